Context: an optimization exercise on an open-source flow, tuned for small area and a short achievable clock period. The choices shown serve that exercise and are no tape-out recipe. At most, simulation tests tie the RTL to the original design; equivalence was not proved. The runs stand in the order in which they began. Some may have run side by side, so a run need not build on the results above it, and the first need not be the original design. Not every run is shown, and edits may drop behaviour that the tests do not exercise. Only the layout flow was run in runs 12 to 14, 16, 17 and 20; the RTL was not checked for function there. No activity file was given, so power comes from the tool's default toggle rates.

$ cat config.mk
export PLATFORM = sky130hd
export DESIGN_NAME = Two_neuron
export DESIGN_NICKNAME = Two_neuron
export VERILOG_FILES = /design/flow/design.v
export SDC_FILE = /design/flow/constraint.sdc
export NUM_CORES = 4
export LEC_CHECK = 0
export CAP_MARGIN = 20
export CORE_MARGIN = 2
export CORE_UTILIZATION = 40
export SLEW_MARGIN = 20
$ cat constraint.sdc
create_clock -name core_clock -period 25.0 [get_ports {clk}]
set_input_delay 5.0000 -clock core_clock [delete_from_list [all_inputs] [get_ports {clk}]]
set_output_delay 5.0000 -clock core_clock [all_outputs]
set_load 0.01 [all_outputs]
$ cat design.v
module Multiplier #(
    parameter DATA_WIDTH = 8,
    parameter LENGTH = 8
)
(
    input signed [DATA_WIDTH-1:0] inp,
    input signed [DATA_WIDTH-1:0] weight,
    output signed [DATA_WIDTH*2-1:0] out
);
    assign out=inp*weight;
endmodule
module Addertree(in_addends, out_sum);
parameter DATA_WIDTH = 8;
parameter LENGTH = 42;
localparam OUT_WIDTH = DATA_WIDTH + $clog2(LENGTH);
localparam LENGTH_A = LENGTH / 2;
localparam LENGTH_B = LENGTH - LENGTH_A;
localparam OUT_WIDTH_A = DATA_WIDTH + $clog2(LENGTH_A);
localparam OUT_WIDTH_B = DATA_WIDTH + $clog2(LENGTH_B);
input [LENGTH*DATA_WIDTH-1:0] in_addends;
output signed [OUT_WIDTH-1:0] out_sum;
generate
	if (LENGTH == 1) begin
		assign out_sum = $signed(in_addends[DATA_WIDTH-1:0]);
	end else begin
		wire signed [OUT_WIDTH_A-1:0] sum_a;
		wire signed [OUT_WIDTH_B-1:0] sum_b;
		wire [LENGTH_A*DATA_WIDTH-1:0] addends_a;
		wire [LENGTH_B*DATA_WIDTH-1:0] addends_b;
		assign addends_a = in_addends[LENGTH_A*DATA_WIDTH-1:0];
		assign addends_b = in_addends[LENGTH*DATA_WIDTH-1:LENGTH_A*DATA_WIDTH];
		Addertree #(
			.DATA_WIDTH(DATA_WIDTH),
			.LENGTH(LENGTH_A)
		) subtree_a (
			.in_addends(addends_a),
			.out_sum(sum_a)
		);
		Addertree #(
			.DATA_WIDTH(DATA_WIDTH),
			.LENGTH(LENGTH_B)
		) subtree_b (
			.in_addends(addends_b),
			.out_sum(sum_b)
		);
		assign out_sum = sum_a + sum_b;
	end
endgenerate
endmodule
module sat_rounding_Q44 (inp,res);
    parameter DATA_WIDTH = 19;
    parameter INT_LENGTH = 10;
    input signed [DATA_WIDTH-1:0] inp;
    output reg signed [7:0] res;
    always_comb begin
        res[7] = inp[DATA_WIDTH-1];
        res[3:0] = inp[DATA_WIDTH-INT_LENGTH-2:DATA_WIDTH-INT_LENGTH-5];
        if((inp[DATA_WIDTH-1]==0&&(~|inp[DATA_WIDTH-2:DATA_WIDTH-INT_LENGTH+2]))||
        (inp[DATA_WIDTH-1]==1&&(&inp[DATA_WIDTH-2:DATA_WIDTH-INT_LENGTH+2]))) begin
            res[6:4] = inp[DATA_WIDTH-INT_LENGTH+1:DATA_WIDTH-INT_LENGTH-1];
        end
        else begin
            res[6:4] = {3{~inp[DATA_WIDTH-1]}};
        end
    end
endmodule
module Sigmoid_unit #(
    parameter DATA_WIDTH = 8
) (
    input signed [DATA_WIDTH-1:0] inp,
    output signed [DATA_WIDTH-1:0] out
);
    localparam SF = 2**((DATA_WIDTH+1)/2);
    logic signed [DATA_WIDTH-1:0] y,z,sum;
    logic signed [2*DATA_WIDTH-1:0] sq,sh,sr;
    always@(*)
    begin
    if(inp[DATA_WIDTH-1]==1'b1)
        y=-inp;
    else
        y=inp;
    z=y>>>2 ;
    sum= z+(-1*SF);
    sq=sum*sum;
    sh=sq>>>1;
    if(inp[DATA_WIDTH-1]==1'b1)
        if(y>=4*SF || y[DATA_WIDTH-1]==1'b1)
            sr=0;
        else
            sr=sh;
    else
        if(y>=4*SF)
            sr=1*SF*SF;
        else
            sr=1*SF*SF-sh;
    end
    assign out={sr[15],sr[10:4]};
endmodule
module MAC_unit(inp,weight,clk,reset,enable,mac_out,rdy);
    parameter DATA_WIDTH = 8;
    parameter S1_NUM = 8;
    localparam MAC_OUT_WIDTH=DATA_WIDTH*2+S1_NUM-1;
    input signed [DATA_WIDTH-1:0] inp;
    input signed [DATA_WIDTH-1:0] weight;
    input clk;
    input reset;
    input enable;
    output reg signed [MAC_OUT_WIDTH-1:0] mac_out;
    output reg rdy;
    logic signed [MAC_OUT_WIDTH-1:0] sum;
    integer sum_num;
    always@(posedge clk ) begin
        if(reset==1) begin
            sum<=0;
            sum_num<=0;
            mac_out<=0;
            rdy<=1'b0;
        end else if(sum_num==S1_NUM) begin
            sum<=inp*weight;
            sum_num<=1;
            mac_out<=sum;
            rdy<=1'b1;
        end else if(enable==1) begin
            sum<=sum+inp*weight;
            sum_num<=sum_num+1;
            rdy<=1'b0;
        end
    end
endmodule
module Stage1 (clk,reset,wgt,inp,out);
    parameter DATA_WIDTH = 8;
    parameter LENGTH = 8;
    localparam MULOUT_DATA_WIDTH = 2*DATA_WIDTH;
    localparam ADTREE_DATA_WIDTH = MULOUT_DATA_WIDTH + $clog2(LENGTH);
    input clk;
    input reset;
    input [LENGTH*DATA_WIDTH-1:0] wgt;
    input [LENGTH*DATA_WIDTH-1:0] inp;
    output signed [DATA_WIDTH-1:0] out;
    logic [LENGTH*MULOUT_DATA_WIDTH-1:0] mul_out;
    logic signed [ADTREE_DATA_WIDTH-1:0] adtree_out;
    logic signed [DATA_WIDTH-1:0] rounding_out;
    genvar i;
    generate
        for(i=0;i<LENGTH;i++) begin
            Multiplier #(
                .DATA_WIDTH(DATA_WIDTH)
            )
            Mul_mod
            (
                .inp(inp[i*DATA_WIDTH+:DATA_WIDTH]),
                .weight(wgt[i*DATA_WIDTH+:DATA_WIDTH]),
                .out(mul_out[i*MULOUT_DATA_WIDTH+:MULOUT_DATA_WIDTH])
            );
        end
    endgenerate
    Addertree #(
        .DATA_WIDTH(MULOUT_DATA_WIDTH),
        .LENGTH(LENGTH)
    )
    Adtree_mod
    (
        .in_addends(mul_out),
        .out_sum(adtree_out)
    );
    sat_rounding_Q44 #(
        .DATA_WIDTH(ADTREE_DATA_WIDTH),
        .INT_LENGTH(ADTREE_DATA_WIDTH-8+1)
    )
    rounding_mod
    (
        .inp(adtree_out),
        .res(rounding_out)
    );
    Sigmoid_unit #(
        .DATA_WIDTH(DATA_WIDTH)
    )
    Sigmoid_mod
    (
        .inp(rounding_out),
        .out(out)
    );
endmodule
module Stage2 (inp,weights,clk,reset,enable,out_vector);
    parameter S1_NUM = 8;
    parameter S2_NUM = 8;
    parameter DATA_WIDTH = 8;
    localparam MAC_OUT_WIDTH = DATA_WIDTH*2+S1_NUM-1;
    input signed [DATA_WIDTH-1:0] inp;
    input [S2_NUM*DATA_WIDTH-1:0] weights;
    input clk;
    input reset;
    input enable;
    output [S2_NUM*DATA_WIDTH-1:0] out_vector;
    logic [S2_NUM-1:0] mac_rdy;
    logic [S2_NUM*MAC_OUT_WIDTH-1:0] mac_out;
    logic [S2_NUM*DATA_WIDTH-1:0] rounding_out;
    genvar i;
    generate
        for(i=0;i<S2_NUM;i++) begin
            MAC_unit #(
                .DATA_WIDTH(DATA_WIDTH),
                .S1_NUM(S1_NUM)
            )
            MAC_mod
            (
                .inp(inp),
                .weight(weights[i*DATA_WIDTH+:DATA_WIDTH]),
                .clk(clk),
                .reset(reset),
                .enable(enable),
                .mac_out(mac_out[i*MAC_OUT_WIDTH+:MAC_OUT_WIDTH]),
                .rdy(mac_rdy[i])
            );    
            sat_rounding_Q44 #(
                .DATA_WIDTH(MAC_OUT_WIDTH),
                .INT_LENGTH(MAC_OUT_WIDTH-8+1)
            )
            rounding_mod
            (
                .inp(mac_out[i*MAC_OUT_WIDTH+:MAC_OUT_WIDTH]),
                .res(rounding_out[i*DATA_WIDTH+:DATA_WIDTH])
            );
            Sigmoid_unit #(
                .DATA_WIDTH(DATA_WIDTH)
            )
            Sigmoid_mod
            (
                .inp(rounding_out[i*DATA_WIDTH+:DATA_WIDTH]),
                .out(out_vector[i*DATA_WIDTH+:DATA_WIDTH])
            );
        end
    endgenerate
endmodule
module Two_neuron (clk,reset,enable,wgt1,wgt2,inp,out_vector);
    parameter S0_NUM = 8;
    parameter S1_NUM = 8;
    parameter S2_NUM = 8;
    parameter DATA_WIDTH = 8;
    input clk;
    input reset;
    input enable;
    input [S0_NUM*DATA_WIDTH-1:0] wgt1;
    input [S2_NUM*DATA_WIDTH-1:0] wgt2;
    input [S0_NUM*DATA_WIDTH-1:0] inp;
    output [S2_NUM*DATA_WIDTH-1:0] out_vector;
    logic signed [DATA_WIDTH-1:0] s1_out;
    Stage1 #(
        .DATA_WIDTH(DATA_WIDTH),
        .LENGTH(S0_NUM)
    )
    S1_mod
    (
        .inp(inp),
        .wgt(wgt1),
        .clk(clk),
        .reset(reset),
        .out(s1_out)
    );
    Stage2 #(
        .S1_NUM(S1_NUM),
        .S2_NUM(S2_NUM),
        .DATA_WIDTH(DATA_WIDTH)
    )
    S2_mod
    (
        .inp(s1_out),
        .weights(wgt2),
        .clk(clk),
        .reset(reset),
        .enable(enable),
        .out_vector(out_vector)
    );
endmodule
$ cat run.sh
#!/bin/bash
# synth_recipe.tcl (not shown) runs the flow's synth.tcl, then flattens the netlist and writes it again
# the make line also repeats each setting of config.mk as NAME=value (left out here)
make -C /OpenROAD-flow-scripts/flow DESIGN_CONFIG=/design/flow/config.mk WORK_HOME=/design/flow/orfs CLKGATE_MAP_FILE= SYNTH_SCRIPT=/design/flow/synth_recipe.tcl finish
==> results.txt, run 1 <==
- Relative slew slack: 25.9%
- Clock H-tree levels: 3
- Status: finished clean
- EDFF count, synth: 0
- TritonCTS Buffers: 73
- Max_cap viols: 0
- Vias in the first global route: 77100
- Synthesis-to-layout area growth: 12.7%
- Flops & latches, synth: 608
- Worst path buffer plus inverter count: 15
- Synth top area share: slightly below 30%
- Synth area leaders: fa_1, dfxtp_1, ha_1, inv_1, nand2_1
- Drt drc: 0
- Pin count of the biggest net entering global routing: approximately 140
- Max Root-Sink Buffers: 3
- Vias: 72900
- Largest family of logic cells by synthesized area: adder cells
- Die ar.: roughly 240000 um2
- Grt total ovfl: 0
- Crit path max-delay family: adder cells
- Mean number of vias per cell: between 5 and 6
- Antenna Nets Post-Route: 0
- Fill cells: between 20000 and 25000
- Final layout net count: 13900
- Clk Latency, worst-skew pair: 700 ps
- Pins Over Slew Limit: 0
- Synth warn: 4
- Crit path launch type: input pin
- Clock sink count: between 600 and 700
- Clock slew at reported path FFs: 60 ps
- Die span in x: just under 500 um
- Total Wirelength: between 200 and 250 mm
- Tmin final: about 24000 ps
- Clock Skew: between 40 and 50 ps
- Worst setup path category: input pin to flop
- Global-route wire length before repair: ~390 mm
- Cell Area, Synth: approximately 90000 um2
- Arr. time, crit path: around 25000 ps
- Layout cell share with drive strength beyond 1: about 6.3%
- Io pins: ~260
- Fin. Hold Viols: 0
- Initial antenna violation count: 38
- Maximum fanout along the worst path: 10
- 1st-iter DRT viols: about 3300
- WL per Instance: approximately 16 um
- TNS Setup: 0 ps
- Asr flop ratio synth: 0%
- Syn_area_per_cell: ~8.5 um2
- Synth Area in Simple Gates: between 10% and 20%
- Primary FF master, synth: dfxtp_1
- Root buf cell: clkbuf_16
- CP most frequent cell: fa_1
- Sequential area share after synthesis: around an eighth
- Worst path slowest cell: fa_1
- Hold Buf Count CTS: 0
- IO buf count: roughly 260
- Area share of xor/xnor cells in the synthesized design: about 7.3%
- Endpoints failing setup: 0
- Critical Path RT: approximately 26000 ps
- Worst path max stage delay: ~660 ps
- CTS tree: built
- HP Class: flop to flop
- Worst Max-Slew Pin Slew: approximately 1100 ps
- Die H: between 400 and 500 um
- Gr usage total: between 10% and 20%
- Post-synthesis mux area share: ~1.2%
- Synth unique cells: 86
- Post-Syn Instances: 10900
- Post-synth top area cell: fa_1
- Synth Area in Adders: a little over two fifths
- Initial Utilization: a little over 40%
- Post-synthesis compound-gate area fraction: 9.86%
- Worst setup EP type: flop
- Row cnt: about 180
- Period utilization: between 90 and 100%
- Detail Placement HPWL: 191 mm
- Core area: between 200000 and 250000 um2
- GP Congestion: around 0.9
- TritonRoute pass-1 iters: 8
- Fmax: around 0.042 GHz
==> cell families (layout without fill, tap and decap cells) <==
family / after synthesis / after routing
fa+ha+maj: 2301 / 2301
compound gates: 1451 / 1451
mux: 114 / 114
other cells: 0 / 21
flops: 608 / 608
simple gates: 3429 / 3429
buf+inv: 2181 / 2742
xor+xnor: 772 / 772
==> placed cells by master, fill, tap and decap left out, drive strengths merged, types with 144 or more instances in the layout <==
cell type and count:
inv 1907, fa 1359, nand2 1126, ha 942, nor2 864, dfxtp 608, a21oi 592, and2 540
xnor2 477, buf 453, xor2 293, clkdlybuf4s50 255, o21ai 194, nand3 181, a211oi 144
==> cells in the mapped netlist (66+ instances only) <==
cell and count:
a211oi_1 143, a21o_1 95, a21oi_1 591, and2_1 540, and3_1 82, clkbuf_1 244
dfxtp_1 608, fa_1 1359, ha_1 942, inv_1 1901, mux2i_1 107, nand2_1 1124
nand2b_1 75, nand3_1 181, nand4_1 107, nor2_1 863, nor2b_1 91, nor3_1 128
nor4_1 72, o21a_1 66, o21ai_0 187, o21bai_1 126, xnor2_1 476, xor2_1 293
==> final timing paths <==
check | from | endpoint | slack (ps) | cells after the start
setup / recovery | inp[55] | S2_mod.genblk1[2].MAC_mod.sum[21] | 930 | 79
hold / removal | S2_mod.genblk1[5].MAC_mod.mac_out[6] | S2_mod.genblk1[5].MAC_mod.mac_out[6] | 450 | 2
setup reg to reg | S2_mod.genblk1[5].MAC_mod.sum[0] | S2_mod.genblk1[5].MAC_mod.sum[22] | 20490 | 19
hold reg to reg | S2_mod.genblk1[5].MAC_mod.mac_out[6] | S2_mod.genblk1[5].MAC_mod.mac_out[6] | 450 | 2
==> worst register-to-register path: stages (launching register included) <==
cell	delay, ps
dfxtp_1	310
ha_1	230
fa_1	450
a21oi_1	170
o21bai_1	130
a2111oi_0	420
buf_4	180
o21ai_0	110
a2111oi_0	460
nor3_1	170
a41oi_1	400
a2111oi_2	130
buf_4	160
o21a_1	180
o21ai_1	220
a21oi_2	100
buf_4	140
a21o_1	170
a32oi_1	150
a31oi_1	100
==> per-layer routing <==
metal	global-route usage (%)	routed length [um]
met2	34.4	111000
met1	25.6	102000
met4	5.29	6020
met3	2.79	10600
met5	0	131
==> layout make-up <==
| class | count | area [um2] | area share, % |
|---|---|---|---|
| multi-input cells | 8067 | 72700 | 69.6 |
| flip-flops and latches | 608 | 12200 | 11.7 |
| inverters | 1903 | 7150 | 6.84 |
| repair buffers | 709 | 6170 | 5.91 |
| well taps | 3026 | 3790 | 3.62 |
| clock buffers | 98 | 2050 | 1.96 |
| clock inverters | 32 | 335 | 0.321 |
| diodes | 21 | 52.6 | 0.0503 |
==> sequential cells by signal (all words and copies together), names as in the netlist <==
name and cells:
S2_mod.genblk1.MAC_mod.mac_out 168, S2_mod.genblk1.MAC_mod.sum 184, S2_mod.genblk1.MAC_mod.sum_num 256
==> stage by stage <==
step                utilization (%)  cells  hold slack, ps  worst slack, ps  instance area [um2]
finish                         45.4  14500             452              925               104000
global route                   45.4  14500             476            -60.2               104000
CTS                            45.2  14400             453              320               104000
detailed placement             44.1  14300             445             -416               102000
global placement               44.1  14300             447            -46.0               102000
floorplan                         -  10900             432              226                92700
==> what timing repair did <==
item / in CTS / in global routing
gates resized for setup: 0 / 80
buffers inserted: 0 / 14
setup endpoints to repair: 0 / 49
Power of run 1 is left out: the tool's default activity adds up to more than one toggle a clock period on the data nets, which glitch-free logic cannot reach.
==> inputs of run 2 (changes only) <==
==> design.v (replaced) <==
module Multiplier (h, w, p);
    input  [4:0] h;
    input  signed [7:0] w;
    output signed [12:0] p;
    assign p = $signed({1'b0, h}) * w;
endmodule
module Dot8 (a, b, p);
    input  [63:0] a;
    input  [63:0] b;
    output signed [18:0] p;
    assign p = $signed(a[ 7: 0]) * $signed(b[ 7: 0]) + $signed(a[15: 8]) * $signed(b[15: 8])
             + $signed(a[23:16]) * $signed(b[23:16]) + $signed(a[31:24]) * $signed(b[31:24])
             + $signed(a[39:32]) * $signed(b[39:32]) + $signed(a[47:40]) * $signed(b[47:40])
             + $signed(a[55:48]) * $signed(b[55:48]) + $signed(a[63:56]) * $signed(b[63:56]);
endmodule
module Sigmoid_unit #(
    parameter W = 19
) (
    input  signed [W-1:0] v,
    output reg [4:0] h
);
    wire neg = v[W-1];
    wire [W-1:0] u = neg ? ~v : v;            
    wire [8:0] t = neg ? ({1'b0, u[7:0]} + 9'd4) : {1'b0, u[7:0]};
    wire sat = (|u[W-2:8]) | t[8];
    always @(*) begin
        if (sat) h = neg ? 5'd0 : 5'd16;
        else if (neg) begin
            case (t[7:4])
                4'd0: h = 5'd8;  4'd1: h = 5'd7;  4'd2: h = 5'd6;  4'd3: h = 5'd5;
                4'd4: h = 5'd4;  4'd5: h = 5'd3;  4'd6: h = 5'd3;  4'd7: h = 5'd2;
                4'd8: h = 5'd2;  4'd9: h = 5'd1;  4'd10: h = 5'd1; default: h = 5'd0;
            endcase
        end else begin
            case (t[7:4])
                4'd0: h = 5'd8;  4'd1: h = 5'd9;  4'd2: h = 5'd9;  4'd3: h = 5'd10;
                4'd4: h = 5'd11; 4'd5: h = 5'd12; 4'd6: h = 5'd12; 4'd7: h = 5'd13;
                4'd8: h = 5'd14; 4'd9: h = 5'd14; 4'd10: h = 5'd14; 4'd11: h = 5'd15;
                4'd12: h = 5'd15; 4'd13: h = 5'd15; 4'd14: h = 5'd15; default: h = 5'd16;
            endcase
        end
    end
endmodule
module MAC_unit (clk, reset, enable, full, h, w, o);
    input clk, reset, enable, full;
    input [4:0] h;
    input signed [7:0] w;
    output reg [4:0] o;
    reg  signed [14:0] sum;
    wire signed [12:0] term;
    wire [4:0] f;
    Multiplier mul_mod (.h(h), .w(w), .p(term));
    Sigmoid_unit #(.W(15)) sig_mod (.v(sum), .h(f));
    wire signed [14:0] base = full ? 15'sd0 : sum;
    always @(posedge clk) begin
        if (reset) begin
            sum <= 15'sd0;
            o   <= 5'd8;
        end else begin
            if (full | enable) sum <= base + term;
            if (full) o <= f;
        end
    end
endmodule
module Stage1 (wgt, inp, h);
    input  [63:0] wgt;
    input  [63:0] inp;
    output [4:0]  h;
    wire signed [18:0] p;
    Dot8 dot_mod (.a(inp), .b(wgt), .p(p));
    Sigmoid_unit #(.W(19)) sig_mod (.v(p), .h(h));
endmodule
module Stage2 (clk, reset, enable, h, weights, out_vector);
    input clk, reset, enable;
    input [4:0] h;
    input [63:0] weights;
    output [63:0] out_vector;
    reg [3:0] cnt;
    wire full = cnt[3];    
    always @(posedge clk) begin
        if (reset) cnt <= 4'd0;
        else if (full) cnt <= 4'd1;
        else if (enable) cnt <= cnt + 4'd1;
    end
    genvar j;
    generate
        for (j = 0; j < 8; j = j + 1) begin : g
            wire [4:0] o;
            MAC_unit mac_mod (.clk(clk), .reset(reset), .enable(enable), .full(full),
                              .h(h), .w(weights[8*j+:8]), .o(o));
            assign out_vector[8*j+:8] = {3'b000, o};
        end
    endgenerate
endmodule
module Two_neuron (clk,reset,enable,wgt1,wgt2,inp,out_vector);
    input clk;
    input reset;
    input enable;
    input  [63:0] wgt1;
    input  [63:0] wgt2;
    input  [63:0] inp;
    output [63:0] out_vector;
    wire [4:0] h;
    Stage1 S1_mod (.wgt(wgt1), .inp(inp), .h(h));
    Stage2 S2_mod (.clk(clk), .reset(reset), .enable(enable), .h(h), .weights(wgt2),
                   .out_vector(out_vector));
endmodule
==> run 2 against run 1 <==
Compared with the run above: final cell count decreased by 50%; largest cell class unchanged; setup slack better by 3100 ps; global-route usage rose by 0.82 points.
==> results.txt, run 2 <==
- Most common cell after layout, fill and taps aside: inv_1
- Initial Utilization: approximately 40%
- Reg-to-reg startpoint: S2_mod.cnt[3]
- Worst path buffer plus inverter count: 11
- Clock Skew: roughly 11 ps
- Postcts setup bufs: 0
- Maximum fanout along the worst path: 50
- Synth Area in Adders: a little under 50%
- Post-Syn Instances: 5537
- Crit path launch type: input pin
- Clock sink count: ~160
- Flop2flop setup slack: about 20000 ps
- Vias: approximately 36000
- Die span in x: 352 um
- HP Class: flop to flop
- Synth warn: 4
- Worst path slowest cell: clkdlybuf4s50_1
- Area share of xor/xnor cells in the synthesized design: 5.24%
- CP most frequent cell: fa_1
- Syn_area_per_cell: roughly 8.7 um2
- Post-synth top area cell: fa_1
- EDFF count, synth: 0
- Asr flop ratio synth: 0%
- Synthesis-to-layout area growth: 9.15%
- Fin. Hold Viols: 0
- Biggest register: S2_mod.g.mac_mod.sum
- Post-synthesis compound-gate area fraction: ~10%
- Synth top area share: ~36%
- Max_cap viols: 0
- WL per Instance: around 17 um
- Relative slew slack: between 20% and 30%
- Max FFs per register: between 100 and 150
- Final layout net count: 7248
- Critical Path RT: approximately 25000 ps
- Flops & latches, synth: between 150 and 200
- Endpoints failing setup: 0
- Clock slew at reported path FFs: 80 ps
- Drt drc: 0
- Gr usage total: ~20%
- Worst reg2reg path endpoint: S2_mod.g[1].mac_mod.sum[14]
- Synth Area in Simple Gates: between 10% and 20%
- Largest family of logic cells by synthesized area: adder cells
- Pins Over Slew Limit: 0
- CP Depth: 55
- Worst setup EP type: flop
- Post-CTS Resized: 0
- Root buf cell: clkbuf_16
- Biggest regs: S2_mod.g.mac_mod.sum (120), S2_mod.g.mac_mod.o (40), S2_mod.cnt (4)
- TritonRoute pass-1 iters: 5
- Critical path capture point: S2_mod.g[2].mac_mod.sum[14]
- Hold Buf Count CTS: 0
- Worst Hold Launch: S2_mod.g[6].mac_mod.sum[1]
- Hold Path Stages: 2
- Leading cell types by count after synthesis: inv_1, fa_1, and2_1
- Tmin final: 20970 ps
- Most common cell in the netlist: inv_1
- Most frequent cells in the layout: inv_1, fa_1, and2_1
- TNS Setup: 0 ps
- Antenna Nets Post-Route: 0
- Layout cell share with drive strength beyond 1: about 1.8%
- Die ar.: 124000 um2
- GP Congestion: between 0.9 and 1
- Period utilization: between 80% and 90%
- Status: finished clean
- Mean number of vias per cell: approximately 5.0
- 1st-iter DRT viols: 1943
- Synth unique cells: 98
- Global-route wire length before repair: just over 200 mm
- Arr. time, crit path: approximately 21000 ps
- Cell Area, Synth: approximately 48000 um2
- Core area: around 120000 um2
- Vias in the first global route: 37400
- Post-synthesis mux area share: less than 1%
- Worst setup path category: input pin to flop
- Clk Latency, worst-skew pair: 470 ps
- Synth area leaders: fa_1, ha_1, inv_1, and2_1, dfxtp_1
- Worst Max-Slew Pin Slew: 1070 ps
- CP startpoint: inp[39]
- Initial antenna violation count: 19
- Max Root-Sink Buffers: 2
- Sequential area share after synthesis: 6.78%
- Pin count of the biggest net entering global routing: between 100 and 150
- Fmax: approximately 0.048 GHz
- Detail Placement HPWL: 106 mm
- Worst path max stage delay: 670 ps
- IO buf count: 234
- Die H: roughly 350 um
- Row cnt: roughly 130
- Grt total ovfl: 0
- Crit path max-delay family: adder cells
- Io pins: 259
- CTS tree: built
- Total Wirelength: between 100 and 150 mm
- TritonCTS Buffers: 17
- RSZ-0062 raised after global routing: false
- Clock H-tree levels: 4
- Worst Reg-to-Reg Cells: 17
- Primary FF master, synth: dfxtp_1
==> run 2: worst min-delay path by stage <==
| stage | end | slack (ps) |
|---|---|---|
| after floorplan | S2_mod.g[0].mac_mod.sum[0] | 430 |
| after global placement | S2_mod.g[7].mac_mod.sum[0] | 430 |
| after CTS | S2_mod.g[6].mac_mod.sum[1] | 450 |
| after detailed placement | S2_mod.g[6].mac_mod.sum[1] | 440 |
| final | S2_mod.g[6].mac_mod.sum[1] | 450 |
| after global routing | S2_mod.g[3].mac_mod.sum[0] | 470 |
==> run 2: stage by stage <==
step | worst slack [ps] | utilization (%) | area (um2) | hold slack (ps) | cells
2_1_floorplan | 5940 | - | 48500 | 427 | 5560
4_1_cts | 4010 | 44.1 | 52900 | 449 | 7288
6_report | 4030 | 44.1 | 52900 | 447 | 7297
3_3_place_gp | 3800 | 43.6 | 52300 | 433 | 7256
5_1_grt | 3110 | 44.1 | 52900 | 469 | 7297
3_5_place_dp | 3530 | 43.6 | 52300 | 438 | 7256
==> run 2: area by class of cell <==
class	instances	area [um2]
fillers	12000	67100
well taps	1612	2020
diodes	9	22.5
multi-input cells	4112	40300
repair buffers	249	2460
inverters	1119	4200
flip-flops and latches	164	3290
clock buffers	24	482
clock inverters	8	65.1
==> run 2: kinds of logic after synthesis <==
kind of cell / Yosys count
other: 1
AND/OR/NAND/NOR: 1649
multiplexers: 24
flip-flops: 164
buffers and inverters: 1284
AO/OA/AOI/OAI: 742
adder cells (fa/ha/maj): 1390
XOR/XNOR: 283
==> run 2: worst reg2reg max path, cell delays in order (launching register included) <==
cell and delay (ps):
dfxtp_4 660, buf_4 510, nor2b_1 110, ha_1 250
fa_1 470, a21o_1 200, a21oi_1 230, nor2b_1 80
o21a_1 200, o41ai_1 550, o21ai_0 250, o21a_1 220
or2_2 290, a32oi_1 160, nand3_1 110, a21oi_2 210
nand2_1 70, a32o_1 270
==> run 2: routing by layer <==
metal	routed length (um)	global-route usage (%)	up-vias
met5	100	0	-
met4	3620	6.49	16
met3	5780	2.78	152
met2	58400	33.7	691
met1	57800	28.2	18000
li1	-	-	17500
Power of run 2 is left out for the same reason.
## Run 3: large edit since run 2, in outline
design.v: 107 -> 1262 lines; modules unchanged: 0
  FA: new, 6 lines
  HA: new, 6 lines
  Two_neuron: edited, 13 -> 1250 lines, shown in part
  removed: Multiplier, Dot8, Sigmoid_unit, MAC_unit, Stage1, Stage2
==> module FA as of run 3 <==
module FA (a, b, c, s, co);
    input a, b, c;
    output s, co;
    assign s  = a ^ b ^ c;
    assign co = (a & b) | (a & c) | (b & c);
endmodule
==> module HA as of run 3 <==
module HA (a, b, s, co);
    input a, b;
    output s, co;
    assign s  = a ^ b;
    assign co = a & b;
endmodule
==> module Two_neuron, changes in run 3, first 36 of 1249 lines <==
@@ -7,7 +7,1244 @@
     input  [63:0] inp;
     output [63:0] out_vector;
-    wire [4:0] h;
-    Stage1 S1_mod (.wgt(wgt1), .inp(inp), .h(h));
-    Stage2 S2_mod (.clk(clk), .reset(reset), .enable(enable), .h(h), .weights(wgt2),
-                   .out_vector(out_vector));
+    function automatic [4:0] sigc;
+        input [18:0] v;
+        reg neg, sat;
+        reg [18:0] u;
+        reg [8:0] t;
+        begin
+            neg = v[18];
+            u = neg ? ~v : v;
+            t = neg ? ({1'b0, u[7:0]} + 9'd4) : {1'b0, u[7:0]};
+            sat = (|u[17:8]) | t[8];
+            if (sat) sigc = neg ? 5'd0 : 5'd16;
+            else if (neg) begin
+                case (t[7:4])
+                    4'd0: sigc = 5'd8;  4'd1: sigc = 5'd7;  4'd2: sigc = 5'd6;  4'd3: sigc = 5'd5;
+                    4'd4: sigc = 5'd4;  4'd5: sigc = 5'd3;  4'd6: sigc = 5'd3;  4'd7: sigc = 5'd2;
+                    4'd8: sigc = 5'd2;  4'd9: sigc = 5'd1;  4'd10: sigc = 5'd1; default: sigc = 5'd0;
+                endcase
+            end else begin
+                case (t[7:4])
+                    4'd0: sigc = 5'd8;  4'd1: sigc = 5'd9;  4'd2: sigc = 5'd9;  4'd3: sigc = 5'd10;
+                    4'd4: sigc = 5'd11; 4'd5: sigc = 5'd12; 4'd6: sigc = 5'd12; 4'd7: sigc = 5'd13;
+                    4'd8: sigc = 5'd14; 4'd9: sigc = 5'd14; 4'd10: sigc = 5'd14; 4'd11: sigc = 5'd15;
+                    4'd12: sigc = 5'd15; 4'd13: sigc = 5'd15; 4'd14: sigc = 5'd15; default: sigc = 5'd16;
+                endcase
+            end
+        end
+    endfunction
+    wire a1, a2, a3, a4, a5, a6, a7, a8, a9, a10, a11, a12, a13, a14, a15, a16;
+    wire a17, a18, a19, a20, a21, a22, a23, a24, a25, a26, a27, a28, a29, a30, a31, a32;
--- a/config.mk
+++ b/config.mk
@@ -10,2 +10,4 @@
 export CORE_UTILIZATION = 40
 export SLEW_MARGIN = 20
+export SYNTH_HIERARCHICAL = 1
+export SYNTH_MINIMUM_KEEP_SIZE = 0
==> run 3 against run 2 <==
Compared with the run above: still clean on timing, DRC and antenna; hold slack better by 9.7 ps; via count down 26%; clock-buffer cell count up 24; wire length down 18%; sequential cell count up 104; first-iteration DRC count down 2.8%; global-route usage up 2.2 points; maximum frequency up 93%; synthesized cell count down 34%; critical endpoint is now o5[0]; highest routed layer is now met4.
==> results.txt, run 3 <==
- WHS: between 400 and 500 ps
- Status: finished clean
- Tmin final: 10880 ps
- Fin. Hold Viols: 0
- 1st-iter DRT viols: ~1900
- TritonRoute pass-1 iters: 5
- Arr. time, crit path: about 11000 ps
- IO buf count: approximately 230
- Initial Utilization: 40.4%
- Antenna Nets Post-Route: 0
- Clock sink count: 268
- Final Cell Area: between 30000 and 40000 um2
- Synthesis-to-layout area growth: 11.4%
- Critical Path RT: 25440 ps
- HP Class: flop to flop
- Max FFs per register: between 60 and 70
- Worst path slowest cell: fa_1
- Worst path max stage delay: roughly 560 ps
- Dpl cell area: 38600 um2
- Die ar.: between 90000 and 100000 um2
- Crit path max-delay family: adder cells
- Sequential area share after synthesis: 15.0%
- Most common cell in the netlist: fa_1
- Met2 WL: slightly above 50 mm
- Post-CTS Resized: 0
- Fmax: about 0.092 GHz
- Core area: roughly 88000 um2
- Hold Buf Count CTS: 0
- WL per Instance: roughly 21 um
- TNS Setup: 0 ps
- Postcts setup bufs: 0
- Synth warn: 7
- Vias in the first global route: 27800
- Initial antenna violation count: 4
- Primary FF master, synth: dfxtp_1
- Global-route wire length before repair: around 160 mm
- Asr flop ratio synth: 0%
- Cell Area, Synth: 35700 um2
- Period utilization: 43.5%
- CP startpoint: q13_0
- Grt total ovfl: 0
- Drt drc: 0
- Maximum fanout along the worst path: 40
- Layout cell share with drive strength beyond 1: around 4.5%
- Endpoints failing setup: 0
- Biggest register: pw
- Reg-to-reg startpoint: q13_0
- Synth unique cells: 90
- Worst setup EP type: flop
- Top Metal Used: met4
- Worst setup path category: flop to flop
- Die H: slightly above 300 um
- Pins Over Slew Limit: 0
- Gr usage total: a little under a quarter
- Die span in x: ~300 um
- CP most frequent cell: fa_1
- Clock H-tree levels: 2
- Mean number of vias per cell: about 5.5
- M1 WL: around 43 mm
- Total Wirelength: 103 mm
- Pin count of the biggest net entering global routing: between 200 and 250
- Final layout net count: 4865
- Relative slew slack: between 20% and 30%
- CTS tree: built
- Max Root-Sink Buffers: 3
- EDFF count, synth: 0
- GP Congestion: ~0.9
- Clock slew at reported path FFs: 60 ps
- Max_cap viols: 0
- Worst path buffer plus inverter count: 3
- RSZ-0062 raised after global routing: false
- Detail Placement HPWL: between 80 and 90 mm
- Row cnt: between 100 and 150
- Io pins: ~260
- Syn_area_per_cell: slightly below 10 um2
- Leading cell types by count after synthesis: fa_1, nand2_1, nand3_1
- Post-Syn Instances: ~3600
- Worst Hold Launch: o2[2]
- Clock Skew: between 10 and 15 ps
- Flops & latches, synth: roughly 270
- Most frequent cells in the layout: fa_1, nand2_1, nand3_1
- Post-synth top area cell: fa_1
- WL met3: 6.27 mm
- Worst Max-Slew Pin Slew: 1090 ps
- TritonCTS Buffers: 36
- Clk Latency, worst-skew pair: 550 ps
- Synth area leaders: fa_1, dfxtp_1, ha_1, nand2_1, nand3_1
- Most common cell after layout, fill and taps aside: fa_1
- Synth top area share: between 40% and 50%
- Inserted Diodes: 0
- Root buf cell: clkbuf_16
- Vias: around 27000
- Crit path launch type: flop
-- run 3: cell type report --
type	count	area, um2
inverters	221	830
flip-flops and latches	268	5370
well taps	1165	1460
clock inverters	9	105
clock buffers	48	1050
fillers	8408	48600
repair buffers	249	2490
multi-input cells	2935	28500
-- run 3: metal layers --
layer  up-vias  global-route usage (%)
li1      12100                       -
met1     13600                    29.8
met2       920                    38.9
met3       173                    3.14
met4         0                    8.02
met5         -                       0
-- run 3: final timing paths --
check        slack (ps)     to  depth (start not counted)
max               14120  o5[0]                         38
min                 460  o2[2]                          2
max reg2reg       14120  o5[0]                         38
min reg2reg         460  o2[2]                          2
-- run 3: cells by family (layout without fill, tap and decap cells) --
group	count (synthesis)	after routing	share of synthesized area (%)
other	1	24	0.0105
adder cells (fa/ha/maj)	959	959	49.2
multiplexers	23	23	0.676
AO/OA/AOI/OAI	411	411	7.98
flip-flops	268	268	15.0
AND/OR/NAND/NOR	1405	1405	18.8
XOR/XNOR	113	113	2.81
buffers and inverters	460	527	5.50
-- run 3: Yosys stat by module, one instance, submodules excluded --
| module | times used | cells inside | cell area (um2) |
|---|---|---|---|
| FA | 732 | 1 | 20.0 |
| HA | 36 | 1 | 12.5 |
| Two_neuron | 1 | 2872 | 20600 |
-- run 3: stage by stage --
stage	setup WS, ps	std cells	util (%)
2_1_floorplan	15720	3663	-
3_3_place_gp	14370	4837	43.7
3_5_place_dp	14220	4838	43.7
4_1_cts	14190	4895	45.0
5_1_grt	13430	4895	45.0
6_report	14120	4895	45.0
-- run 3: worst min-delay path: cells and delay by family (launching register included) --
| family | cells | cell delay [ps] |
|---|---|---|
| DFF | 1 | 320 |
| AOI/OAI and AO/OA | 1 | 60 |
| and+or+nand+nor | 1 | 50 |
Power of run 3 is left out for the same reason.
--- run 4: outline of the changes from run 3 ---
design.v: 1262 -> 1237 lines; modules unchanged: 2
  Two_neuron: edited, 1250 -> 1225 lines, shown in part
==> module Two_neuron, changes in run 4, first 29 of 1278 lines <==
@@ -95,5 +95,5 @@
     wire a945, a946, a947, a948, a949, a950, a951, a952, a953, a954, a955, a956, a957, a958, a959, a960;
     wire a961, a962, a963, a964, a965, a966, a967, a968, a969, a970, a971, a972, a973, a974, a975, a976;
-    wire a977, a978, a979, a980;
+    wire a977, a978, a979, a980, a981, a982, a983, a984, a985, a986, a987, a988, a989, a990;
     assign a1 = ~(~(inp[0] & wgt1[0]) ^ ~(inp[8] & wgt1[8]));
     assign a2 = ~(inp[0] & wgt1[0]) | ~(inp[8] & wgt1[8]);
@@ -276,5 +276,5 @@
     FA u_a345 (.a(a248), .b(a339), .c(a341), .s(a345), .co(a346));
     FA u_a347 (.a(a250), .b(a343), .c(a345), .s(a347), .co(a348));
-    HA u_a349 (.a(a252), .b(a347), .s(a349), .co(a350));
+    FA u_a349 (.a(a252), .b(a347), .c(a254), .s(a349), .co(a350));
     assign a351 = ~((inp[0] & wgt1[7]) ^ ~(inp[1] & wgt1[6]));
     assign a352 = (inp[0] & wgt1[7]) | ~(inp[1] & wgt1[6]);
@@ -332,6 +332,6 @@
     FA u_a455 (.a(a447), .b(a342), .c(a449), .s(a455), .co(a456));
     FA u_a457 (.a(a451), .b(a344), .c(a453), .s(a457), .co(a458));
-    HA u_a459 (.a(a346), .b(a455), .s(a459), .co(a460));
-    HA u_a461 (.a(a459), .b(a457), .s(a461), .co(a462));
+    FA u_a459 (.a(a346), .b(a455), .c(a457), .s(a459), .co(a460));
+    HA u_a461 (.a(a348), .b(a459), .s(a461), .co(a462));
     assign a463 = ~((inp[1] & wgt1[7]) ^ ~(inp[2] & wgt1[6]));
     assign a464 = (inp[1] & wgt1[7]) | ~(inp[2] & wgt1[6]);
@@ -389,211 +389,216 @@
     FA u_a567 (.a(a559), .b(a561), .c(a454), .s(a567), .co(a568));
     FA u_a569 (.a(a563), .b(a456), .c(a565), .s(a569), .co(a570));
-    FA u_a571 (.a(a460), .b(a458), .c(a567), .s(a571), .co(a572));
-    assign a573 = ~((inp[2] & wgt1[7]) ^ ~(inp[3] & wgt1[6]));
-    assign a574 = (inp[2] & wgt1[7]) | ~(inp[3] & wgt1[6]);
==> run 4 against run 3 <==
Compared with the run above: clock skew shrank 3.8 ps; critical path depth decreased by 3; hold slack got worse by 11 ps; still clean; core utilization rose by 0.21 points; maximum frequency grew 5.5%; via count about the same; non-clock buffer count rose by 6; final cell count increased by 0.18%; setup slack better by 570 ps; critical endpoint is now o5[1]; die area shrank 2.0%; sequential cell count down 8; first-iteration DRC count fell by 7.2%.
==> results.txt, run 4 <==
- Postcts setup bufs: 0
- Drt drc: 0
- GP Congestion: between 1 and 1.5
- Fin. Hold Viols: 0
- Crit path max-delay family: adder cells
- Antenna Nets Post-Route: 0
- Crit path launch type: flop
- EDFF count, synth: 0
- Worst Max-Slew Pin Slew: 1010 ps
- Vias in the first global route: roughly 28000
- Period utilization: 41.2%
- Grt total ovfl: 0
- Total area of sequential cells: 5210 um2
- Layout cell share with drive strength beyond 1: roughly 4.0%
- Fill cells: roughly 8400
- Clock slew at reported path FFs: ~60 ps
- Synth unique cells: between 80 and 90
- 1st-iter DRT viols: about 1800
- Worst setup path category: flop to flop
- Post-CTS Resized: 0
- Gr usage total: between 20% and 30%
- Clk Latency, worst-skew pair: approximately 600 ps
- Arr. time, crit path: 10820 ps
- Most common cell in the netlist: fa_1
- Syn_area_per_cell: between 9 and 10 um2
- Pin count of the biggest net entering global routing: 73
- Clock sink count: 260
- Synth top area share: 38.7%
- Flop2flop setup slack: around 15000 ps
- Max FFs per register: 64
- Io pins: between 200 and 300
- Die ar.: 89900 um2
- Worst setup EP type: flop
- Critical Path RT: 25510 ps
- TritonCTS Buffers: 31
- Most common cell after layout, fill and taps aside: fa_1
- CP most frequent cell: fa_1
- Sequential area share after synthesis: between 10% and 20%
- Endpoints failing setup: 0
- Post-Place Cells: 4846
- Asr flop ratio synth: 0%
- Worst path slowest cell: xnor2_1
- Hold Buf Count CTS: 0
- IO buf count: between 200 and 250
- Maximum fanout along the worst path: 39
- Max Root-Sink Buffers: 3
- Clock Skew: 10.6 ps
- Core area: a little under 90000 um2
- Primary FF master, synth: dfxtp_1
- Worst path max stage delay: 820 ps
- Flops & latches, synth: 260
- Multi-input combinational cell area: 28200 um2
- Mean number of vias per cell: ~5.5
- Row cnt: 108
- Die span in x: about 300 um
- Tmin final: between 10000 and 15000 ps
- Synth area leaders: fa_1, dfxtp_1, ha_1, nand2_1, and2_1
- Biggest register: pw
- Global-route wire length before repair: roughly 160 mm
- Detail Placement HPWL: 85.8 mm
- Initial Utilization: 40.3%
- Fmax: 0.0970 GHz
- Worst path buffer plus inverter count: 3
- Max_cap viols: 0
- CTS tree: built
- Non-Filler Instances: 4904
- Status: finished clean
- Post-synth top area cell: fa_1
- TritonRoute pass-1 iters: 6
- Die H: about 300 um
- Pins Over Slew Limit: 0
- Root buf cell: clkbuf_16
- WL per Instance: approximately 21 um
- Total Wirelength: roughly 100 mm
- RSZ-0062 raised after global routing: false
- Synthesis-to-layout area growth: 12.1%
- HP Class: flop to flop
- Relative slew slack: between 30% and 40%
- Leading cell types by count after synthesis: fa_1, nand2_1, ha_1
- Post-Syn Instances: 3629
- Most frequent cells in the layout: fa_1, nand2_1, ha_1
- Vias: 26700
- Synth warn: 7
- TNS Setup: 0 ps
- Final layout net count: between 4000 and 5000
- Clock H-tree levels: 1
- Cell Area, Synth: ~35000 um2
- Initial antenna violation count: 5
[run 4: path summary, 6_finish.rpt]
path              endpoint  cells after the start  start
hold reg to reg      o3[2]                      2  o3[2]
setup reg to reg     o5[1]                     35   q9_0
setup / recovery     o5[1]                     35   q9_0
hold / removal       o3[2]                      2  o3[2]
[run 4: tightest hold or removal path, stage by stage, from the launching register on]
cell     delay [ps]
dfxtp_1         310
nand2_1          50
o21ai_1          50
[run 4: modules after synthesis, one instance, submodules excluded]
module	cells	flops+latches	times used	area, um2
Two_neuron	2871	260	1	20500
FA	1	0	667	20.0
HA	1	0	91	12.5
[run 4: logic make-up after synthesis]
logic type                 after synthesis  share of synthesized area, %
muxes                                   22                         0.640
adders and majority gates              958                          48.7
buffers and inverters                  422                          4.84
xor gates and xnor gates               101                          2.57
DFF                                    260                          14.9
AOI/OAI and AO/OA                      576                          11.4
and+or+nand+nor                       1289                          16.9
other                                    1                        0.0107
[run 4: cell type report]
| class | count | area share, % |
|---|---|---|
| timing repair buffer | 255 | 6.37 |
| clock buffer | 44 | 2.33 |
| antenna | 1 | 0.00638 |
| sequential | 260 | 13.3 |
| multi-input combinational | 2970 | 72.0 |
| clock inverter | 13 | 0.373 |
| tap | 1155 | 3.68 |
| inverter | 206 | 1.97 |
[run 4: metrics by stage]
stage               hold slack [ps]  utilization [%]  setup WS [ps]  area (um2)
global route                    482             45.2          14000       39200
CTS                             452             45.2          14720       39200
finish                          446             45.2          14690       39200
global placement                439             44.0          14610       38200
floorplan                       441                -          15500       35100
detailed placement              444             44.0          14560       38200
[run 4: layer usage]
layer  up-vias  routed length [um]  track usage [%]
met5         -                  27                0
met1     13500               44600             31.2
li1      12200                   -                -
met3       193                6480             3.71
met2       846               50800             40.0
met4         4                3090             6.50
Power of run 4 is left out for the same reason.
==> inputs of run 5 (changes only) <==
--- a/design.v
+++ b/design.v
@@ -708,5 +708,5 @@
     wire h34 = h[3] | h[4];
     reg [14:0] zs0;
-    reg [4:0] o0;
+    reg [14:0] acc0;    
     wire [14:0] zt0 = clr ? 15'h7fff : zs0;
     wire m0_1, m0_2, m0_3, m0_4, m0_5, m0_6, m0_7, m0_8, m0_9, m0_10, m0_11, m0_12, m0_13, m0_14, m0_15, m0_16;
@@ -769,10 +769,10 @@
     always @(posedge clk) begin
         zs0 <= zn0;
-        if (reset) o0 <= 5'd8;
-        else if (full) o0 <= sigc({{4{~zn0[14]}}, ~zn0});
+        if (reset) acc0 <= 15'h7fff;
+        else if (full) acc0 <= zn0;
     end
-    assign out_vector[7:0] = {3'b000, o0};
+    assign out_vector[7:0] = {3'b000, sigc({{4{~acc0[14]}}, ~acc0})};
     reg [14:0] zs1;
-    reg [4:0] o1;
+    reg [14:0] acc1;    
     wire [14:0] zt1 = clr ? 15'h7fff : zs1;
     wire m1_1, m1_2, m1_3, m1_4, m1_5, m1_6, m1_7, m1_8, m1_9, m1_10, m1_11, m1_12, m1_13, m1_14, m1_15, m1_16;
@@ -835,10 +835,10 @@
     always @(posedge clk) begin
         zs1 <= zn1;
-        if (reset) o1 <= 5'd8;
-        else if (full) o1 <= sigc({{4{~zn1[14]}}, ~zn1});
+        if (reset) acc1 <= 15'h7fff;
+        else if (full) acc1 <= zn1;
     end
-    assign out_vector[15:8] = {3'b000, o1};
+    assign out_vector[15:8] = {3'b000, sigc({{4{~acc1[14]}}, ~acc1})};
     reg [14:0] zs2;
-    reg [4:0] o2;
+    reg [14:0] acc2;    
     wire [14:0] zt2 = clr ? 15'h7fff : zs2;
     wire m2_1, m2_2, m2_3, m2_4, m2_5, m2_6, m2_7, m2_8, m2_9, m2_10, m2_11, m2_12, m2_13, m2_14, m2_15, m2_16;
@@ -901,10 +901,10 @@
     always @(posedge clk) begin
         zs2 <= zn2;
-        if (reset) o2 <= 5'd8;
-        else if (full) o2 <= sigc({{4{~zn2[14]}}, ~zn2});
+        if (reset) acc2 <= 15'h7fff;
+        else if (full) acc2 <= zn2;
     end
-    assign out_vector[23:16] = {3'b000, o2};
+    assign out_vector[23:16] = {3'b000, sigc({{4{~acc2[14]}}, ~acc2})};
     reg [14:0] zs3;
-    reg [4:0] o3;
+    reg [14:0] acc3;    
     wire [14:0] zt3 = clr ? 15'h7fff : zs3;
     wire m3_1, m3_2, m3_3, m3_4, m3_5, m3_6, m3_7, m3_8, m3_9, m3_10, m3_11, m3_12, m3_13, m3_14, m3_15, m3_16;
@@ -967,10 +967,10 @@
     always @(posedge clk) begin
         zs3 <= zn3;
-        if (reset) o3 <= 5'd8;
-        else if (full) o3 <= sigc({{4{~zn3[14]}}, ~zn3});
+        if (reset) acc3 <= 15'h7fff;
+        else if (full) acc3 <= zn3;
     end
-    assign out_vector[31:24] = {3'b000, o3};
+    assign out_vector[31:24] = {3'b000, sigc({{4{~acc3[14]}}, ~acc3})};
     reg [14:0] zs4;
-    reg [4:0] o4;
+    reg [14:0] acc4;    
     wire [14:0] zt4 = clr ? 15'h7fff : zs4;
     wire m4_1, m4_2, m4_3, m4_4, m4_5, m4_6, m4_7, m4_8, m4_9, m4_10, m4_11, m4_12, m4_13, m4_14, m4_15, m4_16;
@@ -1033,10 +1033,10 @@
     always @(posedge clk) begin
         zs4 <= zn4;
-        if (reset) o4 <= 5'd8;
-        else if (full) o4 <= sigc({{4{~zn4[14]}}, ~zn4});
+        if (reset) acc4 <= 15'h7fff;
+        else if (full) acc4 <= zn4;
     end
-    assign out_vector[39:32] = {3'b000, o4};
+    assign out_vector[39:32] = {3'b000, sigc({{4{~acc4[14]}}, ~acc4})};
     reg [14:0] zs5;
-    reg [4:0] o5;
+    reg [14:0] acc5;    
     wire [14:0] zt5 = clr ? 15'h7fff : zs5;
     wire m5_1, m5_2, m5_3, m5_4, m5_5, m5_6, m5_7, m5_8, m5_9, m5_10, m5_11, m5_12, m5_13, m5_14, m5_15, m5_16;
@@ -1099,10 +1099,10 @@
     always @(posedge clk) begin
         zs5 <= zn5;
-        if (reset) o5 <= 5'd8;
-        else if (full) o5 <= sigc({{4{~zn5[14]}}, ~zn5});
+        if (reset) acc5 <= 15'h7fff;
+        else if (full) acc5 <= zn5;
     end
-    assign out_vector[47:40] = {3'b000, o5};
+    assign out_vector[47:40] = {3'b000, sigc({{4{~acc5[14]}}, ~acc5})};
     reg [14:0] zs6;
-    reg [4:0] o6;
+    reg [14:0] acc6;    
     wire [14:0] zt6 = clr ? 15'h7fff : zs6;
     wire m6_1, m6_2, m6_3, m6_4, m6_5, m6_6, m6_7, m6_8, m6_9, m6_10, m6_11, m6_12, m6_13, m6_14, m6_15, m6_16;
@@ -1165,10 +1165,10 @@
     always @(posedge clk) begin
         zs6 <= zn6;
-        if (reset) o6 <= 5'd8;
-        else if (full) o6 <= sigc({{4{~zn6[14]}}, ~zn6});
+        if (reset) acc6 <= 15'h7fff;
+        else if (full) acc6 <= zn6;
     end
-    assign out_vector[55:48] = {3'b000, o6};
+    assign out_vector[55:48] = {3'b000, sigc({{4{~acc6[14]}}, ~acc6})};
     reg [14:0] zs7;
-    reg [4:0] o7;
+    reg [14:0] acc7;    
     wire [14:0] zt7 = clr ? 15'h7fff : zs7;
     wire m7_1, m7_2, m7_3, m7_4, m7_5, m7_6, m7_7, m7_8, m7_9, m7_10, m7_11, m7_12, m7_13, m7_14, m7_15, m7_16;
@@ -1231,7 +1231,7 @@
     always @(posedge clk) begin
         zs7 <= zn7;
-        if (reset) o7 <= 5'd8;
-        else if (full) o7 <= sigc({{4{~zn7[14]}}, ~zn7});
+        if (reset) acc7 <= 15'h7fff;
+        else if (full) acc7 <= zn7;
     end
-    assign out_vector[63:56] = {3'b000, o7};
+    assign out_vector[63:56] = {3'b000, sigc({{4{~acc7[14]}}, ~acc7})};
 endmodule
==> run 5 against run 4 <==
Compared with the run above: final area rose by 8.9%; largest cell class unchanged; wire length up 12%; clock skew increased by 9.5 ps; critical path type is now input pin to flop; die area grew 9.9%.
==> results.txt, run 5 <==
- Worst setup EP type: flop
- Worst path buffer plus inverter count: 1
- Gr usage total: a little under a quarter
- Worst setup path category: input pin to flop
- Row cnt: 113
- Post-synth top area cell: fa_1
- Detail Placement HPWL: 91.6 mm
- Clock Skew: approximately 20 ps
- Grt total ovfl: 0
- Most common cell in the netlist: fa_1
- RSZ-0062 raised after global routing: false
- Initial antenna violation count: 9
- TritonCTS Buffers: 40
- Maximum fanout along the worst path: 8
- TritonRoute pass-1 iters: 5
- Vias in the first global route: 30600
- Max FFs per register: 64
- WL per Instance: 22.3 um
- Worst Hold Launch: cnt[1]
- Worst Reg-to-Reg Cells: 28
- Flops & latches, synth: 324
- Hold Path Stages: 2
- Post-Syn Instances: approximately 4000
- Worst path max stage delay: 910 ps
- CTS tree: built
- Cell Area, Synth: a little under 40000 um2
- Fin. Hold Viols: 0
- Leading cell types by count after synthesis: fa_1, nand2_1, dfxtp_1
- Relative slew slack: 39.1%
- Hold Buf Count CTS: 0
- Max_cap viols: 0
- Tmin final: ~10000 ps
- Die span in x: roughly 310 um
- Fmax: 0.101 GHz
- Status: finished clean
- EDFF count, synth: 0
- Fin util: between 40 and 50%
- Worst path slowest cell: clkdlybuf4s50_1
- Reg-to-reg startpoint: q13_0
- Crit path launch type: input pin
- Root buf cell: clkbuf_16
- Synth warn: 7
- Grt peak-use layer: met2
- Clock sink count: between 300 and 400
- 1st-iter DRT viols: 2302
- Postcts setup bufs: 0
- Met3 Usage GRT: under 10%
- Drt drc: 0
- Synth unique cells: 76
- Primary FF master, synth: dfxtp_1
- Worst Max-Slew Pin Slew: 914 ps
- Core area: 95200 um2
- Total Wirelength: roughly 120 mm
- Crit path max-delay family: adder cells
- Antenna Nets Post-Route: 0
- GP Congestion: about 0.98
- Max Root-Sink Buffers: 3
- Critical Path RT: between 20000 and 30000 ps
- Post-Place Cells: 5202
- Worst reg2reg path endpoint: acc1[12]
- Most frequent cells in the layout: fa_1, nand2_1, dfxtp_1
- Period utilization: roughly two fifths
- TNS Setup: 0 ps
- Clock H-tree levels: 2
- CP most frequent cell: fa_1
- Worst Hold Endpoint: cnt[3]
- Syn_area_per_cell: 9.71 um2
- Layout cell share with drive strength beyond 1: 4.02%
- Global-route wire length before repair: about 180 mm
- Vias: around 30000
- Pins Over Slew Limit: 0
- CP cell instances: clkdlybuf4s50_1 -> nand2_1 -> fa_1 -> fa_1 -> fa_1 -> fa_1 -> fa_1 -> fa_1 -> fa_1 -> fa_1 -> ha_1
- Biggest register: pw
- M1 GR Usage: a little under a third
- Synthesis-to-layout area growth: 10.9%
- Io pins: 259
- Asr flop ratio synth: 0%
- Most common cell after layout, fill and taps aside: fa_1
- Post-CTS Resized: 0
- Die ar.: approximately 99000 um2
- Synth top area share: 35.1%
- Pin count of the biggest net entering global routing: roughly 80
- Die H: 314 um
- HP Class: flop to flop
- Clock slew at reported path FFs: about 60 ps
- Non-Filler Instances: 5273
- Met2 Use GR: 40.3%
- Flop2flop setup slack: between 15000 and 20000 ps
- Arr. time, crit path: 10330 ps
- Clk Latency, worst-skew pair: roughly 570 ps
- Sequential area share after synthesis: between 10% and 20%
- Final layout net count: slightly above 5000
- IO buf count: approximately 230
- Endpoints failing setup: 0
- Mean number of vias per cell: ~5.6
- Initial Utilization: between 40 and 50%
- WHS: 459 ps
- Synth area leaders: fa_1, dfxtp_1, ha_1, nand2_1, inv_1
[run 5: changes by cell type in the layout (fill, tap and decap cells not counted), moves of 34 or more]
| cell | before | now |
|---|---|---|
| inv_1 | 195 | 239 |
| nor2b_1 | 20 | 62 |
| nand2_1 | 651 | 555 |
| a211o_1 | 15 | 89 |
| a22oi_1 | 52 | 6 |
| o2111ai_1 | 38 | 0 |
| mux2i_1 | 19 | 53 |
| a32oi_1 | 2 | 48 |
| o211a_1 | 6 | 46 |
| nor3_1 | 28 | 62 |
| o211ai_1 | 10 | 116 |
| dfxtp_1 | 259 | 322 |
[run 5: stage by stage]
step / setup slack, ps / cell area, um2
2_1_floorplan: 15500 / 38600
3_3_place_gp: 14600 / 41400
3_5_place_dp: 14580 / 41400
4_1_cts: 15180 / 42700
5_1_grt: 15040 / 42700
6_report: 15110 / 42700
[run 5: how the worst max path moves through the flow]
stage | from | endpoint | slack (ps) | depth (start not counted)
floorplan | wgt1[14] | q11_1 | 15500 | 11
global placement | inp[37] | q10_1 | 14600 | 11
detailed placement | wgt1[40] | q10_1 | 14580 | 11
CTS | wgt1[40] | q10_1 | 15180 | 11
global route | wgt1[27] | q10_1 | 15040 | 11
finish | inp[62] | q12_1 | 15110 | 11
[run 5: Yosys stat by module (local to each module, per instance)]
| module | flops+latches | cells | copies in the design |
|---|---|---|---|
| Two_neuron | 324 | 3210 | 1 |
| HA | 0 | 1 | 91 |
| FA | 0 | 1 | 667 |
[run 5: final cells by class]
type                       instances  area [um2]
fill                            9055       52400
multi-input combinational       3120       29900
sequential                       324        6490
timing repair buffer             253        2480
tap                             1265        1580
clock buffer                      53        1110
inverter                         240         901
clock inverter                    14         229
antenna                            4        10.0
[run 5: cells by family after synthesis]
group / count (synthesis) / share of synthesized area (%)
other: 1 / 0.00974
DFF: 324 / 16.8
AOI/OAI and AO/OA: 677 / 12.9
xor gates and xnor gates: 123 / 2.80
muxes: 57 / 1.49
and+or+nand+nor: 1286 / 15.9
buffers and inverters: 547 / 5.90
adders and majority gates: 953 / 44.1
[run 5: layer usage]
metal / up-vias / routed length (um) / share of wire [%]
met5: - / 74 / 0.063
li1: 13300 / - / -
met2: 1047 / 56700 / 48
met4: 12 / 4100 / 3.5
met1: 14900 / 49500 / 42
met3: 218 / 7150 / 6.1
[run 5: worst reg2reg max path, delay by kind of cell (launching register included)]
kind                       cells  cell delay [ps]
buffers and inverters          2              740
DFF                            1              320
AOI/OAI and AO/OA             13             3190
and+or+nand+nor                3              370
adders and majority gates      8             3370
xor gates and xnor gates       2              310
Power of run 5 is not shown: the default activity estimate is doubtful for this run.
==> inputs of run 6 (changes only) <==
==> flow/run.sh (new file) <==
#!/bin/bash
# The standard layout (standard.sh, unchanged synthesis), with every input and
# output port buffered by a sky130_fd_sc_hd__buf_2 instead of the resizer's default pick.
set -e
export BUFFER_PORTS_ARGS="-buffer_cell sky130_fd_sc_hd__buf_2"
bash standard.sh > standard.log 2>&1
==> standard.sh (new file) <==
#!/bin/bash
# synth_recipe.tcl (not shown) runs the flow's synth.tcl, then flattens the netlist and writes it again
# the make line also repeats each setting of config.mk as NAME=value (left out here)
make -C /OpenROAD-flow-scripts/flow DESIGN_CONFIG=/design/flow/config.mk WORK_HOME=/design/flow/orfs CLKGATE_MAP_FILE= SYNTH_SCRIPT=/design/flow/synth_recipe.tcl "${@:-finish}"
removed: run.sh
==> run 6 against run 5 <==
Compared with the run above: wire length decreased by 3.2%; synthesized cell count stayed put; hold slack gained 8.0 ps; register-to-register slack is essentially flat; clock-buffer cell count up 1; sequential cell count unchanged; global-route usage decreased by 0.74 points; highest routed layer unchanged; final cell count grew 0.15%; area after synthesis stayed put.
==> results.txt, run 6 <==
- Status: finished clean
- Worst Hold Launch: cnt[1]
- Io pins: approximately 260
- Row cnt: between 100 and 150
- Worst path max stage delay: around 530 ps
- Period utilization: 37.2%
- Crit path launch type: input pin
- Flops & latches, synth: roughly 320
- Pin count of the biggest net entering global routing: a little over 80
- CTS tree: built
- Critical Path RT: around 25000 ps
- Grt total ovfl: 0
- Clock slew at reported path FFs: around 60 ps
- Antenna Nets Post-Route: 0
- Clk Latency, worst-skew pair: about 550 ps
- Gr usage total: between 20% and 30%
- Multi-input combinational cell area: approximately 30000 um2
- CP most frequent cell: fa_1
- Most common cell after layout, fill and taps aside: fa_1
- Initial Utilization: approximately two fifths
- Biggest register: pw
- Synth top area share: 35.1%
- Synth area leaders: fa_1, dfxtp_1, ha_1, nand2_1, inv_1
- Sequential area share after synthesis: between 10% and 20%
- Total Wirelength: between 100 and 150 mm
- Relative slew slack: 35.9%
- Worst setup EP type: flop
- Maximum fanout along the worst path: 8
- Mean number of vias per cell: around 5.6
- Total area of sequential cells: 6490 um2
- Initial antenna violation count: 17
- HP Class: flop to flop
- Reg-to-reg startpoint: q12_0
- TritonCTS Buffers: 38
- Post-CTS Resized: 0
- Detail Placement HPWL: between 80 and 90 mm
- Hold Buf Count CTS: 0
- Drt drc: 0
- Post-Syn Instances: roughly 4000
- Non-Filler Instances: roughly 5300
- Clock sink count: about 320
- EDFF count, synth: 0
- Fmax: roughly 0.11 GHz
- Clock H-tree levels: 2
- Root buf cell: clkbuf_16
- IO buf count: 234
- Asr flop ratio synth: 0%
- Postcts setup bufs: 0
- Worst Reg-to-Reg Cells: 27
- Fin. Hold Viols: 0
- Vias: ~29000
- Cell Area, Synth: between 30000 and 40000 um2
- Die ar.: 98800 um2
- Primary FF master, synth: dfxtp_1
- Fill cells: 9205
- Most frequent cells in the layout: fa_1, nand2_1, dfxtp_1
- Layout cell share with drive strength beyond 1: under 10%
- Vias in the first global route: 30400
- WL per Instance: ~22 um
- Final layout net count: ~5100
- Flop2flop setup slack: approximately 17000 ps
- Worst Max-Slew Pin Slew: roughly 960 ps
- Max_cap viols: 0
- Die span in x: around 310 um
- Fin util: 43.7%
- Die H: approximately 310 um
- Max Root-Sink Buffers: 3
- Tmin final: 9300 ps
- Clock Skew: between 10 and 15 ps
- Worst setup path category: input pin to flop
- 1st-iter DRT viols: 2189
- Synthesis-to-layout area growth: 7.95%
- Leading cell types by count after synthesis: fa_1, nand2_1, dfxtp_1
- Most common cell in the netlist: fa_1
- TNS Setup: 0 ps
- Synth unique cells: 76
- Max FFs per register: 64
- Synth warn: 7
- Post-synth top area cell: fa_1
- Post-Place Cells: 5204
- Worst path slowest cell: fa_1
- Global-route wire length before repair: 178 mm
- Pins Over Slew Limit: 0
- Worst reg2reg path endpoint: acc1[12]
- Endpoints failing setup: 0
- Worst Hold Endpoint: cnt[3]
- RSZ-0062 raised after global routing: false
- CP cell instances: buf_2 -> nand2_1 -> fa_1 -> fa_1 -> fa_1 -> fa_1 -> fa_1 -> fa_1 -> fa_1 -> fa_1 -> fa_1
- Arr. time, crit path: between 9000 and 10000 ps
- Hold Path Stages: 2
- TritonRoute pass-1 iters: 5
- Core area: 95200 um2
- Syn_area_per_cell: roughly 9.7 um2
- GP Congestion: 0.967
## run 6: final cells by class
class	count	area share [%]
inverters	240	2.17
multi-input cells	3120	71.9
flip-flops and latches	324	15.6
diodes	10	0.0602
clock buffers	54	2.67
repair buffers	255	3.20
clock inverters	13	0.551
well taps	1265	3.81
## run 6: critical path, delay by kind of cell
kind | cells | cell delay, ps
simple gates | 1 | 150
buf+inv | 1 | 230
fa+ha+maj | 9 | 4330
## run 6: routing by layer
| layer | routed length [um] | GRT usage, % |
|---|---|---|
| met1 | 47500 | 30.3 |
| met2 | 54500 | 39.2 |
| met3 | 8060 | 3.99 |
| met4 | 3680 | 7.22 |
| met5 | 56 | 0 |
## run 6: how the worst max path moves through the flow
| stage | from | to | slack [ps] | cells past startpoint |
|---|---|---|---|---|
| 2_1_floorplan | wgt1[14] | q11_1 | 15500 | 11 |
| 3_3_place_gp | wgt1[27] | q10_1 | 15240 | 11 |
| 3_5_place_dp | inp[5] | q10_1 | 15160 | 11 |
| 4_1_cts | inp[5] | q10_1 | 15770 | 11 |
| 5_1_grt | inp[26] | q10_1 | 15630 | 11 |
| 6_report | inp[5] | q10_1 | 15700 | 11 |
## run 6: kinds of logic (layout without fill, tap and decap cells)
| family | Yosys count | after routing | synth area share (%) |
|---|---|---|---|
| adders and majority gates | 953 | 953 | 44.1 |
| muxes | 57 | 57 | 1.49 |
| and+or+nand+nor | 1286 | 1286 | 15.9 |
| AOI/OAI and AO/OA | 677 | 677 | 12.9 |
| xor gates and xnor gates | 123 | 123 | 2.80 |
| DFF | 324 | 324 | 16.8 |
| buffers and inverters | 547 | 562 | 5.90 |
| other | 1 | 34 | 0.00974 |
## run 6: per-stage QoR
step | hold WS [ps] | instance area (um2) | worst slack, ps
after detailed placement | 464 | 40200 | 15160
after CTS | 471 | 41600 | 15770
after floorplan | 441 | 38600 | 15500
final | 467 | 41600 | 15700
after global placement | 453 | 40200 | 15240
after global routing | 521 | 41600 | 15630
## run 6: modules after synthesis (local to each module, per instance)
module | flip-flops and latches | copies in the design | area, um2 | cells inside
FA | 0 | 667 | 20.0 | 1
Two_neuron | 324 | 1 | 24000 | 3210
HA | 0 | 91 | 12.5 | 1
Power of run 6 is not shown: the default activity estimate is doubtful for this run.
==> inputs of run 7 (changes only) <==
--- a/design.v
+++ b/design.v
@@ -19,29 +19,38 @@
     input  [63:0] inp;
     output [63:0] out_vector;
-    function automatic [4:0] sigc;
-        input [18:0] v;
-        reg neg, sat;
-        reg [18:0] u;
+    function automatic [4:0] sig_pos;
+        input sat;
+        input [3:0] m;
+        begin
+            if (sat) sig_pos = 5'd16;
+            else case (m)
+                4'd0: sig_pos = 5'd8;  4'd1: sig_pos = 5'd9;  4'd2: sig_pos = 5'd9;  4'd3: sig_pos = 5'd10;
+                4'd4: sig_pos = 5'd11; 4'd5: sig_pos = 5'd12; 4'd6: sig_pos = 5'd12; 4'd7: sig_pos = 5'd13;
+                4'd8: sig_pos = 5'd14; 4'd9: sig_pos = 5'd14; 4'd10: sig_pos = 5'd14; 4'd11: sig_pos = 5'd15;
+                4'd12: sig_pos = 5'd15; 4'd13: sig_pos = 5'd15; 4'd14: sig_pos = 5'd15; default: sig_pos = 5'd16;
+            endcase
+        end
+    endfunction
+    function automatic [4:0] sig_neg;
+        input sat;
+        input [3:0] m;
+        begin
+            if (sat) sig_neg = 5'd0;
+            else case (m)
+                4'd0: sig_neg = 5'd8;  4'd1: sig_neg = 5'd7;  4'd2: sig_neg = 5'd6;  4'd3: sig_neg = 5'd5;
+                4'd4: sig_neg = 5'd4;  4'd5: sig_neg = 5'd3;  4'd6: sig_neg = 5'd3;  4'd7: sig_neg = 5'd2;
+                4'd8: sig_neg = 5'd2;  4'd9: sig_neg = 5'd1;  4'd10: sig_neg = 5'd1; default: sig_neg = 5'd0;
+            endcase
+        end
+    endfunction
+    function automatic [4:0] sig_sel;
+        input neg;
+        input hi_any;       
+        input hi_all;       
+        input [7:0] lo;
         reg [8:0] t;
         begin
-            neg = v[18];
-            u = neg ? ~v : v;
-            t = neg ? ({1'b0, u[7:0]} + 9'd4) : {1'b0, u[7:0]};
-            sat = (|u[17:8]) | t[8];
-            if (sat) sigc = neg ? 5'd0 : 5'd16;
-            else if (neg) begin
-                case (t[7:4])
-                    4'd0: sigc = 5'd8;  4'd1: sigc = 5'd7;  4'd2: sigc = 5'd6;  4'd3: sigc = 5'd5;
-                    4'd4: sigc = 5'd4;  4'd5: sigc = 5'd3;  4'd6: sigc = 5'd3;  4'd7: sigc = 5'd2;
-                    4'd8: sigc = 5'd2;  4'd9: sigc = 5'd1;  4'd10: sigc = 5'd1; default: sigc = 5'd0;
-                endcase
-            end else begin
-                case (t[7:4])
-                    4'd0: sigc = 5'd8;  4'd1: sigc = 5'd9;  4'd2: sigc = 5'd9;  4'd3: sigc = 5'd10;
-                    4'd4: sigc = 5'd11; 4'd5: sigc = 5'd12; 4'd6: sigc = 5'd12; 4'd7: sigc = 5'd13;
-                    4'd8: sigc = 5'd14; 4'd9: sigc = 5'd14; 4'd10: sigc = 5'd14; 4'd11: sigc = 5'd15;
-                    4'd12: sigc = 5'd15; 4'd13: sigc = 5'd15; 4'd14: sigc = 5'd15; default: sigc = 5'd16;
-                endcase
-            end
+            t = {1'b0, ~lo} + 9'd4;
+            sig_sel = neg ? sig_neg(~hi_all | t[8], t[7:4]) : sig_pos(hi_any, lo[7:4]);
         end
     endfunction
@@ -704,9 +713,10 @@
     wire [18:0] n1 = {1'b1, b17, b15, b13, b10, b9, b7, b5, b2, 1'b0, q8_1, q7_1, 1'b0, 1'b0, 1'b0, 1'b0, 1'b0, 1'b0, 1'b0};
     wire [18:0] np = n0 + n1;                  
-    wire [4:0] hs = sigc(~np);
+    wire [18:0] pp = ~np;                      
+    wire [4:0] hs = sig_sel(pp[18], |pp[17:8], &pp[17:8], pp[7:0]);
     wire [4:0] h = pv ? hs : 5'd0;
     wire h34 = h[3] | h[4];
     reg [14:0] zs0;
-    reg [14:0] acc0;    
+    reg [4:0] o0;
     wire [14:0] zt0 = clr ? 15'h7fff : zs0;
     wire m0_1, m0_2, m0_3, m0_4, m0_5, m0_6, m0_7, m0_8, m0_9, m0_10, m0_11, m0_12, m0_13, m0_14, m0_15, m0_16;
@@ -769,10 +779,10 @@
     always @(posedge clk) begin
         zs0 <= zn0;
-        if (reset) acc0 <= 15'h7fff;
-        else if (full) acc0 <= zn0;
+        if (reset) o0 <= 5'd8;
+        else if (full) o0 <= sig_sel(~zn0[14], ~&zn0[13:8], ~|zn0[13:8], ~zn0[7:0]);
     end
-    assign out_vector[7:0] = {3'b000, sigc({{4{~acc0[14]}}, ~acc0})};
+    assign out_vector[7:0] = {3'b000, o0};
     reg [14:0] zs1;
-    reg [14:0] acc1;    
+    reg [4:0] o1;
     wire [14:0] zt1 = clr ? 15'h7fff : zs1;
     wire m1_1, m1_2, m1_3, m1_4, m1_5, m1_6, m1_7, m1_8, m1_9, m1_10, m1_11, m1_12, m1_13, m1_14, m1_15, m1_16;
@@ -835,10 +845,10 @@
     always @(posedge clk) begin
         zs1 <= zn1;
-        if (reset) acc1 <= 15'h7fff;
-        else if (full) acc1 <= zn1;
+        if (reset) o1 <= 5'd8;
+        else if (full) o1 <= sig_sel(~zn1[14], ~&zn1[13:8], ~|zn1[13:8], ~zn1[7:0]);
     end
-    assign out_vector[15:8] = {3'b000, sigc({{4{~acc1[14]}}, ~acc1})};
+    assign out_vector[15:8] = {3'b000, o1};
     reg [14:0] zs2;
-    reg [14:0] acc2;    
+    reg [4:0] o2;
     wire [14:0] zt2 = clr ? 15'h7fff : zs2;
     wire m2_1, m2_2, m2_3, m2_4, m2_5, m2_6, m2_7, m2_8, m2_9, m2_10, m2_11, m2_12, m2_13, m2_14, m2_15, m2_16;
@@ -901,10 +911,10 @@
     always @(posedge clk) begin
         zs2 <= zn2;
-        if (reset) acc2 <= 15'h7fff;
-        else if (full) acc2 <= zn2;
+        if (reset) o2 <= 5'd8;
+        else if (full) o2 <= sig_sel(~zn2[14], ~&zn2[13:8], ~|zn2[13:8], ~zn2[7:0]);
     end
-    assign out_vector[23:16] = {3'b000, sigc({{4{~acc2[14]}}, ~acc2})};
+    assign out_vector[23:16] = {3'b000, o2};
     reg [14:0] zs3;
-    reg [14:0] acc3;    
+    reg [4:0] o3;
     wire [14:0] zt3 = clr ? 15'h7fff : zs3;
     wire m3_1, m3_2, m3_3, m3_4, m3_5, m3_6, m3_7, m3_8, m3_9, m3_10, m3_11, m3_12, m3_13, m3_14, m3_15, m3_16;
@@ -967,10 +977,10 @@
     always @(posedge clk) begin
         zs3 <= zn3;
-        if (reset) acc3 <= 15'h7fff;
-        else if (full) acc3 <= zn3;
+        if (reset) o3 <= 5'd8;
+        else if (full) o3 <= sig_sel(~zn3[14], ~&zn3[13:8], ~|zn3[13:8], ~zn3[7:0]);
     end
-    assign out_vector[31:24] = {3'b000, sigc({{4{~acc3[14]}}, ~acc3})};
+    assign out_vector[31:24] = {3'b000, o3};
     reg [14:0] zs4;
-    reg [14:0] acc4;    
+    reg [4:0] o4;
     wire [14:0] zt4 = clr ? 15'h7fff : zs4;
     wire m4_1, m4_2, m4_3, m4_4, m4_5, m4_6, m4_7, m4_8, m4_9, m4_10, m4_11, m4_12, m4_13, m4_14, m4_15, m4_16;
@@ -1033,10 +1043,10 @@
     always @(posedge clk) begin
         zs4 <= zn4;
-        if (reset) acc4 <= 15'h7fff;
-        else if (full) acc4 <= zn4;
+        if (reset) o4 <= 5'd8;
+        else if (full) o4 <= sig_sel(~zn4[14], ~&zn4[13:8], ~|zn4[13:8], ~zn4[7:0]);
     end
-    assign out_vector[39:32] = {3'b000, sigc({{4{~acc4[14]}}, ~acc4})};
+    assign out_vector[39:32] = {3'b000, o4};
     reg [14:0] zs5;
-    reg [14:0] acc5;    
+    reg [4:0] o5;
     wire [14:0] zt5 = clr ? 15'h7fff : zs5;
     wire m5_1, m5_2, m5_3, m5_4, m5_5, m5_6, m5_7, m5_8, m5_9, m5_10, m5_11, m5_12, m5_13, m5_14, m5_15, m5_16;
@@ -1099,10 +1109,10 @@
     always @(posedge clk) begin
         zs5 <= zn5;
-        if (reset) acc5 <= 15'h7fff;
-        else if (full) acc5 <= zn5;
+        if (reset) o5 <= 5'd8;
+        else if (full) o5 <= sig_sel(~zn5[14], ~&zn5[13:8], ~|zn5[13:8], ~zn5[7:0]);
     end
-    assign out_vector[47:40] = {3'b000, sigc({{4{~acc5[14]}}, ~acc5})};
+    assign out_vector[47:40] = {3'b000, o5};
     reg [14:0] zs6;
-    reg [14:0] acc6;    
+    reg [4:0] o6;
     wire [14:0] zt6 = clr ? 15'h7fff : zs6;
     wire m6_1, m6_2, m6_3, m6_4, m6_5, m6_6, m6_7, m6_8, m6_9, m6_10, m6_11, m6_12, m6_13, m6_14, m6_15, m6_16;
@@ -1165,10 +1175,10 @@
     always @(posedge clk) begin
         zs6 <= zn6;
-        if (reset) acc6 <= 15'h7fff;
-        else if (full) acc6 <= zn6;
+        if (reset) o6 <= 5'd8;
+        else if (full) o6 <= sig_sel(~zn6[14], ~&zn6[13:8], ~|zn6[13:8], ~zn6[7:0]);
     end
-    assign out_vector[55:48] = {3'b000, sigc({{4{~acc6[14]}}, ~acc6})};
+    assign out_vector[55:48] = {3'b000, o6};
     reg [14:0] zs7;
-    reg [14:0] acc7;    
+    reg [4:0] o7;
     wire [14:0] zt7 = clr ? 15'h7fff : zs7;
     wire m7_1, m7_2, m7_3, m7_4, m7_5, m7_6, m7_7, m7_8, m7_9, m7_10, m7_11, m7_12, m7_13, m7_14, m7_15, m7_16;
@@ -1231,7 +1241,7 @@
     always @(posedge clk) begin
         zs7 <= zn7;
-        if (reset) acc7 <= 15'h7fff;
-        else if (full) acc7 <= zn7;
+        if (reset) o7 <= 5'd8;
+        else if (full) o7 <= sig_sel(~zn7[14], ~&zn7[13:8], ~|zn7[13:8], ~zn7[7:0]);
     end
-    assign out_vector[63:56] = {3'b000, sigc({{4{~acc7[14]}}, ~acc7})};
+    assign out_vector[63:56] = {3'b000, o7};
 endmodule
==> run 7 against run 6 <==
Compared with the run above: synthesized cell count is 13% lower; sequential cell count is 64 lower; setup slack better by 72 ps; hold slack worse by 3.5 ps; final cell count is 11% lower; clock-buffer cell count is 15 lower; non-clock buffer count is 9 lower; highest routed layer unchanged; via count is 14% lower; still clean; critical path type unchanged; largest cell class unchanged.
==> results.txt, run 7 <==
- IO buf count: 234
- Synth unique cells: 90
- Period utilization: a little under two fifths
- Worst setup path category: input pin to flop
- Final layout net count: between 4000 and 5000
- Post-Syn Instances: between 3000 and 4000
- Global-route wire length before repair: between 150 and 200 mm
- Clock slew at reported path FFs: approximately 60 ps
- Primary FF master, synth: dfxtp_1
- Worst setup EP type: flop
- Max FFs per register: 64
- Postcts setup bufs: 0
- Pins Over Slew Limit: 0
- Synthesis-to-layout area growth: 8.57%
- CP cell instances: buf_2 -> nand2_1 -> fa_1 -> fa_1 -> fa_1 -> fa_1 -> fa_1 -> fa_1 -> fa_1 -> fa_1 -> fa_1
- Status: finished clean
- Crit path launch type: input pin
- Crit path max-delay family: adder cells
- Drt drc: 0
- WL per Instance: about 21 um
- Mean number of vias per cell: 5.38
- Syn_area_per_cell: approximately 9.9 um2
- Asr flop ratio synth: 0%
- Fill cells: between 8000 and 9000
- Initial Utilization: around 40%
- Synth area leaders: fa_1, dfxtp_1, ha_1, nand2_1, nand3_1
- Worst path slowest cell: fa_1
- Fin. Hold Viols: 0
- Flops & latches, synth: 260
- RSZ-0062 raised after global routing: false
- Pin count of the biggest net entering global routing: 234
- Initial antenna violation count: 5
- Clk Latency, worst-skew pair: approximately 600 ps
- Hold Buf Count CTS: 0
- Max Root-Sink Buffers: 3
- Total Wirelength: 98.7 mm
- Tmin final: 9230 ps
- Vias: ~25000
- HP Class: flop to flop
- Sequential area share after synthesis: roughly 15%
- Detail Placement HPWL: between 80 and 90 mm
- TNS Setup: 0 ps
- Clock sink count: 260
- 1st-iter DRT viols: about 1400
- Core area: 85000 um2
- CP most frequent cell: fa_1
- EDFF count, synth: 0
- Layout cell share with drive strength beyond 1: between 10% and 20%
- Critical Path RT: around 25000 ps
- CTS tree: built
- Die span in x: around 300 um
- Hold Path Stages: 2
- Most frequent cells in the layout: fa_1, nand2_1, ha_1
- Clock H-tree levels: 1
- Worst Reg-to-Reg Cells: 24
- Worst path max stage delay: roughly 530 ps
- Most common cell in the netlist: fa_1
- Row cnt: ~110
- GP Congestion: about 1
- Synth top area share: between 30% and 40%
- Endpoints failing setup: 0
- Antenna Nets Post-Route: 0
- Biggest register: pw
- Grt total ovfl: 0
- Most common cell after layout, fill and taps aside: fa_1
- Leading cell types by count after synthesis: fa_1, nand2_1, ha_1
- Cell Area, Synth: around 34000 um2
- Worst Max-Slew Pin Slew: 884 ps
- Maximum fanout along the worst path: 8
- Flop2flop setup slack: 16250 ps
- TritonRoute pass-1 iters: 7
- Synth warn: 7
- Arr. time, crit path: 9690 ps
- Die H: roughly 300 um
- Io pins: roughly 260
- Relative slew slack: roughly 41%
- Clock Skew: 17.1 ps
- Root buf cell: clkbuf_16
- Worst path buffer plus inverter count: 1
- Die ar.: 87900 um2
- CP Depth: 11
- Post-CTS Resized: 0
- Vias in the first global route: between 20000 and 30000
- Gr usage total: 22.8%
- TritonCTS Buffers: 31
- Post-synth top area cell: fa_1
- Max_cap viols: 0
- Fmax: approximately 0.11 GHz
==> run 7: cell families after synthesis <==
family	synth area share, %
compound gates	7.81
mux	0.369
buf+inv	4.87
xor+xnor	3.53
simple gates	18.2
flops	15.2
fa+ha+maj	50.0
other cells	0.0110
==> run 7: cell type report <==
| cell class | instances | area, um2 | share of cell area (%) |
|---|---|---|---|
| diodes | 3 | 7.51 | 0.0202 |
| flip-flops and latches | 260 | 5210 | 14.0 |
| well taps | 1144 | 1430 | 3.85 |
| inverters | 189 | 709 | 1.91 |
| multi-input cells | 2806 | 27500 | 74.0 |
| repair buffers | 246 | 1270 | 3.43 |
| clock buffers | 39 | 857 | 2.31 |
| clock inverters | 14 | 170 | 0.458 |
==> run 7: stage by stage <==
| stage | instance area, um2 | utilization (%) | setup WS [ps] | hold slack (ps) | std cells |
|---|---|---|---|---|---|
| detailed placement | 36100 | 42.5 | 15220 | 456 | 4645 |
| global route | 37200 | 43.7 | 15690 | 494 | 4700 |
| global placement | 36100 | 42.5 | 15250 | 435 | 4645 |
| CTS | 37200 | 43.7 | 15840 | 470 | 4698 |
| finish | 37200 | 43.7 | 15770 | 464 | 4701 |
| floorplan | 34300 | - | 15500 | 441 | 3475 |
==> run 7: Yosys stat by module (local to each module, per instance) <==
module,flip-flops and latches,cell area [um2],times used,cells
FA,0,20.0,667,1
HA,0,12.5,91,1
Two_neuron,260,19700,1,2694
==> run 7: worst reg2reg max path, cell delays in order, from the launching register on <==
cell and delay (ps):
dfxtp_1 320, fa_1 480, ha_1 390, o21ai_1 110
a221oi_1 450, a21boi_1 140, xnor2_1 170, or4b_1 640
nor3_2 260, a32o_4 470, buf_4 540, nand3_1 230
fa_1 590, fa_1 450, fa_1 410, ha_1 250
fa_1 430, a211oi_1 270, o21bai_1 160, a2111oi_2 410
or3_1 180, o211ai_1 110, or4b_1 580, or4b_1 520
o211ai_1 110
==> run 7: layer usage <==
| layer | share of wire [%] | track usage (%) |
|---|---|---|
| met4 | 3.4 | 7.55 |
| met1 | 41 | 29.2 |
| met5 | 0.0081 | 0 |
| met2 | 49 | 39.8 |
| met3 | 6.0 | 3.03 |
==> run 7: final timing paths <==
path                             start  endpoint
worst min-delay path             o1[4]     o1[4]
worst max-delay path            inp[2]     q10_1
worst max register to register   q13_0     o3[2]
worst min register to register   o1[4]     o1[4]
Power of run 7 is left out: the tool's default activity adds up to more than one toggle a clock period on the data nets, which glitch-free logic cannot reach.
==> run 8: too many edits to list; what changed since run 7 <==
design.v: 1247 -> 1266 lines; modules unchanged: 2
  Two_neuron: edited, 1235 -> 1254 lines, shown in part
==> module Two_neuron, changes in run 8, first 36 of 807 lines <==
@@ -43,4 +43,15 @@
         end
     endfunction
+    function automatic [5:0] sig_pre;
+        input neg;
+        input hi_any;
+        input hi_all;
+        input [7:0] lo;
+        reg [8:0] t;
+        begin
+            t = {1'b0, ~lo} + 9'd4;
+            sig_pre = neg ? {1'b1, ~hi_all | t[8], t[7:4]} : {1'b0, hi_any, lo[7:4]};
+        end
+    endfunction
     wire a1, a2, a3, a4, a5, a6, a7, a8, a9, a10, a11, a12, a13, a14, a15, a16;
     wire a17, a18, a19, a20, a21, a22, a23, a24, a25, a26, a27, a28, a29, a30, a31, a32;
@@ -104,5 +115,5 @@
     wire a945, a946, a947, a948, a949, a950, a951, a952, a953, a954, a955, a956, a957, a958, a959, a960;
     wire a961, a962, a963, a964, a965, a966, a967, a968, a969, a970, a971, a972, a973, a974, a975, a976;
-    wire a977, a978, a979, a980, a981, a982, a983, a984, a985, a986, a987, a988, a989, a990;
+    wire a977, a978, a979, a980, a981, a982;
     assign a1 = ~(~(inp[0] & wgt1[0]) ^ ~(inp[8] & wgt1[8]));
     assign a2 = ~(inp[0] & wgt1[0]) | ~(inp[8] & wgt1[8]);
@@ -285,5 +296,5 @@
     FA u_a345 (.a(a248), .b(a339), .c(a341), .s(a345), .co(a346));
     FA u_a347 (.a(a250), .b(a343), .c(a345), .s(a347), .co(a348));
-    FA u_a349 (.a(a252), .b(a347), .c(a254), .s(a349), .co(a350));
+    HA u_a349 (.a(a252), .b(a347), .s(a349), .co(a350));
     assign a351 = ~((inp[0] & wgt1[7]) ^ ~(inp[1] & wgt1[6]));
     assign a352 = (inp[0] & wgt1[7]) | ~(inp[1] & wgt1[6]);
@@ -342,272 +353,268 @@
     FA u_a457 (.a(a451), .b(a344), .c(a453), .s(a457), .co(a458));
     FA u_a459 (.a(a346), .b(a455), .c(a457), .s(a459), .co(a460));
-    HA u_a461 (.a(a348), .b(a459), .s(a461), .co(a462));
-    assign a463 = ~((inp[1] & wgt1[7]) ^ ~(inp[2] & wgt1[6]));
-    assign a464 = (inp[1] & wgt1[7]) | ~(inp[2] & wgt1[6]);
==> run 8 against run 7 <==
Compared with the run above: maximum frequency decreased by 4.3%; global-route usage decreased by 0.67 points; synthesized cell count increased by 3.3%; sequential cell count increased by 85; sequential share of layout area increased by 3.5 points; clock skew increased by 0.96 ps; highest routed layer unchanged; core utilization increased by 0.23 points; clock-buffer cell count increased by 9; hold slack got worse by 19 ps; critical path depth increased by 18; setup slack got worse by 410 ps; still clean on timing, DRC and antenna.
==> results.txt, run 8 <==
- Syn_area_per_cell: roughly 10 um2
- Pins Over Slew Limit: 0
- Clock Skew: ~18 ps
- Worst path max stage delay: 670 ps
- Post-Syn Instances: about 3600
- Pin count of the biggest net entering global routing: 80
- 1st-iter DRT viols: 1653
- Gr usage total: roughly 22%
- Fin. Hold Viols: 0
- Worst setup path category: flop to flop
- Antenna Nets Post-Route: 0
- Clk Latency, worst-skew pair: slightly below 600 ps
- Die ar.: 93000 um2
- Worst Hold Launch: o1[1]
- Period utilization: between 30% and 40%
- Sequential area share after synthesis: about a fifth
- Endpoints failing setup: 0
- Synth warn: 7
- Flops & latches, synth: 345
- CP most frequent cell: fa_1
- TritonCTS Buffers: 41
- Core area: about 90000 um2
- Grt total ovfl: 0
- Tmin final: around 9600 ps
- Initial antenna violation count: 13
- EDFF count, synth: 0
- Detail Placement HPWL: around 83 mm
- Relative slew slack: ~33%
- Hold Buf Count CTS: 0
- Root buf cell: clkbuf_16
- Asr flop ratio synth: 0%
- Drt drc: 0
- Postcts setup bufs: 0
- Fill cells: about 8700
- WL per Instance: approximately 21 um
- Reg-to-reg startpoint: q9_0
- Mean number of vias per cell: 5.31
- Die H: just over 300 um
- Global-route wire length before repair: between 150 and 200 mm
- Critical Path RT: roughly 26000 ps
- CTS tree: built
- Vias in the first global route: 27500
- Initial Utilization: between 40% and 50%
- Post-CTS Resized: 0
- RSZ-0062 raised after global routing: false
- Vias: about 26000
- Die span in x: between 300 and 400 um
- Max_cap viols: 0
- TritonRoute pass-1 iters: 5
- Most common cell in the netlist: fa_1
- Io pins: ~260
- CP startpoint: q9_0
- Layout cell share with drive strength beyond 1: approximately 11%
- Most common cell after layout, fill and taps aside: fa_1
- HP Class: flop to flop
- WHS: 445 ps
- Primary FF master, synth: dfxtp_1
- TNS Setup: 0 ps
- Clock slew at reported path FFs: approximately 60 ps
- Status: finished clean
- Non-Filler Instances: a little under 5000
- IO buf count: approximately 230
- Row cnt: 110
- Worst Max-Slew Pin Slew: between 1000 and 1500 ps
- Worst path slowest cell: buf_4
- Fmax: between 0.1 and 0.15 GHz
- Cell Area, Synth: 36200 um2
- Final layout net count: about 4800
- Clock H-tree levels: 2
- Most frequent cells in the layout: fa_1, nand2_1, dfxtp_1
- Clock sink count: about 350
- Synth unique cells: 84
- Total Wirelength: about 100 mm
- Maximum fanout along the worst path: 79
- Max Root-Sink Buffers: 3
- Arr. time, crit path: 10140 ps
- Post-synth top area cell: fa_1
- Synthesis-to-layout area growth: 9.07%
- GP Congestion: just over 0.9
- Synth top area share: between 30 and 40%
- Post-Place Cells: about 4800
- Crit path launch type: flop
- Leading cell types by count after synthesis: fa_1, nand2_1, dfxtp_1
- Worst setup EP type: flop
- Synth area leaders: fa_1, dfxtp_1, ha_1, nand2_1, nand3_1
## run 8: cell count changes in the layout (fill, tap and decap cells not counted), moves of 20 or more
cell / before / now
a22oi_1: 1 / 57
nor2_1: 165 / 210
inv_1: 188 / 208
mux2i_1: 7 / 64
dfxtp_1: 258 / 344
a21o_1: 34 / 13
a31oi_1: 64 / 21
xnor2_1: 105 / 77
and3_1: 95 / 58
nand3_1: 206 / 169
## run 8: layout make-up
type | instances | area [um2] | share of cell area [%]
antenna | 2 | 5.00 | 0.0127
clock buffer | 48 | 1140 | 2.90
clock inverter | 26 | 338 | 0.855
inverter | 217 | 815 | 2.06
multi-input combinational | 2806 | 27500 | 69.7
sequential | 345 | 6910 | 17.5
tap | 1176 | 1470 | 3.72
timing repair buffer | 249 | 1280 | 3.24
## run 8: critical path: cells and delay by family (launching register included)
kind | cells | cell delay, ps
DFF | 1 | 310
and+or+nand+nor | 4 | 1140
buffers and inverters | 2 | 800
xor gates and xnor gates | 3 | 800
adders and majority gates | 8 | 3260
AOI/OAI and AO/OA | 12 | 3120
## run 8: Yosys stat by module (local to each module, per instance)
module | times used | cells | area (um2) | flip-flops and latches
Two_neuron | 1 | 2811 | 21800 | 345
HA | 90 | 1 | 12.5 | 0
FA | 666 | 1 | 20.0 | 0
## run 8: per-layer routing
layer  up-vias  global-route usage [%]  wire (um)
li1      11900                       -          -
met1     12900                    28.0      41800
met2       889                    37.9      49500
met3       176                    5.41       7970
met4        22                    5.71       2600
met5         -                       0        138
## run 8: path summary, 6_finish.rpt
check | slack [ps] | cells after the start | end
worst max-delay path | 15360 | 29 | flop
worst min-delay path | 440 | 2 | o1[1]
worst max register to register | 15360 | 29 | flop
worst min register to register | 440 | 2 | o1[1]
## run 8: cell families (layout without fill, tap and decap cells)
| family | after synthesis | in the layout | synth area share (%) |
|---|---|---|---|
| AO/OA/AOI/OAI | 394 | 394 | 7.70 |
| XOR/XNOR | 124 | 124 | 3.02 |
| adder cells (fa/ha/maj) | 960 | 960 | 47.1 |
| buffers and inverters | 439 | 540 | 5.23 |
| flip-flops | 345 | 345 | 19.1 |
| multiplexers | 66 | 66 | 1.83 |
| other | 1 | 26 | 0.0104 |
| AND/OR/NAND/NOR | 1238 | 1238 | 16.0 |
## run 8: metrics by stage
stage          utilization, %  area [um2]  worst slack, ps
2_1_floorplan               -       36300            15770
3_3_place_gp             42.3       38000            15450
3_5_place_dp             42.3       38000            15390
4_1_cts                  43.9       39500            15370
5_1_grt                  44.0       39500            14720
6_report                 44.0       39500            15360
Power of run 8 is left out for the same reason.
==> inputs of run 9 (changes only) <==
--- a/config.mk
+++ b/config.mk
@@ -8,5 +8,5 @@
 export CAP_MARGIN = 20
 export CORE_MARGIN = 2
-export CORE_UTILIZATION = 40
+export CORE_UTILIZATION = 60
 export SLEW_MARGIN = 20
 export SYNTH_HIERARCHICAL = 1
==> run 9 against run 8 <==
Compared with the run above: non-clock buffer count down 1; die area fell by 33%; critical path type unchanged; global-route usage is 10 points higher; sequential share of layout area up 0.32 points; core utilization up 21 points; via count rose by 3.4%; clock skew rose by 13 ps.
==> results.txt, run 9 <==
- HP Class: flop to flop
- Final layout net count: between 4000 and 5000
- Endpoints failing setup: 0
- Period utilization: 39.9%
- Worst Max-Slew Pin Slew: 1040 ps
- Hold Buf Count CTS: 0
- Worst path buffer plus inverter count: 2
- Grt total ovfl: 0
- Initial antenna violation count: 1
- Clock sink count: roughly 350
- Most frequent cells in the layout: fa_1, nand2_1, dfxtp_1
- WL per Instance: 22.4 um
- Gr usage total: between 30% and 40%
- Max Root-Sink Buffers: 3
- Synthesis-to-layout area growth: 7.13%
- Postcts setup bufs: 0
- Leading cell types by count after synthesis: fa_1, nand2_1, dfxtp_1
- IO buf count: about 230
- Area share of xor/xnor cells in the synthesized design: a little over 3%
- Maximum fanout along the worst path: 100
- Most common cell after layout, fill and taps aside: fa_1
- Worst Reg-to-Reg Cells: 30
- RSZ-0062 raised after global routing: false
- Tmin final: 9990 ps
- Fmax: between 0.1 and 0.15 GHz
- Vias: about 27000
- Post-synth top area cell: fa_1
- CP Depth: 30
- Clock H-tree levels: 2
- Root buf cell: clkbuf_16
- Layout cell share with drive strength beyond 1: 11.0%
- Synth top area share: a little under two fifths
- Detail Placement HPWL: between 80 and 90 mm
- Worst setup EP type: flop
- Drt drc: 0
- Total Wirelength: roughly 100 mm
- Synth Area in Adders: a little under half
- Most common cell in the netlist: fa_1
- Clock slew at reported path FFs: 60 ps
- Clock Skew: just over 30 ps
- TNS Setup: 0 ps
- Primary FF master, synth: dfxtp_1
- 1st-iter DRT viols: roughly 1600
- Mean number of vias per cell: 5.99
- Worst path slowest cell: buf_4
- Crit path launch type: flop
- CP most frequent cell: fa_1
- Syn_area_per_cell: between 10 and 15 um2
- Pin count of the biggest net entering global routing: 101
- Io pins: ~260
- Relative slew slack: a little under a third
- Synth warn: 7
- Worst path max stage delay: about 860 ps
- Post-CTS Resized: 0
- Global-route wire length before repair: ~160 mm
- Asr flop ratio synth: 0%
- Synth Area in Simple Gates: between 15 and 20%
- Pins Over Slew Limit: 0
- Core area: ~60000 um2
- Inserted Diodes: 0
- Synth area leaders: fa_1, dfxtp_1, ha_1, nand2_1, nand3_1
- Largest family of logic cells by synthesized area: adder cells
- Synth unique cells: 84
- Status: finished clean
- Die span in x: between 200 and 250 um
- Initial Utilization: 60.4%
- Post-synthesis mux area share: under 10%
- Clk Latency, worst-skew pair: approximately 550 ps
- Reg-to-reg startpoint: q9_0
- GP Congestion: about 1.1
- Critical Path RT: ~25000 ps
- Die ar.: ~62000 um2
- Cell Area, Synth: 36200 um2
- Row cnt: 90
- Flop2flop setup slack: 15010 ps
- Post-Syn Instances: between 3000 and 4000
- Fin. Hold Viols: 0
- Antenna Nets Post-Route: 0
- Die H: about 250 um
- Flops & latches, synth: 345
- Crit path max-delay family: adder cells
- TritonRoute pass-1 iters: 6
- EDFF count, synth: 0
- CTS tree: built
- Worst setup path category: flop to flop
- Max_cap viols: 0
- Arr. time, crit path: ~10000 ps
- TritonCTS Buffers: 38
- Sequential area share after synthesis: between 10% and 20%
- Vias in the first global route: a little under 30000
- CP startpoint: q9_0
- Post-synthesis compound-gate area fraction: under 10%
-- run 9: cell families (layout without fill, tap and decap cells) --
family / after synthesis / after routing
buffers and inverters: 439 / 531
other: 1 / 24
flip-flops: 345 / 345
AO/OA/AOI/OAI: 394 / 394
adder cells (fa/ha/maj): 960 / 960
AND/OR/NAND/NOR: 1238 / 1238
XOR/XNOR: 124 / 124
multiplexers: 66 / 66
-- run 9: how the worst min path moves through the flow --
stage | cells after the start | startpoint | slack, ps | endpoint
floorplan | 2 | o0[1] | 410 | o0[1]
global placement | 2 | o4[0] | 420 | o4[0]
detailed placement | 2 | o0[1] | 440 | o0[1]
CTS | 2 | o0[1] | 450 | o0[1]
global route | 2 | o2[1] | 480 | o2[1]
finish | 2 | o1[1] | 440 | o1[1]
-- run 9: worst reg2reg max path: cells and delay by family, from the launching register on --
kind            cells  cell delay (ps)
flops               1              310
simple gates        6             1540
fa+ha+maj           8             3310
xor+xnor            3              570
compound gates     11             3180
buf+inv             2             1040
-- run 9: layout make-up --
cell class | instances | area (um2)
clock buffer | 47 | 1060
clock inverter | 19 | 238
fill | 4876 | 21200
inverter | 217 | 815
multi-input combinational | 2806 | 27500
sequential | 345 | 6910
tap | 782 | 978
timing repair buffer | 248 | 1280
-- run 9: modules after synthesis (local to each module, per instance) --
module	flip-flops and latches	area, um2	copies in the design
Two_neuron	345	21800	1
HA	0	12.5	90
FA	0	20.0	666
-- run 9: per-layer routing --
| metal | GRT usage, % | vias to the layer above | share of wire [%] |
|---|---|---|---|
| met5 | 0 | - | 0 |
| met4 | 17.7 | 0 | 5.9 |
| met3 | 3.74 | 396 | 5.2 |
| met2 | 57.1 | 1084 | 50 |
| met1 | 38.8 | 13400 | 39 |
| li1 | - | 11800 | - |
-- run 9: per-stage QoR --
stage	area, um2	setup slack (ps)	hold slack, ps	util (%)	instances
3_3_place_gp	37500	15360	425	62.5	4398
2_1_floorplan	36300	15770	415	-	3590
6_report	38800	15010	444	64.7	4464
4_1_cts	38800	15110	449	64.7	4464
3_5_place_dp	37500	15180	436	62.5	4398
5_1_grt	38800	14390	482	64.7	4464
Power of run 9 is left out for the same reason.
## Run 10: large edit since run 9, in outline
design.v: 1266 -> 1111 lines; modules unchanged: 2
  Two_neuron: edited, 1254 -> 1099 lines, shown in part
==> module Two_neuron, changes in run 10, first 36 of 868 lines <==
@@ -7,28 +7,17 @@
     input  [63:0] inp;
     output [63:0] out_vector;
+    localparam [79:0] TAB_POS = {5'd16, 5'd15, 5'd15, 5'd15, 5'd15, 5'd14, 5'd14, 5'd14,
+                                 5'd13, 5'd12, 5'd12, 5'd11, 5'd10, 5'd9,  5'd9,  5'd8};
+    localparam [79:0] TAB_NEG = {5'd0,  5'd0,  5'd0,  5'd0,  5'd0,  5'd1,  5'd1,  5'd2,
+                                 5'd2,  5'd3,  5'd3,  5'd4,  5'd5,  5'd6,  5'd7,  5'd8};
     function automatic [4:0] sig_pos;
         input sat;
         input [3:0] m;
-        begin
-            if (sat) sig_pos = 5'd16;
-            else case (m)
-                4'd0: sig_pos = 5'd8;  4'd1: sig_pos = 5'd9;  4'd2: sig_pos = 5'd9;  4'd3: sig_pos = 5'd10;
-                4'd4: sig_pos = 5'd11; 4'd5: sig_pos = 5'd12; 4'd6: sig_pos = 5'd12; 4'd7: sig_pos = 5'd13;
-                4'd8: sig_pos = 5'd14; 4'd9: sig_pos = 5'd14; 4'd10: sig_pos = 5'd14; 4'd11: sig_pos = 5'd15;
-                4'd12: sig_pos = 5'd15; 4'd13: sig_pos = 5'd15; 4'd14: sig_pos = 5'd15; default: sig_pos = 5'd16;
-            endcase
-        end
+        sig_pos = sat ? 5'd16 : TAB_POS[5*m +: 5];
     endfunction
     function automatic [4:0] sig_neg;
         input sat;
         input [3:0] m;
-        begin
-            if (sat) sig_neg = 5'd0;
-            else case (m)
-                4'd0: sig_neg = 5'd8;  4'd1: sig_neg = 5'd7;  4'd2: sig_neg = 5'd6;  4'd3: sig_neg = 5'd5;
-                4'd4: sig_neg = 5'd4;  4'd5: sig_neg = 5'd3;  4'd6: sig_neg = 5'd3;  4'd7: sig_neg = 5'd2;
-                4'd8: sig_neg = 5'd2;  4'd9: sig_neg = 5'd1;  4'd10: sig_neg = 5'd1; default: sig_neg = 5'd0;
-            endcase
-        end
+        sig_neg = sat ? 5'd0 : TAB_NEG[5*m +: 5];
     endfunction
     function automatic [4:0] sig_sel;
@@ -726,528 +715,384 @@
--- a/config.mk
+++ b/config.mk
@@ -8,5 +8,5 @@
 export CAP_MARGIN = 20
 export CORE_MARGIN = 2
-export CORE_UTILIZATION = 60
+export CORE_UTILIZATION = 40
 export SLEW_MARGIN = 20
 export SYNTH_HIERARCHICAL = 1
==> run 10 against run 9 <==
Compared with the run above: hold slack better by 58 ps; final cell count is 1.6% higher; core utilization is 21 points lower; via count is 8.0% lower; first-iteration DRC count is 2.6% lower; global-route usage is 9.0 points lower; wire length hardly changed; maximum frequency is 12% higher; largest cell class unchanged.
==> results.txt, run 10 <==
- Io pins: approximately 260
- P per Cell Area: about 130 nW/um2
- Flops & latches, synth: about 270
- Met2 Use GR: roughly 39%
- Vias: approximately 25000
- Synth area leaders: fa_1, dfxtp_1, ha_1, nand2_1, nor2b_1
- Syn_area_per_cell: just over 10 um2
- Synth warn: 7
- Layout cell share with drive strength beyond 1: under 10%
- Synthesis-to-layout area growth: 8.90%
- IO buf count: between 200 and 250
- Post-synth top area cell: fa_1
- Biggest register: pw
- IR drop worst, VDD: 0.123 mV
- Static Leak: 15.2 nW
- Worst reg2reg path endpoint: o5[4]
- Post-Place Worst Slack: between 15000 and 20000 ps
- Status: finished clean
- Core area: between 80000 and 90000 um2
- Cell Area, Synth: approximately 34000 um2
- Clk Latency, worst-skew pair: 560 ps
- TritonCTS Buffers: 36
- Drt drc: 0
- Primary FF master, synth: dfxtp_1
- Sequential area share after synthesis: 16.2%
- CTS tree: built
- Total Wirelength: around 100 mm
- Die H: between 200 and 300 um
- Most frequent cells in the layout: fa_1, nand2_1, dfxtp_1
- Row cnt: ~110
- Antenna Nets Post-Route: 0
- Setup WS post-layout: between 15000 and 20000 ps
- Crit path launch type: input pin
- Synth top area share: between 40 and 50%
- Clock Skew: just under 40 ps
- Clock slew at reported path FFs: 60 ps
- Worst Max-Slew Pin Slew: about 1000 ps
- Grt peak-use layer: met2
- Clock H-tree levels: 2
- RSZ-0062 raised after global routing: false
- Vias in the first global route: roughly 26000
- Reg-to-reg startpoint: q11_0
- Max_cap viols: 0
- Pins Over Slew Limit: 0
- Leading cell types by count after synthesis: fa_1, nand2_1, dfxtp_1
- Period utilization: between 30% and 40%
- Fmax: approximately 0.11 GHz
- 1st-iter DRT viols: roughly 1600
- GP Congestion: just under 1
- TritonRoute pass-1 iters: 5
- WL per Instance: 22.0 um
- Maximum fanout along the worst path: 8
- Post-Syn Instances: 3346
- HP Class: flop to flop
- Root buf cell: clkbuf_16
- Initial Utilization: 40.4%
- Worst setup path category: input pin to flop
- Gr usage total: about a quarter
- Endpoints failing setup: 0
- Arr. time, crit path: 9350 ps
- Detail Placement HPWL: slightly above 80 mm
- Final layout net count: around 4500
- Relative slew slack: 30.9%
- Hold Buf Count CTS: 0
- Grt total ovfl: 0
- Hold Path Stages: 2
- Asr flop ratio synth: 0%
- Flop2flop setup slack: approximately 17000 ps
- Most common cell after layout, fill and taps aside: fa_1
- Fin. Hold Viols: 0
- Initial antenna violation count: 7
- Pin count of the biggest net entering global routing: 65
- Global-route wire length before repair: around 150 mm
- Max Root-Sink Buffers: 3
- Synth unique cells: 76
- Worst Hold Launch: cnt[2]
- Met3 Usage GRT: about 3.4%
- Postcts setup bufs: 0
- M1 GR Usage: a little under a third
- Fin util: about 44%
- Fill cells: between 8000 and 9000
- Clock sink count: ~270
- Max FFs per register: 64
- Post-CTS Resized: 0
- Most common cell in the netlist: fa_1
- Power, Total: around 0.0046 W
- Die ar.: a little under 90000 um2
- Critical Path RT: between 20000 and 30000 ps
- Worst Hold Endpoint: cnt[3]
- Worst Reg-to-Reg Cells: 24
- Tmin final: ~9000 ps
- Worst setup EP type: flop
- Die span in x: roughly 290 um
- EDFF count, synth: 0
- TNS Setup: 0 ps
- Mean number of vias per cell: about 5.4
run 10: cell count changes in the layout (fill, tap and decap cells not counted), sizes merged, moves of 72 or more:
| cell | delta |
|---|---|
| dfxtp | -72 |
| ha | -117 |
| inv | -94 |
| nand3 | -112 |
| nor2 | -90 |
| nor2b | +218 |
run 10: report_power, final:
group          internal [W]  switching [W]
combinational       0.00149        0.00196
clock              0.000323       0.000204
sequential         0.000616      0.0000376
total               0.00243        0.00220
run 10: how the worst max path moves through the flow:
stage	startpoint	end	cells after the start
after detailed placement	inp[8]	q11_1	10
after global placement	wgt1[28]	q11_1	10
after floorplan	wgt1[14]	q11_1	10
after global routing	inp[8]	q11_1	10
final	inp[40]	q11_1	10
after CTS	inp[8]	q11_1	10
run 10: layout make-up:
class / count / area, um2 / area share [%]
sequential: 273 / 5470 / 14.9
multi-input combinational: 2751 / 27000 / 73.5
antenna: 1 / 2.50 / 0.00681
clock inverter: 12 / 178 / 0.484
clock buffer: 49 / 1010 / 2.75
tap: 1080 / 1350 / 3.68
inverter: 124 / 465 / 1.27
timing repair buffer: 246 / 1260 / 3.43
run 10: logic make-up (layout without fill, tap and decap cells):
logic type | Yosys count | after routing | synth area share, %
buffers and inverters | 345 | 431 | 4.15
AND/OR/NAND/NOR | 1290 | 1290 | 19.2
flip-flops | 273 | 273 | 16.2
other | 1 | 25 | 0.0111
multiplexers | 24 | 24 | 0.720
adder cells (fa/ha/maj) | 851 | 851 | 46.7
AO/OA/AOI/OAI | 409 | 409 | 8.95
XOR/XNOR | 153 | 153 | 3.97
run 10: per-layer routing:
| metal | vias up | share of wire, % |
|---|---|---|
| met3 | 187 | 6.3 |
| met2 | 872 | 48 |
| li1 | 11100 | - |
| met4 | 8 | 4.4 |
| met1 | 12400 | 41 |
| met5 | - | 0.055 |
run 10: modules after synthesis, one instance, submodules excluded:
module | area, um2 | flops+latches | cells
HA | 12.5 | 0 | 1
FA | 20.0 | 0 | 1
Two_neuron | 20000 | 273 | 2654
run 10: stage by stage:
step / hold slack (ps) / instance area, um2 / cells
floorplan: 451 / 33800 / 3369
global placement: 466 / 35500 / 4474
detailed placement: 486 / 35500 / 4474
CTS: 499 / 36700 / 4535
global route: 541 / 36700 / 4536
finish: 502 / 36700 / 4536
run 10: worst max-delay path, cell delays in order:
cell,delay [ps]
buf_2,240
nand2_1,130
fa_1,460
fa_1,530
fa_1,490
fa_1,480
fa_1,480
fa_1,530
fa_1,600
fa_1,410
--- run 11: outline of the changes from run 10 ---
design.v: 1111 -> 1139 lines; modules unchanged: 2
  HSEL: new, 6 lines
  Two_neuron: edited, 1099 -> 1121 lines, shown in part
==> module HSEL as of run 11 <==
module HSEL (neg, pv, hn, hp, h);
    input neg, pv;
    input [4:0] hn, hp;
    output [4:0] h;
    assign h = pv ? (neg ? hn : hp) : 5'd0;
endmodule
==> module Two_neuron as of run 11, first 47 of 1121 lines <==
module Two_neuron (clk,reset,enable,wgt1,wgt2,inp,out_vector);
    input clk;
    input reset;
    input enable;
    input  [63:0] wgt1;
    input  [63:0] wgt2;
    input  [63:0] inp;
    output [63:0] out_vector;
    localparam [79:0] TAB_POS = {5'd16, 5'd15, 5'd15, 5'd15, 5'd15, 5'd14, 5'd14, 5'd14,
                                 5'd13, 5'd12, 5'd12, 5'd11, 5'd10, 5'd9,  5'd9,  5'd8};
    localparam [79:0] TAB_NEG = {5'd0,  5'd0,  5'd0,  5'd0,  5'd0,  5'd1,  5'd1,  5'd2,
                                 5'd2,  5'd3,  5'd3,  5'd4,  5'd5,  5'd6,  5'd7,  5'd8};
    function automatic [4:0] sig_pos;
        input sat;
        input [3:0] m;
        sig_pos = sat ? 5'd16 : TAB_POS[5*m +: 5];
    endfunction
    function automatic [4:0] sig_neg;
        input sat;
        input [3:0] m;
        sig_neg = sat ? 5'd0 : TAB_NEG[5*m +: 5];
    endfunction
    function automatic [4:0] sig_sel;
        input neg;
        input hi_any;       
        input hi_all;       
        input [7:0] lo;
        reg [8:0] t;
        begin
            t = {1'b0, ~lo} + 9'd4;
            sig_sel = neg ? sig_neg(~hi_all | t[8], t[7:4]) : sig_pos(hi_any, lo[7:4]);
        end
    endfunction
    function automatic [5:0] sig_pre;
        input neg;
        input hi_any;
        input hi_all;
        input [7:0] lo;
        reg [8:0] t;
        begin
            t = {1'b0, ~lo} + 9'd4;
            sig_pre = neg ? {1'b1, ~hi_all | t[8], t[7:4]} : {1'b0, hi_any, lo[7:4]};
        end
    endfunction
    wire a1, a2, a3, a4, a5, a6, a7, a8, a9, a10, a11, a12, a13, a14, a15, a16;
    wire a17, a18, a19, a20, a21, a22, a23, a24, a25, a26, a27, a28, a29, a30, a31, a32;
    wire a33, a34, a35, a36, a37, a38, a39, a40, a41, a42, a43, a44, a45, a46, a47, a48;
==> run 11 against run 10 <==
Compared with the run above: largest power group unchanged; synthesized cell count increased by 1.7%; non-clock buffer count increased by 13; setup slack improved by 180 ps.
==> results.txt, run 11 <==
- Status: finished clean
- CP most frequent cell: fa_1
- Post-synth top area cell: fa_1
- Clock slew at reported path FFs: 60 ps
- Pin count of the biggest net entering global routing: 56
- Row cnt: around 110
- Synth Area in Adders: roughly 46%
- Worst path max stage delay: roughly 500 ps
- TNS Setup: 0 ps
- Endpoints failing setup: 0
- Synth area leaders: fa_1, dfxtp_1, ha_1, and2_1, nand2_1
- Clock Skew: ~21 ps
- Sequential area share after synthesis: between 15 and 20%
- TritonRoute pass-1 iters: 5
- Arr. time, crit path: 9190 ps
- Worst path slowest cell: fa_1
- Area share of xor/xnor cells in the synthesized design: around 3.5%
- Most frequent cells in the layout: fa_1, nand2_1, and2_1
- Non-Filler Instances: between 4000 and 5000
- Pins Over Slew Limit: 0
- Max Root-Sink Buffers: 3
- Drt drc: 0
- Post-Syn Instances: 3402
- Most common cell after layout, fill and taps aside: fa_1
- Post-CTS Resized: 0
- Io pins: approximately 260
- Worst setup EP type: flop
- Static Leak: approximately 16 nW
- CP cell instances: buf_2 -> nand2_1 -> fa_1 -> fa_1 -> fa_1 -> fa_1 -> fa_1 -> fa_1 -> fa_1 -> fa_1
- Final layout net count: between 4000 and 5000
- Synth top area share: approximately two fifths
- 1st-iter DRT viols: between 1000 and 1500
- Die H: 297 um
- Synth warn: 7
- P per Cell Area: approximately 130 nW/um2
- Detail Placement HPWL: approximately 82 mm
- Fmax: about 0.11 GHz
- Maximum fanout along the worst path: 8
- Fin util: between 40% and 50%
- Antenna Nets Post-Route: 0
- Vias in the first global route: ~26000
- Leading cell types by count after synthesis: fa_1, nand2_1, and2_1
- Hold Buf Count CTS: 0
- IO buf count: ~230
- Worst setup path category: input pin to flop
- TritonCTS Buffers: 35
- EDFF count, synth: 0
- Synth Area in Simple Gates: between 10% and 20%
- Crit path max-delay family: adder cells
- RSZ-0062 raised after global routing: false
- Primary FF master, synth: dfxtp_1
- Synth unique cells: 85
- Die ar.: slightly below 90000 um2
- IR drop worst, VDD: between 0.1 and 0.15 mV
- Fin. Hold Viols: 0
- WL per Instance: ~21 um
- Core area: roughly 85000 um2
- Layout cell share with drive strength beyond 1: about a tenth
- Syn_area_per_cell: roughly 10 um2
- Total Wirelength: between 90 and 100 mm
- Dpl cell area: between 30000 and 40000 um2
- Initial Utilization: 40.4%
- Initial antenna violation count: 10
- Synthesis-to-layout area growth: 9.20%
- Worst Max-Slew Pin Slew: around 840 ps
- Relative slew slack: between 40 and 50%
- Most common cell in the netlist: fa_1
- HP Class: flop to flop
- Postcts setup bufs: 0
- Clock sink count: 276
- Final Cell Area: ~37000 um2
- Max_cap viols: 0
- Largest family of logic cells by synthesized area: adder cells
- Post-synthesis compound-gate area fraction: a little under a tenth
- Vias: approximately 25000
- Flops & latches, synth: 276
- Cell Area, Synth: 34300 um2
- Clock H-tree levels: 2
- Biggest register: pw
- Tmin final: roughly 8800 ps
- Crit path launch type: input pin
- Global-route wire length before repair: roughly 150 mm
- CTS tree: built
- Asr flop ratio synth: 0%
- Gr usage total: between 20% and 30%
- Clk Latency, worst-skew pair: around 560 ps
- Root buf cell: clkbuf_16
- GP Congestion: between 0.9 and 1
- Post-synthesis mux area share: under 10%
- Mean number of vias per cell: around 5.3
- Critical Path RT: 25420 ps
- Die span in x: approximately 300 um
- Worst path buffer plus inverter count: 1
- Grt total ovfl: 0
- Post-Place Cells: 4615
- Max FFs per register: between 60 and 70
- Period utilization: 35.1%
-- run 11: routing by layer --
layer	share of wire, %	wire length, um	up-vias	GRT usage (%)
met3	5.3	5240	196	3.39
met2	50	49300	764	39.4
li1	-	-	11400	-
met4	3.1	3010	6	6.51
met5	0.046	45	-	0
met1	41	40700	12600	28.0
-- run 11: logic make-up after synthesis --
| group | after synthesis |
|---|---|
| flops | 276 |
| buf+inv | 349 |
| compound gates | 410 |
| simple gates | 1337 |
| xor+xnor | 136 |
| mux | 44 |
| other cells | 1 |
| fa+ha+maj | 849 |
-- run 11: final cells by class --
class	count	area, um2
clock inverter	14	188
timing repair buffer	259	1360
tap	1144	1430
inverter	132	495
multi-input combinational	2804	27400
antenna	1	2.50
fill	8187	47600
clock buffer	48	1020
sequential	276	5530
-- run 11: worst paths after layout --
check | startpoint | endpoint | slack, ps | depth (start not counted)
max reg2reg | q10_0 | o4[0] | 16850 | 24
min | cnt[2] | cnt[3] | 470 | 2
max | wgt1[11] | q13_3 | 16230 | 10
min reg2reg | cnt[2] | cnt[3] | 470 | 2
-- run 11: Yosys stat by module (local to each module, per instance) --
| module | copies in the design | area [um2] |
|---|---|---|
| Two_neuron | 1 | 20100 |
| FA | 684 | 20.0 |
| HSEL | 4 | 92.6 |
| HA | 12 | 12.5 |
-- run 11: stage by stage --
step	setup WS, ps	hold WS [ps]	total power (W)
6_report	16230	469	0.00472
5_1_grt	16130	489	0.00524
4_1_cts	16280	469	0.00477
3_5_place_dp	15690	458	0.00420
3_3_place_gp	15720	465	0.00413
2_1_floorplan	15920	451	0.00325
-- run 11: worst reg2reg max path: stages (launching register included) --
cell and delay [ps]:
dfxtp_1 310, fa_1 480, fa_1 380, ha_1 390, and3_1 190, a221oi_2 300
xnor2_1 230, nor4bb_1 360, o211ai_1 230, nor4_1 600, mux2i_1 180, nor2b_2 570
and2_1 260, fa_1 190, fa_1 430, fa_1 390, fa_1 390, ha_1 350
nand3_1 120, or3_1 350, o22ai_2 140, and3_1 380, nor3_1 110, or4_1 500
a311oi_1 250
-- run 11: report_power, final --
| group | switching (W) | total (W) | internal, W |
|---|---|---|---|
| combinational | 0.00197 | 0.00351 | 0.00153 |
| sequential | 0.0000455 | 0.000673 | 0.000628 |
| clock | 0.000209 | 0.000535 | 0.000326 |
==> inputs of run 12 (changes only) <==
--- a/design.v
+++ b/design.v
@@ -122,5 +122,5 @@
     wire a945, a946, a947, a948, a949, a950, a951, a952, a953, a954, a955, a956, a957, a958, a959, a960;
     wire a961, a962, a963, a964, a965, a966, a967, a968, a969, a970, a971, a972, a973, a974, a975, a976;
-    wire a977, a978, a979, a980;
+    wire a977, a978, a979, a980, a981, a982;
     assign a1 = ~(~(inp[0] & wgt1[0]) ^ ~(inp[8] & wgt1[8]));
     assign a2 = ~(inp[0] & wgt1[0]) | ~(inp[8] & wgt1[8]);
@@ -359,159 +359,159 @@
     FA u_a455 (.a(a447), .b(a342), .c(a449), .s(a455), .co(a456));
     FA u_a457 (.a(a451), .b(a344), .c(a453), .s(a457), .co(a458));
-    HA u_a459 (.a(a346), .b(a455), .s(a459), .co(a460));
-    HA u_a461 (.a(a459), .b(a457), .s(a461), .co(a462));
-    assign a463 = ~((inp[1] & wgt1[7]) ^ ~(inp[2] & wgt1[6]));
-    assign a464 = (inp[1] & wgt1[7]) | ~(inp[2] & wgt1[6]);
-    FA u_a465 (.a(~(inp[3] & wgt1[5])), .b(~(inp[4] & wgt1[4])), .c(~(inp[5] & wgt1[3])), .s(a465), .co(a466));
-    FA u_a467 (.a(~(inp[6] & wgt1[2])), .b((inp[7] & wgt1[1])), .c((inp[9] & wgt1[15])), .s(a467), .co(a468));
-    FA u_a469 (.a(~(inp[10] & wgt1[14])), .b(~(inp[11] & wgt1[13])), .c(~(inp[12] & wgt1[12])), .s(a469), .co(a470));
-    FA u_a471 (.a(~(inp[13] & wgt1[11])), .b(~(inp[14] & wgt1[10])), .c((inp[15] & wgt1[9])), .s(a471), .co(a472));
-    FA u_a473 (.a((inp[17] & wgt1[23])), .b(~(inp[18] & wgt1[22])), .c(~(inp[19] & wgt1[21])), .s(a473), .co(a474));
-    FA u_a475 (.a(~(inp[20] & wgt1[20])), .b(~(inp[21] & wgt1[19])), .c(~(inp[22] & wgt1[18])), .s(a475), .co(a476));
-    FA u_a477 (.a((inp[23] & wgt1[17])), .b((inp[25] & wgt1[31])), .c(~(inp[26] & wgt1[30])), .s(a477), .co(a478));
-    FA u_a479 (.a(~(inp[27] & wgt1[29])), .b(~(inp[28] & wgt1[28])), .c(~(inp[29] & wgt1[27])), .s(a479), .co(a480));
-    FA u_a481 (.a(~(inp[30] & wgt1[26])), .b((inp[31] & wgt1[25])), .c((inp[33] & wgt1[39])), .s(a481), .co(a482));
-    FA u_a483 (.a(~(inp[34] & wgt1[38])), .b(~(inp[35] & wgt1[37])), .c(~(inp[36] & wgt1[36])), .s(a483), .co(a484));
-    FA u_a485 (.a(~(inp[37] & wgt1[35])), .b(~(inp[38] & wgt1[34])), .c((inp[39] & wgt1[33])), .s(a485), .co(a486));
-    FA u_a487 (.a((inp[41] & wgt1[47])), .b(~(inp[42] & wgt1[46])), .c(~(inp[43] & wgt1[45])), .s(a487), .co(a488));
-    FA u_a489 (.a(~(inp[44] & wgt1[44])), .b(~(inp[45] & wgt1[43])), .c(~(inp[46] & wgt1[42])), .s(a489), .co(a490));
-    FA u_a491 (.a((inp[47] & wgt1[41])), .b((inp[49] & wgt1[55])), .c(~(inp[50] & wgt1[54])), .s(a491), .co(a492));
-    FA u_a493 (.a(~(inp[51] & wgt1[53])), .b(~(inp[52] & wgt1[52])), .c(~(inp[53] & wgt1[51])), .s(a493), .co(a494));
-    FA u_a495 (.a(~(inp[54] & wgt1[50])), .b((inp[55] & wgt1[49])), .c((inp[57] & wgt1[63])), .s(a495), .co(a496));
-    FA u_a497 (.a(~(inp[58] & wgt1[62])), .b(~(inp[59] & wgt1[61])), .c(~(inp[60] & wgt1[60])), .s(a497), .co(a498));
-    FA u_a499 (.a(~(inp[61] & wgt1[59])), .b(~(inp[62] & wgt1[58])), .c((inp[63] & wgt1[57])), .s(a499), .co(a500));
-    FA u_a501 (.a(a352), .b(a463), .c(a354), .s(a501), .co(a502));
-    FA u_a503 (.a(a356), .b(a358), .c(a360), .s(a503), .co(a504));
-    FA u_a505 (.a(a362), .b(a364), .c(a366), .s(a505), .co(a506));
-    FA u_a507 (.a(a368), .b(a370), .c(a372), .s(a507), .co(a508));
-    FA u_a509 (.a(a374), .b(a376), .c(a378), .s(a509), .co(a510));
-    FA u_a511 (.a(a380), .b(a382), .c(a384), .s(a511), .co(a512));
-    FA u_a513 (.a(a386), .b(a388), .c(a390), .s(a513), .co(a514));
-    FA u_a515 (.a(a392), .b(a465), .c(a467), .s(a515), .co(a516));
-    FA u_a517 (.a(a469), .b(a471), .c(a473), .s(a517), .co(a518));
-    FA u_a519 (.a(a475), .b(a477), .c(a479), .s(a519), .co(a520));
-    FA u_a521 (.a(a481), .b(a483), .c(a485), .s(a521), .co(a522));
-    FA u_a523 (.a(a487), .b(a489), .c(a491), .s(a523), .co(a524));
-    FA u_a525 (.a(a493), .b(a495), .c(a497), .s(a525), .co(a526));
-    FA u_a527 (.a(a499), .b(a394), .c(a396), .s(a527), .co(a528));
-    FA u_a529 (.a(a398), .b(a400), .c(a402), .s(a529), .co(a530));
-    FA u_a531 (.a(a404), .b(a406), .c(a408), .s(a531), .co(a532));
-    FA u_a533 (.a(a410), .b(a412), .c(a414), .s(a533), .co(a534));
-    FA u_a535 (.a(a416), .b(a418), .c(a420), .s(a535), .co(a536));
-    FA u_a537 (.a(a501), .b(a503), .c(a505), .s(a537), .co(a538));
-    FA u_a539 (.a(a507), .b(a509), .c(a511), .s(a539), .co(a540));
-    FA u_a541 (.a(a513), .b(a515), .c(a517), .s(a541), .co(a542));
-    FA u_a543 (.a(a519), .b(a521), .c(a523), .s(a543), .co(a544));
-    FA u_a545 (.a(a525), .b(a422), .c(a424), .s(a545), .co(a546));
-    FA u_a547 (.a(a426), .b(a428), .c(a430), .s(a547), .co(a548));
-    FA u_a549 (.a(a432), .b(a527), .c(a529), .s(a549), .co(a550));
-    FA u_a551 (.a(a434), .b(a436), .c(a531), .s(a551), .co(a552));
-    FA u_a553 (.a(a533), .b(a535), .c(a537), .s(a553), .co(a554));
-    FA u_a555 (.a(a539), .b(a541), .c(a543), .s(a555), .co(a556));
-    FA u_a557 (.a(a438), .b(a440), .c(a545), .s(a557), .co(a558));
-    FA u_a559 (.a(a547), .b(a549), .c(a442), .s(a559), .co(a560));
-    FA u_a561 (.a(a444), .b(a446), .c(a551), .s(a561), .co(a562));
-    FA u_a563 (.a(a553), .b(a555), .c(a448), .s(a563), .co(a564));
-    FA u_a565 (.a(a450), .b(a557), .c(a452), .s(a565), .co(a566));
-    FA u_a567 (.a(a559), .b(a561), .c(a454), .s(a567), .co(a568));
-    FA u_a569 (.a(a563), .b(a456), .c(a565), .s(a569), .co(a570));
-    FA u_a571 (.a(a460), .b(a458), .c(a567), .s(a571), .co(a572));
-    assign a573 = ~((inp[2] & wgt1[7]) ^ ~(inp[3] & wgt1[6]));
-    assign a574 = (inp[2] & wgt1[7]) | ~(inp[3] & wgt1[6]);
-    FA u_a575 (.a(~(inp[4] & wgt1[5])), .b(~(inp[5] & wgt1[4])), .c(~(inp[6] & wgt1[3])), .s(a575), .co(a576));
-    FA u_a577 (.a((inp[7] & wgt1[2])), .b((inp[10] & wgt1[15])), .c(~(inp[11] & wgt1[14])), .s(a577), .co(a578));
-    FA u_a579 (.a(~(inp[12] & wgt1[13])), .b(~(inp[13] & wgt1[12])), .c(~(inp[14] & wgt1[11])), .s(a579), .co(a580));
-    FA u_a581 (.a((inp[15] & wgt1[10])), .b((inp[18] & wgt1[23])), .c(~(inp[19] & wgt1[22])), .s(a581), .co(a582));
-    FA u_a583 (.a(~(inp[20] & wgt1[21])), .b(~(inp[21] & wgt1[20])), .c(~(inp[22] & wgt1[19])), .s(a583), .co(a584));
-    FA u_a585 (.a((inp[23] & wgt1[18])), .b((inp[26] & wgt1[31])), .c(~(inp[27] & wgt1[30])), .s(a585), .co(a586));
-    FA u_a587 (.a(~(inp[28] & wgt1[29])), .b(~(inp[29] & wgt1[28])), .c(~(inp[30] & wgt1[27])), .s(a587), .co(a588));
-    FA u_a589 (.a((inp[31] & wgt1[26])), .b((inp[34] & wgt1[39])), .c(~(inp[35] & wgt1[38])), .s(a589), .co(a590));
-    FA u_a591 (.a(~(inp[36] & wgt1[37])), .b(~(inp[37] & wgt1[36])), .c(~(inp[38] & wgt1[35])), .s(a591), .co(a592));
-    FA u_a593 (.a((inp[39] & wgt1[34])), .b((inp[42] & wgt1[47])), .c(~(inp[43] & wgt1[46])), .s(a593), .co(a594));
-    FA u_a595 (.a(~(inp[44] & wgt1[45])), .b(~(inp[45] & wgt1[44])), .c(~(inp[46] & wgt1[43])), .s(a595), .co(a596));
-    FA u_a597 (.a((inp[47] & wgt1[42])), .b((inp[50] & wgt1[55])), .c(~(inp[51] & wgt1[54])), .s(a597), .co(a598));
-    FA u_a599 (.a(~(inp[52] & wgt1[53])), .b(~(inp[53] & wgt1[52])), .c(~(inp[54] & wgt1[51])), .s(a599), .co(a600));
-    FA u_a601 (.a((inp[55] & wgt1[50])), .b((inp[58] & wgt1[63])), .c(~(inp[59] & wgt1[62])), .s(a601), .co(a602));
-    FA u_a603 (.a(~(inp[60] & wgt1[61])), .b(~(inp[61] & wgt1[60])), .c(~(inp[62] & wgt1[59])), .s(a603), .co(a604));
-    FA u_a605 (.a((inp[63] & wgt1[58])), .b(a464), .c(a573), .s(a605), .co(a606));
-    FA u_a607 (.a(a466), .b(a468), .c(a470), .s(a607), .co(a608));
-    FA u_a609 (.a(a472), .b(a474), .c(a476), .s(a609), .co(a610));
-    FA u_a611 (.a(a478), .b(a480), .c(a482), .s(a611), .co(a612));
-    FA u_a613 (.a(a484), .b(a486), .c(a488), .s(a613), .co(a614));
-    FA u_a615 (.a(a490), .b(a492), .c(a494), .s(a615), .co(a616));
-    FA u_a617 (.a(a496), .b(a498), .c(a500), .s(a617), .co(a618));
-    FA u_a619 (.a(a575), .b(a577), .c(a579), .s(a619), .co(a620));
-    FA u_a621 (.a(a581), .b(a583), .c(a585), .s(a621), .co(a622));
-    FA u_a623 (.a(a587), .b(a589), .c(a591), .s(a623), .co(a624));
-    FA u_a625 (.a(a593), .b(a595), .c(a597), .s(a625), .co(a626));
-    FA u_a627 (.a(a599), .b(a601), .c(a603), .s(a627), .co(a628));
-    FA u_a629 (.a(a605), .b(a502), .c(a504), .s(a629), .co(a630));
-    FA u_a631 (.a(a506), .b(a508), .c(a510), .s(a631), .co(a632));
-    FA u_a633 (.a(a512), .b(a514), .c(a516), .s(a633), .co(a634));
-    FA u_a635 (.a(a518), .b(a520), .c(a522), .s(a635), .co(a636));
-    FA u_a637 (.a(a524), .b(a526), .c(a607), .s(a637), .co(a638));
-    FA u_a639 (.a(a609), .b(a611), .c(a613), .s(a639), .co(a640));
-    FA u_a641 (.a(a615), .b(a617), .c(a619), .s(a641), .co(a642));
-    FA u_a643 (.a(a621), .b(a623), .c(a625), .s(a643), .co(a644));
-    FA u_a645 (.a(a627), .b(a528), .c(a530), .s(a645), .co(a646));
-    FA u_a647 (.a(a532), .b(a534), .c(a536), .s(a647), .co(a648));
-    FA u_a649 (.a(a538), .b(a540), .c(a629), .s(a649), .co(a650));
-    FA u_a651 (.a(a631), .b(a542), .c(a544), .s(a651), .co(a652));
-    FA u_a653 (.a(a633), .b(a635), .c(a637), .s(a653), .co(a654));
-    FA u_a655 (.a(a639), .b(a641), .c(a643), .s(a655), .co(a656));
-    FA u_a657 (.a(a546), .b(a548), .c(a550), .s(a657), .co(a658));
-    FA u_a659 (.a(a645), .b(a647), .c(a649), .s(a659), .co(a660));
-    FA u_a661 (.a(a552), .b(a554), .c(a556), .s(a661), .co(a662));
-    FA u_a663 (.a(a651), .b(a653), .c(a655), .s(a663), .co(a664));
-    FA u_a665 (.a(a558), .b(a560), .c(a657), .s(a665), .co(a666));
-    FA u_a667 (.a(a562), .b(a659), .c(a661), .s(a667), .co(a668));
-    FA u_a669 (.a(a663), .b(a564), .c(a566), .s(a669), .co(a670));
-    FA u_a671 (.a(a665), .b(a667), .c(a568), .s(a671), .co(a672));
-    HA u_a673 (.a(a570), .b(a669), .s(a673), .co(a674));
-    assign a675 = ~((inp[3] & wgt1[7]) ^ ~(inp[4] & wgt1[6]));
-    assign a676 = (inp[3] & wgt1[7]) | ~(inp[4] & wgt1[6]);
-    FA u_a677 (.a(~(inp[5] & wgt1[5])), .b(~(inp[6] & wgt1[4])), .c((inp[7] & wgt1[3])), .s(a677), .co(a678));
-    FA u_a679 (.a((inp[11] & wgt1[15])), .b(~(inp[12] & wgt1[14])), .c(~(inp[13] & wgt1[13])), .s(a679), .co(a680));
-    FA u_a681 (.a(~(inp[14] & wgt1[12])), .b((inp[15] & wgt1[11])), .c((inp[19] & wgt1[23])), .s(a681), .co(a682));
-    FA u_a683 (.a(~(inp[20] & wgt1[22])), .b(~(inp[21] & wgt1[21])), .c(~(inp[22] & wgt1[20])), .s(a683), .co(a684));
-    FA u_a685 (.a((inp[23] & wgt1[19])), .b((inp[27] & wgt1[31])), .c(~(inp[28] & wgt1[30])), .s(a685), .co(a686));
-    FA u_a687 (.a(~(inp[29] & wgt1[29])), .b(~(inp[30] & wgt1[28])), .c((inp[31] & wgt1[27])), .s(a687), .co(a688));
-    FA u_a689 (.a((inp[35] & wgt1[39])), .b(~(inp[36] & wgt1[38])), .c(~(inp[37] & wgt1[37])), .s(a689), .co(a690));
-    FA u_a691 (.a(~(inp[38] & wgt1[36])), .b((inp[39] & wgt1[35])), .c((inp[43] & wgt1[47])), .s(a691), .co(a692));
-    FA u_a693 (.a(~(inp[44] & wgt1[46])), .b(~(inp[45] & wgt1[45])), .c(~(inp[46] & wgt1[44])), .s(a693), .co(a694));
-    FA u_a695 (.a((inp[47] & wgt1[43])), .b((inp[51] & wgt1[55])), .c(~(inp[52] & wgt1[54])), .s(a695), .co(a696));
-    FA u_a697 (.a(~(inp[53] & wgt1[53])), .b(~(inp[54] & wgt1[52])), .c((inp[55] & wgt1[51])), .s(a697), .co(a698));
-    FA u_a699 (.a((inp[59] & wgt1[63])), .b(~(inp[60] & wgt1[62])), .c(~(inp[61] & wgt1[61])), .s(a699), .co(a700));
-    FA u_a701 (.a(~(inp[62] & wgt1[60])), .b((inp[63] & wgt1[59])), .c(a574), .s(a701), .co(a702));
-    FA u_a703 (.a(a675), .b(a576), .c(a578), .s(a703), .co(a704));
-    FA u_a705 (.a(a580), .b(a582), .c(a584), .s(a705), .co(a706));
-    FA u_a707 (.a(a586), .b(a588), .c(a590), .s(a707), .co(a708));
-    FA u_a709 (.a(a592), .b(a594), .c(a596), .s(a709), .co(a710));
-    FA u_a711 (.a(a598), .b(a600), .c(a602), .s(a711), .co(a712));
-    FA u_a713 (.a(a604), .b(a677), .c(a679), .s(a713), .co(a714));
-    FA u_a715 (.a(a681), .b(a683), .c(a685), .s(a715), .co(a716));
-    FA u_a717 (.a(a687), .b(a689), .c(a691), .s(a717), .co(a718));
-    FA u_a719 (.a(a693), .b(a695), .c(a697), .s(a719), .co(a720));
-    FA u_a721 (.a(a699), .b(a606), .c(a701), .s(a721), .co(a722));
-    FA u_a723 (.a(a608), .b(a610), .c(a612), .s(a723), .co(a724));
-    FA u_a725 (.a(a614), .b(a616), .c(a618), .s(a725), .co(a726));
-    FA u_a727 (.a(a620), .b(a622), .c(a624), .s(a727), .co(a728));
-    FA u_a729 (.a(a626), .b(a628), .c(a703), .s(a729), .co(a730));
-    FA u_a731 (.a(a705), .b(a707), .c(a709), .s(a731), .co(a732));
-    FA u_a733 (.a(a711), .b(a713), .c(a715), .s(a733), .co(a734));
-    FA u_a735 (.a(a717), .b(a719), .c(a721), .s(a735), .co(a736));
-    FA u_a737 (.a(a630), .b(a632), .c(a634), .s(a737), .co(a738));
-    FA u_a739 (.a(a636), .b(a638), .c(a640), .s(a739), .co(a740));
-    FA u_a741 (.a(a723), .b(a725), .c(a642), .s(a741), .co(a742));
-    FA u_a743 (.a(a644), .b(a727), .c(a729), .s(a743), .co(a744));
-    FA u_a745 (.a(a731), .b(a733), .c(a646), .s(a745), .co(a746));
-    FA u_a747 (.a(a648), .b(a650), .c(a735), .s(a747), .co(a748));
-    FA u_a749 (.a(a737), .b(a739), .c(a652), .s(a749), .co(a750));
-    FA u_a751 (.a(a654), .b(a656), .c(a741), .s(a751), .co(a752));
-    FA u_a753 (.a(a743), .b(a658), .c(a745), .s(a753), .co(a754));
-    FA u_a755 (.a(a660), .b(a747), .c(a662), .s(a755), .co(a756));
-    FA u_a757 (.a(a749), .b(a664), .c(a751), .s(a757), .co(a758));
-    FA u_a759 (.a(a666), .b(a753), .c(a668), .s(a759), .co(a760));
-    FA u_a761 (.a(a755), .b(a757), .c(a670), .s(a761), .co(a762));
+    FA u_a459 (.a(a346), .b(a455), .c(a457), .s(a459), .co(a460));
+    assign a461 = ~((inp[1] & wgt1[7]) ^ ~(inp[2] & wgt1[6]));
+    assign a462 = (inp[1] & wgt1[7]) | ~(inp[2] & wgt1[6]);
+    FA u_a463 (.a(~(inp[3] & wgt1[5])), .b(~(inp[4] & wgt1[4])), .c(~(inp[5] & wgt1[3])), .s(a463), .co(a464));
+    FA u_a465 (.a(~(inp[6] & wgt1[2])), .b((inp[7] & wgt1[1])), .c((inp[9] & wgt1[15])), .s(a465), .co(a466));
+    FA u_a467 (.a(~(inp[10] & wgt1[14])), .b(~(inp[11] & wgt1[13])), .c(~(inp[12] & wgt1[12])), .s(a467), .co(a468));
+    FA u_a469 (.a(~(inp[13] & wgt1[11])), .b(~(inp[14] & wgt1[10])), .c((inp[15] & wgt1[9])), .s(a469), .co(a470));
+    FA u_a471 (.a((inp[17] & wgt1[23])), .b(~(inp[18] & wgt1[22])), .c(~(inp[19] & wgt1[21])), .s(a471), .co(a472));
+    FA u_a473 (.a(~(inp[20] & wgt1[20])), .b(~(inp[21] & wgt1[19])), .c(~(inp[22] & wgt1[18])), .s(a473), .co(a474));
+    FA u_a475 (.a((inp[23] & wgt1[17])), .b((inp[25] & wgt1[31])), .c(~(inp[26] & wgt1[30])), .s(a475), .co(a476));
+    FA u_a477 (.a(~(inp[27] & wgt1[29])), .b(~(inp[28] & wgt1[28])), .c(~(inp[29] & wgt1[27])), .s(a477), .co(a478));
+    FA u_a479 (.a(~(inp[30] & wgt1[26])), .b((inp[31] & wgt1[25])), .c((inp[33] & wgt1[39])), .s(a479), .co(a480));
+    FA u_a481 (.a(~(inp[34] & wgt1[38])), .b(~(inp[35] & wgt1[37])), .c(~(inp[36] & wgt1[36])), .s(a481), .co(a482));
+    FA u_a483 (.a(~(inp[37] & wgt1[35])), .b(~(inp[38] & wgt1[34])), .c((inp[39] & wgt1[33])), .s(a483), .co(a484));
+    FA u_a485 (.a((inp[41] & wgt1[47])), .b(~(inp[42] & wgt1[46])), .c(~(inp[43] & wgt1[45])), .s(a485), .co(a486));
+    FA u_a487 (.a(~(inp[44] & wgt1[44])), .b(~(inp[45] & wgt1[43])), .c(~(inp[46] & wgt1[42])), .s(a487), .co(a488));
+    FA u_a489 (.a((inp[47] & wgt1[41])), .b((inp[49] & wgt1[55])), .c(~(inp[50] & wgt1[54])), .s(a489), .co(a490));
+    FA u_a491 (.a(~(inp[51] & wgt1[53])), .b(~(inp[52] & wgt1[52])), .c(~(inp[53] & wgt1[51])), .s(a491), .co(a492));
+    FA u_a493 (.a(~(inp[54] & wgt1[50])), .b((inp[55] & wgt1[49])), .c((inp[57] & wgt1[63])), .s(a493), .co(a494));
+    FA u_a495 (.a(~(inp[58] & wgt1[62])), .b(~(inp[59] & wgt1[61])), .c(~(inp[60] & wgt1[60])), .s(a495), .co(a496));
+    FA u_a497 (.a(~(inp[61] & wgt1[59])), .b(~(inp[62] & wgt1[58])), .c((inp[63] & wgt1[57])), .s(a497), .co(a498));
+    FA u_a499 (.a(a352), .b(a461), .c(a354), .s(a499), .co(a500));
+    FA u_a501 (.a(a356), .b(a358), .c(a360), .s(a501), .co(a502));
+    FA u_a503 (.a(a362), .b(a364), .c(a366), .s(a503), .co(a504));
+    FA u_a505 (.a(a368), .b(a370), .c(a372), .s(a505), .co(a506));
+    FA u_a507 (.a(a374), .b(a376), .c(a378), .s(a507), .co(a508));
+    FA u_a509 (.a(a380), .b(a382), .c(a384), .s(a509), .co(a510));
+    FA u_a511 (.a(a386), .b(a388), .c(a390), .s(a511), .co(a512));
+    FA u_a513 (.a(a392), .b(a463), .c(a465), .s(a513), .co(a514));
+    FA u_a515 (.a(a467), .b(a469), .c(a471), .s(a515), .co(a516));
+    FA u_a517 (.a(a473), .b(a475), .c(a477), .s(a517), .co(a518));
+    FA u_a519 (.a(a479), .b(a481), .c(a483), .s(a519), .co(a520));
+    FA u_a521 (.a(a485), .b(a487), .c(a489), .s(a521), .co(a522));
+    FA u_a523 (.a(a491), .b(a493), .c(a495), .s(a523), .co(a524));
+    FA u_a525 (.a(a497), .b(a394), .c(a396), .s(a525), .co(a526));
+    FA u_a527 (.a(a398), .b(a400), .c(a402), .s(a527), .co(a528));
+    FA u_a529 (.a(a404), .b(a406), .c(a408), .s(a529), .co(a530));
+    FA u_a531 (.a(a410), .b(a412), .c(a414), .s(a531), .co(a532));
+    FA u_a533 (.a(a416), .b(a418), .c(a420), .s(a533), .co(a534));
+    FA u_a535 (.a(a499), .b(a501), .c(a503), .s(a535), .co(a536));
+    FA u_a537 (.a(a505), .b(a507), .c(a509), .s(a537), .co(a538));
+    FA u_a539 (.a(a511), .b(a513), .c(a515), .s(a539), .co(a540));
+    FA u_a541 (.a(a517), .b(a519), .c(a521), .s(a541), .co(a542));
+    FA u_a543 (.a(a523), .b(a422), .c(a424), .s(a543), .co(a544));
+    FA u_a545 (.a(a426), .b(a428), .c(a430), .s(a545), .co(a546));
+    FA u_a547 (.a(a432), .b(a525), .c(a527), .s(a547), .co(a548));
+    FA u_a549 (.a(a434), .b(a436), .c(a529), .s(a549), .co(a550));
+    FA u_a551 (.a(a531), .b(a533), .c(a535), .s(a551), .co(a552));
+    FA u_a553 (.a(a537), .b(a539), .c(a541), .s(a553), .co(a554));
+    FA u_a555 (.a(a438), .b(a440), .c(a543), .s(a555), .co(a556));
+    FA u_a557 (.a(a545), .b(a547), .c(a442), .s(a557), .co(a558));
+    FA u_a559 (.a(a444), .b(a446), .c(a549), .s(a559), .co(a560));
+    FA u_a561 (.a(a551), .b(a553), .c(a448), .s(a561), .co(a562));
+    FA u_a563 (.a(a450), .b(a555), .c(a452), .s(a563), .co(a564));
+    FA u_a565 (.a(a557), .b(a559), .c(a454), .s(a565), .co(a566));
+    FA u_a567 (.a(a561), .b(a456), .c(a563), .s(a567), .co(a568));
+    FA u_a569 (.a(a458), .b(a565), .c(a567), .s(a569), .co(a570));
+    assign a571 = ~((inp[2] & wgt1[7]) ^ ~(inp[3] & wgt1[6]));
+    assign a572 = (inp[2] & wgt1[7]) | ~(inp[3] & wgt1[6]);
+    FA u_a573 (.a(~(inp[4] & wgt1[5])), .b(~(inp[5] & wgt1[4])), .c(~(inp[6] & wgt1[3])), .s(a573), .co(a574));
+    FA u_a575 (.a((inp[7] & wgt1[2])), .b((inp[10] & wgt1[15])), .c(~(inp[11] & wgt1[14])), .s(a575), .co(a576));
+    FA u_a577 (.a(~(inp[12] & wgt1[13])), .b(~(inp[13] & wgt1[12])), .c(~(inp[14] & wgt1[11])), .s(a577), .co(a578));
+    FA u_a579 (.a((inp[15] & wgt1[10])), .b((inp[18] & wgt1[23])), .c(~(inp[19] & wgt1[22])), .s(a579), .co(a580));
+    FA u_a581 (.a(~(inp[20] & wgt1[21])), .b(~(inp[21] & wgt1[20])), .c(~(inp[22] & wgt1[19])), .s(a581), .co(a582));
+    FA u_a583 (.a((inp[23] & wgt1[18])), .b((inp[26] & wgt1[31])), .c(~(inp[27] & wgt1[30])), .s(a583), .co(a584));
+    FA u_a585 (.a(~(inp[28] & wgt1[29])), .b(~(inp[29] & wgt1[28])), .c(~(inp[30] & wgt1[27])), .s(a585), .co(a586));
+    FA u_a587 (.a((inp[31] & wgt1[26])), .b((inp[34] & wgt1[39])), .c(~(inp[35] & wgt1[38])), .s(a587), .co(a588));
+    FA u_a589 (.a(~(inp[36] & wgt1[37])), .b(~(inp[37] & wgt1[36])), .c(~(inp[38] & wgt1[35])), .s(a589), .co(a590));
+    FA u_a591 (.a((inp[39] & wgt1[34])), .b((inp[42] & wgt1[47])), .c(~(inp[43] & wgt1[46])), .s(a591), .co(a592));
+    FA u_a593 (.a(~(inp[44] & wgt1[45])), .b(~(inp[45] & wgt1[44])), .c(~(inp[46] & wgt1[43])), .s(a593), .co(a594));
+    FA u_a595 (.a((inp[47] & wgt1[42])), .b((inp[50] & wgt1[55])), .c(~(inp[51] & wgt1[54])), .s(a595), .co(a596));
+    FA u_a597 (.a(~(inp[52] & wgt1[53])), .b(~(inp[53] & wgt1[52])), .c(~(inp[54] & wgt1[51])), .s(a597), .co(a598));
+    FA u_a599 (.a((inp[55] & wgt1[50])), .b((inp[58] & wgt1[63])), .c(~(inp[59] & wgt1[62])), .s(a599), .co(a600));
+    FA u_a601 (.a(~(inp[60] & wgt1[61])), .b(~(inp[61] & wgt1[60])), .c(~(inp[62] & wgt1[59])), .s(a601), .co(a602));
+    FA u_a603 (.a((inp[63] & wgt1[58])), .b(a462), .c(a571), .s(a603), .co(a604));
+    FA u_a605 (.a(a464), .b(a466), .c(a468), .s(a605), .co(a606));
+    FA u_a607 (.a(a470), .b(a472), .c(a474), .s(a607), .co(a608));
+    FA u_a609 (.a(a476), .b(a478), .c(a480), .s(a609), .co(a610));
+    FA u_a611 (.a(a482), .b(a484), .c(a486), .s(a611), .co(a612));
+    FA u_a613 (.a(a488), .b(a490), .c(a492), .s(a613), .co(a614));
+    FA u_a615 (.a(a494), .b(a496), .c(a498), .s(a615), .co(a616));
+    FA u_a617 (.a(a573), .b(a575), .c(a577), .s(a617), .co(a618));
+    FA u_a619 (.a(a579), .b(a581), .c(a583), .s(a619), .co(a620));
+    FA u_a621 (.a(a585), .b(a587), .c(a589), .s(a621), .co(a622));
+    FA u_a623 (.a(a591), .b(a593), .c(a595), .s(a623), .co(a624));
+    FA u_a625 (.a(a597), .b(a599), .c(a601), .s(a625), .co(a626));
+    FA u_a627 (.a(a603), .b(a500), .c(a502), .s(a627), .co(a628));
+    FA u_a629 (.a(a504), .b(a506), .c(a508), .s(a629), .co(a630));
+    FA u_a631 (.a(a510), .b(a512), .c(a514), .s(a631), .co(a632));
+    FA u_a633 (.a(a516), .b(a518), .c(a520), .s(a633), .co(a634));
+    FA u_a635 (.a(a522), .b(a524), .c(a605), .s(a635), .co(a636));
+    FA u_a637 (.a(a607), .b(a609), .c(a611), .s(a637), .co(a638));
+    FA u_a639 (.a(a613), .b(a615), .c(a617), .s(a639), .co(a640));
+    FA u_a641 (.a(a619), .b(a621), .c(a623), .s(a641), .co(a642));
+    FA u_a643 (.a(a625), .b(a526), .c(a528), .s(a643), .co(a644));
+    FA u_a645 (.a(a530), .b(a532), .c(a534), .s(a645), .co(a646));
+    FA u_a647 (.a(a536), .b(a538), .c(a627), .s(a647), .co(a648));
+    FA u_a649 (.a(a629), .b(a540), .c(a542), .s(a649), .co(a650));
+    FA u_a651 (.a(a631), .b(a633), .c(a635), .s(a651), .co(a652));
+    FA u_a653 (.a(a637), .b(a639), .c(a641), .s(a653), .co(a654));
+    FA u_a655 (.a(a544), .b(a546), .c(a548), .s(a655), .co(a656));
+    FA u_a657 (.a(a643), .b(a645), .c(a647), .s(a657), .co(a658));
+    FA u_a659 (.a(a550), .b(a552), .c(a554), .s(a659), .co(a660));
+    FA u_a661 (.a(a649), .b(a651), .c(a653), .s(a661), .co(a662));
+    FA u_a663 (.a(a556), .b(a558), .c(a655), .s(a663), .co(a664));
+    FA u_a665 (.a(a560), .b(a657), .c(a659), .s(a665), .co(a666));
+    FA u_a667 (.a(a661), .b(a562), .c(a564), .s(a667), .co(a668));
+    FA u_a669 (.a(a663), .b(a665), .c(a566), .s(a669), .co(a670));
+    HA u_a671 (.a(a568), .b(a667), .s(a671), .co(a672));
+    assign a673 = ~((inp[3] & wgt1[7]) ^ ~(inp[4] & wgt1[6]));
+    assign a674 = (inp[3] & wgt1[7]) | ~(inp[4] & wgt1[6]);
+    FA u_a675 (.a(~(inp[5] & wgt1[5])), .b(~(inp[6] & wgt1[4])), .c((inp[7] & wgt1[3])), .s(a675), .co(a676));
+    FA u_a677 (.a((inp[11] & wgt1[15])), .b(~(inp[12] & wgt1[14])), .c(~(inp[13] & wgt1[13])), .s(a677), .co(a678));
+    FA u_a679 (.a(~(inp[14] & wgt1[12])), .b((inp[15] & wgt1[11])), .c((inp[19] & wgt1[23])), .s(a679), .co(a680));
+    FA u_a681 (.a(~(inp[20] & wgt1[22])), .b(~(inp[21] & wgt1[21])), .c(~(inp[22] & wgt1[20])), .s(a681), .co(a682));
+    FA u_a683 (.a((inp[23] & wgt1[19])), .b((inp[27] & wgt1[31])), .c(~(inp[28] & wgt1[30])), .s(a683), .co(a684));
+    FA u_a685 (.a(~(inp[29] & wgt1[29])), .b(~(inp[30] & wgt1[28])), .c((inp[31] & wgt1[27])), .s(a685), .co(a686));
+    FA u_a687 (.a((inp[35] & wgt1[39])), .b(~(inp[36] & wgt1[38])), .c(~(inp[37] & wgt1[37])), .s(a687), .co(a688));
+    FA u_a689 (.a(~(inp[38] & wgt1[36])), .b((inp[39] & wgt1[35])), .c((inp[43] & wgt1[47])), .s(a689), .co(a690));
+    FA u_a691 (.a(~(inp[44] & wgt1[46])), .b(~(inp[45] & wgt1[45])), .c(~(inp[46] & wgt1[44])), .s(a691), .co(a692));
+    FA u_a693 (.a((inp[47] & wgt1[43])), .b((inp[51] & wgt1[55])), .c(~(inp[52] & wgt1[54])), .s(a693), .co(a694));
+    FA u_a695 (.a(~(inp[53] & wgt1[53])), .b(~(inp[54] & wgt1[52])), .c((inp[55] & wgt1[51])), .s(a695), .co(a696));
+    FA u_a697 (.a((inp[59] & wgt1[63])), .b(~(inp[60] & wgt1[62])), .c(~(inp[61] & wgt1[61])), .s(a697), .co(a698));
+    FA u_a699 (.a(~(inp[62] & wgt1[60])), .b((inp[63] & wgt1[59])), .c(a572), .s(a699), .co(a700));
+    FA u_a701 (.a(a673), .b(a574), .c(a576), .s(a701), .co(a702));
+    FA u_a703 (.a(a578), .b(a580), .c(a582), .s(a703), .co(a704));
+    FA u_a705 (.a(a584), .b(a586), .c(a588), .s(a705), .co(a706));
+    FA u_a707 (.a(a590), .b(a592), .c(a594), .s(a707), .co(a708));
+    FA u_a709 (.a(a596), .b(a598), .c(a600), .s(a709), .co(a710));
+    FA u_a711 (.a(a602), .b(a675), .c(a677), .s(a711), .co(a712));
+    FA u_a713 (.a(a679), .b(a681), .c(a683), .s(a713), .co(a714));
+    FA u_a715 (.a(a685), .b(a687), .c(a689), .s(a715), .co(a716));
+    FA u_a717 (.a(a691), .b(a693), .c(a695), .s(a717), .co(a718));
+    FA u_a719 (.a(a697), .b(a604), .c(a699), .s(a719), .co(a720));
+    FA u_a721 (.a(a606), .b(a608), .c(a610), .s(a721), .co(a722));
+    FA u_a723 (.a(a612), .b(a614), .c(a616), .s(a723), .co(a724));
+    FA u_a725 (.a(a618), .b(a620), .c(a622), .s(a725), .co(a726));
+    FA u_a727 (.a(a624), .b(a626), .c(a701), .s(a727), .co(a728));
+    FA u_a729 (.a(a703), .b(a705), .c(a707), .s(a729), .co(a730));
+    FA u_a731 (.a(a709), .b(a711), .c(a713), .s(a731), .co(a732));
+    FA u_a733 (.a(a715), .b(a717), .c(a719), .s(a733), .co(a734));
+    FA u_a735 (.a(a628), .b(a630), .c(a632), .s(a735), .co(a736));
+    FA u_a737 (.a(a634), .b(a636), .c(a638), .s(a737), .co(a738));
+    FA u_a739 (.a(a721), .b(a723), .c(a640), .s(a739), .co(a740));
+    FA u_a741 (.a(a642), .b(a725), .c(a727), .s(a741), .co(a742));
+    FA u_a743 (.a(a729), .b(a731), .c(a644), .s(a743), .co(a744));
+    FA u_a745 (.a(a646), .b(a648), .c(a733), .s(a745), .co(a746));
+    FA u_a747 (.a(a735), .b(a737), .c(a650), .s(a747), .co(a748));
+    FA u_a749 (.a(a652), .b(a654), .c(a739), .s(a749), .co(a750));
+    FA u_a751 (.a(a741), .b(a656), .c(a743), .s(a751), .co(a752));
+    FA u_a753 (.a(a658), .b(a745), .c(a660), .s(a753), .co(a754));
+    FA u_a755 (.a(a747), .b(a662), .c(a749), .s(a755), .co(a756));
+    FA u_a757 (.a(a664), .b(a751), .c(a666), .s(a757), .co(a758));
+    FA u_a759 (.a(a753), .b(a755), .c(a668), .s(a759), .co(a760));
+    HA u_a761 (.a(a757), .b(a670), .s(a761), .co(a762));
     FA u_a763 (.a((inp[4] & wgt1[7])), .b(~(inp[5] & wgt1[6])), .c(~(inp[6] & wgt1[5])), .s(a763), .co(a764));
     FA u_a765 (.a((inp[7] & wgt1[4])), .b((inp[12] & wgt1[15])), .c(~(inp[13] & wgt1[14])), .s(a765), .co(a766));
@@ -524,31 +524,31 @@
     FA u_a779 (.a((inp[52] & wgt1[55])), .b(~(inp[53] & wgt1[54])), .c(~(inp[54] & wgt1[53])), .s(a779), .co(a780));
     FA u_a781 (.a((inp[55] & wgt1[52])), .b((inp[60] & wgt1[63])), .c(~(inp[61] & wgt1[62])), .s(a781), .co(a782));
-    FA u_a783 (.a(~(inp[62] & wgt1[61])), .b((inp[63] & wgt1[60])), .c(a676), .s(a783), .co(a784));
-    FA u_a785 (.a(a678), .b(a680), .c(a682), .s(a785), .co(a786));
-    FA u_a787 (.a(a684), .b(a686), .c(a688), .s(a787), .co(a788));
-    FA u_a789 (.a(a690), .b(a692), .c(a694), .s(a789), .co(a790));
-    FA u_a791 (.a(a696), .b(a698), .c(a700), .s(a791), .co(a792));
+    FA u_a783 (.a(~(inp[62] & wgt1[61])), .b((inp[63] & wgt1[60])), .c(a674), .s(a783), .co(a784));
+    FA u_a785 (.a(a676), .b(a678), .c(a680), .s(a785), .co(a786));
+    FA u_a787 (.a(a682), .b(a684), .c(a686), .s(a787), .co(a788));
+    FA u_a789 (.a(a688), .b(a690), .c(a692), .s(a789), .co(a790));
+    FA u_a791 (.a(a694), .b(a696), .c(a698), .s(a791), .co(a792));
     FA u_a793 (.a(a763), .b(a765), .c(a767), .s(a793), .co(a794));
     FA u_a795 (.a(a769), .b(a771), .c(a773), .s(a795), .co(a796));
     FA u_a797 (.a(a775), .b(a777), .c(a779), .s(a797), .co(a798));
-    FA u_a799 (.a(a781), .b(a702), .c(a783), .s(a799), .co(a800));
-    FA u_a801 (.a(a704), .b(a706), .c(a708), .s(a801), .co(a802));
-    FA u_a803 (.a(a710), .b(a712), .c(a714), .s(a803), .co(a804));
-    FA u_a805 (.a(a716), .b(a718), .c(a720), .s(a805), .co(a806));
+    FA u_a799 (.a(a781), .b(a700), .c(a783), .s(a799), .co(a800));
+    FA u_a801 (.a(a702), .b(a704), .c(a706), .s(a801), .co(a802));
+    FA u_a803 (.a(a708), .b(a710), .c(a712), .s(a803), .co(a804));
+    FA u_a805 (.a(a714), .b(a716), .c(a718), .s(a805), .co(a806));
     FA u_a807 (.a(a785), .b(a787), .c(a789), .s(a807), .co(a808));
     FA u_a809 (.a(a791), .b(a793), .c(a795), .s(a809), .co(a810));
-    FA u_a811 (.a(a797), .b(a722), .c(a799), .s(a811), .co(a812));
-    FA u_a813 (.a(a724), .b(a726), .c(a728), .s(a813), .co(a814));
-    FA u_a815 (.a(a730), .b(a732), .c(a801), .s(a815), .co(a816));
-    FA u_a817 (.a(a734), .b(a803), .c(a805), .s(a817), .co(a818));
-    FA u_a819 (.a(a807), .b(a809), .c(a736), .s(a819), .co(a820));
-    FA u_a821 (.a(a738), .b(a740), .c(a811), .s(a821), .co(a822));
-    FA u_a823 (.a(a813), .b(a815), .c(a742), .s(a823), .co(a824));
-    FA u_a825 (.a(a744), .b(a817), .c(a746), .s(a825), .co(a826));
-    FA u_a827 (.a(a748), .b(a819), .c(a750), .s(a827), .co(a828));
-    FA u_a829 (.a(a821), .b(a752), .c(a823), .s(a829), .co(a830));
-    FA u_a831 (.a(a754), .b(a825), .c(a756), .s(a831), .co(a832));
-    FA u_a833 (.a(a827), .b(a758), .c(a829), .s(a833), .co(a834));
-    HA u_a835 (.a(a760), .b(a831), .s(a835), .co(a836));
+    FA u_a811 (.a(a797), .b(a720), .c(a799), .s(a811), .co(a812));
+    FA u_a813 (.a(a722), .b(a724), .c(a726), .s(a813), .co(a814));
+    FA u_a815 (.a(a728), .b(a730), .c(a801), .s(a815), .co(a816));
+    FA u_a817 (.a(a732), .b(a803), .c(a805), .s(a817), .co(a818));
+    FA u_a819 (.a(a807), .b(a809), .c(a734), .s(a819), .co(a820));
+    FA u_a821 (.a(a736), .b(a738), .c(a811), .s(a821), .co(a822));
+    FA u_a823 (.a(a813), .b(a815), .c(a740), .s(a823), .co(a824));
+    FA u_a825 (.a(a742), .b(a817), .c(a744), .s(a825), .co(a826));
+    FA u_a827 (.a(a746), .b(a819), .c(a748), .s(a827), .co(a828));
+    FA u_a829 (.a(a821), .b(a750), .c(a823), .s(a829), .co(a830));
+    FA u_a831 (.a(a752), .b(a825), .c(a754), .s(a831), .co(a832));
+    FA u_a833 (.a(a827), .b(a756), .c(a829), .s(a833), .co(a834));
+    FA u_a835 (.a(a758), .b(a831), .c(a833), .s(a835), .co(a836));
     FA u_a837 (.a((inp[5] & wgt1[7])), .b(~(inp[6] & wgt1[6])), .c((inp[7] & wgt1[5])), .s(a837), .co(a838));
     FA u_a839 (.a((inp[13] & wgt1[15])), .b(~(inp[14] & wgt1[14])), .c((inp[15] & wgt1[13])), .s(a839), .co(a840));
@@ -579,48 +579,49 @@
     FA u_a889 (.a(a883), .b(a826), .c(a885), .s(a889), .co(a890));
     FA u_a891 (.a(a828), .b(a830), .c(a887), .s(a891), .co(a892));
-    HA u_a893 (.a(a889), .b(a832), .s(a893), .co(a894));
-    HA u_a895 (.a(a834), .b(a891), .s(a895), .co(a896));
-    FA u_a897 (.a((inp[6] & wgt1[7])), .b((inp[7] & wgt1[6])), .c((inp[14] & wgt1[15])), .s(a897), .co(a898));
-    FA u_a899 (.a((inp[15] & wgt1[14])), .b((inp[22] & wgt1[23])), .c((inp[23] & wgt1[22])), .s(a899), .co(a900));
-    FA u_a901 (.a((inp[30] & wgt1[31])), .b((inp[31] & wgt1[30])), .c((inp[38] & wgt1[39])), .s(a901), .co(a902));
-    FA u_a903 (.a((inp[39] & wgt1[38])), .b((inp[46] & wgt1[47])), .c((inp[47] & wgt1[46])), .s(a903), .co(a904));
-    FA u_a905 (.a((inp[54] & wgt1[55])), .b((inp[55] & wgt1[54])), .c((inp[62] & wgt1[63])), .s(a905), .co(a906));
-    FA u_a907 (.a((inp[63] & wgt1[62])), .b(a838), .c(a840), .s(a907), .co(a908));
-    FA u_a909 (.a(a842), .b(a844), .c(a846), .s(a909), .co(a910));
-    FA u_a911 (.a(a848), .b(a850), .c(a852), .s(a911), .co(a912));
-    FA u_a913 (.a(a897), .b(a899), .c(a901), .s(a913), .co(a914));
-    FA u_a915 (.a(a903), .b(a905), .c(a854), .s(a915), .co(a916));
-    FA u_a917 (.a(a856), .b(a858), .c(a860), .s(a917), .co(a918));
-    FA u_a919 (.a(a862), .b(a864), .c(a907), .s(a919), .co(a920));
-    FA u_a921 (.a(a909), .b(a911), .c(a913), .s(a921), .co(a922));
-    FA u_a923 (.a(a866), .b(a868), .c(a870), .s(a923), .co(a924));
-    FA u_a925 (.a(a915), .b(a872), .c(a917), .s(a925), .co(a926));
-    FA u_a927 (.a(a919), .b(a921), .c(a874), .s(a927), .co(a928));
-    FA u_a929 (.a(a876), .b(a923), .c(a878), .s(a929), .co(a930));
-    FA u_a931 (.a(a880), .b(a925), .c(a927), .s(a931), .co(a932));
-    FA u_a933 (.a(a882), .b(a884), .c(a929), .s(a933), .co(a934));
-    FA u_a935 (.a(a886), .b(a931), .c(a888), .s(a935), .co(a936));
-    FA u_a937 (.a(a933), .b(a890), .c(a892), .s(a937), .co(a938));
-    FA u_a939 (.a(~(inp[7] & wgt1[7])), .b(~(inp[15] & wgt1[15])), .c(~(inp[23] & wgt1[23])), .s(a939), .co(a940));
-    FA u_a941 (.a(~(inp[31] & wgt1[31])), .b(~(inp[39] & wgt1[39])), .c(~(inp[47] & wgt1[47])), .s(a941), .co(a942));
-    FA u_a943 (.a(~(inp[55] & wgt1[55])), .b(~(inp[63] & wgt1[63])), .c(a898), .s(a943), .co(a944));
-    FA u_a945 (.a(a900), .b(a902), .c(a904), .s(a945), .co(a946));
-    FA u_a947 (.a(a906), .b(a939), .c(a941), .s(a947), .co(a948));
-    FA u_a949 (.a(a908), .b(a910), .c(a912), .s(a949), .co(a950));
-    FA u_a951 (.a(a914), .b(a943), .c(a945), .s(a951), .co(a952));
-    FA u_a953 (.a(a947), .b(a916), .c(a918), .s(a953), .co(a954));
-    FA u_a955 (.a(a920), .b(a949), .c(a922), .s(a955), .co(a956));
-    FA u_a957 (.a(a951), .b(a924), .c(a953), .s(a957), .co(a958));
-    FA u_a959 (.a(a926), .b(a955), .c(a928), .s(a959), .co(a960));
-    FA u_a961 (.a(a930), .b(a957), .c(a932), .s(a961), .co(a962));
-    FA u_a963 (.a(a959), .b(a934), .c(a961), .s(a963), .co(a964));
-    FA u_a965 (.a(a940), .b(a942), .c(a944), .s(a965), .co(a966));
-    FA u_a967 (.a(a946), .b(a948), .c(a950), .s(a967), .co(a968));
-    FA u_a969 (.a(a952), .b(a965), .c(a954), .s(a969), .co(a970));
-    FA u_a971 (.a(a967), .b(a956), .c(a958), .s(a971), .co(a972));
-    FA u_a973 (.a(a969), .b(a960), .c(a971), .s(a973), .co(a974));
-    HA u_a975 (.a(a962), .b(a973), .s(a975), .co(a976));
-    FA u_a977 (.a(a966), .b(a968), .c(a970), .s(a977), .co(a978));
-    FA u_a979 (.a(a972), .b(a977), .c(a974), .s(a979), .co(a980));
+    FA u_a893 (.a(a889), .b(a832), .c(a834), .s(a893), .co(a894));
+    FA u_a895 (.a((inp[6] & wgt1[7])), .b((inp[7] & wgt1[6])), .c((inp[14] & wgt1[15])), .s(a895), .co(a896));
+    FA u_a897 (.a((inp[15] & wgt1[14])), .b((inp[22] & wgt1[23])), .c((inp[23] & wgt1[22])), .s(a897), .co(a898));
+    FA u_a899 (.a((inp[30] & wgt1[31])), .b((inp[31] & wgt1[30])), .c((inp[38] & wgt1[39])), .s(a899), .co(a900));
+    FA u_a901 (.a((inp[39] & wgt1[38])), .b((inp[46] & wgt1[47])), .c((inp[47] & wgt1[46])), .s(a901), .co(a902));
+    FA u_a903 (.a((inp[54] & wgt1[55])), .b((inp[55] & wgt1[54])), .c((inp[62] & wgt1[63])), .s(a903), .co(a904));
+    FA u_a905 (.a((inp[63] & wgt1[62])), .b(a838), .c(a840), .s(a905), .co(a906));
+    FA u_a907 (.a(a842), .b(a844), .c(a846), .s(a907), .co(a908));
+    FA u_a909 (.a(a848), .b(a850), .c(a852), .s(a909), .co(a910));
+    FA u_a911 (.a(a895), .b(a897), .c(a899), .s(a911), .co(a912));
+    FA u_a913 (.a(a901), .b(a903), .c(a854), .s(a913), .co(a914));
+    FA u_a915 (.a(a856), .b(a858), .c(a860), .s(a915), .co(a916));
+    FA u_a917 (.a(a862), .b(a864), .c(a905), .s(a917), .co(a918));
+    FA u_a919 (.a(a907), .b(a909), .c(a911), .s(a919), .co(a920));
+    FA u_a921 (.a(a866), .b(a868), .c(a870), .s(a921), .co(a922));
+    FA u_a923 (.a(a913), .b(a872), .c(a915), .s(a923), .co(a924));
+    FA u_a925 (.a(a917), .b(a919), .c(a874), .s(a925), .co(a926));
+    FA u_a927 (.a(a876), .b(a921), .c(a878), .s(a927), .co(a928));
+    FA u_a929 (.a(a880), .b(a923), .c(a925), .s(a929), .co(a930));
+    FA u_a931 (.a(a882), .b(a884), .c(a927), .s(a931), .co(a932));
+    FA u_a933 (.a(a886), .b(a929), .c(a888), .s(a933), .co(a934));
+    FA u_a935 (.a(a931), .b(a890), .c(a892), .s(a935), .co(a936));
+    FA u_a937 (.a(~(inp[7] & wgt1[7])), .b(~(inp[15] & wgt1[15])), .c(~(inp[23] & wgt1[23])), .s(a937), .co(a938));
+    FA u_a939 (.a(~(inp[31] & wgt1[31])), .b(~(inp[39] & wgt1[39])), .c(~(inp[47] & wgt1[47])), .s(a939), .co(a940));
+    FA u_a941 (.a(~(inp[55] & wgt1[55])), .b(~(inp[63] & wgt1[63])), .c(a896), .s(a941), .co(a942));
+    FA u_a943 (.a(a898), .b(a900), .c(a902), .s(a943), .co(a944));
+    FA u_a945 (.a(a904), .b(a937), .c(a939), .s(a945), .co(a946));
+    FA u_a947 (.a(a906), .b(a908), .c(a910), .s(a947), .co(a948));
+    FA u_a949 (.a(a912), .b(a941), .c(a943), .s(a949), .co(a950));
+    FA u_a951 (.a(a945), .b(a914), .c(a916), .s(a951), .co(a952));
+    FA u_a953 (.a(a918), .b(a947), .c(a920), .s(a953), .co(a954));
+    FA u_a955 (.a(a949), .b(a922), .c(a951), .s(a955), .co(a956));
+    FA u_a957 (.a(a924), .b(a953), .c(a926), .s(a957), .co(a958));
+    FA u_a959 (.a(a928), .b(a955), .c(a930), .s(a959), .co(a960));
+    FA u_a961 (.a(a957), .b(a932), .c(a959), .s(a961), .co(a962));
+    HA u_a963 (.a(a934), .b(a961), .s(a963), .co(a964));
+    FA u_a965 (.a(a938), .b(a940), .c(a942), .s(a965), .co(a966));
+    FA u_a967 (.a(a944), .b(a946), .c(a948), .s(a967), .co(a968));
+    FA u_a969 (.a(a950), .b(a965), .c(a952), .s(a969), .co(a970));
+    FA u_a971 (.a(a967), .b(a954), .c(a956), .s(a971), .co(a972));
+    FA u_a973 (.a(a969), .b(a958), .c(a971), .s(a973), .co(a974));
+    HA u_a975 (.a(a960), .b(a973), .s(a975), .co(a976));
+    HA u_a977 (.a(a962), .b(a975), .s(a977), .co(a978));
+    FA u_a979 (.a(a966), .b(a968), .c(a970), .s(a979), .co(a980));
+    FA u_a981 (.a(a972), .b(a979), .c(a974), .s(a981), .co(a982));
     reg q0_0;
     reg q1_0;
@@ -636,5 +637,4 @@
     reg q8_0;
     reg q8_1;
-    reg q8_2;
     reg q9_0;
     reg q9_1;
@@ -643,5 +643,4 @@
     reg q10_1;
     reg q10_2;
-    reg q10_3;
     reg q11_0;
     reg q11_1;
@@ -653,12 +652,11 @@
     reg q13_1;
     reg q13_2;
-    reg q13_3;
     reg q14_0;
     reg q14_1;
-    reg q14_2;
     reg q15_0;
     reg q15_1;
     reg q16_0;
     reg q16_1;
+    reg q16_2;
     reg q17_0;
     reg q17_1;
@@ -678,35 +676,32 @@
         q6_1 <= a349;
         q7_0 <= a348;
-        q7_1 <= a461;
-        q7_2 <= a350;
-        q8_0 <= a569;
-        q8_1 <= a462;
-        q8_2 <= a571;
-        q9_0 <= a673;
-        q9_1 <= a572;
-        q9_2 <= a671;
-        q10_0 <= a759;
-        q10_1 <= a672;
-        q10_2 <= a674;
-        q10_3 <= a761;
-        q11_0 <= a833;
+        q7_1 <= a350;
+        q7_2 <= a459;
+        q8_0 <= a460;
+        q8_1 <= a569;
+        q9_0 <= a671;
+        q9_1 <= a669;
+        q9_2 <= a570;
+        q10_0 <= a672;
+        q10_1 <= a759;
+        q10_2 <= a761;
+        q11_0 <= a760;
         q11_1 <= a835;
         q11_2 <= a762;
-        q12_0 <= a893;
+        q12_0 <= a891;
         q12_1 <= a836;
-        q12_2 <= a895;
-        q13_0 <= a935;
+        q12_2 <= a893;
+        q13_0 <= a933;
         q13_1 <= a894;
-        q13_2 <= a896;
-        q13_3 <= a937;
+        q13_2 <= a935;
         q14_0 <= a936;
         q14_1 <= a963;
-        q14_2 <= a938;
         q15_0 <= a964;
-        q15_1 <= a975;
+        q15_1 <= a977;
         q16_0 <= a976;
-        q16_1 <= a979;
-        q17_0 <= a978;
-        q17_1 <= a980;
+        q16_1 <= a981;
+        q16_2 <= a978;
+        q17_0 <= a980;
+        q17_1 <= a982;
         pw  <= wgt2;
         pv  <= ~reset & (full | enable);
@@ -717,23 +712,18 @@
     end
     wire b1, b2, b3, b4, b5, b6, b7, b8, b9, b10, b11, b12, b13, b14, b15, b16;
-    wire b17, b18, b19, b20, b21, b22, b23, b24, b25, b26, b27, b28, b29, b30, b31, b32;
+    wire b17, b18, b19, b20, b21, b22;
     FA u_b1 (.a(q7_0), .b(q7_1), .c(q7_2), .s(b1), .co(b2));
-    FA u_b3 (.a(q8_0), .b(q8_1), .c(q8_2), .s(b3), .co(b4));
+    HA u_b3 (.a(q8_0), .b(q8_1), .s(b3), .co(b4));
     FA u_b5 (.a(q9_0), .b(q9_1), .c(q9_2), .s(b5), .co(b6));
     FA u_b7 (.a(q10_0), .b(q10_1), .c(q10_2), .s(b7), .co(b8));
-    FA u_b9 (.a(q10_3), .b(b6), .c(b7), .s(b9), .co(b10));
-    FA u_b11 (.a(q11_0), .b(q11_1), .c(q11_2), .s(b11), .co(b12));
-    HA u_b13 (.a(b8), .b(b11), .s(b13), .co(b14));
-    FA u_b15 (.a(q12_0), .b(q12_1), .c(q12_2), .s(b15), .co(b16));
-    HA u_b17 (.a(b12), .b(b15), .s(b17), .co(b18));
-    FA u_b19 (.a(q13_0), .b(q13_1), .c(q13_2), .s(b19), .co(b20));
-    FA u_b21 (.a(q13_3), .b(b16), .c(b19), .s(b21), .co(b22));
-    FA u_b23 (.a(q14_0), .b(q14_1), .c(q14_2), .s(b23), .co(b24));
-    HA u_b25 (.a(b20), .b(b23), .s(b25), .co(b26));
-    FA u_b27 (.a(q15_0), .b(q15_1), .c(b24), .s(b27), .co(b28));
-    HA u_b29 (.a(q16_0), .b(q16_1), .s(b29), .co(b30));
-    FA u_b31 (.a(q17_0), .b(q17_1), .c(b30), .s(b31), .co(b32));
-    wire [18:0] n0 = {b32, b31, b29, b26, b25, b18, b14, b13, b9, b4, b2, b1, q6_0, q5_0, q4_0, q3_0, q2_0, q1_0, q0_0};
-    wire [18:0] n1 = {1'b1, 1'b0, b28, b27, b22, b21, b17, b10, 1'b0, b5, b3, 1'b0, q6_1, 1'b0, 1'b0, 1'b0, 1'b0, 1'b0, 1'b0};
+    FA u_b9 (.a(q11_0), .b(q11_1), .c(q11_2), .s(b9), .co(b10));
+    FA u_b11 (.a(q12_0), .b(q12_1), .c(q12_2), .s(b11), .co(b12));
+    FA u_b13 (.a(q13_0), .b(q13_1), .c(q13_2), .s(b13), .co(b14));
+    HA u_b15 (.a(q14_0), .b(q14_1), .s(b15), .co(b16));
+    HA u_b17 (.a(q15_0), .b(q15_1), .s(b17), .co(b18));
+    FA u_b19 (.a(q16_0), .b(q16_1), .c(q16_2), .s(b19), .co(b20));
+    HA u_b21 (.a(q17_0), .b(q17_1), .s(b21), .co(b22));
+    wire [18:0] n0 = {b22, b21, b18, b16, b15, b12, b10, b8, b6, b4, b3, b1, q6_0, q5_0, q4_0, q3_0, q2_0, q1_0, q0_0};
+    wire [18:0] n1 = {1'b1, b20, b19, b17, b14, b13, b11, b9, b7, b5, b2, 1'b0, q6_1, 1'b0, 1'b0, 1'b0, 1'b0, 1'b0, 1'b0};
     wire [18:0] np = n0 + n1;                  
     wire [18:0] pp = ~np;                      
==> run 12 against run 11 <==
Compared with the run above: still clean; first-iteration DRC count shrank 4.2%; sequential cell count shrank 3; register-to-register slack lost 350 ps; global-route usage up 0.11 points; core utilization grew 0.18 points; area after synthesis fell by 0.96%; final cell count decreased by 0.73%; synthesized cell count decreased by 0.73%; critical endpoint is now q11_1; largest power group unchanged.
==> results.txt, run 12 <==
- Status: finished clean
- Crit path launch type: input pin
- Primary FF master, synth: dfxtp_1
- RSZ-0062 raised after global routing: false
- Most common cell in the netlist: fa_1
- IR drop worst, VDD: about 0.1 mV
- Power, Total: around 0.0045 W
- Critical path capture point: q11_1
- Clock sink count: 273
- Die span in x: around 300 um
- Most frequent cells in the layout: fa_1, nand2_1, and2_1
- Post-synth top area cell: fa_1
- Asr flop ratio synth: 0%
- Post-CTS Resized: 0
- Postcts setup bufs: 0
- Crit path max-delay family: adder cells
- Layout cell share with drive strength beyond 1: 9.75%
- WHS: ~480 ps
- Max Root-Sink Buffers: 3
- Tmin final: between 8000 and 9000 ps
- Worst setup EP type: flop
- 1st-iter DRT viols: about 1400
- Root buf cell: clkbuf_16
- Most common cell after layout, fill and taps aside: fa_1
- Worst path max stage delay: 540 ps
- Synthesis-to-layout area growth: 9.15%
- Sequential area share after synthesis: 16.1%
- Relative slew slack: between 30% and 40%
- Post-Syn Instances: between 3000 and 4000
- TritonCTS Buffers: 36
- Core area: 83800 um2
- Gr usage total: 22.4%
- CTS tree: built
- Pins Over Slew Limit: 0
- Fin. Hold Viols: 0
- Arr. time, crit path: 9290 ps
- CP startpoint: inp[52]
- Synth area leaders: fa_1, dfxtp_1, ha_1, and2_1, nand2_1
- P per Cell Area: 123 nW/um2
- Initial Utilization: 40.5%
- Flop2flop setup slack: between 15000 and 20000 ps
- Flops & latches, synth: 273
- Static Leak: around 15 nW
- Worst path buffer plus inverter count: 1
- Grt total ovfl: 0
- Synth warn: 7
- Row cnt: between 100 and 150
- CP cell instances: buf_2 -> nand2_1 -> fa_1 -> fa_1 -> fa_1 -> fa_1 -> fa_1 -> fa_1 -> fa_1 -> fa_1
- Syn_area_per_cell: 10.1 um2
- Detail Placement HPWL: 80.7 mm
- Clock slew at reported path FFs: roughly 60 ps
- Pin count of the biggest net entering global routing: 62
- CP most frequent cell: fa_1
- Worst setup path category: input pin to flop
- Worst path slowest cell: fa_1
- Worst Max-Slew Pin Slew: 1020 ps
- TritonRoute pass-1 iters: 5
- Global-route wire length before repair: around 150 mm
- Hold Buf Count CTS: 0
- Mean number of vias per cell: 5.24
- Drt drc: 0
- Clk Latency, worst-skew pair: 560 ps
- Total Wirelength: between 90 and 100 mm
- Maximum fanout along the worst path: 8
- HP Class: flop to flop
- WL per Instance: about 21 um
- Clock Skew: 23.7 ps
- Vias: between 20000 and 25000
- Period utilization: between 30 and 40%
- IO buf count: between 200 and 250
- GP Congestion: ~0.98
- Initial antenna violation count: 10
- Critical Path RT: about 25000 ps
- Worst Reg-to-Reg Cells: 24
- Io pins: about 260
- Synth unique cells: between 80 and 90
- Reg-to-reg startpoint: q7_0
- Endpoints failing setup: 0
- Dpl cell area: approximately 36000 um2
- Die H: about 300 um
- Max_cap viols: 0
- Fmax: about 0.11 GHz
- Vias in the first global route: between 20000 and 30000
- Final Cell Area: ~37000 um2
- Worst reg2reg path endpoint: o3[1]
- Max FFs per register: 64
- Synth top area share: 40.2%
- TNS Setup: 0 ps
- EDFF count, synth: 0
- Biggest register: pw
- Final layout net count: between 4000 and 5000
- Clock H-tree levels: 2
- CP Depth: 10
- Die ar.: 87300 um2
- Antenna Nets Post-Route: 0
- Cell Area, Synth: around 34000 um2
- Leading cell types by count after synthesis: fa_1, nand2_1, and2_1
-- run 12: per-layer routing --
metal  wire [um]  track usage [%]  up-vias
li1            -                -    11200
met1       39700             27.9    12200
met2       47700             39.4      724
met3        5620             3.71      190
met4        3150             7.09       10
met5          67                0        -
-- run 12: tightest hold or removal path: stages (launching register included) --
cell,delay [ps]
dfxtp_1,320
nand4_1,90
nor2_1,40
-- run 12: how the worst min path moves through the flow --
stage / cells past startpoint / start / to / slack [ps]
2_1_floorplan: 2 / cnt[2] / cnt[3] / 450
3_3_place_gp: 2 / cnt[1] / cnt[3] / 470
3_5_place_dp: 2 / cnt[2] / cnt[3] / 470
4_1_cts: 2 / cnt[2] / cnt[3] / 480
5_1_grt: 2 / cnt[0] / cnt[3] / 520
6_report: 2 / cnt[2] / cnt[3] / 480
-- run 12: area by class of cell --
cell class                 instances  area, um2
tap                             1134       1420
fill                            8164      46700
clock inverter                    10        141
clock buffer                      51       1030
inverter                         141        529
antenna                            3       7.51
multi-input combinational       2777      27200
timing repair buffer             255       1330
sequential                       273       5470
-- run 12: power by group --
part           switching (W)  total (W)  internal [W]
Combinational        0.00186    0.00335       0.00149
Clock               0.000209   0.000526      0.000317
Sequential         0.0000464   0.000671      0.000624
Total                0.00212    0.00455       0.00243
-- run 12: logic make-up after synthesis --
kind of cell,share of synthesized area (%)
other,0.0110
muxes,1.39
AOI/OAI and AO/OA,8.50
xor gates and xnor gates,3.97
buffers and inverters,4.31
adders and majority gates,46.3
DFF,16.1
and+or+nand+nor,19.5
-- run 12: through the flow --
step                      utilization (%)  std cells  setup WS, ps
after detailed placement             42.8       4580         15590
after floorplan                         -       3404         15770
final                                44.2       4644         16130
after global placement               42.8       4580         15580
after CTS                            44.2       4641         16180
after global routing                 44.2       4643         15780
-- run 12: modules after synthesis (local to each module, per instance) --
module      flops+latches  times used
Two_neuron            273           1
HSEL                    0           4
FA                      0         682
HA                      0          10
==> run 13: too many edits to list; what changed since run 12 <==
design.v: 1129 -> 1172 lines; modules unchanged: 3
  Two_neuron: edited, 1111 -> 1154 lines, shown in part
==> module Two_neuron as of run 13, first 47 of 1154 lines <==
module Two_neuron (clk,reset,enable,wgt1,wgt2,inp,out_vector);
    input clk;
    input reset;
    input enable;
    input  [63:0] wgt1;
    input  [63:0] wgt2;
    input  [63:0] inp;
    output [63:0] out_vector;
    localparam [79:0] TAB_POS = {5'd16, 5'd15, 5'd15, 5'd15, 5'd15, 5'd14, 5'd14, 5'd14,
                                 5'd13, 5'd12, 5'd12, 5'd11, 5'd10, 5'd9,  5'd9,  5'd8};
    localparam [79:0] TAB_NEG = {5'd0,  5'd0,  5'd0,  5'd0,  5'd0,  5'd1,  5'd1,  5'd2,
                                 5'd2,  5'd3,  5'd3,  5'd4,  5'd5,  5'd6,  5'd7,  5'd8};
    function automatic [4:0] sig_pos;
        input sat;
        input [3:0] m;
        sig_pos = sat ? 5'd16 : TAB_POS[5*m +: 5];
    endfunction
    function automatic [4:0] sig_neg;
        input sat;
        input [3:0] m;
        sig_neg = sat ? 5'd0 : TAB_NEG[5*m +: 5];
    endfunction
    function automatic [4:0] sig_sel;
        input neg;
        input hi_any;       
        input hi_all;       
        input [7:0] lo;
        reg [8:0] t;
        begin
            t = {1'b0, ~lo} + 9'd4;
            sig_sel = neg ? sig_neg(~hi_all | t[8], t[7:4]) : sig_pos(hi_any, lo[7:4]);
        end
    endfunction
    function automatic [5:0] sig_pre;
        input neg;
        input hi_any;
        input hi_all;
        input [7:0] lo;
        reg [8:0] t;
        begin
            t = {1'b0, ~lo} + 9'd4;
            sig_pre = neg ? {1'b1, ~hi_all | t[8], t[7:4]} : {1'b0, hi_any, lo[7:4]};
        end
    endfunction
    wire a1, a2, a3, a4, a5, a6, a7, a8, a9, a10, a11, a12, a13, a14, a15, a16;
    wire a17, a18, a19, a20, a21, a22, a23, a24, a25, a26, a27, a28, a29, a30, a31, a32;
    wire a33, a34, a35, a36, a37, a38, a39, a40, a41, a42, a43, a44, a45, a46, a47, a48;
==> run 13 against run 12 <==
Compared with the run above: final area up 2.7%; first-iteration DRC count up 7.2%; die area up 2.4%; final cell count up 2.1%; critical endpoint is now o7[0]; largest cell class unchanged; synthesized cell count up 1.9%.
==> results.txt, run 13 <==
- Period utilization: 34.8%
- Clock slew at reported path FFs: approximately 60 ps
- Grt total ovfl: 0
- Flops & latches, synth: ~280
- Sw Pwr: between 0.002 and 0.0025 W
- Worst path slowest cell: or4_4
- Hold Path Stages: 2
- EDFF count, synth: 0
- Cell Area, Synth: approximately 35000 um2
- Pin count of the biggest net entering global routing: 46
- Non-Filler Instances: about 4700
- Leading cell types by count after synthesis: fa_1, nand2_1, and2_1
- TNS Setup: 0 ps
- Endpoints failing setup: 0
- CTS tree: built
- Sw Ratio: 47.7%
- Worst reg2reg path endpoint: o7[0]
- Global-route wire length before repair: around 160 mm
- RSZ-0062 raised after global routing: false
- Synth Area in Adders: a little under half
- Post-Place Cells: between 4000 and 5000
- Most frequent cells in the layout: fa_1, nand2_1, and2_1
- Die span in x: 299 um
- Fin util: approximately 44%
- Hold Buf Count CTS: 0
- Postcts setup bufs: 0
- Worst path max stage delay: 610 ps
- Detail Placement HPWL: around 84 mm
- Biggest register: pw
- IR drop worst, VDD: ~0.15 mV
- Flop2flop setup slack: roughly 16000 ps
- Post-synth top area cell: fa_1
- CP most frequent cell: fa_1
- Gr usage total: a little under a quarter
- Synthesis-to-layout area growth: 9.47%
- Vias: 25200
- Maximum fanout along the worst path: 10
- Synth warn: 7
- Row cnt: roughly 110
- Worst setup path category: flop to flop
- Asr flop ratio synth: 0%
- 1st-iter DRT viols: between 1000 and 1500
- Worst Hold Launch: cnt[1]
- Layout cell share with drive strength beyond 1: under 10%
- Syn_area_per_cell: roughly 10 um2
- Internal: 0.00258 W
- Tmin final: between 8000 and 9000 ps
- GP Congestion: 0.960
- Worst setup EP type: flop
- Fill cells: 8393
- P per Cell Area: approximately 130 nW/um2
- Clock Skew: 33.0 ps
- Synth Area in Simple Gates: about a fifth
- Crit path launch type: flop
- Synth top area share: 39.1%
- IO buf count: about 230
- Antenna Nets Post-Route: 0
- Die H: approximately 300 um
- Total Wirelength: between 100 and 150 mm
- Most common cell in the netlist: fa_1
- Synth area leaders: fa_1, dfxtp_1, ha_1, and2_1, nand2_1
- Relative slew slack: 41.4%
- Clock H-tree levels: 2
- Clock sink count: 283
- Initial antenna violation count: 5
- Static Leak: between 15 and 20 nW
- Post-synthesis compound-gate area fraction: under 10%
- Post-CTS Resized: 0
- HP Class: flop to flop
- Worst Max-Slew Pin Slew: 877 ps
- TritonCTS Buffers: 38
- Flop pwr share: a little over an eighth
- Core area: roughly 86000 um2
- Arr. time, crit path: 9130 ps
- Clk Latency, worst-skew pair: ~580 ps
- Drt drc: 0
- Root buf cell: clkbuf_16
- Clock Power Share: about an eighth
- Synth unique cells: 90
- Critical Path RT: about 25000 ps
- Max FFs per register: 64
- Final layout net count: about 4600
- Fin. Hold Viols: 0
- Post-synthesis mux area share: between 1.5 and 2%
- Worst Reg-to-Reg Cells: 26
- Largest family of logic cells by synthesized area: adder cells
- Sequential area share after synthesis: between 10% and 20%
- Post-Syn Instances: 3442
- WL per Instance: 21.4 um
- Fmax: ~0.11 GHz
- Die ar.: 89400 um2
- Max_cap viols: 0
- Area share of xor/xnor cells in the synthesized design: 3.71%
- Reg-to-reg startpoint: q11_0
- Mean number of vias per cell: 5.31
- Part of the power in combinational logic: roughly 74%
- Max Root-Sink Buffers: 3
- Status: finished clean
- TritonRoute pass-1 iters: 5
- Most common cell after layout, fill and taps aside: fa_1
- Worst Hold Endpoint: cnt[3]
- Primary FF master, synth: dfxtp_1
- Io pins: 259
- Pins Over Slew Limit: 0
- Initial Utilization: about 40%
- Power, Total: 0.00494 W
- Vias in the first global route: 26800
-- run 13: Yosys stat by module, one instance, submodules excluded --
module	cells inside	flip-flops and latches	cell area, um2
Two_neuron	2653	283	20200
HSEL	11	0	92.6
HA	1	0	12.5
FA	1	0	20.0
-- run 13: power by group through the flow --
stage	combinational (W)	sequential (W)	clock (W)
floorplan	0.00267	0.000674	0
global placement	0.00362	0.000689	0
detailed placement	0.00366	0.000689	0
CTS	0.00368	0.000681	0.000612
global route	0.00412	0.000690	0.000628
finish	0.00367	0.000679	0.000592
-- run 13: critical path, delay by kind of cell (launching register included) --
kind / cells / cell delay (ps)
multiplexers: 1 / 80
adder cells (fa/ha/maj): 8 / 3080
buffers and inverters: 1 / 270
flip-flops: 1 / 310
AND/OR/NAND/NOR: 6 / 2060
AO/OA/AOI/OAI: 7 / 1690
XOR/XNOR: 3 / 1060
-- run 13: layer usage --
layer  global-route usage (%)  vias up  wire length, um
li1                         -    11600                -
met1                     28.6    12600            41300
met2                     40.5      799            50500
met3                     3.77      206             6150
met4                     7.26        6             3490
met5                        0        -               30
-- run 13: how the worst max path moves through the flow --
stage / slack [ps] / from / end
after floorplan: 16080 / wgt1[34] / q13_2
after global placement: 15820 / wgt1[28] / q11_3
after detailed placement: 15810 / inp[36] / q11_3
after CTS: 16130 / q11_0 / o7[0]
after global routing: 15540 / q11_0 / o7[0]
final: 16300 / q11_0 / o7[0]
-- run 13: cell families after synthesis --
| kind of cell | count (synthesis) |
|---|---|
| and+or+nand+nor | 1347 |
| adders and majority gates | 858 |
| buffers and inverters | 341 |
| muxes | 58 |
| DFF | 283 |
| other | 1 |
| AOI/OAI and AO/OA | 409 |
| xor gates and xnor gates | 145 |
-- run 13: final cells by class --
class	instances	area, um2	share of cell area [%]
multi-input cells	2849	27800	73.0
repair buffers	252	1310	3.43
clock inverters	18	258	0.677
diodes	3	7.51	0.0197
clock buffers	50	1090	2.85
well taps	1155	1450	3.79
inverters	132	495	1.30
flip-flops and latches	283	5670	14.9
-- run 13: per-stage QoR --
stage,cell area (um2),hold WS [ps],worst slack (ps)
after floorplan,34900,426,16080
after global placement,36700,443,15820
after detailed placement,36700,447,15810
after CTS,38100,456,16130
after global routing,38100,504,15540
final,38100,453,16300
==> inputs of run 14 (changes only) <==
--- a/design.v
+++ b/design.v
@@ -121,6 +121,5 @@
     wire a929, a930, a931, a932, a933, a934, a935, a936, a937, a938, a939, a940, a941, a942, a943, a944;
     wire a945, a946, a947, a948, a949, a950, a951, a952, a953, a954, a955, a956, a957, a958, a959, a960;
-    wire a961, a962, a963, a964, a965, a966, a967, a968, a969, a970, a971, a972, a973, a974, a975, a976;
-    wire a977, a978, a979, a980, a981, a982, a983, a984, a985, a986;
+    wire a961, a962;
     assign a1 = ~(~(inp[0] & wgt1[0]) ^ ~(inp[8] & wgt1[8]));
     assign a2 = ~(inp[0] & wgt1[0]) | ~(inp[8] & wgt1[8]);
@@ -254,53 +253,53 @@
     FA u_a249 (.a(a241), .b(a243), .c(a170), .s(a249), .co(a250));
     FA u_a251 (.a(a245), .b(a247), .c(a172), .s(a251), .co(a252));
-    HA u_a253 (.a(a249), .b(a174), .s(a253), .co(a254));
-    assign a255 = ~(~(inp[0] & wgt1[6]) ^ ~(inp[1] & wgt1[5]));
-    assign a256 = ~(inp[0] & wgt1[6]) | ~(inp[1] & wgt1[5]);
-    FA u_a257 (.a(~(inp[2] & wgt1[4])), .b(~(inp[3] & wgt1[3])), .c(~(inp[4] & wgt1[2])), .s(a257), .co(a258));
-    FA u_a259 (.a(~(inp[5] & wgt1[1])), .b(~(inp[6] & wgt1[0])), .c(~(inp[8] & wgt1[14])), .s(a259), .co(a260));
-    FA u_a261 (.a(~(inp[9] & wgt1[13])), .b(~(inp[10] & wgt1[12])), .c(~(inp[11] & wgt1[11])), .s(a261), .co(a262));
-    FA u_a263 (.a(~(inp[12] & wgt1[10])), .b(~(inp[13] & wgt1[9])), .c(~(inp[14] & wgt1[8])), .s(a263), .co(a264));
-    FA u_a265 (.a(~(inp[16] & wgt1[22])), .b(~(inp[17] & wgt1[21])), .c(~(inp[18] & wgt1[20])), .s(a265), .co(a266));
-    FA u_a267 (.a(~(inp[19] & wgt1[19])), .b(~(inp[20] & wgt1[18])), .c(~(inp[21] & wgt1[17])), .s(a267), .co(a268));
-    FA u_a269 (.a(~(inp[22] & wgt1[16])), .b(~(inp[24] & wgt1[30])), .c(~(inp[25] & wgt1[29])), .s(a269), .co(a270));
-    FA u_a271 (.a(~(inp[26] & wgt1[28])), .b(~(inp[27] & wgt1[27])), .c(~(inp[28] & wgt1[26])), .s(a271), .co(a272));
-    FA u_a273 (.a(~(inp[29] & wgt1[25])), .b(~(inp[30] & wgt1[24])), .c(~(inp[32] & wgt1[38])), .s(a273), .co(a274));
-    FA u_a275 (.a(~(inp[33] & wgt1[37])), .b(~(inp[34] & wgt1[36])), .c(~(inp[35] & wgt1[35])), .s(a275), .co(a276));
-    FA u_a277 (.a(~(inp[36] & wgt1[34])), .b(~(inp[37] & wgt1[33])), .c(~(inp[38] & wgt1[32])), .s(a277), .co(a278));
-    FA u_a279 (.a(~(inp[40] & wgt1[46])), .b(~(inp[41] & wgt1[45])), .c(~(inp[42] & wgt1[44])), .s(a279), .co(a280));
-    FA u_a281 (.a(~(inp[43] & wgt1[43])), .b(~(inp[44] & wgt1[42])), .c(~(inp[45] & wgt1[41])), .s(a281), .co(a282));
-    FA u_a283 (.a(~(inp[46] & wgt1[40])), .b(~(inp[48] & wgt1[54])), .c(~(inp[49] & wgt1[53])), .s(a283), .co(a284));
-    FA u_a285 (.a(~(inp[50] & wgt1[52])), .b(~(inp[51] & wgt1[51])), .c(~(inp[52] & wgt1[50])), .s(a285), .co(a286));
-    FA u_a287 (.a(~(inp[53] & wgt1[49])), .b(~(inp[54] & wgt1[48])), .c(~(inp[56] & wgt1[62])), .s(a287), .co(a288));
-    FA u_a289 (.a(~(inp[57] & wgt1[61])), .b(~(inp[58] & wgt1[60])), .c(~(inp[59] & wgt1[59])), .s(a289), .co(a290));
-    FA u_a291 (.a(~(inp[60] & wgt1[58])), .b(~(inp[61] & wgt1[57])), .c(~(inp[62] & wgt1[56])), .s(a291), .co(a292));
-    FA u_a293 (.a(a176), .b(a255), .c(a178), .s(a293), .co(a294));
-    FA u_a295 (.a(a180), .b(a182), .c(a184), .s(a295), .co(a296));
-    FA u_a297 (.a(a186), .b(a188), .c(a190), .s(a297), .co(a298));
-    FA u_a299 (.a(a192), .b(a194), .c(a196), .s(a299), .co(a300));
-    FA u_a301 (.a(a198), .b(a200), .c(a202), .s(a301), .co(a302));
-    FA u_a303 (.a(a204), .b(a206), .c(a257), .s(a303), .co(a304));
-    FA u_a305 (.a(a259), .b(a261), .c(a263), .s(a305), .co(a306));
-    FA u_a307 (.a(a265), .b(a267), .c(a269), .s(a307), .co(a308));
-    FA u_a309 (.a(a271), .b(a273), .c(a275), .s(a309), .co(a310));
-    FA u_a311 (.a(a277), .b(a279), .c(a281), .s(a311), .co(a312));
-    FA u_a313 (.a(a283), .b(a285), .c(a287), .s(a313), .co(a314));
-    FA u_a315 (.a(a289), .b(a291), .c(a208), .s(a315), .co(a316));
-    FA u_a317 (.a(a210), .b(a212), .c(a214), .s(a317), .co(a318));
-    FA u_a319 (.a(a216), .b(a218), .c(a220), .s(a319), .co(a320));
-    FA u_a321 (.a(a222), .b(a224), .c(a226), .s(a321), .co(a322));
-    FA u_a323 (.a(a293), .b(a295), .c(a297), .s(a323), .co(a324));
-    FA u_a325 (.a(a299), .b(a301), .c(a303), .s(a325), .co(a326));
-    FA u_a327 (.a(a305), .b(a307), .c(a309), .s(a327), .co(a328));
-    FA u_a329 (.a(a311), .b(a313), .c(a315), .s(a329), .co(a330));
-    FA u_a331 (.a(a228), .b(a230), .c(a232), .s(a331), .co(a332));
-    FA u_a333 (.a(a234), .b(a317), .c(a236), .s(a333), .co(a334));
-    FA u_a335 (.a(a238), .b(a319), .c(a321), .s(a335), .co(a336));
-    FA u_a337 (.a(a323), .b(a325), .c(a327), .s(a337), .co(a338));
-    FA u_a339 (.a(a329), .b(a240), .c(a331), .s(a339), .co(a340));
-    FA u_a341 (.a(a242), .b(a244), .c(a333), .s(a341), .co(a342));
-    FA u_a343 (.a(a335), .b(a337), .c(a246), .s(a343), .co(a344));
-    FA u_a345 (.a(a248), .b(a339), .c(a341), .s(a345), .co(a346));
-    FA u_a347 (.a(a250), .b(a343), .c(a345), .s(a347), .co(a348));
+    assign a253 = ~(~(inp[0] & wgt1[6]) ^ ~(inp[1] & wgt1[5]));
+    assign a254 = ~(inp[0] & wgt1[6]) | ~(inp[1] & wgt1[5]);
+    FA u_a255 (.a(~(inp[2] & wgt1[4])), .b(~(inp[3] & wgt1[3])), .c(~(inp[4] & wgt1[2])), .s(a255), .co(a256));
+    FA u_a257 (.a(~(inp[5] & wgt1[1])), .b(~(inp[6] & wgt1[0])), .c(~(inp[8] & wgt1[14])), .s(a257), .co(a258));
+    FA u_a259 (.a(~(inp[9] & wgt1[13])), .b(~(inp[10] & wgt1[12])), .c(~(inp[11] & wgt1[11])), .s(a259), .co(a260));
+    FA u_a261 (.a(~(inp[12] & wgt1[10])), .b(~(inp[13] & wgt1[9])), .c(~(inp[14] & wgt1[8])), .s(a261), .co(a262));
+    FA u_a263 (.a(~(inp[16] & wgt1[22])), .b(~(inp[17] & wgt1[21])), .c(~(inp[18] & wgt1[20])), .s(a263), .co(a264));
+    FA u_a265 (.a(~(inp[19] & wgt1[19])), .b(~(inp[20] & wgt1[18])), .c(~(inp[21] & wgt1[17])), .s(a265), .co(a266));
+    FA u_a267 (.a(~(inp[22] & wgt1[16])), .b(~(inp[24] & wgt1[30])), .c(~(inp[25] & wgt1[29])), .s(a267), .co(a268));
+    FA u_a269 (.a(~(inp[26] & wgt1[28])), .b(~(inp[27] & wgt1[27])), .c(~(inp[28] & wgt1[26])), .s(a269), .co(a270));
+    FA u_a271 (.a(~(inp[29] & wgt1[25])), .b(~(inp[30] & wgt1[24])), .c(~(inp[32] & wgt1[38])), .s(a271), .co(a272));
+    FA u_a273 (.a(~(inp[33] & wgt1[37])), .b(~(inp[34] & wgt1[36])), .c(~(inp[35] & wgt1[35])), .s(a273), .co(a274));
+    FA u_a275 (.a(~(inp[36] & wgt1[34])), .b(~(inp[37] & wgt1[33])), .c(~(inp[38] & wgt1[32])), .s(a275), .co(a276));
+    FA u_a277 (.a(~(inp[40] & wgt1[46])), .b(~(inp[41] & wgt1[45])), .c(~(inp[42] & wgt1[44])), .s(a277), .co(a278));
+    FA u_a279 (.a(~(inp[43] & wgt1[43])), .b(~(inp[44] & wgt1[42])), .c(~(inp[45] & wgt1[41])), .s(a279), .co(a280));
+    FA u_a281 (.a(~(inp[46] & wgt1[40])), .b(~(inp[48] & wgt1[54])), .c(~(inp[49] & wgt1[53])), .s(a281), .co(a282));
+    FA u_a283 (.a(~(inp[50] & wgt1[52])), .b(~(inp[51] & wgt1[51])), .c(~(inp[52] & wgt1[50])), .s(a283), .co(a284));
+    FA u_a285 (.a(~(inp[53] & wgt1[49])), .b(~(inp[54] & wgt1[48])), .c(~(inp[56] & wgt1[62])), .s(a285), .co(a286));
+    FA u_a287 (.a(~(inp[57] & wgt1[61])), .b(~(inp[58] & wgt1[60])), .c(~(inp[59] & wgt1[59])), .s(a287), .co(a288));
+    FA u_a289 (.a(~(inp[60] & wgt1[58])), .b(~(inp[61] & wgt1[57])), .c(~(inp[62] & wgt1[56])), .s(a289), .co(a290));
+    FA u_a291 (.a(a176), .b(a253), .c(a178), .s(a291), .co(a292));
+    FA u_a293 (.a(a180), .b(a182), .c(a184), .s(a293), .co(a294));
+    FA u_a295 (.a(a186), .b(a188), .c(a190), .s(a295), .co(a296));
+    FA u_a297 (.a(a192), .b(a194), .c(a196), .s(a297), .co(a298));
+    FA u_a299 (.a(a198), .b(a200), .c(a202), .s(a299), .co(a300));
+    FA u_a301 (.a(a204), .b(a206), .c(a255), .s(a301), .co(a302));
+    FA u_a303 (.a(a257), .b(a259), .c(a261), .s(a303), .co(a304));
+    FA u_a305 (.a(a263), .b(a265), .c(a267), .s(a305), .co(a306));
+    FA u_a307 (.a(a269), .b(a271), .c(a273), .s(a307), .co(a308));
+    FA u_a309 (.a(a275), .b(a277), .c(a279), .s(a309), .co(a310));
+    FA u_a311 (.a(a281), .b(a283), .c(a285), .s(a311), .co(a312));
+    FA u_a313 (.a(a287), .b(a289), .c(a208), .s(a313), .co(a314));
+    FA u_a315 (.a(a210), .b(a212), .c(a214), .s(a315), .co(a316));
+    FA u_a317 (.a(a216), .b(a218), .c(a220), .s(a317), .co(a318));
+    FA u_a319 (.a(a222), .b(a224), .c(a226), .s(a319), .co(a320));
+    FA u_a321 (.a(a291), .b(a293), .c(a295), .s(a321), .co(a322));
+    FA u_a323 (.a(a297), .b(a299), .c(a301), .s(a323), .co(a324));
+    FA u_a325 (.a(a303), .b(a305), .c(a307), .s(a325), .co(a326));
+    FA u_a327 (.a(a309), .b(a311), .c(a313), .s(a327), .co(a328));
+    FA u_a329 (.a(a228), .b(a230), .c(a232), .s(a329), .co(a330));
+    FA u_a331 (.a(a234), .b(a315), .c(a236), .s(a331), .co(a332));
+    FA u_a333 (.a(a238), .b(a317), .c(a319), .s(a333), .co(a334));
+    FA u_a335 (.a(a321), .b(a323), .c(a325), .s(a335), .co(a336));
+    FA u_a337 (.a(a327), .b(a240), .c(a329), .s(a337), .co(a338));
+    FA u_a339 (.a(a242), .b(a244), .c(a331), .s(a339), .co(a340));
+    FA u_a341 (.a(a333), .b(a335), .c(a246), .s(a341), .co(a342));
+    FA u_a343 (.a(a248), .b(a337), .c(a339), .s(a343), .co(a344));
+    HA u_a345 (.a(a250), .b(a341), .s(a345), .co(a346));
+    HA u_a347 (.a(a343), .b(a345), .s(a347), .co(a348));
     assign a349 = ~((inp[0] & wgt1[7]) ^ ~(inp[1] & wgt1[6]));
     assign a350 = (inp[0] & wgt1[7]) | ~(inp[1] & wgt1[6]);
@@ -325,12 +324,12 @@
     FA u_a387 (.a((inp[56] & wgt1[63])), .b(~(inp[57] & wgt1[62])), .c(~(inp[58] & wgt1[61])), .s(a387), .co(a388));
     FA u_a389 (.a(~(inp[59] & wgt1[60])), .b(~(inp[60] & wgt1[59])), .c(~(inp[61] & wgt1[58])), .s(a389), .co(a390));
-    FA u_a391 (.a(~(inp[62] & wgt1[57])), .b((inp[63] & wgt1[56])), .c(a256), .s(a391), .co(a392));
-    FA u_a393 (.a(a349), .b(a258), .c(a260), .s(a393), .co(a394));
-    FA u_a395 (.a(a262), .b(a264), .c(a266), .s(a395), .co(a396));
-    FA u_a397 (.a(a268), .b(a270), .c(a272), .s(a397), .co(a398));
-    FA u_a399 (.a(a274), .b(a276), .c(a278), .s(a399), .co(a400));
-    FA u_a401 (.a(a280), .b(a282), .c(a284), .s(a401), .co(a402));
-    FA u_a403 (.a(a286), .b(a288), .c(a290), .s(a403), .co(a404));
-    FA u_a405 (.a(a292), .b(a351), .c(a353), .s(a405), .co(a406));
+    FA u_a391 (.a(~(inp[62] & wgt1[57])), .b((inp[63] & wgt1[56])), .c(a254), .s(a391), .co(a392));
+    FA u_a393 (.a(a349), .b(a256), .c(a258), .s(a393), .co(a394));
+    FA u_a395 (.a(a260), .b(a262), .c(a264), .s(a395), .co(a396));
+    FA u_a397 (.a(a266), .b(a268), .c(a270), .s(a397), .co(a398));
+    FA u_a399 (.a(a272), .b(a274), .c(a276), .s(a399), .co(a400));
+    FA u_a401 (.a(a278), .b(a280), .c(a282), .s(a401), .co(a402));
+    FA u_a403 (.a(a284), .b(a286), .c(a288), .s(a403), .co(a404));
+    FA u_a405 (.a(a290), .b(a351), .c(a353), .s(a405), .co(a406));
     FA u_a407 (.a(a355), .b(a357), .c(a359), .s(a407), .co(a408));
     FA u_a409 (.a(a361), .b(a363), .c(a365), .s(a409), .co(a410));
@@ -339,24 +338,24 @@
     FA u_a415 (.a(a379), .b(a381), .c(a383), .s(a415), .co(a416));
     FA u_a417 (.a(a385), .b(a387), .c(a389), .s(a417), .co(a418));
-    FA u_a419 (.a(a391), .b(a294), .c(a296), .s(a419), .co(a420));
-    FA u_a421 (.a(a298), .b(a300), .c(a302), .s(a421), .co(a422));
-    FA u_a423 (.a(a304), .b(a306), .c(a308), .s(a423), .co(a424));
-    FA u_a425 (.a(a310), .b(a312), .c(a314), .s(a425), .co(a426));
+    FA u_a419 (.a(a391), .b(a292), .c(a294), .s(a419), .co(a420));
+    FA u_a421 (.a(a296), .b(a298), .c(a300), .s(a421), .co(a422));
+    FA u_a423 (.a(a302), .b(a304), .c(a306), .s(a423), .co(a424));
+    FA u_a425 (.a(a308), .b(a310), .c(a312), .s(a425), .co(a426));
     FA u_a427 (.a(a393), .b(a395), .c(a397), .s(a427), .co(a428));
     FA u_a429 (.a(a399), .b(a401), .c(a403), .s(a429), .co(a430));
     FA u_a431 (.a(a405), .b(a407), .c(a409), .s(a431), .co(a432));
     FA u_a433 (.a(a411), .b(a413), .c(a415), .s(a433), .co(a434));
-    FA u_a435 (.a(a417), .b(a316), .c(a318), .s(a435), .co(a436));
-    FA u_a437 (.a(a320), .b(a322), .c(a324), .s(a437), .co(a438));
-    FA u_a439 (.a(a419), .b(a421), .c(a326), .s(a439), .co(a440));
-    FA u_a441 (.a(a328), .b(a423), .c(a425), .s(a441), .co(a442));
+    FA u_a435 (.a(a417), .b(a314), .c(a316), .s(a435), .co(a436));
+    FA u_a437 (.a(a318), .b(a320), .c(a322), .s(a437), .co(a438));
+    FA u_a439 (.a(a419), .b(a421), .c(a324), .s(a439), .co(a440));
+    FA u_a441 (.a(a326), .b(a423), .c(a425), .s(a441), .co(a442));
     FA u_a443 (.a(a427), .b(a429), .c(a431), .s(a443), .co(a444));
-    FA u_a445 (.a(a433), .b(a330), .c(a332), .s(a445), .co(a446));
-    FA u_a447 (.a(a435), .b(a437), .c(a334), .s(a447), .co(a448));
-    FA u_a449 (.a(a336), .b(a338), .c(a439), .s(a449), .co(a450));
-    FA u_a451 (.a(a441), .b(a443), .c(a340), .s(a451), .co(a452));
-    FA u_a453 (.a(a445), .b(a342), .c(a447), .s(a453), .co(a454));
-    FA u_a455 (.a(a449), .b(a344), .c(a451), .s(a455), .co(a456));
-    HA u_a457 (.a(a346), .b(a453), .s(a457), .co(a458));
+    FA u_a445 (.a(a433), .b(a328), .c(a330), .s(a445), .co(a446));
+    FA u_a447 (.a(a435), .b(a437), .c(a332), .s(a447), .co(a448));
+    FA u_a449 (.a(a334), .b(a336), .c(a439), .s(a449), .co(a450));
+    FA u_a451 (.a(a441), .b(a443), .c(a338), .s(a451), .co(a452));
+    FA u_a453 (.a(a445), .b(a340), .c(a447), .s(a453), .co(a454));
+    FA u_a455 (.a(a449), .b(a342), .c(a451), .s(a455), .co(a456));
+    HA u_a457 (.a(a344), .b(a453), .s(a457), .co(a458));
     assign a459 = ~((inp[1] & wgt1[7]) ^ ~(inp[2] & wgt1[6]));
     assign a460 = (inp[1] & wgt1[7]) | ~(inp[2] & wgt1[6]);
@@ -414,216 +413,204 @@
     FA u_a563 (.a(a555), .b(a557), .c(a452), .s(a563), .co(a564));
     FA u_a565 (.a(a559), .b(a454), .c(a561), .s(a565), .co(a566));
-    HA u_a567 (.a(a458), .b(a456), .s(a567), .co(a568));
-    assign a569 = ~((inp[2] & wgt1[7]) ^ ~(inp[3] & wgt1[6]));
-    assign a570 = (inp[2] & wgt1[7]) | ~(inp[3] & wgt1[6]);
-    FA u_a571 (.a(~(inp[4] & wgt1[5])), .b(~(inp[5] & wgt1[4])), .c(~(inp[6] & wgt1[3])), .s(a571), .co(a572));
-    FA u_a573 (.a((inp[7] & wgt1[2])), .b((inp[10] & wgt1[15])), .c(~(inp[11] & wgt1[14])), .s(a573), .co(a574));
-    FA u_a575 (.a(~(inp[12] & wgt1[13])), .b(~(inp[13] & wgt1[12])), .c(~(inp[14] & wgt1[11])), .s(a575), .co(a576));
-    FA u_a577 (.a((inp[15] & wgt1[10])), .b((inp[18] & wgt1[23])), .c(~(inp[19] & wgt1[22])), .s(a577), .co(a578));
-    FA u_a579 (.a(~(inp[20] & wgt1[21])), .b(~(inp[21] & wgt1[20])), .c(~(inp[22] & wgt1[19])), .s(a579), .co(a580));
-    FA u_a581 (.a((inp[23] & wgt1[18])), .b((inp[26] & wgt1[31])), .c(~(inp[27] & wgt1[30])), .s(a581), .co(a582));
-    FA u_a583 (.a(~(inp[28] & wgt1[29])), .b(~(inp[29] & wgt1[28])), .c(~(inp[30] & wgt1[27])), .s(a583), .co(a584));
-    FA u_a585 (.a((inp[31] & wgt1[26])), .b((inp[34] & wgt1[39])), .c(~(inp[35] & wgt1[38])), .s(a585), .co(a586));
-    FA u_a587 (.a(~(inp[36] & wgt1[37])), .b(~(inp[37] & wgt1[36])), .c(~(inp[38] & wgt1[35])), .s(a587), .co(a588));
-    FA u_a589 (.a((inp[39] & wgt1[34])), .b((inp[42] & wgt1[47])), .c(~(inp[43] & wgt1[46])), .s(a589), .co(a590));
-    FA u_a591 (.a(~(inp[44] & wgt1[45])), .b(~(inp[45] & wgt1[44])), .c(~(inp[46] & wgt1[43])), .s(a591), .co(a592));
-    FA u_a593 (.a((inp[47] & wgt1[42])), .b((inp[50] & wgt1[55])), .c(~(inp[51] & wgt1[54])), .s(a593), .co(a594));
-    FA u_a595 (.a(~(inp[52] & wgt1[53])), .b(~(inp[53] & wgt1[52])), .c(~(inp[54] & wgt1[51])), .s(a595), .co(a596));
-    FA u_a597 (.a((inp[55] & wgt1[50])), .b((inp[58] & wgt1[63])), .c(~(inp[59] & wgt1[62])), .s(a597), .co(a598));
-    FA u_a599 (.a(~(inp[60] & wgt1[61])), .b(~(inp[61] & wgt1[60])), .c(~(inp[62] & wgt1[59])), .s(a599), .co(a600));
-    FA u_a601 (.a((inp[63] & wgt1[58])), .b(a460), .c(a569), .s(a601), .co(a602));
-    FA u_a603 (.a(a462), .b(a464), .c(a466), .s(a603), .co(a604));
-    FA u_a605 (.a(a468), .b(a470), .c(a472), .s(a605), .co(a606));
-    FA u_a607 (.a(a474), .b(a476), .c(a478), .s(a607), .co(a608));
-    FA u_a609 (.a(a480), .b(a482), .c(a484), .s(a609), .co(a610));
-    FA u_a611 (.a(a486), .b(a488), .c(a490), .s(a611), .co(a612));
-    FA u_a613 (.a(a492), .b(a494), .c(a496), .s(a613), .co(a614));
-    FA u_a615 (.a(a571), .b(a573), .c(a575), .s(a615), .co(a616));
-    FA u_a617 (.a(a577), .b(a579), .c(a581), .s(a617), .co(a618));
-    FA u_a619 (.a(a583), .b(a585), .c(a587), .s(a619), .co(a620));
-    FA u_a621 (.a(a589), .b(a591), .c(a593), .s(a621), .co(a622));
-    FA u_a623 (.a(a595), .b(a597), .c(a599), .s(a623), .co(a624));
-    FA u_a625 (.a(a601), .b(a498), .c(a500), .s(a625), .co(a626));
-    FA u_a627 (.a(a502), .b(a504), .c(a506), .s(a627), .co(a628));
-    FA u_a629 (.a(a508), .b(a510), .c(a512), .s(a629), .co(a630));
-    FA u_a631 (.a(a514), .b(a516), .c(a518), .s(a631), .co(a632));
-    FA u_a633 (.a(a520), .b(a522), .c(a603), .s(a633), .co(a634));
-    FA u_a635 (.a(a605), .b(a607), .c(a609), .s(a635), .co(a636));
-    FA u_a637 (.a(a611), .b(a613), .c(a615), .s(a637), .co(a638));
-    FA u_a639 (.a(a617), .b(a619), .c(a621), .s(a639), .co(a640));
-    FA u_a641 (.a(a623), .b(a524), .c(a526), .s(a641), .co(a642));
-    FA u_a643 (.a(a528), .b(a530), .c(a532), .s(a643), .co(a644));
-    FA u_a645 (.a(a534), .b(a536), .c(a625), .s(a645), .co(a646));
-    FA u_a647 (.a(a627), .b(a538), .c(a540), .s(a647), .co(a648));
-    FA u_a649 (.a(a629), .b(a631), .c(a633), .s(a649), .co(a650));
-    FA u_a651 (.a(a635), .b(a637), .c(a639), .s(a651), .co(a652));
-    FA u_a653 (.a(a542), .b(a544), .c(a546), .s(a653), .co(a654));
-    FA u_a655 (.a(a641), .b(a643), .c(a645), .s(a655), .co(a656));
-    FA u_a657 (.a(a548), .b(a550), .c(a552), .s(a657), .co(a658));
-    FA u_a659 (.a(a647), .b(a649), .c(a651), .s(a659), .co(a660));
-    FA u_a661 (.a(a554), .b(a556), .c(a653), .s(a661), .co(a662));
-    FA u_a663 (.a(a558), .b(a655), .c(a657), .s(a663), .co(a664));
-    FA u_a665 (.a(a659), .b(a560), .c(a562), .s(a665), .co(a666));
-    HA u_a667 (.a(a661), .b(a663), .s(a667), .co(a668));
-    HA u_a669 (.a(a564), .b(a667), .s(a669), .co(a670));
-    HA u_a671 (.a(a566), .b(a665), .s(a671), .co(a672));
-    assign a673 = ~((inp[3] & wgt1[7]) ^ ~(inp[4] & wgt1[6]));
-    assign a674 = (inp[3] & wgt1[7]) | ~(inp[4] & wgt1[6]);
-    FA u_a675 (.a(~(inp[5] & wgt1[5])), .b(~(inp[6] & wgt1[4])), .c((inp[7] & wgt1[3])), .s(a675), .co(a676));
-    FA u_a677 (.a((inp[11] & wgt1[15])), .b(~(inp[12] & wgt1[14])), .c(~(inp[13] & wgt1[13])), .s(a677), .co(a678));
-    FA u_a679 (.a(~(inp[14] & wgt1[12])), .b((inp[15] & wgt1[11])), .c((inp[19] & wgt1[23])), .s(a679), .co(a680));
-    FA u_a681 (.a(~(inp[20] & wgt1[22])), .b(~(inp[21] & wgt1[21])), .c(~(inp[22] & wgt1[20])), .s(a681), .co(a682));
-    FA u_a683 (.a((inp[23] & wgt1[19])), .b((inp[27] & wgt1[31])), .c(~(inp[28] & wgt1[30])), .s(a683), .co(a684));
-    FA u_a685 (.a(~(inp[29] & wgt1[29])), .b(~(inp[30] & wgt1[28])), .c((inp[31] & wgt1[27])), .s(a685), .co(a686));
-    FA u_a687 (.a((inp[35] & wgt1[39])), .b(~(inp[36] & wgt1[38])), .c(~(inp[37] & wgt1[37])), .s(a687), .co(a688));
-    FA u_a689 (.a(~(inp[38] & wgt1[36])), .b((inp[39] & wgt1[35])), .c((inp[43] & wgt1[47])), .s(a689), .co(a690));
-    FA u_a691 (.a(~(inp[44] & wgt1[46])), .b(~(inp[45] & wgt1[45])), .c(~(inp[46] & wgt1[44])), .s(a691), .co(a692));
-    FA u_a693 (.a((inp[47] & wgt1[43])), .b((inp[51] & wgt1[55])), .c(~(inp[52] & wgt1[54])), .s(a693), .co(a694));
-    FA u_a695 (.a(~(inp[53] & wgt1[53])), .b(~(inp[54] & wgt1[52])), .c((inp[55] & wgt1[51])), .s(a695), .co(a696));
-    FA u_a697 (.a((inp[59] & wgt1[63])), .b(~(inp[60] & wgt1[62])), .c(~(inp[61] & wgt1[61])), .s(a697), .co(a698));
-    FA u_a699 (.a(~(inp[62] & wgt1[60])), .b((inp[63] & wgt1[59])), .c(a570), .s(a699), .co(a700));
-    FA u_a701 (.a(a673), .b(a572), .c(a574), .s(a701), .co(a702));
-    FA u_a703 (.a(a576), .b(a578), .c(a580), .s(a703), .co(a704));
-    FA u_a705 (.a(a582), .b(a584), .c(a586), .s(a705), .co(a706));
-    FA u_a707 (.a(a588), .b(a590), .c(a592), .s(a707), .co(a708));
-    FA u_a709 (.a(a594), .b(a596), .c(a598), .s(a709), .co(a710));
-    FA u_a711 (.a(a600), .b(a675), .c(a677), .s(a711), .co(a712));
-    FA u_a713 (.a(a679), .b(a681), .c(a683), .s(a713), .co(a714));
-    FA u_a715 (.a(a685), .b(a687), .c(a689), .s(a715), .co(a716));
-    FA u_a717 (.a(a691), .b(a693), .c(a695), .s(a717), .co(a718));
-    FA u_a719 (.a(a697), .b(a602), .c(a699), .s(a719), .co(a720));
-    FA u_a721 (.a(a604), .b(a606), .c(a608), .s(a721), .co(a722));
-    FA u_a723 (.a(a610), .b(a612), .c(a614), .s(a723), .co(a724));
-    FA u_a725 (.a(a616), .b(a618), .c(a620), .s(a725), .co(a726));
-    FA u_a727 (.a(a622), .b(a624), .c(a701), .s(a727), .co(a728));
-    FA u_a729 (.a(a703), .b(a705), .c(a707), .s(a729), .co(a730));
-    FA u_a731 (.a(a709), .b(a711), .c(a713), .s(a731), .co(a732));
-    FA u_a733 (.a(a715), .b(a717), .c(a719), .s(a733), .co(a734));
-    FA u_a735 (.a(a626), .b(a628), .c(a630), .s(a735), .co(a736));
-    FA u_a737 (.a(a632), .b(a634), .c(a636), .s(a737), .co(a738));
-    FA u_a739 (.a(a721), .b(a723), .c(a638), .s(a739), .co(a740));
-    FA u_a741 (.a(a640), .b(a725), .c(a727), .s(a741), .co(a742));
-    FA u_a743 (.a(a729), .b(a731), .c(a642), .s(a743), .co(a744));
-    FA u_a745 (.a(a644), .b(a646), .c(a733), .s(a745), .co(a746));
-    FA u_a747 (.a(a735), .b(a737), .c(a648), .s(a747), .co(a748));
-    FA u_a749 (.a(a650), .b(a652), .c(a739), .s(a749), .co(a750));
-    FA u_a751 (.a(a741), .b(a654), .c(a743), .s(a751), .co(a752));
-    FA u_a753 (.a(a656), .b(a745), .c(a658), .s(a753), .co(a754));
-    FA u_a755 (.a(a747), .b(a660), .c(a749), .s(a755), .co(a756));
-    FA u_a757 (.a(a662), .b(a751), .c(a664), .s(a757), .co(a758));
-    HA u_a759 (.a(a753), .b(a755), .s(a759), .co(a760));
-    HA u_a761 (.a(a666), .b(a668), .s(a761), .co(a762));
-    FA u_a763 (.a((inp[4] & wgt1[7])), .b(~(inp[5] & wgt1[6])), .c(~(inp[6] & wgt1[5])), .s(a763), .co(a764));
-    FA u_a765 (.a((inp[7] & wgt1[4])), .b((inp[12] & wgt1[15])), .c(~(inp[13] & wgt1[14])), .s(a765), .co(a766));
-    FA u_a767 (.a(~(inp[14] & wgt1[13])), .b((inp[15] & wgt1[12])), .c((inp[20] & wgt1[23])), .s(a767), .co(a768));
-    FA u_a769 (.a(~(inp[21] & wgt1[22])), .b(~(inp[22] & wgt1[21])), .c((inp[23] & wgt1[20])), .s(a769), .co(a770));
-    FA u_a771 (.a((inp[28] & wgt1[31])), .b(~(inp[29] & wgt1[30])), .c(~(inp[30] & wgt1[29])), .s(a771), .co(a772));
-    FA u_a773 (.a((inp[31] & wgt1[28])), .b((inp[36] & wgt1[39])), .c(~(inp[37] & wgt1[38])), .s(a773), .co(a774));
-    FA u_a775 (.a(~(inp[38] & wgt1[37])), .b((inp[39] & wgt1[36])), .c((inp[44] & wgt1[47])), .s(a775), .co(a776));
-    FA u_a777 (.a(~(inp[45] & wgt1[46])), .b(~(inp[46] & wgt1[45])), .c((inp[47] & wgt1[44])), .s(a777), .co(a778));
-    FA u_a779 (.a((inp[52] & wgt1[55])), .b(~(inp[53] & wgt1[54])), .c(~(inp[54] & wgt1[53])), .s(a779), .co(a780));
-    FA u_a781 (.a((inp[55] & wgt1[52])), .b((inp[60] & wgt1[63])), .c(~(inp[61] & wgt1[62])), .s(a781), .co(a782));
-    FA u_a783 (.a(~(inp[62] & wgt1[61])), .b((inp[63] & wgt1[60])), .c(a674), .s(a783), .co(a784));
-    FA u_a785 (.a(a676), .b(a678), .c(a680), .s(a785), .co(a786));
-    FA u_a787 (.a(a682), .b(a684), .c(a686), .s(a787), .co(a788));
-    FA u_a789 (.a(a688), .b(a690), .c(a692), .s(a789), .co(a790));
-    FA u_a791 (.a(a694), .b(a696), .c(a698), .s(a791), .co(a792));
-    FA u_a793 (.a(a763), .b(a765), .c(a767), .s(a793), .co(a794));
-    FA u_a795 (.a(a769), .b(a771), .c(a773), .s(a795), .co(a796));
-    FA u_a797 (.a(a775), .b(a777), .c(a779), .s(a797), .co(a798));
-    FA u_a799 (.a(a781), .b(a700), .c(a783), .s(a799), .co(a800));
-    FA u_a801 (.a(a702), .b(a704), .c(a706), .s(a801), .co(a802));
-    FA u_a803 (.a(a708), .b(a710), .c(a712), .s(a803), .co(a804));
-    FA u_a805 (.a(a714), .b(a716), .c(a718), .s(a805), .co(a806));
-    FA u_a807 (.a(a785), .b(a787), .c(a789), .s(a807), .co(a808));
-    FA u_a809 (.a(a791), .b(a793), .c(a795), .s(a809), .co(a810));
-    FA u_a811 (.a(a797), .b(a720), .c(a799), .s(a811), .co(a812));
-    FA u_a813 (.a(a722), .b(a724), .c(a726), .s(a813), .co(a814));
-    FA u_a815 (.a(a728), .b(a730), .c(a801), .s(a815), .co(a816));
-    FA u_a817 (.a(a732), .b(a803), .c(a805), .s(a817), .co(a818));
-    FA u_a819 (.a(a807), .b(a809), .c(a734), .s(a819), .co(a820));
-    FA u_a821 (.a(a736), .b(a738), .c(a811), .s(a821), .co(a822));
-    FA u_a823 (.a(a813), .b(a815), .c(a740), .s(a823), .co(a824));
-    FA u_a825 (.a(a742), .b(a817), .c(a744), .s(a825), .co(a826));
-    FA u_a827 (.a(a746), .b(a819), .c(a748), .s(a827), .co(a828));
-    FA u_a829 (.a(a821), .b(a750), .c(a823), .s(a829), .co(a830));
-    FA u_a831 (.a(a752), .b(a825), .c(a754), .s(a831), .co(a832));
-    FA u_a833 (.a(a827), .b(a756), .c(a829), .s(a833), .co(a834));
-    HA u_a835 (.a(a760), .b(a758), .s(a835), .co(a836));
-    FA u_a837 (.a((inp[5] & wgt1[7])), .b(~(inp[6] & wgt1[6])), .c((inp[7] & wgt1[5])), .s(a837), .co(a838));
-    FA u_a839 (.a((inp[13] & wgt1[15])), .b(~(inp[14] & wgt1[14])), .c((inp[15] & wgt1[13])), .s(a839), .co(a840));
-    FA u_a841 (.a((inp[21] & wgt1[23])), .b(~(inp[22] & wgt1[22])), .c((inp[23] & wgt1[21])), .s(a841), .co(a842));
-    FA u_a843 (.a((inp[29] & wgt1[31])), .b(~(inp[30] & wgt1[30])), .c((inp[31] & wgt1[29])), .s(a843), .co(a844));
-    FA u_a845 (.a((inp[37] & wgt1[39])), .b(~(inp[38] & wgt1[38])), .c((inp[39] & wgt1[37])), .s(a845), .co(a846));
-    FA u_a847 (.a((inp[45] & wgt1[47])), .b(~(inp[46] & wgt1[46])), .c((inp[47] & wgt1[45])), .s(a847), .co(a848));
-    FA u_a849 (.a((inp[53] & wgt1[55])), .b(~(inp[54] & wgt1[54])), .c((inp[55] & wgt1[53])), .s(a849), .co(a850));
-    FA u_a851 (.a((inp[61] & wgt1[63])), .b(~(inp[62] & wgt1[62])), .c((inp[63] & wgt1[61])), .s(a851), .co(a852));
-    FA u_a853 (.a(a764), .b(a766), .c(a768), .s(a853), .co(a854));
-    FA u_a855 (.a(a770), .b(a772), .c(a774), .s(a855), .co(a856));
-    FA u_a857 (.a(a776), .b(a778), .c(a780), .s(a857), .co(a858));
-    FA u_a859 (.a(a782), .b(a837), .c(a839), .s(a859), .co(a860));
-    FA u_a861 (.a(a841), .b(a843), .c(a845), .s(a861), .co(a862));
-    FA u_a863 (.a(a847), .b(a849), .c(a851), .s(a863), .co(a864));
-    FA u_a865 (.a(a784), .b(a786), .c(a788), .s(a865), .co(a866));
-    FA u_a867 (.a(a790), .b(a792), .c(a794), .s(a867), .co(a868));
-    FA u_a869 (.a(a796), .b(a798), .c(a853), .s(a869), .co(a870));
-    FA u_a871 (.a(a855), .b(a857), .c(a859), .s(a871), .co(a872));
-    FA u_a873 (.a(a861), .b(a863), .c(a800), .s(a873), .co(a874));
-    FA u_a875 (.a(a802), .b(a804), .c(a806), .s(a875), .co(a876));
-    FA u_a877 (.a(a808), .b(a865), .c(a810), .s(a877), .co(a878));
-    FA u_a879 (.a(a867), .b(a869), .c(a871), .s(a879), .co(a880));
-    FA u_a881 (.a(a873), .b(a812), .c(a814), .s(a881), .co(a882));
-    FA u_a883 (.a(a816), .b(a875), .c(a818), .s(a883), .co(a884));
-    FA u_a885 (.a(a877), .b(a879), .c(a820), .s(a885), .co(a886));
-    FA u_a887 (.a(a822), .b(a824), .c(a881), .s(a887), .co(a888));
-    FA u_a889 (.a(a883), .b(a826), .c(a885), .s(a889), .co(a890));
-    FA u_a891 (.a(a828), .b(a830), .c(a887), .s(a891), .co(a892));
-    HA u_a893 (.a(a889), .b(a832), .s(a893), .co(a894));
-    FA u_a895 (.a((inp[6] & wgt1[7])), .b((inp[7] & wgt1[6])), .c((inp[14] & wgt1[15])), .s(a895), .co(a896));
-    FA u_a897 (.a((inp[15] & wgt1[14])), .b((inp[22] & wgt1[23])), .c((inp[23] & wgt1[22])), .s(a897), .co(a898));
-    FA u_a899 (.a((inp[30] & wgt1[31])), .b((inp[31] & wgt1[30])), .c((inp[38] & wgt1[39])), .s(a899), .co(a900));
-    FA u_a901 (.a((inp[39] & wgt1[38])), .b((inp[46] & wgt1[47])), .c((inp[47] & wgt1[46])), .s(a901), .co(a902));
-    FA u_a903 (.a((inp[54] & wgt1[55])), .b((inp[55] & wgt1[54])), .c((inp[62] & wgt1[63])), .s(a903), .co(a904));
-    FA u_a905 (.a((inp[63] & wgt1[62])), .b(a838), .c(a840), .s(a905), .co(a906));
-    FA u_a907 (.a(a842), .b(a844), .c(a846), .s(a907), .co(a908));
-    FA u_a909 (.a(a848), .b(a850), .c(a852), .s(a909), .co(a910));
-    FA u_a911 (.a(a895), .b(a897), .c(a899), .s(a911), .co(a912));
-    FA u_a913 (.a(a901), .b(a903), .c(a854), .s(a913), .co(a914));
-    FA u_a915 (.a(a856), .b(a858), .c(a860), .s(a915), .co(a916));
-    FA u_a917 (.a(a862), .b(a864), .c(a905), .s(a917), .co(a918));
-    FA u_a919 (.a(a907), .b(a909), .c(a911), .s(a919), .co(a920));
-    FA u_a921 (.a(a866), .b(a868), .c(a870), .s(a921), .co(a922));
-    FA u_a923 (.a(a913), .b(a872), .c(a915), .s(a923), .co(a924));
-    FA u_a925 (.a(a917), .b(a919), .c(a874), .s(a925), .co(a926));
-    FA u_a927 (.a(a876), .b(a921), .c(a878), .s(a927), .co(a928));
-    FA u_a929 (.a(a880), .b(a923), .c(a925), .s(a929), .co(a930));
-    FA u_a931 (.a(a882), .b(a884), .c(a927), .s(a931), .co(a932));
-    FA u_a933 (.a(a886), .b(a929), .c(a888), .s(a933), .co(a934));
-    HA u_a935 (.a(a931), .b(a890), .s(a935), .co(a936));
-    HA u_a937 (.a(a892), .b(a933), .s(a937), .co(a938));
-    FA u_a939 (.a(~(inp[7] & wgt1[7])), .b(~(inp[15] & wgt1[15])), .c(~(inp[23] & wgt1[23])), .s(a939), .co(a940));
-    FA u_a941 (.a(~(inp[31] & wgt1[31])), .b(~(inp[39] & wgt1[39])), .c(~(inp[47] & wgt1[47])), .s(a941), .co(a942));
-    FA u_a943 (.a(~(inp[55] & wgt1[55])), .b(~(inp[63] & wgt1[63])), .c(a896), .s(a943), .co(a944));
-    FA u_a945 (.a(a898), .b(a900), .c(a902), .s(a945), .co(a946));
-    FA u_a947 (.a(a904), .b(a939), .c(a941), .s(a947), .co(a948));
-    FA u_a949 (.a(a906), .b(a908), .c(a910), .s(a949), .co(a950));
-    FA u_a951 (.a(a912), .b(a943), .c(a945), .s(a951), .co(a952));
-    FA u_a953 (.a(a947), .b(a914), .c(a916), .s(a953), .co(a954));
-    FA u_a955 (.a(a918), .b(a949), .c(a920), .s(a955), .co(a956));
-    FA u_a957 (.a(a951), .b(a922), .c(a953), .s(a957), .co(a958));
-    FA u_a959 (.a(a924), .b(a955), .c(a926), .s(a959), .co(a960));
-    FA u_a961 (.a(a928), .b(a957), .c(a930), .s(a961), .co(a962));
-    HA u_a963 (.a(a959), .b(a932), .s(a963), .co(a964));
-    HA u_a965 (.a(a961), .b(a963), .s(a965), .co(a966));
-    FA u_a967 (.a(a940), .b(a942), .c(a944), .s(a967), .co(a968));
-    FA u_a969 (.a(a946), .b(a948), .c(a950), .s(a969), .co(a970));
-    FA u_a971 (.a(a952), .b(a967), .c(a954), .s(a971), .co(a972));
-    FA u_a973 (.a(a969), .b(a956), .c(a958), .s(a973), .co(a974));
-    FA u_a975 (.a(a971), .b(a960), .c(a973), .s(a975), .co(a976));
-    HA u_a977 (.a(a962), .b(a964), .s(a977), .co(a978));
-    FA u_a979 (.a(a968), .b(a970), .c(a972), .s(a979), .co(a980));
-    HA u_a981 (.a(a974), .b(a979), .s(a981), .co(a982));
-    HA u_a983 (.a(a981), .b(a976), .s(a983), .co(a984));
-    HA u_a985 (.a(a980), .b(a982), .s(a985), .co(a986));
+    assign a567 = ~((inp[2] & wgt1[7]) ^ ~(inp[3] & wgt1[6]));
+    assign a568 = (inp[2] & wgt1[7]) | ~(inp[3] & wgt1[6]);
+    FA u_a569 (.a(~(inp[4] & wgt1[5])), .b(~(inp[5] & wgt1[4])), .c(~(inp[6] & wgt1[3])), .s(a569), .co(a570));
+    FA u_a571 (.a((inp[7] & wgt1[2])), .b((inp[10] & wgt1[15])), .c(~(inp[11] & wgt1[14])), .s(a571), .co(a572));
+    FA u_a573 (.a(~(inp[12] & wgt1[13])), .b(~(inp[13] & wgt1[12])), .c(~(inp[14] & wgt1[11])), .s(a573), .co(a574));
+    FA u_a575 (.a((inp[15] & wgt1[10])), .b((inp[18] & wgt1[23])), .c(~(inp[19] & wgt1[22])), .s(a575), .co(a576));
+    FA u_a577 (.a(~(inp[20] & wgt1[21])), .b(~(inp[21] & wgt1[20])), .c(~(inp[22] & wgt1[19])), .s(a577), .co(a578));
+    FA u_a579 (.a((inp[23] & wgt1[18])), .b((inp[26] & wgt1[31])), .c(~(inp[27] & wgt1[30])), .s(a579), .co(a580));
+    FA u_a581 (.a(~(inp[28] & wgt1[29])), .b(~(inp[29] & wgt1[28])), .c(~(inp[30] & wgt1[27])), .s(a581), .co(a582));
+    FA u_a583 (.a((inp[31] & wgt1[26])), .b((inp[34] & wgt1[39])), .c(~(inp[35] & wgt1[38])), .s(a583), .co(a584));
+    FA u_a585 (.a(~(inp[36] & wgt1[37])), .b(~(inp[37] & wgt1[36])), .c(~(inp[38] & wgt1[35])), .s(a585), .co(a586));
+    FA u_a587 (.a((inp[39] & wgt1[34])), .b((inp[42] & wgt1[47])), .c(~(inp[43] & wgt1[46])), .s(a587), .co(a588));
+    FA u_a589 (.a(~(inp[44] & wgt1[45])), .b(~(inp[45] & wgt1[44])), .c(~(inp[46] & wgt1[43])), .s(a589), .co(a590));
+    FA u_a591 (.a((inp[47] & wgt1[42])), .b((inp[50] & wgt1[55])), .c(~(inp[51] & wgt1[54])), .s(a591), .co(a592));
+    FA u_a593 (.a(~(inp[52] & wgt1[53])), .b(~(inp[53] & wgt1[52])), .c(~(inp[54] & wgt1[51])), .s(a593), .co(a594));
+    FA u_a595 (.a((inp[55] & wgt1[50])), .b((inp[58] & wgt1[63])), .c(~(inp[59] & wgt1[62])), .s(a595), .co(a596));
+    FA u_a597 (.a(~(inp[60] & wgt1[61])), .b(~(inp[61] & wgt1[60])), .c(~(inp[62] & wgt1[59])), .s(a597), .co(a598));
+    FA u_a599 (.a((inp[63] & wgt1[58])), .b(a460), .c(a567), .s(a599), .co(a600));
+    FA u_a601 (.a(a462), .b(a464), .c(a466), .s(a601), .co(a602));
+    FA u_a603 (.a(a468), .b(a470), .c(a472), .s(a603), .co(a604));
+    FA u_a605 (.a(a474), .b(a476), .c(a478), .s(a605), .co(a606));
+    FA u_a607 (.a(a480), .b(a482), .c(a484), .s(a607), .co(a608));
+    FA u_a609 (.a(a486), .b(a488), .c(a490), .s(a609), .co(a610));
+    FA u_a611 (.a(a492), .b(a494), .c(a496), .s(a611), .co(a612));
+    FA u_a613 (.a(a569), .b(a571), .c(a573), .s(a613), .co(a614));
+    FA u_a615 (.a(a575), .b(a577), .c(a579), .s(a615), .co(a616));
+    FA u_a617 (.a(a581), .b(a583), .c(a585), .s(a617), .co(a618));
+    FA u_a619 (.a(a587), .b(a589), .c(a591), .s(a619), .co(a620));
+    FA u_a621 (.a(a593), .b(a595), .c(a597), .s(a621), .co(a622));
+    FA u_a623 (.a(a599), .b(a498), .c(a500), .s(a623), .co(a624));
+    FA u_a625 (.a(a502), .b(a504), .c(a506), .s(a625), .co(a626));
+    FA u_a627 (.a(a508), .b(a510), .c(a512), .s(a627), .co(a628));
+    FA u_a629 (.a(a514), .b(a516), .c(a518), .s(a629), .co(a630));
+    FA u_a631 (.a(a520), .b(a522), .c(a601), .s(a631), .co(a632));
+    FA u_a633 (.a(a603), .b(a605), .c(a607), .s(a633), .co(a634));
+    FA u_a635 (.a(a609), .b(a611), .c(a613), .s(a635), .co(a636));
+    FA u_a637 (.a(a615), .b(a617), .c(a619), .s(a637), .co(a638));
+    FA u_a639 (.a(a621), .b(a524), .c(a526), .s(a639), .co(a640));
+    FA u_a641 (.a(a528), .b(a530), .c(a532), .s(a641), .co(a642));
+    FA u_a643 (.a(a534), .b(a536), .c(a623), .s(a643), .co(a644));
+    FA u_a645 (.a(a625), .b(a538), .c(a540), .s(a645), .co(a646));
+    FA u_a647 (.a(a627), .b(a629), .c(a631), .s(a647), .co(a648));
+    FA u_a649 (.a(a633), .b(a635), .c(a637), .s(a649), .co(a650));
+    FA u_a651 (.a(a542), .b(a544), .c(a546), .s(a651), .co(a652));
+    FA u_a653 (.a(a639), .b(a641), .c(a643), .s(a653), .co(a654));
+    FA u_a655 (.a(a548), .b(a550), .c(a552), .s(a655), .co(a656));
+    FA u_a657 (.a(a645), .b(a647), .c(a649), .s(a657), .co(a658));
+    FA u_a659 (.a(a554), .b(a556), .c(a651), .s(a659), .co(a660));
+    FA u_a661 (.a(a558), .b(a653), .c(a655), .s(a661), .co(a662));
+    FA u_a663 (.a(a657), .b(a560), .c(a562), .s(a663), .co(a664));
+    HA u_a665 (.a(a659), .b(a661), .s(a665), .co(a666));
+    assign a667 = ~((inp[3] & wgt1[7]) ^ ~(inp[4] & wgt1[6]));
+    assign a668 = (inp[3] & wgt1[7]) | ~(inp[4] & wgt1[6]);
+    FA u_a669 (.a(~(inp[5] & wgt1[5])), .b(~(inp[6] & wgt1[4])), .c((inp[7] & wgt1[3])), .s(a669), .co(a670));
+    FA u_a671 (.a((inp[11] & wgt1[15])), .b(~(inp[12] & wgt1[14])), .c(~(inp[13] & wgt1[13])), .s(a671), .co(a672));
+    FA u_a673 (.a(~(inp[14] & wgt1[12])), .b((inp[15] & wgt1[11])), .c((inp[19] & wgt1[23])), .s(a673), .co(a674));
+    FA u_a675 (.a(~(inp[20] & wgt1[22])), .b(~(inp[21] & wgt1[21])), .c(~(inp[22] & wgt1[20])), .s(a675), .co(a676));
+    FA u_a677 (.a((inp[23] & wgt1[19])), .b((inp[27] & wgt1[31])), .c(~(inp[28] & wgt1[30])), .s(a677), .co(a678));
+    FA u_a679 (.a(~(inp[29] & wgt1[29])), .b(~(inp[30] & wgt1[28])), .c((inp[31] & wgt1[27])), .s(a679), .co(a680));
+    FA u_a681 (.a((inp[35] & wgt1[39])), .b(~(inp[36] & wgt1[38])), .c(~(inp[37] & wgt1[37])), .s(a681), .co(a682));
+    FA u_a683 (.a(~(inp[38] & wgt1[36])), .b((inp[39] & wgt1[35])), .c((inp[43] & wgt1[47])), .s(a683), .co(a684));
+    FA u_a685 (.a(~(inp[44] & wgt1[46])), .b(~(inp[45] & wgt1[45])), .c(~(inp[46] & wgt1[44])), .s(a685), .co(a686));
+    FA u_a687 (.a((inp[47] & wgt1[43])), .b((inp[51] & wgt1[55])), .c(~(inp[52] & wgt1[54])), .s(a687), .co(a688));
+    FA u_a689 (.a(~(inp[53] & wgt1[53])), .b(~(inp[54] & wgt1[52])), .c((inp[55] & wgt1[51])), .s(a689), .co(a690));
+    FA u_a691 (.a((inp[59] & wgt1[63])), .b(~(inp[60] & wgt1[62])), .c(~(inp[61] & wgt1[61])), .s(a691), .co(a692));
+    FA u_a693 (.a(~(inp[62] & wgt1[60])), .b((inp[63] & wgt1[59])), .c(a568), .s(a693), .co(a694));
+    FA u_a695 (.a(a667), .b(a570), .c(a572), .s(a695), .co(a696));
+    FA u_a697 (.a(a574), .b(a576), .c(a578), .s(a697), .co(a698));
+    FA u_a699 (.a(a580), .b(a582), .c(a584), .s(a699), .co(a700));
+    FA u_a701 (.a(a586), .b(a588), .c(a590), .s(a701), .co(a702));
+    FA u_a703 (.a(a592), .b(a594), .c(a596), .s(a703), .co(a704));
+    FA u_a705 (.a(a598), .b(a669), .c(a671), .s(a705), .co(a706));
+    FA u_a707 (.a(a673), .b(a675), .c(a677), .s(a707), .co(a708));
+    FA u_a709 (.a(a679), .b(a681), .c(a683), .s(a709), .co(a710));
+    FA u_a711 (.a(a685), .b(a687), .c(a689), .s(a711), .co(a712));
+    FA u_a713 (.a(a691), .b(a600), .c(a693), .s(a713), .co(a714));
+    FA u_a715 (.a(a602), .b(a604), .c(a606), .s(a715), .co(a716));
+    FA u_a717 (.a(a608), .b(a610), .c(a612), .s(a717), .co(a718));
+    FA u_a719 (.a(a614), .b(a616), .c(a618), .s(a719), .co(a720));
+    FA u_a721 (.a(a620), .b(a622), .c(a695), .s(a721), .co(a722));
+    FA u_a723 (.a(a697), .b(a699), .c(a701), .s(a723), .co(a724));
+    FA u_a725 (.a(a703), .b(a705), .c(a707), .s(a725), .co(a726));
+    FA u_a727 (.a(a709), .b(a711), .c(a713), .s(a727), .co(a728));
+    FA u_a729 (.a(a624), .b(a626), .c(a628), .s(a729), .co(a730));
+    FA u_a731 (.a(a630), .b(a632), .c(a634), .s(a731), .co(a732));
+    FA u_a733 (.a(a715), .b(a717), .c(a636), .s(a733), .co(a734));
+    FA u_a735 (.a(a638), .b(a719), .c(a721), .s(a735), .co(a736));
+    FA u_a737 (.a(a723), .b(a725), .c(a640), .s(a737), .co(a738));
+    FA u_a739 (.a(a642), .b(a644), .c(a727), .s(a739), .co(a740));
+    FA u_a741 (.a(a729), .b(a731), .c(a646), .s(a741), .co(a742));
+    FA u_a743 (.a(a648), .b(a650), .c(a733), .s(a743), .co(a744));
+    FA u_a745 (.a(a735), .b(a652), .c(a737), .s(a745), .co(a746));
+    FA u_a747 (.a(a654), .b(a739), .c(a656), .s(a747), .co(a748));
+    FA u_a749 (.a(a741), .b(a658), .c(a743), .s(a749), .co(a750));
+    FA u_a751 (.a(a660), .b(a745), .c(a662), .s(a751), .co(a752));
+    HA u_a753 (.a(a747), .b(a749), .s(a753), .co(a754));
+    FA u_a755 (.a((inp[4] & wgt1[7])), .b(~(inp[5] & wgt1[6])), .c(~(inp[6] & wgt1[5])), .s(a755), .co(a756));
+    FA u_a757 (.a((inp[7] & wgt1[4])), .b((inp[12] & wgt1[15])), .c(~(inp[13] & wgt1[14])), .s(a757), .co(a758));
+    FA u_a759 (.a(~(inp[14] & wgt1[13])), .b((inp[15] & wgt1[12])), .c((inp[20] & wgt1[23])), .s(a759), .co(a760));
+    FA u_a761 (.a(~(inp[21] & wgt1[22])), .b(~(inp[22] & wgt1[21])), .c((inp[23] & wgt1[20])), .s(a761), .co(a762));
+    FA u_a763 (.a((inp[28] & wgt1[31])), .b(~(inp[29] & wgt1[30])), .c(~(inp[30] & wgt1[29])), .s(a763), .co(a764));
+    FA u_a765 (.a((inp[31] & wgt1[28])), .b((inp[36] & wgt1[39])), .c(~(inp[37] & wgt1[38])), .s(a765), .co(a766));
+    FA u_a767 (.a(~(inp[38] & wgt1[37])), .b((inp[39] & wgt1[36])), .c((inp[44] & wgt1[47])), .s(a767), .co(a768));
+    FA u_a769 (.a(~(inp[45] & wgt1[46])), .b(~(inp[46] & wgt1[45])), .c((inp[47] & wgt1[44])), .s(a769), .co(a770));
+    FA u_a771 (.a((inp[52] & wgt1[55])), .b(~(inp[53] & wgt1[54])), .c(~(inp[54] & wgt1[53])), .s(a771), .co(a772));
+    FA u_a773 (.a((inp[55] & wgt1[52])), .b((inp[60] & wgt1[63])), .c(~(inp[61] & wgt1[62])), .s(a773), .co(a774));
+    FA u_a775 (.a(~(inp[62] & wgt1[61])), .b((inp[63] & wgt1[60])), .c(a668), .s(a775), .co(a776));
+    FA u_a777 (.a(a670), .b(a672), .c(a674), .s(a777), .co(a778));
+    FA u_a779 (.a(a676), .b(a678), .c(a680), .s(a779), .co(a780));
+    FA u_a781 (.a(a682), .b(a684), .c(a686), .s(a781), .co(a782));
+    FA u_a783 (.a(a688), .b(a690), .c(a692), .s(a783), .co(a784));
+    FA u_a785 (.a(a755), .b(a757), .c(a759), .s(a785), .co(a786));
+    FA u_a787 (.a(a761), .b(a763), .c(a765), .s(a787), .co(a788));
+    FA u_a789 (.a(a767), .b(a769), .c(a771), .s(a789), .co(a790));
+    FA u_a791 (.a(a773), .b(a694), .c(a775), .s(a791), .co(a792));
+    FA u_a793 (.a(a696), .b(a698), .c(a700), .s(a793), .co(a794));
+    FA u_a795 (.a(a702), .b(a704), .c(a706), .s(a795), .co(a796));
+    FA u_a797 (.a(a708), .b(a710), .c(a712), .s(a797), .co(a798));
+    FA u_a799 (.a(a777), .b(a779), .c(a781), .s(a799), .co(a800));
+    FA u_a801 (.a(a783), .b(a785), .c(a787), .s(a801), .co(a802));
+    FA u_a803 (.a(a789), .b(a714), .c(a791), .s(a803), .co(a804));
+    FA u_a805 (.a(a716), .b(a718), .c(a720), .s(a805), .co(a806));
+    FA u_a807 (.a(a722), .b(a724), .c(a793), .s(a807), .co(a808));
+    FA u_a809 (.a(a726), .b(a795), .c(a797), .s(a809), .co(a810));
+    FA u_a811 (.a(a799), .b(a801), .c(a728), .s(a811), .co(a812));
+    FA u_a813 (.a(a730), .b(a732), .c(a803), .s(a813), .co(a814));
+    FA u_a815 (.a(a805), .b(a807), .c(a734), .s(a815), .co(a816));
+    FA u_a817 (.a(a736), .b(a809), .c(a738), .s(a817), .co(a818));
+    FA u_a819 (.a(a740), .b(a811), .c(a742), .s(a819), .co(a820));
+    FA u_a821 (.a(a813), .b(a744), .c(a815), .s(a821), .co(a822));
+    FA u_a823 (.a(a746), .b(a817), .c(a748), .s(a823), .co(a824));
+    FA u_a825 (.a(a819), .b(a750), .c(a821), .s(a825), .co(a826));
+    FA u_a827 (.a((inp[5] & wgt1[7])), .b(~(inp[6] & wgt1[6])), .c((inp[7] & wgt1[5])), .s(a827), .co(a828));
+    FA u_a829 (.a((inp[13] & wgt1[15])), .b(~(inp[14] & wgt1[14])), .c((inp[15] & wgt1[13])), .s(a829), .co(a830));
+    FA u_a831 (.a((inp[21] & wgt1[23])), .b(~(inp[22] & wgt1[22])), .c((inp[23] & wgt1[21])), .s(a831), .co(a832));
+    FA u_a833 (.a((inp[29] & wgt1[31])), .b(~(inp[30] & wgt1[30])), .c((inp[31] & wgt1[29])), .s(a833), .co(a834));
+    FA u_a835 (.a((inp[37] & wgt1[39])), .b(~(inp[38] & wgt1[38])), .c((inp[39] & wgt1[37])), .s(a835), .co(a836));
+    FA u_a837 (.a((inp[45] & wgt1[47])), .b(~(inp[46] & wgt1[46])), .c((inp[47] & wgt1[45])), .s(a837), .co(a838));
+    FA u_a839 (.a((inp[53] & wgt1[55])), .b(~(inp[54] & wgt1[54])), .c((inp[55] & wgt1[53])), .s(a839), .co(a840));
+    FA u_a841 (.a((inp[61] & wgt1[63])), .b(~(inp[62] & wgt1[62])), .c((inp[63] & wgt1[61])), .s(a841), .co(a842));
+    FA u_a843 (.a(a756), .b(a758), .c(a760), .s(a843), .co(a844));
+    FA u_a845 (.a(a762), .b(a764), .c(a766), .s(a845), .co(a846));
+    FA u_a847 (.a(a768), .b(a770), .c(a772), .s(a847), .co(a848));
+    FA u_a849 (.a(a774), .b(a827), .c(a829), .s(a849), .co(a850));
+    FA u_a851 (.a(a831), .b(a833), .c(a835), .s(a851), .co(a852));
+    FA u_a853 (.a(a837), .b(a839), .c(a841), .s(a853), .co(a854));
+    FA u_a855 (.a(a776), .b(a778), .c(a780), .s(a855), .co(a856));
+    FA u_a857 (.a(a782), .b(a784), .c(a786), .s(a857), .co(a858));
+    FA u_a859 (.a(a788), .b(a790), .c(a843), .s(a859), .co(a860));
+    FA u_a861 (.a(a845), .b(a847), .c(a849), .s(a861), .co(a862));
+    FA u_a863 (.a(a851), .b(a853), .c(a792), .s(a863), .co(a864));
+    FA u_a865 (.a(a794), .b(a796), .c(a798), .s(a865), .co(a866));
+    FA u_a867 (.a(a800), .b(a855), .c(a802), .s(a867), .co(a868));
+    FA u_a869 (.a(a857), .b(a859), .c(a861), .s(a869), .co(a870));
+    FA u_a871 (.a(a863), .b(a804), .c(a806), .s(a871), .co(a872));
+    FA u_a873 (.a(a808), .b(a865), .c(a810), .s(a873), .co(a874));
+    FA u_a875 (.a(a867), .b(a869), .c(a812), .s(a875), .co(a876));
+    FA u_a877 (.a(a814), .b(a816), .c(a871), .s(a877), .co(a878));
+    FA u_a879 (.a(a873), .b(a818), .c(a875), .s(a879), .co(a880));
+    FA u_a881 (.a(a820), .b(a822), .c(a877), .s(a881), .co(a882));
+    FA u_a883 (.a((inp[6] & wgt1[7])), .b((inp[7] & wgt1[6])), .c((inp[14] & wgt1[15])), .s(a883), .co(a884));
+    FA u_a885 (.a((inp[15] & wgt1[14])), .b((inp[22] & wgt1[23])), .c((inp[23] & wgt1[22])), .s(a885), .co(a886));
+    FA u_a887 (.a((inp[30] & wgt1[31])), .b((inp[31] & wgt1[30])), .c((inp[38] & wgt1[39])), .s(a887), .co(a888));
+    FA u_a889 (.a((inp[39] & wgt1[38])), .b((inp[46] & wgt1[47])), .c((inp[47] & wgt1[46])), .s(a889), .co(a890));
+    FA u_a891 (.a((inp[54] & wgt1[55])), .b((inp[55] & wgt1[54])), .c((inp[62] & wgt1[63])), .s(a891), .co(a892));
+    FA u_a893 (.a((inp[63] & wgt1[62])), .b(a828), .c(a830), .s(a893), .co(a894));
+    FA u_a895 (.a(a832), .b(a834), .c(a836), .s(a895), .co(a896));
+    FA u_a897 (.a(a838), .b(a840), .c(a842), .s(a897), .co(a898));
+    FA u_a899 (.a(a883), .b(a885), .c(a887), .s(a899), .co(a900));
+    FA u_a901 (.a(a889), .b(a891), .c(a844), .s(a901), .co(a902));
+    FA u_a903 (.a(a846), .b(a848), .c(a850), .s(a903), .co(a904));
+    FA u_a905 (.a(a852), .b(a854), .c(a893), .s(a905), .co(a906));
+    FA u_a907 (.a(a895), .b(a897), .c(a899), .s(a907), .co(a908));
+    FA u_a909 (.a(a856), .b(a858), .c(a860), .s(a909), .co(a910));
+    FA u_a911 (.a(a901), .b(a862), .c(a903), .s(a911), .co(a912));
+    FA u_a913 (.a(a905), .b(a907), .c(a864), .s(a913), .co(a914));
+    FA u_a915 (.a(a866), .b(a909), .c(a868), .s(a915), .co(a916));
+    FA u_a917 (.a(a870), .b(a911), .c(a913), .s(a917), .co(a918));
+    FA u_a919 (.a(a872), .b(a874), .c(a915), .s(a919), .co(a920));
+    FA u_a921 (.a(a876), .b(a917), .c(a878), .s(a921), .co(a922));
+    FA u_a923 (.a(~(inp[7] & wgt1[7])), .b(~(inp[15] & wgt1[15])), .c(~(inp[23] & wgt1[23])), .s(a923), .co(a924));
+    FA u_a925 (.a(~(inp[31] & wgt1[31])), .b(~(inp[39] & wgt1[39])), .c(~(inp[47] & wgt1[47])), .s(a925), .co(a926));
+    FA u_a927 (.a(~(inp[55] & wgt1[55])), .b(~(inp[63] & wgt1[63])), .c(a884), .s(a927), .co(a928));
+    FA u_a929 (.a(a886), .b(a888), .c(a890), .s(a929), .co(a930));
+    FA u_a931 (.a(a892), .b(a923), .c(a925), .s(a931), .co(a932));
+    FA u_a933 (.a(a894), .b(a896), .c(a898), .s(a933), .co(a934));
+    FA u_a935 (.a(a900), .b(a927), .c(a929), .s(a935), .co(a936));
+    FA u_a937 (.a(a931), .b(a902), .c(a904), .s(a937), .co(a938));
+    FA u_a939 (.a(a906), .b(a933), .c(a908), .s(a939), .co(a940));
+    FA u_a941 (.a(a935), .b(a910), .c(a937), .s(a941), .co(a942));
+    FA u_a943 (.a(a912), .b(a939), .c(a914), .s(a943), .co(a944));
+    FA u_a945 (.a(a916), .b(a941), .c(a918), .s(a945), .co(a946));
+    HA u_a947 (.a(a943), .b(a920), .s(a947), .co(a948));
+    FA u_a949 (.a(a924), .b(a926), .c(a928), .s(a949), .co(a950));
+    FA u_a951 (.a(a930), .b(a932), .c(a934), .s(a951), .co(a952));
+    FA u_a953 (.a(a936), .b(a949), .c(a938), .s(a953), .co(a954));
+    FA u_a955 (.a(a951), .b(a940), .c(a942), .s(a955), .co(a956));
+    FA u_a957 (.a(a953), .b(a944), .c(a955), .s(a957), .co(a958));
+    FA u_a959 (.a(a950), .b(a952), .c(a954), .s(a959), .co(a960));
+    HA u_a961 (.a(a956), .b(a959), .s(a961), .co(a962));
     reg q0_0;
     reg q1_0;
@@ -633,21 +620,23 @@
     reg q5_0;
     reg q5_1;
+    reg q5_2;
     reg q6_0;
     reg q6_1;
-    reg q6_2;
     reg q7_0;
     reg q7_1;
     reg q7_2;
+    reg q7_3;
     reg q8_0;
     reg q8_1;
     reg q8_2;
+    reg q8_3;
     reg q9_0;
     reg q9_1;
     reg q9_2;
+    reg q9_3;
     reg q10_0;
     reg q10_1;
     reg q10_2;
     reg q10_3;
-    reg q10_4;
     reg q11_0;
     reg q11_1;
@@ -661,8 +650,8 @@
     reg q13_1;
     reg q13_2;
+    reg q13_3;
     reg q14_0;
     reg q14_1;
     reg q14_2;
-    reg q14_3;
     reg q15_0;
     reg q15_1;
@@ -672,5 +661,4 @@
     reg q17_0;
     reg q17_1;
-    reg q18_0;
     reg [63:0] pw;      
     reg pv;             
@@ -684,46 +672,47 @@
         q3_0 <= a109;
         q4_0 <= a173;
-        q5_0 <= a251;
-        q5_1 <= a253;
+        q5_0 <= a249;
+        q5_1 <= a174;
+        q5_2 <= a251;
         q6_0 <= a252;
         q6_1 <= a347;
-        q6_2 <= a254;
-        q7_0 <= a457;
-        q7_1 <= a455;
-        q7_2 <= a348;
-        q8_0 <= a563;
-        q8_1 <= a565;
-        q8_2 <= a567;
-        q9_0 <= a568;
-        q9_1 <= a669;
-        q9_2 <= a671;
-        q10_0 <= a759;
-        q10_1 <= a757;
-        q10_2 <= a670;
-        q10_3 <= a761;
-        q10_4 <= a672;
-        q11_0 <= a831;
-        q11_1 <= a833;
-        q11_2 <= a762;
-        q11_3 <= a835;
-        q12_0 <= a834;
-        q12_1 <= a891;
-        q12_2 <= a893;
-        q12_3 <= a836;
-        q13_0 <= a935;
-        q13_1 <= a894;
-        q13_2 <= a937;
-        q14_0 <= a934;
-        q14_1 <= a936;
-        q14_2 <= a965;
-        q14_3 <= a938;
-        q15_0 <= a975;
-        q15_1 <= a966;
-        q15_2 <= a977;
-        q16_0 <= a978;
-        q16_1 <= a983;
-        q17_0 <= a985;
-        q17_1 <= a984;
-        q18_0 <= a986;
+        q7_0 <= a346;
+        q7_1 <= a457;
+        q7_2 <= a455;
+        q7_3 <= a348;
+        q8_0 <= a458;
+        q8_1 <= a456;
+        q8_2 <= a563;
+        q8_3 <= a565;
+        q9_0 <= a564;
+        q9_1 <= a665;
+        q9_2 <= a566;
+        q9_3 <= a663;
+        q10_0 <= a664;
+        q10_1 <= a666;
+        q10_2 <= a753;
+        q10_3 <= a751;
+        q11_0 <= a754;
+        q11_1 <= a752;
+        q11_2 <= a823;
+        q11_3 <= a825;
+        q12_0 <= a879;
+        q12_1 <= a824;
+        q12_2 <= a826;
+        q12_3 <= a881;
+        q13_0 <= a919;
+        q13_1 <= a880;
+        q13_2 <= a882;
+        q13_3 <= a921;
+        q14_0 <= a945;
+        q14_1 <= a947;
+        q14_2 <= a922;
+        q15_0 <= a946;
+        q15_1 <= a948;
+        q15_2 <= a957;
+        q16_0 <= a961;
+        q16_1 <= a958;
+        q17_0 <= a960;
+        q17_1 <= a962;
         pw  <= wgt2;
         pv  <= ~reset & (full | enable);
@@ -735,26 +724,29 @@
     wire b1, b2, b3, b4, b5, b6, b7, b8, b9, b10, b11, b12, b13, b14, b15, b16;
     wire b17, b18, b19, b20, b21, b22, b23, b24, b25, b26, b27, b28, b29, b30, b31, b32;
-    wire b33, b34, b35, b36, b37;
-    FA u_b1 (.a(q6_0), .b(q6_1), .c(q6_2), .s(b1), .co(b2));
-    FA u_b3 (.a(q7_0), .b(q7_1), .c(q7_2), .s(b3), .co(b4));
-    FA u_b5 (.a(q8_0), .b(q8_1), .c(q8_2), .s(b5), .co(b6));
-    FA u_b7 (.a(q9_0), .b(q9_1), .c(q9_2), .s(b7), .co(b8));
-    FA u_b9 (.a(q10_0), .b(q10_1), .c(q10_2), .s(b9), .co(b10));
-    FA u_b11 (.a(q10_3), .b(q10_4), .c(b8), .s(b11), .co(b12));
-    FA u_b13 (.a(q11_0), .b(q11_1), .c(q11_2), .s(b13), .co(b14));
-    FA u_b15 (.a(q11_3), .b(b10), .c(b13), .s(b15), .co(b16));
-    FA u_b17 (.a(q12_0), .b(q12_1), .c(q12_2), .s(b17), .co(b18));
-    FA u_b19 (.a(q12_3), .b(b14), .c(b17), .s(b19), .co(b20));
-    FA u_b21 (.a(q13_0), .b(q13_1), .c(q13_2), .s(b21), .co(b22));
-    HA u_b23 (.a(b18), .b(b21), .s(b23), .co(b24));
-    FA u_b25 (.a(q14_0), .b(q14_1), .c(q14_2), .s(b25), .co(b26));
-    FA u_b27 (.a(q14_3), .b(b22), .c(b25), .s(b27), .co(b28));
-    FA u_b29 (.a(q15_0), .b(q15_1), .c(q15_2), .s(b29), .co(b30));
-    HA u_b31 (.a(b26), .b(b29), .s(b31), .co(b32));
-    FA u_b33 (.a(q16_0), .b(q16_1), .c(b30), .s(b33), .co(b34));
-    HA u_b35 (.a(q17_0), .b(q17_1), .s(b35), .co(b36));
-    assign b37 = ~(q18_0 ^ b36);
-    wire [18:0] n0 = {b37, b35, b32, b31, b24, b23, b16, b12, b9, b6, b4, b2, b1, q5_0, q4_0, q3_0, q2_0, q1_0, q0_0};
-    wire [18:0] n1 = {1'b0, b34, b33, b28, b27, b20, b19, b15, b11, b7, b5, b3, 1'b0, q5_1, 1'b0, 1'b0, 1'b0, 1'b0, 1'b0};
+    wire b33, b34, b35, b36, b37, b38, b39, b40, b41, b42, b43, b44;
+    FA u_b1 (.a(q5_0), .b(q5_1), .c(q5_2), .s(b1), .co(b2));
+    FA u_b3 (.a(q6_0), .b(q6_1), .c(b2), .s(b3), .co(b4));
+    FA u_b5 (.a(q7_0), .b(q7_1), .c(q7_2), .s(b5), .co(b6));
+    HA u_b7 (.a(q7_3), .b(b5), .s(b7), .co(b8));
+    FA u_b9 (.a(q8_0), .b(q8_1), .c(q8_2), .s(b9), .co(b10));
+    FA u_b11 (.a(q8_3), .b(b6), .c(b9), .s(b11), .co(b12));
+    FA u_b13 (.a(q9_0), .b(q9_1), .c(q9_2), .s(b13), .co(b14));
+    FA u_b15 (.a(q9_3), .b(b10), .c(b13), .s(b15), .co(b16));
+    FA u_b17 (.a(q10_0), .b(q10_1), .c(q10_2), .s(b17), .co(b18));
+    FA u_b19 (.a(q10_3), .b(b14), .c(b17), .s(b19), .co(b20));
+    FA u_b21 (.a(q11_0), .b(q11_1), .c(q11_2), .s(b21), .co(b22));
+    FA u_b23 (.a(q11_3), .b(b18), .c(b21), .s(b23), .co(b24));
+    FA u_b25 (.a(q12_0), .b(q12_1), .c(q12_2), .s(b25), .co(b26));
+    FA u_b27 (.a(q12_3), .b(b22), .c(b25), .s(b27), .co(b28));
+    FA u_b29 (.a(q13_0), .b(q13_1), .c(q13_2), .s(b29), .co(b30));
+    FA u_b31 (.a(q13_3), .b(b26), .c(b29), .s(b31), .co(b32));
+    FA u_b33 (.a(q14_0), .b(q14_1), .c(q14_2), .s(b33), .co(b34));
+    HA u_b35 (.a(b30), .b(b33), .s(b35), .co(b36));
+    FA u_b37 (.a(q15_0), .b(q15_1), .c(q15_2), .s(b37), .co(b38));
+    HA u_b39 (.a(b34), .b(b37), .s(b39), .co(b40));
+    FA u_b41 (.a(q16_0), .b(q16_1), .c(b38), .s(b41), .co(b42));
+    HA u_b43 (.a(q17_0), .b(q17_1), .s(b43), .co(b44));
+    wire [18:0] n0 = {b44, b43, b40, b36, b35, b28, b24, b20, b16, b12, b8, b7, b3, b1, q4_0, q3_0, q2_0, q1_0, q0_0};
+    wire [18:0] n1 = {1'b1, b42, b41, b39, b32, b31, b27, b23, b19, b15, b11, b4, 1'b0, 1'b0, 1'b0, 1'b0, 1'b0, 1'b0, 1'b0};
     wire [18:0] np = n0 + n1;                  
     wire [18:0] pp = ~np;                      
==> run 14 against run 13 <==
Compared with the run above: synthesized cell count decreased by 1.4%; highest routed layer unchanged; clock power down 7.4%; still clean on timing, DRC and antenna; sequential power shrank 0.7%; critical path type unchanged; die area decreased by 1.5%; total power down 10%.
==> results.txt, run 14 <==
- Final Cell Area: ~37000 um2
- Synth warn: 7
- 1st-iter DRT viols: 1392
- Layout cell share with drive strength beyond 1: between 9 and 10%
- IO buf count: 234
- Worst setup EP type: flop
- Post-CTS Resized: 0
- Post-synth top area cell: fa_1
- Die ar.: around 88000 um2
- GP Congestion: between 0.9 and 1
- Worst path buffer plus inverter count: 1
- Most common cell after layout, fill and taps aside: fa_1
- Cell Area, Synth: ~34000 um2
- Fin. Hold Viols: 0
- Worst setup path category: flop to flop
- Hold Buf Count CTS: 0
- Clock Skew: between 15 and 20 ps
- Worst reg2reg path endpoint: o6[0]
- Die span in x: about 300 um
- Crit path max-delay family: adder cells
- Worst Hold Endpoint: cnt[3]
- Vias in the first global route: about 26000
- Endpoints failing setup: 0
- Worst Max-Slew Pin Slew: around 1000 ps
- Asr flop ratio synth: 0%
- Worst path slowest cell: nor4_4
- Most common cell in the netlist: fa_1
- Pins Over Slew Limit: 0
- Clock slew at reported path FFs: around 60 ps
- EDFF count, synth: 0
- Synth unique cells: between 80 and 90
- Antenna Nets Post-Route: 0
- Biggest register: pw
- CP most frequent cell: fa_1
- Initial Utilization: about two fifths
- Postcts setup bufs: 0
- Die H: around 300 um
- Root buf cell: clkbuf_16
- Worst Hold Launch: cnt[2]
- Critical Path RT: between 20000 and 30000 ps
- Io pins: ~260
- Gr usage total: between 20% and 30%
- RSZ-0062 raised after global routing: false
- Max Root-Sink Buffers: 3
- Pin count of the biggest net entering global routing: 68
- Detail Placement HPWL: 79.0 mm
- Sequential area share after synthesis: ~17%
- TritonCTS Buffers: 36
- Arr. time, crit path: approximately 10000 ps
- Relative slew slack: 31.5%
- Initial antenna violation count: 3
- Leading cell types by count after synthesis: fa_1, nand2_1, and2_1
- Dpl cell area: about 36000 um2
- Clock H-tree levels: 2
- Worst path max stage delay: slightly below 1000 ps
- P per Cell Area: approximately 120 nW/um2
- Flop2flop setup slack: 15510 ps
- Flops & latches, synth: ~280
- Status: finished clean
- Most frequent cells in the layout: fa_1, nand2_1, and2_1
- Worst Reg-to-Reg Cells: 27
- Static Leak: ~15 nW
- Post-Syn Instances: 3395
- CTS tree: built
- Clock sink count: roughly 280
- Max_cap viols: 0
- Final layout net count: 4536
- Period utilization: a little under two fifths
- IR drop worst, VDD: approximately 0.12 mV
- WL per Instance: slightly above 20 um
- TritonRoute pass-1 iters: 5
- CP Depth: 27
- Fmax: roughly 0.11 GHz
- Grt total ovfl: 0
- Hold Path Stages: 2
- Drt drc: 0
- Total Wirelength: about 95 mm
- TNS Setup: 0 ps
- Tmin final: ~9500 ps
- Primary FF master, synth: dfxtp_1
- Synth area leaders: fa_1, dfxtp_1, ha_1, and2_1, nand2_1
- Maximum fanout along the worst path: 12
- HP Class: flop to flop
- Global-route wire length before repair: roughly 150 mm
- Syn_area_per_cell: roughly 10 um2
- Row cnt: approximately 110
- Core area: about 85000 um2
- Crit path launch type: flop
- Max FFs per register: 64
- Mean number of vias per cell: between 5 and 6
- Synthesis-to-layout area growth: 8.96%
- Synth top area share: 39.9%
- Reg-to-reg startpoint: q8_0
- Clk Latency, worst-skew pair: 560 ps
- Vias: around 24000
[run 14: cells by family after synthesis]
| group | after synthesis | share of synthesized area, % |
|---|---|---|
| other cells | 1 | 0.0109 |
| fa+ha+maj | 849 | 46.0 |
| buf+inv | 345 | 4.28 |
| flops | 284 | 16.6 |
| simple gates | 1336 | 19.6 |
| compound gates | 371 | 7.91 |
| xor+xnor | 150 | 3.88 |
| mux | 59 | 1.72 |
[run 14: worst max-delay path by stage]
stage | start | end | slack (ps)
floorplan | wgt1[34] | q11_3 | 16240
global placement | q7_0 | o1[4] | 15420
detailed placement | q7_0 | o6[0] | 15350
CTS | q8_0 | o6[0] | 15340
global route | q7_0 | o6[0] | 14650
finish | q8_0 | o6[0] | 15510
[run 14: worst min-delay path, cell delays in order (launching register included)]
cell and delay, ps:
dfxtp_1 320, nand4_1 80, nor2_1 30
[run 14: through the flow]
stage | power [W] | worst slack [ps] | std cells | utilization, % | hold WS [ps]
global placement | 0.00390 | 15420 | 4598 | 42.5 | 459
CTS | 0.00450 | 15340 | 4663 | 43.9 | 471
floorplan | 0.00314 | 16240 | 3426 | - | 451
finish | 0.00444 | 15510 | 4666 | 43.9 | 465
global route | 0.00494 | 14650 | 4663 | 43.9 | 488
detailed placement | 0.00393 | 15350 | 4598 | 42.5 | 462
[run 14: modules after synthesis (local to each module, per instance)]
| module | flops+latches | cells | area [um2] | times used |
|---|---|---|---|---|
| HA | 0 | 1 | 12.5 | 11 |
| FA | 0 | 1 | 20.0 | 682 |
| HSEL | 0 | 11 | 92.6 | 8 |
| Two_neuron | 284 | 2614 | 19700 | 1 |
[run 14: layout make-up]
| cell class | instances | area, um2 |
|---|---|---|
| Antenna cell | 3 | 7.51 |
| Clock buffer | 51 | 1040 |
| Clock inverter | 14 | 181 |
| Fill cell | 8268 | 47700 |
| Inverter | 129 | 484 |
| Multi-Input combinational cell | 2797 | 27200 |
| Sequential cell | 284 | 5690 |
| Tap cell | 1144 | 1430 |
| Timing Repair Buffer | 244 | 1250 |
[run 14: report_power, final]
part           switching (W)  total, W  internal [W]
combinational        0.00183   0.00322       0.00139
clock               0.000217  0.000548      0.000332
sequential         0.0000472  0.000674      0.000627
[run 14: metal layers]
metal  up-vias  global-route usage (%)  routed length, um
met5         -                       0                 13
met4         2                    6.52               2950
met3       192                    3.95               6130
met2       827                    38.6              47300
met1     12100                    27.5              38800
li1      11200                       -                  -
==> inputs of run 15 (changes only) <==
==> design.v: back to that of run 11 <==
--- a/config.mk
+++ b/config.mk
@@ -6,8 +6,8 @@
 export NUM_CORES = 4
 export LEC_CHECK = 0
-export CAP_MARGIN = 20
+export CAP_MARGIN = 50
 export CORE_MARGIN = 2
 export CORE_UTILIZATION = 40
-export SLEW_MARGIN = 20
+export SLEW_MARGIN = 70
 export SYNTH_HIERARCHICAL = 1
 export SYNTH_MINIMUM_KEEP_SIZE = 0
==> run 15 against run 14 <==
Compared with the run above: still clean; global-route usage increased by 0.48 points; final cell count increased by 0.41%; synthesized cell count increased by 0.21%; clock skew increased by 0.93 ps; hold slack improved by 7.5 ps; wire length increased by 4.0%; via count increased by 2.4%; setup slack improved by 720 ps; maximum frequency increased by 8.2%.
==> results.txt, run 15 <==
- Worst path buffer plus inverter count: 1
- Pin count of the biggest net entering global routing: 56
- IR drop worst, VDD: between 0.1 and 0.15 mV
- Period utilization: a little over a third
- Root buf cell: clkbuf_16
- Synth warn: 7
- Row cnt: 107
- Sequential area share after synthesis: between 10% and 20%
- Post-Syn Instances: around 3400
- Clk Latency, worst-skew pair: about 560 ps
- 1st-iter DRT viols: between 1000 and 1500
- Inserted Diodes: 0
- Io pins: around 260
- Synth top area share: about two fifths
- Clock Skew: a little under 20 ps
- Flops & latches, synth: about 280
- Synth Area in Simple Gates: about a fifth
- Max FFs per register: between 60 and 70
- Fin. Hold Viols: 0
- Crit path max-delay family: adder cells
- Vias: around 25000
- Total Wirelength: 98.9 mm
- Syn_area_per_cell: roughly 10 um2
- Worst setup EP type: flop
- Worst setup path category: input pin to flop
- Max Root-Sink Buffers: 3
- Initial Utilization: ~40%
- Die span in x: 297 um
- WHS: between 400 and 500 ps
- Biggest register: pw
- Arr. time, crit path: 9190 ps
- Most common cell in the netlist: fa_1
- Worst Hold Launch: cnt[2]
- Leading cell types by count after synthesis: fa_1, nand2_1, and2_1
- Core area: 85000 um2
- Antenna Nets Post-Route: 0
- Detail Placement HPWL: 82.6 mm
- Synth unique cells: between 80 and 90
- Vias in the first global route: between 20000 and 30000
- Worst path max stage delay: around 540 ps
- Initial antenna violation count: 9
- Crit path launch type: input pin
- Gr usage total: 22.4%
- IO buf count: 234
- TritonRoute pass-1 iters: 5
- Post-CTS Resized: 0
- Global-route wire length before repair: around 150 mm
- Grt total ovfl: 0
- Area share of xor/xnor cells in the synthesized design: roughly 3.5%
- Postcts setup bufs: 0
- Post-synthesis compound-gate area fraction: about 9%
- GP Congestion: 0.995
- Most frequent cells in the layout: fa_1, nand2_1, and2_1
- Most common cell after layout, fill and taps aside: fa_1
- Synthesis-to-layout area growth: 10.8%
- TNS Setup: 0 ps
- Maximum fanout along the worst path: 8
- RSZ-0062 raised after global routing: false
- Reg-to-reg startpoint: q10_0
- Power, Total: around 0.005 W
- Endpoints failing setup: 0
- CTS tree: built
- Final layout net count: 4560
- Hold Buf Count CTS: 0
- Primary FF master, synth: dfxtp_1
- WL per Instance: 21.1 um
- CP most frequent cell: fa_1
- Worst path slowest cell: fa_1
- Critical Path RT: ~25000 ps
- Clock H-tree levels: 2
- Asr flop ratio synth: 0%
- Max_cap viols: 0
- Layout cell share with drive strength beyond 1: a little under an eighth
- HP Class: flop to flop
- Largest family of logic cells by synthesized area: adder cells
- Tmin final: 8770 ps
- Die H: 297 um
- Pins Over Slew Limit: 0
- Clock sink count: about 280
- P per Cell Area: approximately 130 nW/um2
- Drt drc: 0
- Synth Area in Adders: 45.9%
- Static Leak: roughly 16 nW
- Die ar.: between 80000 and 90000 um2
- EDFF count, synth: 0
- Mean number of vias per cell: 5.32
- Fmax: between 0.1 and 0.15 GHz
- CP cell instances: buf_2 -> nand2_1 -> fa_1 -> fa_1 -> fa_1 -> fa_1 -> fa_1 -> fa_1 -> fa_1 -> fa_1
- CP startpoint: wgt1[53]
- Status: finished clean
- Post-synth top area cell: fa_1
- Fill cells: approximately 8200
- TritonCTS Buffers: 35
- Cell Area, Synth: about 34000 um2
- Clock slew at reported path FFs: 60 ps
- Synth area leaders: fa_1, dfxtp_1, ha_1, and2_1, nand2_1
- Post-synthesis mux area share: 1.29%
[run 15: changes by cell type in the layout (fill, tap and decap cells not counted), sizes merged, moves of 9 or more]
cell,before,now
nor2b,151,131
nor2,149,126
nor3,32,41
xor2,64,52
buf,244,267
mux2i,59,42
a211oi,33,43
nor4,18,28
and3,7,18
[run 15: layer usage]
layer,GRT usage (%),up-vias,part of all wire (%)
li1,-,11400,-
met1,28.2,12600,41
met2,39.5,722,50
met3,3.20,199,4.9
met4,7.52,2,3.5
met5,0,-,0.016
[run 15: worst min-delay path, cell delays in order, from the launching register on]
cell and delay (ps):
dfxtp_1 320, nand4_1 80, nor2_1 40
[run 15: cell families (layout without fill, tap and decap cells)]
logic type	count (synthesis)	after routing
AOI/OAI and AO/OA	410	410
xor gates and xnor gates	136	136
adders and majority gates	849	849
buffers and inverters	349	461
DFF	276	276
muxes	44	44
other	1	28
and+or+nand+nor	1337	1337
[run 15: power by group]
group,switching [W],internal (W),leakage (nW)
Combinational,0.00209,0.00162,12.9
Sequential,0.0000464,0.000628,2.30
Clock,0.000211,0.000328,0.583
[run 15: path summary, 6_finish.rpt]
path                  to  slack, ps  depth (start not counted)
hold / removal    cnt[3]        470                          2
hold reg to reg   cnt[3]        470                          2
setup / recovery   q13_3      16230                         10
setup reg to reg   o1[4]      16970                         25
[run 15: cell type report]
cell class	instances	area, um2	area share, %
multi-input cells	2804	27900	73.4
clock inverters	14	211	0.556
repair buffers	267	1450	3.82
inverters	132	495	1.30
flip-flops and latches	276	5550	14.6
clock buffers	48	985	2.59
well taps	1144	1430	3.77
[run 15: per-module statistics from Yosys, one instance, submodules excluded]
module      cell area, um2  flip-flops and latches  times used  cells
FA                    20.0                       0         684      1
HA                    12.5                       0          12      1
Two_neuron           20100                     276           1   2662
HSEL                  92.6                       0           4     11
[run 15: through the flow]
stage | cell area [um2] | util, % | instances | setup WS (ps)
floorplan | 34400 | - | 3429 | 15920
global placement | 36300 | 42.6 | 4615 | 15720
detailed placement | 36600 | 43.0 | 4621 | 15700
CTS | 37800 | 44.4 | 4683 | 16280
global route | 38000 | 44.7 | 4685 | 16110
finish | 38000 | 44.7 | 4685 | 16230
## Run 16: large edit since run 15, in outline
design.v: 1139 -> 1180 lines; modules unchanged: 3
  Two_neuron: edited, 1121 -> 1162 lines, shown in part
==> module Two_neuron, changes in run 16, first 34 of 1302 lines <==
@@ -32,4 +32,12 @@
         end
     endfunction
+    function automatic [4:0] sig_out;
+        input [7:0] r;
+        reg [3:0] mn;
+        begin
+            mn = ~r[4:1] + {3'b000, r[0]};
+            sig_out = r[7] ? sig_neg(~r[5] | (r[4:1] == 4'd0 & r[0]), mn) : sig_pos(r[6], r[4:1]);
+        end
+    endfunction
     function automatic [5:0] sig_pre;
         input neg;
@@ -104,5 +112,5 @@
     wire a945, a946, a947, a948, a949, a950, a951, a952, a953, a954, a955, a956, a957, a958, a959, a960;
     wire a961, a962, a963, a964, a965, a966, a967, a968, a969, a970, a971, a972, a973, a974, a975, a976;
-    wire a977, a978, a979, a980;
+    wire a977, a978, a979, a980, a981, a982, a983, a984, a985, a986;
     assign a1 = ~(~(inp[0] & wgt1[0]) ^ ~(inp[8] & wgt1[8]));
     assign a2 = ~(inp[0] & wgt1[0]) | ~(inp[8] & wgt1[8]);
@@ -236,5 +244,5 @@
     FA u_a249 (.a(a241), .b(a243), .c(a170), .s(a249), .co(a250));
     FA u_a251 (.a(a245), .b(a247), .c(a172), .s(a251), .co(a252));
-    FA u_a253 (.a(a249), .b(a174), .c(a251), .s(a253), .co(a254));
+    HA u_a253 (.a(a249), .b(a174), .s(a253), .co(a254));
     assign a255 = ~(~(inp[0] & wgt1[6]) ^ ~(inp[1] & wgt1[5]));
     assign a256 = ~(inp[0] & wgt1[6]) | ~(inp[1] & wgt1[5]);
@@ -285,215 +293,215 @@
     FA u_a345 (.a(a248), .b(a339), .c(a341), .s(a345), .co(a346));
     FA u_a347 (.a(a250), .b(a343), .c(a345), .s(a347), .co(a348));
-    HA u_a349 (.a(a252), .b(a347), .s(a349), .co(a350));
-    assign a351 = ~((inp[0] & wgt1[7]) ^ ~(inp[1] & wgt1[6]));
-    assign a352 = (inp[0] & wgt1[7]) | ~(inp[1] & wgt1[6]);
-    FA u_a353 (.a(~(inp[2] & wgt1[5])), .b(~(inp[3] & wgt1[4])), .c(~(inp[4] & wgt1[3])), .s(a353), .co(a354));
--- a/config.mk
+++ b/config.mk
@@ -6,8 +6,8 @@
 export NUM_CORES = 4
 export LEC_CHECK = 0
-export CAP_MARGIN = 50
+export CAP_MARGIN = 20
 export CORE_MARGIN = 2
 export CORE_UTILIZATION = 40
-export SLEW_MARGIN = 70
+export SLEW_MARGIN = 20
 export SYNTH_HIERARCHICAL = 1
 export SYNTH_MINIMUM_KEEP_SIZE = 0
==> run 16 against run 15 <==
Compared with the run above: die area is 3.9% higher; wire length up 2.0%; clock skew up 14 ps; final cell count rose by 2.8%; final area increased by 2.3%; synthesized cell count increased by 3.2%; clock power about the same; largest power group unchanged; area after synthesis is 4.0% higher; still clean on timing, DRC and antenna.
==> results.txt, run 16 <==
- Clock H-tree levels: 2
- Synth Area in Adders: 45.3%
- Period utilization: between 30% and 40%
- Vias in the first global route: around 27000
- Worst setup EP type: flop
- Most common cell in the netlist: fa_1
- Initial Utilization: 40.4%
- Drt drc: 0
- Die ar.: about 92000 um2
- Initial antenna violation count: 5
- Fill cells: about 8600
- Primary FF master, synth: dfxtp_1
- Static Leak: 16.2 nW
- WHS: 466 ps
- Worst setup path category: flop to flop
- Total area of sequential cells: around 6000 um2
- Pin count of the biggest net entering global routing: 70
- IO buf count: ~230
- Cell Area, Synth: 35700 um2
- Pins Over Slew Limit: 0
- Syn_area_per_cell: roughly 10 um2
- Biggest register: pw
- Crit path launch type: flop
- IR drop worst, VDD: approximately 0.12 mV
- TNS Setup: 0 ps
- Synth top area share: 38.2%
- Area share of xor/xnor cells in the synthesized design: between 3 and 4%
- Max_cap viols: 0
- Die span in x: 303 um
- Sequential area share after synthesis: around 17%
- CTS tree: built
- CP startpoint: q12_0
- GP Congestion: 0.994
- Synth area leaders: fa_1, dfxtp_1, ha_1, and2_1, nand2_1
- Clk Latency, worst-skew pair: around 580 ps
- Layout cell share with drive strength beyond 1: 9.40%
- Vias: approximately 25000
- Global-route wire length before repair: 157 mm
- Asr flop ratio synth: 0%
- Relative slew slack: between 20 and 30%
- Worst Hold Launch: cnt[2]
- Most frequent cells in the layout: fa_1, nand2_1, and2_1
- Fin util: 44.0%
- Reg-to-reg startpoint: q12_0
- Final layout net count: about 4700
- Gr usage total: around 22%
- Post-CTS Resized: 0
- Mean number of vias per cell: 5.27
- 1st-iter DRT viols: 1349
- TritonCTS Buffers: 38
- WL per Instance: 20.9 um
- Hold Buf Count CTS: 0
- Worst Max-Slew Pin Slew: 1090 ps
- P per Cell Area: approximately 130 nW/um2
- Tmin final: just under 9000 ps
- Row cnt: ~110
- Post-Place Worst Slack: approximately 16000 ps
- Post-Place Cells: about 4700
- Detail Placement HPWL: 83.9 mm
- EDFF count, synth: 0
- Flops & latches, synth: about 300
- Most common cell after layout, fill and taps aside: fa_1
- Max Root-Sink Buffers: 3
- Core area: ~90000 um2
- Setup WS post-layout: roughly 16000 ps
- Fmax: 0.115 GHz
- Endpoints failing setup: 0
- Fin. Hold Viols: 0
- Max FFs per register: 64
- HP Class: flop to flop
- Post-synthesis mux area share: between 2 and 3%
- Clock sink count: roughly 300
- Postcts setup bufs: 0
- Synth unique cells: 75
- Synth Area in Simple Gates: about a fifth
- Antenna Nets Post-Route: 0
- TritonRoute pass-1 iters: 5
- Post-synth top area cell: fa_1
- Grt total ovfl: 0
- Clock slew at reported path FFs: about 60 ps
- Maximum fanout along the worst path: 9
- Io pins: 259
- Root buf cell: clkbuf_16
- Die H: around 300 um
- Status: finished clean
- Leading cell types by count after synthesis: fa_1, nand2_1, and2_1
- Non-Filler Instances: 4818
- Synth warn: 7
- RSZ-0062 raised after global routing: false
- Post-synthesis compound-gate area fraction: 8.11%
- Synthesis-to-layout area growth: 9.00%
- Largest family of logic cells by synthesized area: adder cells
- Total Wirelength: a little over 100 mm
- Clock Skew: between 30 and 40 ps
- Multi-input combinational cell area: ~28000 um2
- Arr. time, crit path: between 9000 and 10000 ps
- Critical Path RT: 25450 ps
- Post-Syn Instances: between 3000 and 4000
[run 16: worst paths after layout]
kind / end / slack (ps) / cells past startpoint
max reg2reg: o7[6] / 16320 / 22
min reg2reg: cnt[3] / 470 / 2
max: o7[6] / 16320 / 22
min: cnt[3] / 470 / 2
[run 16: where the power goes]
group	total, W	switching (W)	internal [W]
Sequential	0.000706	0.0000467	0.000659
Combinational	0.00364	0.00204	0.00160
Clock	0.000540	0.000224	0.000316
[run 16: per-layer routing]
layer / GRT usage [%] / routed length, um
met3: 3.54 / 5690
met2: 39.3 / 50000
met4: 7.25 / 3440
met5: 0 / 26
met1: 28.1 / 41700
[run 16: worst max-delay path, cell delays in order (launching register included)]
cell	delay [ps]
dfxtp_1	310
fa_1	550
fa_1	410
ha_1	390
a21oi_1	300
o21ai_0	200
a211oi_1	430
mux2_2	390
o211ai_1	410
a211o_1	620
mux2i_1	150
nor2b_1	540
a22o_1	250
fa_1	440
fa_1	410
fa_1	380
ha_1	360
a21oi_1	550
o22ai_1	180
a311oi_1	290
o211ai_1	220
or4b_1	520
o31a_1	250
[run 16: area by class of cell]
cell class | count | share of cell area (%)
well taps | 1165 | 3.75
clock inverters | 12 | 0.219
repair buffers | 249 | 3.30
clock buffers | 57 | 2.92
multi-input cells | 2898 | 73.1
diodes | 3 | 0.0193
inverters | 135 | 1.30
flip-flops and latches | 299 | 15.4
[run 16: stage by stage]
step	total power, W	instance area (um2)
floorplan	0.00343	35800
global placement	0.00432	37600
detailed placement	0.00436	37600
CTS	0.00493	38900
global route	0.00541	38900
finish	0.00488	38900
[run 16: logic make-up after synthesis]
family                   count (synthesis)
XOR/XNOR                               157
AO/OA/AOI/OAI                          391
AND/OR/NAND/NOR                       1337
flip-flops                             299
other                                    1
multiplexers                            99
adder cells (fa/ha/maj)                882
buffers and inverters                  346
[run 16: modules after synthesis (local to each module, per instance)]
module	times used	cells inside
HSEL	8	11
Two_neuron	1	2723
FA	680	1
HA	21	1
==> inputs of run 17 (changes only) <==
==> design.v: back to that of run 13 <==
--- a/config.mk
+++ b/config.mk
@@ -9,4 +9,5 @@
 export CORE_MARGIN = 2
 export CORE_UTILIZATION = 40
+export GPL_TIMING_DRIVEN = 0
 export SLEW_MARGIN = 20
 export SYNTH_HIERARCHICAL = 1
==> run 17 against run 16 <==
Compared with the run above: critical path type is now input pin to flop; total power shrank 1.3%; final area is 1.4% lower; sequential cell count shrank 16; clock skew decreased by 19 ps; maximum frequency shrank 3.3%; sequential power decreased by 4.4%; hold slack got worse by 15 ps; via count up 1.2%.
==> results.txt, run 17 <==
- Pins Over Slew Limit: 0
- Primary FF master, synth: dfxtp_1
- Vias in the first global route: roughly 27000
- Flop pwr share: 14.0%
- Initial Utilization: just over 40%
- Cell Area, Synth: around 35000 um2
- Vias: ~26000
- Tmin final: 8980 ps
- Grt total ovfl: 0
- Synthesis-to-layout area growth: 10.2%
- Post-Syn Instances: between 3000 and 4000
- Io pins: 259
- Max FFs per register: between 60 and 70
- Critical Path RT: 25420 ps
- WL per Instance: ~21 um
- IO buf count: 134
- Post-synthesis compound-gate area fraction: 8.74%
- Status: finished clean
- Post-CTS Resized: 0
- Arr. time, crit path: around 9400 ps
- Worst setup EP type: flop
- Syn_area_per_cell: ~10 um2
- Layout cell share with drive strength beyond 1: under 10%
- Postcts setup bufs: 0
- Clock Power Share: a little over a tenth
- Worst Reg-to-Reg Cells: 26
- Total Wirelength: 102 mm
- Most common cell after layout, fill and taps aside: fa_1
- Synth Area in Simple Gates: between 10% and 20%
- Synth top area share: 39.1%
- Part of the power in combinational logic: between 70% and 80%
- Die span in x: roughly 300 um
- TNS Setup: 0 ps
- Endpoints failing setup: 0
- IR drop worst, VDD: around 0.11 mV
- Initial antenna violation count: 3
- Row cnt: about 110
- Max Root-Sink Buffers: 3
- Fill cells: about 8400
- Max_cap viols: 0
- HP Class: flop to flop
- Final layout net count: about 4700
- Synth Area in Adders: a little under half
- Internal: about 0.0025 W
- Mean number of vias per cell: approximately 5.3
- Clock Skew: about 15 ps
- Core area: between 80000 and 90000 um2
- Drt drc: 0
- Post-synthesis mux area share: under 10%
- Fin util: between 40% and 50%
- Fin. Hold Viols: 0
- Clock slew at reported path FFs: roughly 50 ps
- Detail Placement HPWL: roughly 86 mm
- Die ar.: just under 90000 um2
- P per Cell Area: roughly 130 nW/um2
- TritonCTS Buffers: 36
- Synth unique cells: 90
- Asr flop ratio synth: 0%
- Most frequent cells in the layout: fa_1, nand2_1, and2_1
- Maximum fanout along the worst path: 8
- TritonRoute pass-1 iters: 5
- Die H: approximately 300 um
- Synth warn: 7
- EDFF count, synth: 0
- Worst setup path category: input pin to flop
- Static Leak: between 15 and 20 nW
- Flop2flop setup slack: about 16000 ps
- Pin count of the biggest net entering global routing: 41
- Clock H-tree levels: 2
- Post-synth top area cell: fa_1
- Sw Pwr: between 0.002 and 0.0025 W
- Global-route wire length before repair: 159 mm
- 1st-iter DRT viols: roughly 1300
- GP Congestion: approximately 0.97
- Area share of xor/xnor cells in the synthesized design: 3.71%
- Antenna Nets Post-Route: 0
- Synth area leaders: fa_1, dfxtp_1, ha_1, and2_1, nand2_1
- Flops & latches, synth: roughly 280
- Most common cell in the netlist: fa_1
- Sequential area share after synthesis: about 16%
- Non-Filler Instances: around 4800
- Clock sink count: roughly 280
- Worst Max-Slew Pin Slew: 1010 ps
- Crit path launch type: input pin
- Hold Path Stages: 2
- Gr usage total: 23.1%
- Leading cell types by count after synthesis: fa_1, nand2_1, and2_1
- Fmax: 0.111 GHz
- Largest family of logic cells by synthesized area: adder cells
- Root buf cell: clkbuf_16
- Clk Latency, worst-skew pair: between 500 and 600 ps
- Hold Buf Count CTS: 0
- RSZ-0062 raised after global routing: false
- Relative slew slack: about a third
- Period utilization: 35.9%
- Sw Ratio: between 40% and 50%
- CTS tree: built
- Post-Place Cells: 4772
- Biggest register: pw
## run 17: per-module statistics from Yosys, one instance, submodules excluded
module | copies in the design | area [um2] | flip-flops and latches | cells
HA | 21 | 12.5 | 0 | 1
HSEL | 8 | 92.6 | 0 | 11
FA | 680 | 20.0 | 0 | 1
Two_neuron | 1 | 20200 | 283 | 2653
## run 17: logic make-up (layout without fill, tap and decap cells)
kind of cell / after synthesis / after routing
and+or+nand+nor: 1347 / 1347
adders and majority gates: 858 / 858
AOI/OAI and AO/OA: 409 / 409
buffers and inverters: 341 / 549
DFF: 283 / 283
xor gates and xnor gates: 145 / 145
muxes: 58 / 58
other: 1 / 34
## run 17: final cells by class
type	count	area, um2	area share, %
Clock buffer	53	1050	2.73
Tap cell	1155	1450	3.77
Clock inverter	11	104	0.271
Inverter	132	495	1.29
Multi-Input combinational cell	2849	27900	72.7
Timing Repair Buffer	144	758	1.98
Antenna cell	2	5.00	0.0131
Sequential cell	283	5670	14.8
Buffer	209	952	2.48
## run 17: power groups by stage
| stage | logic (W) | clock network, W | registers, W |
|---|---|---|---|
| after floorplan | 0.00267 | 0 | 0.000674 |
| after global placement | 0.00354 | 0 | 0.000684 |
| after detailed placement | 0.00364 | 0 | 0.000684 |
| after CTS | 0.00367 | 0.000530 | 0.000675 |
| after global routing | 0.00412 | 0.000547 | 0.000687 |
| final | 0.00363 | 0.000513 | 0.000675 |
## run 17: path summary, 6_finish.rpt
check | from | endpoint
max | inp[37] | q9_2
min | cnt[1] | cnt[3]
max reg2reg | q11_0 | o7[1]
min reg2reg | cnt[1] | cnt[3]
## run 17: metal layers
metal	part of all wire (%)	vias up	GRT usage, %	wire [um]
met5	0.0098	-	0	10
met1	40	12900	28.5	40600
met3	6.7	199	4.06	6890
met4	3.3	2	7.45	3400
met2	50	838	41.0	51300
li1	-	11700	-	-
## run 17: worst max-delay path: stages
cell and delay (ps):
clkbuf_1 440, nand2_1 230, fa_1 540, fa_1 470, fa_1 440, fa_1 520
fa_1 470, fa_1 510, fa_1 470, ha_1 280
## run 17: metrics by stage
stage	area [um2]	total power, W	hold WS, ps	setup slack (ps)
floorplan	34900	0.00334	426	16080
global placement	37000	0.00422	441	14280
detailed placement	37200	0.00433	440	15450
CTS	38300	0.00488	448	15990
global route	38300	0.00535	493	15430
finish	38300	0.00482	450	16020
==> inputs of run 18 (changes only) <==
==> design.v: back to that of run 10 <==
--- a/config.mk
+++ b/config.mk
@@ -9,5 +9,5 @@
 export CORE_MARGIN = 2
 export CORE_UTILIZATION = 40
-export GPL_TIMING_DRIVEN = 0
+export PLACE_DENSITY = 0.8
 export SLEW_MARGIN = 20
 export SYNTH_HIERARCHICAL = 1
==> run 18 against run 17 <==
Compared with the run above: setup slack got worse by 4.9 ps; sequential power decreased by 3%; clock power increased by 9.7%; total power decreased by 0.71%; largest cell class unchanged; die area decreased by 3.0%; sequential share of layout area increased by 0.085 points; core utilization decreased by 0.29 points; final area decreased by 4.0%; area after synthesis decreased by 3.1%; highest routed layer unchanged; still clean on timing, DRC and antenna; first-iteration DRC count increased by 61%.
==> results.txt, run 18 <==
- Status: finished clean
- IO buf count: 234
- Flops & latches, synth: 273
- Antenna Nets Post-Route: 0
- Clock sink count: ~270
- Postcts setup bufs: 0
- Max FFs per register: 64
- Io pins: roughly 260
- Asr flop ratio synth: 0%
- Multi-input combinational cell area: between 20000 and 30000 um2
- Synth Area in Adders: between 40% and 50%
- Synth top area share: between 40% and 50%
- CTS tree: built
- Flop pwr share: a little over an eighth
- Post-Syn Instances: 3346
- Internal: roughly 0.0025 W
- Most frequent cells in the layout: fa_1, nand2_1, dfxtp_1
- Gr usage total: between 20 and 25%
- Post-CTS Resized: 0
- Critical Path RT: 25430 ps
- Clock Power Share: between 10% and 20%
- TritonRoute pass-1 iters: 6
- Power, Total: ~0.0048 W
- TNS Setup: 0 ps
- Synth unique cells: 76
- Total Wirelength: slightly below 100 mm
- Static Leak: 15.2 nW
- IR drop worst, VDD: between 0.15 and 0.2 mV
- Endpoints failing setup: 0
- Period utilization: 35.9%
- Met2 Use GR: between 30% and 40%
- EDFF count, synth: 0
- Crit path max-delay family: adder cells
- Final layout net count: ~4500
- Root buf cell: clkbuf_16
- Die H: slightly below 300 um
- Clock Skew: around 35 ps
- Worst path buffer plus inverter count: 1
- Total area of sequential cells: between 5000 and 6000 um2
- Synthesis-to-layout area growth: 9.10%
- 1st-iter DRT viols: roughly 2100
- Sequential area share after synthesis: between 10% and 20%
- Hold Buf Count CTS: 0
- Mean number of vias per cell: between 5 and 6
- Worst setup path category: input pin to flop
- Cell Area, Synth: between 30000 and 40000 um2
- Max Root-Sink Buffers: 3
- Die ar.: a little under 90000 um2
- Fin util: about 44%
- Worst Max-Slew Pin Slew: roughly 1000 ps
- Fmax: ~0.11 GHz
- HP Class: flop to flop
- TritonCTS Buffers: 36
- CP cell instances: buf_2 -> nand2_1 -> fa_1 -> fa_1 -> fa_1 -> fa_1 -> fa_1 -> fa_1 -> fa_1 -> fa_1
- Tmin final: about 9000 ps
- Part of the power in combinational logic: about three quarters
- Synth area leaders: fa_1, dfxtp_1, ha_1, nand2_1, nor2b_1
- Area share of xor/xnor cells in the synthesized design: 3.97%
- Die span in x: around 290 um
- Clock slew at reported path FFs: 60 ps
- Dpl cell area: 35500 um2
- Row cnt: roughly 110
- Vias in the first global route: 26400
- Max_cap viols: 0
- Worst path slowest cell: fa_1
- Pins Over Slew Limit: 0
- Drt drc: 0
- Post-synthesis mux area share: 0.720%
- Worst path max stage delay: around 570 ps
- Relative slew slack: between 20% and 30%
- Synth Area in Simple Gates: about 19%
- Fin. Hold Viols: 0
- Layout cell share with drive strength beyond 1: about a tenth
- Sw Ratio: between 40% and 50%
- Sw Pwr: ~0.0023 W
- Grt total ovfl: 0
- Syn_area_per_cell: 10.1 um2
- Initial Utilization: between 40% and 50%
- Maximum fanout along the worst path: 8
- Arr. time, crit path: between 9000 and 10000 ps
- Final Cell Area: between 30000 and 40000 um2
- Global-route wire length before repair: about 150 mm
- P per Cell Area: between 100 and 150 nW/um2
- RSZ-0062 raised after global routing: false
- Core area: ~84000 um2
- Biggest register: pw
- Crit path launch type: input pin
- Pin count of the biggest net entering global routing: 70
- Grt peak-use layer: met2
- Synth warn: 7
- Clk Latency, worst-skew pair: around 550 ps
- Post-synthesis compound-gate area fraction: 8.95%
- Detail Placement HPWL: 78.0 mm
- Most common cell in the netlist: fa_1
- Met3 Usage GRT: under 10%
- Fill cells: 7774
- Leading cell types by count after synthesis: fa_1, nand2_1, dfxtp_1
- Primary FF master, synth: dfxtp_1
- M1 GR Usage: about a quarter
- Largest family of logic cells by synthesized area: adder cells
- Initial antenna violation count: 16
- Most common cell after layout, fill and taps aside: fa_1
- Vias: roughly 25000
- Clock H-tree levels: 2
- WL per Instance: between 20 and 25 um
- CP most frequent cell: fa_1
- Worst setup EP type: flop
- Post-synth top area cell: fa_1
- GP Congestion: about 1
==> run 18: changes by cell type after synthesis, sizes merged, moves of 9 or more <==
cell | before | now
and2 | 317 | 199
nor2b | 151 | 230
mux2i | 56 | 22
clkbuf | 155 | 181
nor3 | 46 | 30
buf | 54 | 40
o21ai | 44 | 57
xor2 | 60 | 72
a211oi | 39 | 28
a21o | 14 | 4
dfxtp | 283 | 273
ha | 178 | 169
==> run 18: final timing paths <==
| path | slack [ps] | depth (start not counted) | startpoint | to |
|---|---|---|---|---|
| hold reg to reg | 470 | 2 | cnt[2] | cnt[3] |
| setup / recovery | 16020 | 10 | inp[59] | q11_1 |
| hold / removal | 470 | 2 | cnt[2] | cnt[3] |
| setup reg to reg | 17060 | 23 | q13_2 | o3[0] |
==> run 18: power groups by stage <==
| stage | logic (W) | registers [W] | clock network, W |
|---|---|---|---|
| 2_1_floorplan | 0.00246 | 0.000650 | 0 |
| 3_3_place_gp | 0.00337 | 0.000662 | 0 |
| 3_5_place_dp | 0.00349 | 0.000665 | 0 |
| 4_1_cts | 0.00352 | 0.000657 | 0.000577 |
| 5_1_grt | 0.00400 | 0.000667 | 0.000591 |
| 6_report | 0.00357 | 0.000658 | 0.000563 |
==> run 18: cell families after synthesis <==
logic type / Yosys count
and+or+nand+nor: 1290
adders and majority gates: 851
AOI/OAI and AO/OA: 409
buffers and inverters: 345
DFF: 273
xor gates and xnor gates: 153
muxes: 24
other: 1
==> run 18: per-module statistics from Yosys (local to each module, per instance) <==
module | times used | flip-flops and latches
FA | 682 | 0
HA | 10 | 0
Two_neuron | 1 | 273
==> run 18: worst reg2reg max path: cells and delay by family (launching register included) <==
kind            cells  cell delay, ps
flops               1             410
compound gates     12            3100
xor+xnor            1             240
simple gates        2             420
fa+ha+maj           6            2620
buf+inv             2             970
==> run 18: through the flow <==
| step | setup WS (ps) | std cells | hold slack [ps] |
|---|---|---|---|
| 2_1_floorplan | 15770 | 3369 | 451 |
| 3_3_place_gp | 15530 | 4472 | 463 |
| 3_5_place_dp | 15510 | 4472 | 465 |
| 4_1_cts | 16080 | 4534 | 475 |
| 5_1_grt | 15980 | 4535 | 497 |
| 6_report | 16020 | 4537 | 472 |
==> run 18: routing by layer <==
metal  routed length [um]  share of wire (%)
met1                35900                 37
met4                 4990                5.2
met3                 9230                9.6
met2                46200                 48
met5                   87              0.090
==> run 18: area by class of cell <==
cell class / count / area share (%)
sequential: 273 / 14.9
clock buffer: 47 / 2.70
tap: 1080 / 3.67
antenna: 3 / 0.0204
timing repair buffer: 244 / 3.39
inverter: 124 / 1.26
clock inverter: 15 / 0.745
multi-input combinational: 2751 / 73.4
==> inputs of run 19 (changes only) <==
==> flow/run.sh (replaced) <==
#!/bin/bash
# The standard layout (standard.sh, unchanged synthesis), with every input and
# output port buffered by a sky130_fd_sc_hd__buf_4 instead of the resizer's default pick.
set -e
export BUFFER_PORTS_ARGS="-buffer_cell sky130_fd_sc_hd__buf_4"
bash standard.sh > standard.log 2>&1
--- a/config.mk
+++ b/config.mk
@@ -9,5 +9,4 @@
 export CORE_MARGIN = 2
 export CORE_UTILIZATION = 40
-export PLACE_DENSITY = 0.8
 export SLEW_MARGIN = 20
 export SYNTH_HIERARCHICAL = 1
==> run 19 against run 18 <==
Compared with the run above: critical path depth is the same; sequential cell count is the same; non-clock buffer count is 1 higher; setup slack better by 59 ps; largest cell class unchanged; clock power increased by 7.1%; clock skew shrank 6.6 ps; maximum frequency rose by 0.66%; still clean; final area up 1.9%; first-iteration DRC count shrank 32%; sequential power is essentially flat; area after synthesis is the same.
==> results.txt, run 19 <==
- Status: finished clean
- Mean number of vias per cell: approximately 5.4
- Tmin final: 8920 ps
- P per Cell Area: about 120 nW/um2
- Fin. Hold Viols: 0
- Clock sink count: between 200 and 300
- Clock slew at reported path FFs: ~60 ps
- Detail Placement HPWL: approximately 80 mm
- Clock H-tree levels: 2
- CP cell instances: buf_4 -> and2_1 -> fa_1 -> fa_1 -> fa_1 -> fa_1 -> fa_1 -> fa_1 -> fa_1 -> fa_1
- Arr. time, crit path: between 9000 and 10000 ps
- Max FFs per register: 64
- Cell Area, Synth: 33700 um2
- IR drop worst, VDD: about 0.11 mV
- RSZ-0062 raised after global routing: false
- HP Class: flop to flop
- Most frequent cells in the layout: fa_1, nand2_1, dfxtp_1
- Clk Latency, worst-skew pair: approximately 560 ps
- Worst Hold Launch: cnt[2]
- IO buf count: 234
- Fin util: between 40 and 50%
- Pins Over Slew Limit: 0
- Endpoints failing setup: 0
- Die ar.: between 80000 and 90000 um2
- Post-Syn Instances: about 3300
- Die span in x: approximately 300 um
- Worst setup EP type: flop
- Period utilization: around 36%
- Sw Pwr: around 0.0022 W
- Initial antenna violation count: 6
- Synth top area share: 40.5%
- Hold Buf Count CTS: 0
- TritonCTS Buffers: 37
- Synthesis-to-layout area growth: 11.2%
- Layout cell share with drive strength beyond 1: approximately a tenth
- Crit path launch type: input pin
- Vias: between 20000 and 25000
- Post-CTS Resized: 0
- Asr flop ratio synth: 0%
- Most common cell in the netlist: fa_1
- Pin count of the biggest net entering global routing: 65
- Synth warn: 7
- Post-synth top area cell: fa_1
- EDFF count, synth: 0
- Worst Max-Slew Pin Slew: between 1000 and 1500 ps
- Part of the power in combinational logic: 73.1%
- Biggest register: pw
- Total Wirelength: ~100 mm
- Primary FF master, synth: dfxtp_1
- Maximum fanout along the worst path: 8
- Antenna Nets Post-Route: 0
- Worst path max stage delay: 550 ps
- TritonRoute pass-1 iters: 5
- TNS Setup: 0 ps
- Root buf cell: clkbuf_16
- Core area: about 84000 um2
- Max Root-Sink Buffers: 3
- Synth unique cells: 76
- Die H: between 200 and 300 um
- WL per Instance: approximately 22 um
- Worst setup path category: input pin to flop
- 1st-iter DRT viols: approximately 1500
- GP Congestion: around 0.94
- Worst path slowest cell: fa_1
- Io pins: around 260
- Row cnt: between 100 and 150
- Relative slew slack: 30.0%
- Gr usage total: 23.1%
- Syn_area_per_cell: roughly 10 um2
- Initial Utilization: about two fifths
- CP most frequent cell: fa_1
- Fmax: between 0.1 and 0.15 GHz
- Reg-to-reg startpoint: q7_0
- Vias in the first global route: about 26000
- Max_cap viols: 0
- CP startpoint: inp[39]
- Drt drc: 0
- CTS tree: built
- Synth area leaders: fa_1, dfxtp_1, ha_1, nand2_1, nor2b_1
- Static Leak: around 15 nW
- Clock Skew: 28.5 ps
- Internal: approximately 0.0025 W
- Critical Path RT: ~25000 ps
- Global-route wire length before repair: around 150 mm
- Leading cell types by count after synthesis: fa_1, nand2_1, dfxtp_1
- Final layout net count: roughly 4500
- Flop pwr share: roughly 14%
- Most common cell after layout, fill and taps aside: fa_1
- Sw Ratio: 46.9%
- Clock Power Share: 12.9%
- Postcts setup bufs: 0
- Grt total ovfl: 0
- Sequential area share after synthesis: 16.2%
- Flops & latches, synth: approximately 270
run 19: cell counts after synthesis:
Identical to the previous run, type by type.
run 19: worst max-delay path: cells and delay by family:
family                     cells  cell delay [ps]
adders and majority gates      8             3980
and+or+nand+nor                1              170
buffers and inverters          1              180
run 19: cell families (layout without fill, tap and decap cells):
kind of cell	count (synthesis)	count (layout)	synth area share, %
other	1	26	0.0111
AND/OR/NAND/NOR	1290	1290	19.2
AO/OA/AOI/OAI	409	409	8.95
flip-flops	273	273	16.2
buffers and inverters	345	435	4.15
adder cells (fa/ha/maj)	851	851	46.7
multiplexers	24	24	0.720
XOR/XNOR	153	153	3.97
run 19: final timing paths:
path | endpoint | slack (ps) | depth (start not counted)
setup / recovery | q11_1 | 16080 | 10
hold / removal | cnt[3] | 470 | 2
setup reg to reg | o5[4] | 16720 | 24
hold reg to reg | cnt[3] | 470 | 2
run 19: layout make-up:
class | count | area, um2
Multi-Input combinational cell | 2751 | 27000
Antenna cell | 2 | 5.00
Timing Repair Buffer | 245 | 1840
Sequential cell | 273 | 5470
Inverter | 124 | 465
Clock inverter | 21 | 348
Clock buffer | 45 | 1030
Fill cell | 8012 | 46100
Tap cell | 1080 | 1350
run 19: power by group through the flow:
stage	clock network, W	logic, W	registers (W)
after floorplan	0	0.00246	0.000650
after global placement	0	0.00334	0.000665
after detailed placement	0	0.00343	0.000666
after CTS	0.000623	0.00345	0.000657
after global routing	0.000636	0.00388	0.000666
final	0.000603	0.00342	0.000656
run 19: metrics by stage:
stage	hold WS, ps	total power, W	instance area [um2]	setup slack, ps	std cells
floorplan	451	0.00311	33800	15770	3369
global placement	462	0.00401	36100	15600	4473
detailed placement	463	0.00410	36100	15560	4473
CTS	471	0.00473	37500	16170	4539
global route	499	0.00519	37500	16040	4540
finish	472	0.00468	37500	16080	4541
run 19: Yosys stat by module (local to each module, per instance):
module	cells	copies in the design	cell area (um2)	flops+latches
HA	1	10	12.5	0
Two_neuron	2654	1	20000	273
FA	1	682	20.0	0
run 19: metal layers:
layer | vias up | global-route usage [%] | share of wire (%)
met2 | 820 | 39.1 | 48
li1 | 11100 | - | -
met5 | - | 0 | 0.053
met3 | 197 | 5.15 | 7.4
met1 | 12200 | 29.1 | 41
met4 | 8 | 8.20 | 3.8
--- run 20: outline of the changes from run 19 ---
design.v: 1111 -> 1140 lines; modules unchanged: 2
  HSEL: new, 6 lines
  Two_neuron: edited, 1099 -> 1122 lines, shown in part
==> module HSEL as of run 20 <==
module HSEL (neg, pv, hn, hp, h);
    input neg, pv;
    input [4:0] hn, hp;
    output [4:0] h;
    assign h = pv ? (neg ? hn : hp) : 5'd0;
endmodule
==> module Two_neuron, changes in run 20, first 28 of 1390 lines <==
@@ -103,6 +103,5 @@
     wire a929, a930, a931, a932, a933, a934, a935, a936, a937, a938, a939, a940, a941, a942, a943, a944;
     wire a945, a946, a947, a948, a949, a950, a951, a952, a953, a954, a955, a956, a957, a958, a959, a960;
-    wire a961, a962, a963, a964, a965, a966, a967, a968, a969, a970, a971, a972, a973, a974, a975, a976;
-    wire a977, a978, a979, a980, a981, a982;
+    wire a961, a962, a963, a964, a965, a966, a967, a968, a969, a970, a971, a972;
     assign a1 = ~(~(inp[0] & wgt1[0]) ^ ~(inp[8] & wgt1[8]));
     assign a2 = ~(inp[0] & wgt1[0]) | ~(inp[8] & wgt1[8]);
@@ -155,10 +154,10 @@
     FA u_a91 (.a(a67), .b(a69), .c(a71), .s(a91), .co(a92));
     FA u_a93 (.a(a73), .b(a75), .c(a77), .s(a93), .co(a94));
-    FA u_a95 (.a(a79), .b(a81), .c(a46), .s(a95), .co(a96));
-    FA u_a97 (.a(a83), .b(a48), .c(a50), .s(a97), .co(a98));
+    FA u_a95 (.a(a79), .b(a81), .c(a83), .s(a95), .co(a96));
+    FA u_a97 (.a(a46), .b(a48), .c(a50), .s(a97), .co(a98));
     FA u_a99 (.a(a52), .b(a85), .c(a87), .s(a99), .co(a100));
     FA u_a101 (.a(a89), .b(a91), .c(a93), .s(a101), .co(a102));
     FA u_a103 (.a(a54), .b(a95), .c(a56), .s(a103), .co(a104));
-    FA u_a105 (.a(a58), .b(a97), .c(a99), .s(a105), .co(a106));
+    FA u_a105 (.a(a97), .b(a58), .c(a99), .s(a105), .co(a106));
     FA u_a107 (.a(a101), .b(a103), .c(a60), .s(a107), .co(a108));
     FA u_a109 (.a(a105), .b(a62), .c(a107), .s(a109), .co(a110));
@@ -191,9 +190,9 @@
     FA u_a161 (.a(a147), .b(a149), .c(a151), .s(a161), .co(a162));
     FA u_a163 (.a(a96), .b(a153), .c(a98), .s(a163), .co(a164));
-    FA u_a165 (.a(a100), .b(a102), .c(a155), .s(a165), .co(a166));
+    FA u_a165 (.a(a100), .b(a155), .c(a102), .s(a165), .co(a166));
     FA u_a167 (.a(a157), .b(a159), .c(a161), .s(a167), .co(a168));
==> flow/run.sh (replaced) <==
#!/bin/bash
# The standard layout (standard.sh, unchanged synthesis), with every input and
# output port buffered by a sky130_fd_sc_hd__buf_2 instead of the resizer's default pick.
set -e
export BUFFER_PORTS_ARGS="-buffer_cell sky130_fd_sc_hd__buf_2"
bash standard.sh > standard.log 2>&1
==> run 20 against run 19 <==
Compared with the run above: wire length shrank 3.1%; clock power fell by 11%; setup slack gained 180 ps; hold slack better by 2.8 ps; still clean; final cell count rose by 3.4%; maximum frequency rose by 2.1%; core utilization fell by 0.81 points; sequential power is 3% higher.
==> results.txt, run 20 <==
- Mean number of vias per cell: 5.29
- RSZ-0062 raised after global routing: false
- Synth area leaders: fa_1, dfxtp_1, ha_1, and2_1, nand2_1
- Asr flop ratio synth: 0%
- Core area: 85000 um2
- Worst Max-Slew Pin Slew: 1080 ps
- Clock H-tree levels: 2
- 1st-iter DRT viols: around 1400
- Post-Syn Instances: between 3000 and 4000
- Post-synth top area cell: fa_1
- Max FFs per register: 64
- Sw Pwr: around 0.0021 W
- Io pins: around 260
- Dpl cell area: about 36000 um2
- Crit path max-delay family: adder cells
- Period utilization: a little over a third
- Worst path max stage delay: approximately 840 ps
- Clock slew at reported path FFs: ~60 ps
- Primary FF master, synth: dfxtp_1
- Fill cells: a little over 8000
- Post-CTS Resized: 0
- Die span in x: ~300 um
- CP most frequent cell: fa_1
- TritonCTS Buffers: 38
- Worst setup path category: flop to flop
- CP Depth: 26
- Clk Latency, worst-skew pair: approximately 570 ps
- Post-Place Worst Slack: 15730 ps
- Worst setup EP type: flop
- Sequential area share after synthesis: about 16%
- Worst path slowest cell: nor2b_1
- Setup WS post-layout: roughly 16000 ps
- Detail Placement HPWL: between 70 and 80 mm
- Biggest register: pw
- IO buf count: approximately 230
- Syn_area_per_cell: 10.0 um2
- GP Congestion: approximately 0.95
- Critical Path RT: 25470 ps
- Tmin final: between 8000 and 9000 ps
- CTS tree: built
- Total Wirelength: 95.4 mm
- Leading cell types by count after synthesis: fa_1, nand2_1, and2_1
- IR drop worst, VDD: between 0.09 and 0.1 mV
- Grt total ovfl: 0
- Pins Over Slew Limit: 0
- Part of the power in combinational logic: around 73%
- Max_cap viols: 0
- Synth warn: 7
- Crit path launch type: flop
- Worst Reg-to-Reg Cells: 26
- Die H: ~300 um
- Flops & latches, synth: approximately 280
- TritonRoute pass-1 iters: 5
- Initial Utilization: between 40% and 50%
- Die ar.: 88100 um2
- Synth unique cells: 82
- Pin count of the biggest net entering global routing: 62
- Row cnt: roughly 110
- Static Leak: 15.6 nW
- Most common cell after layout, fill and taps aside: fa_1
- Vias in the first global route: about 26000
- Fin. Hold Viols: 0
- Sw Ratio: 46.8%
- Synth top area share: 39.4%
- Hold Path Stages: 2
- Internal: 0.00237 W
- Relative slew slack: 27.7%
- P per Cell Area: roughly 120 nW/um2
- Global-route wire length before repair: around 150 mm
- WL per Instance: between 20 and 25 um
- Power, Total: 0.00447 W
- Initial antenna violation count: 19
- Endpoints failing setup: 0
- TNS Setup: 0 ps
- Worst path buffer plus inverter count: 0
- Layout cell share with drive strength beyond 1: under 10%
- Clock Power Share: approximately an eighth
- Flop pwr share: between 15 and 20%
- Maximum fanout along the worst path: 16
- Final Cell Area: 37500 um2
- Fin util: 44.1%
- Final layout net count: ~4600
- Postcts setup bufs: 0
- Clock Skew: roughly 26 ps
- Fmax: 0.114 GHz
- Drt drc: 0
- Status: finished clean
- Hold Buf Count CTS: 0
- Most common cell in the netlist: fa_1
- Most frequent cells in the layout: fa_1, nand2_1, and2_1
- Antenna Nets Post-Route: 0
- Gr usage total: 21.8%
- Cell Area, Synth: between 30000 and 40000 um2
- EDFF count, synth: 0
- Clock sink count: approximately 280
- HP Class: flop to flop
- Synthesis-to-layout area growth: 9.21%
- Root buf cell: clkbuf_16
- Arr. time, crit path: ~9000 ps
- Vias: 24800
- Max Root-Sink Buffers: 3
==> run 20: changes by cell type in the layout (fill, tap and decap cells not counted), moves of 12 or more <==
| cell | previous run | this run |
|---|---|---|
| xor2_1 | 72 | 53 |
| mux2i_1 | 22 | 41 |
| a211oi_1 | 27 | 48 |
| and2_1 | 198 | 322 |
| and3_1 | 15 | 3 |
| buf_4 | 245 | 24 |
| o21ai_0 | 52 | 37 |
| buf_2 | 0 | 234 |
| nor2_1 | 120 | 133 |
| nor2b_1 | 230 | 129 |
==> run 20: worst paths after layout <==
kind,startpoint,slack [ps],endpoint
max,q6_0,16260,o2[2]
min,cnt[0],470,cnt[3]
max reg2reg,q6_0,16260,o2[2]
min reg2reg,cnt[0],470,cnt[3]
==> run 20: cells by family after synthesis <==
| family | share of synthesized area [%] |
|---|---|
| and+or+nand+nor | 19.5 |
| adders and majority gates | 45.9 |
| AOI/OAI and AO/OA | 8.98 |
| buffers and inverters | 4.28 |
| DFF | 16.3 |
| xor gates and xnor gates | 3.80 |
| muxes | 1.23 |
| other | 0.0109 |
==> run 20: power by group through the flow <==
stage	combinational (W)	sequential (W)	clock (W)
3_3_place_gp	0.00322	0.000685	0
3_5_place_dp	0.00328	0.000685	0
2_1_floorplan	0.00246	0.000665	0
5_1_grt	0.00373	0.000688	0.000571
6_report	0.00326	0.000676	0.000534
4_1_cts	0.00331	0.000677	0.000554
==> run 20: worst register-to-register path: cells and delay by family (launching register included) <==
family	cells	cell delay, ps
multiplexers	1	110
AO/OA/AOI/OAI	9	2570
flip-flops	1	320
AND/OR/NAND/NOR	6	2180
adder cells (fa/ha/maj)	7	2780
XOR/XNOR	3	710
==> run 20: layer usage <==
layer	vias to the layer above	routed length, um	track usage [%]
met5	-	65	0
met4	10	3520	7.50
met3	214	5640	3.89
met2	742	46600	37.1
met1	12400	39600	27.8
li1	11400	-	-
==> run 20: final cells by class <==
cell class	instances	area, um2	area share [%]
diodes	3	7.51	0.0200
clock inverters	14	154	0.411
multi-input cells	2809	27400	73.0
inverters	133	500	1.34
repair buffers	258	1350	3.61
well taps	1144	1430	3.82
clock buffers	54	1070	2.86
flip-flops and latches	279	5590	14.9
==> run 20: metrics by stage <==
step                      std cells  hold WS [ps]
final                          4694           475
after global routing           4694           502
after CTS                      4691           482
after detailed placement       4623           465
after global placement         4623           468
after floorplan                3442           451
==> run 20: Yosys stat by module (local to each module, per instance) <==
module	copies in the design	cells inside	area [um2]
HSEL	4	11	92.6
HA	16	1	12.5
FA	676	1	20.0
Two_neuron	1	2679	20200
==> inputs of run 21 (changes only) <==
==> design.v: back to that of run 10 <==
--- a/config.mk
+++ b/config.mk
@@ -9,4 +9,5 @@
 export CORE_MARGIN = 2
 export CORE_UTILIZATION = 40
+export CTS_BUF_LIST = sky130_fd_sc_hd__clkbuf_4 sky130_fd_sc_hd__clkbuf_8
 export SLEW_MARGIN = 20
 export SYNTH_HIERARCHICAL = 1
==> run 21 against run 20 <==
Compared with the run above: register-to-register slack gained 600 ps; area after synthesis shrank 1.7%; clock power shrank 1%; global-route usage grew 1.7 points; still clean on timing, DRC and antenna; largest power group unchanged.
==> results.txt, run 21 <==
- Status: finished clean
- Worst setup path category: input pin to flop
- Clk Latency, worst-skew pair: roughly 670 ps
- Vias: roughly 25000
- P per Cell Area: 126 nW/um2
- Biggest register: pw
- CP startpoint: inp[8]
- Fmax: 0.113 GHz
- Cell Area, Synth: 33700 um2
- Clock Skew: 47.2 ps
- Post-synth top area cell: fa_1
- Core area: approximately 84000 um2
- Pins Over Slew Limit: 0
- Sequential area share after synthesis: between 10% and 20%
- Synth warn: 7
- TritonCTS Buffers: 52
- GP Congestion: just under 1
- Clock H-tree levels: 2
- Io pins: about 260
- Arr. time, crit path: about 9400 ps
- CTS tree: built
- Total Wirelength: between 100 and 150 mm
- Worst setup EP type: flop
- Die H: 294 um
- Synthesis-to-layout area growth: 9.08%
- Grt total ovfl: 0
- Critical Path RT: ~26000 ps
- RSZ-0062 raised after global routing: false
- Power, Total: roughly 0.0046 W
- Maximum fanout along the worst path: 8
- Die span in x: about 290 um
- Crit path max-delay family: adder cells
- Vias in the first global route: 25800
- Clock slew at reported path FFs: 60 ps
- WHS: 506 ps
- Max Root-Sink Buffers: 3
- Mean number of vias per cell: roughly 5.4
- Hold Buf Count CTS: 0
- Row cnt: approximately 110
- CP most frequent cell: fa_1
- Fill cells: 8110
- Drt drc: 0
- Worst Max-Slew Pin Slew: between 1000 and 1500 ps
- Post-Place Cells: between 4000 and 5000
- Tmin final: slightly below 9000 ps
- Most common cell after layout, fill and taps aside: fa_1
- Syn_area_per_cell: roughly 10 um2
- IO buf count: approximately 230
- Root buf cell: clkbuf_8
- Endpoints failing setup: 0
- Postcts setup bufs: 0
- IR drop worst, VDD: roughly 0.12 mV
- HP Class: flop to flop
- Synth top area share: 40.5%
- CP cell instances: buf_2 -> and2_1 -> fa_1 -> fa_1 -> fa_1 -> fa_1 -> fa_1 -> fa_1 -> fa_1 -> fa_1
- Worst path slowest cell: fa_1
- Relative slew slack: a little under a third
- Most frequent cells in the layout: fa_1, nand2_1, dfxtp_1
- Setup WS post-layout: between 15000 and 20000 ps
- Max FFs per register: 64
- CP Depth: 10
- Worst Hold Launch: cnt[2]
- Primary FF master, synth: dfxtp_1
- Fin. Hold Viols: 0
- WL per Instance: approximately 22 um
- Flops & latches, synth: 273
- Worst Reg-to-Reg Cells: 24
- Detail Placement HPWL: ~80 mm
- Worst Hold Endpoint: cnt[3]
- Worst reg2reg path endpoint: o5[4]
- Final layout net count: roughly 4500
- 1st-iter DRT viols: between 1500 and 2000
- Asr flop ratio synth: 0%
- Crit path launch type: input pin
- Synth unique cells: between 70 and 80
- Global-route wire length before repair: 154 mm
- Post-Syn Instances: 3346
- Layout cell share with drive strength beyond 1: 10.5%
- Clock sink count: roughly 270
- Gr usage total: about a quarter
- TritonRoute pass-1 iters: 5
- Hold Path Stages: 2
- Max_cap viols: 0
- Worst path buffer plus inverter count: 1
- EDFF count, synth: 0
- Post-CTS Resized: 0
- Initial antenna violation count: 8
- Initial Utilization: just over 40%
- Pin count of the biggest net entering global routing: 65
- Leading cell types by count after synthesis: fa_1, nand2_1, dfxtp_1
- Post-Place Worst Slack: about 16000 ps
- Synth area leaders: fa_1, dfxtp_1, ha_1, nand2_1, nor2b_1
- Most common cell in the netlist: fa_1
- Static Leak: between 15 and 20 nW
- Antenna Nets Post-Route: 0
- Reg-to-reg startpoint: q11_0
- Non-Filler Instances: 4575
- TNS Setup: 0 ps
- Period utilization: 35.4%
- Flop2flop setup slack: ~17000 ps
- Worst path max stage delay: 600 ps
- Die ar.: 86700 um2
[run 21: cell types whose count changed after synthesis, moves of 8 or more]
| cell | before | now |
|---|---|---|
| and2_1 | 322 | 198 |
| nor2b_1 | 129 | 230 |
| a211oi_1 | 48 | 27 |
| mux2i_1 | 41 | 22 |
| xor2_1 | 54 | 72 |
| o21ai_0 | 37 | 52 |
| and3_1 | 3 | 15 |
| nor2_1 | 133 | 122 |
| xnor2_1 | 91 | 81 |
| ha_1 | 178 | 169 |
| a21oi_1 | 66 | 58 |
[run 21: worst max path at each step]
stage                 end
floorplan           q11_1
detailed placement  q11_1
global placement    q11_1
global route        q11_1
finish              q11_1
CTS                 q11_1
[run 21: report_power, final]
part           internal [W]  switching [W]  leakage (nW)
logic               0.00149        0.00196          12.3
registers          0.000616      0.0000374          2.26
clock network      0.000305       0.000223         0.661
[run 21: tightest hold or removal path: stages, from the launching register on]
cell and delay (ps):
dfxtp_1 320, nand4_1 90, nor2_1 50
[run 21: area by class of cell]
class	instances	area [um2]	share of cell area, %
inverter	124	465	1.27
tap	1080	1350	3.67
multi-input combinational	2751	27000	73.4
timing repair buffer	246	1260	3.43
clock inverter	29	324	0.881
clock buffer	69	918	2.50
antenna	3	7.51	0.0204
sequential	273	5470	14.9
[run 21: layer usage]
metal | vias to the layer above | wire length [um] | track usage, %
met2 | 830 | 47700 | 39.4
met1 | 12500 | 41400 | 30.2
met3 | 209 | 6160 | 3.63
met4 | 8 | 4720 | 9.92
met5 | - | 57 | 0
li1 | 11200 | - | -
[run 21: stage by stage]
step	instance area, um2	utilization (%)
after floorplan	33800	-
after global placement	35500	42.5
after detailed placement	35500	42.5
after CTS	36800	44.0
after global routing	36800	44.0
final	36800	44.0
[run 21: cells by family (layout without fill, tap and decap cells)]
kind of cell	after synthesis	count (layout)	share of synthesized area (%)
other	1	27	0.0111
DFF	273	273	16.2
and+or+nand+nor	1290	1290	19.2
adders and majority gates	851	851	46.7
buffers and inverters	345	468	4.15
AOI/OAI and AO/OA	409	409	8.95
xor gates and xnor gates	153	153	3.97
muxes	24	24	0.720
[run 21: per-module statistics from Yosys (local to each module, per instance)]
module / cell area [um2] / times used / cells inside / flip-flops and latches
Two_neuron: 20000 / 1 / 2654 / 273
FA: 20.0 / 682 / 1 / 0
HA: 12.5 / 10 / 1 / 0
==> inputs of run 22 (changes only) <==
--- a/config.mk
+++ b/config.mk
@@ -9,5 +9,7 @@
 export CORE_MARGIN = 2
 export CORE_UTILIZATION = 40
-export CTS_BUF_LIST = sky130_fd_sc_hd__clkbuf_4 sky130_fd_sc_hd__clkbuf_8
+export CTS_BUF_LIST = sky130_fd_sc_hd__clkbuf_8 sky130_fd_sc_hd__clkbuf_16
+export CTS_CLUSTER_DIAMETER = 60
+export CTS_CLUSTER_SIZE = 20
 export SLEW_MARGIN = 20
 export SYNTH_HIERARCHICAL = 1
==> run 22 against run 21 <==
Compared with the run above: setup slack worse by 38 ps; clock-buffer cell count is 37 lower; sequential cell count stayed put; critical endpoint unchanged; clock skew is 9.4 ps lower; non-clock buffer count stayed put; area after synthesis stayed put; final cell count is 0.94% lower; maximum frequency is 0.43% lower.
==> results.txt, run 22 <==
- Post-synthesis compound-gate area fraction: ~9.0%
- Sequential area share after synthesis: 16.2%
- Drt drc: 0
- Initial antenna violation count: 8
- Syn_area_per_cell: approximately 10 um2
- WHS: roughly 500 ps
- Critical Path RT: 25470 ps
- Area share of xor/xnor cells in the synthesized design: around 4.0%
- Die H: 294 um
- Biggest register: pw
- Worst Max-Slew Pin Slew: between 1000 and 1500 ps
- Clk Latency, worst-skew pair: roughly 620 ps
- Most frequent cells in the layout: fa_1, nand2_1, dfxtp_1
- Hold Buf Count CTS: 0
- Period utilization: 35.5%
- Max Root-Sink Buffers: 3
- Fmax: about 0.11 GHz
- Mean number of vias per cell: around 5.4
- Most common cell after layout, fill and taps aside: fa_1
- Status: finished clean
- Most common cell in the netlist: fa_1
- Grt total ovfl: 0
- Max FFs per register: 64
- Vias: 24500
- Flops & latches, synth: between 200 and 300
- Postcts setup bufs: 0
- Clock Skew: 37.8 ps
- Synth top area share: 40.5%
- TNS Setup: 0 ps
- HP Class: flop to flop
- Synth area leaders: fa_1, dfxtp_1, ha_1, nand2_1, nor2b_1
- Post-CTS Resized: 0
- Antenna Nets Post-Route: 0
- Clock sink count: approximately 270
- Worst setup path category: input pin to flop
- Worst path slowest cell: fa_1
- Tmin final: 8880 ps
- Post-synth top area cell: fa_1
- Total area of sequential cells: roughly 5500 um2
- P per Cell Area: 125 nW/um2
- TritonRoute pass-1 iters: 6
- Crit path max-delay family: adder cells
- Endpoints failing setup: 0
- Detail Placement HPWL: 81.1 mm
- Largest family of logic cells by synthesized area: adder cells
- Clock slew at reported path FFs: about 70 ps
- CP cell instances: buf_2 -> and2_1 -> fa_1 -> fa_1 -> fa_1 -> fa_1 -> fa_1 -> fa_1 -> fa_1 -> fa_1
- Crit path launch type: input pin
- Root buf cell: clkbuf_16
- GP Congestion: about 0.98
- Max_cap viols: 0
- Die ar.: between 80000 and 90000 um2
- Layout cell share with drive strength beyond 1: under 10%
- Total Wirelength: ~99 mm
- Post-synthesis mux area share: less than 1%
- IO buf count: between 200 and 250
- Multi-input combinational cell area: 27000 um2
- Worst setup EP type: flop
- Row cnt: roughly 110
- Asr flop ratio synth: 0%
- WL per Instance: between 20 and 25 um
- Initial Utilization: around two fifths
- Pins Over Slew Limit: 0
- EDFF count, synth: 0
- Power, Total: roughly 0.0046 W
- Worst path buffer plus inverter count: 1
- Final layout net count: approximately 4500
- Synth Area in Simple Gates: 19.2%
- Global-route wire length before repair: ~150 mm
- Gr usage total: around a quarter
- RSZ-0062 raised after global routing: false
- Static Leak: 15.1 nW
- Arr. time, crit path: slightly above 9000 ps
- Synth warn: 7
- Fill cells: slightly above 8000
- Post-Syn Instances: ~3300
- Synth Area in Adders: a little under half
- Fin. Hold Viols: 0
- Pin count of the biggest net entering global routing: 65
- CP most frequent cell: fa_1
- Worst path max stage delay: ~600 ps
- Synth unique cells: 76
- 1st-iter DRT viols: approximately 1600
- CTS tree: built
- IR drop worst, VDD: about 0.12 mV
- Cell Area, Synth: 33700 um2
- Die span in x: 294 um
- Leading cell types by count after synthesis: fa_1, nand2_1, dfxtp_1
- Primary FF master, synth: dfxtp_1
- TritonCTS Buffers: 31
- Synthesis-to-layout area growth: 8.57%
- Clock H-tree levels: 1
- Core area: between 80000 and 90000 um2
- Relative slew slack: 31.9%
- Io pins: 259
- Vias in the first global route: around 26000
- Maximum fanout along the worst path: 8
run 22: cell counts after synthesis:
Identical to the previous run, type by type.
run 22: logic make-up after synthesis:
group	Yosys count
AND/OR/NAND/NOR	1290
adder cells (fa/ha/maj)	851
AO/OA/AOI/OAI	409
buffers and inverters	345
flip-flops	273
XOR/XNOR	153
multiplexers	24
other	1
run 22: layout make-up:
cell class              instances  area share, %
flip-flops and latches        273           14.9
multi-input cells            2751           73.7
clock inverters                25          0.782
inverters                     124           1.27
well taps                    1080           3.69
repair buffers                246           3.44
diodes                          1        0.00683
clock buffers                  32           2.16
run 22: worst paths after layout:
path / start / to / slack (ps) / cells past startpoint
setup reg to reg: q11_0 / o5[4] / 16870 / 24
hold reg to reg: cnt[2] / cnt[3] / 500 / 2
hold / removal: cnt[2] / cnt[3] / 500 / 2
setup / recovery: inp[8] / q11_1 / 16120 / 10
run 22: report_power, final:
group	internal, W	switching, W
logic	0.00149	0.00196
clock network	0.000261	0.000223
registers	0.000616	0.0000378
run 22: per-module statistics from Yosys, one instance, submodules excluded:
| module | area [um2] | copies in the design |
|---|---|---|
| Two_neuron | 20000 | 1 |
| FA | 20.0 | 682 |
| HA | 12.5 | 10 |
run 22: tightest hold or removal path, delay by kind of cell, from the launching register on:
| kind | cells | cell delay [ps] |
|---|---|---|
| flip-flops | 1 | 320 |
| AND/OR/NAND/NOR | 2 | 140 |
run 22: routing by layer:
metal	global-route usage, %	wire, um	vias to the layer above
li1	-	-	11100
met1	30.2	41200	12400
met2	39.6	47900	837
met3	3.02	6200	178
met4	8.87	4130	8
met5	0	55	-
run 22: metrics by stage:
step,utilization (%),std cells,instance area [um2],setup slack [ps]
final,43.8,4532,36600,16120
after global routing,43.8,4532,36600,16050
after CTS,43.8,4531,36600,16170
after detailed placement,42.5,4474,35500,15510
after global placement,42.5,4474,35500,15570
after floorplan,-,3369,33800,15770
==> inputs of run 23 (changes only) <==
--- a/config.mk
+++ b/config.mk
@@ -9,7 +9,7 @@
 export CORE_MARGIN = 2
 export CORE_UTILIZATION = 40
-export CTS_BUF_LIST = sky130_fd_sc_hd__clkbuf_8 sky130_fd_sc_hd__clkbuf_16
+export CTS_BUF_LIST = sky130_fd_sc_hd__clkbuf_8
 export CTS_CLUSTER_DIAMETER = 60
-export CTS_CLUSTER_SIZE = 20
+export CTS_CLUSTER_SIZE = 16
 export SLEW_MARGIN = 20
 export SYNTH_HIERARCHICAL = 1
==> run 23 against run 22 <==
Compared with the run above: hold slack gained 4.1 ps; core utilization shrank 0.43 points; register-to-register slack is essentially flat; synthesized cell count is the same.
==> results.txt, run 23 <==
- Post-synth top area cell: fa_1
- Hold Buf Count CTS: 0
- Layout cell share with drive strength beyond 1: 9.42%
- Initial antenna violation count: 8
- Pin count of the biggest net entering global routing: 65
- Initial Utilization: between 40 and 50%
- Relative slew slack: 30.7%
- Cell Area, Synth: between 30000 and 40000 um2
- CP most frequent cell: fa_1
- RSZ-0062 raised after global routing: false
- Most common cell after layout, fill and taps aside: fa_1
- Worst reg2reg path endpoint: o5[4]
- Crit path launch type: input pin
- Static Leak: around 15 nW
- EDFF count, synth: 0
- Worst path slowest cell: fa_1
- Status: finished clean
- Clock H-tree levels: 1
- Reg-to-reg startpoint: q11_0
- Endpoints failing setup: 0
- Root buf cell: clkbuf_8
- 1st-iter DRT viols: approximately 1600
- Hold Path Stages: 2
- Post-Syn Instances: 3346
- IR drop worst, VDD: between 0.1 and 0.15 mV
- HP Class: flop to flop
- CTS tree: built
- Detail Placement HPWL: roughly 81 mm
- TritonCTS Buffers: 31
- Synth unique cells: between 70 and 80
- Clock sink count: about 270
- Vias: 24400
- Worst setup path category: input pin to flop
- Biggest register: pw
- Synth warn: 7
- Synth top area share: between 40% and 50%
- Worst path buffer plus inverter count: 1
- CP cell instances: buf_2 -> and2_1 -> fa_1 -> fa_1 -> fa_1 -> fa_1 -> fa_1 -> fa_1 -> fa_1 -> fa_1
- Antenna Nets Post-Route: 0
- Io pins: 259
- Flops & latches, synth: between 200 and 300
- Die H: about 290 um
- Worst Hold Endpoint: cnt[3]
- Core area: between 80000 and 90000 um2
- Post-CTS Resized: 0
- Synthesis-to-layout area growth: 7.52%
- Most common cell in the netlist: fa_1
- Asr flop ratio synth: 0%
- Grt total ovfl: 0
- TNS Setup: 0 ps
- Max FFs per register: between 60 and 70
- Sequential area share after synthesis: around 16%
- Syn_area_per_cell: approximately 10 um2
- Die span in x: about 290 um
- Row cnt: approximately 110
- Most frequent cells in the layout: fa_1, nand2_1, dfxtp_1
- Worst Hold Launch: cnt[2]
- Fin. Hold Viols: 0
- Clk Latency, worst-skew pair: 690 ps
- Period utilization: a little over a third
- Maximum fanout along the worst path: 8
- IO buf count: roughly 230
- Postcts setup bufs: 0
- Global-route wire length before repair: roughly 150 mm
- Worst Max-Slew Pin Slew: approximately 1000 ps
- Pins Over Slew Limit: 0
- Gr usage total: about 23%
- Worst path max stage delay: about 590 ps
- Arr. time, crit path: roughly 9300 ps
- Clock Skew: approximately 55 ps
- GP Congestion: 0.984
- Worst setup EP type: flop
- Drt drc: 0
- Vias in the first global route: 25600
- TritonRoute pass-1 iters: 7
- WL per Instance: 21.9 um
- Worst Reg-to-Reg Cells: 24
- P per Cell Area: 123 nW/um2
- Flop2flop setup slack: around 17000 ps
- Tmin final: around 9000 ps
- Total Wirelength: 99.2 mm
- Mean number of vias per cell: between 5 and 6
- Synth area leaders: fa_1, dfxtp_1, ha_1, nand2_1, nor2b_1
- Max_cap viols: 0
- Clock slew at reported path FFs: 90 ps
- Leading cell types by count after synthesis: fa_1, nand2_1, dfxtp_1
- Crit path max-delay family: adder cells
- Critical Path RT: ~26000 ps
- Fmax: ~0.11 GHz
- Die ar.: 86700 um2
- Final layout net count: 4473
- Primary FF master, synth: dfxtp_1
- Max Root-Sink Buffers: 3
- Power, Total: between 0.004 and 0.005 W
run 23: kinds of logic after synthesis:
family	share of synthesized area, %
AND/OR/NAND/NOR	19.2
multiplexers	0.720
other	0.0111
AO/OA/AOI/OAI	8.95
flip-flops	16.2
adder cells (fa/ha/maj)	46.7
buffers and inverters	4.15
XOR/XNOR	3.97
run 23: report_power, final:
part           total [W]  switching (W)  internal (W)
combinational    0.00344        0.00195       0.00149
clock           0.000360       0.000206      0.000153
sequential      0.000653      0.0000377      0.000615
total            0.00445        0.00219       0.00226
run 23: per-stage QoR:
stage	worst slack, ps	utilization, %	cell area [um2]	cells	hold slack (ps)
after floorplan	15770	-	33800	3369	451
after global placement	15570	42.5	35500	4474	466
after detailed placement	15510	42.5	35500	4474	486
after CTS	16260	43.4	36300	4531	500
after global routing	16130	43.4	36300	4532	539
final	16190	43.4	36300	4533	500
run 23: cell type report:
type / instances / area, um2
fillers: 8129 / 47300
flip-flops and latches: 273 / 5470
diodes: 2 / 5.00
well taps: 1080 / 1350
multi-input cells: 2751 / 27000
repair buffers: 246 / 1260
clock buffers: 32 / 440
inverters: 124 / 465
clock inverters: 25 / 278
run 23: worst reg2reg max path, stage by stage (launching register included):
cell	delay [ps]
dfxtp_1	320
fa_1	470
ha_1	400
nor3_1	270
o21bai_1	160
a211oi_1	220
and3b_1	230
nor4_1	340
nand4_1	290
o21bai_4	700
buf_4	640
a22o_1	300
fa_1	450
fa_1	490
fa_1	410
ha_1	360
and3_1	200
o21ai_0	120
a31oi_1	160
o21ai_0	110
xnor2_1	360
inv_1	260
or3_1	410
o41ai_1	270
a21oi_1	70
run 23: worst max path at each step:
stage | end | slack (ps) | start | depth (start not counted)
global route | q11_1 | 16130 | inp[8] | 10
detailed placement | q11_1 | 15510 | inp[8] | 10
global placement | q11_1 | 15570 | wgt1[28] | 10
floorplan | q11_1 | 15770 | wgt1[14] | 10
CTS | q11_1 | 16260 | inp[8] | 10
finish | q11_1 | 16190 | inp[8] | 10
run 23: modules after synthesis, one instance, submodules excluded:
module	area [um2]	flip-flops and latches	cells inside	copies in the design
FA	20.0	0	1	682
HA	12.5	0	1	10
Two_neuron	20000	273	2654	1
run 23: layer usage:
layer  routed length, um  part of all wire (%)  GRT usage, %
met5                  56                 0.056             0
met4                3960                   4.0          8.16
met3                6030                   6.1          3.09
met2               47900                    48          39.7
met1               41200                    42          30.2
==> inputs of run 24 (changes only) <==
--- a/config.mk
+++ b/config.mk
@@ -11,5 +11,5 @@
 export CTS_BUF_LIST = sky130_fd_sc_hd__clkbuf_8
 export CTS_CLUSTER_DIAMETER = 60
-export CTS_CLUSTER_SIZE = 16
+export CTS_CLUSTER_SIZE = 20
 export SLEW_MARGIN = 20
 export SYNTH_HIERARCHICAL = 1
==> run 24 against run 23 <==
Compared with the run above: still clean; first-iteration DRC count stayed put; total power unchanged; via count did not move; critical path type unchanged; largest power group unchanged.
==> results.txt, run 24 <==
- Root buf cell: clkbuf_8
- Grt total ovfl: 0
- Worst path max stage delay: around 600 ps
- Most common cell in the netlist: fa_1
- Max FFs per register: 64
- Gr usage total: around 23%
- Drt drc: 0
- Antenna Nets Post-Route: 0
- Initial antenna violation count: 8
- Fill cells: 8129
- Clock slew at reported path FFs: approximately 90 ps
- Flop2flop setup slack: 16880 ps
- Io pins: ~260
- Post-Syn Instances: between 3000 and 4000
- Clock H-tree levels: 1
- Most frequent cells in the layout: fa_1, nand2_1, dfxtp_1
- Pin count of the biggest net entering global routing: 65
- Final layout net count: ~4500
- Setup WS post-layout: about 16000 ps
- Synth top area share: 40.5%
- Period utilization: between 30% and 40%
- Crit path max-delay family: adder cells
- Post-Place Worst Slack: about 16000 ps
- EDFF count, synth: 0
- Die H: about 290 um
- TritonCTS Buffers: 31
- Clock Skew: between 50 and 60 ps
- Maximum fanout along the worst path: 8
- Post-CTS Resized: 0
- Endpoints failing setup: 0
- Arr. time, crit path: just over 9000 ps
- Asr flop ratio synth: 0%
- Initial Utilization: between 40% and 50%
- Multi-input combinational cell area: 27000 um2
- IO buf count: 234
- Worst setup EP type: flop
- Leading cell types by count after synthesis: fa_1, nand2_1, dfxtp_1
- Clk Latency, worst-skew pair: 690 ps
- RSZ-0062 raised after global routing: false
- Worst Max-Slew Pin Slew: a little over 1000 ps
- Total area of sequential cells: between 5000 and 6000 um2
- Postcts setup bufs: 0
- TNS Setup: 0 ps
- Worst setup path category: input pin to flop
- Global-route wire length before repair: about 150 mm
- IR drop worst, VDD: 0.119 mV
- Fin. Hold Viols: 0
- Layout cell share with drive strength beyond 1: a little under a tenth
- Synthesis-to-layout area growth: 7.52%
- Synth area leaders: fa_1, dfxtp_1, ha_1, nand2_1, nor2b_1
- TritonRoute pass-1 iters: 7
- Mean number of vias per cell: between 5 and 6
- Static Leak: approximately 15 nW
- GP Congestion: 0.984
- Die ar.: 86700 um2
- Max_cap viols: 0
- CP most frequent cell: fa_1
- Power, Total: 0.00445 W
- Clock sink count: around 270
- CTS tree: built
- Hold Buf Count CTS: 0
- Synth warn: 7
- Primary FF master, synth: dfxtp_1
- Crit path launch type: input pin
- Flops & latches, synth: ~270
- Sequential area share after synthesis: 16.2%
- WL per Instance: 21.9 um
- Detail Placement HPWL: 81.1 mm
- Vias in the first global route: ~26000
- Row cnt: around 110
- Core area: 83600 um2
- Pins Over Slew Limit: 0
- Critical Path RT: about 26000 ps
- Most common cell after layout, fill and taps aside: fa_1
- Relative slew slack: between 30 and 40%
- Synth unique cells: 76
- Worst path slowest cell: fa_1
- Tmin final: 8810 ps
- 1st-iter DRT viols: ~1600
- Syn_area_per_cell: roughly 10 um2
- P per Cell Area: around 120 nW/um2
- Max Root-Sink Buffers: 3
- HP Class: flop to flop
- Die span in x: between 200 and 300 um
- Vias: 24400
- Worst path buffer plus inverter count: 1
- Biggest register: pw
- Total Wirelength: 99.2 mm
- Cell Area, Synth: 33700 um2
- CP cell instances: buf_2 -> and2_1 -> fa_1 -> fa_1 -> fa_1 -> fa_1 -> fa_1 -> fa_1 -> fa_1 -> fa_1
- Status: finished clean
- Post-synth top area cell: fa_1
- Fmax: between 0.1 and 0.15 GHz
## run 24: Yosys stat by module, one instance, submodules excluded
module	flops+latches	cell area, um2	cells	copies in the design
Two_neuron	273	20000	2654	1
HA	0	12.5	1	10
FA	0	20.0	1	682
## run 24: worst paths after layout
kind / startpoint / to / depth (start not counted)
max: inp[8] / q11_1 / 10
min reg2reg: cnt[2] / cnt[3] / 2
max reg2reg: q11_0 / o5[4] / 24
min: cnt[2] / cnt[3] / 2
## run 24: cells by family (layout without fill, tap and decap cells)
group	after synthesis	in the layout	share of synthesized area, %
and+or+nand+nor	1290	1290	19.2
AOI/OAI and AO/OA	409	409	8.95
DFF	273	273	16.2
muxes	24	24	0.720
adders and majority gates	851	851	46.7
other	1	26	0.0111
xor gates and xnor gates	153	153	3.97
buffers and inverters	345	427	4.15
## run 24: cell type report
class | instances | area share, %
timing repair buffer | 246 | 3.48
clock buffer | 32 | 1.21
antenna | 2 | 0.0138
multi-input combinational | 2751 | 74.4
sequential | 273 | 15.1
tap | 1080 | 3.73
inverter | 124 | 1.28
clock inverter | 25 | 0.766
## run 24: metal layers
metal / vias up / global-route usage [%] / share of wire [%] / routed length [um]
met5: - / 0 / 0.056 / 56
met4: 8 / 8.16 / 4.0 / 3960
met3: 172 / 3.09 / 6.1 / 6030
met2: 808 / 39.7 / 48 / 47900
met1: 12300 / 30.2 / 42 / 41200
li1: 11100 / - / - / -
## run 24: worst register-to-register path: cells and delay by family (launching register included)
kind	cells	cell delay (ps)
buf+inv	2	900
flops	1	320
xor+xnor	1	360
simple gates	6	1740
compound gates	9	2110
fa+ha+maj	6	2580
## run 24: through the flow
step                instance area [um2]  hold slack [ps]  util, %  instances
global route                      36300              539     43.4       4532
global placement                  35500              466     42.5       4474
CTS                               36300              500     43.4       4531
detailed placement                35500              486     42.5       4474
finish                            36300              500     43.4       4533
floorplan                         33800              451        -       3369
## run 24: where the power goes
| part | switching (W) | total [W] | internal [W] |
|---|---|---|---|
| combinational | 0.00195 | 0.00344 | 0.00149 |
| clock | 0.000206 | 0.000360 | 0.000153 |
| sequential | 0.0000377 | 0.000653 | 0.000615 |
| total | 0.00219 | 0.00445 | 0.00226 |
==> inputs of run 25 (changes only) <==
==> design.v: back to that of run 11 <==
--- a/config.mk
+++ b/config.mk
@@ -11,5 +11,5 @@
 export CTS_BUF_LIST = sky130_fd_sc_hd__clkbuf_8
 export CTS_CLUSTER_DIAMETER = 60
-export CTS_CLUSTER_SIZE = 20
+export CTS_CLUSTER_SIZE = 16
 export SLEW_MARGIN = 20
 export SYNTH_HIERARCHICAL = 1
==> run 25 against run 24 <==
Compared with the run above: setup slack improved by 140 ps; maximum frequency rose by 1.6%; clock-buffer cell count did not move; clock power rose by 4%; sequential share of layout area fell by 0.14 points; global-route usage fell by 1.1 points; critical path depth did not move; critical path type unchanged; critical endpoint is now q13_3; largest cell class unchanged.
==> results.txt, run 25 <==
- WHS: roughly 480 ps
- RSZ-0062 raised after global routing: false
- Clock slew at reported path FFs: 90 ps
- IR drop worst, VDD: around 0.11 mV
- Post-Place Cells: ~4600
- Die H: ~300 um
- Antenna Nets Post-Route: 0
- IO buf count: about 230
- Global-route wire length before repair: 152 mm
- Synth Area in Simple Gates: approximately a fifth
- 1st-iter DRT viols: around 1400
- Worst path max stage delay: around 500 ps
- Status: finished clean
- Fill cells: a little over 8000
- Vias in the first global route: ~26000
- Total area of sequential cells: ~5500 um2
- TritonRoute pass-1 iters: 7
- Worst path slowest cell: fa_1
- Initial antenna violation count: 10
- Mean number of vias per cell: between 5 and 6
- Core area: 85000 um2
- Sequential area share after synthesis: 16.1%
- Synth top area share: around two fifths
- Syn_area_per_cell: 10.1 um2
- Area share of xor/xnor cells in the synthesized design: under 10%
- HP Class: flop to flop
- Dpl cell area: 36300 um2
- Postcts setup bufs: 0
- EDFF count, synth: 0
- Synth area leaders: fa_1, dfxtp_1, ha_1, and2_1, nand2_1
- Asr flop ratio synth: 0%
- Clock H-tree levels: 1
- Post-synthesis compound-gate area fraction: under 10%
- Pins Over Slew Limit: 0
- Max Root-Sink Buffers: 3
- WL per Instance: between 20 and 25 um
- Biggest register: pw
- Most frequent cells in the layout: fa_1, nand2_1, and2_1
- Detail Placement HPWL: around 80 mm
- Root buf cell: clkbuf_8
- Clk Latency, worst-skew pair: between 600 and 700 ps
- Synth warn: 7
- CTS tree: built
- Crit path launch type: input pin
- Final Cell Area: around 37000 um2
- GP Congestion: 0.995
- Synth unique cells: 85
- Hold Buf Count CTS: 0
- Largest family of logic cells by synthesized area: adder cells
- Most common cell in the netlist: fa_1
- Arr. time, crit path: just over 9000 ps
- CP most frequent cell: fa_1
- Die ar.: around 88000 um2
- Multi-input combinational cell area: 27400 um2
- Primary FF master, synth: dfxtp_1
- Period utilization: a little over a third
- Non-Filler Instances: 4675
- Vias: about 25000
- Total Wirelength: approximately 100 mm
- Fmax: around 0.12 GHz
- Synth Area in Adders: a little under half
- Static Leak: 15.4 nW
- TNS Setup: 0 ps
- Post-Syn Instances: around 3400
- Die span in x: around 300 um
- Row cnt: approximately 110
- Endpoints failing setup: 0
- CP cell instances: buf_2 -> and2_1 -> fa_1 -> fa_1 -> fa_1 -> fa_1 -> fa_1 -> fa_1 -> fa_1 -> fa_1
- Drt drc: 0
- Flops & latches, synth: 276
- Fin. Hold Viols: 0
- Most common cell after layout, fill and taps aside: fa_1
- Worst setup EP type: flop
- Tmin final: 8680 ps
- Worst setup path category: input pin to flop
- Cell Area, Synth: 34300 um2
- Post-synth top area cell: fa_1
- TritonCTS Buffers: 31
- Post-synthesis mux area share: under 10%
- Synthesis-to-layout area growth: 7.95%
- Max FFs per register: 64
- Maximum fanout along the worst path: 8
- Clock Skew: approximately 39 ps
- Critical Path RT: approximately 26000 ps
- Io pins: between 200 and 300
- Max_cap viols: 0
- Final layout net count: around 4500
- P per Cell Area: ~120 nW/um2
- Post-CTS Resized: 0
- Relative slew slack: between 40% and 50%
- Gr usage total: around 22%
- Grt total ovfl: 0
- Leading cell types by count after synthesis: fa_1, nand2_1, and2_1
- Layout cell share with drive strength beyond 1: ~10%
- Power, Total: 0.00457 W
- Worst Max-Slew Pin Slew: around 850 ps
- Pin count of the biggest net entering global routing: 56
- Clock sink count: between 200 and 300
- Initial Utilization: 40.4%
run 25: changes by cell type after synthesis, sizes merged, moves of 8 or more:
cell	before	now
nor4	16	28
nand3	57	44
and2	199	316
nor3	30	41
nor2b	230	131
inv	124	132
mux2i	22	42
a211oi	28	43
or2	4	12
xor2	72	52
run 25: cells by family after synthesis:
family          Yosys count
simple gates           1337
fa+ha+maj               849
compound gates          410
buf+inv                 349
flops                   276
xor+xnor                136
mux                      44
other cells               1
run 25: worst max-delay path: cells and delay by family:
kind | cells | cell delay, ps
simple gates | 1 | 250
buf+inv | 1 | 270
fa+ha+maj | 8 | 3660
run 25: cell type report:
cell class | count | share of cell area (%)
multi-input combinational | 2804 | 74.1
sequential | 276 | 14.9
tap | 1144 | 3.87
timing repair buffer | 259 | 3.67
inverter | 132 | 1.34
clock buffer | 32 | 1.19
clock inverter | 26 | 0.892
antenna | 2 | 0.0135
run 25: power breakdown:
group | leakage, nW | internal (W) | switching, W | total (W)
sequential | 2.29 | 0.000627 | 0.0000459 | 0.000672
clock | 0.379 | 0.000173 | 0.000203 | 0.000376
combinational | 12.7 | 0.00154 | 0.00198 | 0.00352
run 25: path summary, 6_finish.rpt:
kind,startpoint,endpoint,slack [ps],cells past startpoint
worst min register to register,cnt[2],cnt[3],480,2
worst max-delay path,wgt1[55],q13_3,16320,10
worst min-delay path,cnt[2],cnt[3],480,2
worst max register to register,q10_0,o4[0],16840,24
run 25: metrics by stage:
stage / setup slack (ps) / utilization (%)
detailed placement: 15690 / 42.6
global placement: 15720 / 42.6
CTS: 16420 / 43.5
finish: 16320 / 43.6
global route: 16180 / 43.6
floorplan: 15920 / -
run 25: modules after synthesis (local to each module, per instance):
| module | flops+latches | cells inside | copies in the design | area (um2) |
|---|---|---|---|---|
| HSEL | 0 | 11 | 4 | 92.6 |
| Two_neuron | 276 | 2662 | 1 | 20100 |
| HA | 0 | 1 | 12 | 12.5 |
| FA | 0 | 1 | 684 | 20.0 |
run 25: layer usage:
layer | GRT usage, % | wire, um | part of all wire (%) | up-vias
li1 | - | - | - | 11400
met1 | 28.1 | 40400 | 41 | 12600
met2 | 39.4 | 49300 | 50 | 782
met3 | 2.97 | 5380 | 5.5 | 180
met4 | 5.94 | 2820 | 2.9 | 6
met5 | 0 | 44 | 0.045 | -
==> run 26: too many edits to list; what changed since run 25 <==
design.v: 1139 -> 1142 lines; modules unchanged: 2
  Two_neuron: edited, 1121 -> 1130 lines, shown in part
  removed: HSEL
==> module Two_neuron as of run 26, first 47 of 1130 lines <==
module Two_neuron (clk,reset,enable,wgt1,wgt2,inp,out_vector);
    input clk;
    input reset;
    input enable;
    input  [63:0] wgt1;
    input  [63:0] wgt2;
    input  [63:0] inp;
    output [63:0] out_vector;
    localparam [79:0] TAB_POS = {5'd16, 5'd15, 5'd15, 5'd15, 5'd15, 5'd14, 5'd14, 5'd14,
                                 5'd13, 5'd12, 5'd12, 5'd11, 5'd10, 5'd9,  5'd9,  5'd8};
    localparam [79:0] TAB_NEG = {5'd0,  5'd0,  5'd0,  5'd0,  5'd0,  5'd1,  5'd1,  5'd2,
                                 5'd2,  5'd3,  5'd3,  5'd4,  5'd5,  5'd6,  5'd7,  5'd8};
    function automatic [4:0] sig_pos;
        input sat;
        input [3:0] m;
        sig_pos = sat ? 5'd16 : TAB_POS[5*m +: 5];
    endfunction
    function automatic [4:0] sig_neg;
        input sat;
        input [3:0] m;
        sig_neg = sat ? 5'd0 : TAB_NEG[5*m +: 5];
    endfunction
    function automatic [4:0] sig_sel;
        input neg;
        input hi_any;       
        input hi_all;       
        input [7:0] lo;
        reg [8:0] t;
        begin
            t = {1'b0, ~lo} + 9'd4;
            sig_sel = neg ? sig_neg(~hi_all | t[8], t[7:4]) : sig_pos(hi_any, lo[7:4]);
        end
    endfunction
    function automatic [5:0] sig_pre;
        input neg;
        input hi_any;
        input hi_all;
        input [7:0] lo;
        reg [8:0] t;
        begin
            t = {1'b0, ~lo} + 9'd4;
            sig_pre = neg ? {1'b1, ~hi_all | t[8], t[7:4]} : {1'b0, hi_any, lo[7:4]};
        end
    endfunction
    wire a1, a2, a3, a4, a5, a6, a7, a8, a9, a10, a11, a12, a13, a14, a15, a16;
    wire a17, a18, a19, a20, a21, a22, a23, a24, a25, a26, a27, a28, a29, a30, a31, a32;
    wire a33, a34, a35, a36, a37, a38, a39, a40, a41, a42, a43, a44, a45, a46, a47, a48;
==> run 26 against run 25 <==
Compared with the run above: still clean; clock skew up 25 ps; combinational power up 9.9%; sequential power about the same; total power up 9.0%; die area down 0.64%; critical endpoint is now o5[4].
==> results.txt, run 26 <==
- WL per Instance: 21.3 um
- Power, Total: 0.00498 W
- Clock Skew: 64.6 ps
- Primary FF master, synth: dfxtp_1
- Clock sink count: about 280
- Synth area leaders: fa_1, dfxtp_1, ha_1, nand2_1, nor2_1
- Row cnt: between 100 and 150
- Synthesis-to-layout area growth: 7.98%
- Synth top area share: roughly two fifths
- Flops & latches, synth: 283
- Detail Placement HPWL: 82.6 mm
- Sequential area share after synthesis: between 10% and 20%
- Synth Area in Simple Gates: between 10% and 20%
- Initial Utilization: between 40 and 50%
- Clock H-tree levels: 2
- Relative slew slack: around 37%
- Fin. Hold Viols: 0
- Maximum fanout along the worst path: 49
- Worst setup EP type: flop
- Final Cell Area: between 30000 and 40000 um2
- 1st-iter DRT viols: about 1600
- Largest family of logic cells by synthesized area: adder cells
- Mean number of vias per cell: approximately 5.3
- Fin util: approximately 43%
- Max_cap viols: 0
- Synth warn: 7
- TNS Setup: 0 ps
- Pins Over Slew Limit: 0
- Die span in x: 296 um
- Tmin final: approximately 9000 ps
- Static Leak: about 15 nW
- Postcts setup bufs: 0
- Global-route wire length before repair: roughly 150 mm
- Synth Area in Adders: 46.6%
- Worst path slowest cell: buf_4
- Asr flop ratio synth: 0%
- Pin count of the biggest net entering global routing: about 80
- RSZ-0062 raised after global routing: false
- Post-synth top area cell: fa_1
- EDFF count, synth: 0
- Core area: 84700 um2
- IO buf count: 234
- Critical Path RT: between 20000 and 30000 ps
- Hold Buf Count CTS: 0
- CTS tree: built
- Leading cell types by count after synthesis: fa_1, nand2_1, nor2_1
- HP Class: flop to flop
- Worst setup path category: flop to flop
- Post-synthesis compound-gate area fraction: a little under a tenth
- Clk Latency, worst-skew pair: around 650 ps
- P per Cell Area: ~140 nW/um2
- Die ar.: 87600 um2
- CP cell instances: fa_1 -> fa_1 -> ha_1 -> nand4_1 -> o211a_4 -> o21a_1 -> a311oi_4 -> and4b_1 -> a22oi_4 -> buf_4 -> nor2_1 -> fa_1 -> fa_1 -> fa_1 -> fa_1 -> ha_1 -> nand3_1 -> o31ai_1 -> mux2_2 -> nor2_1 -> nor2_1 -> nor4bb_1 -> a2111oi_0
- Post-synthesis mux area share: 0.767%
- TritonCTS Buffers: 41
- Grt total ovfl: 0
- Post-CTS Resized: 0
- Crit path launch type: flop
- Most common cell after layout, fill and taps aside: fa_1
- IR drop worst, VDD: around 0.11 mV
- Period utilization: between 30 and 40%
- Vias: roughly 25000
- Most frequent cells in the layout: fa_1, nand2_1, nor2_1
- Synth unique cells: 79
- Vias in the first global route: between 20000 and 30000
- Most common cell in the netlist: fa_1
- Worst Max-Slew Pin Slew: about 950 ps
- Non-Filler Instances: ~4700
- CP most frequent cell: fa_1
- Total Wirelength: about 100 mm
- Post-Place Cells: around 4600
- Max Root-Sink Buffers: 3
- Syn_area_per_cell: slightly below 10 um2
- Io pins: 259
- Biggest register: pw
- Arr. time, crit path: approximately 9500 ps
- Die H: slightly below 300 um
- TritonRoute pass-1 iters: 5
- Final layout net count: 4596
- Gr usage total: 23.3%
- Worst path max stage delay: 660 ps
- Antenna Nets Post-Route: 0
- Initial antenna violation count: 27
- Post-Syn Instances: between 3000 and 4000
- Status: finished clean
- Max FFs per register: 64
- Layout cell share with drive strength beyond 1: between 9 and 10%
- Cell Area, Synth: around 34000 um2
- Fill cells: 8204
- Root buf cell: clkbuf_8
- GP Congestion: 0.954
- Clock slew at reported path FFs: around 100 ps
- Fmax: between 0.1 and 0.15 GHz
- Area share of xor/xnor cells in the synthesized design: about 4%
- Drt drc: 0
- Endpoints failing setup: 0
- Dpl cell area: 35900 um2
[run 26: changes by cell type in the layout (fill, tap and decap cells not counted), sizes merged, moves of 19 or more]
| cell | before | now |
|---|---|---|
| xor2 | 52 | 71 |
| nand3 | 44 | 66 |
| a22o | 49 | 0 |
| inv | 140 | 162 |
| nand2 | 493 | 546 |
| o2bb2ai | 1 | 49 |
| nor2b | 131 | 107 |
| and2 | 316 | 134 |
| nor2 | 126 | 315 |
[run 26: power breakdown]
part / switching, W / internal (W)
Clock: 0.000236 / 0.000197
Combinational: 0.00223 / 0.00164
Sequential: 0.0000423 / 0.000633
Total: 0.00251 / 0.00247
[run 26: final cells by class]
cell class	instances	area [um2]	share of cell area (%)
Sequential cell	283	5670	15.4
Clock buffer	42	578	1.57
Multi-Input combinational cell	2829	27000	73.3
Inverter	140	526	1.43
Clock inverter	34	347	0.942
Tap cell	1144	1430	3.89
Timing Repair Buffer	245	1250	3.41
Antenna cell	2	5.00	0.0136
[run 26: cell families (layout without fill, tap and decap cells)]
logic type,after synthesis,count (layout)
AOI/OAI and AO/OA,407,407
xor gates and xnor gates,156,156
adders and majority gates,861,861
buffers and inverters,358,461
DFF,283,283
muxes,26,26
other,1,26
and+or+nand+nor,1355,1355
[run 26: per-module statistics from Yosys, one instance, submodules excluded]
module      times used  cell area [um2]  cells inside  flops+latches
HA                  21             12.5             1              0
FA                 680             20.0             1              0
Two_neuron           1            20200          2746            283
[run 26: worst paths after layout]
kind	from	to	slack, ps	cells past startpoint
max reg2reg	q12_0	o5[4]	15960	23
min	cnt[1]	cnt[3]	490	2
min reg2reg	cnt[1]	cnt[3]	490	2
max	q12_0	o5[4]	15960	23
[run 26: routing by layer]
metal / global-route usage [%] / up-vias / wire, um
met5: 0 / - / 56
met2: 39.8 / 800 / 48600
li1: - / 11400 / -
met1: 29.3 / 12700 / 40800
met3: 3.00 / 235 / 5410
met4: 10.7 / 8 / 5440
[run 26: metrics by stage]
step           worst slack (ps)  hold WS [ps]
2_1_floorplan             16080           451
3_3_place_gp              15840           460
3_5_place_dp              15800           471
4_1_cts                   15950           489
5_1_grt                   15420           538
6_report                  15960           493
[run 26: worst max-delay path: cells and delay by family, from the launching register on]
kind | cells | cell delay [ps]
adders and majority gates | 8 | 3540
DFF | 1 | 320
muxes | 1 | 390
and+or+nand+nor | 7 | 1560
AOI/OAI and AO/OA | 6 | 2370
buffers and inverters | 1 | 660
==> inputs of run 27 (changes only) <==
--- a/design.v
+++ b/design.v
@@ -116,5 +116,5 @@
     wire a945, a946, a947, a948, a949, a950, a951, a952, a953, a954, a955, a956, a957, a958, a959, a960;
     wire a961, a962, a963, a964, a965, a966, a967, a968, a969, a970, a971, a972, a973, a974, a975, a976;
-    wire a977, a978, a979, a980, a981, a982, a983, a984, a985, a986;
+    wire a977, a978, a979, a980;
     assign a1 = ~(~(inp[0] & wgt1[0]) ^ ~(inp[8] & wgt1[8]));
     assign a2 = ~(inp[0] & wgt1[0]) | ~(inp[8] & wgt1[8]);
@@ -248,5 +248,5 @@
     FA u_a249 (.a(a241), .b(a243), .c(a170), .s(a249), .co(a250));
     FA u_a251 (.a(a245), .b(a247), .c(a172), .s(a251), .co(a252));
-    HA u_a253 (.a(a249), .b(a174), .s(a253), .co(a254));
+    FA u_a253 (.a(a249), .b(a174), .c(a251), .s(a253), .co(a254));
     assign a255 = ~(~(inp[0] & wgt1[6]) ^ ~(inp[1] & wgt1[5]));
     assign a256 = ~(inp[0] & wgt1[6]) | ~(inp[1] & wgt1[5]);
@@ -297,215 +297,215 @@
     FA u_a345 (.a(a248), .b(a339), .c(a341), .s(a345), .co(a346));
     FA u_a347 (.a(a250), .b(a343), .c(a345), .s(a347), .co(a348));
-    assign a349 = ~((inp[0] & wgt1[7]) ^ ~(inp[1] & wgt1[6]));
-    assign a350 = (inp[0] & wgt1[7]) | ~(inp[1] & wgt1[6]);
-    FA u_a351 (.a(~(inp[2] & wgt1[5])), .b(~(inp[3] & wgt1[4])), .c(~(inp[4] & wgt1[3])), .s(a351), .co(a352));
-    FA u_a353 (.a(~(inp[5] & wgt1[2])), .b(~(inp[6] & wgt1[1])), .c((inp[7] & wgt1[0])), .s(a353), .co(a354));
-    FA u_a355 (.a((inp[8] & wgt1[15])), .b(~(inp[9] & wgt1[14])), .c(~(inp[10] & wgt1[13])), .s(a355), .co(a356));
-    FA u_a357 (.a(~(inp[11] & wgt1[12])), .b(~(inp[12] & wgt1[11])), .c(~(inp[13] & wgt1[10])), .s(a357), .co(a358));
-    FA u_a359 (.a(~(inp[14] & wgt1[9])), .b((inp[15] & wgt1[8])), .c((inp[16] & wgt1[23])), .s(a359), .co(a360));
-    FA u_a361 (.a(~(inp[17] & wgt1[22])), .b(~(inp[18] & wgt1[21])), .c(~(inp[19] & wgt1[20])), .s(a361), .co(a362));
-    FA u_a363 (.a(~(inp[20] & wgt1[19])), .b(~(inp[21] & wgt1[18])), .c(~(inp[22] & wgt1[17])), .s(a363), .co(a364));
-    FA u_a365 (.a((inp[23] & wgt1[16])), .b((inp[24] & wgt1[31])), .c(~(inp[25] & wgt1[30])), .s(a365), .co(a366));
-    FA u_a367 (.a(~(inp[26] & wgt1[29])), .b(~(inp[27] & wgt1[28])), .c(~(inp[28] & wgt1[27])), .s(a367), .co(a368));
-    FA u_a369 (.a(~(inp[29] & wgt1[26])), .b(~(inp[30] & wgt1[25])), .c((inp[31] & wgt1[24])), .s(a369), .co(a370));
-    FA u_a371 (.a((inp[32] & wgt1[39])), .b(~(inp[33] & wgt1[38])), .c(~(inp[34] & wgt1[37])), .s(a371), .co(a372));
-    FA u_a373 (.a(~(inp[35] & wgt1[36])), .b(~(inp[36] & wgt1[35])), .c(~(inp[37] & wgt1[34])), .s(a373), .co(a374));
-    FA u_a375 (.a(~(inp[38] & wgt1[33])), .b((inp[39] & wgt1[32])), .c((inp[40] & wgt1[47])), .s(a375), .co(a376));
-    FA u_a377 (.a(~(inp[41] & wgt1[46])), .b(~(inp[42] & wgt1[45])), .c(~(inp[43] & wgt1[44])), .s(a377), .co(a378));
-    FA u_a379 (.a(~(inp[44] & wgt1[43])), .b(~(inp[45] & wgt1[42])), .c(~(inp[46] & wgt1[41])), .s(a379), .co(a380));
-    FA u_a381 (.a((inp[47] & wgt1[40])), .b((inp[48] & wgt1[55])), .c(~(inp[49] & wgt1[54])), .s(a381), .co(a382));
-    FA u_a383 (.a(~(inp[50] & wgt1[53])), .b(~(inp[51] & wgt1[52])), .c(~(inp[52] & wgt1[51])), .s(a383), .co(a384));
-    FA u_a385 (.a(~(inp[53] & wgt1[50])), .b(~(inp[54] & wgt1[49])), .c((inp[55] & wgt1[48])), .s(a385), .co(a386));
-    FA u_a387 (.a((inp[56] & wgt1[63])), .b(~(inp[57] & wgt1[62])), .c(~(inp[58] & wgt1[61])), .s(a387), .co(a388));
-    FA u_a389 (.a(~(inp[59] & wgt1[60])), .b(~(inp[60] & wgt1[59])), .c(~(inp[61] & wgt1[58])), .s(a389), .co(a390));
-    FA u_a391 (.a(~(inp[62] & wgt1[57])), .b((inp[63] & wgt1[56])), .c(a256), .s(a391), .co(a392));
-    FA u_a393 (.a(a349), .b(a258), .c(a260), .s(a393), .co(a394));
-    FA u_a395 (.a(a262), .b(a264), .c(a266), .s(a395), .co(a396));
-    FA u_a397 (.a(a268), .b(a270), .c(a272), .s(a397), .co(a398));
-    FA u_a399 (.a(a274), .b(a276), .c(a278), .s(a399), .co(a400));
-    FA u_a401 (.a(a280), .b(a282), .c(a284), .s(a401), .co(a402));
-    FA u_a403 (.a(a286), .b(a288), .c(a290), .s(a403), .co(a404));
-    FA u_a405 (.a(a292), .b(a351), .c(a353), .s(a405), .co(a406));
-    FA u_a407 (.a(a355), .b(a357), .c(a359), .s(a407), .co(a408));
-    FA u_a409 (.a(a361), .b(a363), .c(a365), .s(a409), .co(a410));
-    FA u_a411 (.a(a367), .b(a369), .c(a371), .s(a411), .co(a412));
-    FA u_a413 (.a(a373), .b(a375), .c(a377), .s(a413), .co(a414));
-    FA u_a415 (.a(a379), .b(a381), .c(a383), .s(a415), .co(a416));
-    FA u_a417 (.a(a385), .b(a387), .c(a389), .s(a417), .co(a418));
-    FA u_a419 (.a(a391), .b(a294), .c(a296), .s(a419), .co(a420));
-    FA u_a421 (.a(a298), .b(a300), .c(a302), .s(a421), .co(a422));
-    FA u_a423 (.a(a304), .b(a306), .c(a308), .s(a423), .co(a424));
-    FA u_a425 (.a(a310), .b(a312), .c(a314), .s(a425), .co(a426));
-    FA u_a427 (.a(a393), .b(a395), .c(a397), .s(a427), .co(a428));
-    FA u_a429 (.a(a399), .b(a401), .c(a403), .s(a429), .co(a430));
-    FA u_a431 (.a(a405), .b(a407), .c(a409), .s(a431), .co(a432));
-    FA u_a433 (.a(a411), .b(a413), .c(a415), .s(a433), .co(a434));
-    FA u_a435 (.a(a417), .b(a316), .c(a318), .s(a435), .co(a436));
-    FA u_a437 (.a(a320), .b(a322), .c(a324), .s(a437), .co(a438));
-    FA u_a439 (.a(a419), .b(a421), .c(a326), .s(a439), .co(a440));
-    FA u_a441 (.a(a328), .b(a423), .c(a425), .s(a441), .co(a442));
-    FA u_a443 (.a(a427), .b(a429), .c(a431), .s(a443), .co(a444));
-    FA u_a445 (.a(a433), .b(a330), .c(a332), .s(a445), .co(a446));
-    FA u_a447 (.a(a435), .b(a437), .c(a334), .s(a447), .co(a448));
-    FA u_a449 (.a(a336), .b(a338), .c(a439), .s(a449), .co(a450));
-    FA u_a451 (.a(a441), .b(a443), .c(a340), .s(a451), .co(a452));
-    FA u_a453 (.a(a445), .b(a342), .c(a447), .s(a453), .co(a454));
-    FA u_a455 (.a(a449), .b(a344), .c(a451), .s(a455), .co(a456));
-    HA u_a457 (.a(a346), .b(a453), .s(a457), .co(a458));
-    assign a459 = ~((inp[1] & wgt1[7]) ^ ~(inp[2] & wgt1[6]));
-    assign a460 = (inp[1] & wgt1[7]) | ~(inp[2] & wgt1[6]);
-    FA u_a461 (.a(~(inp[3] & wgt1[5])), .b(~(inp[4] & wgt1[4])), .c(~(inp[5] & wgt1[3])), .s(a461), .co(a462));
-    FA u_a463 (.a(~(inp[6] & wgt1[2])), .b((inp[7] & wgt1[1])), .c((inp[9] & wgt1[15])), .s(a463), .co(a464));
-    FA u_a465 (.a(~(inp[10] & wgt1[14])), .b(~(inp[11] & wgt1[13])), .c(~(inp[12] & wgt1[12])), .s(a465), .co(a466));
-    FA u_a467 (.a(~(inp[13] & wgt1[11])), .b(~(inp[14] & wgt1[10])), .c((inp[15] & wgt1[9])), .s(a467), .co(a468));
-    FA u_a469 (.a((inp[17] & wgt1[23])), .b(~(inp[18] & wgt1[22])), .c(~(inp[19] & wgt1[21])), .s(a469), .co(a470));
-    FA u_a471 (.a(~(inp[20] & wgt1[20])), .b(~(inp[21] & wgt1[19])), .c(~(inp[22] & wgt1[18])), .s(a471), .co(a472));
-    FA u_a473 (.a((inp[23] & wgt1[17])), .b((inp[25] & wgt1[31])), .c(~(inp[26] & wgt1[30])), .s(a473), .co(a474));
-    FA u_a475 (.a(~(inp[27] & wgt1[29])), .b(~(inp[28] & wgt1[28])), .c(~(inp[29] & wgt1[27])), .s(a475), .co(a476));
-    FA u_a477 (.a(~(inp[30] & wgt1[26])), .b((inp[31] & wgt1[25])), .c((inp[33] & wgt1[39])), .s(a477), .co(a478));
-    FA u_a479 (.a(~(inp[34] & wgt1[38])), .b(~(inp[35] & wgt1[37])), .c(~(inp[36] & wgt1[36])), .s(a479), .co(a480));
-    FA u_a481 (.a(~(inp[37] & wgt1[35])), .b(~(inp[38] & wgt1[34])), .c((inp[39] & wgt1[33])), .s(a481), .co(a482));
-    FA u_a483 (.a((inp[41] & wgt1[47])), .b(~(inp[42] & wgt1[46])), .c(~(inp[43] & wgt1[45])), .s(a483), .co(a484));
-    FA u_a485 (.a(~(inp[44] & wgt1[44])), .b(~(inp[45] & wgt1[43])), .c(~(inp[46] & wgt1[42])), .s(a485), .co(a486));
-    FA u_a487 (.a((inp[47] & wgt1[41])), .b((inp[49] & wgt1[55])), .c(~(inp[50] & wgt1[54])), .s(a487), .co(a488));
-    FA u_a489 (.a(~(inp[51] & wgt1[53])), .b(~(inp[52] & wgt1[52])), .c(~(inp[53] & wgt1[51])), .s(a489), .co(a490));
-    FA u_a491 (.a(~(inp[54] & wgt1[50])), .b((inp[55] & wgt1[49])), .c((inp[57] & wgt1[63])), .s(a491), .co(a492));
-    FA u_a493 (.a(~(inp[58] & wgt1[62])), .b(~(inp[59] & wgt1[61])), .c(~(inp[60] & wgt1[60])), .s(a493), .co(a494));
-    FA u_a495 (.a(~(inp[61] & wgt1[59])), .b(~(inp[62] & wgt1[58])), .c((inp[63] & wgt1[57])), .s(a495), .co(a496));
-    FA u_a497 (.a(a350), .b(a459), .c(a352), .s(a497), .co(a498));
-    FA u_a499 (.a(a354), .b(a356), .c(a358), .s(a499), .co(a500));
-    FA u_a501 (.a(a360), .b(a362), .c(a364), .s(a501), .co(a502));
-    FA u_a503 (.a(a366), .b(a368), .c(a370), .s(a503), .co(a504));
-    FA u_a505 (.a(a372), .b(a374), .c(a376), .s(a505), .co(a506));
-    FA u_a507 (.a(a378), .b(a380), .c(a382), .s(a507), .co(a508));
-    FA u_a509 (.a(a384), .b(a386), .c(a388), .s(a509), .co(a510));
-    FA u_a511 (.a(a390), .b(a461), .c(a463), .s(a511), .co(a512));
-    FA u_a513 (.a(a465), .b(a467), .c(a469), .s(a513), .co(a514));
-    FA u_a515 (.a(a471), .b(a473), .c(a475), .s(a515), .co(a516));
-    FA u_a517 (.a(a477), .b(a479), .c(a481), .s(a517), .co(a518));
-    FA u_a519 (.a(a483), .b(a485), .c(a487), .s(a519), .co(a520));
-    FA u_a521 (.a(a489), .b(a491), .c(a493), .s(a521), .co(a522));
-    FA u_a523 (.a(a495), .b(a392), .c(a394), .s(a523), .co(a524));
-    FA u_a525 (.a(a396), .b(a398), .c(a400), .s(a525), .co(a526));
-    FA u_a527 (.a(a402), .b(a404), .c(a406), .s(a527), .co(a528));
-    FA u_a529 (.a(a408), .b(a410), .c(a412), .s(a529), .co(a530));
-    FA u_a531 (.a(a414), .b(a416), .c(a418), .s(a531), .co(a532));
-    FA u_a533 (.a(a497), .b(a499), .c(a501), .s(a533), .co(a534));
-    FA u_a535 (.a(a503), .b(a505), .c(a507), .s(a535), .co(a536));
-    FA u_a537 (.a(a509), .b(a511), .c(a513), .s(a537), .co(a538));
-    FA u_a539 (.a(a515), .b(a517), .c(a519), .s(a539), .co(a540));
-    FA u_a541 (.a(a521), .b(a420), .c(a422), .s(a541), .co(a542));
-    FA u_a543 (.a(a424), .b(a426), .c(a428), .s(a543), .co(a544));
-    FA u_a545 (.a(a430), .b(a523), .c(a525), .s(a545), .co(a546));
-    FA u_a547 (.a(a432), .b(a434), .c(a527), .s(a547), .co(a548));
-    FA u_a549 (.a(a529), .b(a531), .c(a533), .s(a549), .co(a550));
-    FA u_a551 (.a(a535), .b(a537), .c(a539), .s(a551), .co(a552));
-    FA u_a553 (.a(a436), .b(a438), .c(a541), .s(a553), .co(a554));
-    FA u_a555 (.a(a543), .b(a545), .c(a440), .s(a555), .co(a556));
-    FA u_a557 (.a(a442), .b(a444), .c(a547), .s(a557), .co(a558));
-    FA u_a559 (.a(a549), .b(a551), .c(a446), .s(a559), .co(a560));
-    FA u_a561 (.a(a448), .b(a553), .c(a450), .s(a561), .co(a562));
-    FA u_a563 (.a(a555), .b(a557), .c(a452), .s(a563), .co(a564));
-    FA u_a565 (.a(a559), .b(a454), .c(a561), .s(a565), .co(a566));
-    HA u_a567 (.a(a458), .b(a456), .s(a567), .co(a568));
-    assign a569 = ~((inp[2] & wgt1[7]) ^ ~(inp[3] & wgt1[6]));
-    assign a570 = (inp[2] & wgt1[7]) | ~(inp[3] & wgt1[6]);
-    FA u_a571 (.a(~(inp[4] & wgt1[5])), .b(~(inp[5] & wgt1[4])), .c(~(inp[6] & wgt1[3])), .s(a571), .co(a572));
-    FA u_a573 (.a((inp[7] & wgt1[2])), .b((inp[10] & wgt1[15])), .c(~(inp[11] & wgt1[14])), .s(a573), .co(a574));
-    FA u_a575 (.a(~(inp[12] & wgt1[13])), .b(~(inp[13] & wgt1[12])), .c(~(inp[14] & wgt1[11])), .s(a575), .co(a576));
-    FA u_a577 (.a((inp[15] & wgt1[10])), .b((inp[18] & wgt1[23])), .c(~(inp[19] & wgt1[22])), .s(a577), .co(a578));
-    FA u_a579 (.a(~(inp[20] & wgt1[21])), .b(~(inp[21] & wgt1[20])), .c(~(inp[22] & wgt1[19])), .s(a579), .co(a580));
-    FA u_a581 (.a((inp[23] & wgt1[18])), .b((inp[26] & wgt1[31])), .c(~(inp[27] & wgt1[30])), .s(a581), .co(a582));
-    FA u_a583 (.a(~(inp[28] & wgt1[29])), .b(~(inp[29] & wgt1[28])), .c(~(inp[30] & wgt1[27])), .s(a583), .co(a584));
-    FA u_a585 (.a((inp[31] & wgt1[26])), .b((inp[34] & wgt1[39])), .c(~(inp[35] & wgt1[38])), .s(a585), .co(a586));
-    FA u_a587 (.a(~(inp[36] & wgt1[37])), .b(~(inp[37] & wgt1[36])), .c(~(inp[38] & wgt1[35])), .s(a587), .co(a588));
-    FA u_a589 (.a((inp[39] & wgt1[34])), .b((inp[42] & wgt1[47])), .c(~(inp[43] & wgt1[46])), .s(a589), .co(a590));
-    FA u_a591 (.a(~(inp[44] & wgt1[45])), .b(~(inp[45] & wgt1[44])), .c(~(inp[46] & wgt1[43])), .s(a591), .co(a592));
-    FA u_a593 (.a((inp[47] & wgt1[42])), .b((inp[50] & wgt1[55])), .c(~(inp[51] & wgt1[54])), .s(a593), .co(a594));
-    FA u_a595 (.a(~(inp[52] & wgt1[53])), .b(~(inp[53] & wgt1[52])), .c(~(inp[54] & wgt1[51])), .s(a595), .co(a596));
-    FA u_a597 (.a((inp[55] & wgt1[50])), .b((inp[58] & wgt1[63])), .c(~(inp[59] & wgt1[62])), .s(a597), .co(a598));
-    FA u_a599 (.a(~(inp[60] & wgt1[61])), .b(~(inp[61] & wgt1[60])), .c(~(inp[62] & wgt1[59])), .s(a599), .co(a600));
-    FA u_a601 (.a((inp[63] & wgt1[58])), .b(a460), .c(a569), .s(a601), .co(a602));
-    FA u_a603 (.a(a462), .b(a464), .c(a466), .s(a603), .co(a604));
-    FA u_a605 (.a(a468), .b(a470), .c(a472), .s(a605), .co(a606));
-    FA u_a607 (.a(a474), .b(a476), .c(a478), .s(a607), .co(a608));
-    FA u_a609 (.a(a480), .b(a482), .c(a484), .s(a609), .co(a610));
-    FA u_a611 (.a(a486), .b(a488), .c(a490), .s(a611), .co(a612));
-    FA u_a613 (.a(a492), .b(a494), .c(a496), .s(a613), .co(a614));
-    FA u_a615 (.a(a571), .b(a573), .c(a575), .s(a615), .co(a616));
-    FA u_a617 (.a(a577), .b(a579), .c(a581), .s(a617), .co(a618));
-    FA u_a619 (.a(a583), .b(a585), .c(a587), .s(a619), .co(a620));
-    FA u_a621 (.a(a589), .b(a591), .c(a593), .s(a621), .co(a622));
-    FA u_a623 (.a(a595), .b(a597), .c(a599), .s(a623), .co(a624));
-    FA u_a625 (.a(a601), .b(a498), .c(a500), .s(a625), .co(a626));
-    FA u_a627 (.a(a502), .b(a504), .c(a506), .s(a627), .co(a628));
-    FA u_a629 (.a(a508), .b(a510), .c(a512), .s(a629), .co(a630));
-    FA u_a631 (.a(a514), .b(a516), .c(a518), .s(a631), .co(a632));
-    FA u_a633 (.a(a520), .b(a522), .c(a603), .s(a633), .co(a634));
-    FA u_a635 (.a(a605), .b(a607), .c(a609), .s(a635), .co(a636));
-    FA u_a637 (.a(a611), .b(a613), .c(a615), .s(a637), .co(a638));
-    FA u_a639 (.a(a617), .b(a619), .c(a621), .s(a639), .co(a640));
-    FA u_a641 (.a(a623), .b(a524), .c(a526), .s(a641), .co(a642));
-    FA u_a643 (.a(a528), .b(a530), .c(a532), .s(a643), .co(a644));
-    FA u_a645 (.a(a534), .b(a536), .c(a625), .s(a645), .co(a646));
-    FA u_a647 (.a(a627), .b(a538), .c(a540), .s(a647), .co(a648));
-    FA u_a649 (.a(a629), .b(a631), .c(a633), .s(a649), .co(a650));
-    FA u_a651 (.a(a635), .b(a637), .c(a639), .s(a651), .co(a652));
-    FA u_a653 (.a(a542), .b(a544), .c(a546), .s(a653), .co(a654));
-    FA u_a655 (.a(a641), .b(a643), .c(a645), .s(a655), .co(a656));
-    FA u_a657 (.a(a548), .b(a550), .c(a552), .s(a657), .co(a658));
-    FA u_a659 (.a(a647), .b(a649), .c(a651), .s(a659), .co(a660));
-    FA u_a661 (.a(a554), .b(a556), .c(a653), .s(a661), .co(a662));
-    FA u_a663 (.a(a558), .b(a655), .c(a657), .s(a663), .co(a664));
-    FA u_a665 (.a(a659), .b(a560), .c(a562), .s(a665), .co(a666));
-    HA u_a667 (.a(a661), .b(a663), .s(a667), .co(a668));
-    HA u_a669 (.a(a564), .b(a667), .s(a669), .co(a670));
-    HA u_a671 (.a(a566), .b(a665), .s(a671), .co(a672));
-    assign a673 = ~((inp[3] & wgt1[7]) ^ ~(inp[4] & wgt1[6]));
-    assign a674 = (inp[3] & wgt1[7]) | ~(inp[4] & wgt1[6]);
-    FA u_a675 (.a(~(inp[5] & wgt1[5])), .b(~(inp[6] & wgt1[4])), .c((inp[7] & wgt1[3])), .s(a675), .co(a676));
-    FA u_a677 (.a((inp[11] & wgt1[15])), .b(~(inp[12] & wgt1[14])), .c(~(inp[13] & wgt1[13])), .s(a677), .co(a678));
-    FA u_a679 (.a(~(inp[14] & wgt1[12])), .b((inp[15] & wgt1[11])), .c((inp[19] & wgt1[23])), .s(a679), .co(a680));
-    FA u_a681 (.a(~(inp[20] & wgt1[22])), .b(~(inp[21] & wgt1[21])), .c(~(inp[22] & wgt1[20])), .s(a681), .co(a682));
-    FA u_a683 (.a((inp[23] & wgt1[19])), .b((inp[27] & wgt1[31])), .c(~(inp[28] & wgt1[30])), .s(a683), .co(a684));
-    FA u_a685 (.a(~(inp[29] & wgt1[29])), .b(~(inp[30] & wgt1[28])), .c((inp[31] & wgt1[27])), .s(a685), .co(a686));
-    FA u_a687 (.a((inp[35] & wgt1[39])), .b(~(inp[36] & wgt1[38])), .c(~(inp[37] & wgt1[37])), .s(a687), .co(a688));
-    FA u_a689 (.a(~(inp[38] & wgt1[36])), .b((inp[39] & wgt1[35])), .c((inp[43] & wgt1[47])), .s(a689), .co(a690));
-    FA u_a691 (.a(~(inp[44] & wgt1[46])), .b(~(inp[45] & wgt1[45])), .c(~(inp[46] & wgt1[44])), .s(a691), .co(a692));
-    FA u_a693 (.a((inp[47] & wgt1[43])), .b((inp[51] & wgt1[55])), .c(~(inp[52] & wgt1[54])), .s(a693), .co(a694));
-    FA u_a695 (.a(~(inp[53] & wgt1[53])), .b(~(inp[54] & wgt1[52])), .c((inp[55] & wgt1[51])), .s(a695), .co(a696));
-    FA u_a697 (.a((inp[59] & wgt1[63])), .b(~(inp[60] & wgt1[62])), .c(~(inp[61] & wgt1[61])), .s(a697), .co(a698));
-    FA u_a699 (.a(~(inp[62] & wgt1[60])), .b((inp[63] & wgt1[59])), .c(a570), .s(a699), .co(a700));
-    FA u_a701 (.a(a673), .b(a572), .c(a574), .s(a701), .co(a702));
-    FA u_a703 (.a(a576), .b(a578), .c(a580), .s(a703), .co(a704));
-    FA u_a705 (.a(a582), .b(a584), .c(a586), .s(a705), .co(a706));
-    FA u_a707 (.a(a588), .b(a590), .c(a592), .s(a707), .co(a708));
-    FA u_a709 (.a(a594), .b(a596), .c(a598), .s(a709), .co(a710));
-    FA u_a711 (.a(a600), .b(a675), .c(a677), .s(a711), .co(a712));
-    FA u_a713 (.a(a679), .b(a681), .c(a683), .s(a713), .co(a714));
-    FA u_a715 (.a(a685), .b(a687), .c(a689), .s(a715), .co(a716));
-    FA u_a717 (.a(a691), .b(a693), .c(a695), .s(a717), .co(a718));
-    FA u_a719 (.a(a697), .b(a602), .c(a699), .s(a719), .co(a720));
-    FA u_a721 (.a(a604), .b(a606), .c(a608), .s(a721), .co(a722));
-    FA u_a723 (.a(a610), .b(a612), .c(a614), .s(a723), .co(a724));
-    FA u_a725 (.a(a616), .b(a618), .c(a620), .s(a725), .co(a726));
-    FA u_a727 (.a(a622), .b(a624), .c(a701), .s(a727), .co(a728));
-    FA u_a729 (.a(a703), .b(a705), .c(a707), .s(a729), .co(a730));
-    FA u_a731 (.a(a709), .b(a711), .c(a713), .s(a731), .co(a732));
-    FA u_a733 (.a(a715), .b(a717), .c(a719), .s(a733), .co(a734));
-    FA u_a735 (.a(a626), .b(a628), .c(a630), .s(a735), .co(a736));
-    FA u_a737 (.a(a632), .b(a634), .c(a636), .s(a737), .co(a738));
-    FA u_a739 (.a(a721), .b(a723), .c(a638), .s(a739), .co(a740));
-    FA u_a741 (.a(a640), .b(a725), .c(a727), .s(a741), .co(a742));
-    FA u_a743 (.a(a729), .b(a731), .c(a642), .s(a743), .co(a744));
-    FA u_a745 (.a(a644), .b(a646), .c(a733), .s(a745), .co(a746));
-    FA u_a747 (.a(a735), .b(a737), .c(a648), .s(a747), .co(a748));
-    FA u_a749 (.a(a650), .b(a652), .c(a739), .s(a749), .co(a750));
-    FA u_a751 (.a(a741), .b(a654), .c(a743), .s(a751), .co(a752));
-    FA u_a753 (.a(a656), .b(a745), .c(a658), .s(a753), .co(a754));
-    FA u_a755 (.a(a747), .b(a660), .c(a749), .s(a755), .co(a756));
-    FA u_a757 (.a(a662), .b(a751), .c(a664), .s(a757), .co(a758));
-    HA u_a759 (.a(a753), .b(a755), .s(a759), .co(a760));
-    HA u_a761 (.a(a666), .b(a668), .s(a761), .co(a762));
+    HA u_a349 (.a(a252), .b(a347), .s(a349), .co(a350));
+    assign a351 = ~((inp[0] & wgt1[7]) ^ ~(inp[1] & wgt1[6]));
+    assign a352 = (inp[0] & wgt1[7]) | ~(inp[1] & wgt1[6]);
+    FA u_a353 (.a(~(inp[2] & wgt1[5])), .b(~(inp[3] & wgt1[4])), .c(~(inp[4] & wgt1[3])), .s(a353), .co(a354));
+    FA u_a355 (.a(~(inp[5] & wgt1[2])), .b(~(inp[6] & wgt1[1])), .c((inp[7] & wgt1[0])), .s(a355), .co(a356));
+    FA u_a357 (.a((inp[8] & wgt1[15])), .b(~(inp[9] & wgt1[14])), .c(~(inp[10] & wgt1[13])), .s(a357), .co(a358));
+    FA u_a359 (.a(~(inp[11] & wgt1[12])), .b(~(inp[12] & wgt1[11])), .c(~(inp[13] & wgt1[10])), .s(a359), .co(a360));
+    FA u_a361 (.a(~(inp[14] & wgt1[9])), .b((inp[15] & wgt1[8])), .c((inp[16] & wgt1[23])), .s(a361), .co(a362));
+    FA u_a363 (.a(~(inp[17] & wgt1[22])), .b(~(inp[18] & wgt1[21])), .c(~(inp[19] & wgt1[20])), .s(a363), .co(a364));
+    FA u_a365 (.a(~(inp[20] & wgt1[19])), .b(~(inp[21] & wgt1[18])), .c(~(inp[22] & wgt1[17])), .s(a365), .co(a366));
+    FA u_a367 (.a((inp[23] & wgt1[16])), .b((inp[24] & wgt1[31])), .c(~(inp[25] & wgt1[30])), .s(a367), .co(a368));
+    FA u_a369 (.a(~(inp[26] & wgt1[29])), .b(~(inp[27] & wgt1[28])), .c(~(inp[28] & wgt1[27])), .s(a369), .co(a370));
+    FA u_a371 (.a(~(inp[29] & wgt1[26])), .b(~(inp[30] & wgt1[25])), .c((inp[31] & wgt1[24])), .s(a371), .co(a372));
+    FA u_a373 (.a((inp[32] & wgt1[39])), .b(~(inp[33] & wgt1[38])), .c(~(inp[34] & wgt1[37])), .s(a373), .co(a374));
+    FA u_a375 (.a(~(inp[35] & wgt1[36])), .b(~(inp[36] & wgt1[35])), .c(~(inp[37] & wgt1[34])), .s(a375), .co(a376));
+    FA u_a377 (.a(~(inp[38] & wgt1[33])), .b((inp[39] & wgt1[32])), .c((inp[40] & wgt1[47])), .s(a377), .co(a378));
+    FA u_a379 (.a(~(inp[41] & wgt1[46])), .b(~(inp[42] & wgt1[45])), .c(~(inp[43] & wgt1[44])), .s(a379), .co(a380));
+    FA u_a381 (.a(~(inp[44] & wgt1[43])), .b(~(inp[45] & wgt1[42])), .c(~(inp[46] & wgt1[41])), .s(a381), .co(a382));
+    FA u_a383 (.a((inp[47] & wgt1[40])), .b((inp[48] & wgt1[55])), .c(~(inp[49] & wgt1[54])), .s(a383), .co(a384));
+    FA u_a385 (.a(~(inp[50] & wgt1[53])), .b(~(inp[51] & wgt1[52])), .c(~(inp[52] & wgt1[51])), .s(a385), .co(a386));
+    FA u_a387 (.a(~(inp[53] & wgt1[50])), .b(~(inp[54] & wgt1[49])), .c((inp[55] & wgt1[48])), .s(a387), .co(a388));
+    FA u_a389 (.a((inp[56] & wgt1[63])), .b(~(inp[57] & wgt1[62])), .c(~(inp[58] & wgt1[61])), .s(a389), .co(a390));
+    FA u_a391 (.a(~(inp[59] & wgt1[60])), .b(~(inp[60] & wgt1[59])), .c(~(inp[61] & wgt1[58])), .s(a391), .co(a392));
+    FA u_a393 (.a(~(inp[62] & wgt1[57])), .b((inp[63] & wgt1[56])), .c(a256), .s(a393), .co(a394));
+    FA u_a395 (.a(a351), .b(a258), .c(a260), .s(a395), .co(a396));
+    FA u_a397 (.a(a262), .b(a264), .c(a266), .s(a397), .co(a398));
+    FA u_a399 (.a(a268), .b(a270), .c(a272), .s(a399), .co(a400));
+    FA u_a401 (.a(a274), .b(a276), .c(a278), .s(a401), .co(a402));
+    FA u_a403 (.a(a280), .b(a282), .c(a284), .s(a403), .co(a404));
+    FA u_a405 (.a(a286), .b(a288), .c(a290), .s(a405), .co(a406));
+    FA u_a407 (.a(a292), .b(a353), .c(a355), .s(a407), .co(a408));
+    FA u_a409 (.a(a357), .b(a359), .c(a361), .s(a409), .co(a410));
+    FA u_a411 (.a(a363), .b(a365), .c(a367), .s(a411), .co(a412));
+    FA u_a413 (.a(a369), .b(a371), .c(a373), .s(a413), .co(a414));
+    FA u_a415 (.a(a375), .b(a377), .c(a379), .s(a415), .co(a416));
+    FA u_a417 (.a(a381), .b(a383), .c(a385), .s(a417), .co(a418));
+    FA u_a419 (.a(a387), .b(a389), .c(a391), .s(a419), .co(a420));
+    FA u_a421 (.a(a393), .b(a294), .c(a296), .s(a421), .co(a422));
+    FA u_a423 (.a(a298), .b(a300), .c(a302), .s(a423), .co(a424));
+    FA u_a425 (.a(a304), .b(a306), .c(a308), .s(a425), .co(a426));
+    FA u_a427 (.a(a310), .b(a312), .c(a314), .s(a427), .co(a428));
+    FA u_a429 (.a(a395), .b(a397), .c(a399), .s(a429), .co(a430));
+    FA u_a431 (.a(a401), .b(a403), .c(a405), .s(a431), .co(a432));
+    FA u_a433 (.a(a407), .b(a409), .c(a411), .s(a433), .co(a434));
+    FA u_a435 (.a(a413), .b(a415), .c(a417), .s(a435), .co(a436));
+    FA u_a437 (.a(a419), .b(a316), .c(a318), .s(a437), .co(a438));
+    FA u_a439 (.a(a320), .b(a322), .c(a324), .s(a439), .co(a440));
+    FA u_a441 (.a(a421), .b(a423), .c(a326), .s(a441), .co(a442));
+    FA u_a443 (.a(a328), .b(a425), .c(a427), .s(a443), .co(a444));
+    FA u_a445 (.a(a429), .b(a431), .c(a433), .s(a445), .co(a446));
+    FA u_a447 (.a(a435), .b(a330), .c(a332), .s(a447), .co(a448));
+    FA u_a449 (.a(a437), .b(a439), .c(a334), .s(a449), .co(a450));
+    FA u_a451 (.a(a336), .b(a338), .c(a441), .s(a451), .co(a452));
+    FA u_a453 (.a(a443), .b(a445), .c(a340), .s(a453), .co(a454));
+    FA u_a455 (.a(a447), .b(a342), .c(a449), .s(a455), .co(a456));
+    FA u_a457 (.a(a451), .b(a344), .c(a453), .s(a457), .co(a458));
+    HA u_a459 (.a(a346), .b(a455), .s(a459), .co(a460));
+    HA u_a461 (.a(a459), .b(a457), .s(a461), .co(a462));
+    assign a463 = ~((inp[1] & wgt1[7]) ^ ~(inp[2] & wgt1[6]));
+    assign a464 = (inp[1] & wgt1[7]) | ~(inp[2] & wgt1[6]);
+    FA u_a465 (.a(~(inp[3] & wgt1[5])), .b(~(inp[4] & wgt1[4])), .c(~(inp[5] & wgt1[3])), .s(a465), .co(a466));
+    FA u_a467 (.a(~(inp[6] & wgt1[2])), .b((inp[7] & wgt1[1])), .c((inp[9] & wgt1[15])), .s(a467), .co(a468));
+    FA u_a469 (.a(~(inp[10] & wgt1[14])), .b(~(inp[11] & wgt1[13])), .c(~(inp[12] & wgt1[12])), .s(a469), .co(a470));
+    FA u_a471 (.a(~(inp[13] & wgt1[11])), .b(~(inp[14] & wgt1[10])), .c((inp[15] & wgt1[9])), .s(a471), .co(a472));
+    FA u_a473 (.a((inp[17] & wgt1[23])), .b(~(inp[18] & wgt1[22])), .c(~(inp[19] & wgt1[21])), .s(a473), .co(a474));
+    FA u_a475 (.a(~(inp[20] & wgt1[20])), .b(~(inp[21] & wgt1[19])), .c(~(inp[22] & wgt1[18])), .s(a475), .co(a476));
+    FA u_a477 (.a((inp[23] & wgt1[17])), .b((inp[25] & wgt1[31])), .c(~(inp[26] & wgt1[30])), .s(a477), .co(a478));
+    FA u_a479 (.a(~(inp[27] & wgt1[29])), .b(~(inp[28] & wgt1[28])), .c(~(inp[29] & wgt1[27])), .s(a479), .co(a480));
+    FA u_a481 (.a(~(inp[30] & wgt1[26])), .b((inp[31] & wgt1[25])), .c((inp[33] & wgt1[39])), .s(a481), .co(a482));
+    FA u_a483 (.a(~(inp[34] & wgt1[38])), .b(~(inp[35] & wgt1[37])), .c(~(inp[36] & wgt1[36])), .s(a483), .co(a484));
+    FA u_a485 (.a(~(inp[37] & wgt1[35])), .b(~(inp[38] & wgt1[34])), .c((inp[39] & wgt1[33])), .s(a485), .co(a486));
+    FA u_a487 (.a((inp[41] & wgt1[47])), .b(~(inp[42] & wgt1[46])), .c(~(inp[43] & wgt1[45])), .s(a487), .co(a488));
+    FA u_a489 (.a(~(inp[44] & wgt1[44])), .b(~(inp[45] & wgt1[43])), .c(~(inp[46] & wgt1[42])), .s(a489), .co(a490));
+    FA u_a491 (.a((inp[47] & wgt1[41])), .b((inp[49] & wgt1[55])), .c(~(inp[50] & wgt1[54])), .s(a491), .co(a492));
+    FA u_a493 (.a(~(inp[51] & wgt1[53])), .b(~(inp[52] & wgt1[52])), .c(~(inp[53] & wgt1[51])), .s(a493), .co(a494));
+    FA u_a495 (.a(~(inp[54] & wgt1[50])), .b((inp[55] & wgt1[49])), .c((inp[57] & wgt1[63])), .s(a495), .co(a496));
+    FA u_a497 (.a(~(inp[58] & wgt1[62])), .b(~(inp[59] & wgt1[61])), .c(~(inp[60] & wgt1[60])), .s(a497), .co(a498));
+    FA u_a499 (.a(~(inp[61] & wgt1[59])), .b(~(inp[62] & wgt1[58])), .c((inp[63] & wgt1[57])), .s(a499), .co(a500));
+    FA u_a501 (.a(a352), .b(a463), .c(a354), .s(a501), .co(a502));
+    FA u_a503 (.a(a356), .b(a358), .c(a360), .s(a503), .co(a504));
+    FA u_a505 (.a(a362), .b(a364), .c(a366), .s(a505), .co(a506));
+    FA u_a507 (.a(a368), .b(a370), .c(a372), .s(a507), .co(a508));
+    FA u_a509 (.a(a374), .b(a376), .c(a378), .s(a509), .co(a510));
+    FA u_a511 (.a(a380), .b(a382), .c(a384), .s(a511), .co(a512));
+    FA u_a513 (.a(a386), .b(a388), .c(a390), .s(a513), .co(a514));
+    FA u_a515 (.a(a392), .b(a465), .c(a467), .s(a515), .co(a516));
+    FA u_a517 (.a(a469), .b(a471), .c(a473), .s(a517), .co(a518));
+    FA u_a519 (.a(a475), .b(a477), .c(a479), .s(a519), .co(a520));
+    FA u_a521 (.a(a481), .b(a483), .c(a485), .s(a521), .co(a522));
+    FA u_a523 (.a(a487), .b(a489), .c(a491), .s(a523), .co(a524));
+    FA u_a525 (.a(a493), .b(a495), .c(a497), .s(a525), .co(a526));
+    FA u_a527 (.a(a499), .b(a394), .c(a396), .s(a527), .co(a528));
+    FA u_a529 (.a(a398), .b(a400), .c(a402), .s(a529), .co(a530));
+    FA u_a531 (.a(a404), .b(a406), .c(a408), .s(a531), .co(a532));
+    FA u_a533 (.a(a410), .b(a412), .c(a414), .s(a533), .co(a534));
+    FA u_a535 (.a(a416), .b(a418), .c(a420), .s(a535), .co(a536));
+    FA u_a537 (.a(a501), .b(a503), .c(a505), .s(a537), .co(a538));
+    FA u_a539 (.a(a507), .b(a509), .c(a511), .s(a539), .co(a540));
+    FA u_a541 (.a(a513), .b(a515), .c(a517), .s(a541), .co(a542));
+    FA u_a543 (.a(a519), .b(a521), .c(a523), .s(a543), .co(a544));
+    FA u_a545 (.a(a525), .b(a422), .c(a424), .s(a545), .co(a546));
+    FA u_a547 (.a(a426), .b(a428), .c(a430), .s(a547), .co(a548));
+    FA u_a549 (.a(a432), .b(a527), .c(a529), .s(a549), .co(a550));
+    FA u_a551 (.a(a434), .b(a436), .c(a531), .s(a551), .co(a552));
+    FA u_a553 (.a(a533), .b(a535), .c(a537), .s(a553), .co(a554));
+    FA u_a555 (.a(a539), .b(a541), .c(a543), .s(a555), .co(a556));
+    FA u_a557 (.a(a438), .b(a440), .c(a545), .s(a557), .co(a558));
+    FA u_a559 (.a(a547), .b(a549), .c(a442), .s(a559), .co(a560));
+    FA u_a561 (.a(a444), .b(a446), .c(a551), .s(a561), .co(a562));
+    FA u_a563 (.a(a553), .b(a555), .c(a448), .s(a563), .co(a564));
+    FA u_a565 (.a(a450), .b(a557), .c(a452), .s(a565), .co(a566));
+    FA u_a567 (.a(a559), .b(a561), .c(a454), .s(a567), .co(a568));
+    FA u_a569 (.a(a563), .b(a456), .c(a565), .s(a569), .co(a570));
+    FA u_a571 (.a(a460), .b(a458), .c(a567), .s(a571), .co(a572));
+    assign a573 = ~((inp[2] & wgt1[7]) ^ ~(inp[3] & wgt1[6]));
+    assign a574 = (inp[2] & wgt1[7]) | ~(inp[3] & wgt1[6]);
+    FA u_a575 (.a(~(inp[4] & wgt1[5])), .b(~(inp[5] & wgt1[4])), .c(~(inp[6] & wgt1[3])), .s(a575), .co(a576));
+    FA u_a577 (.a((inp[7] & wgt1[2])), .b((inp[10] & wgt1[15])), .c(~(inp[11] & wgt1[14])), .s(a577), .co(a578));
+    FA u_a579 (.a(~(inp[12] & wgt1[13])), .b(~(inp[13] & wgt1[12])), .c(~(inp[14] & wgt1[11])), .s(a579), .co(a580));
+    FA u_a581 (.a((inp[15] & wgt1[10])), .b((inp[18] & wgt1[23])), .c(~(inp[19] & wgt1[22])), .s(a581), .co(a582));
+    FA u_a583 (.a(~(inp[20] & wgt1[21])), .b(~(inp[21] & wgt1[20])), .c(~(inp[22] & wgt1[19])), .s(a583), .co(a584));
+    FA u_a585 (.a((inp[23] & wgt1[18])), .b((inp[26] & wgt1[31])), .c(~(inp[27] & wgt1[30])), .s(a585), .co(a586));
+    FA u_a587 (.a(~(inp[28] & wgt1[29])), .b(~(inp[29] & wgt1[28])), .c(~(inp[30] & wgt1[27])), .s(a587), .co(a588));
+    FA u_a589 (.a((inp[31] & wgt1[26])), .b((inp[34] & wgt1[39])), .c(~(inp[35] & wgt1[38])), .s(a589), .co(a590));
+    FA u_a591 (.a(~(inp[36] & wgt1[37])), .b(~(inp[37] & wgt1[36])), .c(~(inp[38] & wgt1[35])), .s(a591), .co(a592));
+    FA u_a593 (.a((inp[39] & wgt1[34])), .b((inp[42] & wgt1[47])), .c(~(inp[43] & wgt1[46])), .s(a593), .co(a594));
+    FA u_a595 (.a(~(inp[44] & wgt1[45])), .b(~(inp[45] & wgt1[44])), .c(~(inp[46] & wgt1[43])), .s(a595), .co(a596));
+    FA u_a597 (.a((inp[47] & wgt1[42])), .b((inp[50] & wgt1[55])), .c(~(inp[51] & wgt1[54])), .s(a597), .co(a598));
+    FA u_a599 (.a(~(inp[52] & wgt1[53])), .b(~(inp[53] & wgt1[52])), .c(~(inp[54] & wgt1[51])), .s(a599), .co(a600));
+    FA u_a601 (.a((inp[55] & wgt1[50])), .b((inp[58] & wgt1[63])), .c(~(inp[59] & wgt1[62])), .s(a601), .co(a602));
+    FA u_a603 (.a(~(inp[60] & wgt1[61])), .b(~(inp[61] & wgt1[60])), .c(~(inp[62] & wgt1[59])), .s(a603), .co(a604));
+    FA u_a605 (.a((inp[63] & wgt1[58])), .b(a464), .c(a573), .s(a605), .co(a606));
+    FA u_a607 (.a(a466), .b(a468), .c(a470), .s(a607), .co(a608));
+    FA u_a609 (.a(a472), .b(a474), .c(a476), .s(a609), .co(a610));
+    FA u_a611 (.a(a478), .b(a480), .c(a482), .s(a611), .co(a612));
+    FA u_a613 (.a(a484), .b(a486), .c(a488), .s(a613), .co(a614));
+    FA u_a615 (.a(a490), .b(a492), .c(a494), .s(a615), .co(a616));
+    FA u_a617 (.a(a496), .b(a498), .c(a500), .s(a617), .co(a618));
+    FA u_a619 (.a(a575), .b(a577), .c(a579), .s(a619), .co(a620));
+    FA u_a621 (.a(a581), .b(a583), .c(a585), .s(a621), .co(a622));
+    FA u_a623 (.a(a587), .b(a589), .c(a591), .s(a623), .co(a624));
+    FA u_a625 (.a(a593), .b(a595), .c(a597), .s(a625), .co(a626));
+    FA u_a627 (.a(a599), .b(a601), .c(a603), .s(a627), .co(a628));
+    FA u_a629 (.a(a605), .b(a502), .c(a504), .s(a629), .co(a630));
+    FA u_a631 (.a(a506), .b(a508), .c(a510), .s(a631), .co(a632));
+    FA u_a633 (.a(a512), .b(a514), .c(a516), .s(a633), .co(a634));
+    FA u_a635 (.a(a518), .b(a520), .c(a522), .s(a635), .co(a636));
+    FA u_a637 (.a(a524), .b(a526), .c(a607), .s(a637), .co(a638));
+    FA u_a639 (.a(a609), .b(a611), .c(a613), .s(a639), .co(a640));
+    FA u_a641 (.a(a615), .b(a617), .c(a619), .s(a641), .co(a642));
+    FA u_a643 (.a(a621), .b(a623), .c(a625), .s(a643), .co(a644));
+    FA u_a645 (.a(a627), .b(a528), .c(a530), .s(a645), .co(a646));
+    FA u_a647 (.a(a532), .b(a534), .c(a536), .s(a647), .co(a648));
+    FA u_a649 (.a(a538), .b(a540), .c(a629), .s(a649), .co(a650));
+    FA u_a651 (.a(a631), .b(a542), .c(a544), .s(a651), .co(a652));
+    FA u_a653 (.a(a633), .b(a635), .c(a637), .s(a653), .co(a654));
+    FA u_a655 (.a(a639), .b(a641), .c(a643), .s(a655), .co(a656));
+    FA u_a657 (.a(a546), .b(a548), .c(a550), .s(a657), .co(a658));
+    FA u_a659 (.a(a645), .b(a647), .c(a649), .s(a659), .co(a660));
+    FA u_a661 (.a(a552), .b(a554), .c(a556), .s(a661), .co(a662));
+    FA u_a663 (.a(a651), .b(a653), .c(a655), .s(a663), .co(a664));
+    FA u_a665 (.a(a558), .b(a560), .c(a657), .s(a665), .co(a666));
+    FA u_a667 (.a(a562), .b(a659), .c(a661), .s(a667), .co(a668));
+    FA u_a669 (.a(a663), .b(a564), .c(a566), .s(a669), .co(a670));
+    FA u_a671 (.a(a665), .b(a667), .c(a568), .s(a671), .co(a672));
+    HA u_a673 (.a(a570), .b(a669), .s(a673), .co(a674));
+    assign a675 = ~((inp[3] & wgt1[7]) ^ ~(inp[4] & wgt1[6]));
+    assign a676 = (inp[3] & wgt1[7]) | ~(inp[4] & wgt1[6]);
+    FA u_a677 (.a(~(inp[5] & wgt1[5])), .b(~(inp[6] & wgt1[4])), .c((inp[7] & wgt1[3])), .s(a677), .co(a678));
+    FA u_a679 (.a((inp[11] & wgt1[15])), .b(~(inp[12] & wgt1[14])), .c(~(inp[13] & wgt1[13])), .s(a679), .co(a680));
+    FA u_a681 (.a(~(inp[14] & wgt1[12])), .b((inp[15] & wgt1[11])), .c((inp[19] & wgt1[23])), .s(a681), .co(a682));
+    FA u_a683 (.a(~(inp[20] & wgt1[22])), .b(~(inp[21] & wgt1[21])), .c(~(inp[22] & wgt1[20])), .s(a683), .co(a684));
+    FA u_a685 (.a((inp[23] & wgt1[19])), .b((inp[27] & wgt1[31])), .c(~(inp[28] & wgt1[30])), .s(a685), .co(a686));
+    FA u_a687 (.a(~(inp[29] & wgt1[29])), .b(~(inp[30] & wgt1[28])), .c((inp[31] & wgt1[27])), .s(a687), .co(a688));
+    FA u_a689 (.a((inp[35] & wgt1[39])), .b(~(inp[36] & wgt1[38])), .c(~(inp[37] & wgt1[37])), .s(a689), .co(a690));
+    FA u_a691 (.a(~(inp[38] & wgt1[36])), .b((inp[39] & wgt1[35])), .c((inp[43] & wgt1[47])), .s(a691), .co(a692));
+    FA u_a693 (.a(~(inp[44] & wgt1[46])), .b(~(inp[45] & wgt1[45])), .c(~(inp[46] & wgt1[44])), .s(a693), .co(a694));
+    FA u_a695 (.a((inp[47] & wgt1[43])), .b((inp[51] & wgt1[55])), .c(~(inp[52] & wgt1[54])), .s(a695), .co(a696));
+    FA u_a697 (.a(~(inp[53] & wgt1[53])), .b(~(inp[54] & wgt1[52])), .c((inp[55] & wgt1[51])), .s(a697), .co(a698));
+    FA u_a699 (.a((inp[59] & wgt1[63])), .b(~(inp[60] & wgt1[62])), .c(~(inp[61] & wgt1[61])), .s(a699), .co(a700));
+    FA u_a701 (.a(~(inp[62] & wgt1[60])), .b((inp[63] & wgt1[59])), .c(a574), .s(a701), .co(a702));
+    FA u_a703 (.a(a675), .b(a576), .c(a578), .s(a703), .co(a704));
+    FA u_a705 (.a(a580), .b(a582), .c(a584), .s(a705), .co(a706));
+    FA u_a707 (.a(a586), .b(a588), .c(a590), .s(a707), .co(a708));
+    FA u_a709 (.a(a592), .b(a594), .c(a596), .s(a709), .co(a710));
+    FA u_a711 (.a(a598), .b(a600), .c(a602), .s(a711), .co(a712));
+    FA u_a713 (.a(a604), .b(a677), .c(a679), .s(a713), .co(a714));
+    FA u_a715 (.a(a681), .b(a683), .c(a685), .s(a715), .co(a716));
+    FA u_a717 (.a(a687), .b(a689), .c(a691), .s(a717), .co(a718));
+    FA u_a719 (.a(a693), .b(a695), .c(a697), .s(a719), .co(a720));
+    FA u_a721 (.a(a699), .b(a606), .c(a701), .s(a721), .co(a722));
+    FA u_a723 (.a(a608), .b(a610), .c(a612), .s(a723), .co(a724));
+    FA u_a725 (.a(a614), .b(a616), .c(a618), .s(a725), .co(a726));
+    FA u_a727 (.a(a620), .b(a622), .c(a624), .s(a727), .co(a728));
+    FA u_a729 (.a(a626), .b(a628), .c(a703), .s(a729), .co(a730));
+    FA u_a731 (.a(a705), .b(a707), .c(a709), .s(a731), .co(a732));
+    FA u_a733 (.a(a711), .b(a713), .c(a715), .s(a733), .co(a734));
+    FA u_a735 (.a(a717), .b(a719), .c(a721), .s(a735), .co(a736));
+    FA u_a737 (.a(a630), .b(a632), .c(a634), .s(a737), .co(a738));
+    FA u_a739 (.a(a636), .b(a638), .c(a640), .s(a739), .co(a740));
+    FA u_a741 (.a(a723), .b(a725), .c(a642), .s(a741), .co(a742));
+    FA u_a743 (.a(a644), .b(a727), .c(a729), .s(a743), .co(a744));
+    FA u_a745 (.a(a731), .b(a733), .c(a646), .s(a745), .co(a746));
+    FA u_a747 (.a(a648), .b(a650), .c(a735), .s(a747), .co(a748));
+    FA u_a749 (.a(a737), .b(a739), .c(a652), .s(a749), .co(a750));
+    FA u_a751 (.a(a654), .b(a656), .c(a741), .s(a751), .co(a752));
+    FA u_a753 (.a(a743), .b(a658), .c(a745), .s(a753), .co(a754));
+    FA u_a755 (.a(a660), .b(a747), .c(a662), .s(a755), .co(a756));
+    FA u_a757 (.a(a749), .b(a664), .c(a751), .s(a757), .co(a758));
+    FA u_a759 (.a(a666), .b(a753), .c(a668), .s(a759), .co(a760));
+    FA u_a761 (.a(a755), .b(a757), .c(a670), .s(a761), .co(a762));
     FA u_a763 (.a((inp[4] & wgt1[7])), .b(~(inp[5] & wgt1[6])), .c(~(inp[6] & wgt1[5])), .s(a763), .co(a764));
     FA u_a765 (.a((inp[7] & wgt1[4])), .b((inp[12] & wgt1[15])), .c(~(inp[13] & wgt1[14])), .s(a765), .co(a766));
@@ -518,31 +518,31 @@
     FA u_a779 (.a((inp[52] & wgt1[55])), .b(~(inp[53] & wgt1[54])), .c(~(inp[54] & wgt1[53])), .s(a779), .co(a780));
     FA u_a781 (.a((inp[55] & wgt1[52])), .b((inp[60] & wgt1[63])), .c(~(inp[61] & wgt1[62])), .s(a781), .co(a782));
-    FA u_a783 (.a(~(inp[62] & wgt1[61])), .b((inp[63] & wgt1[60])), .c(a674), .s(a783), .co(a784));
-    FA u_a785 (.a(a676), .b(a678), .c(a680), .s(a785), .co(a786));
-    FA u_a787 (.a(a682), .b(a684), .c(a686), .s(a787), .co(a788));
-    FA u_a789 (.a(a688), .b(a690), .c(a692), .s(a789), .co(a790));
-    FA u_a791 (.a(a694), .b(a696), .c(a698), .s(a791), .co(a792));
+    FA u_a783 (.a(~(inp[62] & wgt1[61])), .b((inp[63] & wgt1[60])), .c(a676), .s(a783), .co(a784));
+    FA u_a785 (.a(a678), .b(a680), .c(a682), .s(a785), .co(a786));
+    FA u_a787 (.a(a684), .b(a686), .c(a688), .s(a787), .co(a788));
+    FA u_a789 (.a(a690), .b(a692), .c(a694), .s(a789), .co(a790));
+    FA u_a791 (.a(a696), .b(a698), .c(a700), .s(a791), .co(a792));
     FA u_a793 (.a(a763), .b(a765), .c(a767), .s(a793), .co(a794));
     FA u_a795 (.a(a769), .b(a771), .c(a773), .s(a795), .co(a796));
     FA u_a797 (.a(a775), .b(a777), .c(a779), .s(a797), .co(a798));
-    FA u_a799 (.a(a781), .b(a700), .c(a783), .s(a799), .co(a800));
-    FA u_a801 (.a(a702), .b(a704), .c(a706), .s(a801), .co(a802));
-    FA u_a803 (.a(a708), .b(a710), .c(a712), .s(a803), .co(a804));
-    FA u_a805 (.a(a714), .b(a716), .c(a718), .s(a805), .co(a806));
+    FA u_a799 (.a(a781), .b(a702), .c(a783), .s(a799), .co(a800));
+    FA u_a801 (.a(a704), .b(a706), .c(a708), .s(a801), .co(a802));
+    FA u_a803 (.a(a710), .b(a712), .c(a714), .s(a803), .co(a804));
+    FA u_a805 (.a(a716), .b(a718), .c(a720), .s(a805), .co(a806));
     FA u_a807 (.a(a785), .b(a787), .c(a789), .s(a807), .co(a808));
     FA u_a809 (.a(a791), .b(a793), .c(a795), .s(a809), .co(a810));
-    FA u_a811 (.a(a797), .b(a720), .c(a799), .s(a811), .co(a812));
-    FA u_a813 (.a(a722), .b(a724), .c(a726), .s(a813), .co(a814));
-    FA u_a815 (.a(a728), .b(a730), .c(a801), .s(a815), .co(a816));
-    FA u_a817 (.a(a732), .b(a803), .c(a805), .s(a817), .co(a818));
-    FA u_a819 (.a(a807), .b(a809), .c(a734), .s(a819), .co(a820));
-    FA u_a821 (.a(a736), .b(a738), .c(a811), .s(a821), .co(a822));
-    FA u_a823 (.a(a813), .b(a815), .c(a740), .s(a823), .co(a824));
-    FA u_a825 (.a(a742), .b(a817), .c(a744), .s(a825), .co(a826));
-    FA u_a827 (.a(a746), .b(a819), .c(a748), .s(a827), .co(a828));
-    FA u_a829 (.a(a821), .b(a750), .c(a823), .s(a829), .co(a830));
-    FA u_a831 (.a(a752), .b(a825), .c(a754), .s(a831), .co(a832));
-    FA u_a833 (.a(a827), .b(a756), .c(a829), .s(a833), .co(a834));
-    HA u_a835 (.a(a760), .b(a758), .s(a835), .co(a836));
+    FA u_a811 (.a(a797), .b(a722), .c(a799), .s(a811), .co(a812));
+    FA u_a813 (.a(a724), .b(a726), .c(a728), .s(a813), .co(a814));
+    FA u_a815 (.a(a730), .b(a732), .c(a801), .s(a815), .co(a816));
+    FA u_a817 (.a(a734), .b(a803), .c(a805), .s(a817), .co(a818));
+    FA u_a819 (.a(a807), .b(a809), .c(a736), .s(a819), .co(a820));
+    FA u_a821 (.a(a738), .b(a740), .c(a811), .s(a821), .co(a822));
+    FA u_a823 (.a(a813), .b(a815), .c(a742), .s(a823), .co(a824));
+    FA u_a825 (.a(a744), .b(a817), .c(a746), .s(a825), .co(a826));
+    FA u_a827 (.a(a748), .b(a819), .c(a750), .s(a827), .co(a828));
+    FA u_a829 (.a(a821), .b(a752), .c(a823), .s(a829), .co(a830));
+    FA u_a831 (.a(a754), .b(a825), .c(a756), .s(a831), .co(a832));
+    FA u_a833 (.a(a827), .b(a758), .c(a829), .s(a833), .co(a834));
+    HA u_a835 (.a(a760), .b(a831), .s(a835), .co(a836));
     FA u_a837 (.a((inp[5] & wgt1[7])), .b(~(inp[6] & wgt1[6])), .c((inp[7] & wgt1[5])), .s(a837), .co(a838));
     FA u_a839 (.a((inp[13] & wgt1[15])), .b(~(inp[14] & wgt1[14])), .c((inp[15] & wgt1[13])), .s(a839), .co(a840));
@@ -574,50 +574,47 @@
     FA u_a891 (.a(a828), .b(a830), .c(a887), .s(a891), .co(a892));
     HA u_a893 (.a(a889), .b(a832), .s(a893), .co(a894));
-    FA u_a895 (.a((inp[6] & wgt1[7])), .b((inp[7] & wgt1[6])), .c((inp[14] & wgt1[15])), .s(a895), .co(a896));
-    FA u_a897 (.a((inp[15] & wgt1[14])), .b((inp[22] & wgt1[23])), .c((inp[23] & wgt1[22])), .s(a897), .co(a898));
-    FA u_a899 (.a((inp[30] & wgt1[31])), .b((inp[31] & wgt1[30])), .c((inp[38] & wgt1[39])), .s(a899), .co(a900));
-    FA u_a901 (.a((inp[39] & wgt1[38])), .b((inp[46] & wgt1[47])), .c((inp[47] & wgt1[46])), .s(a901), .co(a902));
-    FA u_a903 (.a((inp[54] & wgt1[55])), .b((inp[55] & wgt1[54])), .c((inp[62] & wgt1[63])), .s(a903), .co(a904));
-    FA u_a905 (.a((inp[63] & wgt1[62])), .b(a838), .c(a840), .s(a905), .co(a906));
-    FA u_a907 (.a(a842), .b(a844), .c(a846), .s(a907), .co(a908));
-    FA u_a909 (.a(a848), .b(a850), .c(a852), .s(a909), .co(a910));
-    FA u_a911 (.a(a895), .b(a897), .c(a899), .s(a911), .co(a912));
-    FA u_a913 (.a(a901), .b(a903), .c(a854), .s(a913), .co(a914));
-    FA u_a915 (.a(a856), .b(a858), .c(a860), .s(a915), .co(a916));
-    FA u_a917 (.a(a862), .b(a864), .c(a905), .s(a917), .co(a918));
-    FA u_a919 (.a(a907), .b(a909), .c(a911), .s(a919), .co(a920));
-    FA u_a921 (.a(a866), .b(a868), .c(a870), .s(a921), .co(a922));
-    FA u_a923 (.a(a913), .b(a872), .c(a915), .s(a923), .co(a924));
-    FA u_a925 (.a(a917), .b(a919), .c(a874), .s(a925), .co(a926));
-    FA u_a927 (.a(a876), .b(a921), .c(a878), .s(a927), .co(a928));
-    FA u_a929 (.a(a880), .b(a923), .c(a925), .s(a929), .co(a930));
-    FA u_a931 (.a(a882), .b(a884), .c(a927), .s(a931), .co(a932));
-    FA u_a933 (.a(a886), .b(a929), .c(a888), .s(a933), .co(a934));
-    HA u_a935 (.a(a931), .b(a890), .s(a935), .co(a936));
-    HA u_a937 (.a(a892), .b(a933), .s(a937), .co(a938));
+    HA u_a895 (.a(a834), .b(a891), .s(a895), .co(a896));
+    FA u_a897 (.a((inp[6] & wgt1[7])), .b((inp[7] & wgt1[6])), .c((inp[14] & wgt1[15])), .s(a897), .co(a898));
+    FA u_a899 (.a((inp[15] & wgt1[14])), .b((inp[22] & wgt1[23])), .c((inp[23] & wgt1[22])), .s(a899), .co(a900));
+    FA u_a901 (.a((inp[30] & wgt1[31])), .b((inp[31] & wgt1[30])), .c((inp[38] & wgt1[39])), .s(a901), .co(a902));
+    FA u_a903 (.a((inp[39] & wgt1[38])), .b((inp[46] & wgt1[47])), .c((inp[47] & wgt1[46])), .s(a903), .co(a904));
+    FA u_a905 (.a((inp[54] & wgt1[55])), .b((inp[55] & wgt1[54])), .c((inp[62] & wgt1[63])), .s(a905), .co(a906));
+    FA u_a907 (.a((inp[63] & wgt1[62])), .b(a838), .c(a840), .s(a907), .co(a908));
+    FA u_a909 (.a(a842), .b(a844), .c(a846), .s(a909), .co(a910));
+    FA u_a911 (.a(a848), .b(a850), .c(a852), .s(a911), .co(a912));
+    FA u_a913 (.a(a897), .b(a899), .c(a901), .s(a913), .co(a914));
+    FA u_a915 (.a(a903), .b(a905), .c(a854), .s(a915), .co(a916));
+    FA u_a917 (.a(a856), .b(a858), .c(a860), .s(a917), .co(a918));
+    FA u_a919 (.a(a862), .b(a864), .c(a907), .s(a919), .co(a920));
+    FA u_a921 (.a(a909), .b(a911), .c(a913), .s(a921), .co(a922));
+    FA u_a923 (.a(a866), .b(a868), .c(a870), .s(a923), .co(a924));
+    FA u_a925 (.a(a915), .b(a872), .c(a917), .s(a925), .co(a926));
+    FA u_a927 (.a(a919), .b(a921), .c(a874), .s(a927), .co(a928));
+    FA u_a929 (.a(a876), .b(a923), .c(a878), .s(a929), .co(a930));
+    FA u_a931 (.a(a880), .b(a925), .c(a927), .s(a931), .co(a932));
+    FA u_a933 (.a(a882), .b(a884), .c(a929), .s(a933), .co(a934));
+    FA u_a935 (.a(a886), .b(a931), .c(a888), .s(a935), .co(a936));
+    FA u_a937 (.a(a933), .b(a890), .c(a892), .s(a937), .co(a938));
     FA u_a939 (.a(~(inp[7] & wgt1[7])), .b(~(inp[15] & wgt1[15])), .c(~(inp[23] & wgt1[23])), .s(a939), .co(a940));
     FA u_a941 (.a(~(inp[31] & wgt1[31])), .b(~(inp[39] & wgt1[39])), .c(~(inp[47] & wgt1[47])), .s(a941), .co(a942));
-    FA u_a943 (.a(~(inp[55] & wgt1[55])), .b(~(inp[63] & wgt1[63])), .c(a896), .s(a943), .co(a944));
-    FA u_a945 (.a(a898), .b(a900), .c(a902), .s(a945), .co(a946));
-    FA u_a947 (.a(a904), .b(a939), .c(a941), .s(a947), .co(a948));
-    FA u_a949 (.a(a906), .b(a908), .c(a910), .s(a949), .co(a950));
-    FA u_a951 (.a(a912), .b(a943), .c(a945), .s(a951), .co(a952));
-    FA u_a953 (.a(a947), .b(a914), .c(a916), .s(a953), .co(a954));
-    FA u_a955 (.a(a918), .b(a949), .c(a920), .s(a955), .co(a956));
-    FA u_a957 (.a(a951), .b(a922), .c(a953), .s(a957), .co(a958));
-    FA u_a959 (.a(a924), .b(a955), .c(a926), .s(a959), .co(a960));
-    FA u_a961 (.a(a928), .b(a957), .c(a930), .s(a961), .co(a962));
-    HA u_a963 (.a(a959), .b(a932), .s(a963), .co(a964));
-    HA u_a965 (.a(a961), .b(a963), .s(a965), .co(a966));
-    FA u_a967 (.a(a940), .b(a942), .c(a944), .s(a967), .co(a968));
-    FA u_a969 (.a(a946), .b(a948), .c(a950), .s(a969), .co(a970));
-    FA u_a971 (.a(a952), .b(a967), .c(a954), .s(a971), .co(a972));
-    FA u_a973 (.a(a969), .b(a956), .c(a958), .s(a973), .co(a974));
-    FA u_a975 (.a(a971), .b(a960), .c(a973), .s(a975), .co(a976));
-    HA u_a977 (.a(a962), .b(a964), .s(a977), .co(a978));
-    FA u_a979 (.a(a968), .b(a970), .c(a972), .s(a979), .co(a980));
-    HA u_a981 (.a(a974), .b(a979), .s(a981), .co(a982));
-    HA u_a983 (.a(a981), .b(a976), .s(a983), .co(a984));
-    HA u_a985 (.a(a980), .b(a982), .s(a985), .co(a986));
+    FA u_a943 (.a(~(inp[55] & wgt1[55])), .b(~(inp[63] & wgt1[63])), .c(a898), .s(a943), .co(a944));
+    FA u_a945 (.a(a900), .b(a902), .c(a904), .s(a945), .co(a946));
+    FA u_a947 (.a(a906), .b(a939), .c(a941), .s(a947), .co(a948));
+    FA u_a949 (.a(a908), .b(a910), .c(a912), .s(a949), .co(a950));
+    FA u_a951 (.a(a914), .b(a943), .c(a945), .s(a951), .co(a952));
+    FA u_a953 (.a(a947), .b(a916), .c(a918), .s(a953), .co(a954));
+    FA u_a955 (.a(a920), .b(a949), .c(a922), .s(a955), .co(a956));
+    FA u_a957 (.a(a951), .b(a924), .c(a953), .s(a957), .co(a958));
+    FA u_a959 (.a(a926), .b(a955), .c(a928), .s(a959), .co(a960));
+    FA u_a961 (.a(a930), .b(a957), .c(a932), .s(a961), .co(a962));
+    FA u_a963 (.a(a959), .b(a934), .c(a961), .s(a963), .co(a964));
+    FA u_a965 (.a(a940), .b(a942), .c(a944), .s(a965), .co(a966));
+    FA u_a967 (.a(a946), .b(a948), .c(a950), .s(a967), .co(a968));
+    FA u_a969 (.a(a952), .b(a965), .c(a954), .s(a969), .co(a970));
+    FA u_a971 (.a(a967), .b(a956), .c(a958), .s(a971), .co(a972));
+    FA u_a973 (.a(a969), .b(a960), .c(a971), .s(a973), .co(a974));
+    HA u_a975 (.a(a962), .b(a973), .s(a975), .co(a976));
+    FA u_a977 (.a(a966), .b(a968), .c(a970), .s(a977), .co(a978));
+    FA u_a979 (.a(a972), .b(a977), .c(a974), .s(a979), .co(a980));
     reg q0_0;
     reg q1_0;
@@ -626,8 +623,6 @@
     reg q4_0;
     reg q5_0;
-    reg q5_1;
     reg q6_0;
     reg q6_1;
-    reg q6_2;
     reg q7_0;
     reg q7_1;
@@ -643,28 +638,23 @@
     reg q10_2;
     reg q10_3;
-    reg q10_4;
     reg q11_0;
     reg q11_1;
     reg q11_2;
-    reg q11_3;
     reg q12_0;
     reg q12_1;
     reg q12_2;
-    reg q12_3;
     reg q13_0;
     reg q13_1;
     reg q13_2;
+    reg q13_3;
     reg q14_0;
     reg q14_1;
     reg q14_2;
-    reg q14_3;
     reg q15_0;
     reg q15_1;
-    reg q15_2;
     reg q16_0;
     reg q16_1;
     reg q17_0;
     reg q17_1;
-    reg q18_0;
     reg [63:0] pw;      
     reg pv;             
@@ -678,46 +668,39 @@
         q3_0 <= a109;
         q4_0 <= a173;
-        q5_0 <= a251;
-        q5_1 <= a253;
-        q6_0 <= a252;
-        q6_1 <= a347;
-        q6_2 <= a254;
-        q7_0 <= a457;
-        q7_1 <= a455;
-        q7_2 <= a348;
-        q8_0 <= a563;
-        q8_1 <= a565;
-        q8_2 <= a567;
-        q9_0 <= a568;
-        q9_1 <= a669;
+        q5_0 <= a253;
+        q6_0 <= a254;
+        q6_1 <= a349;
+        q7_0 <= a348;
+        q7_1 <= a461;
+        q7_2 <= a350;
+        q8_0 <= a569;
+        q8_1 <= a462;
+        q8_2 <= a571;
+        q9_0 <= a673;
+        q9_1 <= a572;
         q9_2 <= a671;
         q10_0 <= a759;
-        q10_1 <= a757;
-        q10_2 <= a670;
+        q10_1 <= a672;
+        q10_2 <= a674;
         q10_3 <= a761;
-        q10_4 <= a672;
-        q11_0 <= a831;
-        q11_1 <= a833;
+        q11_0 <= a833;
+        q11_1 <= a835;
         q11_2 <= a762;
-        q11_3 <= a835;
-        q12_0 <= a834;
-        q12_1 <= a891;
-        q12_2 <= a893;
-        q12_3 <= a836;
+        q12_0 <= a893;
+        q12_1 <= a836;
+        q12_2 <= a895;
         q13_0 <= a935;
         q13_1 <= a894;
-        q13_2 <= a937;
-        q14_0 <= a934;
-        q14_1 <= a936;
-        q14_2 <= a965;
-        q14_3 <= a938;
-        q15_0 <= a975;
-        q15_1 <= a966;
-        q15_2 <= a977;
-        q16_0 <= a978;
-        q16_1 <= a983;
-        q17_0 <= a985;
-        q17_1 <= a984;
-        q18_0 <= a986;
+        q13_2 <= a896;
+        q13_3 <= a937;
+        q14_0 <= a936;
+        q14_1 <= a963;
+        q14_2 <= a938;
+        q15_0 <= a964;
+        q15_1 <= a975;
+        q16_0 <= a976;
+        q16_1 <= a979;
+        q17_0 <= a978;
+        q17_1 <= a980;
         pw  <= wgt2;
         pv  <= ~reset & (full | enable);
@@ -729,26 +712,22 @@
     wire b1, b2, b3, b4, b5, b6, b7, b8, b9, b10, b11, b12, b13, b14, b15, b16;
     wire b17, b18, b19, b20, b21, b22, b23, b24, b25, b26, b27, b28, b29, b30, b31, b32;
-    wire b33, b34, b35, b36, b37;
-    FA u_b1 (.a(q6_0), .b(q6_1), .c(q6_2), .s(b1), .co(b2));
-    FA u_b3 (.a(q7_0), .b(q7_1), .c(q7_2), .s(b3), .co(b4));
-    FA u_b5 (.a(q8_0), .b(q8_1), .c(q8_2), .s(b5), .co(b6));
-    FA u_b7 (.a(q9_0), .b(q9_1), .c(q9_2), .s(b7), .co(b8));
-    FA u_b9 (.a(q10_0), .b(q10_1), .c(q10_2), .s(b9), .co(b10));
-    FA u_b11 (.a(q10_3), .b(q10_4), .c(b8), .s(b11), .co(b12));
-    FA u_b13 (.a(q11_0), .b(q11_1), .c(q11_2), .s(b13), .co(b14));
-    FA u_b15 (.a(q11_3), .b(b10), .c(b13), .s(b15), .co(b16));
-    FA u_b17 (.a(q12_0), .b(q12_1), .c(q12_2), .s(b17), .co(b18));
-    FA u_b19 (.a(q12_3), .b(b14), .c(b17), .s(b19), .co(b20));
-    FA u_b21 (.a(q13_0), .b(q13_1), .c(q13_2), .s(b21), .co(b22));
-    HA u_b23 (.a(b18), .b(b21), .s(b23), .co(b24));
-    FA u_b25 (.a(q14_0), .b(q14_1), .c(q14_2), .s(b25), .co(b26));
-    FA u_b27 (.a(q14_3), .b(b22), .c(b25), .s(b27), .co(b28));
-    FA u_b29 (.a(q15_0), .b(q15_1), .c(q15_2), .s(b29), .co(b30));
-    HA u_b31 (.a(b26), .b(b29), .s(b31), .co(b32));
-    FA u_b33 (.a(q16_0), .b(q16_1), .c(b30), .s(b33), .co(b34));
-    HA u_b35 (.a(q17_0), .b(q17_1), .s(b35), .co(b36));
-    assign b37 = ~(q18_0 ^ b36);
-    wire [18:0] n0 = {b37, b35, b32, b31, b24, b23, b16, b12, b9, b6, b4, b2, b1, q5_0, q4_0, q3_0, q2_0, q1_0, q0_0};
-    wire [18:0] n1 = {1'b0, b34, b33, b28, b27, b20, b19, b15, b11, b7, b5, b3, 1'b0, q5_1, 1'b0, 1'b0, 1'b0, 1'b0, 1'b0};
+    FA u_b1 (.a(q7_0), .b(q7_1), .c(q7_2), .s(b1), .co(b2));
+    FA u_b3 (.a(q8_0), .b(q8_1), .c(q8_2), .s(b3), .co(b4));
+    FA u_b5 (.a(q9_0), .b(q9_1), .c(q9_2), .s(b5), .co(b6));
+    FA u_b7 (.a(q10_0), .b(q10_1), .c(q10_2), .s(b7), .co(b8));
+    FA u_b9 (.a(q10_3), .b(b6), .c(b7), .s(b9), .co(b10));
+    FA u_b11 (.a(q11_0), .b(q11_1), .c(q11_2), .s(b11), .co(b12));
+    HA u_b13 (.a(b8), .b(b11), .s(b13), .co(b14));
+    FA u_b15 (.a(q12_0), .b(q12_1), .c(q12_2), .s(b15), .co(b16));
+    HA u_b17 (.a(b12), .b(b15), .s(b17), .co(b18));
+    FA u_b19 (.a(q13_0), .b(q13_1), .c(q13_2), .s(b19), .co(b20));
+    FA u_b21 (.a(q13_3), .b(b16), .c(b19), .s(b21), .co(b22));
+    FA u_b23 (.a(q14_0), .b(q14_1), .c(q14_2), .s(b23), .co(b24));
+    HA u_b25 (.a(b20), .b(b23), .s(b25), .co(b26));
+    FA u_b27 (.a(q15_0), .b(q15_1), .c(b24), .s(b27), .co(b28));
+    HA u_b29 (.a(q16_0), .b(q16_1), .s(b29), .co(b30));
+    FA u_b31 (.a(q17_0), .b(q17_1), .c(b30), .s(b31), .co(b32));
+    wire [18:0] n0 = {b32, b31, b29, b26, b25, b18, b14, b13, b9, b4, b2, b1, q6_0, q5_0, q4_0, q3_0, q2_0, q1_0, q0_0};
+    wire [18:0] n1 = {1'b1, 1'b0, b28, b27, b22, b21, b17, b10, 1'b0, b5, b3, 1'b0, q6_1, 1'b0, 1'b0, 1'b0, 1'b0, 1'b0, 1'b0};
     wire [18:0] np = n0 + n1;                  
     wire [18:0] pp = ~np;                      
==> run 27 against run 26 <==
Compared with the run above: wire length is 4.5% lower; die area is 0.43% higher; clock-buffer cell count is the same; non-clock buffer count down 2; register-to-register slack improved by 580 ps; largest cell class unchanged; first-iteration DRC count rose by 5.2%; critical endpoint is now q13_3; sequential cell count is 7 lower; clock skew shrank 2.1 ps; final area barely moved; highest routed layer unchanged; hold slack improved by 7.2 ps.
==> results.txt, run 27 <==
- Status: finished clean
- Grt total ovfl: 0
- IO buf count: 234
- Leading cell types by count after synthesis: fa_1, nand2_1, dfxtp_1
- Drt drc: 0
- Endpoints failing setup: 0
- Worst setup path category: input pin to flop
- Most frequent cells in the layout: fa_1, nand2_1, dfxtp_1
- WHS: ~500 ps
- Clock Skew: between 60 and 70 ps
- Synth top area share: roughly two fifths
- TritonRoute pass-1 iters: 5
- Die span in x: between 200 and 300 um
- Cell Area, Synth: between 30000 and 40000 um2
- Vias in the first global route: approximately 26000
- Synth warn: 7
- TritonCTS Buffers: 38
- HP Class: flop to flop
- Die ar.: between 80000 and 90000 um2
- 1st-iter DRT viols: 1679
- Initial antenna violation count: 22
- Antenna Nets Post-Route: 0
- Pin count of the biggest net entering global routing: 73
- WL per Instance: about 21 um
- Clock H-tree levels: 2
- Sequential area share after synthesis: between 10% and 20%
- Root buf cell: clkbuf_8
- Fmax: 0.115 GHz
- Critical Path RT: ~25000 ps
- Fin. Hold Viols: 0
- Non-Filler Instances: ~4600
- WL met3: ~6.4 mm
- Setup WS post-layout: between 15000 and 20000 ps
- Vias: ~25000
- Clock sink count: about 280
- Top Metal Used: met5
- Io pins: 259
- Global-route wire length before repair: about 150 mm
- Post-Place Worst Slack: around 16000 ps
- Clock slew at reported path FFs: around 90 ps
- Max_cap viols: 0
- Maximum fanout along the worst path: 8
- Postcts setup bufs: 0
- Final layout net count: about 4500
- Asr flop ratio synth: 0%
- Post-CTS Resized: 0
- Period utilization: a little over a third
- Hold Buf Count CTS: 0
- Post-synth top area cell: fa_1
- Total Wirelength: approximately 96 mm
- GP Congestion: between 0.9 and 1
- Met2 WL: approximately 45 mm
- Mean number of vias per cell: 5.30
- Crit path launch type: input pin
- Initial Utilization: between 40 and 50%
- Max FFs per register: 64
- Worst Max-Slew Pin Slew: 949 ps
- Layout cell share with drive strength beyond 1: between 10% and 20%
- RSZ-0062 raised after global routing: false
- Clk Latency, worst-skew pair: between 600 and 700 ps
- Relative slew slack: 36.7%
- Flops & latches, synth: roughly 280
- Detail Placement HPWL: about 79 mm
- M1 WL: approximately 40 mm
- Most common cell after layout, fill and taps aside: fa_1
- Row cnt: around 110
- EDFF count, synth: 0
- Pins Over Slew Limit: 0
- CTS tree: built
- Most common cell in the netlist: fa_1
- TNS Setup: 0 ps
- Syn_area_per_cell: 10.1 um2
- Worst setup EP type: flop
- Max Root-Sink Buffers: 3
- Biggest register: pw
- Arr. time, crit path: around 9000 ps
- Synth unique cells: 87
- Die H: around 300 um
- Core area: approximately 85000 um2
- Post-Place Cells: approximately 4600
- Gr usage total: approximately 22%
- Primary FF master, synth: dfxtp_1
- Synthesis-to-layout area growth: 7.47%
- Tmin final: between 8000 and 9000 ps
- Post-Syn Instances: roughly 3400
- Synth area leaders: fa_1, dfxtp_1, ha_1, nand2_1, and2_1
## run 27: cell count changes in the layout (fill, tap and decap cells not counted), sizes merged, moves of 13 or more
cell / previous run / this run
o2bb2ai: 49 / 1
a22o: 0 / 48
nand4: 18 / 31
ha: 181 / 168
nand2: 546 / 490
nor2: 315 / 130
inv: 162 / 145
and2: 134 / 251
nor2b: 107 / 175
## run 27: final timing paths
kind	start	endpoint	slack, ps	cells after the start
hold reg to reg	cnt[0]	cnt[3]	500	2
setup reg to reg	q10_0	o4[2]	16540	24
setup / recovery	inp[42]	q13_3	16290	10
hold / removal	cnt[0]	cnt[3]	500	2
## run 27: kinds of logic (layout without fill, tap and decap cells)
family                     after synthesis  count (layout)  synth area share [%]
and+or+nand+nor                       1295            1295                  19.2
adders and majority gates              852             852                  46.1
AOI/OAI and AO/OA                      416             416                  9.03
buffers and inverters                  363             447                  4.86
DFF                                    276             276                  16.1
xor gates and xnor gates               154             154                  4.00
muxes                                   21              21                 0.669
other                                    1              33                0.0110
## run 27: cell type report
type | instances | area (um2)
Antenna cell | 9 | 22.5
Inverter | 134 | 503
Timing Repair Buffer | 243 | 1240
Clock inverter | 28 | 348
Sequential cell | 276 | 5530
Tap cell | 1144 | 1430
Multi-Input combinational cell | 2762 | 27100
Fill cell | 8272 | 48200
Clock buffer | 42 | 578
## run 27: metrics by stage
| step | instance area, um2 | utilization (%) |
|---|---|---|
| after global routing | 36800 | 43.3 |
| after CTS | 36800 | 43.2 |
| after global placement | 35800 | 42.2 |
| after floorplan | 34300 | - |
| after detailed placement | 35800 | 42.2 |
| final | 36800 | 43.3 |
## run 27: Yosys stat by module, one instance, submodules excluded
module | copies in the design | flops+latches
HA | 12 | 0
FA | 684 | 0
Two_neuron | 1 | 276
## run 27: routing by layer
metal	vias up	GRT usage, %
met1	12300	28.8
met4	6	9.77
met5	-	0
met2	831	37.2
met3	211	3.66
li1	11200	-
## run 27: worst max-delay path: stages
cell and delay (ps):
buf_2 170, and2_1 210, fa_1 500, fa_1 500, fa_1 460, fa_1 580, fa_1 440, fa_1 400
fa_1 480, fa_1 450
Power of run 27 is not shown: the default activity estimate is doubtful for this run.

port drivers added, routing unchanged:
The flow's constraints put no driver on any port. The routed layouts listed below were extracted and timed again, unchanged, in two steps. Step 1 assumes that a clkbuf_16 drives the clock port and a buf_2 every other input. Step 2 times the ports against the registers' clock, not the clock port: input delays grow and output delays shrink by t, the midpoint of the rising clock arrivals with the driver on. Three values: ideal ports, drivers, drivers and shift; two values: the first two.
run | t, ns | slack for setup (ns) | slew at the worst register clock pin (ns) | worst slew at a driven data input, ns
run 1 | 0.762 | 0.925 / 0.984 / 0.222 | 0.07 / 0.07 | 0.27
run 2 | 0.522 | 4.028 / 4.018 / 3.495 | 0.08 / 0.08 | 0.14
run 3 | 0.607 | 14.124 / 14.124 / 14.124 | 0.06 / 0.06 | 0.14
run 4 | 0.653 | 14.691 / 14.691 / 14.556 | 0.07 / 0.07 | 0.12
run 5 | 0.625 | 15.113 / 15.146 / 14.521 | 0.06 / 0.06 | 0.16
run 6 | 0.609 | 15.701 / 15.733 / 15.124 | 0.07 / 0.07 | 0.17
run 7 | 0.652 | 15.773 / 15.813 / 15.161 | 0.07 / 0.07 | 0.13
run 8 | 0.633 | 15.362 / 15.362 / 15.362 | 0.06 / 0.06 | 0.10
run 9 | 0.595 | 15.014 / 15.014 / 15.014 | 0.06 / 0.06 | 0.07
run 10 | 0.595 | 16.044 / 16.040 / 15.445 | 0.06 / 0.06 | 0.16
run 11 | 0.603 | 16.226 / 16.227 / 15.625 | 0.06 / 0.06 | 0.10
run 12 | 0.609 | 16.133 / 16.105 / 15.496 | 0.06 / 0.06 | 0.15
run 13 | 0.627 | 16.300 / 16.300 / 15.734 | 0.07 / 0.07 | 0.15
run 14 | 0.604 | 15.509 / 15.509 / 15.509 | 0.06 / 0.06 | 0.08
run 15 | 0.608 | 16.231 / 16.213 / 15.605 | 0.07 / 0.07 | 0.10
run 16 | 0.619 | 16.321 / 16.321 / 15.820 | 0.06 / 0.06 | 0.15
run 17 | 0.599 | 16.024 / 16.054 / 15.455 | 0.06 / 0.06 | 0.14
run 18 | 0.587 | 16.019 / 16.018 / 15.432 | 0.06 / 0.06 | 0.18
run 19 | 0.607 | 16.079 / 16.073 / 15.466 | 0.06 / 0.06 | 0.14
run 20 | 0.609 | 16.260 / 16.260 / 15.715 | 0.06 / 0.06 | 0.12
run 21 | 0.700 | 16.155 / 16.169 / 15.469 | 0.07 / 0.07 | 0.15
run 22 | 0.658 | 16.117 / 16.115 / 15.457 | 0.08 / 0.08 | 0.15
run 23 | 0.724 | 16.186 / 16.194 / 15.470 | 0.11 / 0.11 | 0.16
run 24 | 0.724 | 16.186 / 16.194 / 15.470 | 0.11 / 0.11 | 0.16
run 25 | 0.706 | 16.322 / 16.336 / 15.630 | 0.11 / 0.11 | 0.10
run 26 | 0.690 | 15.960 / 15.960 / 15.700 | 0.10 / 0.10 | 0.15
run 27 | 0.662 | 16.292 / 16.183 / 15.520 | 0.10 / 0.10 | 0.17
After both steps setup and hold are still met in every run listed. For run 27, which loses most, drivers alone change the setup slack by -0.109 ns; drivers and shift together by -0.772 ns.
